This design comes from an exercise in tuning for small area, a short achievable clock period and few clock cycles per item on the open sky130 flow, not from production work. Where RTL was checked, it was by simulation tests only, not by an equivalence proof against the original. Runs are listed by start time; runs that overlapped did not see each other's results, and the first one shown may already differ from the original design. Not every run is shown, and edits may drop behaviour that the tests do not exercise. For runs 4, 5, 14, 17 to 20, 23 to 25, 31, 32 and 37, only the layout was checked, not whether the RTL still works. Power and IR drop assume default switching activity.

`flow/design.v`:
```
module CORDIC_LUT(N, value);
	input [4:0] N;
	output signed [31:0] value;
	wire signed [31:0] atan_LUT [0:30];
	assign atan_LUT[00] = 32'b00100000000000000000000000000000;  
	assign atan_LUT[01] = 32'b00010010111001000000010100011101;  
	assign atan_LUT[02] = 32'b00001001111110110011100001011011;  
	assign atan_LUT[03] = 32'b00000101000100010001000111010100;  
	assign atan_LUT[04] = 32'b00000010100010110000110101000011;
	assign atan_LUT[05] = 32'b00000001010001011101011111100001;
	assign atan_LUT[06] = 32'b00000000101000101111011000011110;
	assign atan_LUT[07] = 32'b00000000010100010111110001010101;
	assign atan_LUT[08] = 32'b00000000001010001011111001010011;
	assign atan_LUT[09] = 32'b00000000000101000101111100101110;
	assign atan_LUT[10] = 32'b00000000000010100010111110011000;
	assign atan_LUT[11] = 32'b00000000000001010001011111001100;
	assign atan_LUT[12] = 32'b00000000000000101000101111100110;
	assign atan_LUT[13] = 32'b00000000000000010100010111110011;
	assign atan_LUT[14] = 32'b00000000000000001010001011111001;
	assign atan_LUT[15] = 32'b00000000000000000101000101111101;
	assign atan_LUT[16] = 32'b00000000000000000010100010111110;
	assign atan_LUT[17] = 32'b00000000000000000001010001011111;
	assign atan_LUT[18] = 32'b00000000000000000000101000101111;
	assign atan_LUT[19] = 32'b00000000000000000000010100011000;
	assign atan_LUT[20] = 32'b00000000000000000000001010001100;
	assign atan_LUT[21] = 32'b00000000000000000000000101000110;
	assign atan_LUT[22] = 32'b00000000000000000000000010100011;
	assign atan_LUT[23] = 32'b00000000000000000000000001010001;
	assign atan_LUT[24] = 32'b00000000000000000000000000101000;
	assign atan_LUT[25] = 32'b00000000000000000000000000010100;
	assign atan_LUT[26] = 32'b00000000000000000000000000001010;
	assign atan_LUT[27] = 32'b00000000000000000000000000000101;
	assign atan_LUT[28] = 32'b00000000000000000000000000000010;
	assign atan_LUT[29] = 32'b00000000000000000000000000000001;
	assign atan_LUT[30] = 32'b00000000000000000000000000000000;
	assign value = atan_LUT[N];
endmodule
module CORDIC_sin_cos (clock, rst, strobe_in, angle, strobe_out, cos, sin);
	parameter XY_SZ = 16;
	localparam STG = XY_SZ;
	parameter signed [XY_SZ-1:0] Xin = 32000/1.647;
	parameter signed [XY_SZ-1:0] Yin = 0;
	input clock;
	input rst;
	input strobe_in;
	input signed [31:0] angle;
	output strobe_out;
	output signed [XY_SZ:0] cos;
	output signed [XY_SZ:0] sin;
	reg signed [XY_SZ:0] X;
	reg signed [XY_SZ:0] Y;
	reg signed [31:0] Z;
	wire signed [XY_SZ:0] X_;
	wire signed [XY_SZ:0] Y_;
	wire signed [31:0] Z_;
	reg [4:0] N;
	reg state, prev_state;
	reg prev_strobe_in;
	wire signed [31:0] cordic_atan_value;
	CORDIC_LUT CORDIC_atan_LUT(N, cordic_atan_value);
	always @(posedge clock) begin
		prev_strobe_in <= strobe_in;
		prev_state <= state;
		if(rst) begin
			prev_strobe_in <= 0;
			prev_state <= 0;
			state <= 0;
		end
		else if(!prev_strobe_in & strobe_in) begin
			N<=0;
			state <=1;			
		end
		else if(state) begin
			if(N < STG)
				N<=N+1;
			else
				state <= 0;
		end
	end
	wire [1:0] quadrant = angle[31:30];
	assign X_ = (N!=0)? X : ((quadrant == 2'b01)? -Yin : ((quadrant == 2'b10)? -Yin: Xin));
	assign Y_ = (N!=0)? Y : ((quadrant == 2'b01)? Xin : ((quadrant == 2'b10)? -Xin: Yin));
	assign Z_ = (N!=0)? Z : ((quadrant == 2'b01)? {2'b00,angle[29:0]} : ((quadrant == 2'b10)? {2'b11,angle[29:0]}: angle));
	always @(posedge clock) begin
		if(!prev_strobe_in & strobe_in) begin
			X <= 0;
			Y <= 0;
			Z <= 0;
		end
		else if(state) begin
			if (Z_[31]) begin
				X <= X_ + (Y_ >>> N);
				Y <= Y_ - (X_ >>> N);
				Z <= Z_ + cordic_atan_value;
			end
			else begin
				X <= X_ - (Y_ >>> N);
				Y <= Y_ + (X_ >>> N);
				Z <= Z_ - cordic_atan_value;
			end
		end
	end
	assign cos = X;
	assign sin = Y;
	assign strobe_out = prev_state & !state;
endmodule
```
`flow/run.sh`:
```
#!/bin/bash
# synth_recipe.tcl (not shown) runs the flow's synth.tcl, then flattens the netlist and writes it again
# the make line also repeats each setting of config.mk as NAME=value (left out here)
make -C /OpenROAD-flow-scripts/flow DESIGN_CONFIG=/design/flow/config.mk WORK_HOME=/design/flow/orfs CLKGATE_MAP_FILE= SYNTH_SCRIPT=/design/flow/synth_recipe.tcl finish
```
`flow/config.mk`:
```
export PLATFORM = sky130hd
export DESIGN_NAME = CORDIC_sin_cos
export DESIGN_NICKNAME = CORDIC_sin_cos
export VERILOG_FILES = /design/flow/design.v
export SDC_FILE = /design/flow/constraint.sdc
export NUM_CORES = 4
export LEC_CHECK = 0
export CAP_MARGIN = 20
export CORE_MARGIN = 2
export CORE_UTILIZATION = 40
export SLEW_MARGIN = 20
```
`flow/constraint.sdc`:
```
create_clock -name core_clock -period 6.5 [get_ports {clock}]
set_input_delay 1.3000 -clock core_clock [delete_from_list [all_inputs] [get_ports {clock}]]
set_output_delay 1.3000 -clock core_clock [all_outputs]
set_load 0.01 [all_outputs]
```
==> flow_summary.toml, run 1 <==
[run_status]
status = "complete, no violations"

[place]
gp_congestion = 1.01
place_area_mm2 = 0.0123
dp_hpwl_um = 27500
port_buffers = 69

[sta]
min_period_ns = 6.19
whs_ns = 0.469
finalHoldViolations = 0
tightest_slew_ns = 0.848
drv_slew = 0
min_period_over_period = 0.952
maxSlewHeadroom = 0.435
setup_viol = 0
fmax_mhz = 162
clock-skew-final_ns = 0.00982

[worst_setup_path]
cp_top_family = "compound AO/OA/AOI/OAI gates"
setup.worst_path.start_class = "input pin"
cpMostUsedCell = "ha_1"
worstPathCellList = "clkdlybuf4s50_1, inv_1, ha_1, inv_2, buf_4, mux2i_2, o21ai_1, mux4_2, a211oi_2, or2_2, ha_1, nor2_1, or4_4, xor2_1, ha_1, and3_1, a21oi_2, o21ai_2, o41ai_4, o21ai_2, a31o_2, nor3_2, o211a_1, nor3_2"
crit_path_max_fanout = 6
end_kind = "register"
crit_start = "angle[31]"
reg2reg_slack_ns = 0.41
critPathMaxStageDelay_ns = 0.55
ff2ff_path_depth = 23
worstSetupPathType = "input pin to register"
crit_buf_inv = 4
slowest_stage = "mux4_2"
path_depth = 24
critical_path_arrival_ns = 6.44
r2r-start = "N[0]"
crit_required_ns = 6.75
regToRegEndpoint = "Y[16]"

[die]
rows = 58
ioPinCount = 70
die_w_um = 164
coreArea_mm2 = 0.0252
die_h_um = 164
start_util = 0.407
dieArea_mm2 = 0.0269

[finish]
syn_to_final_growth_pct = 24.0
finalNetCount = 1711
drive_gt1_frac = 0.166
antenna_cells = 0
fin_area_mm2 = 0.0127

[synth]
async_flop_share = 0
yosysTopAreaCellShare = 0.135
yosysSeqAreaShare = 0.150
synth_fp_nets = 1554
synth_flop_cell = "dfxtp_1"
ys_ff_latch = 74
ys_top_cells_by_area = "dfxtp_1 (13%), ha_1 (9.3%), nand2_1 (8.4%), mux2i_1 (7.4%), nor2_1 (5.9%)"
yosysUniqueCellTypes = 82
yosysWarnings = 3
synth_area_mm2 = 0.0102
syn_inst = 1440
yosys.area.top_type = "dfxtp_1"
syn_area_per_cell_um2 = 7.11
synth_edf_count = 5

[grt]
grt_pass1_vias = 10818
grt_usage = 0.266
grt_overflow = 0
grt_pass1_wl_um = 56900
antenna_found_initial = 0
grt_max_degree = 52

[clock_tree]
cts_max_level = 3
cts_buffers = 9
clk_pin_slew_ns = 0.07
cts.sinks = 74
clockBufferDepth = 2
clk_latency_ns = 0.36
cts_tree = "done"
clockRootBuffer = "clkbuf_16"

[drt]
via_count = 11196
drt_wl_total_um = 35900
route.detailed.drc = 0
drtPass1Iterations = 8
first_iter_violations = 951
postRouteAntennaNets = 0
wl_per_cell_um = 18.6
via_per_inst = 5.80

[power_and_ir_drop]
p_per_area_mw_per_mm2 = 402
irDropWorstVdd_mv = 0.219
p_leak_nw = 5.63
finalPower_mw = 5.10

[run]
max_cap_viol_count = 0

[hold_path]
hold_end = "Z[28]"
min_path_cells = 2
min-delay-start = "Z[28]"
hold_class = "register to register"
## layout by cell type, fill, tap and decap left out, types with 26 or more instances in the layout
cell / netlist / layout
a21oi_1: 97 / 95
buf_4: 1 / 169
a211oi_1: 28 / 26
dfxtp_1: 69 / 68
xnor2_1: 57 / 57
ha_1: 76 / 74
clkdlybuf4s50_1: 0 / 69
nor3_1: 35 / 34
nor2_1: 162 / 162
o21ai_0: 84 / 78
nand2_1: 229 / 229
xor2_1: 40 / 40
mux2i_1: 76 / 70
inv_1: 41 / 40
## what timing repair did
| item | CTS | global route |
|---|---|---|
| hold buffers | 0 | 0 |
| setup buffers | 0 | 2 |
| resized for setup | 0 | 31 |
| endpoints found under the setup margin | 0 | 10 |
| endpoints found under the hold margin | 0 | 0 |
## cells by family after synthesis
kind of cell,share of synthesized area
simple gates,0.236
buf+inv,0.0507
flops,0.150
xor+xnor,0.0830
fa+ha+maj,0.0987
compound gates,0.257
mux,0.125
## sequential cells by signal, summed over array words and instances (netlist names)
| register | flops |
|---|---|
| Z | 32 |
| X | 17 |
| N | 5 |
| state | 1 |
| Y | 17 |
| prev_strobe_in | 1 |
| prev_state | 1 |
## worst max-delay path by stage
stage                        to  slack [ns]
final                     Y[16]        0.31
after global routing      Y[16]       -0.02
after CTS                 Y[16]        0.09
after detailed placement  Y[16]       -0.26
after global placement    X[16]       -0.23
after floorplan           Y[16]        0.02
## routing by layer
layer	track usage	up-vias	routed length (um)
met3	0.0328	76	2060
met1	0.334	5223	15400
met5	0	-	0
li1	-	5504	-
met2	0.469	393	17400
met4	0.0933	0	1100
## tightest hold or removal path: stages (launching register included)
cell	delay, ns
dfxtp_1	0.31
nand2_1	0.06
a21oi_1	0.05
## through the flow
step	setup slack, ns	std cells	setup TNS [ns]	utilization
after floorplan	0.0223	1440	0	-
after detailed placement	-0.259	1914	-0.731	0.488
after global routing	-0.0188	1932	-0.0188	0.504
final	0.309	1932	0	0.504
after CTS	0.0940	1930	0	0.500
after global placement	-0.229	1914	-0.658	0.488
## cells in the mapped netlist, types with 5 or more instances
cell,count
nand2_1,229
nor2_1,162
a21oi_1,97
o21ai_0,84
ha_1,76
mux2i_1,76
clkbuf_1,73
dfxtp_1,69
xnor2_1,57
inv_1,41
xor2_1,40
nor3_1,35
a211oi_1,28
a31oi_1,26
a21o_1,25
nand3_1,24
nand2b_1,17
mux2_2,16
o21a_1,16
and2_1,15
buf_1,15
mux4_2,15
nor2b_1,15
o31ai_1,14
or2_2,12
o211ai_1,9
o21bai_1,9
a21boi_0,8
a22oi_1,7
o221ai_1,7
o22ai_1,7
a221oi_1,6
nor4_1,6
and4_1,5
edfxtp_1,5
## power by group
part / internal (mW) / switching (mW)
Sequential: 0.615 / 0.194
Clock: 0.300 / 0.243
Combinational: 1.85 / 1.90
## final cells by class
type	instances	area, um2
Clock buffer	10	229
Sequential cell	74	1540
Tap cell	330	413
Multi-Input combinational cell	1230	8310
Clock inverter	6	63.8
Fill cell	2562	12500
Timing Repair Buffer	239	1980
Inverter	43	161
Testbench counts, summed over its fixed seeds: cycles 36,872, items 2,048.
==> run 2: changes to the inputs <==
==> flow/design.v (replaced) <==
module CORDIC_LUT(N, value);
	input [3:0] N;
	output [29:0] value;
	wire [29:0] atan_LUT [0:15];
	assign atan_LUT[00] = 30'h12E4051D;  
	assign atan_LUT[01] = 30'h09FB385B;  
	assign atan_LUT[02] = 30'h051111D4;  
	assign atan_LUT[03] = 30'h028B0D43;  
	assign atan_LUT[04] = 30'h0145D7E1;  
	assign atan_LUT[05] = 30'h00A2F61E;  
	assign atan_LUT[06] = 30'h00517C55;  
	assign atan_LUT[07] = 30'h0028BE53;  
	assign atan_LUT[08] = 30'h00145F2E;  
	assign atan_LUT[09] = 30'h000A2F98;  
	assign atan_LUT[10] = 30'h000517CC;  
	assign atan_LUT[11] = 30'h00028BE6;  
	assign atan_LUT[12] = 30'h000145F3;  
	assign atan_LUT[13] = 30'h0000A2F9;  
	assign atan_LUT[14] = 30'h0000517D;  
	assign atan_LUT[15] = 30'h000028BE;  
	assign value = atan_LUT[N];
endmodule
module CORDIC_sin_cos (clock, rst, strobe_in, angle, strobe_out, cos, sin);
	input clock;
	input rst;
	input strobe_in;
	input [31:0] angle;
	output strobe_out;
	output [16:0] cos;
	output [16:0] sin;
	reg signed [15:0] X, Y;
	reg signed [29:0] Z;
	reg [3:0] C;             
	reg busy, done, prev_strobe_in;
	wire start = strobe_in & ~prev_strobe_in;
	wire [29:0] atan;
	CORDIC_LUT lut(C, atan);
	wire signed [15:0] X1 = (angle[31] ^ angle[30]) ? -16'sd19429 : 16'sd19429;
	wire signed [15:0] Y1 = angle[31] ? -16'sd19429 : 16'sd19429;
	wire signed [29:0] Z1 = {~angle[29], angle[28:0]};
	wire signed [15:0] Xs = (X >>> 1) >>> C;
	wire signed [15:0] Ys = (Y >>> 1) >>> C;
	wire pos = ~Z[29];
	wire neg = Z[29];
	always @(posedge clock) begin
		prev_strobe_in <= strobe_in;
		if (rst) begin
			prev_strobe_in <= 1'b0;
			busy <= 1'b0;
			done <= 1'b0;
		end else begin
			done <= busy & (C == 4'd15);
			if (start)
				busy <= 1'b1;
			else if (C == 4'd15)
				busy <= 1'b0;
		end
	end
	always @(posedge clock) begin
		if (start) begin
			C <= 4'd0;
			X <= X1;
			Y <= Y1;
			Z <= Z1;
		end else begin
			C <= C + 4'd1;
			X <= X + (Ys ^ {16{pos}}) + pos;
			Y <= Y + (Xs ^ {16{neg}}) + neg;
			Z <= Z + (atan ^ {30{pos}}) + pos;
		end
	end
	assign cos = {X[15], X};
	assign sin = {Y[15], Y};
	assign strobe_out = done;
endmodule
--- a/flow/config.mk
+++ b/flow/config.mk
@@ -5,7 +5,9 @@
 export SDC_FILE = /design/flow/constraint.sdc
 export NUM_CORES = 4
 export LEC_CHECK = 0
+export ABC_CLOCK_PERIOD_IN_PS = 2500
 export CAP_MARGIN = 20
 export CORE_MARGIN = 2
 export CORE_UTILIZATION = 40
+export SETUP_SLACK_MARGIN = 3.5
 export SLEW_MARGIN = 20
==> run 2 against run 1 <==
Still clean. Flip-flop and latch count is 5 lower. Routed wire length is 35% lower. Worst hold slack better by 0.0081 ns. Register-to-register slack better by 2.3 ns. Clock-buffer cell count stayed put. Core utilization is 7.5 points higher. Via count is 33% lower. First-iteration DRC count is 23% lower. Maximum frequency is 63% higher. Largest cell class unchanged. Highest routed layer unchanged.
==> flow_summary.toml, run 2 <==
[drt]
postRouteAntennaNets = 0
via_count = 7452
wl_per_cell_um = 18.0
via_per_inst = 5.71
drt_wl_total_um = 23500
route.detailed.drc = 0
drtPass1Iterations = 5
first_iter_violations = 733

[worst_setup_path]
critical_path_arrival_ns = 4.04
ff2ff_path_depth = 19
crit_start = "C[0]"
crit_path_max_fanout = 8
end_kind = "register"
setup.worst_path.start_class = "register"
r2r-start = "C[0]"
crit_required_ns = 6.74
reg2reg_slack_ns = 2.70
regToRegEndpoint = "Z[26]"
worstSetupPathType = "register to register"

[synth]
yosysSeqAreaShare = 0.190
yosysMostFrequentCell = "a21oi_1"
synth_top_family_by_area = "compound AO/OA/AOI/OAI gates"
yosysTopAreaCellShare = 0.190
synth_area_mm2 = 0.00725
synthXorXnorAreaFrac = 0.132
synth_flop_cell = "dfxtp_1"
synth_fa_ha_area_frac = 0.114
synthSimpleGateAreaFrac = 0.157
ys_top_cells_by_area = "dfxtp_1 (19%), ha_1 (11%), xnor2_1 (9.5%), a21oi_1 (6.7%), o21ai_0 (5.5%)"
synth_edf_count = 0
synth_fp_nets = 1029
synth_mux_area_frac = 0.112
ys_ff_latch = 69
synth_compound_gate_area_share = 0.248
synthTopCellsByCount = "a21oi_1 (97), nand2_1 (88), o21ai_0 (80)"
async_flop_share = 0
syn_area_per_cell_um2 = 7.80
yosysWarnings = 2
syn_inst = 930
yosysUniqueCellTypes = 69
yosys.area.top_type = "dfxtp_1"

[die]
die_h_um = 139
die_w_um = 139
ioPinCount = 70
start_util = 0.405
coreArea_mm2 = 0.0179
dieArea_mm2 = 0.0192
rows = 49

[grt]
antenna_found_initial = 0
grt_pass1_wl_um = 36400
grt_pass1_vias = 7257
grt_usage = 0.229
grt_max_degree = 47
grt_overflow = 0

[sta]
setup_viol = 0
fin_ws_ns = 2.70
maxSlewHeadroom = 0.688
tightest_slew_ns = 0.467
min_period_ns = 3.80
rsz0062_at_grt = "true"
fmax_mhz = 263
finalHoldViolations = 0
clock-skew-final_ns = 0.0106
whs_ns = 0.477
tns_ns = 0
drv_slew = 0
min_period_over_period = 0.585

[place]
port_buffers = 69
pre_cts_ws_ns = 2.03
gp_congestion = 0.903
dp_hpwl_um = 14900

[hold_path]
hold_class = "register to register"
min_path_cells = 1
hold_end = "done"
min-delay-start = "busy"

[clock_tree]
cts_max_level = 3
clk_latency_ns = 0.35
clk_pin_slew_ns = 0.06
cts_tree = "done"
clockRootBuffer = "clkbuf_16"
cts.sinks = 69
cts-hold-fix-buffers = 0
clockBufferDepth = 2
cts_buffers = 9

[finish]
syn_to_final_growth_pct = 43.0
multi_input_area_mm2 = 0.00646
largest_reg_flops = 30
seqCellArea_mm2 = 0.00140
antenna_cells = 0
finalNetCount = 1170
registers.top_by_ff_count = "Z"
final_cell_mix = "nand2_1 (84), buf_4 (83), clkdlybuf4s50_1 (69)"
nFillCells = 1559
top_regs = "Z x30, X x16, Y x16"
drive_gt1_frac = 0.307
final_common_cell = "nand2_1"

[run]
max_cap_viol_count = 0

[run_status]
status = "complete, no violations"
==> run 2: cell count changes after synthesis, sizes merged, moves of 15 or more <==
cell and change:
nor2 -91, mux2i -43, a211oi -17, ha -15, nand2 -141, nor3 -26
xnor2 +22, clkbuf -33
==> run 2: worst max-delay path, cell delays in order (launching register included) <==
cell and delay, ns:
dfxtp_4 0.39, buf_12 0.16, ha_4 0.20, buf_12 0.14, nor2_2 0.14, nor2_1 0.09, o21ai_0 0.20, nand2_1 0.13
xnor2_1 0.16, ha_1 0.25, a21o_1 0.20, a21o_1 0.16, a21oi_2 0.17, nor3b_4 0.29, a21oi_4 0.12, o211ai_1 0.21
nand3b_1 0.16, a21oi_2 0.17, o221ai_1 0.13, a41o_1 0.22
==> run 2: logic make-up after synthesis <==
family / after synthesis
adders and majority gates: 64
and+or+nand+nor: 247
muxes: 59
AOI/OAI and AO/OA: 297
DFF: 69
xor gates and xnor gates: 109
buffers and inverters: 85
==> run 2: cell type report <==
type	instances	share of cell area
Timing Repair inverter	1	0.000845
Clock buffer	10	0.0230
Inverter	29	0.0127
Clock inverter	6	0.00603
Sequential cell	69	0.135
Tap cell	229	0.0276
Timing Repair Buffer	185	0.172
Multi-Input combinational cell	776	0.623
==> run 2: worst max path at each step <==
stage	end	slack, ns	cells past startpoint
after global routing	Z[24]	2.44	20
after floorplan	Z[16]	2.74	20
after CTS	Z[26]	2.77	19
final	Z[26]	2.70	19
after global placement	Z[16]	2.10	17
after detailed placement	Z[16]	2.03	17
==> run 2: layer usage <==
layer / track usage / routed length (um) / vias to the layer above
li1: - / - / 3615
met1: 0.281 / 10000 / 3524
met2: 0.407 / 11600 / 257
met3: 0.0442 / 1170 / 56
met4: 0.0728 / 658 / 0
met5: 0 / 0 / -
==> run 2: timing repair <==
| action | CTS | global route |
|---|---|---|
| setup buffers | 68 | 36 |
| pin swaps | 80 | 41 |
| setup endpoints to repair | 57 | 53 |
| cloned | 2 | 2 |
| resized for setup | 119 | 86 |
==> run 2: stage by stage <==
| step | utilization | instance area (um2) | cells |
|---|---|---|---|
| finish | 0.579 | 10400 | 1305 |
| floorplan | - | 7610 | 930 |
| global route | 0.579 | 10400 | 1305 |
| global placement | 0.465 | 8320 | 1181 |
| CTS | 0.540 | 9660 | 1267 |
| detailed placement | 0.465 | 8320 | 1181 |
Testbench counts for the RTL of run 2, summed over its fixed seeds: cycles 34,824, items 2,048.
Power of run 2 is not shown: default switching activity piles up to over one toggle a cycle in this logic, so the estimate is an artifact.
==> run 3: changes to the inputs <==
--- a/flow/config.mk
+++ b/flow/config.mk
@@ -5,9 +5,7 @@
 export SDC_FILE = /design/flow/constraint.sdc
 export NUM_CORES = 4
 export LEC_CHECK = 0
-export ABC_CLOCK_PERIOD_IN_PS = 2500
 export CAP_MARGIN = 20
 export CORE_MARGIN = 2
 export CORE_UTILIZATION = 40
-export SETUP_SLACK_MARGIN = 3.5
 export SLEW_MARGIN = 20
==> run 3 against run 2 <==
Die area did not move. Register-to-register slack lost 1.0 ns. Synthesized cell count is the same. Worst hold slack better by 0.0044 ns. Synthesized area unchanged. Clock skew shrank 0.0026 ns. Critical path type unchanged.
==> flow_summary.toml, run 3 <==
[synth]
synth_flop_cell = "dfxtp_1"
async_flop_share = 0
yosysSeqAreaShare = 0.190
yosysUniqueCellTypes = 69
synth_area_mm2 = 0.00725
yosysTopAreaCellShare = 0.190
synth_fp_nets = 1029
synthSimpleGateAreaFrac = 0.157
ys_ff_latch = 69
syn_inst = 930
synthXorXnorAreaFrac = 0.132
syn_area_per_cell_um2 = 7.80
ys_top_cells_by_area = "dfxtp_1 (19%), ha_1 (11%), xnor2_1 (9.5%), a21oi_1 (6.7%), o21ai_0 (5.5%)"
yosys.area.top_type = "dfxtp_1"
synthTopCellsByCount = "a21oi_1 (97), nand2_1 (88), o21ai_0 (80)"
yosysMostFrequentCell = "a21oi_1"
synth_mux_area_frac = 0.112
synth_compound_gate_area_share = 0.248
synth_top_family_by_area = "compound AO/OA/AOI/OAI gates"
synth_fa_ha_area_frac = 0.114
yosysWarnings = 2
synth_edf_count = 0

[worst_setup_path]
critPathMaxStageDelay_ns = 0.67
crit_path_max_fanout = 21
worstSetupPathType = "register to register"
end_kind = "register"
worstPathCellList = "ha_1, nand2_1, o32a_1, o311a_1, nor2_1, a21oi_1, fa_1, nor2b_1, o21ai_1, a21boi_0, o21bai_1, a211oi_1, o21ai_0, nand2b_1, a21oi_1, or4b_2, nand3_1"
setup.worst_path.start_class = "register"
slowest_stage = "dfxtp_2"
ff2ff_path_depth = 17
crit_required_ns = 6.79
cpMostUsedCell = "a21oi_1"
crit_buf_inv = 0
critical_path_arrival_ns = 5.12
cp_top_family = "compound AO/OA/AOI/OAI gates"
path_depth = 17

[finish]
finalNetCount = 1064
final_util = 0.469
final_common_cell = "a21oi_1"
syn_to_final_growth_pct = 15.6
drive_gt1_frac = 0.0691
final_cell_mix = "a21oi_1 (97), nand2_1 (88), o21ai_0 (80)"
largest_reg_flops = 30
top_regs = "Z x30, X x16, Y x16"
seqCellArea_mm2 = 0.00138
nFillCells = 1848
antenna_cells = 0
multi_input_area_mm2 = 0.00554
registers.top_by_ff_count = "Z"

[run]
max_cap_viol_count = 0

[sta]
fmax_mhz = 207
fin_ws_ns = 1.67
clock-skew-final_ns = 0.00806
min_period_ns = 4.83
min_period_over_period = 0.742
finalHoldViolations = 0
setup_viol = 0
tightest_slew_ns = 1.06
tns_ns = 0
rsz0062_at_grt = "false"
drv_slew = 0
maxSlewHeadroom = 0.292

[place]
gp_congestion = 0.934
port_buffers = 69
pre_cts_ws_ns = 1.77
dp_hpwl_um = 14700

[run_status]
status = "complete, no violations"

[clock_tree]
cts_buffers = 9
cts-hold-fix-buffers = 0
cts_tree = "done"
clockBufferDepth = 2
cts.sinks = 69
clockRootBuffer = "clkbuf_16"
postCtsSetupRepairBufs = 0
clk_latency_ns = 0.35
cts-resized-gates = 0
cts_max_level = 3
clk_pin_slew_ns = 0.06

[die]
start_util = 0.405
coreArea_mm2 = 0.0179
die_h_um = 139
die_w_um = 139
rows = 49
dieArea_mm2 = 0.0192
ioPinCount = 70

[drt]
first_iter_violations = 477
drt_wl_total_um = 19900
route.detailed.drc = 0
postRouteAntennaNets = 0
via_per_inst = 5.64
wl_per_cell_um = 16.6
drtPass1Iterations = 5
via_count = 6763

[grt]
grt_overflow = 0
grt_pass1_wl_um = 32900
grt_max_degree = 47
grt_pass1_vias = 6664
grt_usage = 0.207
antenna_found_initial = 0

[hold_path]
hold_class = "register to register"
min_path_cells = 2
run 3: cell counts after synthesis:
Identical to the previous run, type by type.
run 3: metrics by stage:
step,std cells,area (um2),hold slack (ns)
finish,1199,8390,0.481
CTS,1199,8390,0.487
global route,1199,8390,0.518
detailed placement,1183,8090,0.472
floorplan,930,7250,0.448
global placement,1183,8090,0.465
run 3: final cells by class:
class	instances	share of cell area
multi-input combinational	776	0.661
sequential	69	0.165
clock buffer	12	0.0294
clock inverter	4	0.00567
inverter	29	0.0130
tap	229	0.0342
timing repair buffer	80	0.0922
run 3: path summary, 6_finish.rpt:
kind	endpoint	slack, ns	start
max	Z[16]	1.67	C[0]
min	busy	0.48	busy
max reg2reg	Z[16]	1.67	C[0]
min reg2reg	busy	0.48	busy
run 3: worst reg2reg max path, stage by stage (launching register included):
cell,delay [ns]
dfxtp_2,0.67
ha_1,0.64
nand2_1,0.16
o32a_1,0.20
o311a_1,0.35
nor2_1,0.11
a21oi_1,0.07
fa_1,0.41
nor2b_1,0.13
o21ai_1,0.09
a21boi_0,0.39
o21bai_1,0.19
a211oi_1,0.32
o21ai_0,0.12
nand2b_1,0.12
a21oi_1,0.09
or4b_2,0.61
nand3_1,0.09
run 3: layer usage:
| metal | GRT usage | vias up | wire length [um] |
|---|---|---|---|
| met4 | 0.0569 | 0 | 307 |
| li1 | - | 3417 | - |
| met5 | 0 | - | 0 |
| met1 | 0.259 | 3177 | 8920 |
| met2 | 0.368 | 150 | 9950 |
| met3 | 0.0342 | 19 | 763 |
run 3: cell families after synthesis:
group / after synthesis
DFF: 69
adders and majority gates: 64
muxes: 59
xor gates and xnor gates: 109
buffers and inverters: 85
and+or+nand+nor: 247
AOI/OAI and AO/OA: 297
Power of run 3 is left out for the same reason.
==> run 4: changes to the inputs <==
--- a/flow/design.v
+++ b/flow/design.v
@@ -29,19 +29,37 @@
 	output [16:0] cos;
 	output [16:0] sin;
 	reg signed [15:0] X, Y;
-	reg signed [29:0] Z;
-	reg [3:0] C;             
+	reg [29:0] Z;            
+	reg [7:1] PC;            
+	reg [3:0] C;                 
 	reg busy, done, prev_strobe_in;
 	wire start = strobe_in & ~prev_strobe_in;
 	wire [29:0] atan;
 	CORDIC_LUT lut(C, atan);
 	wire signed [15:0] X1 = (angle[31] ^ angle[30]) ? -16'sd19429 : 16'sd19429;
 	wire signed [15:0] Y1 = angle[31] ? -16'sd19429 : 16'sd19429;
-	wire signed [29:0] Z1 = {~angle[29], angle[28:0]};
+	wire [29:0] Z1 = {{1{~angle[29]}}, angle[28:0]};
+	wire [29:0] pend;
+	assign pend = {1'b0, PC[7], 1'b0, 1'b0, 1'b0, PC[6], 1'b0, 1'b0, 1'b0, PC[5], 1'b0, 1'b0, 1'b0, PC[4], 1'b0, 1'b0, 1'b0, PC[3], 1'b0, 1'b0, 1'b0, PC[2], 1'b0, 1'b0, 1'b0, PC[1], 1'b0, 1'b0, 1'b0, 1'b0};
+	wire [29:0] zfull = Z + pend;
+	wire neg = zfull[29];
+	wire pos = ~neg;
+	wire [29:0] K = atan ^ {30{pos}};
+	wire [29:0] Zn;
+	wire [8:0] co;
+	assign co[0] = pos;
+	RCA4 za0(Z[3:0], K[3:0], pos, Zn[3:0], co[1]);
+	RCA4 za1(Z[7:4], K[7:4], PC[1], Zn[7:4], co[2]);
+	RCA4 za2(Z[11:8], K[11:8], PC[2], Zn[11:8], co[3]);
+	RCA4 za3(Z[15:12], K[15:12], PC[3], Zn[15:12], co[4]);
+	RCA4 za4(Z[19:16], K[19:16], PC[4], Zn[19:16], co[5]);
+	RCA4 za5(Z[23:20], K[23:20], PC[5], Zn[23:20], co[6]);
+	RCA4 za6(Z[27:24], K[27:24], PC[6], Zn[27:24], co[7]);
+	RCA2 za7(Z[29:28], K[29:28], PC[7], Zn[29:28], co[8]);
 	wire signed [15:0] Xs = (X >>> 1) >>> C;
 	wire signed [15:0] Ys = (Y >>> 1) >>> C;
-	wire pos = ~Z[29];
-	wire neg = Z[29];
+	wire signed [15:0] Xn = X + (Ys ^ {16{pos}}) + pos;
+	wire signed [15:0] Yn = Y + (Xs ^ {16{neg}}) + neg;
 	always @(posedge clock) begin
 		prev_strobe_in <= strobe_in;
 		if (rst) begin
@@ -62,14 +80,44 @@
 			X <= X1;
 			Y <= Y1;
 			Z <= Z1;
+			PC <= 7'd0;
 		end else begin
 			C <= C + 4'd1;
-			X <= X + (Ys ^ {16{pos}}) + pos;
-			Y <= Y + (Xs ^ {16{neg}}) + neg;
-			Z <= Z + (atan ^ {30{pos}}) + pos;
+			X <= Xn;
+			Y <= Yn;
+			Z <= Zn;
+			PC <= co[7:1];
 		end
 	end
 	assign cos = {X[15], X};
 	assign sin = {Y[15], Y};
 	assign strobe_out = done;
 endmodule
+module RCA2(a, b, ci, s, co);
+	input [1:0] a, b;
+	input ci;
+	output [1:0] s;
+	output co;
+	wire [2:0] c;
+	assign c[0] = ci;
+	genvar i;
+	generate for (i = 0; i < 2; i = i + 1) begin : bit_
+		assign s[i] = a[i] ^ b[i] ^ c[i];
+		assign c[i+1] = (a[i] & b[i]) | (a[i] & c[i]) | (b[i] & c[i]);
+	end endgenerate
+	assign co = c[2];
+endmodule
+module RCA4(a, b, ci, s, co);
+	input [3:0] a, b;
+	input ci;
+	output [3:0] s;
+	output co;
+	wire [4:0] c;
+	assign c[0] = ci;
+	genvar i;
+	generate for (i = 0; i < 4; i = i + 1) begin : bit_
+		assign s[i] = a[i] ^ b[i] ^ c[i];
+		assign c[i+1] = (a[i] & b[i]) | (a[i] & c[i]) | (b[i] & c[i]);
+	end endgenerate
+	assign co = c[4];
+endmodule
--- a/flow/config.mk
+++ b/flow/config.mk
@@ -8,4 +8,5 @@
 export CAP_MARGIN = 20
 export CORE_MARGIN = 2
 export CORE_UTILIZATION = 40
+export SETUP_SLACK_MARGIN = 3.5
 export SLEW_MARGIN = 20
==> run 4 against run 3 <==
Synthesized cell count down 11%. Clock skew down 0.0042 ns. Clock-buffer cell count unchanged. Design area up 14%. Worst setup slack better by 0.97 ns. Register-to-register slack better by 0.97 ns. Core utilization up 8.7 points. Largest cell class unchanged. Highest routed layer unchanged.
==> flow_summary.toml, run 4 <==
[drt]
first_iter_violations = 589
wl_per_cell_um = 17.3
via_count = 6431
drt_wl_total_um = 20000
via_per_inst = 5.55
drtPass1Iterations = 6
route.detailed.drc = 0
postRouteAntennaNets = 0

[worst_setup_path]
worstSetupPathType = "register to register"
critical_path_arrival_ns = 4.15
end_kind = "register"
cpMostUsedCell = "fa_2"
setup.worst_path.start_class = "register"
crit_required_ns = 6.80
slowest_stage = "fa_2"
crit_buf_inv = 4
critPathMaxStageDelay_ns = 0.51
r2r-start = "Z[12]"
crit_start = "Z[12]"
worstPathCellList = "ha_2, a41oi_2, nor3_4, o31a_4, or2_4, buf_4, buf_12, xnor2_2, fa_2, fa_2, inv_2, fa_2, inv_1, fa_2, nand2_1, nand2_1"
crit_path_max_fanout = 7
cp_top_family = "adder cells"

[synth]
synthTopCellsByCount = "nand2_1 (112), dfxtp_1 (76), xnor2_1 (70)"
yosys.area.top_type = "dfxtp_1"
synth_fp_nets = 935
yosysUniqueCellTypes = 78
synth_area_mm2 = 0.00705
yosysWarnings = 2
yosysSeqAreaShare = 0.216
synth_flop_cell = "dfxtp_1"
synth_edf_count = 0
ys_ff_latch = 76
yosysMostFrequentCell = "nand2_1"
yosysTopAreaCellShare = 0.216
syn_inst = 832
syn_area_per_cell_um2 = 8.47
ys_top_cells_by_area = "dfxtp_1 (22%), xnor2_1 (8.7%), fa_1 (8.5%), mux4_2 (7.0%), ha_1 (6.7%)"
async_flop_share = 0

[grt]
grt_usage = 0.217
grt_max_degree = 64
grt_overflow = 0
antenna_found_initial = 0
grt_pass1_wl_um = 31800
grt_pass1_vias = 6202

[clock_tree]
clockBufferDepth = 2
cts_buffers = 9
clockRootBuffer = "clkbuf_16"
cts_tree = "done"
clk_pin_slew_ns = 0.06
clk_latency_ns = 0.35
cts_max_level = 3
cts.sinks = 76

[sta]
tns_ns = 0
finalHoldViolations = 0
rsz0062_at_grt = "true"
clock-skew-final_ns = 0.00388
min_period_over_period = 0.593
tightest_slew_ns = 0.892
maxSlewHeadroom = 0.403
min_period_ns = 3.85
fmax_mhz = 259
drv_slew = 0
setup_viol = 0

[die]
die_h_um = 137
rows = 48
start_util = 0.409
ioPinCount = 70
dieArea_mm2 = 0.0187
die_w_um = 137
coreArea_mm2 = 0.0172

[place]
gp_congestion = 0.854
dp_hpwl_um = 13200
port_buffers = 69
dp_cells = 1074

[finish]
stdcell_count = 1159
syn_to_final_growth_pct = 36.0
finalNetCount = 1032
final_common_cell = "nand2_1"
largest_reg_flops = 30
drive_gt1_frac = 0.304
antenna_cells = 0
registers.top_by_ff_count = "Z"
nFillCells = 1535
seqCellArea_mm2 = 0.00154
multi_input_area_mm2 = 0.00591
final_cell_mix = "nand2_1 (109), clkdlybuf4s50_1 (69), dfxtp_1 (68)"
top_regs = "Z x30, X x16, Y x16"

[hold_path]
min-delay-start = "busy"
hold_class = "register to register"

[run_status]
status = "complete, no violations"

[run]
max_cap_viol_count = 0
-- run 4: cell count changes in the layout (fill, tap and decap cells not counted), sizes merged, moves of 20 or more --
cell / delta
buf: +66
xor2: -20
a21oi: -41
nand2: +24
ha: -23
mux2i: -20
fa: +27
o21ai: -37
-- run 4: final cells by class --
cell class / count / area share
sequential: 76 / 0.161
timing repair buffer: 146 / 0.148
multi-input combinational: 658 / 0.617
tap: 225 / 0.0294
clock inverter: 4 / 0.00522
clock buffer: 12 / 0.0247
inverter: 38 / 0.0153
-- run 4: worst paths after layout --
kind          end  slack, ns  cells past startpoint
min          done       0.48                      1
max reg2reg  Z[7]       2.65                     16
max          Z[7]       2.65                     16
min reg2reg  done       0.48                      1
-- run 4: logic make-up after synthesis --
family          share of synthesized area
simple gates                        0.176
compound gates                      0.196
buf+inv                            0.0586
xor+xnor                            0.103
flops                               0.216
fa+ha+maj                           0.153
mux                                0.0984
-- run 4: repair_timing --
action	in CTS	in global routing
cloned	1	0
setup endpoints to repair	66	57
pin swaps	75	52
setup buffers	55	13
hold buffers	0	0
gates resized for setup	110	45
hold endpoints to repair	0	0
-- run 4: per-stage QoR --
| step | hold slack [ns] | area, um2 | utilization | setup slack [ns] |
|---|---|---|---|---|
| detailed placement | 0.469 | 7970 | 0.462 | 1.82 |
| finish | 0.477 | 9580 | 0.556 | 2.65 |
| floorplan | 0.448 | 7260 | - | 2.70 |
| CTS | 0.477 | 9240 | 0.536 | 2.65 |
| global route | 0.500 | 9580 | 0.556 | 2.42 |
| global placement | 0.461 | 7970 | 0.462 | 1.88 |
-- run 4: routing by layer --
metal	routed length [um]	GRT usage	vias to the layer above
met5	0	0	-
met4	381	0.0712	0
met3	995	0.0374	34
met2	10200	0.380	189
met1	8450	0.271	3097
li1	-	-	3111
Power of run 4 is left out for the same reason.
==> run 5: changes to the inputs <==
==> flow/design.v (replaced) <==
module CORDIC_LUT(N, value);
	input [3:0] N;
	output [29:0] value;
	wire [29:0] atan_LUT [0:15];
	assign atan_LUT[00] = 30'h12E4051D;  
	assign atan_LUT[01] = 30'h09FB385B;  
	assign atan_LUT[02] = 30'h051111D4;  
	assign atan_LUT[03] = 30'h028B0D43;  
	assign atan_LUT[04] = 30'h0145D7E1;  
	assign atan_LUT[05] = 30'h00A2F61E;  
	assign atan_LUT[06] = 30'h00517C55;  
	assign atan_LUT[07] = 30'h0028BE53;  
	assign atan_LUT[08] = 30'h00145F2E;  
	assign atan_LUT[09] = 30'h000A2F98;  
	assign atan_LUT[10] = 30'h000517CC;  
	assign atan_LUT[11] = 30'h00028BE6;  
	assign atan_LUT[12] = 30'h000145F3;  
	assign atan_LUT[13] = 30'h0000A2F9;  
	assign atan_LUT[14] = 30'h0000517D;  
	assign atan_LUT[15] = 30'h000028BE;  
	assign value = atan_LUT[N];
endmodule
module CORDIC_sin_cos (clock, rst, strobe_in, angle, strobe_out, cos, sin);
	input clock;
	input rst;
	input strobe_in;
	input [31:0] angle;
	output strobe_out;
	output [16:0] cos;
	output [16:0] sin;
	reg signed [15:0] X, Y;
	reg [29:0] Z;            
	reg [15:1] PC;            
	reg [3:0] C;                 
	reg busy, done, prev_strobe_in;
	wire start = strobe_in & ~prev_strobe_in;
	wire [29:0] atan;
	CORDIC_LUT lut(C, atan);
	wire signed [15:0] X1 = (angle[31] ^ angle[30]) ? -16'sd19429 : 16'sd19429;
	wire signed [15:0] Y1 = angle[31] ? -16'sd19429 : 16'sd19429;
	wire [29:0] Z1 = {{1{~angle[29]}}, angle[28:0]};
	wire g1 = PC[1] & (&Z[3:2]);
	wire r1 = (&Z[3:3]) & (PC[1] | Z[2]);
	wire g2 = PC[2] & (&Z[5:4]);
	wire r2 = (&Z[5:5]) & (PC[2] | Z[4]);
	wire g3 = PC[3] & (&Z[7:6]);
	wire r3 = (&Z[7:7]) & (PC[3] | Z[6]);
	wire g4 = PC[4] & (&Z[9:8]);
	wire r4 = (&Z[9:9]) & (PC[4] | Z[8]);
	wire g5 = PC[5] & (&Z[11:10]);
	wire r5 = (&Z[11:11]) & (PC[5] | Z[10]);
	wire g6 = PC[6] & (&Z[13:12]);
	wire r6 = (&Z[13:13]) & (PC[6] | Z[12]);
	wire g7 = PC[7] & (&Z[15:14]);
	wire r7 = (&Z[15:15]) & (PC[7] | Z[14]);
	wire g8 = PC[8] & (&Z[17:16]);
	wire r8 = (&Z[17:17]) & (PC[8] | Z[16]);
	wire g9 = PC[9] & (&Z[19:18]);
	wire r9 = (&Z[19:19]) & (PC[9] | Z[18]);
	wire g10 = PC[10] & (&Z[21:20]);
	wire r10 = (&Z[21:21]) & (PC[10] | Z[20]);
	wire g11 = PC[11] & (&Z[23:22]);
	wire r11 = (&Z[23:23]) & (PC[11] | Z[22]);
	wire g12 = PC[12] & (&Z[25:24]);
	wire r12 = (&Z[25:25]) & (PC[12] | Z[24]);
	wire g13 = PC[13] & (&Z[27:26]);
	wire r13 = (&Z[27:27]) & (PC[13] | Z[26]);
	wire g14 = PC[14] & (&Z[28:28]);
	wire r14 = 1'b1 & (PC[14] | Z[28]);
	wire la_g0 = g3 | (r3 & g2);
	wire la_r0 = r3 & r2;
	wire la_g1 = la_g0 | (la_r0 & g1);
	wire la_r1 = la_r0 & r1;
	wire la_g2 = g5 | (r5 & g4);
	wire la_r2 = r5 & r4;
	wire la_g3 = g7 | (r7 & g6);
	wire la_r3 = r7 & r6;
	wire la_g4 = la_g3 | (la_r3 & la_g2);
	wire la_r4 = la_r3 & la_r2;
	wire la_g5 = la_g4 | (la_r4 & la_g1);
	wire la_r5 = la_r4 & la_r1;
	wire la_g6 = g10 | (r10 & g9);
	wire la_r6 = r10 & r9;
	wire la_g7 = la_g6 | (la_r6 & g8);
	wire la_r7 = la_r6 & r8;
	wire la_g8 = g12 | (r12 & g11);
	wire la_r8 = r12 & r11;
	wire la_g9 = g14 | (r14 & g13);
	wire la_r9 = r14 & r13;
	wire la_g10 = la_g9 | (la_r9 & la_g8);
	wire la_r10 = la_r9 & la_r8;
	wire la_g11 = la_g10 | (la_r10 & la_g7);
	wire la_r11 = la_r10 & la_r7;
	wire la_g12 = la_g11 | (la_r11 & la_g5);
	wire la_r12 = la_r11 & la_r5;
	wire neg = Z[29] ^ PC[15] ^ la_g12;
	wire pos = ~neg;
	wire [29:0] K = atan ^ {30{pos}};
	wire [29:0] Zn;
	wire [16:0] co;
	RCA2 za0(Z[1:0], K[1:0], pos, Zn[1:0], co[1]);
	RCA2 za1(Z[3:2], K[3:2], PC[1], Zn[3:2], co[2]);
	RCA2 za2(Z[5:4], K[5:4], PC[2], Zn[5:4], co[3]);
	RCA2 za3(Z[7:6], K[7:6], PC[3], Zn[7:6], co[4]);
	RCA2 za4(Z[9:8], K[9:8], PC[4], Zn[9:8], co[5]);
	RCA2 za5(Z[11:10], K[11:10], PC[5], Zn[11:10], co[6]);
	RCA2 za6(Z[13:12], K[13:12], PC[6], Zn[13:12], co[7]);
	RCA2 za7(Z[15:14], K[15:14], PC[7], Zn[15:14], co[8]);
	RCA2 za8(Z[17:16], K[17:16], PC[8], Zn[17:16], co[9]);
	RCA2 za9(Z[19:18], K[19:18], PC[9], Zn[19:18], co[10]);
	RCA2 za10(Z[21:20], K[21:20], PC[10], Zn[21:20], co[11]);
	RCA2 za11(Z[23:22], K[23:22], PC[11], Zn[23:22], co[12]);
	RCA2 za12(Z[25:24], K[25:24], PC[12], Zn[25:24], co[13]);
	RCA2 za13(Z[27:26], K[27:26], PC[13], Zn[27:26], co[14]);
	RCA1 za14(Z[28:28], K[28:28], PC[14], Zn[28:28], co[15]);
	RCA1 za15(Z[29:29], K[29:29], PC[15], Zn[29:29], co[16]);
	wire signed [15:0] Xs = (X >>> 1) >>> C;
	wire signed [15:0] Ys = (Y >>> 1) >>> C;
	wire [15:0] Xn, Yn;
	ADD16 ax(X, Ys ^ {16{pos}}, pos, Xn);
	ADD16 ay(Y, Xs ^ {16{neg}}, neg, Yn);
	always @(posedge clock) begin
		prev_strobe_in <= strobe_in;
		if (rst) begin
			prev_strobe_in <= 1'b0;
			busy <= 1'b0;
			done <= 1'b0;
		end else begin
			done <= busy & (C == 4'd15);
			if (start)
				busy <= 1'b1;
			else if (C == 4'd15)
				busy <= 1'b0;
		end
	end
	always @(posedge clock) begin
		if (start) begin
			C <= 4'd0;
			X <= X1;
			Y <= Y1;
			Z <= Z1;
			PC <= 15'd0;
		end else begin
			C <= C + 4'd1;
			X <= Xn;
			Y <= Yn;
			Z <= Zn;
			PC <= co[15:1];
		end
	end
	assign cos = {X[15], X};
	assign sin = {Y[15], Y};
	assign strobe_out = done;
endmodule
module RCA1(a, b, ci, s, co);
	input [0:0] a, b;
	input ci;
	output [0:0] s;
	output co;
	wire [1:0] c;
	assign c[0] = ci;
	genvar i;
	generate for (i = 0; i < 1; i = i + 1) begin : bit_
		assign s[i] = a[i] ^ b[i] ^ c[i];
		assign c[i+1] = (a[i] & b[i]) | (a[i] & c[i]) | (b[i] & c[i]);
	end endgenerate
	assign co = c[1];
endmodule
module RCA2(a, b, ci, s, co);
	input [1:0] a, b;
	input ci;
	output [1:0] s;
	output co;
	wire [2:0] c;
	assign c[0] = ci;
	genvar i;
	generate for (i = 0; i < 2; i = i + 1) begin : bit_
		assign s[i] = a[i] ^ b[i] ^ c[i];
		assign c[i+1] = (a[i] & b[i]) | (a[i] & c[i]) | (b[i] & c[i]);
	end endgenerate
	assign co = c[2];
endmodule
module ADD16(input [15:0] a, b, input ci, output [15:0] s);
wire [16:0] g0 = {a & b, ci};
wire [16:0] p0 = {a ^ b, 1'b0};
wire gg0 = g0[1] | (p0[1] & g0[0]);
wire pp0 = p0[1] & p0[0];
wire gg1 = g0[3] | (p0[3] & g0[2]);
wire pp1 = p0[3] & p0[2];
wire gg2 = g0[5] | (p0[5] & g0[4]);
wire pp2 = p0[5] & p0[4];
wire gg3 = g0[7] | (p0[7] & g0[6]);
wire pp3 = p0[7] & p0[6];
wire gg4 = g0[9] | (p0[9] & g0[8]);
wire pp4 = p0[9] & p0[8];
wire gg5 = g0[11] | (p0[11] & g0[10]);
wire pp5 = p0[11] & p0[10];
wire gg6 = g0[13] | (p0[13] & g0[12]);
wire pp6 = p0[13] & p0[12];
wire gg7 = g0[15] | (p0[15] & g0[14]);
wire pp7 = p0[15] & p0[14];
wire gg8 = gg1 | (pp1 & gg0);
wire pp8 = pp1 & pp0;
wire gg9 = gg3 | (pp3 & gg2);
wire pp9 = pp3 & pp2;
wire gg10 = gg5 | (pp5 & gg4);
wire pp10 = pp5 & pp4;
wire gg11 = gg7 | (pp7 & gg6);
wire pp11 = pp7 & pp6;
wire gg12 = gg9 | (pp9 & gg8);
wire pp12 = pp9 & pp8;
wire gg13 = gg11 | (pp11 & gg10);
wire pp13 = pp11 & pp10;
wire gg14 = gg13 | (pp13 & gg12);
wire pp14 = pp13 & pp12;
wire gg15 = gg10 | (pp10 & gg12);
wire pp15 = pp10 & pp12;
wire gg16 = gg2 | (pp2 & gg8);
wire pp16 = pp2 & pp8;
wire gg17 = gg4 | (pp4 & gg12);
wire pp17 = pp4 & pp12;
wire gg18 = gg6 | (pp6 & gg15);
wire pp18 = pp6 & pp15;
wire gg19 = g0[2] | (p0[2] & gg0);
wire pp19 = p0[2] & pp0;
wire gg20 = g0[4] | (p0[4] & gg8);
wire pp20 = p0[4] & pp8;
wire gg21 = g0[6] | (p0[6] & gg16);
wire pp21 = p0[6] & pp16;
wire gg22 = g0[8] | (p0[8] & gg12);
wire pp22 = p0[8] & pp12;
wire gg23 = g0[10] | (p0[10] & gg17);
wire pp23 = p0[10] & pp17;
wire gg24 = g0[12] | (p0[12] & gg15);
wire pp24 = p0[12] & pp15;
wire gg25 = g0[14] | (p0[14] & gg18);
wire pp25 = p0[14] & pp18;
wire gg26 = g0[16] | (p0[16] & gg14);
wire pp26 = p0[16] & pp14;
wire [15:0] cc = {gg14, gg25, gg18, gg24, gg15, gg23, gg17, gg22, gg12, gg21, gg16, gg20, gg8, gg19, gg0, g0[0]};
assign s = a ^ b ^ cc;
endmodule
--- a/flow/config.mk
+++ b/flow/config.mk
@@ -8,5 +8,4 @@
 export CAP_MARGIN = 20
 export CORE_MARGIN = 2
 export CORE_UTILIZATION = 40
-export SETUP_SLACK_MARGIN = 3.5
 export SLEW_MARGIN = 20
==> run 5 against run 4 <==
Still clean. Design area down 15%. Clock skew up 0.0041 ns. Maximum frequency fell by 19%. Core utilization is 8.3 points lower. Routed wire length decreased by 13%. Synthesized area fell by 0.16%. Final cell count fell by 7.2%. First-iteration DRC count down 26%. Highest routed layer unchanged.
==> flow_summary.toml, run 5 <==
[grt]
grt_usage = 0.199
grt_overflow = 0
grt_pass1_vias = 5411
grt_max_degree = 53
grt_pass1_wl_um = 29000
antenna_found_initial = 0

[clock_tree]
clockBufferDepth = 2
clockRootBuffer = "clkbuf_16"
postCtsSetupRepairBufs = 0
cts-resized-gates = 0
cts-hold-fix-buffers = 0
cts_max_level = 3
cts_tree = "done"
clk_latency_ns = 0.35
cts.sinks = 84
clk_pin_slew_ns = 0.07
cts_buffers = 9

[die]
die_h_um = 137
dieArea_mm2 = 0.0187
coreArea_mm2 = 0.0172
rows = 48
die_w_um = 137
ioPinCount = 70
start_util = 0.408

[synth]
yosysTopAreaCellShare = 0.239
synth_fp_nets = 919
synth_flop_cell = "dfxtp_1"
yosysUniqueCellTypes = 61
syn_inst = 810
synth_area_mm2 = 0.00703
yosys.area.top_type = "dfxtp_1"
syn_area_per_cell_um2 = 8.68
async_flop_share = 0
yosysWarnings = 2
synth_edf_count = 0
yosysSeqAreaShare = 0.239
ys_ff_latch = 84
ys_top_cells_by_area = "dfxtp_1 (24%), fa_1 (12%), nand2_1 (6.3%), ha_1 (5.7%), xnor2_1 (5.2%)"
yosysMostFrequentCell = "nand2_1"
synthTopCellsByCount = "nand2_1 (118), dfxtp_1 (84), nor2_1 (64)"

[worst_setup_path]
worstPathCellList = "o211ai_1, o21ai_0, a32oi_1, nand3_1, a21oi_2, xnor2_4, xnor2_1, ha_1, and4_1, nand3_1, nor2_2, a2111oi_4, o21ba_2, a311oi_2, o21a_1, nor2_1, o21ba_2, fa_1, xor2_1, o21ai_0"
setup.worst_path.start_class = "register"
worstSetupPathType = "register to register"
end_kind = "register"
critical_path_arrival_ns = 5.05
crit_required_ns = 6.77
ff2ff_path_depth = 20
reg2reg_slack_ns = 1.72
critPathMaxStageDelay_ns = 0.40
crit_path_max_fanout = 12
slowest_stage = "ha_1"

[hold_path]
hold_class = "register to register"
min_path_cells = 2

[sta]
tns_ns = 0
maxSlewHeadroom = 0.316
min_period_over_period = 0.735
clock-skew-final_ns = 0.00801
fmax_mhz = 209
tightest_slew_ns = 1.03
drv_slew = 0
rsz0062_at_grt = "false"
finalHoldViolations = 0
min_period_ns = 4.78
setup_viol = 0

[drt]
wl_per_cell_um = 16.2
via_count = 5642
postRouteAntennaNets = 0
first_iter_violations = 433
via_per_inst = 5.24
route.detailed.drc = 0
drt_wl_total_um = 17400
drtPass1Iterations = 5

[run]
max_cap_viol_count = 0

[finish]
multi_input_area_mm2 = 0.00500
top_regs = "Z x30, X x16, Y x16"
largest_reg_flops = 30
drive_gt1_frac = 0.0906
final_common_cell = "nand2_1"
syn_to_final_growth_pct = 15.9
nFillCells = 1692
finalNetCount = 954
seqCellArea_mm2 = 0.00168
registers.top_by_ff_count = "Z"
final_cell_mix = "nand2_1 (118), dfxtp_1 (82), clkdlybuf4s50_1 (69)"

[place]
port_buffers = 69
gp_congestion = 0.875
dp_hpwl_um = 13100

[run_status]
status = "complete, no violations"
run 5: cell count changes after synthesis, moves of 8 or more:
cell | before | now
and2_1 | 13 | 21
dfxtp_1 | 76 | 84
fa_1 | 30 | 42
mux2_2 | 5 | 16
mux2i_1 | 13 | 24
mux4_2 | 22 | 14
nor3_1 | 15 | 6
o21ai_0 | 48 | 38
xnor2_1 | 70 | 42
xor2_1 | 10 | 38
run 5: cell type report:
type                       instances  area share
timing repair buffer              78      0.0954
sequential                        84       0.207
tap                              225      0.0345
inverter                          32      0.0147
antenna                            1    0.000307
clock buffer                      10      0.0293
multi-input combinational        640       0.613
clock inverter                     6     0.00583
run 5: metrics by stage:
step | hold WS, ns | area, um2 | instances | worst slack [ns] | utilization
after floorplan | 0.422 | 7030 | 810 | 1.93 | -
after global placement | 0.466 | 7840 | 1058 | 1.41 | 0.455
after detailed placement | 0.457 | 7870 | 1059 | 1.78 | 0.456
after CTS | 0.471 | 8150 | 1075 | 1.74 | 0.473
after global routing | 0.497 | 8150 | 1075 | 1.20 | 0.473
final | 0.471 | 8150 | 1076 | 1.72 | 0.473
run 5: worst paths after layout:
| kind | startpoint | endpoint |
|---|---|---|
| hold reg to reg | busy | done |
| setup / recovery | Z[10] | Y[14] |
| hold / removal | busy | done |
| setup reg to reg | Z[10] | Y[14] |
run 5: cell families after synthesis:
logic type | share of synthesized area
XOR/XNOR | 0.102
buffers and inverters | 0.0530
AND/OR/NAND/NOR | 0.170
flip-flops | 0.239
AO/OA/AOI/OAI | 0.146
multiplexers | 0.114
adder cells (fa/ha/maj) | 0.176
run 5: layer usage:
metal	wire length, um	part of all wire	track usage
met5	0	0	0
met4	294	0.017	0.0602
met3	799	0.046	0.0393
met2	7340	0.42	0.286
met1	8950	0.51	0.298
run 5: worst max-delay path, delay by kind of cell, from the launching register on:
| family | cells | cell delay [ns] |
|---|---|---|
| AO/OA/AOI/OAI | 10 | 2.16 |
| XOR/XNOR | 3 | 0.65 |
| adder cells (fa/ha/maj) | 2 | 0.79 |
| flip-flops | 1 | 0.34 |
| AND/OR/NAND/NOR | 5 | 0.79 |
Power of run 5 is left out for the same reason.
==> run 6: changes to the inputs <==
--- a/flow/design.v
+++ b/flow/design.v
@@ -30,7 +30,7 @@
 	output [16:0] sin;
 	reg signed [15:0] X, Y;
 	reg [29:0] Z;            
-	reg [15:1] PC;            
+	reg [10:1] PC;            
 	reg [3:0] C;                 
 	reg busy, done, prev_strobe_in;
 	wire start = strobe_in & ~prev_strobe_in;
@@ -39,81 +39,56 @@
 	wire signed [15:0] X1 = (angle[31] ^ angle[30]) ? -16'sd19429 : 16'sd19429;
 	wire signed [15:0] Y1 = angle[31] ? -16'sd19429 : 16'sd19429;
 	wire [29:0] Z1 = {{1{~angle[29]}}, angle[28:0]};
-	wire g1 = PC[1] & (&Z[3:2]);
-	wire r1 = (&Z[3:3]) & (PC[1] | Z[2]);
-	wire g2 = PC[2] & (&Z[5:4]);
-	wire r2 = (&Z[5:5]) & (PC[2] | Z[4]);
-	wire g3 = PC[3] & (&Z[7:6]);
-	wire r3 = (&Z[7:7]) & (PC[3] | Z[6]);
-	wire g4 = PC[4] & (&Z[9:8]);
-	wire r4 = (&Z[9:9]) & (PC[4] | Z[8]);
-	wire g5 = PC[5] & (&Z[11:10]);
-	wire r5 = (&Z[11:11]) & (PC[5] | Z[10]);
-	wire g6 = PC[6] & (&Z[13:12]);
-	wire r6 = (&Z[13:13]) & (PC[6] | Z[12]);
-	wire g7 = PC[7] & (&Z[15:14]);
-	wire r7 = (&Z[15:15]) & (PC[7] | Z[14]);
-	wire g8 = PC[8] & (&Z[17:16]);
-	wire r8 = (&Z[17:17]) & (PC[8] | Z[16]);
-	wire g9 = PC[9] & (&Z[19:18]);
-	wire r9 = (&Z[19:19]) & (PC[9] | Z[18]);
-	wire g10 = PC[10] & (&Z[21:20]);
-	wire r10 = (&Z[21:21]) & (PC[10] | Z[20]);
-	wire g11 = PC[11] & (&Z[23:22]);
-	wire r11 = (&Z[23:23]) & (PC[11] | Z[22]);
-	wire g12 = PC[12] & (&Z[25:24]);
-	wire r12 = (&Z[25:25]) & (PC[12] | Z[24]);
-	wire g13 = PC[13] & (&Z[27:26]);
-	wire r13 = (&Z[27:27]) & (PC[13] | Z[26]);
-	wire g14 = PC[14] & (&Z[28:28]);
-	wire r14 = 1'b1 & (PC[14] | Z[28]);
-	wire la_g0 = g3 | (r3 & g2);
-	wire la_r0 = r3 & r2;
-	wire la_g1 = la_g0 | (la_r0 & g1);
-	wire la_r1 = la_r0 & r1;
-	wire la_g2 = g5 | (r5 & g4);
-	wire la_r2 = r5 & r4;
-	wire la_g3 = g7 | (r7 & g6);
-	wire la_r3 = r7 & r6;
-	wire la_g4 = la_g3 | (la_r3 & la_g2);
-	wire la_r4 = la_r3 & la_r2;
-	wire la_g5 = la_g4 | (la_r4 & la_g1);
-	wire la_r5 = la_r4 & la_r1;
-	wire la_g6 = g10 | (r10 & g9);
-	wire la_r6 = r10 & r9;
-	wire la_g7 = la_g6 | (la_r6 & g8);
-	wire la_r7 = la_r6 & r8;
-	wire la_g8 = g12 | (r12 & g11);
-	wire la_r8 = r12 & r11;
-	wire la_g9 = g14 | (r14 & g13);
-	wire la_r9 = r14 & r13;
-	wire la_g10 = la_g9 | (la_r9 & la_g8);
-	wire la_r10 = la_r9 & la_r8;
-	wire la_g11 = la_g10 | (la_r10 & la_g7);
-	wire la_r11 = la_r10 & la_r7;
-	wire la_g12 = la_g11 | (la_r11 & la_g5);
-	wire la_r12 = la_r11 & la_r5;
-	wire neg = Z[29] ^ PC[15] ^ la_g12;
+	wire g1 = PC[1] & (&Z[5:3]);
+	wire r1 = (&Z[5:4]) & (PC[1] | Z[3]);
+	wire g2 = PC[2] & (&Z[8:6]);
+	wire r2 = (&Z[8:7]) & (PC[2] | Z[6]);
+	wire g3 = PC[3] & (&Z[11:9]);
+	wire r3 = (&Z[11:10]) & (PC[3] | Z[9]);
+	wire g4 = PC[4] & (&Z[14:12]);
+	wire r4 = (&Z[14:13]) & (PC[4] | Z[12]);
+	wire g5 = PC[5] & (&Z[17:15]);
+	wire r5 = (&Z[17:16]) & (PC[5] | Z[15]);
+	wire g6 = PC[6] & (&Z[20:18]);
+	wire r6 = (&Z[20:19]) & (PC[6] | Z[18]);
+	wire g7 = PC[7] & (&Z[23:21]);
+	wire r7 = (&Z[23:22]) & (PC[7] | Z[21]);
+	wire g8 = PC[8] & (&Z[26:24]);
+	wire r8 = (&Z[26:25]) & (PC[8] | Z[24]);
+	wire g9 = PC[9] & (&Z[28:27]);
+	wire r9 = (&Z[28:28]) & (PC[9] | Z[27]);
+	wire la_g0 = g2 | (r2 & g1);
+	wire la_r0 = r2 & r1;
+	wire la_g1 = g4 | (r4 & g3);
+	wire la_r1 = r4 & r3;
+	wire la_g2 = la_g1 | (la_r1 & la_g0);
+	wire la_r2 = la_r1 & la_r0;
+	wire la_g3 = g6 | (r6 & g5);
+	wire la_r3 = r6 & r5;
+	wire la_g4 = g9 | (r9 & g8);
+	wire la_r4 = r9 & r8;
+	wire la_g5 = la_g4 | (la_r4 & g7);
+	wire la_r5 = la_r4 & r7;
+	wire la_g6 = la_g5 | (la_r5 & la_g3);
+	wire la_r6 = la_r5 & la_r3;
+	wire la_g7 = la_g6 | (la_r6 & la_g2);
+	wire la_r7 = la_r6 & la_r2;
+	wire neg = Z[29] ^ PC[10] ^ la_g7;
 	wire pos = ~neg;
 	wire [29:0] K = atan ^ {30{pos}};
 	wire [29:0] Zn;
-	wire [16:0] co;
-	RCA2 za0(Z[1:0], K[1:0], pos, Zn[1:0], co[1]);
-	RCA2 za1(Z[3:2], K[3:2], PC[1], Zn[3:2], co[2]);
-	RCA2 za2(Z[5:4], K[5:4], PC[2], Zn[5:4], co[3]);
-	RCA2 za3(Z[7:6], K[7:6], PC[3], Zn[7:6], co[4]);
-	RCA2 za4(Z[9:8], K[9:8], PC[4], Zn[9:8], co[5]);
-	RCA2 za5(Z[11:10], K[11:10], PC[5], Zn[11:10], co[6]);
-	RCA2 za6(Z[13:12], K[13:12], PC[6], Zn[13:12], co[7]);
-	RCA2 za7(Z[15:14], K[15:14], PC[7], Zn[15:14], co[8]);
-	RCA2 za8(Z[17:16], K[17:16], PC[8], Zn[17:16], co[9]);
-	RCA2 za9(Z[19:18], K[19:18], PC[9], Zn[19:18], co[10]);
-	RCA2 za10(Z[21:20], K[21:20], PC[10], Zn[21:20], co[11]);
-	RCA2 za11(Z[23:22], K[23:22], PC[11], Zn[23:22], co[12]);
-	RCA2 za12(Z[25:24], K[25:24], PC[12], Zn[25:24], co[13]);
-	RCA2 za13(Z[27:26], K[27:26], PC[13], Zn[27:26], co[14]);
-	RCA1 za14(Z[28:28], K[28:28], PC[14], Zn[28:28], co[15]);
-	RCA1 za15(Z[29:29], K[29:29], PC[15], Zn[29:29], co[16]);
+	wire [11:0] co;
+	RCA3 za0(Z[2:0], K[2:0], pos, Zn[2:0], co[1]);
+	RCA3 za1(Z[5:3], K[5:3], PC[1], Zn[5:3], co[2]);
+	RCA3 za2(Z[8:6], K[8:6], PC[2], Zn[8:6], co[3]);
+	RCA3 za3(Z[11:9], K[11:9], PC[3], Zn[11:9], co[4]);
+	RCA3 za4(Z[14:12], K[14:12], PC[4], Zn[14:12], co[5]);
+	RCA3 za5(Z[17:15], K[17:15], PC[5], Zn[17:15], co[6]);
+	RCA3 za6(Z[20:18], K[20:18], PC[6], Zn[20:18], co[7]);
+	RCA3 za7(Z[23:21], K[23:21], PC[7], Zn[23:21], co[8]);
+	RCA3 za8(Z[26:24], K[26:24], PC[8], Zn[26:24], co[9]);
+	RCA2 za9(Z[28:27], K[28:27], PC[9], Zn[28:27], co[10]);
+	RCA1 za10(Z[29:29], K[29:29], PC[10], Zn[29:29], co[11]);
 	wire signed [15:0] Xs = (X >>> 1) >>> C;
 	wire signed [15:0] Ys = (Y >>> 1) >>> C;
 	wire [15:0] Xn, Yn;
@@ -139,13 +114,13 @@
 			X <= X1;
 			Y <= Y1;
 			Z <= Z1;
-			PC <= 15'd0;
+			PC <= 10'd0;
 		end else begin
 			C <= C + 4'd1;
 			X <= Xn;
 			Y <= Yn;
 			Z <= Zn;
-			PC <= co[15:1];
+			PC <= co[10:1];
 		end
 	end
 	assign cos = {X[15], X};
@@ -179,6 +154,20 @@
 		assign c[i+1] = (a[i] & b[i]) | (a[i] & c[i]) | (b[i] & c[i]);
 	end endgenerate
 	assign co = c[2];
+endmodule
+module RCA3(a, b, ci, s, co);
+	input [2:0] a, b;
+	input ci;
+	output [2:0] s;
+	output co;
+	wire [3:0] c;
+	assign c[0] = ci;
+	genvar i;
+	generate for (i = 0; i < 3; i = i + 1) begin : bit_
+		assign s[i] = a[i] ^ b[i] ^ c[i];
+		assign c[i+1] = (a[i] & b[i]) | (a[i] & c[i]) | (b[i] & c[i]);
+	end endgenerate
+	assign co = c[3];
 endmodule
 module ADD16(input [15:0] a, b, input ci, output [15:0] s);
 wire [16:0] g0 = {a & b, ci};
==> run 6 against run 5 <==
Flip-flop and latch count decreased by 5. Core utilization grew 0.46 points. Die area down 2.6%. Synthesized area decreased by 2.7%. Design area is 2.5% lower. First-iteration DRC count is 34% higher. Routed wire length decreased by 0.83%. Critical endpoint is now X[7].
==> flow_summary.toml, run 6 <==
[die]
coreArea_mm2 = 0.0166
dieArea_mm2 = 0.0182
die_w_um = 135
start_util = 0.411
rows = 47
ioPinCount = 70
die_h_um = 135

[clock_tree]
cts_max_level = 3
cts-resized-gates = 0
cts_buffers = 9
postCtsSetupRepairBufs = 0
clockRootBuffer = "clkbuf_16"
cts_tree = "done"
cts.sinks = 79
clockBufferDepth = 2
clk_pin_slew_ns = 0.06
cts-hold-fix-buffers = 0
clk_latency_ns = 0.35

[synth]
yosys.area.top_type = "dfxtp_1"
synth_fp_nets = 924
ys_top_cells_by_area = "dfxtp_1 (23%), fa_1 (12%), xnor2_1 (8.7%), nand2_1 (6.0%), ha_1 (5.9%)"
synthTopCellsByCount = "nand2_1 (109), dfxtp_1 (79), nor2_1 (75)"
synth_flop_cell = "dfxtp_1"
syn_area_per_cell_um2 = 8.40
synth_area_mm2 = 0.00684
syn_inst = 815
async_flop_share = 0
ys_ff_latch = 79
yosysSeqAreaShare = 0.231
yosysTopAreaCellShare = 0.231
yosysMostFrequentCell = "nand2_1"
yosysUniqueCellTypes = 56
synth_edf_count = 0
yosysWarnings = 2

[drt]
postRouteAntennaNets = 0
via_count = 5656
wl_per_cell_um = 16.0
drtPass1Iterations = 5
drt_wl_total_um = 17200
first_iter_violations = 581
via_per_inst = 5.25
route.detailed.drc = 0

[sta]
tns_ns = 0
drv_slew = 0
fmax_mhz = 207
clock-skew-final_ns = 0.00637
tightest_slew_ns = 0.999
rsz0062_at_grt = "false"
maxSlewHeadroom = 0.332
setup_viol = 0
min_period_over_period = 0.745
finalHoldViolations = 0
min_period_ns = 4.84

[finish]
stdcell_count = 1078
nFillCells = 1631
seqCellArea_mm2 = 0.00158
syn_to_final_growth_pct = 16.2
registers.top_by_ff_count = "Z"
antenna_cells = 0
top_regs = "Z x30, X x16, Y x16"
multi_input_area_mm2 = 0.00483
final_common_cell = "nand2_1"
finalNetCount = 962
drive_gt1_frac = 0.0758
largest_reg_flops = 30
final_util = 0.478
final_cell_mix = "nand2_1 (109), dfxtp_1 (78), nor2_1 (75)"

[grt]
grt_overflow = 0
grt_usage = 0.201
grt_pass1_wl_um = 28800
grt_max_degree = 77
antenna_found_initial = 0
grt_pass1_vias = 5395

[place]
gp_congestion = 0.868
dp_cells = 1062
port_buffers = 69
dp_hpwl_um = 12700

[worst_setup_path]
crit_path_max_fanout = 16
critical_path_arrival_ns = 5.12
crit_required_ns = 6.78
setup.worst_path.start_class = "register"
worstSetupPathType = "register to register"
end_kind = "register"

[hold_path]
hold_class = "register to register"

[run]
max_cap_viol_count = 0

[run_status]
status = "complete, no violations"
run 6: cell types whose count changed in the layout (fill, tap and decap cells not counted), sizes merged, moves of 5 or more:
cell / delta
a21oi: +16
and2: -5
dfxtp: -5
inv: +20
mux2i: -6
nand2: -9
nor2: +10
nor2b: -8
xnor2: +26
xor2: -27
run 6: worst max-delay path, cell delays in order (launching register included):
cell	delay, ns
dfxtp_1	0.33
o211ai_1	0.18
a221oi_1	0.07
a211oi_1	0.46
o221ai_1	0.31
or3_1	0.77
buf_4	0.37
xnor2_1	0.21
ha_1	0.30
a21o_1	0.18
a21o_1	0.16
a21oi_1	0.14
o21a_1	0.16
o21ai_0	0.15
a21o_1	0.21
a21oi_1	0.19
fa_1	0.44
a21oi_1	0.12
run 6: worst paths after layout:
kind                            start    to  slack, ns  depth (start not counted)
worst max-delay path            PC[2]  X[7]       1.66                         17
worst min-delay path             busy  done       0.45                          2
worst max register to register  PC[2]  X[7]       1.66                         17
worst min register to register   busy  done       0.45                          2
run 6: kinds of logic after synthesis:
logic type | after synthesis | synth area share
multiplexers | 49 | 0.101
flip-flops | 79 | 0.231
XOR/XNOR | 80 | 0.103
AND/OR/NAND/NOR | 243 | 0.154
AO/OA/AOI/OAI | 183 | 0.165
adder cells (fa/ha/maj) | 74 | 0.181
buffers and inverters | 107 | 0.0631
run 6: layer usage:
layer,share of wire,vias up,global-route usage
li1,-,2838,-
met1,0.51,2643,0.310
met2,0.42,149,0.286
met3,0.052,26,0.0274
met4,0.018,0,0.0678
met5,0,-,0
run 6: layout make-up:
| cell class | instances | share of cell area |
|---|---|---|
| tap | 220 | 0.0346 |
| clock inverter | 5 | 0.00740 |
| sequential | 79 | 0.199 |
| timing repair buffer | 77 | 0.0944 |
| clock buffer | 11 | 0.0293 |
| multi-input combinational | 629 | 0.608 |
| inverter | 57 | 0.0269 |
run 6: through the flow:
step	setup WS [ns]	hold slack, ns	instance area, um2
4_1_cts	1.66	0.451	7950
2_1_floorplan	2.09	0.422	6840
3_5_place_dp	1.68	0.442	7660
3_3_place_gp	1.67	0.443	7660
5_1_grt	1.28	0.478	7950
6_report	1.66	0.446	7950
Testbench counts for the RTL of run 6, summed over its fixed seeds: cycles 34,824, items 2,048.
Power of run 6 is not shown: the default activity estimate is doubtful for this run.
==> run 7: changes to the inputs <==
--- a/flow/config.mk
+++ b/flow/config.mk
@@ -5,7 +5,9 @@
 export SDC_FILE = /design/flow/constraint.sdc
 export NUM_CORES = 4
 export LEC_CHECK = 0
+export ABC_AREA = 1
 export CAP_MARGIN = 20
 export CORE_MARGIN = 2
 export CORE_UTILIZATION = 40
+export SETUP_SLACK_MARGIN = 3.0
 export SLEW_MARGIN = 20
==> run 7 against run 6 <==
Clock skew increased by 0.0012 ns. Non-clock buffer count is 39 higher. Critical path depth is 4 higher. Clock-buffer cell count fell by 1. Largest cell class unchanged.
==> flow_summary.toml, run 7 <==
[clock_tree]
clk_latency_ns = 0.35
cts_tree = "done"
clockBufferDepth = 2
clk_pin_slew_ns = 0.06
cts_max_level = 3
cts_buffers = 9
clockRootBuffer = "clkbuf_16"
cts.sinks = 79

[synth]
ys_ff_latch = 79
yosys.area.top_type = "dfxtp_1"
async_flop_share = 0
yosysUniqueCellTypes = 46
syn_inst = 943
ys_top_cells_by_area = "dfxtp_1 (24%), nand2_1 (14%), fa_1 (13%), inv_1 (6.2%), ha_1 (6.0%)"
synth_edf_count = 0
synth_fp_nets = 1052
yosysWarnings = 2
yosysSeqAreaShare = 0.237
syn_area_per_cell_um2 = 7.08
yosysTopAreaCellShare = 0.237
synth_area_mm2 = 0.00668
synth_flop_cell = "dfxtp_1"
yosysMostFrequentCell = "nand2_1"
synthTopCellsByCount = "nand2_1 (249), inv_1 (111), dfxtp_1 (79)"

[sta]
clock-skew-final_ns = 0.00759
tightest_slew_ns = 0.720
fin_ws_ns = 3.03
tns_ns = 0
fmax_mhz = 288
rsz0062_at_grt = "true"
drv_slew = 0
min_period_ns = 3.47
setup_viol = 0
maxSlewHeadroom = 0.520
min_period_over_period = 0.535
finalHoldViolations = 0
whs_ns = 0.481

[hold_path]
min-delay-start = "busy"
hold_class = "register to register"
min_path_cells = 2

[drt]
postRouteAntennaNets = 0
via_count = 6318
route.detailed.drc = 0
wl_per_cell_um = 15.1
drt_wl_total_um = 19000
drtPass1Iterations = 5
via_per_inst = 5.02
first_iter_violations = 373

[place]
gp_congestion = 0.924
dp_hpwl_um = 12900
pre_cts_ws_ns = 2.16
port_buffers = 69

[worst_setup_path]
crit_path_max_fanout = 15
worstSetupPathType = "register to register"
critical_path_arrival_ns = 3.69
crit_required_ns = 6.72
ff2ff_path_depth = 21
crit_start = "C[0]"
setup.worst_path.start_class = "register"
end_kind = "register"
r2r-start = "C[0]"

[run_status]
status = "complete, no violations"

[die]
coreArea_mm2 = 0.0165
ioPinCount = 70
dieArea_mm2 = 0.0177
die_h_um = 133
rows = 47
die_w_um = 133
start_util = 0.406

[finish]
final_cell_mix = "nand2_1 (231), inv_1 (109), clkdlybuf4s50_1 (69)"
syn_to_final_growth_pct = 31.7
antenna_cells = 0
drive_gt1_frac = 0.192
top_regs = "Z x30, X x16, Y x16"
registers.top_by_ff_count = "Z"
finalNetCount = 1144
final_common_cell = "nand2_1"
largest_reg_flops = 30

[grt]
grt_overflow = 0
grt_max_degree = 71
grt_pass1_wl_um = 30200
grt_pass1_vias = 5865
grt_usage = 0.214
antenna_found_initial = 0

[run]
max_cap_viol_count = 0
-- run 7: what timing repair did --
| item | 4_1_cts | 5_1_grt |
|---|---|---|
| cloned | 4 | 0 |
| setup endpoints to repair | 56 | 31 |
| pin swaps | 2 | 47 |
| setup buffers | 3 | 38 |
| gates resized for setup | 39 | 157 |
| hold buffers | 0 | 0 |
-- run 7: logic make-up (layout without fill, tap and decap cells) --
kind of cell / after synthesis / count (layout) / synth area share
AO/OA/AOI/OAI: 164 / 164 / 0.133
XOR/XNOR: 62 / 62 / 0.0869
adder cells (fa/ha/maj): 74 / 74 / 0.186
buffers and inverters: 163 / 257 / 0.102
flip-flops: 79 / 79 / 0.237
multiplexers: 7 / 7 / 0.0105
AND/OR/NAND/NOR: 394 / 396 / 0.245
-- run 7: per-layer routing --
metal / vias up / wire length (um) / share of wire / track usage
li1: 3183 / - / - / -
met1: 2883 / 9330 / 0.49 / 0.321
met2: 208 / 8170 / 0.43 / 0.313
met3: 44 / 1020 / 0.054 / 0.0285
met4: 0 / 514 / 0.027 / 0.0780
met5: - / 0 / 0 / 0
-- run 7: critical path: stages (launching register included) --
cell and delay [ns]:
dfxtp_4 0.40, buf_12 0.18, inv_16 0.07, nand2_4 0.06, o21ai_4 0.07, mux2i_2 0.21
o21ai_2 0.12, a221oi_2 0.29, xor2_1 0.17, inv_1 0.09, ha_4 0.28, nand2_1 0.05
inv_1 0.07, nand3_2 0.09, nand2_2 0.08, nand2_1 0.06, nand2_2 0.12, a21oi_4 0.07
o21a_1 0.22, fa_2 0.38, xor2_1 0.16, a21oi_1 0.08
-- run 7: through the flow --
step / util / std cells / cell area [um2]
after floorplan: - / 943 / 6680
after global placement: 0.454 / 1199 / 7480
after detailed placement: 0.454 / 1199 / 7480
after CTS: 0.488 / 1221 / 8040
after global routing: 0.534 / 1259 / 8800
final: 0.534 / 1259 / 8800
-- run 7: layout make-up --
| cell class | count | area, um2 |
|---|---|---|
| flip-flops and latches | 79 | 1630 |
| multi-input cells | 703 | 4900 |
| clock inverters | 5 | 106 |
| inverters | 126 | 513 |
| well taps | 220 | 275 |
| clock buffers | 10 | 229 |
| repair buffers | 116 | 1140 |
| fillers | 1580 | 7670 |
-- run 7: final timing paths --
kind | slack, ns | end
setup / recovery | 3.03 | X[14]
hold / removal | 0.48 | done
setup reg to reg | 3.03 | X[14]
hold reg to reg | 0.48 | done
Power of run 7 is not shown: the default activity estimate is doubtful for this run.
==> run 8: changes to the inputs <==
--- a/flow/design.v
+++ b/flow/design.v
@@ -33,47 +33,14 @@
 	reg [10:1] PC;            
 	reg [3:0] C;                 
 	reg busy, done, prev_strobe_in;
+	reg NEG;                     
 	wire start = strobe_in & ~prev_strobe_in;
 	wire [29:0] atan;
 	CORDIC_LUT lut(C, atan);
 	wire signed [15:0] X1 = (angle[31] ^ angle[30]) ? -16'sd19429 : 16'sd19429;
 	wire signed [15:0] Y1 = angle[31] ? -16'sd19429 : 16'sd19429;
 	wire [29:0] Z1 = {{1{~angle[29]}}, angle[28:0]};
-	wire g1 = PC[1] & (&Z[5:3]);
-	wire r1 = (&Z[5:4]) & (PC[1] | Z[3]);
-	wire g2 = PC[2] & (&Z[8:6]);
-	wire r2 = (&Z[8:7]) & (PC[2] | Z[6]);
-	wire g3 = PC[3] & (&Z[11:9]);
-	wire r3 = (&Z[11:10]) & (PC[3] | Z[9]);
-	wire g4 = PC[4] & (&Z[14:12]);
-	wire r4 = (&Z[14:13]) & (PC[4] | Z[12]);
-	wire g5 = PC[5] & (&Z[17:15]);
-	wire r5 = (&Z[17:16]) & (PC[5] | Z[15]);
-	wire g6 = PC[6] & (&Z[20:18]);
-	wire r6 = (&Z[20:19]) & (PC[6] | Z[18]);
-	wire g7 = PC[7] & (&Z[23:21]);
-	wire r7 = (&Z[23:22]) & (PC[7] | Z[21]);
-	wire g8 = PC[8] & (&Z[26:24]);
-	wire r8 = (&Z[26:25]) & (PC[8] | Z[24]);
-	wire g9 = PC[9] & (&Z[28:27]);
-	wire r9 = (&Z[28:28]) & (PC[9] | Z[27]);
-	wire la_g0 = g2 | (r2 & g1);
-	wire la_r0 = r2 & r1;
-	wire la_g1 = g4 | (r4 & g3);
-	wire la_r1 = r4 & r3;
-	wire la_g2 = la_g1 | (la_r1 & la_g0);
-	wire la_r2 = la_r1 & la_r0;
-	wire la_g3 = g6 | (r6 & g5);
-	wire la_r3 = r6 & r5;
-	wire la_g4 = g9 | (r9 & g8);
-	wire la_r4 = r9 & r8;
-	wire la_g5 = la_g4 | (la_r4 & g7);
-	wire la_r5 = la_r4 & r7;
-	wire la_g6 = la_g5 | (la_r5 & la_g3);
-	wire la_r6 = la_r5 & la_r3;
-	wire la_g7 = la_g6 | (la_r6 & la_g2);
-	wire la_r7 = la_r6 & la_r2;
-	wire neg = Z[29] ^ PC[10] ^ la_g7;
+	wire neg = NEG;
 	wire pos = ~neg;
 	wire [29:0] K = atan ^ {30{pos}};
 	wire [29:0] Zn;
@@ -89,6 +56,41 @@
 	RCA3 za8(Z[26:24], K[26:24], PC[8], Zn[26:24], co[9]);
 	RCA2 za9(Z[28:27], K[28:27], PC[9], Zn[28:27], co[10]);
 	RCA1 za10(Z[29:29], K[29:29], PC[10], Zn[29:29], co[11]);
+	wire n_g1 = co[1] & (&Zn[5:3]);
+	wire n_r1 = (&Zn[5:4]) & (co[1] | Zn[3]);
+	wire n_g2 = co[2] & (&Zn[8:6]);
+	wire n_r2 = (&Zn[8:7]) & (co[2] | Zn[6]);
+	wire n_g3 = co[3] & (&Zn[11:9]);
+	wire n_r3 = (&Zn[11:10]) & (co[3] | Zn[9]);
+	wire n_g4 = co[4] & (&Zn[14:12]);
+	wire n_r4 = (&Zn[14:13]) & (co[4] | Zn[12]);
+	wire n_g5 = co[5] & (&Zn[17:15]);
+	wire n_r5 = (&Zn[17:16]) & (co[5] | Zn[15]);
+	wire n_g6 = co[6] & (&Zn[20:18]);
+	wire n_r6 = (&Zn[20:19]) & (co[6] | Zn[18]);
+	wire n_g7 = co[7] & (&Zn[23:21]);
+	wire n_r7 = (&Zn[23:22]) & (co[7] | Zn[21]);
+	wire n_g8 = co[8] & (&Zn[26:24]);
+	wire n_r8 = (&Zn[26:25]) & (co[8] | Zn[24]);
+	wire n_g9 = co[9] & (&Zn[28:27]);
+	wire n_r9 = (&Zn[28:28]) & (co[9] | Zn[27]);
+	wire n_la_g0 = n_g2 | (n_r2 & n_g1);
+	wire n_la_r0 = n_r2 & n_r1;
+	wire n_la_g1 = n_g4 | (n_r4 & n_g3);
+	wire n_la_r1 = n_r4 & n_r3;
+	wire n_la_g2 = n_la_g1 | (n_la_r1 & n_la_g0);
+	wire n_la_r2 = n_la_r1 & n_la_r0;
+	wire n_la_g3 = n_g6 | (n_r6 & n_g5);
+	wire n_la_r3 = n_r6 & n_r5;
+	wire n_la_g4 = n_g9 | (n_r9 & n_g8);
+	wire n_la_r4 = n_r9 & n_r8;
+	wire n_la_g5 = n_la_g4 | (n_la_r4 & n_g7);
+	wire n_la_r5 = n_la_r4 & n_r7;
+	wire n_la_g6 = n_la_g5 | (n_la_r5 & n_la_g3);
+	wire n_la_r6 = n_la_r5 & n_la_r3;
+	wire n_la_g7 = n_la_g6 | (n_la_r6 & n_la_g2);
+	wire n_la_r7 = n_la_r6 & n_la_r2;
+	wire neg_n = Zn[29] ^ co[10] ^ n_la_g7;
 	wire signed [15:0] Xs = (X >>> 1) >>> C;
 	wire signed [15:0] Ys = (Y >>> 1) >>> C;
 	wire [15:0] Xn, Yn;
@@ -115,12 +117,14 @@
 			Y <= Y1;
 			Z <= Z1;
 			PC <= 10'd0;
+			NEG <= ~angle[29];
 		end else begin
 			C <= C + 4'd1;
 			X <= Xn;
 			Y <= Yn;
 			Z <= Zn;
 			PC <= co[10:1];
+			NEG <= neg_n;
 		end
 	end
 	assign cos = {X[15], X};
==> flow/flow/run.sh (new file) <==
#!/bin/bash
# Layout flow: the standard flow (standard.sh) with two changes.
#  - ADDER_MAP_FILE is empty, so synthesis maps no full/half-adder cells and ABC
#    maps the adders to plain gates, which are faster than the library's fa/ha cells.
#  - buffer_ports puts a buf_1 on each port instead of the delay buffer it picks
#    by default.
# The synthesis is otherwise the standard one, so the registers are the same.
set -euo pipefail
export ADDER_MAP_FILE=
export BUFFER_PORTS_ARGS="-buffer_cell sky130_fd_sc_hd__buf_1"
bash standard.sh > standard.log 2>&1
==> flow/standard.sh (new file) <==
#!/bin/bash
# synth_recipe.tcl (not shown) runs the flow's synth.tcl, then flattens the netlist and writes it again
# the make line also repeats each setting of config.mk as NAME=value (left out here)
make -C /OpenROAD-flow-scripts/flow DESIGN_CONFIG=/design/flow/config.mk WORK_HOME=/design/flow/orfs CLKGATE_MAP_FILE= SYNTH_SCRIPT=/design/flow/synth_recipe.tcl "${@:-finish}"
--- a/flow/config.mk
+++ b/flow/config.mk
@@ -9,5 +9,5 @@
 export CAP_MARGIN = 20
 export CORE_MARGIN = 2
 export CORE_UTILIZATION = 40
-export SETUP_SLACK_MARGIN = 3.0
+export SETUP_SLACK_MARGIN = 3.5
 export SLEW_MARGIN = 20
removed: flow/run.sh
==> run 8 against run 7 <==
Worst setup slack improved by 0.73 ns. Synthesized cell count increased by 38%. First-iteration DRC count increased by 34%.
==> flow_summary.toml, run 8 <==
[drt]
postRouteAntennaNets = 0
via_count = 7942
drt_wl_total_um = 21300
first_iter_violations = 498
via_per_inst = 5.02
route.detailed.drc = 0
wl_per_cell_um = 13.5
drtPass1Iterations = 5

[synth]
yosys.area.top_type = "nand2_1"
async_flop_share = 0
synth_fp_nets = 1337
yosysUniqueCellTypes = 43
synthTopCellsByCount = "nand2_1 (514), nand3_1 (209), inv_1 (103)"
synth_edf_count = 0
syn_inst = 1302
yosysWarnings = 2
yosysTopAreaCellShare = 0.257
yosysSeqAreaShare = 0.214
synth_flop_cell = "dfxtp_1"
synth_area_mm2 = 0.00749
yosysMostFrequentCell = "nand2_1"
ys_top_cells_by_area = "nand2_1 (26%), dfxtp_1 (21%), nand3_1 (14%), xor2_1 (6.1%), inv_1 (5.2%)"
ys_ff_latch = 80
syn_area_per_cell_um2 = 5.76

[die]
die_w_um = 141
die_h_um = 141
ioPinCount = 70
dieArea_mm2 = 0.0198
rows = 50
start_util = 0.405
coreArea_mm2 = 0.0185

[clock_tree]
cts_max_level = 3
cts-hold-fix-buffers = 0
cts.sinks = 80
clockBufferDepth = 2
cts_buffers = 9
clk_pin_slew_ns = 0.07
clk_latency_ns = 0.36
clockRootBuffer = "clkbuf_16"
cts_tree = "done"

[sta]
fmax_mhz = 365
min_period_over_period = 0.422
drv_slew = 0
tightest_slew_ns = 0.744
tns_ns = 0
rsz0062_at_grt = "true"
finalHoldViolations = 0
maxSlewHeadroom = 0.504
clock-skew-final_ns = 0.0117
min_period_ns = 2.74
setup_viol = 0

[grt]
grt_max_degree = 74
grt_usage = 0.214
antenna_found_initial = 0
grt_pass1_wl_um = 34600
grt_overflow = 0
grt_pass1_vias = 7094

[finish]
largest_reg_flops = 30
syn_to_final_growth_pct = 9.75
finalNetCount = 1378
final_common_cell = "nand2_1"
antenna_cells = 0
nFillCells = 2025
final_cell_mix = "nand2_1 (514), nand3_1 (209), inv_1 (103)"
top_regs = "Z x30, X x16, Y x16"
registers.top_by_ff_count = "Z"
drive_gt1_frac = 0.0875

[place]
gp_congestion = 0.890
dp_hpwl_um = 15700
port_buffers = 69

[worst_setup_path]
critical_path_arrival_ns = 3.00
end_kind = "register"
worstSetupPathType = "register to register"
cpMostUsedCell = "nand2_1"
r2r-start = "C[1]"
crit_required_ns = 6.75
critPathMaxStageDelay_ns = 0.40
crit_path_max_fanout = 33
crit_buf_inv = 4
slowest_stage = "dfxtp_2"
crit_start = "C[1]"
worstPathCellList = "buf_12, inv_8, nand2_2, nand2_1, inv_1, nand2_1, nand3_1, xor2_1, inv_1, nand2_1, nand2_1, nand2_1, nand2_1, nor2_1, nor2_1, nor2_2, nand2_1, nand2_1, nand2_1, nand3_1, nand2_1, nand2_1, nand2_1"
setup.worst_path.start_class = "register"
cp_top_family = "simple AND/OR/NAND/NOR gates"

[run]
max_cap_viol_count = 0

[run_status]
status = "complete, no violations"

[hold_path]
min-delay-start = "busy"
hold_class = "register to register"
==> run 8: path summary, 6_finish.rpt <==
path	endpoint	slack, ns	cells after the start
setup / recovery	NEG	3.76	23
hold / removal	done	0.49	2
setup reg to reg	NEG	3.76	23
hold reg to reg	done	0.49	2
==> run 8: metal layers <==
layer	vias to the layer above	track usage	share of wire
met5	-	0	0
li1	4235	-	-
met1	3492	0.307	0.50
met4	0	0.0811	0.020
met2	190	0.327	0.43
met3	25	0.0289	0.048
==> run 8: kinds of logic after synthesis <==
group / count (synthesis) / synth area share
simple gates: 886 / 0.521
xor+xnor: 63 / 0.0773
compound gates: 104 / 0.0801
buf+inv: 169 / 0.108
flops: 80 / 0.214
==> run 8: timing repair <==
item | in CTS | in global routing
setup buffers | 0 | 5
pin swaps | 0 | 2
endpoints found under the setup margin | 20 | 15
resized for setup | 9 | 20
gates cloned | 0 | 2
==> run 8: worst register-to-register path: stages, from the launching register on <==
cell     delay, ns
dfxtp_2       0.40
buf_12        0.19
inv_8         0.11
nand2_2       0.13
nand2_1       0.09
inv_1         0.11
nand2_1       0.10
nand3_1       0.12
xor2_1        0.25
inv_1         0.07
nand2_1       0.09
nand2_1       0.06
nand2_1       0.06
nand2_1       0.06
nor2_1        0.13
nor2_1        0.07
nor2_2        0.16
nand2_1       0.08
nand2_1       0.07
nand2_1       0.06
nand3_1       0.08
nand2_1       0.05
nand2_1       0.05
nand2_1       0.05
==> run 8: layout make-up <==
| type | count | area [um2] | area share |
|---|---|---|---|
| repair buffers | 82 | 437 | 0.0531 |
| clock buffers | 10 | 239 | 0.0291 |
| multi-input cells | 1054 | 5110 | 0.621 |
| well taps | 234 | 293 | 0.0356 |
| clock inverters | 6 | 73.8 | 0.00898 |
| flip-flops and latches | 80 | 1610 | 0.196 |
| inverters | 116 | 464 | 0.0564 |
==> run 8: stage by stage <==
step / cell area [um2] / setup WS [ns] / std cells / hold WS [ns] / utilization
2_1_floorplan: 7490 / 4.05 / 1302 / 0.430 / -
3_3_place_gp: 7750 / 3.21 / 1559 / 0.486 / 0.418
3_5_place_dp: 7750 / 3.17 / 1559 / 0.486 / 0.418
4_1_cts: 8090 / 3.55 / 1575 / 0.496 / 0.437
5_1_grt: 8220 / 3.48 / 1582 / 0.510 / 0.444
6_report: 8220 / 3.76 / 1582 / 0.494 / 0.444
Testbench counts for the RTL of run 8, summed over its fixed seeds: cycles 34,824, items 2,048.
Power of run 8 is not shown: the default activity estimate is doubtful for this run.
==> run 9: changes to the inputs <==
--- a/flow/design.v
+++ b/flow/design.v
@@ -30,7 +30,7 @@
 	output [16:0] sin;
 	reg signed [15:0] X, Y;
 	reg [29:0] Z;            
-	reg [10:1] PC;            
+	reg [8:1] PC;            
 	reg [3:0] C;                 
 	reg busy, done, prev_strobe_in;
 	reg NEG;                     
@@ -44,53 +44,43 @@
 	wire pos = ~neg;
 	wire [29:0] K = atan ^ {30{pos}};
 	wire [29:0] Zn;
-	wire [11:0] co;
-	RCA3 za0(Z[2:0], K[2:0], pos, Zn[2:0], co[1]);
-	RCA3 za1(Z[5:3], K[5:3], PC[1], Zn[5:3], co[2]);
-	RCA3 za2(Z[8:6], K[8:6], PC[2], Zn[8:6], co[3]);
-	RCA3 za3(Z[11:9], K[11:9], PC[3], Zn[11:9], co[4]);
-	RCA3 za4(Z[14:12], K[14:12], PC[4], Zn[14:12], co[5]);
-	RCA3 za5(Z[17:15], K[17:15], PC[5], Zn[17:15], co[6]);
-	RCA3 za6(Z[20:18], K[20:18], PC[6], Zn[20:18], co[7]);
-	RCA3 za7(Z[23:21], K[23:21], PC[7], Zn[23:21], co[8]);
-	RCA3 za8(Z[26:24], K[26:24], PC[8], Zn[26:24], co[9]);
-	RCA2 za9(Z[28:27], K[28:27], PC[9], Zn[28:27], co[10]);
-	RCA1 za10(Z[29:29], K[29:29], PC[10], Zn[29:29], co[11]);
-	wire n_g1 = co[1] & (&Zn[5:3]);
-	wire n_r1 = (&Zn[5:4]) & (co[1] | Zn[3]);
-	wire n_g2 = co[2] & (&Zn[8:6]);
-	wire n_r2 = (&Zn[8:7]) & (co[2] | Zn[6]);
-	wire n_g3 = co[3] & (&Zn[11:9]);
-	wire n_r3 = (&Zn[11:10]) & (co[3] | Zn[9]);
-	wire n_g4 = co[4] & (&Zn[14:12]);
-	wire n_r4 = (&Zn[14:13]) & (co[4] | Zn[12]);
-	wire n_g5 = co[5] & (&Zn[17:15]);
-	wire n_r5 = (&Zn[17:16]) & (co[5] | Zn[15]);
-	wire n_g6 = co[6] & (&Zn[20:18]);
-	wire n_r6 = (&Zn[20:19]) & (co[6] | Zn[18]);
-	wire n_g7 = co[7] & (&Zn[23:21]);
-	wire n_r7 = (&Zn[23:22]) & (co[7] | Zn[21]);
-	wire n_g8 = co[8] & (&Zn[26:24]);
-	wire n_r8 = (&Zn[26:25]) & (co[8] | Zn[24]);
-	wire n_g9 = co[9] & (&Zn[28:27]);
-	wire n_r9 = (&Zn[28:28]) & (co[9] | Zn[27]);
-	wire n_la_g0 = n_g2 | (n_r2 & n_g1);
-	wire n_la_r0 = n_r2 & n_r1;
-	wire n_la_g1 = n_g4 | (n_r4 & n_g3);
-	wire n_la_r1 = n_r4 & n_r3;
-	wire n_la_g2 = n_la_g1 | (n_la_r1 & n_la_g0);
-	wire n_la_r2 = n_la_r1 & n_la_r0;
-	wire n_la_g3 = n_g6 | (n_r6 & n_g5);
-	wire n_la_r3 = n_r6 & n_r5;
-	wire n_la_g4 = n_g9 | (n_r9 & n_g8);
-	wire n_la_r4 = n_r9 & n_r8;
-	wire n_la_g5 = n_la_g4 | (n_la_r4 & n_g7);
-	wire n_la_r5 = n_la_r4 & n_r7;
-	wire n_la_g6 = n_la_g5 | (n_la_r5 & n_la_g3);
-	wire n_la_r6 = n_la_r5 & n_la_r3;
-	wire n_la_g7 = n_la_g6 | (n_la_r6 & n_la_g2);
-	wire n_la_r7 = n_la_r6 & n_la_r2;
-	wire neg_n = Zn[29] ^ co[10] ^ n_la_g7;
+	wire [9:0] co;
+	RCA4 za0(Z[3:0], K[3:0], pos, Zn[3:0], co[1]);
+	RCA4 za1(Z[7:4], K[7:4], PC[1], Zn[7:4], co[2]);
+	RCA4 za2(Z[11:8], K[11:8], PC[2], Zn[11:8], co[3]);
+	RCA4 za3(Z[15:12], K[15:12], PC[3], Zn[15:12], co[4]);
+	RCA4 za4(Z[19:16], K[19:16], PC[4], Zn[19:16], co[5]);
+	RCA4 za5(Z[23:20], K[23:20], PC[5], Zn[23:20], co[6]);
+	RCA4 za6(Z[27:24], K[27:24], PC[6], Zn[27:24], co[7]);
+	RCA1 za7(Z[28:28], K[28:28], PC[7], Zn[28:28], co[8]);
+	RCA1 za8(Z[29:29], K[29:29], PC[8], Zn[29:29], co[9]);
+	wire n_g1 = co[1] & (&Zn[7:4]);
+	wire n_r1 = (&Zn[7:5]) & (co[1] | Zn[4]);
+	wire n_g2 = co[2] & (&Zn[11:8]);
+	wire n_r2 = (&Zn[11:9]) & (co[2] | Zn[8]);
+	wire n_g3 = co[3] & (&Zn[15:12]);
+	wire n_r3 = (&Zn[15:13]) & (co[3] | Zn[12]);
+	wire n_g4 = co[4] & (&Zn[19:16]);
+	wire n_r4 = (&Zn[19:17]) & (co[4] | Zn[16]);
+	wire n_g5 = co[5] & (&Zn[23:20]);
+	wire n_r5 = (&Zn[23:21]) & (co[5] | Zn[20]);
+	wire n_g6 = co[6] & (&Zn[27:24]);
+	wire n_r6 = (&Zn[27:25]) & (co[6] | Zn[24]);
+	wire n_g7 = co[7] & (&Zn[28:28]);
+	wire n_r7 = 1'b1 & (co[7] | Zn[28]);
+	wire n_la_g0 = n_g3 | (n_r3 & n_g2);
+	wire n_la_r0 = n_r3 & n_r2;
+	wire n_la_g1 = n_la_g0 | (n_la_r0 & n_g1);
+	wire n_la_r1 = n_la_r0 & n_r1;
+	wire n_la_g2 = n_g5 | (n_r5 & n_g4);
+	wire n_la_r2 = n_r5 & n_r4;
+	wire n_la_g3 = n_g7 | (n_r7 & n_g6);
+	wire n_la_r3 = n_r7 & n_r6;
+	wire n_la_g4 = n_la_g3 | (n_la_r3 & n_la_g2);
+	wire n_la_r4 = n_la_r3 & n_la_r2;
+	wire n_la_g5 = n_la_g4 | (n_la_r4 & n_la_g1);
+	wire n_la_r5 = n_la_r4 & n_la_r1;
+	wire neg_n = Zn[29] ^ co[8] ^ n_la_g5;
 	wire signed [15:0] Xs = (X >>> 1) >>> C;
 	wire signed [15:0] Ys = (Y >>> 1) >>> C;
 	wire [15:0] Xn, Yn;
@@ -116,14 +106,14 @@
 			X <= X1;
 			Y <= Y1;
 			Z <= Z1;
-			PC <= 10'd0;
+			PC <= 8'd0;
 			NEG <= ~angle[29];
 		end else begin
 			C <= C + 4'd1;
 			X <= Xn;
 			Y <= Yn;
 			Z <= Zn;
-			PC <= co[10:1];
+			PC <= co[8:1];
 			NEG <= neg_n;
 		end
 	end
@@ -145,33 +135,19 @@
 	end endgenerate
 	assign co = c[1];
 endmodule
-module RCA2(a, b, ci, s, co);
-	input [1:0] a, b;
+module RCA4(a, b, ci, s, co);
+	input [3:0] a, b;
 	input ci;
-	output [1:0] s;
+	output [3:0] s;
 	output co;
-	wire [2:0] c;
+	wire [4:0] c;
 	assign c[0] = ci;
 	genvar i;
-	generate for (i = 0; i < 2; i = i + 1) begin : bit_
+	generate for (i = 0; i < 4; i = i + 1) begin : bit_
 		assign s[i] = a[i] ^ b[i] ^ c[i];
 		assign c[i+1] = (a[i] & b[i]) | (a[i] & c[i]) | (b[i] & c[i]);
 	end endgenerate
-	assign co = c[2];
-endmodule
-module RCA3(a, b, ci, s, co);
-	input [2:0] a, b;
-	input ci;
-	output [2:0] s;
-	output co;
-	wire [3:0] c;
-	assign c[0] = ci;
-	genvar i;
-	generate for (i = 0; i < 3; i = i + 1) begin : bit_
-		assign s[i] = a[i] ^ b[i] ^ c[i];
-		assign c[i+1] = (a[i] & b[i]) | (a[i] & c[i]) | (b[i] & c[i]);
-	end endgenerate
-	assign co = c[3];
+	assign co = c[4];
 endmodule
 module ADD16(input [15:0] a, b, input ci, output [15:0] s);
 wire [16:0] g0 = {a & b, ci};
--- a/flow/config.mk
+++ b/flow/config.mk
@@ -9,5 +9,5 @@
 export CAP_MARGIN = 20
 export CORE_MARGIN = 2
 export CORE_UTILIZATION = 40
-export SETUP_SLACK_MARGIN = 3.5
+export SETUP_SLACK_MARGIN = 4.0
 export SLEW_MARGIN = 20
==> run 9 against run 8 <==
Still clean on timing, DRC and antenna. Maximum frequency increased by 6.2%. Die area decreased by 2.8%. Via count increased by 3.9%. Register-to-register slack improved by 0.16 ns. Synthesized cell count decreased by 2.2%. Clock skew decreased by 0.0041 ns. Synthesized area decreased by 2.9%. Final cell count increased by 0.82%. Critical path type unchanged. Highest routed layer unchanged.
==> flow_summary.toml, run 9 <==
[run_status]
status = "complete, no violations"

[finish]
finalNetCount = 1396
registers.top_by_ff_count = "Z"
antenna_cells = 0
largest_reg_flops = 30
final_common_cell = "nand2_1"
fin_area_mm2 = 0.00921
final_cell_mix = "nand2_1 (435), nand3_1 (150), inv_1 (101)"
syn_to_final_growth_pct = 26.5
top_regs = "Z x30, X x16, Y x16"
nFillCells = 1825
drive_gt1_frac = 0.225

[clock_tree]
cts_buffers = 9
cts_max_level = 3
clk_pin_slew_ns = 0.06
cts-hold-fix-buffers = 0
cts.sinks = 78
cts_tree = "done"
clockRootBuffer = "clkbuf_16"
clk_latency_ns = 0.35
clockBufferDepth = 2

[place]
port_buffers = 69
gp_congestion = 0.882
dp_hpwl_um = 14500
place_area_mm2 = 0.00756

[drt]
route.detailed.drc = 0
drtPass1Iterations = 5
wl_per_cell_um = 14.4
via_per_inst = 5.17
via_count = 8253
drt_wl_total_um = 22900
first_iter_violations = 522
postRouteAntennaNets = 0

[sta]
clock-skew-final_ns = 0.00757
min_period_ns = 2.58
min_period_over_period = 0.397
fmax_mhz = 387
whs_ns = 0.470
drv_slew = 0
tightest_slew_ns = 0.797
finalHoldViolations = 0
rsz0062_at_grt = "true"
tns_ns = 0
maxSlewHeadroom = 0.455
setup_viol = 0

[worst_setup_path]
worstSetupPathType = "register to register"
setup.worst_path.start_class = "register"
cpMostUsedCell = "nand2_1"
critPathMaxStageDelay_ns = 0.36
worstPathCellList = "buf_8, buf_4, nand2_1, inv_1, nor2_1, a31oi_4, inv_1, nand2_1, nand3b_1, nand2_1, nand2_1, a21oi_1, nor2_1, nand2_1, nand2_1, nand2_1, nand2_2, nand3_2, nand2_1, nand2_1, nand3_1, nand2_1"
reg2reg_slack_ns = 3.92
end_kind = "register"
r2r-start = "C[1]"
crit_required_ns = 6.74
ff2ff_path_depth = 22
crit_path_max_fanout = 5
crit_start = "C[1]"
regToRegEndpoint = "NEG"
slowest_stage = "dfxtp_4"
critical_path_arrival_ns = 2.82

[die]
dieArea_mm2 = 0.0193
die_w_um = 139
ioPinCount = 70
die_h_um = 139
coreArea_mm2 = 0.0179
start_util = 0.407
rows = 49

[hold_path]
min-delay-start = "Z[0]"
hold_class = "register to register"
hold_end = "Z[0]"
min_path_cells = 2

[synth]
synth_area_mm2 = 0.00728
async_flop_share = 0
yosys.area.top_type = "nand2_1"
yosysSeqAreaShare = 0.215
ys_ff_latch = 78
synth_flop_cell = "dfxtp_1"
syn_area_per_cell_um2 = 5.72
yosysTopAreaCellShare = 0.259
yosysMostFrequentCell = "nand2_1"
ys_top_cells_by_area = "nand2_1 (26%), dfxtp_1 (21%), nand3_1 (13%), xor2_1 (6.9%), inv_1 (5.5%)"
yosysWarnings = 2
syn_inst = 1273
synth_fp_nets = 1308
synth_edf_count = 0
yosysUniqueCellTypes = 45
synthTopCellsByCount = "nand2_1 (503), nand3_1 (193), inv_1 (106)"

[grt]
grt_overflow = 0
grt_max_degree = 74
grt_pass1_vias = 7111
grt_pass1_wl_um = 34500
grt_usage = 0.217
antenna_found_initial = 0

[run]
max_cap_viol_count = 0
run 9: cell count changes in the layout (fill, tap and decap cells not counted), moves of 7 or more:
cell | previous run | this run
nand2_2 | 29 | 83
nand2_1 | 514 | 435
nor2_2 | 7 | 14
o21ai_1 | 8 | 16
nand3_2 | 7 | 53
nor3_1 | 8 | 1
buf_4 | 7 | 34
nand3_1 | 209 | 150
run 9: kinds of logic (layout without fill, tap and decap cells):
group                  Yosys count  count (layout)  synth area share
flip-flops                      78              78             0.215
AND/OR/NAND/NOR                851             852             0.508
AO/OA/AOI/OAI                  100             100            0.0746
buffers and inverters          171             263             0.110
XOR/XNOR                        73              73            0.0937
run 9: repair_timing:
action,in CTS,in global routing
setup buffers,18,21
endpoints found under the hold margin,0,0
gates resized for setup,80,155
pin swaps,17,40
setup endpoints to repair,65,28
gates cloned,8,3
run 9: through the flow:
step | utilization | std cells | worst slack [ns]
global placement | 0.422 | 1529 | 3.05
finish | 0.514 | 1595 | 3.92
floorplan | - | 1273 | 4.20
detailed placement | 0.422 | 1529 | 2.96
CTS | 0.471 | 1571 | 4.00
global route | 0.514 | 1595 | 3.69
run 9: critical path, delay by kind of cell (launching register included):
kind	cells	cell delay, ns
simple gates	16	1.42
compound gates	2	0.24
flops	1	0.36
buf+inv	4	0.47
run 9: final cells by class:
cell class | count | area (um2) | area share
multi-input combinational | 1025 | 5590 | 0.607
tap | 229 | 287 | 0.0311
sequential | 78 | 1580 | 0.171
timing repair inverter | 3 | 45.0 | 0.00489
clock buffer | 11 | 243 | 0.0264
timing repair buffer | 122 | 907 | 0.0985
inverter | 122 | 528 | 0.0573
clock inverter | 5 | 35.0 | 0.00380
run 9: worst max path at each step:
stage | endpoint | slack [ns] | depth (start not counted)
3_3_place_gp | Y[15] | 3.05 | 18
5_1_grt | NEG | 3.69 | 22
4_1_cts | NEG | 4.00 | 21
3_5_place_dp | Y[15] | 2.96 | 21
6_report | NEG | 3.92 | 22
2_1_floorplan | Y[4] | 4.20 | 6
run 9: layer usage:
layer	part of all wire	track usage
met5	0	0
met4	0.035	0.0941
met3	0.064	0.0401
met2	0.43	0.327
met1	0.47	0.304
Testbench counts for the RTL of run 9, summed over its fixed seeds: cycles 34,824, items 2,048.
Power of run 9 is not shown: the default activity estimate is doubtful for this run.
==> run 10: changes to the inputs <==
==> flow/design.v (replaced) <==
module CORDIC_LUT(N, value);
	input [3:0] N;
	output [29:0] value;
	wire [29:0] atan_LUT [0:15];
	assign atan_LUT[00] = 30'h09FB385B;  
	assign atan_LUT[01] = 30'h051111D4;  
	assign atan_LUT[02] = 30'h028B0D43;  
	assign atan_LUT[03] = 30'h0145D7E1;  
	assign atan_LUT[04] = 30'h00A2F61E;  
	assign atan_LUT[05] = 30'h00517C55;  
	assign atan_LUT[06] = 30'h0028BE53;  
	assign atan_LUT[07] = 30'h00145F2E;  
	assign atan_LUT[08] = 30'h000A2F98;  
	assign atan_LUT[09] = 30'h000517CC;  
	assign atan_LUT[10] = 30'h00028BE6;  
	assign atan_LUT[11] = 30'h000145F3;  
	assign atan_LUT[12] = 30'h0000A2F9;  
	assign atan_LUT[13] = 30'h0000517D;  
	assign atan_LUT[14] = 30'h000028BE;  
	assign atan_LUT[15] = 30'h00000000;  
	assign value = atan_LUT[N];
endmodule
module CORDIC_sin_cos (clock, rst, strobe_in, angle, strobe_out, cos, sin);
	input clock;
	input rst;
	input strobe_in;
	input [31:0] angle;
	output strobe_out;
	output [16:0] cos;
	output [16:0] sin;
	reg signed [15:0] X, Y;
	reg [29:0] Z;            
	reg [10:1] PC;            
	reg [3:0] C;                 
	reg NEG;                     
	reg busy, done, prev_strobe_in;
	wire start = strobe_in & ~prev_strobe_in;
	wire signed [15:0] X1 = (angle[31] ^ angle[30]) ? -16'sd19429 : 16'sd19429;
	wire signed [15:0] Y1 = angle[31] ? -16'sd19429 : 16'sd19429;
	wire [29:0] K2 = angle[29] ? 30'h2D1BFAE3 : 30'h32E4051D;
	wire [29:0] A2 = {1'b0, angle[28:0]};
	wire [29:0] Z2;
	wire [11:0] c2;
	assign c2[0] = 1'b0;
	ZADD3 z2a0(A2[2:0], K2[2:0], 1'b0, Z2[2:0], c2[1]);
	ZADD3 z2a1(A2[5:3], K2[5:3], 1'b0, Z2[5:3], c2[2]);
	ZADD3 z2a2(A2[8:6], K2[8:6], 1'b0, Z2[8:6], c2[3]);
	ZADD3 z2a3(A2[11:9], K2[11:9], 1'b0, Z2[11:9], c2[4]);
	ZADD3 z2a4(A2[14:12], K2[14:12], 1'b0, Z2[14:12], c2[5]);
	ZADD3 z2a5(A2[17:15], K2[17:15], 1'b0, Z2[17:15], c2[6]);
	ZADD3 z2a6(A2[20:18], K2[20:18], 1'b0, Z2[20:18], c2[7]);
	ZADD3 z2a7(A2[23:21], K2[23:21], 1'b0, Z2[23:21], c2[8]);
	ZADD3 z2a8(A2[26:24], K2[26:24], 1'b0, Z2[26:24], c2[9]);
	ZADD2 z2a9(A2[28:27], K2[28:27], 1'b0, Z2[28:27], c2[10]);
	ZADD1 z2a10(A2[29:29], K2[29:29], 1'b0, Z2[29:29], c2[11]);
	wire g1 = PC[1] & (&Z[5:3]);
	wire r1 = (&Z[5:4]) & (PC[1] | Z[3]);
	wire g2 = PC[2] & (&Z[8:6]);
	wire r2 = (&Z[8:7]) & (PC[2] | Z[6]);
	wire g3 = PC[3] & (&Z[11:9]);
	wire r3 = (&Z[11:10]) & (PC[3] | Z[9]);
	wire g4 = PC[4] & (&Z[14:12]);
	wire r4 = (&Z[14:13]) & (PC[4] | Z[12]);
	wire g5 = PC[5] & (&Z[17:15]);
	wire r5 = (&Z[17:16]) & (PC[5] | Z[15]);
	wire g6 = PC[6] & (&Z[20:18]);
	wire r6 = (&Z[20:19]) & (PC[6] | Z[18]);
	wire g7 = PC[7] & (&Z[23:21]);
	wire r7 = (&Z[23:22]) & (PC[7] | Z[21]);
	wire g8 = PC[8] & (&Z[26:24]);
	wire r8 = (&Z[26:25]) & (PC[8] | Z[24]);
	wire g9 = PC[9] & (&Z[28:27]);
	wire r9 = (&Z[28:28]) & (PC[9] | Z[27]);
	wire la_g0 = g2 | (r2 & g1);
	wire la_r0 = r2 & r1;
	wire la_g1 = g4 | (r4 & g3);
	wire la_r1 = r4 & r3;
	wire la_g2 = la_g1 | (la_r1 & la_g0);
	wire la_r2 = la_r1 & la_r0;
	wire la_g3 = g6 | (r6 & g5);
	wire la_r3 = r6 & r5;
	wire la_g4 = g9 | (r9 & g8);
	wire la_r4 = r9 & r8;
	wire la_g5 = la_g4 | (la_r4 & g7);
	wire la_r5 = la_r4 & r7;
	wire la_g6 = la_g5 | (la_r5 & la_g3);
	wire la_r6 = la_r5 & la_r3;
	wire la_g7 = la_g6 | (la_r6 & la_g2);
	wire la_r7 = la_r6 & la_r2;
	wire negz = Z[29] ^ PC[10] ^ la_g7;
	wire posz = ~negz;
	wire [29:0] atan;
	CORDIC_LUT lut(C, atan);
	wire [29:0] K = atan ^ {30{posz}};
	wire [29:0] Zn;
	wire [11:0] co;
	assign co[0] = posz;
	ZADD3 za0(Z[2:0], K[2:0], posz, Zn[2:0], co[1]);
	ZADD3 za1(Z[5:3], K[5:3], PC[1], Zn[5:3], co[2]);
	ZADD3 za2(Z[8:6], K[8:6], PC[2], Zn[8:6], co[3]);
	ZADD3 za3(Z[11:9], K[11:9], PC[3], Zn[11:9], co[4]);
	ZADD3 za4(Z[14:12], K[14:12], PC[4], Zn[14:12], co[5]);
	ZADD3 za5(Z[17:15], K[17:15], PC[5], Zn[17:15], co[6]);
	ZADD3 za6(Z[20:18], K[20:18], PC[6], Zn[20:18], co[7]);
	ZADD3 za7(Z[23:21], K[23:21], PC[7], Zn[23:21], co[8]);
	ZADD3 za8(Z[26:24], K[26:24], PC[8], Zn[26:24], co[9]);
	ZADD2 za9(Z[28:27], K[28:27], PC[9], Zn[28:27], co[10]);
	ZADD1 za10(Z[29:29], K[29:29], PC[10], Zn[29:29], co[11]);
	wire pos = ~NEG;
	wire signed [15:0] Xs = (X >>> 1) >>> C;
	wire signed [15:0] Ys = (Y >>> 1) >>> C;
	wire [15:0] Xn, Yn;
	ADD16 ax(X, Ys ^ {16{pos}}, pos, Xn);
	ADD16 ay(Y, Xs ^ {16{NEG}}, NEG, Yn);
	always @(posedge clock) begin
		prev_strobe_in <= strobe_in;
		if (rst) begin
			prev_strobe_in <= 1'b0;
			busy <= 1'b0;
			done <= 1'b0;
		end else begin
			done <= busy & (C == 4'd15);
			if (start)
				busy <= 1'b1;
			else if (C == 4'd15)
				busy <= 1'b0;
		end
	end
	always @(posedge clock) begin
		if (start) begin
			C <= 4'd0;
			X <= X1;
			Y <= Y1;
			NEG <= ~angle[29];
			Z <= Z2;
			PC <= c2[10:1];
		end else begin
			C <= C + 4'd1;
			X <= Xn;
			Y <= Yn;
			NEG <= negz;
			Z <= Zn;
			PC <= co[10:1];
		end
	end
	assign cos = {X[15], X};
	assign sin = {Y[15], Y};
	assign strobe_out = done;
endmodule
module ZADD1(a, b, ci, s, co);
	input [0:0] a, b;
	input ci;
	output [0:0] s;
	output co;
	assign {co, s} = a + b + ci;
endmodule
module ZADD2(a, b, ci, s, co);
	input [1:0] a, b;
	input ci;
	output [1:0] s;
	output co;
	assign {co, s} = a + b + ci;
endmodule
module ZADD3(a, b, ci, s, co);
	input [2:0] a, b;
	input ci;
	output [2:0] s;
	output co;
	assign {co, s} = a + b + ci;
endmodule
module ADD16(input [15:0] a, b, input ci, output [15:0] s);
wire [16:0] g0 = {a & b, ci};
wire [16:0] p0 = {a ^ b, 1'b0};
wire gg0 = g0[1] | (p0[1] & g0[0]);
wire pp0 = p0[1] & p0[0];
wire gg1 = g0[3] | (p0[3] & g0[2]);
wire pp1 = p0[3] & p0[2];
wire gg2 = g0[5] | (p0[5] & g0[4]);
wire pp2 = p0[5] & p0[4];
wire gg3 = g0[7] | (p0[7] & g0[6]);
wire pp3 = p0[7] & p0[6];
wire gg4 = g0[9] | (p0[9] & g0[8]);
wire pp4 = p0[9] & p0[8];
wire gg5 = g0[11] | (p0[11] & g0[10]);
wire pp5 = p0[11] & p0[10];
wire gg6 = g0[13] | (p0[13] & g0[12]);
wire pp6 = p0[13] & p0[12];
wire gg7 = g0[15] | (p0[15] & g0[14]);
wire pp7 = p0[15] & p0[14];
wire gg8 = gg1 | (pp1 & gg0);
wire pp8 = pp1 & pp0;
wire gg9 = gg3 | (pp3 & gg2);
wire pp9 = pp3 & pp2;
wire gg10 = gg5 | (pp5 & gg4);
wire pp10 = pp5 & pp4;
wire gg11 = gg7 | (pp7 & gg6);
wire pp11 = pp7 & pp6;
wire gg12 = gg9 | (pp9 & gg8);
wire pp12 = pp9 & pp8;
wire gg13 = gg11 | (pp11 & gg10);
wire pp13 = pp11 & pp10;
wire gg14 = gg13 | (pp13 & gg12);
wire pp14 = pp13 & pp12;
wire gg15 = gg10 | (pp10 & gg12);
wire pp15 = pp10 & pp12;
wire gg16 = gg2 | (pp2 & gg8);
wire pp16 = pp2 & pp8;
wire gg17 = gg4 | (pp4 & gg12);
wire pp17 = pp4 & pp12;
wire gg18 = gg6 | (pp6 & gg15);
wire pp18 = pp6 & pp15;
wire gg19 = g0[2] | (p0[2] & gg0);
wire pp19 = p0[2] & pp0;
wire gg20 = g0[4] | (p0[4] & gg8);
wire pp20 = p0[4] & pp8;
wire gg21 = g0[6] | (p0[6] & gg16);
wire pp21 = p0[6] & pp16;
wire gg22 = g0[8] | (p0[8] & gg12);
wire pp22 = p0[8] & pp12;
wire gg23 = g0[10] | (p0[10] & gg17);
wire pp23 = p0[10] & pp17;
wire gg24 = g0[12] | (p0[12] & gg15);
wire pp24 = p0[12] & pp15;
wire gg25 = g0[14] | (p0[14] & gg18);
wire pp25 = p0[14] & pp18;
wire gg26 = g0[16] | (p0[16] & gg14);
wire pp26 = p0[16] & pp14;
wire [15:0] cc = {gg14, gg25, gg18, gg24, gg15, gg23, gg17, gg22, gg12, gg21, gg16, gg20, gg8, gg19, gg0, g0[0]};
assign s = a ^ b ^ cc;
endmodule
==> run 10 against run 9 <==
Core utilization rose by 3.0 points. Via count grew 19%. Clock-buffer cell count is 2 lower. Maximum frequency decreased by 0.93%. Critical path type unchanged. Die area grew 8.5%. Critical endpoint is now Z[14]. Sequential share of layout area down 1.7 points. Worst hold slack lost 0.0091 ns.
==> flow_summary.toml, run 10 <==
[worst_setup_path]
regToRegEndpoint = "Z[14]"
critPathMaxStageDelay_ns = 0.37
setup.worst_path.start_class = "register"
reg2reg_slack_ns = 3.89
cp_top_family = "simple AND/OR/NAND/NOR gates"
path_depth = 20
crit_buf_inv = 5
crit_path_max_fanout = 7
crit_required_ns = 6.76
ff2ff_path_depth = 20
end_kind = "register"
critical_path_arrival_ns = 2.87
slowest_stage = "dfxtp_2"
r2r-start = "Z[12]"
worstPathCellList = "inv_1, a21oi_1, inv_1, o221ai_1, nand2_2, buf_12, nand3_4, nand2_8, buf_6, buf_6, nand2_4, nand2_4, nand2_4, nand3_4, nand2_2, nand2_2, nand2_1, nand2_1, nand3_1, nand2_1"
crit_start = "Z[12]"
worstSetupPathType = "register to register"

[synth]
synth_flop_cell = "dfxtp_1"
yosysUniqueCellTypes = 51
synth_edf_count = 0
synthTopCellsByCount = "nand2_1 (521), nand3_1 (222), inv_1 (170)"
yosysSeqAreaShare = 0.202
synth_area_mm2 = 0.00792
yosysTopAreaCellShare = 0.247
syn_area_per_cell_um2 = 5.51
ys_top_cells_by_area = "nand2_1 (25%), dfxtp_1 (20%), nand3_1 (14%), inv_1 (8.1%), nor2_1 (4.8%)"
async_flop_share = 0
ys_ff_latch = 80
yosysMostFrequentCell = "nand2_1"
syn_inst = 1438
yosys.area.top_type = "nand2_1"
synth_fp_nets = 1473
yosysWarnings = 2

[sta]
min_period_ns = 2.61
clock-skew-final_ns = 0.00932
rsz0062_at_grt = "true"
maxSlewHeadroom = 0.628
finalHoldViolations = 0
fmax_mhz = 384
setup_viol = 0
drv_slew = 0
tightest_slew_ns = 0.552
min_period_over_period = 0.401
tns_ns = 0

[run]
max_cap_viol_count = 0

[die]
start_util = 0.407
dieArea_mm2 = 0.0209
coreArea_mm2 = 0.0195
rows = 51
ioPinCount = 70
die_w_um = 145
die_h_um = 145

[finish]
stdcell_count = 1820
registers.top_by_ff_count = "Z"
top_regs = "Z x30, X x16, Y x16"
syn_to_final_growth_pct = 33.7
final_cell_mix = "nand2_1 (427), nand3_1 (160), inv_1 (158)"
nFillCells = 1847
drive_gt1_frac = 0.250
final_util = 0.544
seqCellArea_mm2 = 0.00164
largest_reg_flops = 30
multi_input_area_mm2 = 0.00637
final_common_cell = "nand2_1"
finalNetCount = 1585
antenna_cells = 0

[hold_path]
min_path_cells = 2
hold_end = "done"
min-delay-start = "busy"
hold_class = "register to register"

[grt]
grt_overflow = 0
antenna_found_initial = 0
grt_usage = 0.235
grt_max_degree = 55
grt_pass1_wl_um = 39200
grt_pass1_vias = 8168

[drt]
drtPass1Iterations = 5
route.detailed.drc = 0
via_per_inst = 5.39
drt_wl_total_um = 28300
first_iter_violations = 905
via_count = 9804
postRouteAntennaNets = 0
wl_per_cell_um = 15.6

[clock_tree]
cts-hold-fix-buffers = 0
clockRootBuffer = "clkbuf_16"
clk_latency_ns = 0.37
cts_max_level = 3
cts_tree = "done"
clockBufferDepth = 2
cts.sinks = 80
cts_buffers = 9
clk_pin_slew_ns = 0.07

[place]
dp_cells = 1723
gp_congestion = 0.914
dp_hpwl_um = 17500
port_buffers = 69

[run_status]
status = "complete, no violations"
## run 10: cell types whose count changed after synthesis, sizes merged, moves of 4 or more
cell / previous run / this run
or2: 25 / 20
nand3: 203 / 232
o211ai: 1 / 5
xor2: 58 / 43
a21oi: 22 / 56
inv: 120 / 177
nor2: 79 / 106
nor3: 2 / 13
nand2: 528 / 536
buf: 36 / 40
xnor2: 13 / 8
clkbuf: 13 / 17
## run 10: final cells by class
type / count / area share
Clock inverter: 7 / 0.00745
Clock buffer: 9 / 0.0213
Timing Repair Buffer: 148 / 0.109
Tap cell: 265 / 0.0313
Sequential cell: 80 / 0.155
Inverter: 178 / 0.0694
Multi-Input combinational cell: 1129 / 0.602
Timing Repair inverter: 4 / 0.00473
## run 10: stage by stage
stage / cell area (um2) / setup slack (ns) / hold WS [ns]
2_1_floorplan: 7920 / 4.11 / 0.430
3_3_place_gp: 8220 / 3.05 / 0.452
3_5_place_dp: 8220 / 3.05 / 0.454
4_1_cts: 8900 / 4.00 / 0.463
5_1_grt: 10600 / 3.74 / 0.481
6_report: 10600 / 3.89 / 0.461
## run 10: cells by family (layout without fill, tap and decap cells)
family	count (synthesis)	after routing	synth area share
compound gates	153	153	0.112
xor+xnor	51	51	0.0564
buf+inv	235	346	0.130
flops	80	80	0.202
simple gates	919	925	0.500
## run 10: worst min-delay path: stages (launching register included)
cell and delay, ns:
dfxtp_1 0.30, nand2_1 0.07, nor3_1 0.05
## run 10: worst max-delay path by stage
stage               endpoint
global route           X[14]
global placement        X[1]
finish                 Z[14]
CTS                    Y[15]
detailed placement      X[1]
floorplan               Z[2]
## run 10: per-layer routing
layer,track usage,routed length (um),up-vias
met5,0,0,-
met4,0.0894,1250,0
met3,0.0339,1830,99
met2,0.408,13700,465
met1,0.295,11600,4427
li1,-,-,4813
## run 10: timing repair
item,CTS,global route
endpoints found under the setup margin,74,59
gates cloned,4,12
buffers inserted,11,54
pin swaps,5,85
resized for setup,50,290
Testbench counts for the RTL of run 10, summed over its fixed seeds: cycles 34,824, items 2,048.
Power of run 10 is not shown: the default activity estimate is doubtful for this run.
==> run 11: changes to the inputs <==
==> flow/design.v: back to that of run 8 <==
--- a/flow/config.mk
+++ b/flow/config.mk
@@ -9,5 +9,5 @@
 export CAP_MARGIN = 20
 export CORE_MARGIN = 2
 export CORE_UTILIZATION = 40
-export SETUP_SLACK_MARGIN = 4.0
+export SETUP_SLACK_MARGIN = 3.0
 export SLEW_MARGIN = 20
==> run 11 against run 10 <==
Still clean. Worst setup slack worse by 0.67 ns. Die area decreased by 5.2%. Critical path depth is 1 lower. Global-route usage shrank 2.1 points. Synthesized area down 5.3%. Via count is 19% lower. Non-clock buffer count shrank 72. Clock-buffer cell count is 1 higher. First-iteration DRC count down 46%.
==> flow_summary.toml, run 11 <==
[clock_tree]
cts_tree = "done"
clockBufferDepth = 2
cts.sinks = 80
clockRootBuffer = "clkbuf_16"
clk_pin_slew_ns = 0.07
postCtsSetupRepairBufs = 0
cts_max_level = 3
cts_buffers = 9
cts-resized-gates = 0
clk_latency_ns = 0.36
cts-hold-fix-buffers = 0

[run_status]
status = "complete, no violations"

[finish]
finalNetCount = 1371
final_cell_mix = "nand2_1 (514), nand3_1 (209), inv_1 (103)"
top_regs = "Z x30, X x16, Y x16"
syn_to_final_growth_pct = 7.60
registers.top_by_ff_count = "Z"
final_common_cell = "nand2_1"
nFillCells = 2040
antenna_cells = 0
final_util = 0.435
largest_reg_flops = 30
drive_gt1_frac = 0.0813

[place]
port_buffers = 69
dp_hpwl_um = 15700
gp_congestion = 0.890

[drt]
drt_wl_total_um = 20800
via_per_inst = 5.01
via_count = 7895
wl_per_cell_um = 13.2
route.detailed.drc = 0
drtPass1Iterations = 5
first_iter_violations = 491
postRouteAntennaNets = 0

[die]
rows = 50
die_h_um = 141
die_w_um = 141
ioPinCount = 70
dieArea_mm2 = 0.0198
coreArea_mm2 = 0.0185
start_util = 0.405

[worst_setup_path]
setup.worst_path.start_class = "register"
crit_required_ns = 6.75
end_kind = "register"
r2r-start = "NEG"
reg2reg_slack_ns = 3.23
ff2ff_path_depth = 19
regToRegEndpoint = "NEG"
crit_path_max_fanout = 49
worstSetupEndpoint = "NEG"
worstSetupPathType = "register to register"
critical_path_arrival_ns = 3.53
crit_start = "NEG"

[synth]
yosys.area.top_type = "nand2_1"
ys_ff_latch = 80
yosysWarnings = 2
async_flop_share = 0
yosysTopAreaCellShare = 0.257
synth_fp_nets = 1337
syn_inst = 1302
synthTopCellsByCount = "nand2_1 (514), nand3_1 (209), inv_1 (103)"
synth_flop_cell = "dfxtp_1"
yosysMostFrequentCell = "nand2_1"
synth_area_mm2 = 0.00749
syn_area_per_cell_um2 = 5.76
yosysSeqAreaShare = 0.214
synth_edf_count = 0
ys_top_cells_by_area = "nand2_1 (26%), dfxtp_1 (21%), nand3_1 (14%), xor2_1 (6.1%), inv_1 (5.2%)"
yosysUniqueCellTypes = 43

[hold_path]
hold_class = "register to register"

[sta]
rsz0062_at_grt = "true"
clock-skew-final_ns = 0.0119
min_period_over_period = 0.503
finalHoldViolations = 0
drv_slew = 0
min_period_ns = 3.27
setup_viol = 0
whs_ns = 0.494
tns_ns = 0
fmax_mhz = 306
tightest_slew_ns = 0.748
maxSlewHeadroom = 0.502

[grt]
grt_max_degree = 74
antenna_found_initial = 0
grt_pass1_vias = 7079
grt_pass1_wl_um = 34600
grt_overflow = 0
grt_usage = 0.214

[run]
max_cap_viol_count = 0
## run 11: routing by layer
| metal | share of wire | wire [um] | vias to the layer above | track usage |
|---|---|---|---|---|
| met3 | 0.044 | 917 | 29 | 0.0272 |
| met1 | 0.51 | 10600 | 3476 | 0.307 |
| met2 | 0.42 | 8800 | 167 | 0.328 |
| li1 | - | - | 4223 | - |
| met5 | 0 | 0 | - | 0 |
| met4 | 0.024 | 504 | 0 | 0.0784 |
## run 11: logic make-up (layout without fill, tap and decap cells)
logic type / count (synthesis) / count (layout) / synth area share
AOI/OAI and AO/OA: 104 / 104 / 0.0801
xor gates and xnor gates: 63 / 63 / 0.0773
buffers and inverters: 169 / 208 / 0.108
DFF: 80 / 80 / 0.214
and+or+nand+nor: 886 / 886 / 0.521
## run 11: final cells by class
class,count,area [um2],share of cell area
multi-input combinational,1053,5090,0.632
inverter,116,448,0.0556
clock buffer,10,239,0.0296
clock inverter,6,73.8,0.00916
tap,234,293,0.0363
timing repair buffer,76,312,0.0386
sequential,80,1610,0.199
## run 11: through the flow
stage	cells	setup slack (ns)	cell area, um2
2_1_floorplan	1302	4.05	7490
3_3_place_gp	1559	3.21	7750
3_5_place_dp	1559	3.17	7750
4_1_cts	1575	3.16	8060
5_1_grt	1575	2.86	8060
6_report	1575	3.23	8060
## run 11: worst min-delay path by stage
stage	start	end	slack, ns	cells after the start
global route	busy	done	0.51	2
global placement	busy	busy	0.49	2
detailed placement	busy	done	0.49	2
CTS	busy	done	0.50	2
finish	busy	done	0.49	2
floorplan	busy	done	0.43	2
## run 11: critical path: stages, from the launching register on
cell and delay [ns]:
dfxtp_2 0.32, buf_4 0.49, inv_2 0.31, buf_4 0.37, xor2_1 0.24, or2_1 0.26
nand2_2 0.08, nand2_1 0.06, nand2_1 0.07, nand2_1 0.07, nand2_1 0.08, nor2_1 0.05
nor2_1 0.17, nand3_1 0.13, nor2_1 0.12, nand2_1 0.07, nand3_1 0.07, nand2_1 0.05
nand2_1 0.05, nand2_1 0.05
Testbench counts for the RTL of run 11, summed over its fixed seeds: cycles 34,824, items 2,048.
Power of run 11 is not shown: the default activity estimate is doubtful for this run.
==> run 12: changes to the inputs <==
--- a/flow/config.mk
+++ b/flow/config.mk
@@ -9,5 +9,5 @@
 export CAP_MARGIN = 20
 export CORE_MARGIN = 2
 export CORE_UTILIZATION = 40
-export SETUP_SLACK_MARGIN = 3.0
+export SETUP_SLACK_MARGIN = 3.75
 export SLEW_MARGIN = 20
==> run 12 against run 11 <==
Flip-flop and latch count unchanged. Synthesized cell count is the same. Maximum frequency rose by 24%. Final cell count rose by 3.1%. Via count is 6.4% higher. Core utilization rose by 5.9 points. Worst hold slack got worse by 0.00090 ns. Critical path depth shrank 13. Non-clock buffer count grew 46. Worst setup slack improved by 0.64 ns. Critical endpoint is now Y[4]. Largest cell class unchanged.
==> flow_summary.toml, run 12 <==
[die]
die_h_um = 141
die_w_um = 141
coreArea_mm2 = 0.0185
ioPinCount = 70
rows = 50
start_util = 0.405
dieArea_mm2 = 0.0198

[finish]
final_cell_mix = "nand2_1 (469), nand3_1 (181), inv_1 (97)"
largest_reg_flops = 30
syn_to_final_growth_pct = 22.3
final_common_cell = "nand2_1"
drive_gt1_frac = 0.186
top_regs = "Z x30, X x16, Y x16"
antenna_cells = 0
registers.top_by_ff_count = "Z"
finalNetCount = 1420

[synth]
synth_flop_cell = "dfxtp_1"
yosysWarnings = 2
synth_area_mm2 = 0.00749
ys_top_cells_by_area = "nand2_1 (26%), dfxtp_1 (21%), nand3_1 (14%), xor2_1 (6.1%), inv_1 (5.2%)"
yosys.area.top_type = "nand2_1"
yosysSeqAreaShare = 0.214
synthTopCellsByCount = "nand2_1 (514), nand3_1 (209), inv_1 (103)"
yosysTopAreaCellShare = 0.257
yosysUniqueCellTypes = 43
async_flop_share = 0
synth_fa_ha_area_frac = 0
synth_fp_nets = 1337
synth_compound_gate_area_share = 0.0801
synth_top_family_by_area = "simple AND/OR/NAND/NOR gates"
yosysMostFrequentCell = "nand2_1"
synth_edf_count = 0
syn_area_per_cell_um2 = 5.76
ys_ff_latch = 80
synthSimpleGateAreaFrac = 0.521
synthXorXnorAreaFrac = 0.0773
synth_mux_area_frac = 0
syn_inst = 1302

[worst_setup_path]
path_depth = 6
r2r-start = "C[1]"
crit_buf_inv = 3
critical_path_arrival_ns = 2.89
end_kind = "register"
slowest_stage = "buf_4"
worstSetupPathType = "input pin to register"
critPathMaxStageDelay_ns = 0.62
regToRegEndpoint = "NEG"
crit_path_max_fanout = 73
reg2reg_slack_ns = 3.87
worstPathCellList = "buf_1, inv_1, nor2_4, buf_4, nand2_1, o31ai_1"
crit_required_ns = 6.75
ff2ff_path_depth = 20
cp_top_family = "buffers and inverters"
crit_start = "strobe_in"
worstSetupEndpoint = "Y[4]"
setup.worst_path.start_class = "input pin"

[clock_tree]
cts_max_level = 3
clk_latency_ns = 0.36
cts.sinks = 80
clockBufferDepth = 2
clk_pin_slew_ns = 0.07
clockRootBuffer = "clkbuf_16"
cts_tree = "done"
cts_buffers = 9

[drt]
drt_wl_total_um = 24000
first_iter_violations = 616
wl_per_cell_um = 14.8
drtPass1Iterations = 6
postRouteAntennaNets = 0
via_count = 8403
via_per_inst = 5.17
route.detailed.drc = 0

[grt]
gr-usage-met3 = 0.0309
grt_max_degree = 74
gr-max-usage-layer = "met2"
use_met2 = 0.328
antenna_found_initial = 0
gr-usage-met1 = 0.309
grt_pass1_wl_um = 34800
grt_pass1_vias = 7148
grt_overflow = 0
grt_usage = 0.216

[sta]
tns_ns = 0
fmax_mhz = 379
min_period_over_period = 0.405
tightest_slew_ns = 0.766
clock-skew-final_ns = 0.0119
min_period_ns = 2.64
rsz0062_at_grt = "true"
finalHoldViolations = 0
maxSlewHeadroom = 0.490
drv_slew = 0
setup_viol = 0

[place]
port_buffers = 69
dp_hpwl_um = 15700
gp_congestion = 0.890

[run_status]
status = "complete, no violations"

[hold_path]
hold_class = "register to register"

[run]
max_cap_viol_count = 0
[run 12: worst min path at each step]
stage	start	to	slack, ns	cells past startpoint
4_1_cts	busy	done	0.50	2
6_report	busy	done	0.49	2
3_5_place_dp	busy	done	0.49	2
5_1_grt	busy	done	0.51	2
3_3_place_gp	busy	busy	0.49	2
2_1_floorplan	busy	done	0.43	2
[run 12: layout make-up]
class,count,area [um2]
repair inverters,2,22.5
flip-flops and latches,80,1620
repair buffers,122,931
clock buffers,10,239
well taps,234,293
clock inverters,6,73.8
inverters,116,512
fillers,1933,9360
multi-input cells,1054,5470
[run 12: logic make-up (layout without fill, tap and decap cells)]
kind of cell	after synthesis	count (layout)
AO/OA/AOI/OAI	104	104
XOR/XNOR	63	63
buffers and inverters	169	256
flip-flops	80	80
AND/OR/NAND/NOR	886	887
[run 12: per-layer routing]
metal	up-vias	share of wire
met1	3756	0.48
li1	4311	-
met2	266	0.44
met5	-	0
met3	70	0.054
met4	0	0.033
[run 12: stage by stage]
| step | cell area, um2 | setup WS, ns | util | std cells | hold slack (ns) |
|---|---|---|---|---|---|
| after CTS | 8170 | 3.75 | 0.441 | 1579 | 0.496 |
| after detailed placement | 7750 | 3.17 | 0.418 | 1559 | 0.486 |
| after global placement | 7750 | 3.21 | 0.418 | 1559 | 0.486 |
| after global routing | 9160 | 3.68 | 0.495 | 1624 | 0.510 |
| final | 9160 | 3.86 | 0.495 | 1624 | 0.493 |
| after floorplan | 7490 | 4.05 | - | 1302 | 0.430 |
[run 12: worst register-to-register path: stages, from the launching register on]
cell and delay (ns):
dfxtp_4 0.40, buf_12 0.18, clkinv_16 0.10, nand2_2 0.11, nand3_1 0.18, o21ai_2 0.28, xor2_1 0.18, nand2_1 0.10
nand2_1 0.09, inv_1 0.04, nand2_1 0.06, nand2_1 0.07, nor2_2 0.12, o21a_1 0.16, nand3_1 0.07, nor2_1 0.09
nand2_1 0.07, nand3_1 0.08, nand2_1 0.05, nand2_1 0.05, nand2_1 0.05
[run 12: timing repair]
action	in CTS	in global routing
gates resized for setup	22	125
hold endpoints to repair	0	0
hold buffers	0	0
buffers inserted	3	33
gates cloned	1	12
pin swaps	2	23
endpoints found under the setup margin	31	19
Power of run 12 is not shown: the default activity estimate is doubtful for this run.
==> run 13: changes to the inputs <==
==> flow/design.v: back to that of run 9 <==
--- a/flow/config.mk
+++ b/flow/config.mk
@@ -9,5 +9,5 @@
 export CAP_MARGIN = 20
 export CORE_MARGIN = 2
 export CORE_UTILIZATION = 40
-export SETUP_SLACK_MARGIN = 3.75
+export SETUP_SLACK_MARGIN = 3.5
 export SLEW_MARGIN = 20
==> run 13 against run 12 <==
Still clean. Design area fell by 12%. Final cell count fell by 4.2%. Worst hold slack got worse by 0.023 ns. Clock-buffer cell count rose by 1. Synthesized cell count fell by 2.2%. Critical path type is now register to register. Highest routed layer unchanged.
==> flow_summary.toml, run 13 <==
[clock_tree]
cts-hold-fix-buffers = 0
clk_pin_slew_ns = 0.06
cts_tree = "done"
cts.sinks = 78
clk_latency_ns = 0.35
clockBufferDepth = 2
clockRootBuffer = "clkbuf_16"
cts_max_level = 3
cts_buffers = 9

[worst_setup_path]
crit_required_ns = 6.74
slowest_stage = "dfxtp_4"
cp_top_family = "simple AND/OR/NAND/NOR gates"
cpMostUsedCell = "nand2_1"
crit_path_max_fanout = 34
critPathMaxStageDelay_ns = 0.38
worstPathCellList = "buf_12, inv_8, nand2_2, nand2_1, nand2_1, xor2_1, or2_2, nand2_1, xnor2_1, nand3_1, nor2_1, nand3_1, nor2_1, nand3_1, nand2_1, nand2_1, nand3_1, nand2_1"
crit_start = "C[1]"
crit_buf_inv = 2
reg2reg_slack_ns = 3.76
r2r-start = "C[1]"
ff2ff_path_depth = 18
worstSetupEndpoint = "NEG"
regToRegEndpoint = "NEG"
setup.worst_path.start_class = "register"
end_kind = "register"
path_depth = 18
critical_path_arrival_ns = 2.98
worstSetupPathType = "register to register"

[finish]
top_regs = "Z x30, X x16, Y x16"
largest_reg_flops = 30
drive_gt1_frac = 0.0904
syn_to_final_growth_pct = 10.4
fin_area_mm2 = 0.00804
nFillCells = 1981
final_common_cell = "nand2_1"
registers.top_by_ff_count = "Z"
finalNetCount = 1357
final_cell_mix = "nand2_1 (502), nand3_1 (192), inv_1 (106)"
final_util = 0.449
antenna_cells = 0

[synth]
ys_top_cells_by_area = "nand2_1 (26%), dfxtp_1 (21%), nand3_1 (13%), xor2_1 (6.9%), inv_1 (5.5%)"
synthTopCellsByCount = "nand2_1 (503), nand3_1 (193), inv_1 (106)"
synth_flop_cell = "dfxtp_1"
yosys.area.top_type = "nand2_1"
syn_inst = 1273
synth_fp_nets = 1308
synth_area_mm2 = 0.00728
yosysTopAreaCellShare = 0.259
ys_ff_latch = 78
yosysWarnings = 2
synth_top_family_by_area = "simple AND/OR/NAND/NOR gates"
synth_compound_gate_area_share = 0.0746
yosysMostFrequentCell = "nand2_1"
yosysSeqAreaShare = 0.215
syn_area_per_cell_um2 = 5.72
async_flop_share = 0
synth_mux_area_frac = 0
synthSimpleGateAreaFrac = 0.508
synth_edf_count = 0
synth_fa_ha_area_frac = 0
yosysUniqueCellTypes = 45
synthXorXnorAreaFrac = 0.0937

[sta]
clock-skew-final_ns = 0.00655
min_period_over_period = 0.421
setup_viol = 0
fmax_mhz = 365
drv_slew = 0
finalHoldViolations = 0
whs_ns = 0.471
min_period_ns = 2.74
maxSlewHeadroom = 0.500
tightest_slew_ns = 0.750
rsz0062_at_grt = "false"
tns_ns = 0

[die]
coreArea_mm2 = 0.0179
rows = 49
die_h_um = 139
dieArea_mm2 = 0.0193
start_util = 0.407
die_w_um = 139
ioPinCount = 70

[drt]
first_iter_violations = 510
postRouteAntennaNets = 0
drt_wl_total_um = 19700
via_count = 7594
route.detailed.drc = 0
via_per_inst = 4.88
wl_per_cell_um = 12.7
drtPass1Iterations = 5

[grt]
grt_pass1_wl_um = 32500
grt_overflow = 0
grt_usage = 0.202
grt_pass1_vias = 6721
antenna_found_initial = 0
grt_max_degree = 74

[hold_path]
min_path_cells = 2
hold_class = "register to register"

[place]
dp_hpwl_um = 14500
place_area_mm2 = 0.00756
gp_congestion = 0.882
port_buffers = 69

[run_status]
status = "complete, no violations"

[run]
max_cap_viol_count = 0
run 13: cell types whose count changed after synthesis, sizes merged, moves of 4 or more:
cell    previous run  this run
o21ai             56        61
nand2            544       528
inv              116       120
nand3            216       203
buf               42        36
xnor2              9        13
nand3b             9         5
a21o               7         2
nor2              74        79
xor2              52        58
a21boi             7         1
nor3               8         2
run 13: worst reg2reg max path, delay by kind of cell, from the launching register on:
kind	cells	cell delay, ns
simple gates	14	1.60
flops	1	0.38
xor+xnor	2	0.31
buf+inv	2	0.34
run 13: what timing repair did:
| action | CTS | global route |
|---|---|---|
| cloned | 1 | 2 |
| setup buffers | 4 | 4 |
| setup endpoints to repair | 26 | 22 |
| pin swaps | 2 | 3 |
| resized for setup | 7 | 22 |
run 13: per-layer routing:
metal	global-route usage	share of wire	vias up	wire, um
li1	-	-	4132	-
met1	0.302	0.53	3277	10500
met2	0.303	0.41	167	8140
met3	0.0259	0.041	18	807
met4	0.0617	0.014	0	284
met5	0	0	-	0
run 13: kinds of logic after synthesis:
kind of cell	Yosys count
and+or+nand+nor	851
AOI/OAI and AO/OA	100
DFF	78
xor gates and xnor gates	73
buffers and inverters	171
run 13: stage by stage:
step | cells | setup slack (ns)
2_1_floorplan | 1273 | 4.20
3_3_place_gp | 1529 | 3.05
3_5_place_dp | 1529 | 2.96
4_1_cts | 1550 | 3.52
5_1_grt | 1556 | 3.50
6_report | 1556 | 3.76
run 13: layout make-up:
cell class / count / area (um2) / share of cell area
Clock inverter: 5 / 35.0 / 0.00436
Sequential cell: 78 / 1570 / 0.196
Inverter: 122 / 483 / 0.0601
Clock buffer: 11 / 243 / 0.0302
Multi-Input combinational cell: 1025 / 4960 / 0.617
Timing Repair Buffer: 86 / 454 / 0.0565
Tap cell: 229 / 287 / 0.0356
run 13: worst min path at each step:
stage                     startpoint   end  slack (ns)
after global placement          Z[0]  Z[0]        0.46
after global routing            Z[0]  Z[0]        0.51
after detailed placement        Z[0]  Z[0]        0.46
final                           Z[0]  Z[0]        0.47
after CTS                       Z[0]  Z[0]        0.47
after floorplan                 busy  done        0.43
Testbench counts for the RTL of run 13, summed over its fixed seeds: cycles 34,824, items 2,048.
Power of run 13 is not shown: the default activity estimate is doubtful for this run.
==> run 14: changes to the inputs <==
--- a/flow/design.v
+++ b/flow/design.v
@@ -30,7 +30,7 @@
 	output [16:0] sin;
 	reg signed [15:0] X, Y;
 	reg [29:0] Z;            
-	reg [8:1] PC;            
+	reg [5:1] PC;            
 	reg [3:0] C;                 
 	reg busy, done, prev_strobe_in;
 	reg NEG;                     
@@ -44,43 +44,28 @@
 	wire pos = ~neg;
 	wire [29:0] K = atan ^ {30{pos}};
 	wire [29:0] Zn;
-	wire [9:0] co;
-	RCA4 za0(Z[3:0], K[3:0], pos, Zn[3:0], co[1]);
-	RCA4 za1(Z[7:4], K[7:4], PC[1], Zn[7:4], co[2]);
-	RCA4 za2(Z[11:8], K[11:8], PC[2], Zn[11:8], co[3]);
-	RCA4 za3(Z[15:12], K[15:12], PC[3], Zn[15:12], co[4]);
-	RCA4 za4(Z[19:16], K[19:16], PC[4], Zn[19:16], co[5]);
-	RCA4 za5(Z[23:20], K[23:20], PC[5], Zn[23:20], co[6]);
-	RCA4 za6(Z[27:24], K[27:24], PC[6], Zn[27:24], co[7]);
-	RCA1 za7(Z[28:28], K[28:28], PC[7], Zn[28:28], co[8]);
-	RCA1 za8(Z[29:29], K[29:29], PC[8], Zn[29:29], co[9]);
-	wire n_g1 = co[1] & (&Zn[7:4]);
-	wire n_r1 = (&Zn[7:5]) & (co[1] | Zn[4]);
-	wire n_g2 = co[2] & (&Zn[11:8]);
-	wire n_r2 = (&Zn[11:9]) & (co[2] | Zn[8]);
-	wire n_g3 = co[3] & (&Zn[15:12]);
-	wire n_r3 = (&Zn[15:13]) & (co[3] | Zn[12]);
-	wire n_g4 = co[4] & (&Zn[19:16]);
-	wire n_r4 = (&Zn[19:17]) & (co[4] | Zn[16]);
-	wire n_g5 = co[5] & (&Zn[23:20]);
-	wire n_r5 = (&Zn[23:21]) & (co[5] | Zn[20]);
-	wire n_g6 = co[6] & (&Zn[27:24]);
-	wire n_r6 = (&Zn[27:25]) & (co[6] | Zn[24]);
-	wire n_g7 = co[7] & (&Zn[28:28]);
-	wire n_r7 = 1'b1 & (co[7] | Zn[28]);
-	wire n_la_g0 = n_g3 | (n_r3 & n_g2);
-	wire n_la_r0 = n_r3 & n_r2;
-	wire n_la_g1 = n_la_g0 | (n_la_r0 & n_g1);
-	wire n_la_r1 = n_la_r0 & n_r1;
-	wire n_la_g2 = n_g5 | (n_r5 & n_g4);
-	wire n_la_r2 = n_r5 & n_r4;
-	wire n_la_g3 = n_g7 | (n_r7 & n_g6);
-	wire n_la_r3 = n_r7 & n_r6;
-	wire n_la_g4 = n_la_g3 | (n_la_r3 & n_la_g2);
-	wire n_la_r4 = n_la_r3 & n_la_r2;
-	wire n_la_g5 = n_la_g4 | (n_la_r4 & n_la_g1);
-	wire n_la_r5 = n_la_r4 & n_la_r1;
-	wire neg_n = Zn[29] ^ co[8] ^ n_la_g5;
+	wire [6:0] co;
+	RCA6 za0(Z[5:0], K[5:0], pos, Zn[5:0], co[1]);
+	RCA6 za1(Z[11:6], K[11:6], PC[1], Zn[11:6], co[2]);
+	RCA6 za2(Z[17:12], K[17:12], PC[2], Zn[17:12], co[3]);
+	RCA6 za3(Z[23:18], K[23:18], PC[3], Zn[23:18], co[4]);
+	RCA5 za4(Z[28:24], K[28:24], PC[4], Zn[28:24], co[5]);
+	RCA1 za5(Z[29:29], K[29:29], PC[5], Zn[29:29], co[6]);
+	wire n_g1 = co[1] & (&Zn[11:6]);
+	wire n_r1 = (&Zn[11:7]) & (co[1] | Zn[6]);
+	wire n_g2 = co[2] & (&Zn[17:12]);
+	wire n_r2 = (&Zn[17:13]) & (co[2] | Zn[12]);
+	wire n_g3 = co[3] & (&Zn[23:18]);
+	wire n_r3 = (&Zn[23:19]) & (co[3] | Zn[18]);
+	wire n_g4 = co[4] & (&Zn[28:24]);
+	wire n_r4 = (&Zn[28:25]) & (co[4] | Zn[24]);
+	wire n_la_g0 = n_g2 | (n_r2 & n_g1);
+	wire n_la_r0 = n_r2 & n_r1;
+	wire n_la_g1 = n_g4 | (n_r4 & n_g3);
+	wire n_la_r1 = n_r4 & n_r3;
+	wire n_la_g2 = n_la_g1 | (n_la_r1 & n_la_g0);
+	wire n_la_r2 = n_la_r1 & n_la_r0;
+	wire neg_n = Zn[29] ^ co[5] ^ n_la_g2;
 	wire signed [15:0] Xs = (X >>> 1) >>> C;
 	wire signed [15:0] Ys = (Y >>> 1) >>> C;
 	wire [15:0] Xn, Yn;
@@ -106,14 +91,14 @@
 			X <= X1;
 			Y <= Y1;
 			Z <= Z1;
-			PC <= 8'd0;
+			PC <= 5'd0;
 			NEG <= ~angle[29];
 		end else begin
 			C <= C + 4'd1;
 			X <= Xn;
 			Y <= Yn;
 			Z <= Zn;
-			PC <= co[8:1];
+			PC <= co[5:1];
 			NEG <= neg_n;
 		end
 	end
@@ -135,19 +120,33 @@
 	end endgenerate
 	assign co = c[1];
 endmodule
-module RCA4(a, b, ci, s, co);
-	input [3:0] a, b;
+module RCA5(a, b, ci, s, co);
+	input [4:0] a, b;
 	input ci;
-	output [3:0] s;
+	output [4:0] s;
 	output co;
-	wire [4:0] c;
+	wire [5:0] c;
 	assign c[0] = ci;
 	genvar i;
-	generate for (i = 0; i < 4; i = i + 1) begin : bit_
+	generate for (i = 0; i < 5; i = i + 1) begin : bit_
 		assign s[i] = a[i] ^ b[i] ^ c[i];
 		assign c[i+1] = (a[i] & b[i]) | (a[i] & c[i]) | (b[i] & c[i]);
 	end endgenerate
-	assign co = c[4];
+	assign co = c[5];
+endmodule
+module RCA6(a, b, ci, s, co);
+	input [5:0] a, b;
+	input ci;
+	output [5:0] s;
+	output co;
+	wire [6:0] c;
+	assign c[0] = ci;
+	genvar i;
+	generate for (i = 0; i < 6; i = i + 1) begin : bit_
+		assign s[i] = a[i] ^ b[i] ^ c[i];
+		assign c[i+1] = (a[i] & b[i]) | (a[i] & c[i]) | (b[i] & c[i]);
+	end endgenerate
+	assign co = c[6];
 endmodule
 module ADD16(input [15:0] a, b, input ci, output [15:0] s);
 wire [16:0] g0 = {a & b, ci};
==> run 14 against run 13 <==
Die area is 4.1% lower. Routed wire length is 4.5% higher. Core utilization is 3.0 points higher. Synthesized cell count is 3.5% lower. Worst hold slack better by 0.011 ns. Register-to-register slack worse by 0.04 ns. Via count is 1.3% higher. Synthesized area is 4.2% lower. Design area is 2.3% higher. Sequential share of layout area is 1.1 points lower. Non-clock buffer count is 15 higher. First-iteration DRC count is 14% higher. Critical path type unchanged.
==> flow_summary.toml, run 14 <==
[run_status]
status = "complete, no violations"

[synth]
ys_top_cells_by_area = "nand2_1 (26%), dfxtp_1 (22%), nand3_1 (8.9%), xor2_1 (7.4%), inv_1 (6.8%)"
synth_edf_count = 0
synth_compound_gate_area_share = 0.121
yosysWarnings = 2
synth_fa_ha_area_frac = 0
synth_fp_nets = 1264
syn_area_per_cell_um2 = 5.67
synth_top_family_by_area = "simple AND/OR/NAND/NOR gates"
yosysMostFrequentCell = "nand2_1"
yosysUniqueCellTypes = 47
syn_inst = 1229
synthTopCellsByCount = "nand2_1 (479), inv_1 (127), nand3_1 (124)"
async_flop_share = 0
synth_area_mm2 = 0.00697
yosys.area.top_type = "nand2_1"
yosysSeqAreaShare = 0.215
synthSimpleGateAreaFrac = 0.449
ys_ff_latch = 75
synthXorXnorAreaFrac = 0.100
synth_mux_area_frac = 0.00144
yosysTopAreaCellShare = 0.258
synth_flop_cell = "dfxtp_1"

[finish]
finalNetCount = 1333
syn_to_final_growth_pct = 18.0
stdcell_count = 1528
drive_gt1_frac = 0.117
top_regs = "Z x30, X x16, Y x16"
largest_reg_flops = 30
final_cell_mix = "nand2_1 (472), inv_1 (125), nand3_1 (116)"
antenna_cells = 0
registers.top_by_ff_count = "Z"
final_common_cell = "nand2_1"

[clock_tree]
clk_pin_slew_ns = 0.07
cts.sinks = 75
cts_buffers = 9
clockRootBuffer = "clkbuf_16"
clockBufferDepth = 2
cts_max_level = 3
cts_tree = "done"
clk_latency_ns = 0.36

[worst_setup_path]
worstPathCellList = "nor2_4, inv_1, nor2_1, nand2_1, o21ai_0, xor2_1, nor2_1, inv_1, nand2_1, nand3_1, nand2_1, nor2_1, nand3_1, nor2_1, nand2_1, nand2_1, nand2_1, nand3_1, nand2_1"
cp_top_family = "simple AND/OR/NAND/NOR gates"
setup.worst_path.start_class = "register"
crit_path_max_fanout = 11
critical_path_arrival_ns = 3.02
crit_buf_inv = 2
end_kind = "register"
slowest_stage = "dfxtp_4"
critPathMaxStageDelay_ns = 0.39
crit_required_ns = 6.75
worstSetupPathType = "register to register"
cpMostUsedCell = "nand2_1"

[die]
ioPinCount = 70
die_h_um = 136
rows = 48
start_util = 0.406
dieArea_mm2 = 0.0185
coreArea_mm2 = 0.0172
die_w_um = 136

[grt]
grt_usage = 0.212
use_met2 = 0.374
grt_pass1_wl_um = 31500
antenna_found_initial = 0
gr-max-usage-layer = "met2"
gr-usage-met1 = 0.258
gr-usage-met3 = 0.0257
grt_pass1_vias = 6765
grt_max_degree = 65
grt_overflow = 0

[drt]
drt_wl_total_um = 20600
drtPass1Iterations = 5
via_count = 7691
first_iter_violations = 579
route.detailed.drc = 0
postRouteAntennaNets = 0
wl_per_cell_um = 13.5
via_per_inst = 5.03

[run]
max_cap_viol_count = 0

[place]
dp_hpwl_um = 14400
port_buffers = 69
dp_cells = 1482
gp_congestion = 0.908

[sta]
tns_ns = 0
finalHoldViolations = 0
maxSlewHeadroom = 0.573
clock-skew-final_ns = 0.0108
whs_ns = 0.481
fmax_mhz = 360
tightest_slew_ns = 0.641
rsz0062_at_grt = "true"
setup_viol = 0
min_period_over_period = 0.427
min_period_ns = 2.78
drv_slew = 0

[hold_path]
hold_class = "register to register"
==> run 14: final cells by class <==
| cell class | count | area (um2) |
|---|---|---|
| clock buffers | 12 | 256 |
| multi-input cells | 972 | 4900 |
| repair inverters | 2 | 10.0 |
| clock inverters | 4 | 72.6 |
| flip-flops and latches | 75 | 1520 |
| well taps | 225 | 282 |
| fillers | 1876 | 8950 |
| repair buffers | 101 | 634 |
| inverters | 137 | 552 |
==> run 14: worst register-to-register path, stage by stage, from the launching register on <==
cell and delay [ns]:
dfxtp_4 0.39, nor2_4 0.31, inv_1 0.21, nor2_1 0.17, nand2_1 0.14, o21ai_0 0.19, xor2_1 0.28, nor2_1 0.10
inv_1 0.08, nand2_1 0.07, nand3_1 0.11, nand2_1 0.07, nor2_1 0.10, nand3_1 0.07, nor2_1 0.09, nand2_1 0.07
nand2_1 0.06, nand2_1 0.04, nand3_1 0.06, nand2_1 0.05
==> run 14: routing by layer <==
metal | vias to the layer above | share of wire
li1 | 4021 | -
met1 | 3415 | 0.45
met2 | 211 | 0.48
met3 | 44 | 0.046
met4 | 0 | 0.032
met5 | - | 0
==> run 14: repair_timing <==
item	in CTS	in global routing
hold buffers	0	0
endpoints found under the hold margin	0	0
pin swaps	1	5
resized for setup	14	77
buffers inserted	5	16
setup endpoints to repair	32	12
cloned	1	8
==> run 14: metrics by stage <==
step                worst slack (ns)  area [um2]   util
finish                          3.72        8230  0.479
global route                    3.47        8230  0.479
CTS                             3.51        7700  0.448
detailed placement              2.89        7290  0.424
global placement                2.98        7290  0.424
floorplan                       4.19        6970      -
==> run 14: logic make-up after synthesis <==
logic type | after synthesis
AND/OR/NAND/NOR | 744
buffers and inverters | 183
multiplexers | 1
flip-flops | 75
XOR/XNOR | 76
AO/OA/AOI/OAI | 150
==> run 14: final timing paths <==
check | from | endpoint | slack, ns | cells after the start
worst max-delay path | C[3] | NEG | 3.72 | 19
worst min-delay path | busy | busy | 0.48 | 2
worst max register to register | C[3] | NEG | 3.72 | 19
worst min register to register | busy | busy | 0.48 | 2
Power of run 14 is not shown: the default activity estimate is doubtful for this run.
==> run 15: changes to the inputs <==
==> flow/design.v: back to that of run 9 <==
--- a/flow/config.mk
+++ b/flow/config.mk
@@ -9,5 +9,5 @@
 export CAP_MARGIN = 20
 export CORE_MARGIN = 2
 export CORE_UTILIZATION = 40
-export SETUP_SLACK_MARGIN = 3.5
+export SETUP_SLACK_MARGIN = 3.6
 export SLEW_MARGIN = 20
==> run 15 against run 14 <==
Still clean on timing, DRC and antenna. Via count is 0.35% lower. Worst setup slack better by 0.086 ns. Synthesized cell count is 3.6% higher. Maximum frequency is 3.2% higher. Routed wire length is 3.0% lower. Register-to-register slack better by 0.09 ns. Clock-buffer cell count is 1 lower. Sequential share of layout area is 0.80 points higher. Critical path type unchanged. Largest cell class unchanged.
==> flow_summary.toml, run 15 <==
[die]
start_util = 0.407
ioPinCount = 70
coreArea_mm2 = 0.0179
dieArea_mm2 = 0.0193
die_h_um = 139
die_w_um = 139
rows = 49

[grt]
grt_pass1_vias = 6723
grt_max_degree = 74
grt_usage = 0.203
gr-max-usage-layer = "met1"
grt_overflow = 0
use_met2 = 0.302
gr-usage-met3 = 0.0259
grt_pass1_wl_um = 32500
antenna_found_initial = 0
gr-usage-met1 = 0.302

[sta]
whs_ns = 0.456
min_period_ns = 2.69
drv_slew = 0
tns_ns = 0
rsz0062_at_grt = "true"
clock-skew-final_ns = 0.00610
finalHoldViolations = 0
setup_viol = 0
maxSlewHeadroom = 0.492
min_period_over_period = 0.414
tightest_slew_ns = 0.761
fmax_mhz = 372

[finish]
antenna_cells = 0
final_cell_mix = "nand2_1 (498), nand3_1 (188), inv_1 (105)"
final_common_cell = "nand2_1"
registers.top_by_ff_count = "Z"
drive_gt1_frac = 0.104
top_regs = "Z x30, X x16, Y x16"
stdcell_count = 1562
syn_to_final_growth_pct = 12.3
finalNetCount = 1363
fin_area_mm2 = 0.00818
largest_reg_flops = 30

[synth]
ys_top_cells_by_area = "nand2_1 (26%), dfxtp_1 (21%), nand3_1 (13%), xor2_1 (6.9%), inv_1 (5.5%)"
synth_fp_nets = 1308
yosysMostFrequentCell = "nand2_1"
async_flop_share = 0
yosysWarnings = 2
synth_flop_cell = "dfxtp_1"
yosysUniqueCellTypes = 45
yosysSeqAreaShare = 0.215
yosysTopAreaCellShare = 0.259
synth_edf_count = 0
ys_ff_latch = 78
yosys.area.top_type = "nand2_1"
synth_area_mm2 = 0.00728
syn_area_per_cell_um2 = 5.72
synthTopCellsByCount = "nand2_1 (503), nand3_1 (193), inv_1 (106)"
syn_inst = 1273

[run]
max_cap_viol_count = 0

[place]
gp_congestion = 0.882
port_buffers = 69
place_area_mm2 = 0.00756
dp_cells = 1529
dp_hpwl_um = 14500

[clock_tree]
clk_latency_ns = 0.35
cts.sinks = 78
cts-hold-fix-buffers = 0
cts_tree = "done"
clockRootBuffer = "clkbuf_16"
clk_pin_slew_ns = 0.06
clockBufferDepth = 2
cts_max_level = 3
cts_buffers = 9

[worst_setup_path]
cp_top_family = "simple AND/OR/NAND/NOR gates"
critPathMaxStageDelay_ns = 0.34
crit_buf_inv = 3
end_kind = "register"
crit_path_max_fanout = 23
worstPathCellList = "buf_12, nor2_4, buf_4, inv_1, a31oi_1, nand2_1, nand3b_1, nand2_1, nand2_1, a21oi_1, nor2_1, nand2_1, nand2_1, nand2_1, nand2_1, nand3_1, nand2_1, nand2_1, nand3_1, nand2_1"
cpMostUsedCell = "nand2_1"
slowest_stage = "dfxtp_1"
critical_path_arrival_ns = 2.93
setup.worst_path.start_class = "register"
crit_required_ns = 6.74
worstSetupPathType = "register to register"

[drt]
drt_wl_total_um = 20000
wl_per_cell_um = 12.8
first_iter_violations = 424
route.detailed.drc = 0
drtPass1Iterations = 5
postRouteAntennaNets = 0
via_per_inst = 4.91
via_count = 7664

[hold_path]
hold_class = "register to register"

[run_status]
status = "complete, no violations"
-- run 15: cells by family (layout without fill, tap and decap cells) --
group	after synthesis	in the layout	synth area share
AO/OA/AOI/OAI	100	100	0.0746
XOR/XNOR	73	73	0.0937
buffers and inverters	171	230	0.110
flip-flops	78	78	0.215
AND/OR/NAND/NOR	851	852	0.508
-- run 15: what timing repair did --
item | CTS | global route
cloned | 1 | 2
resized for setup | 12 | 40
setup endpoints to repair | 30 | 23
setup buffers | 4 | 10
pin swaps | 2 | 6
-- run 15: worst paths after layout --
kind / from / endpoint / slack [ns] / depth (start not counted)
setup reg to reg: C[3] / NEG / 3.81 / 20
hold / removal: C[0] / C[0] / 0.46 / 1
hold reg to reg: C[0] / C[0] / 0.46 / 1
setup / recovery: C[3] / NEG / 3.81 / 20
-- run 15: worst reg2reg max path, delay by kind of cell (launching register included) --
kind	cells	cell delay, ns
AO/OA/AOI/OAI	2	0.39
buffers and inverters	3	0.41
flip-flops	1	0.34
AND/OR/NAND/NOR	15	1.45
-- run 15: routing by layer --
layer / wire (um) / up-vias
met4: 324 / 0
met5: 0 / -
li1: - / 4143
met1: 10500 / 3330
met3: 833 / 22
met2: 8370 / 169
-- run 15: per-stage QoR --
stage	util	setup slack [ns]
floorplan	-	4.20
global placement	0.422	3.05
detailed placement	0.422	2.96
CTS	0.442	3.60
global route	0.457	3.56
finish	0.457	3.81
-- run 15: cell type report --
| cell class | count | area (um2) |
|---|---|---|
| Sequential cell | 78 | 1570 |
| Inverter | 122 | 504 |
| Clock buffer | 11 | 243 |
| Timing Repair Buffer | 92 | 517 |
| Clock inverter | 5 | 35.0 |
| Fill cell | 1970 | 9730 |
| Multi-Input combinational cell | 1025 | 5020 |
| Tap cell | 229 | 287 |
Testbench counts for the RTL of run 15, summed over its fixed seeds: cycles 34,824, items 2,048.
Power of run 15 is not shown: the default activity estimate is doubtful for this run.
==> run 16: changes to the inputs <==
--- a/flow/config.mk
+++ b/flow/config.mk
@@ -8,6 +8,6 @@
 export ABC_AREA = 1
 export CAP_MARGIN = 20
 export CORE_MARGIN = 2
-export CORE_UTILIZATION = 40
-export SETUP_SLACK_MARGIN = 3.6
+export CORE_UTILIZATION = 60
+export SETUP_SLACK_MARGIN = 3.5
 export SLEW_MARGIN = 20
==> run 16 against run 15 <==
Still clean on timing, DRC and antenna. Sequential share of layout area rose by 0.77 points. Clock skew fell by 0.00055 ns. Maximum frequency fell by 5.1%. Flip-flop and latch count did not move. First-iteration DRC count rose by 65%. Register-to-register slack got worse by 0.09 ns. Largest cell class unchanged.
==> flow_summary.toml, run 16 <==
[drt]
postRouteAntennaNets = 0
drt_wl_total_um = 19200
via_count = 7816
drtPass1Iterations = 6
via_per_inst = 5.32
first_iter_violations = 701
wl_per_cell_um = 13.1
route.detailed.drc = 0

[run_status]
status = "complete, no violations"

[place]
port_buffers = 69
dp_cells = 1446
dp_hpwl_um = 13900
gp_congestion = 0.922

[sta]
min_period_ns = 2.84
finalHoldViolations = 0
maxSlewHeadroom = 0.632
tns_ns = 0
tightest_slew_ns = 0.551
whs_ns = 0.483
min_period_over_period = 0.436
rsz0062_at_grt = "true"
drv_slew = 0
setup_viol = 0
clock-skew-final_ns = 0.00555
fmax_mhz = 353

[finish]
top_regs = "Z x30, X x16, Y x16"
final_common_cell = "nand2_1"
registers.top_by_ff_count = "Z"
stdcell_count = 1468
final_util = 0.660
largest_reg_flops = 30
drive_gt1_frac = 0.0833
finalNetCount = 1351
syn_to_final_growth_pct = 7.98
antenna_cells = 0
final_cell_mix = "nand2_1 (503), nand3_1 (193), inv_1 (106)"

[worst_setup_path]
worstPathCellList = "buf_1, inv_1, nor2_4, buf_8, clkinv_1, buf_4, or2_2, o21ai_0"
reg2reg_slack_ns = 3.72
slowest_stage = "or2_2"
worstSetupPathType = "input pin to register"
crit_required_ns = 6.77
crit_path_max_fanout = 74
setup.worst_path.start_class = "input pin"
crit_buf_inv = 5
end_kind = "register"
critical_path_arrival_ns = 3.10
critPathMaxStageDelay_ns = 0.40
cp_top_family = "buffers and inverters"

[die]
ioPinCount = 70
die_w_um = 114
dieArea_mm2 = 0.0130
rows = 40
start_util = 0.611
die_h_um = 114
coreArea_mm2 = 0.0119

[clock_tree]
cts.sinks = 78
cts_max_level = 3
clockRootBuffer = "clkbuf_16"
clockBufferDepth = 2
clk_latency_ns = 0.35
cts_tree = "done"
clk_pin_slew_ns = 0.06
cts_buffers = 9

[synth]
async_flop_share = 0
synth_area_mm2 = 0.00728
yosysSeqAreaShare = 0.215
synth_edf_count = 0
ys_top_cells_by_area = "nand2_1 (26%), dfxtp_1 (21%), nand3_1 (13%), xor2_1 (6.9%), inv_1 (5.5%)"
synth_flop_cell = "dfxtp_1"
ys_ff_latch = 78
yosysTopAreaCellShare = 0.259
syn_inst = 1273
yosysMostFrequentCell = "nand2_1"
syn_area_per_cell_um2 = 5.72
yosysWarnings = 2
yosys.area.top_type = "nand2_1"
synth_fp_nets = 1308
synthTopCellsByCount = "nand2_1 (503), nand3_1 (193), inv_1 (106)"
yosysUniqueCellTypes = 45

[hold_path]
hold_class = "register to register"

[grt]
grt_pass1_vias = 6612
grt_overflow = 0
grt_usage = 0.294
grt_max_degree = 75
grt_pass1_wl_um = 31000
antenna_found_initial = 0

[run]
max_cap_viol_count = 0
-- run 16: worst min-delay path: stages, from the launching register on --
cell and delay, ns:
dfxtp_1 0.31, nand2_1 0.06, a31oi_1 0.07
-- run 16: what timing repair did --
| action | CTS | global route |
|---|---|---|
| pin swaps | 2 | 1 |
| setup buffers | 3 | 2 |
| hold buffers | 0 | 0 |
| hold endpoints to repair | 0 | 0 |
| gates resized for setup | 8 | 17 |
| cloned | 0 | 1 |
| endpoints found under the setup margin | 27 | 21 |
-- run 16: cell families (layout without fill, tap and decap cells) --
| kind of cell | Yosys count | count (layout) | synth area share |
|---|---|---|---|
| simple gates | 851 | 852 | 0.508 |
| buf+inv | 171 | 218 | 0.110 |
| compound gates | 100 | 100 | 0.0746 |
| flops | 78 | 78 | 0.215 |
| xor+xnor | 73 | 73 | 0.0937 |
-- run 16: final timing paths --
path | cells past startpoint | startpoint | endpoint
max | 8 | strobe_in | Y[5]
min | 2 | Z[0] | Z[0]
max reg2reg | 20 | C[1] | NEG
min reg2reg | 2 | Z[0] | Z[0]
-- run 16: cell type report --
type | count | area [um2]
Clock buffer | 11 | 243
Clock inverter | 5 | 58.8
Fill cell | 1186 | 4050
Inverter | 122 | 487
Multi-Input combinational cell | 1025 | 4940
Sequential cell | 78 | 1570
Tap cell | 147 | 184
Timing Repair Buffer | 80 | 378
-- run 16: through the flow --
step / cell area [um2] / setup slack, ns
3_5_place_dp: 7450 / 2.99
5_1_grt: 7860 / 3.46
2_1_floorplan: 7280 / 4.20
6_report: 7860 / 3.66
4_1_cts: 7790 / 3.51
3_3_place_gp: 7450 / 3.05
-- run 16: per-layer routing --
layer / track usage / vias up / part of all wire
li1: - / 4114 / -
met1: 0.435 / 3402 / 0.49
met2: 0.444 / 269 / 0.42
met3: 0.0439 / 31 / 0.074
met4: 0.0821 / 0 / 0.018
met5: 0 / - / 0
Power of run 16 is not shown: the default activity estimate is doubtful for this run.
==> run 17: changes to the inputs <==
==> flow/design.v (replaced) <==
module CORDIC_LUT(N, D1, P, value);
	input [3:0] N;
	input D1, P;
	output [29:0] value;
	wire [29:0] atan_LUT [0:15];
	assign atan_LUT[00] = 30'h09FB385B;  
	assign atan_LUT[01] = 30'h051111D4;  
	assign atan_LUT[02] = 30'h028B0D43;  
	assign atan_LUT[03] = 30'h0145D7E1;  
	assign atan_LUT[04] = 30'h00A2F61E;  
	assign atan_LUT[05] = 30'h00517C55;  
	assign atan_LUT[06] = 30'h0028BE53;  
	assign atan_LUT[07] = 30'h00145F2E;  
	assign atan_LUT[08] = 30'h000A2F98;  
	assign atan_LUT[09] = 30'h000517CC;  
	assign atan_LUT[10] = 30'h00028BE6;  
	assign atan_LUT[11] = 30'h000145F3;  
	assign atan_LUT[12] = 30'h0000A2F9;  
	assign atan_LUT[13] = 30'h0000517D;  
	assign atan_LUT[14] = 30'h000028BE;  
	assign atan_LUT[15] = 30'h00000000;  
	wire [29:0] first = D1 ? (P ? 30'h2320C287 : 30'h3717333E) : (P ? 30'h08E8CCC1 : 30'h1CDF3D78);
	assign value = (N == 4'd0) ? first : (atan_LUT[N] ^ {30{P}});
endmodule
module CORDIC_sin_cos (clock, rst, strobe_in, angle, strobe_out, cos, sin);
	input clock;
	input rst;
	input strobe_in;
	input [31:0] angle;
	output strobe_out;
	output [16:0] cos;
	output [16:0] sin;
	reg signed [15:0] X, Y;
	reg [29:0] Z;            
	reg [5:1] PC;            
	reg [3:0] C;                 
	reg NEG;                     
	reg busy, done, prev_strobe_in;
	wire start = strobe_in & ~prev_strobe_in;
	reg signed [15:0] X2, Y2;
	always @* begin
		case (angle[31:29])
			3'd0: begin X2 = 16'sd29143; Y2 = 16'sd9715; end
			3'd1: begin X2 = 16'sd9715; Y2 = 16'sd29143; end
			3'd2: begin X2 = -16'sd9715; Y2 = 16'sd29144; end
			3'd3: begin X2 = -16'sd29143; Y2 = 16'sd9714; end
			3'd4: begin X2 = -16'sd29144; Y2 = -16'sd9714; end
			3'd5: begin X2 = -16'sd9714; Y2 = -16'sd29144; end
			3'd6: begin X2 = 16'sd9714; Y2 = -16'sd29143; end
			3'd7: begin X2 = 16'sd29144; Y2 = -16'sd9715; end
			default: begin X2 = 16'sd0; Y2 = 16'sd0; end
		endcase
	end
	wire [29:0] Z1 = {~angle[29], angle[28:0]};
	wire [29:0] Z2 = Z1 + (angle[29] ? 30'h2D1BFAE3 : 30'h12E4051D);
	wire pos = ~NEG;
	wire [29:0] K;
	CORDIC_LUT lut(C, ~Z[29], pos, K);
	wire [29:0] Zn;
	wire [6:0] co;
	assign co[0] = pos;
	ZADD6 za0(Z[5:0], K[5:0], pos, Zn[5:0], co[1]);
	ZADD6 za1(Z[11:6], K[11:6], PC[1], Zn[11:6], co[2]);
	ZADD6 za2(Z[17:12], K[17:12], PC[2], Zn[17:12], co[3]);
	ZADD6 za3(Z[23:18], K[23:18], PC[3], Zn[23:18], co[4]);
	ZADD5 za4(Z[28:24], K[28:24], PC[4], Zn[28:24], co[5]);
	ZADD1 za5(Z[29:29], K[29:29], PC[5], Zn[29:29], co[6]);
	wire g1 = co[1] & (&Zn[11:6]);
	wire r1 = (&Zn[11:7]) & (co[1] | Zn[6]);
	wire g2 = co[2] & (&Zn[17:12]);
	wire r2 = (&Zn[17:13]) & (co[2] | Zn[12]);
	wire g3 = co[3] & (&Zn[23:18]);
	wire r3 = (&Zn[23:19]) & (co[3] | Zn[18]);
	wire g4 = co[4] & (&Zn[28:24]);
	wire r4 = (&Zn[28:25]) & (co[4] | Zn[24]);
	wire la_g0 = g2 | (r2 & g1);
	wire la_r0 = r2 & r1;
	wire la_g1 = g4 | (r4 & g3);
	wire la_r1 = r4 & r3;
	wire la_g2 = la_g1 | (la_r1 & la_g0);
	wire la_r2 = la_r1 & la_r0;
	wire neg_n = Zn[29] ^ co[5] ^ la_g2;
	wire signed [15:0] Xs = (X >>> 2) >>> C;
	wire signed [15:0] Ys = (Y >>> 2) >>> C;
	wire [15:0] Xn, Yn;
	ADD16 ax(X, Ys ^ {16{pos}}, pos, Xn);
	ADD16 ay(Y, Xs ^ {16{NEG}}, NEG, Yn);
	always @(posedge clock) begin
		prev_strobe_in <= strobe_in;
		if (rst) begin
			prev_strobe_in <= 1'b0;
			busy <= 1'b0;
			done <= 1'b0;
		end else begin
			done <= busy & (C == 4'd14);
			if (start)
				busy <= 1'b1;
			else if (C == 4'd14)
				busy <= 1'b0;
		end
	end
	always @(posedge clock) begin
		if (start) begin
			C <= 4'd0;
			X <= X2;
			Y <= Y2;
			Z <= Z1;
			PC <= 5'd0;
			NEG <= Z2[29];
		end else begin
			C <= C + 4'd1;
			X <= Xn;
			Y <= Yn;
			Z <= Zn;
			PC <= co[5:1];
			NEG <= neg_n;
		end
	end
	assign cos = {X[15], X};
	assign sin = {Y[15], Y};
	assign strobe_out = done;
endmodule
module ZADD1(a, b, ci, s, co);
	input [0:0] a, b;
	input ci;
	output [0:0] s;
	output co;
	wire [1:0] c;
	assign c[0] = ci;
	genvar i;
	generate for (i = 0; i < 1; i = i + 1) begin : bit_
		assign s[i] = a[i] ^ b[i] ^ c[i];
		assign c[i+1] = (a[i] & b[i]) | (a[i] & c[i]) | (b[i] & c[i]);
	end endgenerate
	assign co = c[1];
endmodule
module ZADD5(a, b, ci, s, co);
	input [4:0] a, b;
	input ci;
	output [4:0] s;
	output co;
	wire [5:0] c;
	assign c[0] = ci;
	genvar i;
	generate for (i = 0; i < 5; i = i + 1) begin : bit_
		assign s[i] = a[i] ^ b[i] ^ c[i];
		assign c[i+1] = (a[i] & b[i]) | (a[i] & c[i]) | (b[i] & c[i]);
	end endgenerate
	assign co = c[5];
endmodule
module ZADD6(a, b, ci, s, co);
	input [5:0] a, b;
	input ci;
	output [5:0] s;
	output co;
	wire [6:0] c;
	assign c[0] = ci;
	genvar i;
	generate for (i = 0; i < 6; i = i + 1) begin : bit_
		assign s[i] = a[i] ^ b[i] ^ c[i];
		assign c[i+1] = (a[i] & b[i]) | (a[i] & c[i]) | (b[i] & c[i]);
	end endgenerate
	assign co = c[6];
endmodule
module ADD16(input [15:0] a, b, input ci, output [15:0] s);
wire [16:0] g0 = {a & b, ci};
wire [16:0] p0 = {a ^ b, 1'b0};
wire gg0 = g0[1] | (p0[1] & g0[0]);
wire pp0 = p0[1] & p0[0];
wire gg1 = g0[3] | (p0[3] & g0[2]);
wire pp1 = p0[3] & p0[2];
wire gg2 = g0[5] | (p0[5] & g0[4]);
wire pp2 = p0[5] & p0[4];
wire gg3 = g0[7] | (p0[7] & g0[6]);
wire pp3 = p0[7] & p0[6];
wire gg4 = g0[9] | (p0[9] & g0[8]);
wire pp4 = p0[9] & p0[8];
wire gg5 = g0[11] | (p0[11] & g0[10]);
wire pp5 = p0[11] & p0[10];
wire gg6 = g0[13] | (p0[13] & g0[12]);
wire pp6 = p0[13] & p0[12];
wire gg7 = g0[15] | (p0[15] & g0[14]);
wire pp7 = p0[15] & p0[14];
wire gg8 = gg1 | (pp1 & gg0);
wire pp8 = pp1 & pp0;
wire gg9 = gg3 | (pp3 & gg2);
wire pp9 = pp3 & pp2;
wire gg10 = gg5 | (pp5 & gg4);
wire pp10 = pp5 & pp4;
wire gg11 = gg7 | (pp7 & gg6);
wire pp11 = pp7 & pp6;
wire gg12 = gg9 | (pp9 & gg8);
wire pp12 = pp9 & pp8;
wire gg13 = gg11 | (pp11 & gg10);
wire pp13 = pp11 & pp10;
wire gg14 = gg13 | (pp13 & gg12);
wire pp14 = pp13 & pp12;
wire gg15 = gg10 | (pp10 & gg12);
wire pp15 = pp10 & pp12;
wire gg16 = gg2 | (pp2 & gg8);
wire pp16 = pp2 & pp8;
wire gg17 = gg4 | (pp4 & gg12);
wire pp17 = pp4 & pp12;
wire gg18 = gg6 | (pp6 & gg15);
wire pp18 = pp6 & pp15;
wire gg19 = g0[2] | (p0[2] & gg0);
wire pp19 = p0[2] & pp0;
wire gg20 = g0[4] | (p0[4] & gg8);
wire pp20 = p0[4] & pp8;
wire gg21 = g0[6] | (p0[6] & gg16);
wire pp21 = p0[6] & pp16;
wire gg22 = g0[8] | (p0[8] & gg12);
wire pp22 = p0[8] & pp12;
wire gg23 = g0[10] | (p0[10] & gg17);
wire pp23 = p0[10] & pp17;
wire gg24 = g0[12] | (p0[12] & gg15);
wire pp24 = p0[12] & pp15;
wire gg25 = g0[14] | (p0[14] & gg18);
wire pp25 = p0[14] & pp18;
wire gg26 = g0[16] | (p0[16] & gg14);
wire pp26 = p0[16] & pp14;
wire [15:0] cc = {gg14, gg25, gg18, gg24, gg15, gg23, gg17, gg22, gg12, gg21, gg16, gg20, gg8, gg19, gg0, g0[0]};
assign s = a ^ b ^ cc;
endmodule
--- a/flow/config.mk
+++ b/flow/config.mk
@@ -8,6 +8,6 @@
 export ABC_AREA = 1
 export CAP_MARGIN = 20
 export CORE_MARGIN = 2
-export CORE_UTILIZATION = 60
+export CORE_UTILIZATION = 40
 export SETUP_SLACK_MARGIN = 3.5
 export SLEW_MARGIN = 20
==> run 17 against run 16 <==
Still clean. Clock skew increased by 0.0040 ns. Worst hold slack lost 0.051 ns. Via count increased by 7.5%. Final cell count rose by 12%. Design area is 9.2% higher. Synthesized area up 4.2%. Critical endpoint is now Y[1]. Largest cell class unchanged.
==> flow_summary.toml, run 17 <==
[synth]
yosysTopAreaCellShare = 0.241
yosysMostFrequentCell = "nand2_1"
synthTopCellsByCount = "nand2_1 (487), inv_1 (132), nand3_1 (108)"
yosysWarnings = 2
yosysSeqAreaShare = 0.198
yosys.area.top_type = "nand2_1"
synth_area_mm2 = 0.00758
synth_flop_cell = "dfxtp_1"
syn_inst = 1335
yosysUniqueCellTypes = 55
syn_area_per_cell_um2 = 5.68
synth_edf_count = 0
ys_top_cells_by_area = "nand2_1 (24%), dfxtp_1 (20%), nand3_1 (7.1%), inv_1 (6.5%), xor2_1 (5.0%)"
synth_fp_nets = 1370
async_flop_share = 0
ys_ff_latch = 75

[die]
ioPinCount = 70
dieArea_mm2 = 0.0201
die_w_um = 142
die_h_um = 142
rows = 50
coreArea_mm2 = 0.0186
start_util = 0.407

[clock_tree]
cts_tree = "done"
clockBufferDepth = 2
cts-hold-fix-buffers = 0
clockRootBuffer = "clkbuf_16"
clk_pin_slew_ns = 0.07
cts.sinks = 75
cts_buffers = 9
clk_latency_ns = 0.36
cts_max_level = 3

[drt]
drt_wl_total_um = 22800
drtPass1Iterations = 6
via_per_inst = 5.12
route.detailed.drc = 0
first_iter_violations = 521
via_count = 8400
postRouteAntennaNets = 0
wl_per_cell_um = 13.9

[grt]
grt_overflow = 0
grt_max_degree = 62
grt_usage = 0.221
antenna_found_initial = 0
grt_pass1_vias = 7339
grt_pass1_wl_um = 35800

[sta]
min_period_over_period = 0.427
rsz0062_at_grt = "true"
maxSlewHeadroom = 0.415
finalHoldViolations = 0
tightest_slew_ns = 0.869
min_period_ns = 2.78
drv_slew = 0
setup_viol = 0
fmax_mhz = 360
clock-skew-final_ns = 0.00950
tns_ns = 0

[finish]
syn_to_final_growth_pct = 13.2
drive_gt1_frac = 0.130
final_common_cell = "nand2_1"
top_regs = "Z x30, X x16, Y x16"
final_cell_mix = "nand2_1 (486), inv_1 (129), nand3_1 (108)"
final_util = 0.461
finalNetCount = 1436
antenna_cells = 0
largest_reg_flops = 30
registers.top_by_ff_count = "Z"
nFillCells = 2058

[worst_setup_path]
critical_path_arrival_ns = 3.02
crit_required_ns = 6.74
end_kind = "register"
setup.worst_path.start_class = "input pin"
worstSetupPathType = "input pin to register"
crit_path_max_fanout = 42

[run]
max_cap_viol_count = 0

[hold_path]
hold_class = "register to register"

[place]
gp_congestion = 0.912
port_buffers = 69
dp_hpwl_um = 16900

[run_status]
status = "complete, no violations"
==> run 17: cell types whose count changed in the layout (fill, tap and decap cells not counted), sizes merged, moves of 4 or more <==
cell	before	now
xnor2	13	3
nand4	7	20
inv	121	149
nand3	203	118
o211ai	1	7
nor2	80	103
o21ai	61	119
a22oi	0	4
a21oi	22	45
buf	80	97
or2	25	29
xor2	58	44
==> run 17: final timing paths <==
path | end | slack (ns) | start | depth (start not counted)
worst min-delay path | done | 0.43 | busy | 2
worst max-delay path | Y[1] | 3.72 | strobe_in | 10
worst max register to register | NEG | 3.74 | C[0] | 24
worst min register to register | done | 0.43 | busy | 2
==> run 17: repair_timing <==
| item | 4_1_cts | 5_1_grt |
|---|---|---|
| setup buffers | 11 | 12 |
| endpoints found under the hold margin | 0 | 0 |
| cloned | 0 | 3 |
| gates resized for setup | 20 | 31 |
| pin swaps | 2 | 2 |
| endpoints found under the setup margin | 49 | 22 |
==> run 17: kinds of logic after synthesis <==
group	Yosys count	share of synthesized area
xor+xnor	47	0.0563
flops	75	0.198
compound gates	200	0.152
simple gates	816	0.478
buf+inv	197	0.116
==> run 17: metal layers <==
layer	vias to the layer above	wire length (um)	global-route usage	share of wire
li1	4401	-	-	-
met1	3732	11100	0.316	0.49
met2	233	9590	0.342	0.42
met3	34	1610	0.0385	0.071
met4	0	449	0.0632	0.020
met5	-	0	0	0
==> run 17: cell type report <==
class,instances,area [um2],area share
multi-input combinational,1063,5290,0.616
sequential,75,1520,0.177
timing repair buffer,101,638,0.0743
inverter,151,587,0.0683
tap,234,293,0.0341
clock buffer,11,233,0.0271
clock inverter,5,30.0,0.00350
==> run 17: critical path, cell delays in order <==
cell and delay, ns:
buf_1 0.07, inv_1 0.10, nor2_4 0.08, inv_1 0.16, buf_4 0.48, nor2_2 0.16
inv_1 0.30, nand2_1 0.15, o21ai_0 0.12, nand2_1 0.08
==> run 17: stage by stage <==
stage	hold WS, ns	cells	setup slack [ns]	cell area (um2)
2_1_floorplan	0.412	1335	3.87	7580
3_3_place_gp	0.421	1598	2.52	7880
3_5_place_dp	0.423	1598	2.48	7880
4_1_cts	0.433	1625	3.52	8310
5_1_grt	0.456	1640	3.48	8590
6_report	0.432	1640	3.72	8590
Power of run 17 is not shown: the default activity estimate is doubtful for this run.
==> run 18: changes to the inputs <==
--- a/flow/design.v
+++ b/flow/design.v
@@ -32,7 +32,7 @@
 	output [16:0] sin;
 	reg signed [15:0] X, Y;
 	reg [29:0] Z;            
-	reg [5:1] PC;            
+	reg [8:1] PC;            
 	reg [3:0] C;                 
 	reg NEG;                     
 	reg busy, done, prev_strobe_in;
@@ -57,29 +57,44 @@
 	wire [29:0] K;
 	CORDIC_LUT lut(C, ~Z[29], pos, K);
 	wire [29:0] Zn;
-	wire [6:0] co;
+	wire [9:0] co;
 	assign co[0] = pos;
-	ZADD6 za0(Z[5:0], K[5:0], pos, Zn[5:0], co[1]);
-	ZADD6 za1(Z[11:6], K[11:6], PC[1], Zn[11:6], co[2]);
-	ZADD6 za2(Z[17:12], K[17:12], PC[2], Zn[17:12], co[3]);
-	ZADD6 za3(Z[23:18], K[23:18], PC[3], Zn[23:18], co[4]);
-	ZADD5 za4(Z[28:24], K[28:24], PC[4], Zn[28:24], co[5]);
-	ZADD1 za5(Z[29:29], K[29:29], PC[5], Zn[29:29], co[6]);
-	wire g1 = co[1] & (&Zn[11:6]);
-	wire r1 = (&Zn[11:7]) & (co[1] | Zn[6]);
-	wire g2 = co[2] & (&Zn[17:12]);
-	wire r2 = (&Zn[17:13]) & (co[2] | Zn[12]);
-	wire g3 = co[3] & (&Zn[23:18]);
-	wire r3 = (&Zn[23:19]) & (co[3] | Zn[18]);
-	wire g4 = co[4] & (&Zn[28:24]);
-	wire r4 = (&Zn[28:25]) & (co[4] | Zn[24]);
-	wire la_g0 = g2 | (r2 & g1);
-	wire la_r0 = r2 & r1;
-	wire la_g1 = g4 | (r4 & g3);
-	wire la_r1 = r4 & r3;
-	wire la_g2 = la_g1 | (la_r1 & la_g0);
-	wire la_r2 = la_r1 & la_r0;
-	wire neg_n = Zn[29] ^ co[5] ^ la_g2;
+	ZADD4 za0(Z[3:0], K[3:0], pos, Zn[3:0], co[1]);
+	ZADD4 za1(Z[7:4], K[7:4], PC[1], Zn[7:4], co[2]);
+	ZADD4 za2(Z[11:8], K[11:8], PC[2], Zn[11:8], co[3]);
+	ZADD4 za3(Z[15:12], K[15:12], PC[3], Zn[15:12], co[4]);
+	ZADD4 za4(Z[19:16], K[19:16], PC[4], Zn[19:16], co[5]);
+	ZADD4 za5(Z[23:20], K[23:20], PC[5], Zn[23:20], co[6]);
+	ZADD4 za6(Z[27:24], K[27:24], PC[6], Zn[27:24], co[7]);
+	ZADD1 za7(Z[28:28], K[28:28], PC[7], Zn[28:28], co[8]);
+	ZADD1 za8(Z[29:29], K[29:29], PC[8], Zn[29:29], co[9]);
+	wire g1 = co[1] & (&Zn[7:4]);
+	wire r1 = (&Zn[7:5]) & (co[1] | Zn[4]);
+	wire g2 = co[2] & (&Zn[11:8]);
+	wire r2 = (&Zn[11:9]) & (co[2] | Zn[8]);
+	wire g3 = co[3] & (&Zn[15:12]);
+	wire r3 = (&Zn[15:13]) & (co[3] | Zn[12]);
+	wire g4 = co[4] & (&Zn[19:16]);
+	wire r4 = (&Zn[19:17]) & (co[4] | Zn[16]);
+	wire g5 = co[5] & (&Zn[23:20]);
+	wire r5 = (&Zn[23:21]) & (co[5] | Zn[20]);
+	wire g6 = co[6] & (&Zn[27:24]);
+	wire r6 = (&Zn[27:25]) & (co[6] | Zn[24]);
+	wire g7 = co[7] & (&Zn[28:28]);
+	wire r7 = 1'b1 & (co[7] | Zn[28]);
+	wire la_g0 = g3 | (r3 & g2);
+	wire la_r0 = r3 & r2;
+	wire la_g1 = la_g0 | (la_r0 & g1);
+	wire la_r1 = la_r0 & r1;
+	wire la_g2 = g5 | (r5 & g4);
+	wire la_r2 = r5 & r4;
+	wire la_g3 = g7 | (r7 & g6);
+	wire la_r3 = r7 & r6;
+	wire la_g4 = la_g3 | (la_r3 & la_g2);
+	wire la_r4 = la_r3 & la_r2;
+	wire la_g5 = la_g4 | (la_r4 & la_g1);
+	wire la_r5 = la_r4 & la_r1;
+	wire neg_n = Zn[29] ^ co[8] ^ la_g5;
 	wire signed [15:0] Xs = (X >>> 2) >>> C;
 	wire signed [15:0] Ys = (Y >>> 2) >>> C;
 	wire [15:0] Xn, Yn;
@@ -105,14 +120,14 @@
 			X <= X2;
 			Y <= Y2;
 			Z <= Z1;
-			PC <= 5'd0;
+			PC <= 8'd0;
 			NEG <= Z2[29];
 		end else begin
 			C <= C + 4'd1;
 			X <= Xn;
 			Y <= Yn;
 			Z <= Zn;
-			PC <= co[5:1];
+			PC <= co[8:1];
 			NEG <= neg_n;
 		end
 	end
@@ -134,33 +149,19 @@
 	end endgenerate
 	assign co = c[1];
 endmodule
-module ZADD5(a, b, ci, s, co);
-	input [4:0] a, b;
+module ZADD4(a, b, ci, s, co);
+	input [3:0] a, b;
 	input ci;
-	output [4:0] s;
+	output [3:0] s;
 	output co;
-	wire [5:0] c;
+	wire [4:0] c;
 	assign c[0] = ci;
 	genvar i;
-	generate for (i = 0; i < 5; i = i + 1) begin : bit_
+	generate for (i = 0; i < 4; i = i + 1) begin : bit_
 		assign s[i] = a[i] ^ b[i] ^ c[i];
 		assign c[i+1] = (a[i] & b[i]) | (a[i] & c[i]) | (b[i] & c[i]);
 	end endgenerate
-	assign co = c[5];
-endmodule
-module ZADD6(a, b, ci, s, co);
-	input [5:0] a, b;
-	input ci;
-	output [5:0] s;
-	output co;
-	wire [6:0] c;
-	assign c[0] = ci;
-	genvar i;
-	generate for (i = 0; i < 6; i = i + 1) begin : bit_
-		assign s[i] = a[i] ^ b[i] ^ c[i];
-		assign c[i+1] = (a[i] & b[i]) | (a[i] & c[i]) | (b[i] & c[i]);
-	end endgenerate
-	assign co = c[6];
+	assign co = c[4];
 endmodule
 module ADD16(input [15:0] a, b, input ci, output [15:0] s);
 wire [16:0] g0 = {a & b, ci};
==> run 18 against run 17 <==
Routed wire length grew 7.7%. Worst hold slack gained 0.067 ns. Synthesized area shrank 0.30%. Critical path depth grew 1. Non-clock buffer count shrank 2. Core utilization shrank 0.054 points. Via count grew 5.0%. First-iteration DRC count grew 13%. Largest cell class unchanged.
==> flow_summary.toml, run 18 <==
[run_status]
status = "complete, no violations"

[synth]
ys_top_cells_by_area = "nand2_1 (27%), dfxtp_1 (21%), nand3_1 (11%), inv_1 (5.8%), nor2_1 (5.0%)"
synthTopCellsByCount = "nand2_1 (539), nand3_1 (165), inv_1 (117)"
synth_edf_count = 0
syn_inst = 1371
async_flop_share = 0
synth_flop_cell = "dfxtp_1"
synth_area_mm2 = 0.00756
yosysTopAreaCellShare = 0.268
yosysUniqueCellTypes = 49
yosysMostFrequentCell = "nand2_1"
yosys.area.top_type = "nand2_1"
yosysWarnings = 2
ys_ff_latch = 78
syn_area_per_cell_um2 = 5.51
synth_fp_nets = 1406
yosysSeqAreaShare = 0.207

[grt]
grt_pass1_wl_um = 38400
antenna_found_initial = 0
grt_max_degree = 63
grt_overflow = 0
grt_usage = 0.240
grt_pass1_vias = 7495

[clock_tree]
cts_tree = "done"
clk_pin_slew_ns = 0.06
cts.sinks = 78
clockBufferDepth = 2
cts_buffers = 9
clk_latency_ns = 0.36
cts-hold-fix-buffers = 0
cts_max_level = 3
clockRootBuffer = "clkbuf_16"

[finish]
top_regs = "Z x30, X x16, Y x16"
registers.top_by_ff_count = "Z"
largest_reg_flops = 30
drive_gt1_frac = 0.0800
syn_to_final_growth_pct = 13.4
finalNetCount = 1468
final_common_cell = "nand2_1"
final_cell_mix = "nand2_1 (535), nand3_1 (165), inv_1 (116)"
antenna_cells = 0

[sta]
clock-skew-final_ns = 0.0129
maxSlewHeadroom = 0.450
rsz0062_at_grt = "true"
finalHoldViolations = 0
tightest_slew_ns = 0.819
tns_ns = 0
setup_viol = 0
fmax_mhz = 355
min_period_ns = 2.82
min_period_over_period = 0.433
drv_slew = 0

[die]
die_h_um = 141
die_w_um = 141
rows = 50
dieArea_mm2 = 0.0200
ioPinCount = 70
start_util = 0.406
coreArea_mm2 = 0.0186

[worst_setup_path]
crit_start = "angle[12]"
worstSetupPathType = "input pin to register"
regToRegEndpoint = "NEG"
crit_path_max_fanout = 3
critical_path_arrival_ns = 3.06
worstSetupEndpoint = "NEG"
ff2ff_path_depth = 22
path_depth = 11
crit_buf_inv = 2
critPathMaxStageDelay_ns = 0.25
setup.worst_path.start_class = "input pin"
slowest_stage = "o31ai_2"
reg2reg_slack_ns = 3.72
end_kind = "register"
cp_top_family = "compound AO/OA/AOI/OAI gates"
crit_required_ns = 6.75
worstPathCellList = "buf_1, nand2_1, inv_1, nand4_1, o21a_1, o221ai_2, a21oi_1, o31ai_2, a21oi_1, o21ai_0, nand2_1"
r2r-start = "C[1]"

[drt]
route.detailed.drc = 0
postRouteAntennaNets = 0
wl_per_cell_um = 14.7
drtPass1Iterations = 5
via_count = 8822
via_per_inst = 5.28
first_iter_violations = 591
drt_wl_total_um = 24500

[hold_path]
hold_class = "register to register"

[place]
gp_congestion = 0.894
port_buffers = 69
dp_hpwl_um = 17900

[run]
max_cap_viol_count = 0
run 18: cell types whose count changed after synthesis, sizes merged, moves of 7 or more:
cell   change
o21ai     -32
nand2     +21
nand3     +55
or2        -7
xor2       -9
inv       -20
run 18: layout make-up:
type / instances / area [um2]
timing repair buffer: 99 / 564
inverter: 135 / 562
multi-input combinational: 1110 / 5280
sequential: 78 / 1580
clock buffer: 13 / 260
clock inverter: 3 / 42.5
fill: 2058 / 10100
tap: 234 / 293
run 18: worst register-to-register path, delay by kind of cell, from the launching register on:
family | cells | cell delay, ns
AND/OR/NAND/NOR | 16 | 1.56
buffers and inverters | 4 | 0.44
flip-flops | 1 | 0.36
AO/OA/AOI/OAI | 2 | 0.32
run 18: through the flow:
step | utilization | area [um2] | hold slack [ns] | cells | worst slack [ns]
2_1_floorplan | - | 7560 | 0.432 | 1371 | 3.74
3_3_place_gp | 0.422 | 7870 | 0.477 | 1631 | 2.87
3_5_place_dp | 0.422 | 7870 | 0.461 | 1631 | 2.85
4_1_cts | 0.443 | 8260 | 0.476 | 1654 | 3.49
5_1_grt | 0.460 | 8580 | 0.517 | 1672 | 3.48
6_report | 0.460 | 8580 | 0.499 | 1672 | 3.68
run 18: worst min-delay path by stage:
stage / from / to / slack (ns) / depth (start not counted)
after floorplan: busy / done / 0.43 / 2
after global placement: busy / busy / 0.48 / 2
after detailed placement: busy / done / 0.46 / 2
after CTS: busy / done / 0.48 / 2
after global routing: C[0] / C[0] / 0.52 / 1
final: busy / done / 0.50 / 2
run 18: logic make-up after synthesis:
logic type / count (synthesis) / share of synthesized area
AND/OR/NAND/NOR: 895 / 0.509
buffers and inverters: 185 / 0.107
flip-flops: 78 / 0.207
AO/OA/AOI/OAI: 169 / 0.125
XOR/XNOR: 44 / 0.0528
run 18: per-layer routing:
layer,vias up,GRT usage,part of all wire
met5,-,0,0
met4,0,0.0674,0.017
met3,27,0.0385,0.082
met2,306,0.354,0.41
met1,3941,0.360,0.49
li1,4548,-,-
run 18: what timing repair did:
item / 4_1_cts / 5_1_grt
resized for setup: 14 / 43
pin swaps: 2 / 2
setup buffers: 5 / 16
endpoints found under the setup margin: 26 / 24
endpoints found under the hold margin: 0 / 0
gates cloned: 2 / 2
Power of run 18 is not shown: the default activity estimate is doubtful for this run.
==> run 19: changes to the inputs <==
--- a/flow/design.v
+++ b/flow/design.v
@@ -1,26 +1,24 @@
-module CORDIC_LUT(N, D1, P, value);
+module CORDIC_LUT(N, value);
 	input [3:0] N;
-	input D1, P;
 	output [29:0] value;
 	wire [29:0] atan_LUT [0:15];
-	assign atan_LUT[00] = 30'h09FB385B;  
-	assign atan_LUT[01] = 30'h051111D4;  
-	assign atan_LUT[02] = 30'h028B0D43;  
-	assign atan_LUT[03] = 30'h0145D7E1;  
-	assign atan_LUT[04] = 30'h00A2F61E;  
-	assign atan_LUT[05] = 30'h00517C55;  
-	assign atan_LUT[06] = 30'h0028BE53;  
-	assign atan_LUT[07] = 30'h00145F2E;  
-	assign atan_LUT[08] = 30'h000A2F98;  
-	assign atan_LUT[09] = 30'h000517CC;  
-	assign atan_LUT[10] = 30'h00028BE6;  
-	assign atan_LUT[11] = 30'h000145F3;  
-	assign atan_LUT[12] = 30'h0000A2F9;  
-	assign atan_LUT[13] = 30'h0000517D;  
-	assign atan_LUT[14] = 30'h000028BE;  
-	assign atan_LUT[15] = 30'h00000000;  
-	wire [29:0] first = D1 ? (P ? 30'h2320C287 : 30'h3717333E) : (P ? 30'h08E8CCC1 : 30'h1CDF3D78);
-	assign value = (N == 4'd0) ? first : (atan_LUT[N] ^ {30{P}});
+	assign atan_LUT[00] = 30'h000028BE;  
+	assign atan_LUT[01] = 30'h12E4051D;  
+	assign atan_LUT[02] = 30'h09FB385B;  
+	assign atan_LUT[03] = 30'h051111D4;  
+	assign atan_LUT[04] = 30'h028B0D43;  
+	assign atan_LUT[05] = 30'h0145D7E1;  
+	assign atan_LUT[06] = 30'h00A2F61E;  
+	assign atan_LUT[07] = 30'h00517C55;  
+	assign atan_LUT[08] = 30'h0028BE53;  
+	assign atan_LUT[09] = 30'h00145F2E;  
+	assign atan_LUT[10] = 30'h000A2F98;  
+	assign atan_LUT[11] = 30'h000517CC;  
+	assign atan_LUT[12] = 30'h00028BE6;  
+	assign atan_LUT[13] = 30'h000145F3;  
+	assign atan_LUT[14] = 30'h0000A2F9;  
+	assign atan_LUT[15] = 30'h0000517D;  
+	assign value = atan_LUT[N];
 endmodule
 module CORDIC_sin_cos (clock, rst, strobe_in, angle, strobe_out, cos, sin);
 	input clock;
@@ -35,27 +33,16 @@
 	reg [8:1] PC;            
 	reg [3:0] C;                 
 	reg NEG;                     
+	reg [3:0] CZ;                
 	reg busy, done, prev_strobe_in;
 	wire start = strobe_in & ~prev_strobe_in;
-	reg signed [15:0] X2, Y2;
-	always @* begin
-		case (angle[31:29])
-			3'd0: begin X2 = 16'sd29143; Y2 = 16'sd9715; end
-			3'd1: begin X2 = 16'sd9715; Y2 = 16'sd29143; end
-			3'd2: begin X2 = -16'sd9715; Y2 = 16'sd29144; end
-			3'd3: begin X2 = -16'sd29143; Y2 = 16'sd9714; end
-			3'd4: begin X2 = -16'sd29144; Y2 = -16'sd9714; end
-			3'd5: begin X2 = -16'sd9714; Y2 = -16'sd29144; end
-			3'd6: begin X2 = 16'sd9714; Y2 = -16'sd29143; end
-			3'd7: begin X2 = 16'sd29144; Y2 = -16'sd9715; end
-			default: begin X2 = 16'sd0; Y2 = 16'sd0; end
-		endcase
-	end
+	wire signed [15:0] X1 = (angle[31] ^ angle[30]) ? -16'sd19429 : 16'sd19429;
+	wire signed [15:0] Y1 = angle[31] ? -16'sd19429 : 16'sd19429;
 	wire [29:0] Z1 = {~angle[29], angle[28:0]};
-	wire [29:0] Z2 = Z1 + (angle[29] ? 30'h2D1BFAE3 : 30'h12E4051D);
 	wire pos = ~NEG;
-	wire [29:0] K;
-	CORDIC_LUT lut(C, ~Z[29], pos, K);
+	wire [29:0] atan;
+	CORDIC_LUT lut(CZ, atan);
+	wire [29:0] K = atan ^ {30{pos}};
 	wire [29:0] Zn;
 	wire [9:0] co;
 	assign co[0] = pos;
@@ -95,8 +82,8 @@
 	wire la_g5 = la_g4 | (la_r4 & la_g1);
 	wire la_r5 = la_r4 & la_r1;
 	wire neg_n = Zn[29] ^ co[8] ^ la_g5;
-	wire signed [15:0] Xs = (X >>> 2) >>> C;
-	wire signed [15:0] Ys = (Y >>> 2) >>> C;
+	wire signed [15:0] Xs = (X >>> 1) >>> C;
+	wire signed [15:0] Ys = (Y >>> 1) >>> C;
 	wire [15:0] Xn, Yn;
 	ADD16 ax(X, Ys ^ {16{pos}}, pos, Xn);
 	ADD16 ay(Y, Xs ^ {16{NEG}}, NEG, Yn);
@@ -107,23 +94,25 @@
 			busy <= 1'b0;
 			done <= 1'b0;
 		end else begin
-			done <= busy & (C == 4'd14);
+			done <= busy & (C == 4'd15);
 			if (start)
 				busy <= 1'b1;
-			else if (C == 4'd14)
+			else if (C == 4'd15)
 				busy <= 1'b0;
 		end
 	end
 	always @(posedge clock) begin
 		if (start) begin
 			C <= 4'd0;
-			X <= X2;
-			Y <= Y2;
+			CZ <= 4'd1;
+			X <= X1;
+			Y <= Y1;
 			Z <= Z1;
 			PC <= 8'd0;
-			NEG <= Z2[29];
+			NEG <= ~angle[29];
 		end else begin
 			C <= C + 4'd1;
+			CZ <= CZ + 4'd1;
 			X <= Xn;
 			Y <= Yn;
 			Z <= Zn;
==> run 19 against run 18 <==
Core utilization is 1.4 points lower. Maximum frequency up 5.1%. Clock-buffer cell count down 4. Critical path depth increased by 9. Largest cell class unchanged. Critical endpoint unchanged. Routed wire length is 14% lower. Final cell count down 4.2%. Flip-flop and latch count up 4. Via count decreased by 7.6%. Synthesized area is 1.7% higher.
==> flow_summary.toml, run 19 <==
[worst_setup_path]
worstSetupPathType = "register to register"
critical_path_arrival_ns = 2.94
crit_path_max_fanout = 10
setup.worst_path.start_class = "register"
reg2reg_slack_ns = 3.82
end_kind = "register"
crit_required_ns = 6.76

[synth]
syn_area_per_cell_um2 = 5.80
yosysSeqAreaShare = 0.213
yosysUniqueCellTypes = 44
synth_flop_cell = "dfxtp_1"
syn_inst = 1326
synth_area_mm2 = 0.00769
yosysTopAreaCellShare = 0.246
yosys.area.top_type = "nand2_1"
synthTopCellsByCount = "nand2_1 (505), nand3_1 (215), inv_1 (99)"
yosysMostFrequentCell = "nand2_1"
ys_ff_latch = 82
ys_top_cells_by_area = "nand2_1 (25%), dfxtp_1 (21%), nand3_1 (14%), xor2_1 (5.5%), inv_1 (4.8%)"
synth_fp_nets = 1361
synth_edf_count = 0
yosysWarnings = 2
async_flop_share = 0

[sta]
fin_ws_ns = 3.82
drv_slew = 0
clock-skew-final_ns = 0.00843
setup_viol = 0
tns_ns = 0
tightest_slew_ns = 0.575
finalHoldViolations = 0
min_period_ns = 2.68
maxSlewHeadroom = 0.617
rsz0062_at_grt = "false"
fmax_mhz = 373
min_period_over_period = 0.412

[finish]
largest_reg_flops = 30
top_regs = "Z x30, X x16, Y x16"
drive_gt1_frac = 0.106
finalNetCount = 1397
final_common_cell = "nand2_1"
registers.top_by_ff_count = "Z"
antenna_cells = 0
final_cell_mix = "nand2_1 (505), nand3_1 (215), inv_1 (98)"
stdcell_count = 1601
syn_to_final_growth_pct = 8.82

[place]
dp_hpwl_um = 15600
gp_congestion = 0.870
port_buffers = 69
pre_cts_ws_ns = 3.01
dp_cells = 1578

[die]
die_h_um = 143
ioPinCount = 70
dieArea_mm2 = 0.0204
rows = 50
die_w_um = 143
start_util = 0.410
coreArea_mm2 = 0.0188

[clock_tree]
clk_latency_ns = 0.37
clockBufferDepth = 2
cts.sinks = 82
clk_pin_slew_ns = 0.07
cts_buffers = 9
cts_tree = "done"
cts_max_level = 3
clockRootBuffer = "clkbuf_16"

[grt]
grt_pass1_wl_um = 34500
use_met2 = 0.365
gr-usage-met3 = 0.0211
antenna_found_initial = 0
grt_overflow = 0
gr-usage-met1 = 0.266
gr-max-usage-layer = "met2"
grt_max_degree = 60
grt_usage = 0.210
grt_pass1_vias = 7182

[drt]
postRouteAntennaNets = 0
drtPass1Iterations = 7
drt_wl_total_um = 21100
route.detailed.drc = 0
first_iter_violations = 568
wl_per_cell_um = 13.2
via_per_inst = 5.09
via_count = 8154

[run_status]
status = "complete, no violations"

[run]
max_cap_viol_count = 0

[hold_path]
hold_class = "register to register"
-- run 19: cell type report --
type                            instances  area, um2
Clock buffer                            9        225
Clock inverter                          7       88.8
Fill cell                            2050      10400
Inverter                              113        443
Multi-Input combinational cell       1077       5300
Sequential cell                        82       1660
Tap cell                              234        293
Timing Repair Buffer                   78        349
Timing Repair inverter                  1       7.51
-- run 19: routing by layer --
metal / vias up / part of all wire
li1: 4321 / -
met1: 3594 / 0.45
met2: 201 / 0.47
met3: 38 / 0.044
met4: 0 / 0.034
met5: - / 0
-- run 19: worst paths after layout --
path	end	cells after the start	startpoint
setup reg to reg	NEG	20	CZ[1]
hold / removal	Z[0]	2	Z[0]
setup / recovery	NEG	20	CZ[1]
hold reg to reg	Z[0]	2	Z[0]
-- run 19: stage by stage --
stage                     hold slack, ns  instance area [um2]  utilization
after floorplan                    0.435                 7690            -
after global placement             0.462                 7950        0.423
after detailed placement           0.476                 7950        0.423
after CTS                          0.485                 8290        0.442
after global routing               0.515                 8370        0.446
final                              0.480                 8370        0.446
-- run 19: cells by family after synthesis --
group,after synthesis,synth area share
and+or+nand+nor,898,0.527
buffers and inverters,167,0.0984
DFF,82,0.213
xor gates and xnor gates,65,0.0769
AOI/OAI and AO/OA,114,0.0847
-- run 19: timing repair --
| action | in CTS | in global routing |
|---|---|---|
| setup buffers | 0 | 6 |
| setup endpoints to repair | 25 | 22 |
| gates resized for setup | 10 | 14 |
| hold buffers | 0 | 0 |
| endpoints found under the hold margin | 0 | 0 |
| cloned | 1 | 0 |
-- run 19: worst max-delay path: stages (launching register included) --
cell	delay [ns]
dfxtp_2	0.51
inv_2	0.14
nor2_4	0.17
nor2_1	0.09
nor2_2	0.21
nand3_1	0.15
nand3_1	0.11
nand3_1	0.13
nand2_1	0.08
nand2_1	0.07
nand2_1	0.08
nand2_1	0.07
nand2_1	0.06
nand2_1	0.06
nor2_1	0.15
a21boi_2	0.18
nand2_1	0.08
nand3b_1	0.09
nand2_1	0.05
nand2_1	0.05
nand2_1	0.05
Power of run 19 is not shown: the default activity estimate is doubtful for this run.
==> run 20: changes to the inputs <==
--- a/flow/design.v
+++ b/flow/design.v
@@ -30,7 +30,7 @@
 	output [16:0] sin;
 	reg signed [15:0] X, Y;
 	reg [29:0] Z;            
-	reg [8:1] PC;            
+	reg [5:1] PC;            
 	reg [3:0] C;                 
 	reg NEG;                     
 	reg [3:0] CZ;                
@@ -44,44 +44,29 @@
 	CORDIC_LUT lut(CZ, atan);
 	wire [29:0] K = atan ^ {30{pos}};
 	wire [29:0] Zn;
-	wire [9:0] co;
+	wire [6:0] co;
 	assign co[0] = pos;
-	ZADD4 za0(Z[3:0], K[3:0], pos, Zn[3:0], co[1]);
-	ZADD4 za1(Z[7:4], K[7:4], PC[1], Zn[7:4], co[2]);
-	ZADD4 za2(Z[11:8], K[11:8], PC[2], Zn[11:8], co[3]);
-	ZADD4 za3(Z[15:12], K[15:12], PC[3], Zn[15:12], co[4]);
-	ZADD4 za4(Z[19:16], K[19:16], PC[4], Zn[19:16], co[5]);
-	ZADD4 za5(Z[23:20], K[23:20], PC[5], Zn[23:20], co[6]);
-	ZADD4 za6(Z[27:24], K[27:24], PC[6], Zn[27:24], co[7]);
-	ZADD1 za7(Z[28:28], K[28:28], PC[7], Zn[28:28], co[8]);
-	ZADD1 za8(Z[29:29], K[29:29], PC[8], Zn[29:29], co[9]);
-	wire g1 = co[1] & (&Zn[7:4]);
-	wire r1 = (&Zn[7:5]) & (co[1] | Zn[4]);
-	wire g2 = co[2] & (&Zn[11:8]);
-	wire r2 = (&Zn[11:9]) & (co[2] | Zn[8]);
-	wire g3 = co[3] & (&Zn[15:12]);
-	wire r3 = (&Zn[15:13]) & (co[3] | Zn[12]);
-	wire g4 = co[4] & (&Zn[19:16]);
-	wire r4 = (&Zn[19:17]) & (co[4] | Zn[16]);
-	wire g5 = co[5] & (&Zn[23:20]);
-	wire r5 = (&Zn[23:21]) & (co[5] | Zn[20]);
-	wire g6 = co[6] & (&Zn[27:24]);
-	wire r6 = (&Zn[27:25]) & (co[6] | Zn[24]);
-	wire g7 = co[7] & (&Zn[28:28]);
-	wire r7 = 1'b1 & (co[7] | Zn[28]);
-	wire la_g0 = g3 | (r3 & g2);
-	wire la_r0 = r3 & r2;
-	wire la_g1 = la_g0 | (la_r0 & g1);
-	wire la_r1 = la_r0 & r1;
-	wire la_g2 = g5 | (r5 & g4);
-	wire la_r2 = r5 & r4;
-	wire la_g3 = g7 | (r7 & g6);
-	wire la_r3 = r7 & r6;
-	wire la_g4 = la_g3 | (la_r3 & la_g2);
-	wire la_r4 = la_r3 & la_r2;
-	wire la_g5 = la_g4 | (la_r4 & la_g1);
-	wire la_r5 = la_r4 & la_r1;
-	wire neg_n = Zn[29] ^ co[8] ^ la_g5;
+	ZADD6 za0(Z[5:0], K[5:0], pos, Zn[5:0], co[1]);
+	ZADD6 za1(Z[11:6], K[11:6], PC[1], Zn[11:6], co[2]);
+	ZADD6 za2(Z[17:12], K[17:12], PC[2], Zn[17:12], co[3]);
+	ZADD6 za3(Z[23:18], K[23:18], PC[3], Zn[23:18], co[4]);
+	ZADD5 za4(Z[28:24], K[28:24], PC[4], Zn[28:24], co[5]);
+	ZADD1 za5(Z[29:29], K[29:29], PC[5], Zn[29:29], co[6]);
+	wire g1 = co[1] & (&Zn[11:6]);
+	wire r1 = (&Zn[11:7]) & (co[1] | Zn[6]);
+	wire g2 = co[2] & (&Zn[17:12]);
+	wire r2 = (&Zn[17:13]) & (co[2] | Zn[12]);
+	wire g3 = co[3] & (&Zn[23:18]);
+	wire r3 = (&Zn[23:19]) & (co[3] | Zn[18]);
+	wire g4 = co[4] & (&Zn[28:24]);
+	wire r4 = (&Zn[28:25]) & (co[4] | Zn[24]);
+	wire la_g0 = g2 | (r2 & g1);
+	wire la_r0 = r2 & r1;
+	wire la_g1 = g4 | (r4 & g3);
+	wire la_r1 = r4 & r3;
+	wire la_g2 = la_g1 | (la_r1 & la_g0);
+	wire la_r2 = la_r1 & la_r0;
+	wire neg_n = Zn[29] ^ co[5] ^ la_g2;
 	wire signed [15:0] Xs = (X >>> 1) >>> C;
 	wire signed [15:0] Ys = (Y >>> 1) >>> C;
 	wire [15:0] Xn, Yn;
@@ -108,7 +93,7 @@
 			X <= X1;
 			Y <= Y1;
 			Z <= Z1;
-			PC <= 8'd0;
+			PC <= 5'd0;
 			NEG <= ~angle[29];
 		end else begin
 			C <= C + 4'd1;
@@ -116,7 +101,7 @@
 			X <= Xn;
 			Y <= Yn;
 			Z <= Zn;
-			PC <= co[8:1];
+			PC <= co[5:1];
 			NEG <= neg_n;
 		end
 	end
@@ -138,19 +123,33 @@
 	end endgenerate
 	assign co = c[1];
 endmodule
-module ZADD4(a, b, ci, s, co);
-	input [3:0] a, b;
+module ZADD5(a, b, ci, s, co);
+	input [4:0] a, b;
 	input ci;
-	output [3:0] s;
+	output [4:0] s;
 	output co;
-	wire [4:0] c;
+	wire [5:0] c;
 	assign c[0] = ci;
 	genvar i;
-	generate for (i = 0; i < 4; i = i + 1) begin : bit_
+	generate for (i = 0; i < 5; i = i + 1) begin : bit_
 		assign s[i] = a[i] ^ b[i] ^ c[i];
 		assign c[i+1] = (a[i] & b[i]) | (a[i] & c[i]) | (b[i] & c[i]);
 	end endgenerate
-	assign co = c[4];
+	assign co = c[5];
+endmodule
+module ZADD6(a, b, ci, s, co);
+	input [5:0] a, b;
+	input ci;
+	output [5:0] s;
+	output co;
+	wire [6:0] c;
+	assign c[0] = ci;
+	genvar i;
+	generate for (i = 0; i < 6; i = i + 1) begin : bit_
+		assign s[i] = a[i] ^ b[i] ^ c[i];
+		assign c[i+1] = (a[i] & b[i]) | (a[i] & c[i]) | (b[i] & c[i]);
+	end endgenerate
+	assign co = c[6];
 endmodule
 module ADD16(input [15:0] a, b, input ci, output [15:0] s);
 wire [16:0] g0 = {a & b, ci};
==> run 20 against run 19 <==
Still clean on timing, DRC and antenna. Global-route usage down 0.16 points. Critical endpoint is now Y[15]. Critical path depth up 6. Synthesized area down 6.9%. Die area down 6.7%. Design area down 0.43%. Highest routed layer unchanged. Synthesized cell count down 6.0%. Flip-flop and latch count down 3. Register-to-register slack worse by 0.098 ns.
==> flow_summary.toml, run 20 <==
[synth]
yosysUniqueCellTypes = 46
yosys.area.top_type = "nand2_1"
synth_area_mm2 = 0.00716
synth_fp_nets = 1282
synthTopCellsByCount = "nand2_1 (466), nand3_1 (118), inv_1 (115)"
async_flop_share = 0
yosysWarnings = 2
ys_ff_latch = 79
yosysMostFrequentCell = "nand2_1"
syn_area_per_cell_um2 = 5.75
synth_edf_count = 0
ys_top_cells_by_area = "nand2_1 (24%), dfxtp_1 (22%), nand3_1 (8.2%), xor2_1 (7.7%), inv_1 (6.0%)"
syn_inst = 1247
yosysSeqAreaShare = 0.221
yosysTopAreaCellShare = 0.244
synth_flop_cell = "dfxtp_1"

[die]
rows = 48
ioPinCount = 70
coreArea_mm2 = 0.0174
die_h_um = 138
start_util = 0.411
die_w_um = 138
dieArea_mm2 = 0.0190

[sta]
tightest_slew_ns = 0.551
clock-skew-final_ns = 0.00841
maxSlewHeadroom = 0.633
rsz0062_at_grt = "false"
setup_viol = 0
finalHoldViolations = 0
whs_ns = 0.459
min_period_over_period = 0.428
min_period_ns = 2.78
fmax_mhz = 360
drv_slew = 0
tns_ns = 0

[clock_tree]
cts.sinks = 79
clockRootBuffer = "clkbuf_16"
clockBufferDepth = 2
clk_latency_ns = 0.35
cts_tree = "done"
cts_buffers = 9
cts-hold-fix-buffers = 0
cts_max_level = 3
clk_pin_slew_ns = 0.07

[worst_setup_path]
r2r-start = "C[0]"
reg2reg_slack_ns = 3.72
ff2ff_path_depth = 26
end_kind = "register"
worstSetupPathType = "register to register"
crit_path_max_fanout = 5
setup.worst_path.start_class = "register"
crit_required_ns = 6.73
critical_path_arrival_ns = 3.01
regToRegEndpoint = "Y[15]"

[hold_path]
hold_end = "done"
min_path_cells = 2
hold_class = "register to register"
min-delay-start = "busy"

[drt]
postRouteAntennaNets = 0
via_per_inst = 5.03
drt_wl_total_um = 20600
drtPass1Iterations = 5
wl_per_cell_um = 13.3
via_count = 7745
first_iter_violations = 482
route.detailed.drc = 0

[place]
gp_congestion = 0.873
port_buffers = 69
dp_hpwl_um = 14600

[finish]
final_cell_mix = "nand2_1 (451), inv_1 (113), nand3_1 (111)"
finalNetCount = 1346
registers.top_by_ff_count = "Z"
largest_reg_flops = 30
syn_to_final_growth_pct = 16.3
drive_gt1_frac = 0.141
final_common_cell = "nand2_1"
antenna_cells = 0
top_regs = "Z x30, X x16, Y x16"

[grt]
grt_overflow = 0
grt_pass1_vias = 6751
grt_usage = 0.209
antenna_found_initial = 0
grt_max_degree = 67
grt_pass1_wl_um = 31600

[run_status]
status = "complete, no violations"

[run]
max_cap_viol_count = 0
[run 20: critical path, cell delays in order, from the launching register on]
cell and delay, ns:
dfxtp_4 0.39, buf_4 0.16, buf_4 0.14, nand2_1 0.05, o21ai_1 0.11, mux2i_1 0.25
nand2_1 0.10, nand3_2 0.10, nand2_1 0.06, nand2_1 0.09, nand2_1 0.06, nand2_1 0.09
nand2_1 0.09, nor2_1 0.11, nand2_1 0.08, nand2_2 0.08, nand2_2 0.06, nand2_2 0.09
nand2_2 0.06, nand2_2 0.07, nand2_2 0.06, nand2_2 0.07, nand2_1 0.07, nand2_1 0.06
nand2_1 0.04, nand3_1 0.07, nand2_1 0.05
[run 20: cells by family (layout without fill, tap and decap cells)]
group,count (synthesis),after routing,share of synthesized area
AO/OA/AOI/OAI,176,176,0.138
XOR/XNOR,72,72,0.0899
buffers and inverters,179,248,0.108
flip-flops,79,79,0.221
multiplexers,3,3,0.00471
AND/OR/NAND/NOR,738,738,0.439
[run 20: stage by stage]
stage               cell area (um2)  cells  setup WS (ns)  utilization
finish                         8330   1541           3.72        0.479
global route                   8330   1541           3.46        0.479
CTS                            7780   1516           3.48        0.447
detailed placement             7480   1499           2.99        0.430
global placement               7480   1499           3.04        0.430
floorplan                      7160   1247           4.15            -
[run 20: final cells by class]
type                            instances  area (um2)
Tap cell                              225         282
Clock inverter                          7        48.8
Inverter                              133         523
Fill cell                            1939        9080
Sequential cell                        79        1610
Timing Repair Buffer                   99         641
Multi-Input combinational cell        989        5000
Clock buffer                            9         225
[run 20: how the worst max path moves through the flow]
stage,startpoint,end,slack [ns],cells after the start
floorplan,Y[15],X[15],4.15,25
global placement,NEG,NEG,3.04,21
detailed placement,NEG,NEG,2.99,24
CTS,CZ[0],NEG,3.48,25
global route,C[0],Y[15],3.46,25
finish,C[0],Y[15],3.72,26
[run 20: repair_timing]
| item | 4_1_cts | 5_1_grt |
|---|---|---|
| hold endpoints to repair | 0 | 0 |
| endpoints found under the setup margin | 28 | 22 |
| pin swaps | 0 | 16 |
| buffers inserted | 1 | 21 |
| resized for setup | 10 | 92 |
| cloned | 0 | 4 |
[run 20: routing by layer]
metal / part of all wire / global-route usage
met3: 0.038 / 0.0379
met2: 0.51 / 0.382
met5: 0 / 0
met1: 0.44 / 0.250
met4: 0.014 / 0.0533
Power of run 20 is not shown: the default activity estimate is doubtful for this run.
==> run 21: changes to the inputs <==
==> flow/design.v (replaced) <==
module CORDIC_LUT(N, value);
	input [3:0] N;
	output [29:0] value;
	wire [29:0] atan_LUT [0:15];
	assign atan_LUT[00] = 30'h12E4051D;  
	assign atan_LUT[01] = 30'h13F670B6;  
	assign atan_LUT[02] = 30'h14444750;  
	assign atan_LUT[03] = 30'h14586A18;  
	assign atan_LUT[04] = 30'h145D7E10;  
	assign atan_LUT[05] = 30'h145EC3C0;  
	assign atan_LUT[06] = 30'h145F1540;  
	assign atan_LUT[07] = 30'h145F2980;  
	assign atan_LUT[08] = 30'h145F2E00;  
	assign atan_LUT[09] = 30'h145F3000;  
	assign atan_LUT[10] = 30'h145F3000;  
	assign atan_LUT[11] = 30'h145F3000;  
	assign atan_LUT[12] = 30'h145F3000;  
	assign atan_LUT[13] = 30'h145F2000;  
	assign atan_LUT[14] = 30'h145F4000;  
	assign atan_LUT[15] = 30'h145F0000;  
	assign value = atan_LUT[N];
endmodule
module CORDIC_sin_cos (clock, rst, strobe_in, angle, strobe_out, cos, sin);
	input clock;
	input rst;
	input strobe_in;
	input [31:0] angle;
	output strobe_out;
	output [16:0] cos;
	output [16:0] sin;
	reg signed [15:0] X, Y;
	reg [29:0] W;                
	reg NEG;                     
	reg [3:0] C;                 
	reg busy, done, prev_strobe_in;
	wire start = strobe_in & ~prev_strobe_in;
	wire signed [15:0] X1 = (angle[31] ^ angle[30]) ? -16'sd19429 : 16'sd19429;
	wire signed [15:0] Y1 = angle[31] ? -16'sd19429 : 16'sd19429;
	wire [29:0] Z1 = {~angle[29], angle[28:0]};
	wire pos = ~NEG;
	wire [29:0] Bn;
	CORDIC_LUT lut(C, Bn);
	wire [29:0] T;
	ZADD30 za(W, Bn ^ {30{pos}}, pos, T);
	wire signed [15:0] Xs = (X >>> 1) >>> C;
	wire signed [15:0] Ys = (Y >>> 1) >>> C;
	wire [15:0] Xn, Yn;
	ADD16 ax(X, Ys ^ {16{pos}}, pos, Xn);
	ADD16 ay(Y, Xs ^ {16{NEG}}, NEG, Yn);
	always @(posedge clock) begin
		prev_strobe_in <= strobe_in;
		if (rst) begin
			prev_strobe_in <= 1'b0;
			busy <= 1'b0;
			done <= 1'b0;
		end else begin
			done <= busy & (C == 4'd15);
			if (start)
				busy <= 1'b1;
			else if (C == 4'd15)
				busy <= 1'b0;
		end
	end
	always @(posedge clock) begin
		if (start) begin
			C <= 4'd0;
			X <= X1;
			Y <= Y1;
			W <= Z1;
			NEG <= ~angle[29];
		end else begin
			C <= C + 4'd1;
			X <= Xn;
			Y <= Yn;
			W <= {T[28:0], 1'b0};
			NEG <= T[29];
		end
	end
	assign cos = {X[15], X};
	assign sin = {Y[15], Y};
	assign strobe_out = done;
endmodule
module ZADD30(input [29:0] a, b, input ci, output [29:0] s);
wire [30:0] g0 = {a & b, ci};
wire [30:0] p0 = {a ^ b, 1'b0};
wire gg0 = g0[1] | (p0[1] & g0[0]);
wire pp0 = p0[1] & p0[0];
wire gg1 = g0[3] | (p0[3] & g0[2]);
wire pp1 = p0[3] & p0[2];
wire gg2 = g0[5] | (p0[5] & g0[4]);
wire pp2 = p0[5] & p0[4];
wire gg3 = g0[7] | (p0[7] & g0[6]);
wire pp3 = p0[7] & p0[6];
wire gg4 = g0[9] | (p0[9] & g0[8]);
wire pp4 = p0[9] & p0[8];
wire gg5 = g0[11] | (p0[11] & g0[10]);
wire pp5 = p0[11] & p0[10];
wire gg6 = g0[13] | (p0[13] & g0[12]);
wire pp6 = p0[13] & p0[12];
wire gg7 = g0[15] | (p0[15] & g0[14]);
wire pp7 = p0[15] & p0[14];
wire gg8 = g0[17] | (p0[17] & g0[16]);
wire pp8 = p0[17] & p0[16];
wire gg9 = g0[19] | (p0[19] & g0[18]);
wire pp9 = p0[19] & p0[18];
wire gg10 = g0[21] | (p0[21] & g0[20]);
wire pp10 = p0[21] & p0[20];
wire gg11 = g0[23] | (p0[23] & g0[22]);
wire pp11 = p0[23] & p0[22];
wire gg12 = g0[25] | (p0[25] & g0[24]);
wire pp12 = p0[25] & p0[24];
wire gg13 = g0[27] | (p0[27] & g0[26]);
wire pp13 = p0[27] & p0[26];
wire gg14 = g0[29] | (p0[29] & g0[28]);
wire pp14 = p0[29] & p0[28];
wire gg15 = gg1 | (pp1 & gg0);
wire pp15 = pp1 & pp0;
wire gg16 = gg3 | (pp3 & gg2);
wire pp16 = pp3 & pp2;
wire gg17 = gg5 | (pp5 & gg4);
wire pp17 = pp5 & pp4;
wire gg18 = gg7 | (pp7 & gg6);
wire pp18 = pp7 & pp6;
wire gg19 = gg9 | (pp9 & gg8);
wire pp19 = pp9 & pp8;
wire gg20 = gg11 | (pp11 & gg10);
wire pp20 = pp11 & pp10;
wire gg21 = gg13 | (pp13 & gg12);
wire pp21 = pp13 & pp12;
wire gg22 = gg16 | (pp16 & gg15);
wire pp22 = pp16 & pp15;
wire gg23 = gg18 | (pp18 & gg17);
wire pp23 = pp18 & pp17;
wire gg24 = gg20 | (pp20 & gg19);
wire pp24 = pp20 & pp19;
wire gg25 = gg23 | (pp23 & gg22);
wire pp25 = pp23 & pp22;
wire gg26 = gg24 | (pp24 & gg25);
wire pp26 = pp24 & pp25;
wire gg27 = gg17 | (pp17 & gg22);
wire pp27 = pp17 & pp22;
wire gg28 = gg19 | (pp19 & gg25);
wire pp28 = pp19 & pp25;
wire gg29 = gg21 | (pp21 & gg26);
wire pp29 = pp21 & pp26;
wire gg30 = gg2 | (pp2 & gg15);
wire pp30 = pp2 & pp15;
wire gg31 = gg4 | (pp4 & gg22);
wire pp31 = pp4 & pp22;
wire gg32 = gg6 | (pp6 & gg27);
wire pp32 = pp6 & pp27;
wire gg33 = gg8 | (pp8 & gg25);
wire pp33 = pp8 & pp25;
wire gg34 = gg10 | (pp10 & gg28);
wire pp34 = pp10 & pp28;
wire gg35 = gg12 | (pp12 & gg26);
wire pp35 = pp12 & pp26;
wire gg36 = gg14 | (pp14 & gg29);
wire pp36 = pp14 & pp29;
wire gg37 = g0[2] | (p0[2] & gg0);
wire pp37 = p0[2] & pp0;
wire gg38 = g0[4] | (p0[4] & gg15);
wire pp38 = p0[4] & pp15;
wire gg39 = g0[6] | (p0[6] & gg30);
wire pp39 = p0[6] & pp30;
wire gg40 = g0[8] | (p0[8] & gg22);
wire pp40 = p0[8] & pp22;
wire gg41 = g0[10] | (p0[10] & gg31);
wire pp41 = p0[10] & pp31;
wire gg42 = g0[12] | (p0[12] & gg27);
wire pp42 = p0[12] & pp27;
wire gg43 = g0[14] | (p0[14] & gg32);
wire pp43 = p0[14] & pp32;
wire gg44 = g0[16] | (p0[16] & gg25);
wire pp44 = p0[16] & pp25;
wire gg45 = g0[18] | (p0[18] & gg33);
wire pp45 = p0[18] & pp33;
wire gg46 = g0[20] | (p0[20] & gg28);
wire pp46 = p0[20] & pp28;
wire gg47 = g0[22] | (p0[22] & gg34);
wire pp47 = p0[22] & pp34;
wire gg48 = g0[24] | (p0[24] & gg26);
wire pp48 = p0[24] & pp26;
wire gg49 = g0[26] | (p0[26] & gg35);
wire pp49 = p0[26] & pp35;
wire gg50 = g0[28] | (p0[28] & gg29);
wire pp50 = p0[28] & pp29;
wire gg51 = g0[30] | (p0[30] & gg36);
wire pp51 = p0[30] & pp36;
wire [29:0] cc = {gg36, gg50, gg29, gg49, gg35, gg48, gg26, gg47, gg34, gg46, gg28, gg45, gg33, gg44, gg25, gg43, gg32, gg42, gg27, gg41, gg31, gg40, gg22, gg39, gg30, gg38, gg15, gg37, gg0, g0[0]};
assign s = a ^ b ^ cc;
endmodule
module ADD16(input [15:0] a, b, input ci, output [15:0] s);
wire [16:0] g0 = {a & b, ci};
wire [16:0] p0 = {a ^ b, 1'b0};
wire gg0 = g0[1] | (p0[1] & g0[0]);
wire pp0 = p0[1] & p0[0];
wire gg1 = g0[3] | (p0[3] & g0[2]);
wire pp1 = p0[3] & p0[2];
wire gg2 = g0[5] | (p0[5] & g0[4]);
wire pp2 = p0[5] & p0[4];
wire gg3 = g0[7] | (p0[7] & g0[6]);
wire pp3 = p0[7] & p0[6];
wire gg4 = g0[9] | (p0[9] & g0[8]);
wire pp4 = p0[9] & p0[8];
wire gg5 = g0[11] | (p0[11] & g0[10]);
wire pp5 = p0[11] & p0[10];
wire gg6 = g0[13] | (p0[13] & g0[12]);
wire pp6 = p0[13] & p0[12];
wire gg7 = g0[15] | (p0[15] & g0[14]);
wire pp7 = p0[15] & p0[14];
wire gg8 = gg1 | (pp1 & gg0);
wire pp8 = pp1 & pp0;
wire gg9 = gg3 | (pp3 & gg2);
wire pp9 = pp3 & pp2;
wire gg10 = gg5 | (pp5 & gg4);
wire pp10 = pp5 & pp4;
wire gg11 = gg7 | (pp7 & gg6);
wire pp11 = pp7 & pp6;
wire gg12 = gg9 | (pp9 & gg8);
wire pp12 = pp9 & pp8;
wire gg13 = gg11 | (pp11 & gg10);
wire pp13 = pp11 & pp10;
wire gg14 = gg13 | (pp13 & gg12);
wire pp14 = pp13 & pp12;
wire gg15 = gg10 | (pp10 & gg12);
wire pp15 = pp10 & pp12;
wire gg16 = gg2 | (pp2 & gg8);
wire pp16 = pp2 & pp8;
wire gg17 = gg4 | (pp4 & gg12);
wire pp17 = pp4 & pp12;
wire gg18 = gg6 | (pp6 & gg15);
wire pp18 = pp6 & pp15;
wire gg19 = g0[2] | (p0[2] & gg0);
wire pp19 = p0[2] & pp0;
wire gg20 = g0[4] | (p0[4] & gg8);
wire pp20 = p0[4] & pp8;
wire gg21 = g0[6] | (p0[6] & gg16);
wire pp21 = p0[6] & pp16;
wire gg22 = g0[8] | (p0[8] & gg12);
wire pp22 = p0[8] & pp12;
wire gg23 = g0[10] | (p0[10] & gg17);
wire pp23 = p0[10] & pp17;
wire gg24 = g0[12] | (p0[12] & gg15);
wire pp24 = p0[12] & pp15;
wire gg25 = g0[14] | (p0[14] & gg18);
wire pp25 = p0[14] & pp18;
wire gg26 = g0[16] | (p0[16] & gg14);
wire pp26 = p0[16] & pp14;
wire [15:0] cc = {gg14, gg25, gg18, gg24, gg15, gg23, gg17, gg22, gg12, gg21, gg16, gg20, gg8, gg19, gg0, g0[0]};
assign s = a ^ b ^ cc;
endmodule
--- a/flow/config.mk
+++ b/flow/config.mk
@@ -9,5 +9,5 @@
 export CAP_MARGIN = 20
 export CORE_MARGIN = 2
 export CORE_UTILIZATION = 40
-export SETUP_SLACK_MARGIN = 3.5
+export SETUP_SLACK_MARGIN = 3.75
 export SLEW_MARGIN = 20
==> run 21 against run 20 <==
Still clean. Clock skew is essentially flat. Worst hold slack lost 0.0068 ns. Maximum frequency grew 4.8%. Worst setup slack gained 0.13 ns. Design area grew 3.5%. Final cell count is essentially flat. Synthesized area shrank 7.3%. Sequential share of layout area shrank 2.9 points. Critical endpoint is now Y[14]. Largest cell class unchanged.
==> flow_summary.toml, run 21 <==
[sta]
drv_slew = 0
tightest_slew_ns = 0.402
tns_ns = 0
finalHoldViolations = 0
setup_viol = 0
min_period_over_period = 0.408
fmax_mhz = 377
clock-skew-final_ns = 0.00857
maxSlewHeadroom = 0.732
min_period_ns = 2.65
rsz0062_at_grt = "true"
fin_ws_ns = 3.85

[die]
die_w_um = 133
coreArea_mm2 = 0.0164
start_util = 0.405
die_h_um = 133
dieArea_mm2 = 0.0177
rows = 47
ioPinCount = 70

[finish]
top_regs = "W x30, X x16, Y x16"
nFillCells = 1702
antenna_cells = 0
finalNetCount = 1352
largest_reg_flops = 30
final_common_cell = "nand2_1"
multi_input_area_mm2 = 0.00521
registers.top_by_ff_count = "W"
drive_gt1_frac = 0.218
syn_to_final_growth_pct = 29.8
final_cell_mix = "nand2_1 (428), nand3_1 (137), inv_1 (103)"
seqCellArea_mm2 = 0.00142
final_util = 0.526

[worst_setup_path]
worstSetupPathType = "register to register"
r2r-start = "C[3]"
ff2ff_path_depth = 19
worstSetupEndpoint = "Y[14]"
end_kind = "register"
setup.worst_path.start_class = "register"
regToRegEndpoint = "Y[14]"
crit_start = "C[3]"
crit_path_max_fanout = 7
reg2reg_slack_ns = 3.85
critical_path_arrival_ns = 2.89
crit_required_ns = 6.74

[synth]
yosysSeqAreaShare = 0.211
yosysUniqueCellTypes = 43
synth_edf_count = 0
yosysMostFrequentCell = "nand2_1"
synth_flop_cell = "dfxtp_1"
ys_top_cells_by_area = "nand2_1 (29%), dfxtp_1 (21%), nand3_1 (14%), inv_1 (6.1%), nor2_1 (5.4%)"
syn_inst = 1227
synth_area_mm2 = 0.00664
syn_area_per_cell_um2 = 5.41
yosys.area.top_type = "nand2_1"
synth_fp_nets = 1262
yosysWarnings = 2
synthTopCellsByCount = "nand2_1 (507), nand3_1 (181), inv_1 (108)"
async_flop_share = 0
ys_ff_latch = 70
yosysTopAreaCellShare = 0.286

[place]
dp_hpwl_um = 14500
port_buffers = 69
pre_cts_ws_ns = 2.91
gp_congestion = 0.883

[drt]
drtPass1Iterations = 8
drt_wl_total_um = 22000
route.detailed.drc = 0
first_iter_violations = 620
via_per_inst = 5.13
via_count = 7918
postRouteAntennaNets = 0
wl_per_cell_um = 14.3

[run]
max_cap_viol_count = 0

[grt]
grt_pass1_vias = 7015
grt_max_degree = 50
grt_pass1_wl_um = 33100
grt_overflow = 0
antenna_found_initial = 0
grt_usage = 0.231

[clock_tree]
cts_buffers = 9
clockRootBuffer = "clkbuf_16"
clk_pin_slew_ns = 0.07
clockBufferDepth = 2
cts.sinks = 70
cts_max_level = 3
clk_latency_ns = 0.36
cts_tree = "done"

[hold_path]
hold_class = "register to register"

[run_status]
status = "complete, no violations"
-- run 21: changes by cell type after synthesis, sizes merged, moves of 4 or more --
cell    before  now
nor2        78  100
or2         34   19
o21ai      121   66
nand2      491  518
dfxtp       79   70
xor2        63   28
inv        132  118
nand3b       1    5
nand3      120  182
o211ai      13    2
-- run 21: through the flow --
step                      area [um2]  instances  hold slack [ns]
final                           8630       1542            0.452
after global routing            8630       1542            0.475
after CTS                       7540       1504            0.453
after detailed placement        6990       1479            0.440
after global placement          6990       1479            0.444
after floorplan                 6640       1227            0.430
-- run 21: worst min path at each step --
stage               cells past startpoint  start   end  slack, ns
floorplan                               2   busy  done       0.43
global placement                        2   busy  done       0.44
detailed placement                      2   busy  done       0.44
CTS                                     2   busy  done       0.45
global route                            2   busy  done       0.47
finish                                  2   busy  done       0.45
-- run 21: layout make-up --
type / count / share of cell area
Clock buffer: 9 / 0.0261
Tap cell: 220 / 0.0319
Sequential cell: 70 / 0.165
Inverter: 120 / 0.0619
Clock inverter: 7 / 0.00711
Timing Repair Buffer: 120 / 0.102
Multi-Input combinational cell: 994 / 0.604
Timing Repair inverter: 2 / 0.00232
-- run 21: worst max-delay path, cell delays in order, from the launching register on --
cell     delay (ns)
dfxtp_4        0.38
buf_12         0.14
nor2_4         0.24
buf_6          0.18
buf_6          0.12
nand3_1        0.10
nand3_1        0.13
xnor3_2        0.30
inv_1          0.06
o21ai_0        0.07
nor2_1         0.13
nand2_2        0.10
nand2_2        0.09
nand2_2        0.06
nand2_2        0.08
nand2_2        0.07
nand2_2        0.07
nand3_1        0.06
nand3_1        0.08
nand2_1        0.06
-- run 21: what timing repair did --
| action | CTS | global route |
|---|---|---|
| endpoints found under the hold margin | 0 | 0 |
| gates resized for setup | 40 | 211 |
| endpoints found under the setup margin | 57 | 41 |
| hold buffers | 0 | 0 |
| pin swaps | 1 | 51 |
| cloned | 2 | 6 |
| buffers inserted | 7 | 32 |
-- run 21: cell families (layout without fill, tap and decap cells) --
logic type,after synthesis,in the layout,share of synthesized area
simple gates,841,841,0.532
buf+inv,163,258,0.105
compound gates,112,112,0.0927
flops,70,70,0.211
xor+xnor,41,41,0.0593
-- run 21: per-layer routing --
metal,up-vias,routed length (um),GRT usage,share of wire
met1,3533,10200,0.321,0.46
met3,46,1320,0.0330,0.060
met4,0,499,0.0806,0.023
met5,-,0,0,0
met2,258,10000,0.366,0.46
li1,4081,-,-,-
Testbench counts for the RTL of run 21, summed over its fixed seeds: cycles 34,824, items 2,048.
Power of run 21 is not shown: the default activity estimate is doubtful for this run.
==> run 22: changes to the inputs <==
--- a/flow/config.mk
+++ b/flow/config.mk
@@ -9,5 +9,5 @@
 export CAP_MARGIN = 20
 export CORE_MARGIN = 2
 export CORE_UTILIZATION = 40
-export SETUP_SLACK_MARGIN = 3.75
+export SETUP_SLACK_MARGIN = 3.5
 export SLEW_MARGIN = 20
==> run 22 against run 21 <==
Largest cell class unchanged. Clock-buffer cell count unchanged. Sequential share of layout area up 1.9 points. Global-route usage down 0.58 points. Synthesized cell count unchanged. Flip-flop and latch count unchanged. Die area unchanged.
==> flow_summary.toml, run 22 <==
[synth]
synth_fp_nets = 1262
ys_ff_latch = 70
async_flop_share = 0
syn_area_per_cell_um2 = 5.41
yosys.area.top_type = "nand2_1"
ys_top_cells_by_area = "nand2_1 (29%), dfxtp_1 (21%), nand3_1 (14%), inv_1 (6.1%), nor2_1 (5.4%)"
synth_area_mm2 = 0.00664
synth_edf_count = 0
yosysTopAreaCellShare = 0.286
yosysMostFrequentCell = "nand2_1"
yosysSeqAreaShare = 0.211
yosysUniqueCellTypes = 43
synthTopCellsByCount = "nand2_1 (507), nand3_1 (181), inv_1 (108)"
yosysWarnings = 2
synth_flop_cell = "dfxtp_1"
syn_inst = 1227

[sta]
min_period_ns = 2.79
tightest_slew_ns = 0.518
setup_viol = 0
drv_slew = 0
whs_ns = 0.452
maxSlewHeadroom = 0.655
min_period_over_period = 0.429
fmax_mhz = 359
rsz0062_at_grt = "false"
tns_ns = 0
clock-skew-final_ns = 0.00798
finalHoldViolations = 0
fin_ws_ns = 3.71

[run]
max_cap_viol_count = 0

[finish]
final_common_cell = "nand2_1"
final_cell_mix = "nand2_1 (493), nand3_1 (175), inv_1 (108)"
stdcell_count = 1510
largest_reg_flops = 30
syn_to_final_growth_pct = 16.0
registers.top_by_ff_count = "W"
top_regs = "W x30, X x16, Y x16"
antenna_cells = 0
drive_gt1_frac = 0.0938
finalNetCount = 1320

[drt]
wl_per_cell_um = 13.3
drtPass1Iterations = 5
first_iter_violations = 510
drt_wl_total_um = 20000
via_per_inst = 5.00
postRouteAntennaNets = 0
via_count = 7556
route.detailed.drc = 0

[worst_setup_path]
reg2reg_slack_ns = 3.73
end_kind = "register"
crit_start = "strobe_in"
ff2ff_path_depth = 24
crit_required_ns = 6.72
critPathMaxStageDelay_ns = 0.37
worstPathCellList = "buf_1, inv_1, nor2_4, buf_4, inv_4, buf_4, nor2_1, inv_1, o21ai_0"
setup.worst_path.start_class = "input pin"
crit_path_max_fanout = 49
slowest_stage = "buf_4"
worstSetupPathType = "input pin to register"
critical_path_arrival_ns = 3.01
r2r-start = "C[0]"

[hold_path]
hold_class = "register to register"
min-delay-start = "busy"
min_path_cells = 2

[grt]
grt_usage = 0.225
grt_overflow = 0
grt_max_degree = 55
antenna_found_initial = 0
grt_pass1_vias = 6863
grt_pass1_wl_um = 32300

[clock_tree]
cts_buffers = 9
cts-hold-fix-buffers = 0
cts_tree = "done"
cts_max_level = 3
clk_latency_ns = 0.35
cts.sinks = 70
clockBufferDepth = 2
clockRootBuffer = "clkbuf_16"
clk_pin_slew_ns = 0.07

[die]
die_w_um = 133
rows = 47
coreArea_mm2 = 0.0164
die_h_um = 133
ioPinCount = 70
start_util = 0.405
dieArea_mm2 = 0.0177

[place]
port_buffers = 69
dp_cells = 1479
dp_hpwl_um = 14500
pre_cts_ws_ns = 2.91
gp_congestion = 0.883

[run_status]
status = "complete, no violations"
[run 22: cell types whose count changed in the layout (fill, tap and decap cells not counted), sizes merged]
cell    before  now
clkbuf      14   13
clkinv       4    1
bufbuf       2    0
inv        123  124
buf        113   86
[run 22: final timing paths]
check,endpoint
max,X[10]
min,done
max reg2reg,Y[14]
min reg2reg,done
[run 22: critical path, delay by kind of cell]
kind,cells,cell delay [ns]
buffers and inverters,6,1.43
AND/OR/NAND/NOR,2,0.14
AO/OA/AOI/OAI,1,0.13
[run 22: layout make-up]
type                            instances  area, um2
Fill cell                            1823       8700
Multi-Input combinational cell        994       4700
Sequential cell                        70       1420
Timing Repair Buffer                   90        537
Inverter                              120        492
Tap cell                              220        275
Clock buffer                            9        225
Clock inverter                          7       61.3
[run 22: what timing repair did]
action,4_1_cts,5_1_grt
pin swaps,0,8
resized for setup,12,66
setup endpoints to repair,49,34
setup buffers,1,10
cloned,0,4
[run 22: metal layers]
| layer | track usage | part of all wire | vias to the layer above |
|---|---|---|---|
| met5 | 0 | 0 | - |
| met4 | 0.0795 | 0.022 | 0 |
| met3 | 0.0326 | 0.062 | 31 |
| met2 | 0.352 | 0.43 | 205 |
| met1 | 0.316 | 0.49 | 3302 |
| li1 | - | - | 4018 |
[run 22: metrics by stage]
stage               area (um2)  utilization
floorplan                 6640            -
global placement          6990        0.426
detailed placement        6990        0.426
CTS                       7320        0.446
global route              7710        0.470
finish                    7710        0.470
[run 22: logic make-up after synthesis]
logic type / synth area share
buf+inv: 0.105
compound gates: 0.0927
flops: 0.211
simple gates: 0.532
xor+xnor: 0.0593
Power of run 22 is not shown: the default activity estimate is doubtful for this run.
==> run 23: changes to the inputs <==
--- a/flow/design.v
+++ b/flow/design.v
@@ -32,6 +32,7 @@
 	reg [29:0] W;                
 	reg NEG;                     
 	reg [3:0] C;                 
+	reg [3:0] CX;                
 	reg busy, done, prev_strobe_in;
 	wire start = strobe_in & ~prev_strobe_in;
 	wire signed [15:0] X1 = (angle[31] ^ angle[30]) ? -16'sd19429 : 16'sd19429;
@@ -42,7 +43,7 @@
 	CORDIC_LUT lut(C, Bn);
 	wire [29:0] T;
 	ZADD30 za(W, Bn ^ {30{pos}}, pos, T);
-	wire signed [15:0] Xs = (X >>> 1) >>> C;
+	wire signed [15:0] Xs = (X >>> 1) >>> (~CX);
 	wire signed [15:0] Ys = (Y >>> 1) >>> C;
 	wire [15:0] Xn, Yn;
 	ADD16 ax(X, Ys ^ {16{pos}}, pos, Xn);
@@ -64,12 +65,14 @@
 	always @(posedge clock) begin
 		if (start) begin
 			C <= 4'd0;
+			CX <= 4'd15;
 			X <= X1;
 			Y <= Y1;
 			W <= Z1;
 			NEG <= ~angle[29];
 		end else begin
 			C <= C + 4'd1;
+			CX <= CX - 4'd1;
 			X <= Xn;
 			Y <= Yn;
 			W <= {T[28:0], 1'b0};
==> run 23 against run 22 <==
Worst setup slack improved by 0.018 ns. Maximum frequency up 0.64%. Clock-buffer cell count grew 3. Non-clock buffer count up 13. Global-route usage increased by 0.28 points. Die area is 5.3% higher. Worst hold slack better by 0.0095 ns. Routed wire length increased by 7.0%. Still clean. Critical path depth rose by 13. Synthesized cell count grew 3.9%. Core utilization down 0.49 points.
==> flow_summary.toml, run 23 <==
[hold_path]
hold_end = "done"
min-delay-start = "busy"
min_path_cells = 2
hold_class = "register to register"

[finish]
seqCellArea_mm2 = 0.00152
multi_input_area_mm2 = 0.00483
final_common_cell = "nand2_1"
registers.top_by_ff_count = "W"
final_cell_mix = "nand2_1 (494), nand3_1 (199), inv_1 (119)"
largest_reg_flops = 30
antenna_cells = 0
syn_to_final_growth_pct = 14.4
nFillCells = 1962
finalNetCount = 1374
top_regs = "W x30, X x16, Y x16"
drive_gt1_frac = 0.101

[worst_setup_path]
critPathMaxStageDelay_ns = 0.40
cp_top_family = "simple AND/OR/NAND/NOR gates"
ff2ff_path_depth = 22
reg2reg_slack_ns = 3.73
setup.worst_path.start_class = "register"
crit_path_max_fanout = 8
r2r-start = "CX[1]"
worstSetupPathType = "register to register"
crit_buf_inv = 4
worstPathCellList = "clkinvlp_4, buf_2, buf_4, nand2_1, nand3_1, nand3_1, nand2_1, or2_1, nand2_1, inv_1, nand2_1, nand2_2, nand2_1, nand2_1, nand2_1, nand2_1, nand2_1, nand2_1, nand2_1, nand3_1, nand3_1, nand2_1"
path_depth = 22
critical_path_arrival_ns = 3.00
slowest_stage = "dfxtp_4"
crit_required_ns = 6.73
end_kind = "register"
cpMostUsedCell = "nand2_1"
regToRegEndpoint = "Y[15]"

[synth]
synth_fa_ha_area_frac = 0
yosysSeqAreaShare = 0.212
async_flop_share = 0
synthSimpleGateAreaFrac = 0.521
synthXorXnorAreaFrac = 0.0627
synth_fp_nets = 1310
ys_top_cells_by_area = "nand2_1 (27%), dfxtp_1 (21%), nand3_1 (15%), inv_1 (6.5%), nor2_1 (4.8%)"
ys_ff_latch = 74
synth_compound_gate_area_share = 0.0936
synth_area_mm2 = 0.00700
synth_flop_cell = "dfxtp_1"
yosysMostFrequentCell = "nand2_1"
syn_inst = 1275
synth_top_family_by_area = "simple AND/OR/NAND/NOR gates"
synth_edf_count = 0
synth_mux_area_frac = 0
yosys.area.top_type = "nand2_1"
yosysWarnings = 2
synthTopCellsByCount = "nand2_1 (498), nand3_1 (206), inv_1 (122)"
yosysTopAreaCellShare = 0.267
syn_area_per_cell_um2 = 5.49
yosysUniqueCellTypes = 45

[clock_tree]
cts_tree = "done"
clockRootBuffer = "clkbuf_16"
clk_latency_ns = 0.35
cts_buffers = 9
clockBufferDepth = 2
cts.sinks = 74
clk_pin_slew_ns = 0.07
cts_max_level = 3

[die]
die_h_um = 136
start_util = 0.406
ioPinCount = 70
dieArea_mm2 = 0.0186
die_w_um = 136
rows = 48
coreArea_mm2 = 0.0172

[drt]
via_per_inst = 5.10
postRouteAntennaNets = 0
drt_wl_total_um = 21400
drtPass1Iterations = 5
route.detailed.drc = 0
via_count = 8004
wl_per_cell_um = 13.7
first_iter_violations = 537

[sta]
min_period_ns = 2.77
setup_viol = 0
clock-skew-final_ns = 0.0106
maxSlewHeadroom = 0.649
drv_slew = 0
tightest_slew_ns = 0.527
min_period_over_period = 0.426
tns_ns = 0
finalHoldViolations = 0
fmax_mhz = 361
rsz0062_at_grt = "true"

[grt]
grt_usage = 0.228
grt_overflow = 0
grt_max_degree = 61
antenna_found_initial = 0
grt_pass1_wl_um = 33600
grt_pass1_vias = 6822

[run]
max_cap_viol_count = 0

[run_status]
status = "complete, no violations"

[place]
gp_congestion = 0.911
port_buffers = 69
dp_hpwl_um = 15500
==> run 23: final cells by class <==
| cell class | instances | area share |
|---|---|---|
| clock buffers | 12 | 0.0308 |
| clock inverters | 4 | 0.00640 |
| inverters | 131 | 0.0649 |
| multi-input cells | 1020 | 0.602 |
| flip-flops and latches | 74 | 0.189 |
| well taps | 225 | 0.0351 |
| repair buffers | 103 | 0.0715 |
==> run 23: worst max-delay path by stage <==
stage | startpoint | to | slack (ns)
2_1_floorplan | strobe_in | NEG | 4.02
3_3_place_gp | C[0] | X[14] | 3.29
3_5_place_dp | C[0] | W[25] | 3.22
4_1_cts | C[0] | W[25] | 3.57
5_1_grt | CX[0] | Y[15] | 3.40
6_report | CX[1] | Y[15] | 3.73
==> run 23: per-layer routing <==
metal | GRT usage | up-vias | share of wire
li1 | - | 4182 | -
met1 | 0.308 | 3600 | 0.47
met2 | 0.374 | 188 | 0.46
met3 | 0.0291 | 34 | 0.042
met4 | 0.0793 | 0 | 0.024
met5 | 0 | - | 0
==> run 23: kinds of logic after synthesis <==
logic type | count (synthesis)
flops | 74
simple gates | 855
xor+xnor | 46
buf+inv | 181
compound gates | 119
==> run 23: timing repair <==
action                                  CTS  global route
setup buffers                             0            30
endpoints found under the setup margin   30            35
hold buffers                              0             0
cloned                                    0             0
pin swaps                                 0             1
gates resized for setup                   9            44
==> run 23: metrics by stage <==
step                      hold slack (ns)  worst slack [ns]  utilization  area, um2  instances
final                               0.461              3.73        0.465       8020       1569
after global placement              0.452              3.29        0.423       7300       1523
after floorplan                     0.430              4.02            -       7000       1275
after detailed placement            0.452              3.22        0.423       7300       1523
after global routing                0.493              3.40        0.465       8020       1569
after CTS                           0.465              3.57        0.442       7610       1539
==> run 23: worst register-to-register path: stages, from the launching register on <==
cell,delay [ns]
dfxtp_4,0.40
clkinvlp_4,0.17
buf_2,0.21
buf_4,0.15
nand2_1,0.05
nand3_1,0.07
nand3_1,0.08
nand2_1,0.08
or2_1,0.23
nand2_1,0.12
inv_1,0.06
nand2_1,0.07
nand2_2,0.08
nand2_1,0.09
nand2_1,0.09
nand2_1,0.10
nand2_1,0.07
nand2_1,0.07
nand2_1,0.08
nand2_1,0.14
nand3_1,0.10
nand3_1,0.10
nand2_1,0.06
Power of run 23 is not shown: the default activity estimate is doubtful for this run.
==> run 24: changes to the inputs <==
--- a/flow/design.v
+++ b/flow/design.v
@@ -32,7 +32,6 @@
 	reg [29:0] W;                
 	reg NEG;                     
 	reg [3:0] C;                 
-	reg [3:0] CX;                
 	reg busy, done, prev_strobe_in;
 	wire start = strobe_in & ~prev_strobe_in;
 	wire signed [15:0] X1 = (angle[31] ^ angle[30]) ? -16'sd19429 : 16'sd19429;
@@ -43,7 +42,7 @@
 	CORDIC_LUT lut(C, Bn);
 	wire [29:0] T;
 	ZADD30 za(W, Bn ^ {30{pos}}, pos, T);
-	wire signed [15:0] Xs = (X >>> 1) >>> (~CX);
+	wire signed [15:0] Xs = (X >>> 1) >>> C;
 	wire signed [15:0] Ys = (Y >>> 1) >>> C;
 	wire [15:0] Xn, Yn;
 	ADD16 ax(X, Ys ^ {16{pos}}, pos, Xn);
@@ -63,16 +62,14 @@
 		end
 	end
 	always @(posedge clock) begin
-		if (start) begin
+		if (!busy) begin
 			C <= 4'd0;
-			CX <= 4'd15;
 			X <= X1;
 			Y <= Y1;
 			W <= Z1;
 			NEG <= ~angle[29];
 		end else begin
 			C <= C + 4'd1;
-			CX <= CX - 4'd1;
 			X <= Xn;
 			Y <= Yn;
 			W <= {T[28:0], 1'b0};
==> run 24 against run 23 <==
Still clean on timing, DRC and antenna. Worst hold slack better by 0.0084 ns. Clock skew is 0.0018 ns higher. Flip-flop and latch count is 4 lower. Register-to-register slack worse by 0.12 ns. Via count is 2.9% lower. Worst setup slack worse by 0.12 ns. Global-route usage is 0.13 points higher.
==> flow_summary.toml, run 24 <==
[drt]
via_per_inst = 5.08
via_count = 7768
wl_per_cell_um = 14.2
route.detailed.drc = 0
postRouteAntennaNets = 0
first_iter_violations = 644
drtPass1Iterations = 6
drt_wl_total_um = 21600

[finish]
nFillCells = 1763
final_util = 0.503
antenna_cells = 0
largest_reg_flops = 30
finalNetCount = 1338
syn_to_final_growth_pct = 24.2
registers.top_by_ff_count = "W"
final_common_cell = "nand2_1"
final_cell_mix = "nand2_1 (444), nand3_1 (153), inv_1 (114)"
top_regs = "W x30, X x16, Y x16"
fin_area_mm2 = 0.00825
drive_gt1_frac = 0.177

[clock_tree]
cts_max_level = 3
clockRootBuffer = "clkbuf_16"
clk_pin_slew_ns = 0.07
cts_buffers = 9
cts.sinks = 70
cts_tree = "done"
clockBufferDepth = 2
clk_latency_ns = 0.36

[synth]
yosys.area.top_type = "nand2_1"
synthTopCellsByCount = "nand2_1 (502), nand3_1 (189), inv_1 (117)"
ys_top_cells_by_area = "nand2_1 (28%), dfxtp_1 (21%), nand3_1 (14%), inv_1 (6.6%), xor2_1 (5.4%)"
synth_edf_count = 0
yosysMostFrequentCell = "nand2_1"
yosysTopAreaCellShare = 0.284
synth_area_mm2 = 0.00664
syn_inst = 1222
ys_ff_latch = 70
yosysWarnings = 2
async_flop_share = 0
synth_fp_nets = 1257
yosysSeqAreaShare = 0.211
synth_flop_cell = "dfxtp_1"
syn_area_per_cell_um2 = 5.44
yosysUniqueCellTypes = 36

[worst_setup_path]
slowest_stage = "dfxtp_4"
setup.worst_path.start_class = "register"
cpMostUsedCell = "nand2_1"
end_kind = "register"
crit_required_ns = 6.78
critical_path_arrival_ns = 3.17
worstSetupPathType = "register to register"
crit_path_max_fanout = 7
critPathMaxStageDelay_ns = 0.36
worstPathCellList = "buf_12, clkinvlp_4, clkbuf_16, nand2_2, nand3_2, nand3_1, nand3_1, xor2_1, xor2_2, nand3_1, nor2_1, nand2_2, nand2_1, nand2_1, nand2_2, nand2_2, nand2_1, nand2_1, nand2_1, nand2_1, nand2_1"

[sta]
fmax_mhz = 346
drv_slew = 0
whs_ns = 0.470
clock-skew-final_ns = 0.0124
tns_ns = 0
finalHoldViolations = 0
min_period_ns = 2.89
min_period_over_period = 0.444
setup_viol = 0
maxSlewHeadroom = 0.608
tightest_slew_ns = 0.588
rsz0062_at_grt = "true"

[place]
port_buffers = 69
place_area_mm2 = 0.00699
gp_congestion = 0.918
dp_hpwl_um = 14600

[power_and_ir_drop]
p_leak_nw = 4.42
p_per_area_mw_per_mm2 = 505
irDropWorstVdd_mv = 0.208

[grt]
gr-max-usage-layer = "met2"
grt_overflow = 0
antenna_found_initial = 0
gr-usage-met3 = 0.0372
use_met2 = 0.344
grt_max_degree = 58
grt_usage = 0.229
grt_pass1_vias = 6644
grt_pass1_wl_um = 32800
gr-usage-met1 = 0.328

[hold_path]
hold_class = "register to register"

[die]
start_util = 0.405
ioPinCount = 70
rows = 47
coreArea_mm2 = 0.0164
die_w_um = 133
dieArea_mm2 = 0.0177
die_h_um = 133

[run]
max_cap_viol_count = 0

[run_status]
status = "complete, no violations"
## run 24: cell types whose count changed after synthesis, moves of 5 or more
cell     previous run  this run
a21oi_1            32        17
nor2_2              7         1
or2_2              15        20
xnor2_1             9        15
nand2_2            12         4
nand3_1           206       189
o21ai_1             8        19
o21ai_0            54        42
inv_1             122       117
xor2_1             33        41
## run 24: report_power, final
part | switching (mW) | total [mW] | internal [mW]
Sequential | 0.190 | 0.776 | 0.585
Combinational | 1.77 | 2.87 | 1.09
Clock | 0.225 | 0.528 | 0.303
Total | 2.19 | 4.17 | 1.98
## run 24: cells by family after synthesis
| family | synth area share |
|---|---|
| simple gates | 0.516 |
| buf+inv | 0.107 |
| compound gates | 0.0821 |
| flops | 0.211 |
| xor+xnor | 0.0840 |
## run 24: layout make-up
class                   count  area, um2  area share
clock buffers               9        225      0.0273
multi-input cells         980       5040       0.610
inverters                 128        508      0.0616
repair inverters            3       21.3     0.00258
clock inverters             7       78.8     0.00955
repair buffers            111        686      0.0831
well taps                 220        275      0.0334
flip-flops and latches     70       1420       0.172
## run 24: worst paths after layout
kind,start,end,slack (ns),depth (start not counted)
worst max-delay path,C[0],X[14],3.61,21
worst min-delay path,prev_strobe_in,busy,0.47,3
worst max register to register,C[0],X[14],3.61,21
worst min register to register,prev_strobe_in,busy,0.47,3
## run 24: per-layer routing
| layer | share of wire | up-vias |
|---|---|---|
| met5 | 0 | - |
| met2 | 0.44 | 269 |
| met1 | 0.47 | 3427 |
| met4 | 0.027 | 0 |
| met3 | 0.060 | 53 |
| li1 | - | 4019 |
## run 24: per-stage QoR
| stage | total power, mW | instances | setup WS (ns) |
|---|---|---|---|
| finish | 4.17 | 1528 | 3.61 |
| global route | 4.60 | 1528 | 3.42 |
| CTS | 3.79 | 1496 | 3.48 |
| detailed placement | 3.22 | 1471 | 2.68 |
| global placement | 3.20 | 1471 | 2.68 |
| floorplan | 2.72 | 1222 | 4.11 |
## run 24: timing repair
item                       CTS  global route
gates cloned                 2             6
pin swaps                    1            33
buffers inserted             7            26
hold buffers                 0             0
setup endpoints to repair   53            37
gates resized for setup     22           143
## run 24: worst max-delay path, delay by kind of cell (launching register included)
kind,cells,cell delay [ns]
AND/OR/NAND/NOR,16,1.25
XOR/XNOR,2,0.62
buffers and inverters,3,0.55
flip-flops,1,0.36
==> run 25: changes to the inputs <==
--- a/flow/config.mk
+++ b/flow/config.mk
@@ -9,5 +9,5 @@
 export CAP_MARGIN = 20
 export CORE_MARGIN = 2
 export CORE_UTILIZATION = 40
-export SETUP_SLACK_MARGIN = 3.5
+export SETUP_SLACK_MARGIN = 3.75
 export SLEW_MARGIN = 20
==> run 25 against run 24 <==
Die area unchanged. Maximum frequency up 1.4%. Global-route usage up 0.98 points. Worst setup slack better by 0.040 ns. Non-clock buffer count up 26. Critical path type unchanged. Critical endpoint is now Y[15]. Largest cell class unchanged.
==> flow_summary.toml, run 25 <==
[synth]
yosysMostFrequentCell = "nand2_1"
syn_area_per_cell_um2 = 5.44
ys_ff_latch = 70
syn_inst = 1222
synthTopCellsByCount = "nand2_1 (502), nand3_1 (189), inv_1 (117)"
synth_flop_cell = "dfxtp_1"
yosysTopAreaCellShare = 0.284
synth_area_mm2 = 0.00664
yosysWarnings = 2
ys_top_cells_by_area = "nand2_1 (28%), dfxtp_1 (21%), nand3_1 (14%), inv_1 (6.6%), xor2_1 (5.4%)"
yosysUniqueCellTypes = 36
synth_fp_nets = 1257
async_flop_share = 0
yosysSeqAreaShare = 0.211
yosys.area.top_type = "nand2_1"
synth_edf_count = 0

[finish]
fin_area_mm2 = 0.00907
seqCellArea_mm2 = 0.00142
final_common_cell = "nand2_1"
drive_gt1_frac = 0.273
stdcell_count = 1554
multi_input_area_mm2 = 0.00563
syn_to_final_growth_pct = 36.5
antenna_cells = 0
top_regs = "W x30, X x16, Y x16"
largest_reg_flops = 30
finalNetCount = 1364
registers.top_by_ff_count = "W"
final_cell_mix = "nand2_1 (379), nand3_1 (134), inv_1 (111)"
nFillCells = 1658

[run]
max_cap_viol_count = 0

[place]
dp_hpwl_um = 14600
port_buffers = 69
gp_congestion = 0.918
place_area_mm2 = 0.00699
dp_cells = 1471

[sta]
clock-skew-final_ns = 0.0117
fmax_mhz = 351
maxSlewHeadroom = 0.602
drv_slew = 0
tns_ns = 0
tightest_slew_ns = 0.596
setup_viol = 0
whs_ns = 0.474
min_period_ns = 2.85
min_period_over_period = 0.438
rsz0062_at_grt = "true"
finalHoldViolations = 0

[drt]
first_iter_violations = 730
wl_per_cell_um = 14.6
drt_wl_total_um = 22600
via_per_inst = 5.20
route.detailed.drc = 0
postRouteAntennaNets = 0
via_count = 8076
drtPass1Iterations = 7

[worst_setup_path]
critical_path_arrival_ns = 3.08
critPathMaxStageDelay_ns = 0.36
end_kind = "register"
worstPathCellList = "buf_12, clkinvlp_4, buf_6, nand2_4, nand3_4, nand3_1, nand3_1, nand2_1, nand2_1, xnor2_2, nand3_1, nor3_1, nand2_4, nand2_4, nand2_4, nand2_4, nand2_2, nand2_1, nand2_1, nand3_1, nand2_1"
crit_path_max_fanout = 7
crit_required_ns = 6.73
worstSetupPathType = "register to register"
setup.worst_path.start_class = "register"
slowest_stage = "dfxtp_4"

[clock_tree]
clk_latency_ns = 0.36
cts_buffers = 9
cts_tree = "done"
cts.sinks = 70
clk_pin_slew_ns = 0.07
clockBufferDepth = 2
clockRootBuffer = "clkbuf_16"
cts_max_level = 3

[die]
ioPinCount = 70
die_w_um = 133
start_util = 0.405
rows = 47
dieArea_mm2 = 0.0177
coreArea_mm2 = 0.0164
die_h_um = 133

[power_and_ir_drop]
finalPower_mw = 4.64
p_leak_nw = 4.75
irDropWorstVdd_mv = 0.214
p_per_area_mw_per_mm2 = 512

[grt]
grt_pass1_wl_um = 34100
grt_pass1_vias = 6828
grt_usage = 0.239
antenna_found_initial = 0
grt_max_degree = 58
grt_overflow = 0

[run_status]
status = "complete, no violations"

[hold_path]
hold_class = "register to register"
==> run 25: cell counts after synthesis <==
Identical to the previous run, type by type.
==> run 25: path summary, 6_finish.rpt <==
check / start / endpoint / slack (ns) / cells past startpoint
worst max-delay path: C[0] / Y[15] / 3.65 / 21
worst min-delay path: prev_strobe_in / busy / 0.47 / 3
worst max register to register: C[0] / Y[15] / 3.65 / 21
worst min register to register: prev_strobe_in / busy / 0.47 / 3
==> run 25: area by class of cell <==
cell class,instances,area share
multi-input cells,980,0.621
flip-flops and latches,70,0.157
repair buffers,137,0.0996
inverters,128,0.0563
well taps,220,0.0304
clock buffers,9,0.0248
clock inverters,7,0.00869
repair inverters,3,0.00235
==> run 25: worst max-delay path: cells and delay by family (launching register included) <==
kind,cells,cell delay (ns)
DFF,1,0.36
xor gates and xnor gates,1,0.23
buffers and inverters,3,0.56
and+or+nand+nor,17,1.55
==> run 25: cell families after synthesis <==
group	synth area share
simple gates	0.516
flops	0.211
compound gates	0.0821
xor+xnor	0.0840
buf+inv	0.107
==> run 25: per-layer routing <==
| metal | wire (um) | up-vias | GRT usage |
|---|---|---|---|
| met1 | 10200 | 3621 | 0.341 |
| met4 | 850 | 0 | 0.102 |
| li1 | - | 4070 | - |
| met5 | 0 | - | 0 |
| met3 | 1510 | 78 | 0.0337 |
| met2 | 10100 | 307 | 0.359 |
==> run 25: report_power, final <==
part | total, mW | internal, mW | leakage (nW) | switching (mW)
Clock | 0.531 | 0.303 | 0.151 | 0.228
Combinational | 3.32 | 1.31 | 4.01 | 2.01
Sequential | 0.794 | 0.585 | 0.592 | 0.208
Total | 4.64 | 2.20 | 4.75 | 2.44
==> run 25: repair_timing <==
| item | 4_1_cts | 5_1_grt |
|---|---|---|
| resized for setup | 53 | 272 |
| endpoints found under the setup margin | 58 | 42 |
| cloned | 5 | 3 |
| pin swaps | 15 | 94 |
| setup buffers | 20 | 39 |
| hold buffers | 0 | 0 |
==> run 25: stage by stage <==
stage          utilization  setup WS (ns)
6_report             0.553           3.65
5_1_grt              0.553           3.48
4_1_cts              0.470           3.70
3_5_place_dp         0.426           2.68
3_3_place_gp         0.426           2.68
2_1_floorplan            -           4.11
==> run 26: changes to the inputs <==
--- a/flow/design.v
+++ b/flow/design.v
@@ -62,7 +62,7 @@
 		end
 	end
 	always @(posedge clock) begin
-		if (!busy) begin
+		if (start) begin
 			C <= 4'd0;
 			X <= X1;
 			Y <= Y1;
--- a/flow/config.mk
+++ b/flow/config.mk
@@ -9,5 +9,5 @@
 export CAP_MARGIN = 20
 export CORE_MARGIN = 2
 export CORE_UTILIZATION = 40
-export SETUP_SLACK_MARGIN = 3.75
+export SETUP_SLACK_MARGIN = 3.6
 export SLEW_MARGIN = 20
==> run 26 against run 25 <==
Synthesized cell count is 0.41% higher. Critical path type is now input pin to register. Via count is 5.1% lower. Highest routed layer unchanged. Design area is 11% lower. Final cell count is 2.0% lower. Flip-flop and latch count stayed put. Critical path depth is 12 lower. Worst hold slack worse by 0.022 ns. Worst setup slack better by 0.12 ns. Clock-buffer cell count stayed put.
==> flow_summary.toml, run 26 <==
[sta]
tightest_slew_ns = 0.536
rsz0062_at_grt = "true"
fmax_mhz = 366
clock-skew-final_ns = 0.00828
tns_ns = 0
finalHoldViolations = 0
min_period_ns = 2.73
maxSlewHeadroom = 0.642
min_period_over_period = 0.420
drv_slew = 0
setup_viol = 0

[finish]
registers.top_by_ff_count = "W"
multi_input_area_mm2 = 0.00486
syn_to_final_growth_pct = 21.0
top_regs = "W x30, X x16, Y x16"
final_common_cell = "nand2_1"
drive_gt1_frac = 0.134
largest_reg_flops = 30
finalNetCount = 1333
final_cell_mix = "nand2_1 (475), nand3_1 (166), inv_1 (106)"
nFillCells = 1775
seqCellArea_mm2 = 0.00142
antenna_cells = 0

[synth]
ys_ff_latch = 70
yosysTopAreaCellShare = 0.286
yosys.area.top_type = "nand2_1"
syn_inst = 1227
yosysSeqAreaShare = 0.211
synth_flop_cell = "dfxtp_1"
syn_area_per_cell_um2 = 5.41
yosysUniqueCellTypes = 43
yosysMostFrequentCell = "nand2_1"
ys_top_cells_by_area = "nand2_1 (29%), dfxtp_1 (21%), nand3_1 (14%), inv_1 (6.1%), nor2_1 (5.4%)"
synth_area_mm2 = 0.00664
async_flop_share = 0
synthTopCellsByCount = "nand2_1 (507), nand3_1 (181), inv_1 (108)"
synth_fp_nets = 1262
synth_edf_count = 0
yosysWarnings = 2

[hold_path]
hold_class = "register to register"

[drt]
drt_wl_total_um = 20700
via_count = 7664
drtPass1Iterations = 6
route.detailed.drc = 0
wl_per_cell_um = 13.6
first_iter_violations = 508
via_per_inst = 5.03
postRouteAntennaNets = 0

[run_status]
status = "complete, no violations"

[worst_setup_path]
slowest_stage = "buf_4"
setup.worst_path.start_class = "input pin"
critical_path_arrival_ns = 2.95
worstPathCellList = "buf_1, inv_1, nor2_4, buf_4, inv_6, buf_4, nor2_1, inv_1, o21ai_0"
crit_path_max_fanout = 49
worstSetupPathType = "input pin to register"
crit_required_ns = 6.72
critPathMaxStageDelay_ns = 0.36
end_kind = "register"
reg2reg_slack_ns = 3.80

[clock_tree]
cts-hold-fix-buffers = 0
cts_tree = "done"
cts.sinks = 70
clk_latency_ns = 0.35
clk_pin_slew_ns = 0.07
cts_max_level = 3
clockBufferDepth = 2
cts_buffers = 9
clockRootBuffer = "clkbuf_16"

[die]
ioPinCount = 70
dieArea_mm2 = 0.0177
die_w_um = 133
die_h_um = 133
rows = 47
coreArea_mm2 = 0.0164
start_util = 0.405

[place]
dp_hpwl_um = 14500
gp_congestion = 0.883
port_buffers = 69

[grt]
grt_max_degree = 55
grt_overflow = 0
grt_pass1_vias = 6888
grt_pass1_wl_um = 32400
grt_usage = 0.226
antenna_found_initial = 0

[run]
max_cap_viol_count = 0
run 26: final cells by class:
cell class,instances,area share
clock inverters,7,0.00763
repair buffers,103,0.0861
clock buffers,9,0.0280
multi-input cells,994,0.605
well taps,220,0.0343
inverters,120,0.0624
flip-flops and latches,70,0.176
run 26: stage by stage:
step / hold WS, ns / util / setup WS, ns / std cells / area, um2
after detailed placement: 0.440 / 0.426 / 2.91 / 1479 / 6990
after global routing: 0.475 / 0.490 / 3.54 / 1523 / 8040
final: 0.452 / 0.490 / 3.77 / 1523 / 8040
after global placement: 0.444 / 0.426 / 2.95 / 1479 / 6990
after floorplan: 0.430 / - / 4.19 / 1227 / 6640
after CTS: 0.453 / 0.450 / 3.60 / 1501 / 7390
run 26: cells by family after synthesis:
group,Yosys count,synth area share
AO/OA/AOI/OAI,112,0.0927
XOR/XNOR,41,0.0593
buffers and inverters,163,0.105
flip-flops,70,0.211
AND/OR/NAND/NOR,841,0.532
run 26: worst paths after layout:
path | cells past startpoint | endpoint | startpoint
setup / recovery | 9 | X[10] | strobe_in
hold / removal | 2 | done | busy
setup reg to reg | 21 | Y[15] | C[2]
hold reg to reg | 2 | done | busy
run 26: routing by layer:
layer	routed length (um)	track usage	vias up	part of all wire
li1	-	-	4042	-
met1	9810	0.316	3376	0.47
met2	9120	0.357	215	0.44
met3	1310	0.0337	31	0.063
met4	447	0.0765	0	0.022
met5	0	0	-	0
run 26: worst max-delay path: cells and delay by family:
family / cells / cell delay, ns
compound gates: 1 / 0.13
simple gates: 2 / 0.14
buf+inv: 6 / 1.37
run 26: timing repair:
item / 4_1_cts / 5_1_grt
resized for setup: 19 / 118
pin swaps: 1 / 18
setup endpoints to repair: 55 / 38
buffers inserted: 6 / 17
gates cloned: 0 / 5
Testbench counts for the RTL of run 26, summed over its fixed seeds: cycles 34,824, items 2,048.
Power of run 26 is not shown: the default activity estimate is doubtful for this run.
==> run 27: changes to the inputs <==
--- a/flow/config.mk
+++ b/flow/config.mk
@@ -9,5 +9,5 @@
 export CAP_MARGIN = 20
 export CORE_MARGIN = 2
 export CORE_UTILIZATION = 40
-export SETUP_SLACK_MARGIN = 3.6
+export SETUP_SLACK_MARGIN = 3.4
 export SLEW_MARGIN = 20
==> run 27 against run 26 <==
Synthesized cell count is the same. Via count shrank 1.6%. Maximum frequency shrank 3.3%. Still clean on timing, DRC and antenna. Final cell count shrank 1.2%. Worst setup slack lost 0.093 ns. Routed wire length shrank 5.4%. First-iteration DRC count shrank 0.98%. Critical path depth grew 16.
==> flow_summary.toml, run 27 <==
[finish]
final_common_cell = "nand2_1"
fin_area_mm2 = 0.00751
drive_gt1_frac = 0.0755
antenna_cells = 0
registers.top_by_ff_count = "W"
top_regs = "W x30, X x16, Y x16"
largest_reg_flops = 30
syn_to_final_growth_pct = 13.0
finalNetCount = 1314
final_cell_mix = "nand2_1 (505), nand3_1 (176), inv_1 (108)"

[synth]
yosysSeqAreaShare = 0.211
ys_ff_latch = 70
syn_inst = 1227
async_flop_share = 0
syn_area_per_cell_um2 = 5.41
yosysTopAreaCellShare = 0.286
synthTopCellsByCount = "nand2_1 (507), nand3_1 (181), inv_1 (108)"
synth_area_mm2 = 0.00664
synth_flop_cell = "dfxtp_1"
synth_edf_count = 0
yosysUniqueCellTypes = 43
yosys.area.top_type = "nand2_1"
synth_fp_nets = 1262
yosysMostFrequentCell = "nand2_1"
ys_top_cells_by_area = "nand2_1 (29%), dfxtp_1 (21%), nand3_1 (14%), inv_1 (6.1%), nor2_1 (5.4%)"
yosysWarnings = 2

[die]
start_util = 0.405
coreArea_mm2 = 0.0164
ioPinCount = 70
dieArea_mm2 = 0.0177
die_w_um = 133
rows = 47
die_h_um = 133

[sta]
drv_slew = 0
tns_ns = 0
finalHoldViolations = 0
clock-skew-final_ns = 0.00764
maxSlewHeadroom = 0.652
tightest_slew_ns = 0.523
whs_ns = 0.451
setup_viol = 0
fin_ws_ns = 3.68
min_period_ns = 2.82
min_period_over_period = 0.434
rsz0062_at_grt = "true"
fmax_mhz = 354

[grt]
antenna_found_initial = 0
grt_pass1_vias = 6846
gr-max-usage-layer = "met2"
gr-usage-met3 = 0.0326
grt_usage = 0.224
use_met2 = 0.350
grt_max_degree = 55
grt_overflow = 0
grt_pass1_wl_um = 32200
gr-usage-met1 = 0.315

[worst_setup_path]
critical_path_arrival_ns = 3.07
end_kind = "register"
crit_required_ns = 6.75
worstSetupPathType = "register to register"
crit_path_max_fanout = 27
setup.worst_path.start_class = "register"

[run_status]
status = "complete, no violations"

[clock_tree]
cts_max_level = 3
clockBufferDepth = 2
clockRootBuffer = "clkbuf_16"
clk_pin_slew_ns = 0.07
cts_buffers = 9
clk_latency_ns = 0.35
cts-hold-fix-buffers = 0
cts_tree = "done"
cts.sinks = 70

[drt]
wl_per_cell_um = 13.0
route.detailed.drc = 0
via_count = 7542
via_per_inst = 5.01
first_iter_violations = 503
drt_wl_total_um = 19600
postRouteAntennaNets = 0
drtPass1Iterations = 6

[place]
dp_hpwl_um = 14500
place_area_mm2 = 0.00699
pre_cts_ws_ns = 2.91
gp_congestion = 0.883
port_buffers = 69

[hold_path]
hold_class = "register to register"

[run]
max_cap_viol_count = 0
## run 27: final cells by class
cell class | instances | area, um2
multi-input combinational | 994 | 4610
tap | 220 | 275
fill | 1840 | 8900
sequential | 70 | 1420
inverter | 120 | 478
clock inverter | 7 | 61.3
timing repair buffer | 84 | 439
clock buffer | 9 | 225
## run 27: per-stage QoR
| step | instances | utilization |
|---|---|---|
| 6_report | 1504 | 0.458 |
| 5_1_grt | 1504 | 0.458 |
| 4_1_cts | 1495 | 0.445 |
| 3_5_place_dp | 1479 | 0.426 |
| 3_3_place_gp | 1479 | 0.426 |
| 2_1_floorplan | 1227 | - |
## run 27: worst paths after layout
check | to | from | slack [ns] | cells after the start
max reg2reg | NEG | C[0] | 3.68 | 25
max | NEG | C[0] | 3.68 | 25
min | done | busy | 0.45 | 2
min reg2reg | done | busy | 0.45 | 2
## run 27: worst max-delay path: stages, from the launching register on
cell and delay (ns):
dfxtp_4 0.38, buf_12 0.16, inv_12 0.11, nand2_1 0.08
nand2_1 0.17, nand2_1 0.13, nand2_1 0.11, nand2_1 0.08
nand2_1 0.10, inv_1 0.04, nor2_1 0.15, nand2_1 0.08
nor2_1 0.08, nand2_1 0.07, nand2_2 0.09, nand3_1 0.11
nand3_2 0.13, nand2_1 0.09, nand2_2 0.08, nand2_1 0.07
nand2_1 0.10, nand2_1 0.07, nand2_1 0.06, nand2_1 0.05
nand3_1 0.05, nand2_1 0.05
## run 27: timing repair
action | 4_1_cts | 5_1_grt
gates cloned | 0 | 1
pin swaps | 0 | 2
resized for setup | 10 | 38
setup endpoints to repair | 44 | 28
buffers inserted | 0 | 8
## run 27: logic make-up (layout without fill, tap and decap cells)
logic type / Yosys count / in the layout / share of synthesized area
compound gates: 112 / 112 / 0.0927
simple gates: 841 / 841 / 0.532
buf+inv: 163 / 220 / 0.105
flops: 70 / 70 / 0.211
xor+xnor: 41 / 41 / 0.0593
## run 27: routing by layer
| layer | part of all wire | vias to the layer above |
|---|---|---|
| met1 | 0.50 | 3300 |
| met3 | 0.052 | 29 |
| met4 | 0.021 | 0 |
| li1 | - | 4009 |
| met2 | 0.43 | 204 |
| met5 | 0 | - |
Power of run 27 is not shown: the default activity estimate is doubtful for this run.
==> run 28: changes to the inputs <==
--- a/flow/config.mk
+++ b/flow/config.mk
@@ -9,5 +9,5 @@
 export CAP_MARGIN = 20
 export CORE_MARGIN = 2
 export CORE_UTILIZATION = 40
-export SETUP_SLACK_MARGIN = 3.4
+export SETUP_SLACK_MARGIN = 3.2
 export SLEW_MARGIN = 20
==> run 28 against run 27 <==
Global-route usage unchanged. Worst setup slack got worse by 0.18 ns. Non-clock buffer count shrank 6. Sequential share of layout area increased by 0.36 points. Core utilization down 0.97 points. Critical path type is now input pin to register. Routed wire length fell by 0.99%. Largest cell class unchanged. Via count is 1.2% lower. Maximum frequency is 6.0% lower. Still clean on timing, DRC and antenna. First-iteration DRC count rose by 2.6%. Synthesized cell count did not move. Register-to-register slack worse by 0.099 ns. Critical endpoint is now X[10]. Flip-flop and latch count unchanged.
==> flow_summary.toml, run 28 <==
[run_status]
status = "complete, no violations"

[synth]
synthSimpleGateAreaFrac = 0.532
ys_top_cells_by_area = "nand2_1 (29%), dfxtp_1 (21%), nand3_1 (14%), inv_1 (6.1%), nor2_1 (5.4%)"
synth_edf_count = 0
synth_fa_ha_area_frac = 0
syn_area_per_cell_um2 = 5.41
synth_flop_cell = "dfxtp_1"
async_flop_share = 0
synth_fp_nets = 1262
synth_top_family_by_area = "simple AND/OR/NAND/NOR gates"
yosys.area.top_type = "nand2_1"
yosysMostFrequentCell = "nand2_1"
synth_area_mm2 = 0.00664
yosysUniqueCellTypes = 43
ys_ff_latch = 70
yosysSeqAreaShare = 0.211
synth_mux_area_frac = 0
yosysWarnings = 2
yosysTopAreaCellShare = 0.286
syn_inst = 1227
synthXorXnorAreaFrac = 0.0593
synthTopCellsByCount = "nand2_1 (507), nand3_1 (181), inv_1 (108)"
synth_compound_gate_area_share = 0.0927

[drt]
routed-wl-met2_um = 8270
route.detailed.drc = 0
first_iter_violations = 516
postRouteAntennaNets = 0
drt_wl_total_um = 19400
via_count = 7452
via_per_inst = 4.97
highest_layer = "met4"
drtPass1Iterations = 7
wl_met3_um = 937
wl_per_cell_um = 12.9
wirelength_met1_um = 9770

[sta]
maxSlewHeadroom = 0.586
min_period_over_period = 0.462
rsz0062_at_grt = "true"
tightest_slew_ns = 0.620
tns_ns = 0
clock-skew-final_ns = 0.00918
finalHoldViolations = 0
fmax_mhz = 333
min_period_ns = 3.00
drv_slew = 0
setup_viol = 0

[grt]
grt_overflow = 0
grt_max_degree = 55
antenna_found_initial = 0
grt_pass1_wl_um = 32200
grt_pass1_vias = 6840
grt_usage = 0.224

[die]
start_util = 0.405
die_w_um = 133
rows = 47
dieArea_mm2 = 0.0177
die_h_um = 133
coreArea_mm2 = 0.0164
ioPinCount = 70

[clock_tree]
cts_tree = "done"
clk_pin_slew_ns = 0.07
cts_max_level = 3
clk_latency_ns = 0.35
clockBufferDepth = 2
cts.sinks = 70
cts_buffers = 9
cts-hold-fix-buffers = 0
clockRootBuffer = "clkbuf_16"

[worst_setup_path]
ff2ff_path_depth = 23
slowest_stage = "inv_2"
reg2reg_slack_ns = 3.58
worstPathCellList = "buf_1, inv_1, nor2_4, buf_4, inv_2, buf_4, nor2_1, inv_1, o21ai_0"
critPathMaxStageDelay_ns = 0.53
critical_path_arrival_ns = 3.22
crit_required_ns = 6.72
setup.worst_path.start_class = "input pin"
r2r-start = "C[3]"
worstSetupPathType = "input pin to register"
end_kind = "register"
regToRegEndpoint = "X[15]"
crit_path_max_fanout = 49

[hold_path]
min-delay-start = "busy"
hold_end = "done"
hold_class = "register to register"
min_path_cells = 2

[place]
dp_hpwl_um = 14500
gp_congestion = 0.883
port_buffers = 69

[finish]
syn_to_final_growth_pct = 10.6
finalNetCount = 1308
top_regs = "W x30, X x16, Y x16"
registers.top_by_ff_count = "W"
drive_gt1_frac = 0.0618
antenna_cells = 0
largest_reg_flops = 30
final_cell_mix = "nand2_1 (507), nand3_1 (181), inv_1 (108)"
final_common_cell = "nand2_1"

[run]
max_cap_viol_count = 0
==> run 28: changes by cell type in the layout (fill, tap and decap cells not counted), moves of 2 or more <==
cell / before / now
a21oi_2: 2 / 0
nand3_2: 6 / 1
nor2_4: 4 / 2
nand2_1: 505 / 507
a21oi_1: 22 / 24
nand2_2: 12 / 10
nand3_1: 176 / 181
buf_4: 10 / 6
buf_12: 4 / 1
==> run 28: area by class of cell <==
type | instances | area (um2)
Clock inverter | 7 | 61.3
Timing Repair Buffer | 78 | 350
Multi-Input combinational cell | 994 | 4560
Tap cell | 220 | 275
Inverter | 120 | 465
Clock buffer | 9 | 225
Sequential cell | 70 | 1410
Fill cell | 1866 | 9060
==> run 28: worst max-delay path: cells and delay by family <==
family / cells / cell delay (ns)
AOI/OAI and AO/OA: 1 / 0.13
and+or+nand+nor: 2 / 0.14
buffers and inverters: 6 / 1.63
==> run 28: logic make-up (layout without fill, tap and decap cells) <==
family,count (synthesis),count (layout)
simple gates,841,841
buf+inv,163,214
flops,70,70
compound gates,112,112
xor+xnor,41,41
==> run 28: worst max path at each step <==
stage / startpoint / endpoint
floorplan: NEG / Y[14]
finish: strobe_in / X[10]
global route: C[1] / X[15]
detailed placement: NEG / W[29]
global placement: C[1] / X[14]
CTS: C[2] / X[15]
==> run 28: what timing repair did <==
item | in CTS | in global routing
setup buffers | 0 | 3
pin swaps | 0 | 1
endpoints found under the setup margin | 27 | 36
gates resized for setup | 3 | 18
==> run 28: per-stage QoR <==
stage,util,instance area (um2),setup slack (ns),hold slack [ns],instances
3_5_place_dp,0.426,6990,2.91,0.440,1479
4_1_cts,0.444,7280,3.21,0.453,1495
2_1_floorplan,-,6640,4.19,0.430,1227
3_3_place_gp,0.426,6990,2.95,0.444,1479
5_1_grt,0.448,7350,3.17,0.475,1498
6_report,0.448,7350,3.50,0.451,1498
==> run 28: routing by layer <==
| layer | vias up | track usage |
|---|---|---|
| li1 | 3990 | - |
| met1 | 3253 | 0.315 |
| met2 | 178 | 0.351 |
| met3 | 31 | 0.0322 |
| met4 | 0 | 0.0765 |
| met5 | - | 0 |
Power of run 28 is not shown: the default activity estimate is doubtful for this run.
==> run 29: changes to the inputs <==
--- a/flow/config.mk
+++ b/flow/config.mk
@@ -9,5 +9,6 @@
 export CAP_MARGIN = 20
 export CORE_MARGIN = 2
 export CORE_UTILIZATION = 40
-export SETUP_SLACK_MARGIN = 3.2
+export CTS_BUF_LIST = sky130_fd_sc_hd__clkbuf_8
+export SETUP_SLACK_MARGIN = 3.4
 export SLEW_MARGIN = 20
==> run 29 against run 28 <==
Still clean. Flip-flop and latch count is the same. Critical path depth grew 16. Routed wire length rose by 1.2%. Highest routed layer unchanged.
==> flow_summary.toml, run 29 <==
[worst_setup_path]
ff2ff_path_depth = 25
critPathMaxStageDelay_ns = 0.39
critical_path_arrival_ns = 3.09
regToRegEndpoint = "NEG"
crit_path_max_fanout = 27
reg2reg_slack_ns = 3.69
setup.worst_path.start_class = "register"
crit_start = "C[0]"
r2r-start = "C[0]"
cpMostUsedCell = "nand2_1"
slowest_stage = "dfxtp_4"
end_kind = "register"
cp_top_family = "simple AND/OR/NAND/NOR gates"
crit_required_ns = 6.78
worstSetupPathType = "register to register"
path_depth = 25
crit_buf_inv = 3
worstSetupEndpoint = "NEG"

[synth]
syn_area_per_cell_um2 = 5.41
synth_fp_nets = 1262
yosysSeqAreaShare = 0.211
synth_edf_count = 0
synth_area_mm2 = 0.00664
ys_top_cells_by_area = "nand2_1 (29%), dfxtp_1 (21%), nand3_1 (14%), inv_1 (6.1%), nor2_1 (5.4%)"
synthTopCellsByCount = "nand2_1 (507), nand3_1 (181), inv_1 (108)"
yosysWarnings = 2
syn_inst = 1227
yosysMostFrequentCell = "nand2_1"
yosysUniqueCellTypes = 43
yosys.area.top_type = "nand2_1"
async_flop_share = 0
ys_ff_latch = 70
synth_flop_cell = "dfxtp_1"
yosysTopAreaCellShare = 0.286

[run]
max_cap_viol_count = 0

[die]
die_w_um = 133
rows = 47
coreArea_mm2 = 0.0164
start_util = 0.405
ioPinCount = 70
die_h_um = 133
dieArea_mm2 = 0.0177

[drt]
first_iter_violations = 480
route.detailed.drc = 0
drt_wl_total_um = 19600
wl_per_cell_um = 13.0
postRouteAntennaNets = 0
via_count = 7498
drtPass1Iterations = 5
via_per_inst = 4.98

[sta]
clock-skew-final_ns = 0.0114
maxSlewHeadroom = 0.648
min_period_over_period = 0.432
tightest_slew_ns = 0.527
min_period_ns = 2.81
tns_ns = 0
setup_viol = 0
rsz0062_at_grt = "false"
drv_slew = 0
fmax_mhz = 356
finalHoldViolations = 0

[grt]
gr-usage-met1 = 0.315
grt_overflow = 0
gr-max-usage-layer = "met2"
grt_pass1_vias = 6808
grt_pass1_wl_um = 32000
use_met2 = 0.348
antenna_found_initial = 0
grt_usage = 0.223
gr-usage-met3 = 0.0310
grt_max_degree = 55

[finish]
final_cell_mix = "nand2_1 (503), nand3_1 (176), inv_1 (108)"
antenna_cells = 0
final_common_cell = "nand2_1"
syn_to_final_growth_pct = 12.1
largest_reg_flops = 30
drive_gt1_frac = 0.0778
finalNetCount = 1315
registers.top_by_ff_count = "W"
top_regs = "W x30, X x16, Y x16"
nFillCells = 1855

[clock_tree]
cts_buffers = 9
clk_latency_ns = 0.38
clockBufferDepth = 2
cts_tree = "done"
cts.sinks = 70
clk_pin_slew_ns = 0.10
clockRootBuffer = "clkbuf_8"
cts_max_level = 3

[run_status]
status = "complete, no violations"

[place]
port_buffers = 69
gp_congestion = 0.883
dp_hpwl_um = 14500

[hold_path]
hold_class = "register to register"
## run 29: cell counts after synthesis
No cell type changed its count.
## run 29: final cells by class
class	count	area (um2)	share of cell area
multi-input combinational	994	4630	0.621
inverter	120	488	0.0655
clock buffer	9	124	0.0166
sequential	70	1420	0.190
timing repair buffer	85	459	0.0616
clock inverter	7	61.3	0.00823
tap	220	275	0.0370
## run 29: cells by family (layout without fill, tap and decap cells)
group,count (synthesis),after routing,share of synthesized area
DFF,70,70,0.211
and+or+nand+nor,841,841,0.532
xor gates and xnor gates,41,41,0.0593
AOI/OAI and AO/OA,112,112,0.0927
buffers and inverters,163,221,0.105
## run 29: worst min path at each step
| stage | startpoint | end | slack (ns) | depth (start not counted) |
|---|---|---|---|---|
| after floorplan | busy | done | 0.43 | 2 |
| after global placement | busy | done | 0.44 | 2 |
| after detailed placement | busy | done | 0.44 | 2 |
| after CTS | busy | done | 0.45 | 2 |
| after global routing | busy | done | 0.48 | 2 |
| final | busy | done | 0.45 | 2 |
## run 29: timing repair
item,CTS,global route
resized for setup,10,44
pin swaps,0,2
endpoints found under the hold margin,0,0
cloned,0,2
setup buffers,0,8
hold buffers,0,0
endpoints found under the setup margin,44,26
## run 29: metal layers
| metal | up-vias | part of all wire |
|---|---|---|
| met4 | 0 | 0.020 |
| met3 | 28 | 0.048 |
| li1 | 4007 | - |
| met2 | 187 | 0.43 |
| met1 | 3276 | 0.51 |
| met5 | - | 0 |
## run 29: worst reg2reg max path, delay by kind of cell (launching register included)
kind,cells,cell delay [ns]
simple gates,22,1.98
flops,1,0.39
buf+inv,3,0.33
## run 29: per-stage QoR
| step | hold WS, ns | setup WS (ns) | area, um2 | cells | util |
|---|---|---|---|---|---|
| after floorplan | 0.430 | 4.19 | 6640 | 1227 | - |
| after global placement | 0.444 | 2.95 | 6990 | 1479 | 0.426 |
| after detailed placement | 0.440 | 2.91 | 6990 | 1479 | 0.426 |
| after CTS | 0.454 | 3.47 | 7200 | 1495 | 0.439 |
| after global routing | 0.476 | 3.38 | 7450 | 1505 | 0.454 |
| final | 0.454 | 3.69 | 7450 | 1505 | 0.454 |
Power of run 29 is not shown: the default activity estimate is doubtful for this run.
==> run 30: changes to the inputs <==
--- a/flow/config.mk
+++ b/flow/config.mk
@@ -8,7 +8,7 @@
 export ABC_AREA = 1
 export CAP_MARGIN = 20
 export CORE_MARGIN = 2
-export CORE_UTILIZATION = 40
+export CORE_UTILIZATION = 55
 export CTS_BUF_LIST = sky130_fd_sc_hd__clkbuf_8
 export SETUP_SLACK_MARGIN = 3.4
 export SLEW_MARGIN = 20
==> run 30 against run 29 <==
Non-clock buffer count up 7. Core utilization up 17 points. Clock-buffer cell count up 1. Register-to-register slack about the same. Via count up 0.63%. Design area down 0.72%. Sequential share of layout area up 0.14 points. Global-route usage up 6.4 points. Still clean. Final cell count down 4.3%. Flip-flop and latch count unchanged. Worst hold slack better by 0.020 ns.
==> flow_summary.toml, run 30 <==
[synth]
syn_area_per_cell_um2 = 5.41
synth_edf_count = 0
synth_fp_nets = 1262
yosysWarnings = 2
yosysTopAreaCellShare = 0.286
syn_inst = 1227
yosys.area.top_type = "nand2_1"
synth_flop_cell = "dfxtp_1"
async_flop_share = 0
synthTopCellsByCount = "nand2_1 (507), nand3_1 (181), inv_1 (108)"
ys_top_cells_by_area = "nand2_1 (29%), dfxtp_1 (21%), nand3_1 (14%), inv_1 (6.1%), nor2_1 (5.4%)"
yosysSeqAreaShare = 0.211
synth_area_mm2 = 0.00664
yosysUniqueCellTypes = 43
ys_ff_latch = 70
yosysMostFrequentCell = "nand2_1"

[finish]
drive_gt1_frac = 0.0742
syn_to_final_growth_pct = 11.3
largest_reg_flops = 30
nFillCells = 1267
top_regs = "W x30, X x16, Y x16"
final_common_cell = "nand2_1"
stdcell_count = 1440
final_cell_mix = "nand2_1 (506), nand3_1 (181), inv_1 (109)"
antenna_cells = 0
finalNetCount = 1323
registers.top_by_ff_count = "W"

[drt]
first_iter_violations = 562
drtPass1Iterations = 5
route.detailed.drc = 0
via_count = 7545
drt_wl_total_um = 18600
wl_per_cell_um = 12.9
via_per_inst = 5.24
postRouteAntennaNets = 0

[worst_setup_path]
crit_buf_inv = 3
worstSetupPathType = "register to register"
cpMostUsedCell = "nand2_1"
reg2reg_slack_ns = 3.69
critical_path_arrival_ns = 3.08
worstPathCellList = "buf_4, nand2_4, inv_2, a21oi_1, nand2_1, nand2_1, nand2_1, nand2_1, inv_1, nor2_1, nand2_1, nor2_1, nand3_1, nand3_2, nand2_1, nand2_2, nand2_1, nand2_1, o21ai_0, a21oi_1, nor2_1"
r2r-start = "C[2]"
setup.worst_path.start_class = "register"
crit_path_max_fanout = 13
critPathMaxStageDelay_ns = 0.40
end_kind = "register"
path_depth = 21
cp_top_family = "simple AND/OR/NAND/NOR gates"
regToRegEndpoint = "W[25]"
slowest_stage = "dfxtp_4"
ff2ff_path_depth = 21
crit_required_ns = 6.77

[grt]
grt_usage = 0.286
grt_overflow = 0
grt_max_degree = 54
antenna_found_initial = 0
grt_pass1_vias = 6341
grt_pass1_wl_um = 30000

[place]
gp_congestion = 0.902
dp_hpwl_um = 13600
port_buffers = 69
pre_cts_ws_ns = 3.11
dp_cells = 1406

[sta]
finalHoldViolations = 0
drv_slew = 0
rsz0062_at_grt = "false"
maxSlewHeadroom = 0.608
fin_ws_ns = 3.69
tns_ns = 0
min_period_over_period = 0.433
tightest_slew_ns = 0.587
clock-skew-final_ns = 0.0113
fmax_mhz = 355
whs_ns = 0.474
setup_viol = 0
min_period_ns = 2.81

[clock_tree]
cts_buffers = 9
cts_max_level = 3
clockBufferDepth = 2
cts_tree = "done"
clk_latency_ns = 0.37
cts-hold-fix-buffers = 0
clockRootBuffer = "clkbuf_8"
cts.sinks = 70
clk_pin_slew_ns = 0.08

[hold_path]
min_path_cells = 2
hold_end = "done"
min-delay-start = "busy"
hold_class = "register to register"

[die]
start_util = 0.558
dieArea_mm2 = 0.0130
rows = 40
die_h_um = 114
die_w_um = 114
ioPinCount = 70
coreArea_mm2 = 0.0119

[run]
max_cap_viol_count = 0

[run_status]
status = "complete, no violations"
[run 30: worst max-delay path by stage]
stage / from / to / slack (ns)
floorplan: NEG / Y[14] / 4.19
global placement: C[1] / W[29] / 3.18
detailed placement: C[1] / W[29] / 3.11
CTS: C[0] / W[29] / 3.46
global route: C[0] / NEG / 3.41
finish: C[2] / W[25] / 3.69
[run 30: repair_timing]
item / in CTS / in global routing
endpoints found under the setup margin: 32 / 34
pin swaps: 0 / 1
resized for setup: 3 / 36
gates cloned: 0 / 2
buffers inserted: 0 / 16
[run 30: stage by stage]
stage                     cell area [um2]  utilization
after floorplan                      6640            -
after global placement               6900        0.579
after detailed placement             6900        0.579
after CTS                            7130        0.598
after global routing                 7390        0.621
final                                7390        0.621
[run 30: layer usage]
layer	vias to the layer above	part of all wire	track usage
met4	0	0.018	0.0789
met3	23	0.059	0.0308
li1	4020	-	-
met2	224	0.42	0.440
met1	3278	0.51	0.425
met5	-	0	0
[run 30: layout make-up]
class / count / area [um2] / area share
Clock inverter: 6 / 86.3 / 0.0117
Inverter: 120 / 482 / 0.0651
Clock buffer: 10 / 138 / 0.0186
Timing Repair Buffer: 92 / 502 / 0.0679
Sequential cell: 70 / 1420 / 0.191
Multi-Input combinational cell: 995 / 4590 / 0.620
Tap cell: 147 / 184 / 0.0249
[run 30: cells by family (layout without fill, tap and decap cells)]
kind of cell | count (synthesis) | after routing | synth area share
xor gates and xnor gates | 41 | 41 | 0.0593
AOI/OAI and AO/OA | 112 | 112 | 0.0927
and+or+nand+nor | 841 | 842 | 0.532
DFF | 70 | 70 | 0.211
buffers and inverters | 163 | 228 | 0.105
[run 30: worst register-to-register path: cells and delay by family (launching register included)]
| family | cells | cell delay, ns |
|---|---|---|
| AOI/OAI and AO/OA | 3 | 0.51 |
| and+or+nand+nor | 15 | 1.44 |
| DFF | 1 | 0.40 |
| buffers and inverters | 3 | 0.33 |
Power of run 30 is not shown: the default activity estimate is doubtful for this run.
==> run 31: changes to the inputs <==
--- a/flow/design.v
+++ b/flow/design.v
@@ -2,22 +2,22 @@
 	input [3:0] N;
 	output [29:0] value;
 	wire [29:0] atan_LUT [0:15];
-	assign atan_LUT[00] = 30'h12E4051D;  
-	assign atan_LUT[01] = 30'h13F670B6;  
-	assign atan_LUT[02] = 30'h14444750;  
-	assign atan_LUT[03] = 30'h14586A18;  
-	assign atan_LUT[04] = 30'h145D7E10;  
-	assign atan_LUT[05] = 30'h145EC3C0;  
-	assign atan_LUT[06] = 30'h145F1540;  
-	assign atan_LUT[07] = 30'h145F2980;  
-	assign atan_LUT[08] = 30'h145F2E00;  
-	assign atan_LUT[09] = 30'h145F3000;  
+	assign atan_LUT[00] = 30'h145F0000;  
+	assign atan_LUT[01] = 30'h12E4051D;  
+	assign atan_LUT[02] = 30'h13F670B6;  
+	assign atan_LUT[03] = 30'h14444750;  
+	assign atan_LUT[04] = 30'h14586A18;  
+	assign atan_LUT[05] = 30'h145D7E10;  
+	assign atan_LUT[06] = 30'h145EC3C0;  
+	assign atan_LUT[07] = 30'h145F1540;  
+	assign atan_LUT[08] = 30'h145F2980;  
+	assign atan_LUT[09] = 30'h145F2E00;  
 	assign atan_LUT[10] = 30'h145F3000;  
 	assign atan_LUT[11] = 30'h145F3000;  
 	assign atan_LUT[12] = 30'h145F3000;  
-	assign atan_LUT[13] = 30'h145F2000;  
-	assign atan_LUT[14] = 30'h145F4000;  
-	assign atan_LUT[15] = 30'h145F0000;  
+	assign atan_LUT[13] = 30'h145F3000;  
+	assign atan_LUT[14] = 30'h145F2000;  
+	assign atan_LUT[15] = 30'h145F4000;  
 	assign value = atan_LUT[N];
 endmodule
 module CORDIC_sin_cos (clock, rst, strobe_in, angle, strobe_out, cos, sin);
@@ -32,6 +32,7 @@
 	reg [29:0] W;                
 	reg NEG;                     
 	reg [3:0] C;                 
+	reg [3:0] CZ;                
 	reg busy, done, prev_strobe_in;
 	wire start = strobe_in & ~prev_strobe_in;
 	wire signed [15:0] X1 = (angle[31] ^ angle[30]) ? -16'sd19429 : 16'sd19429;
@@ -39,7 +40,7 @@
 	wire [29:0] Z1 = {~angle[29], angle[28:0]};
 	wire pos = ~NEG;
 	wire [29:0] Bn;
-	CORDIC_LUT lut(C, Bn);
+	CORDIC_LUT lut(CZ, Bn);
 	wire [29:0] T;
 	ZADD30 za(W, Bn ^ {30{pos}}, pos, T);
 	wire signed [15:0] Xs = (X >>> 1) >>> C;
@@ -64,12 +65,14 @@
 	always @(posedge clock) begin
 		if (start) begin
 			C <= 4'd0;
+			CZ <= 4'd1;
 			X <= X1;
 			Y <= Y1;
 			W <= Z1;
 			NEG <= ~angle[29];
 		end else begin
 			C <= C + 4'd1;
+			CZ <= CZ + 4'd1;
 			X <= Xn;
 			Y <= Yn;
 			W <= {T[28:0], 1'b0};
--- a/flow/config.mk
+++ b/flow/config.mk
@@ -8,7 +8,7 @@
 export ABC_AREA = 1
 export CAP_MARGIN = 20
 export CORE_MARGIN = 2
-export CORE_UTILIZATION = 55
+export CORE_UTILIZATION = 40
 export CTS_BUF_LIST = sky130_fd_sc_hd__clkbuf_8
 export SETUP_SLACK_MARGIN = 3.4
 export SLEW_MARGIN = 20
==> run 31 against run 30 <==
Critical path depth down 14. Die area up 44%. Routed wire length up 3.6%. Via count up 1.1%. Clock skew up 0.00083 ns. Design area up 3.2%. Maximum frequency up 1.5%. Final cell count up 6.8%. Worst hold slack worse by 0.010 ns. Flip-flop and latch count up 4. Worst setup slack better by 0.041 ns. Synthesized area up 6.3%.
==> flow_summary.toml, run 31 <==
[run_status]
status = "complete, no violations"

[worst_setup_path]
crit_required_ns = 6.81
crit_path_max_fanout = 55
setup.worst_path.start_class = "input pin"
critPathMaxStageDelay_ns = 0.51
slowest_stage = "buf_4"
crit_buf_inv = 4
cp_top_family = "buffers and inverters"
worstSetupPathType = "input pin to register"
critical_path_arrival_ns = 3.08
worstPathCellList = "buf_1, inv_1, nor2_4, buf_4, inv_4, or2_2, o21ai_0"
end_kind = "register"

[clock_tree]
clockRootBuffer = "clkbuf_8"
clockBufferDepth = 2
cts_buffers = 9
cts_max_level = 3
clk_latency_ns = 0.38
cts.sinks = 74
clk_pin_slew_ns = 0.08
cts_tree = "done"

[drt]
wirelength_met1_um = 9100
via_per_inst = 4.96
drtPass1Iterations = 5
highest_layer = "met4"
postRouteAntennaNets = 0
wl_met3_um = 761
routed-wl-met2_um = 9110
route.detailed.drc = 0
drt_wl_total_um = 19300
first_iter_violations = 531
via_count = 7631
wl_per_cell_um = 12.6

[die]
dieArea_mm2 = 0.0187
rows = 48
ioPinCount = 70
die_w_um = 137
die_h_um = 137
coreArea_mm2 = 0.0173
start_util = 0.408

[sta]
min_period_over_period = 0.426
drv_slew = 0
clock-skew-final_ns = 0.0122
maxSlewHeadroom = 0.587
fmax_mhz = 361
rsz0062_at_grt = "true"
tns_ns = 0
finalHoldViolations = 0
setup_viol = 0
tightest_slew_ns = 0.620
whs_ns = 0.464
min_period_ns = 2.77

[synth]
yosysTopAreaCellShare = 0.276
synth_flop_cell = "dfxtp_1"
yosysSeqAreaShare = 0.210
async_flop_share = 0
synthTopCellsByCount = "nand2_1 (520), nand3_1 (208), inv_1 (110)"
syn_inst = 1272
ys_ff_latch = 74
ys_top_cells_by_area = "nand2_1 (28%), dfxtp_1 (21%), nand3_1 (15%), inv_1 (5.8%), xor2_1 (4.8%)"
synth_fp_nets = 1307
synth_area_mm2 = 0.00706
yosysMostFrequentCell = "nand2_1"
syn_area_per_cell_um2 = 5.55
yosysUniqueCellTypes = 51
yosysWarnings = 2
yosys.area.top_type = "nand2_1"
synth_edf_count = 0

[run]
max_cap_viol_count = 0

[finish]
final_cell_mix = "nand2_1 (520), nand3_1 (208), inv_1 (108)"
syn_to_final_growth_pct = 8.06
drive_gt1_frac = 0.0754
finalNetCount = 1344
nFillCells = 1892
multi_input_area_mm2 = 0.00485
antenna_cells = 0
final_common_cell = "nand2_1"
largest_reg_flops = 30
final_util = 0.441
seqCellArea_mm2 = 0.00149
registers.top_by_ff_count = "W"
fin_area_mm2 = 0.00763
top_regs = "W x30, X x16, Y x16"

[place]
place_area_mm2 = 0.00736
dp_hpwl_um = 13900
port_buffers = 69
gp_congestion = 0.881

[grt]
grt_overflow = 0
antenna_found_initial = 0
grt_max_degree = 60
grt_pass1_vias = 6503
grt_pass1_wl_um = 30900
grt_usage = 0.208

[hold_path]
hold_class = "register to register"
[run 31: final cells by class]
type                            instances  area share
Sequential cell                        74       0.196
Clock inverter                          3     0.00312
Timing Repair Buffer                   74      0.0410
Tap cell                              225      0.0369
Multi-Input combinational cell       1027       0.636
Timing Repair inverter                  2     0.00197
Clock buffer                           12      0.0216
Inverter                              121      0.0641
[run 31: cells by family after synthesis]
logic type / synth area share
DFF: 0.210
buffers and inverters: 0.105
xor gates and xnor gates: 0.0606
and+or+nand+nor: 0.546
AOI/OAI and AO/OA: 0.0794
[run 31: per-layer routing]
| metal | up-vias | track usage |
|---|---|---|
| met1 | 3329 | 0.268 |
| met2 | 168 | 0.358 |
| met4 | 0 | 0.0596 |
| met5 | - | 0 |
| li1 | 4115 | - |
| met3 | 19 | 0.0307 |
[run 31: path summary, 6_finish.rpt]
path | cells past startpoint | endpoint | startpoint | slack, ns
max | 7 | X[12] | strobe_in | 3.73
min | 2 | done | busy | 0.46
max reg2reg | 21 | NEG | NEG | 3.74
min reg2reg | 2 | done | busy | 0.46
[run 31: worst reg2reg max path, cell delays in order (launching register included)]
cell,delay [ns]
dfxtp_2,0.33
buf_12,0.20
inv_12,0.27
nand4_1,0.15
nand2_2,0.14
clkinv_1,0.21
nor2_1,0.28
a21oi_4,0.07
nand2_1,0.08
nand2_2,0.10
nand2_2,0.10
nand3_4,0.11
nand2_2,0.09
nand2_2,0.07
nand2_2,0.08
nand2_2,0.05
nand2_1,0.09
nand2_1,0.05
nand2_1,0.06
nand2_1,0.04
nand2_1,0.05
nand2_1,0.05
[run 31: what timing repair did]
action / in CTS / in global routing
setup buffers: 0 / 2
gates resized for setup: 8 / 17
gates cloned: 1 / 1
hold buffers: 0 / 0
setup endpoints to repair: 45 / 39
[run 31: through the flow]
stage | setup slack (ns) | cells
after floorplan | 4.24 | 1272
after global placement | 2.91 | 1519
after detailed placement | 2.89 | 1519
after CTS | 3.41 | 1535
after global routing | 3.39 | 1538
final | 3.73 | 1538
Power of run 31 is not shown: the default activity estimate is doubtful for this run.
==> run 32: changes to the inputs <==
--- a/flow/design.v
+++ b/flow/design.v
@@ -33,6 +33,7 @@
 	reg NEG;                     
 	reg [3:0] C;                 
 	reg [3:0] CZ;                
+	reg [3:0] CX;                
 	reg busy, done, prev_strobe_in;
 	wire start = strobe_in & ~prev_strobe_in;
 	wire signed [15:0] X1 = (angle[31] ^ angle[30]) ? -16'sd19429 : 16'sd19429;
@@ -43,7 +44,7 @@
 	CORDIC_LUT lut(CZ, Bn);
 	wire [29:0] T;
 	ZADD30 za(W, Bn ^ {30{pos}}, pos, T);
-	wire signed [15:0] Xs = (X >>> 1) >>> C;
+	wire signed [15:0] Xs = (X >>> 1) >>> (~CX);
 	wire signed [15:0] Ys = (Y >>> 1) >>> C;
 	wire [15:0] Xn, Yn;
 	ADD16 ax(X, Ys ^ {16{pos}}, pos, Xn);
@@ -65,6 +66,7 @@
 	always @(posedge clock) begin
 		if (start) begin
 			C <= 4'd0;
+			CX <= 4'd15;
 			CZ <= 4'd1;
 			X <= X1;
 			Y <= Y1;
@@ -72,6 +74,7 @@
 			NEG <= ~angle[29];
 		end else begin
 			C <= C + 4'd1;
+			CX <= CX - 4'd1;
 			CZ <= CZ + 4'd1;
 			X <= Xn;
 			Y <= Yn;
==> run 32 against run 31 <==
Still clean on timing, DRC and antenna. Critical path depth increased by 12. Synthesized cell count increased by 1.8%. Final cell count increased by 1.9%. Design area increased by 1.7%. Register-to-register slack got worse by 0.03 ns. Via count increased by 3.4%. Worst hold slack got worse by 0.015 ns. Routed wire length increased by 4.9%. Clock skew decreased by 0.0014 ns. Maximum frequency decreased by 0.72%. Critical path type is now register to register. Largest cell class unchanged.
==> flow_summary.toml, run 32 <==
[run_status]
status = "complete, no violations"

[sta]
drv_slew = 0
maxSlewHeadroom = 0.523
tightest_slew_ns = 0.716
setup_viol = 0
fmax_mhz = 358
finalHoldViolations = 0
rsz0062_at_grt = "true"
min_period_over_period = 0.429
min_period_ns = 2.79
clock-skew-final_ns = 0.0108
tns_ns = 0

[finish]
syn_to_final_growth_pct = 9.38
final_util = 0.449
finalNetCount = 1372
antenna_cells = 0
largest_reg_flops = 30
final_cell_mix = "nand2_1 (523), nand3_1 (215), inv_1 (113)"
registers.top_by_ff_count = "W"
nFillCells = 1942
final_common_cell = "nand2_1"
top_regs = "W x30, X x16, Y x16"
drive_gt1_frac = 0.0700

[synth]
ys_top_cells_by_area = "nand2_1 (28%), dfxtp_1 (22%), nand3_1 (15%), inv_1 (6.3%), nor2_1 (4.9%)"
yosysUniqueCellTypes = 47
yosys.area.top_type = "nand2_1"
synth_flop_cell = "dfxtp_1"
async_flop_share = 0
synth_edf_count = 0
ys_ff_latch = 78
synthTopCellsByCount = "nand2_1 (523), nand3_1 (215), inv_1 (119)"
yosysMostFrequentCell = "nand2_1"
synth_area_mm2 = 0.00710
syn_inst = 1295
yosysSeqAreaShare = 0.220
yosysTopAreaCellShare = 0.277
syn_area_per_cell_um2 = 5.48
yosysWarnings = 2
synth_fp_nets = 1330

[worst_setup_path]
setup.worst_path.start_class = "register"
reg2reg_slack_ns = 3.71
critical_path_arrival_ns = 3.13
crit_required_ns = 6.84
crit_path_max_fanout = 53
worstSetupPathType = "register to register"
end_kind = "register"

[grt]
grt_overflow = 0
antenna_found_initial = 0
grt_usage = 0.221
grt_max_degree = 61
grt_pass1_vias = 7032
grt_pass1_wl_um = 33100

[clock_tree]
cts.sinks = 78
cts_max_level = 3
clockBufferDepth = 2
clk_latency_ns = 0.39
clockRootBuffer = "clkbuf_8"
cts_tree = "done"
cts_buffers = 9
cts-hold-fix-buffers = 0
clk_pin_slew_ns = 0.08

[die]
start_util = 0.410
ioPinCount = 70
rows = 48
die_h_um = 137
dieArea_mm2 = 0.0188
coreArea_mm2 = 0.0173
die_w_um = 137

[run]
max_cap_viol_count = 0

[drt]
drtPass1Iterations = 6
via_per_inst = 5.04
wl_per_cell_um = 12.9
route.detailed.drc = 0
first_iter_violations = 488
drt_wl_total_um = 20200
via_count = 7892
postRouteAntennaNets = 0

[place]
dp_hpwl_um = 14800
gp_congestion = 0.906
port_buffers = 69

[hold_path]
hold_class = "register to register"
-- run 32: cell types whose count changed after synthesis, sizes merged, moves of 2 or more --
cell / change
a31oi: +2
dfxtp: +4
o21bai: +4
nand3: +4
a21oi: +2
inv: +9
o31ai: +3
xor2: -4
buf: +3
nor2: +15
clkbuf: -2
nand3b: -4
nand2: -9
o211ai: -2
-- run 32: cells by family (layout without fill, tap and decap cells) --
logic type	Yosys count	after routing	synth area share
AOI/OAI and AO/OA	106	106	0.0851
xor gates and xnor gates	44	44	0.0543
buffers and inverters	180	227	0.109
DFF	78	78	0.220
and+or+nand+nor	887	887	0.532
-- run 32: metal layers --
layer / GRT usage / vias to the layer above / wire, um
met1: 0.275 / 3490 / 9230
met2: 0.381 / 171 / 9560
li1: - / 4190 / -
met5: 0 / - / 0
met4: 0.0888 / 0 / 594
met3: 0.0364 / 41 / 856
-- run 32: what timing repair did --
| action | in CTS | in global routing |
|---|---|---|
| gates resized for setup | 2 | 21 |
| setup endpoints to repair | 6 | 24 |
| setup buffers | 0 | 9 |
-- run 32: worst max-delay path, stage by stage (launching register included) --
cell and delay (ns):
dfxtp_2 0.34, clkbuf_8 0.38, xor2_1 0.34, nand2_1 0.08, o21ai_0 0.13, or2_1 0.19, nand2_1 0.06, inv_1 0.10
nand2_1 0.05, o21ai_0 0.27, a21oi_1 0.17, nand2_2 0.12, nand2_2 0.06, nand2_2 0.08, nand2_2 0.06, nand2_1 0.07
nand2_1 0.05, nand2_1 0.06, nand2_1 0.05, nand2_1 0.08
-- run 32: through the flow --
stage               cells  area (um2)  setup WS [ns]  hold WS [ns]
finish               1567        7760           3.71         0.449
global placement     1542        7390           3.36         0.431
CTS                  1558        7650           3.42         0.452
floorplan            1295        7100           4.22         0.417
detailed placement   1542        7390           3.33         0.437
global route         1567        7760           3.36         0.470
-- run 32: final timing paths --
| kind | cells past startpoint | from | endpoint |
|---|---|---|---|
| min | 2 | busy | done |
| max reg2reg | 19 | NEG | W[29] |
| max | 19 | NEG | W[29] |
| min reg2reg | 2 | busy | done |
-- run 32: area by class of cell --
type                    count  area [um2]  area share
clock buffers              10         138      0.0177
repair buffers             82         367      0.0472
clock inverters             6         115      0.0148
flip-flops and latches     78        1590       0.205
multi-input cells        1037        4770       0.615
inverters                 129         502      0.0646
well taps                 225         282      0.0363
Power of run 32 is not shown: the default activity estimate is doubtful for this run.
==> run 33: changes to the inputs <==
--- a/flow/design.v
+++ b/flow/design.v
@@ -2,22 +2,22 @@
 	input [3:0] N;
 	output [29:0] value;
 	wire [29:0] atan_LUT [0:15];
-	assign atan_LUT[00] = 30'h145F0000;  
-	assign atan_LUT[01] = 30'h12E4051D;  
-	assign atan_LUT[02] = 30'h13F670B6;  
-	assign atan_LUT[03] = 30'h14444750;  
-	assign atan_LUT[04] = 30'h14586A18;  
-	assign atan_LUT[05] = 30'h145D7E10;  
-	assign atan_LUT[06] = 30'h145EC3C0;  
-	assign atan_LUT[07] = 30'h145F1540;  
-	assign atan_LUT[08] = 30'h145F2980;  
-	assign atan_LUT[09] = 30'h145F2E00;  
+	assign atan_LUT[00] = 30'h12E4051D;  
+	assign atan_LUT[01] = 30'h13F670B6;  
+	assign atan_LUT[02] = 30'h14444750;  
+	assign atan_LUT[03] = 30'h14586A18;  
+	assign atan_LUT[04] = 30'h145D7E10;  
+	assign atan_LUT[05] = 30'h145EC3C0;  
+	assign atan_LUT[06] = 30'h145F1540;  
+	assign atan_LUT[07] = 30'h145F2980;  
+	assign atan_LUT[08] = 30'h145F2E00;  
+	assign atan_LUT[09] = 30'h145F3000;  
 	assign atan_LUT[10] = 30'h145F3000;  
 	assign atan_LUT[11] = 30'h145F3000;  
 	assign atan_LUT[12] = 30'h145F3000;  
-	assign atan_LUT[13] = 30'h145F3000;  
-	assign atan_LUT[14] = 30'h145F2000;  
-	assign atan_LUT[15] = 30'h145F4000;  
+	assign atan_LUT[13] = 30'h145F2000;  
+	assign atan_LUT[14] = 30'h145F4000;  
+	assign atan_LUT[15] = 30'h145F0000;  
 	assign value = atan_LUT[N];
 endmodule
 module CORDIC_sin_cos (clock, rst, strobe_in, angle, strobe_out, cos, sin);
@@ -32,8 +32,6 @@
 	reg [29:0] W;                
 	reg NEG;                     
 	reg [3:0] C;                 
-	reg [3:0] CZ;                
-	reg [3:0] CX;                
 	reg busy, done, prev_strobe_in;
 	wire start = strobe_in & ~prev_strobe_in;
 	wire signed [15:0] X1 = (angle[31] ^ angle[30]) ? -16'sd19429 : 16'sd19429;
@@ -41,10 +39,10 @@
 	wire [29:0] Z1 = {~angle[29], angle[28:0]};
 	wire pos = ~NEG;
 	wire [29:0] Bn;
-	CORDIC_LUT lut(CZ, Bn);
+	CORDIC_LUT lut(C, Bn);
 	wire [29:0] T;
 	ZADD30 za(W, Bn ^ {30{pos}}, pos, T);
-	wire signed [15:0] Xs = (X >>> 1) >>> (~CX);
+	wire signed [15:0] Xs = (X >>> 1) >>> C;
 	wire signed [15:0] Ys = (Y >>> 1) >>> C;
 	wire [15:0] Xn, Yn;
 	ADD16 ax(X, Ys ^ {16{pos}}, pos, Xn);
@@ -66,16 +64,12 @@
 	always @(posedge clock) begin
 		if (start) begin
 			C <= 4'd0;
-			CX <= 4'd15;
-			CZ <= 4'd1;
 			X <= X1;
 			Y <= Y1;
 			W <= Z1;
 			NEG <= ~angle[29];
 		end else begin
 			C <= C + 4'd1;
-			CX <= CX - 4'd1;
-			CZ <= CZ + 4'd1;
 			X <= Xn;
 			Y <= Yn;
 			W <= {T[28:0], 1'b0};
--- a/flow/config.mk
+++ b/flow/config.mk
@@ -12,3 +12,4 @@
 export CTS_BUF_LIST = sky130_fd_sc_hd__clkbuf_8
 export SETUP_SLACK_MARGIN = 3.4
 export SLEW_MARGIN = 20
+export TNS_END_PERCENT = 20
==> run 33 against run 32 <==
Still clean on timing, DRC and antenna. First-iteration DRC count down 1.6%. Clock skew up 0.0030 ns. Synthesized cell count down 5.3%. Core utilization up 0.47 points. Highest routed layer unchanged.
==> flow_summary.toml, run 33 <==
[run_status]
status = "complete, no violations"

[drt]
first_iter_violations = 480
via_per_inst = 4.99
drtPass1Iterations = 5
wl_per_cell_um = 13.0
drt_wl_total_um = 19600
route.detailed.drc = 0
via_count = 7509
postRouteAntennaNets = 0

[sta]
finalHoldViolations = 0
maxSlewHeadroom = 0.581
fmax_mhz = 336
fin_ws_ns = 3.52
min_period_over_period = 0.458
tightest_slew_ns = 0.628
tns_ns = 0
clock-skew-final_ns = 0.0138
min_period_ns = 2.98
drv_slew = 0
rsz0062_at_grt = "true"
setup_viol = 0
whs_ns = 0.454

[clock_tree]
clockRootBuffer = "clkbuf_8"
clk_pin_slew_ns = 0.09
cts_tree = "done"
cts.sinks = 70
clk_latency_ns = 0.38
cts_max_level = 3
cts_buffers = 9
clockBufferDepth = 2

[finish]
registers.top_by_ff_count = "W"
final_util = 0.454
antenna_cells = 0
top_regs = "W x30, X x16, Y x16"
drive_gt1_frac = 0.0770
syn_to_final_growth_pct = 12.0
largest_reg_flops = 30
final_cell_mix = "nand2_1 (503), nand3_1 (177), inv_1 (108)"
multi_input_area_mm2 = 0.00462
seqCellArea_mm2 = 0.00142
finalNetCount = 1315
nFillCells = 1857
final_common_cell = "nand2_1"

[hold_path]
hold_class = "register to register"
min-delay-start = "busy"
min_path_cells = 2

[synth]
synth_edf_count = 0
synth_fp_nets = 1262
yosysSeqAreaShare = 0.211
ys_top_cells_by_area = "nand2_1 (29%), dfxtp_1 (21%), nand3_1 (14%), inv_1 (6.1%), nor2_1 (5.4%)"
ys_ff_latch = 70
async_flop_share = 0
yosysTopAreaCellShare = 0.286
synth_area_mm2 = 0.00664
yosysUniqueCellTypes = 43
synth_flop_cell = "dfxtp_1"
yosysMostFrequentCell = "nand2_1"
synthTopCellsByCount = "nand2_1 (507), nand3_1 (181), inv_1 (108)"
syn_area_per_cell_um2 = 5.41
yosysWarnings = 2
syn_inst = 1227
yosys.area.top_type = "nand2_1"

[grt]
grt_pass1_wl_um = 32000
grt_max_degree = 55
grt_overflow = 0
antenna_found_initial = 0
grt_pass1_vias = 6808
grt_usage = 0.223

[place]
gp_congestion = 0.883
dp_hpwl_um = 14500
port_buffers = 69
pre_cts_ws_ns = 2.91

[worst_setup_path]
crit_required_ns = 6.75
setup.worst_path.start_class = "input pin"
r2r-start = "C[0]"
critical_path_arrival_ns = 3.23
crit_path_max_fanout = 49
end_kind = "register"
worstSetupPathType = "input pin to register"
crit_start = "strobe_in"
ff2ff_path_depth = 25

[die]
die_h_um = 133
coreArea_mm2 = 0.0164
rows = 47
die_w_um = 133
start_util = 0.405
dieArea_mm2 = 0.0177
ioPinCount = 70

[run]
max_cap_viol_count = 0
[run 33: cell types whose count changed after synthesis, moves of 5 or more]
cell and change:
buf_4 -7, dfxtp_1 -8, inv_1 -11, nand2_1 -16, nand3_1 -34, o21ai_0 +14, o21bai_1 -5, or2_1 -5
xor2_1 -9
[run 33: final cells by class]
cell class,instances,area share
clock buffers,9,0.0166
clock inverters,7,0.00824
inverters,120,0.0652
multi-input cells,994,0.621
flip-flops and latches,70,0.190
well taps,220,0.0370
repair buffers,85,0.0617
[run 33: worst paths after layout]
path            to  slack, ns
max          X[12]       3.52
min           done       0.45
max reg2reg    NEG       3.68
min reg2reg   done       0.45
[run 33: per-layer routing]
metal  track usage  routed length [um]  vias up  share of wire
li1              -                   -     4001              -
met1         0.315                9830     3296           0.50
met2         0.348                8390      184           0.43
met3        0.0310                 987       28          0.050
met4        0.0729                 383        0          0.020
met5             0                   0        -              0
[run 33: worst max-delay path, stage by stage]
cell	delay (ns)
buf_1	0.07
inv_1	0.10
nor2_4	0.03
buf_4	0.29
inv_2	0.54
buf_4	0.41
nor2_1	0.11
inv_1	0.24
o21ai_0	0.13
[run 33: repair_timing]
action | in CTS | in global routing
hold endpoints to repair | 0 | 0
setup endpoints to repair | 44 | 26
cloned | 0 | 2
hold buffers | 0 | 0
pin swaps | 0 | 2
buffers inserted | 0 | 8
resized for setup | 10 | 41
[run 33: cell families after synthesis]
| family | after synthesis | synth area share |
|---|---|---|
| AO/OA/AOI/OAI | 112 | 0.0927 |
| XOR/XNOR | 41 | 0.0593 |
| buffers and inverters | 163 | 0.105 |
| flip-flops | 70 | 0.211 |
| AND/OR/NAND/NOR | 841 | 0.532 |
[run 33: through the flow]
stage / std cells / instance area [um2]
3_5_place_dp: 1479 / 6990
3_3_place_gp: 1479 / 6990
2_1_floorplan: 1227 / 6640
6_report: 1505 / 7440
5_1_grt: 1505 / 7440
4_1_cts: 1495 / 7200
Testbench counts for the RTL of run 33, summed over its fixed seeds: cycles 34,824, items 2,048.
Power of run 33 is not shown: the default activity estimate is doubtful for this run.
==> run 34: changes to the inputs <==
--- a/flow/config.mk
+++ b/flow/config.mk
@@ -10,6 +10,6 @@
 export CORE_MARGIN = 2
 export CORE_UTILIZATION = 40
 export CTS_BUF_LIST = sky130_fd_sc_hd__clkbuf_8
+export GPL_TIMING_DRIVEN = 0
 export SETUP_SLACK_MARGIN = 3.4
 export SLEW_MARGIN = 20
-export TNS_END_PERCENT = 20
==> run 34 against run 33 <==
Worst hold slack gained 0.026 ns. Via count grew 1.4%. Clock-buffer cell count grew 1. Synthesized cell count is the same. Maximum frequency grew 7.6%. Still clean. Flip-flop and latch count is the same. Die area is the same. Core utilization is the same. Register-to-register slack gained 0.05 ns. Critical path depth grew 16. Critical path type is now register to register. Routed wire length grew 12%.
==> flow_summary.toml, run 34 <==
[worst_setup_path]
slowest_stage = "dfxtp_1"
cpMostUsedCell = "nand2_1"
crit_required_ns = 6.77
worstSetupPathType = "register to register"
critical_path_arrival_ns = 3.04
r2r-start = "C[1]"
crit_path_max_fanout = 8
critPathMaxStageDelay_ns = 0.32
setup.worst_path.start_class = "register"
crit_start = "C[1]"
end_kind = "register"

[synth]
async_flop_share = 0
synth_fp_nets = 1262
synth_flop_cell = "dfxtp_1"
syn_area_per_cell_um2 = 5.41
ys_ff_latch = 70
yosysUniqueCellTypes = 43
yosys.area.top_type = "nand2_1"
synthTopCellsByCount = "nand2_1 (507), nand3_1 (181), inv_1 (108)"
ys_top_cells_by_area = "nand2_1 (29%), dfxtp_1 (21%), nand3_1 (14%), inv_1 (6.1%), nor2_1 (5.4%)"
syn_inst = 1227
yosysMostFrequentCell = "nand2_1"
yosysSeqAreaShare = 0.211
yosysWarnings = 2
synth_area_mm2 = 0.00664
synth_edf_count = 0
yosysTopAreaCellShare = 0.286

[clock_tree]
cts-hold-fix-buffers = 0
cts.sinks = 70
cts-resized-gates = 0
postCtsSetupRepairBufs = 0
cts_buffers = 9
cts_max_level = 3
clk_latency_ns = 0.38
clk_pin_slew_ns = 0.09
clockBufferDepth = 2
clockRootBuffer = "clkbuf_8"
cts_tree = "done"

[place]
gp_congestion = 0.930
dp_hpwl_um = 17000
port_buffers = 69

[drt]
drtPass1Iterations = 8
first_iter_violations = 541
route.detailed.drc = 0
postRouteAntennaNets = 0
via_per_inst = 4.97
wl_per_cell_um = 14.4
via_count = 7612
drt_wl_total_um = 22000

[grt]
grt_usage = 0.251
grt_pass1_vias = 6833
grt_overflow = 0
antenna_found_initial = 0
grt_max_degree = 14
grt_pass1_wl_um = 34900

[finish]
top_regs = "W x30, X x16, Y x16"
nFillCells = 1847
registers.top_by_ff_count = "W"
antenna_cells = 0
final_common_cell = "nand2_1"
syn_to_final_growth_pct = 12.0
drive_gt1_frac = 0.0823
finalNetCount = 1342
largest_reg_flops = 30
final_cell_mix = "nand2_1 (503), nand3_1 (177), inv_1 (108)"

[sta]
setup_viol = 0
min_period_ns = 2.77
min_period_over_period = 0.426
finalHoldViolations = 0
rsz0062_at_grt = "false"
fmax_mhz = 361
maxSlewHeadroom = 0.392
drv_slew = 0
tns_ns = 0
tightest_slew_ns = 0.913
clock-skew-final_ns = 0.00863

[die]
dieArea_mm2 = 0.0177
die_w_um = 133
ioPinCount = 70
coreArea_mm2 = 0.0164
start_util = 0.405
die_h_um = 133
rows = 47

[hold_path]
hold_class = "register to register"
min-delay-start = "busy"

[run_status]
status = "complete, no violations"

[run]
max_cap_viol_count = 0
[run 34: cell count changes in the layout (fill, tap and decap cells not counted), sizes merged]
cell	delta
buf	+14
inv	-6
clkinv	+5
clkbuf	+14
[run 34: metal layers]
metal | global-route usage | part of all wire
met5 | 0 | 0
met2 | 0.388 | 0.42
met4 | 0.0944 | 0.026
met3 | 0.0398 | 0.072
met1 | 0.352 | 0.48
[run 34: layout make-up]
cell class,count,area (um2),area share
timing repair buffer,69,259,0.0348
clock buffer,10,138,0.0185
inverter,120,460,0.0619
clock inverter,6,46.3,0.00622
multi-input combinational,994,4610,0.619
buffer,43,253,0.0340
sequential,70,1400,0.189
tap,220,275,0.0370
[run 34: critical path, delay by kind of cell (launching register included)]
family / cells / cell delay, ns
and+or+nand+nor: 21 / 1.93
DFF: 1 / 0.32
buffers and inverters: 4 / 0.42
[run 34: final timing paths]
kind / to / slack (ns) / cells after the start
setup / recovery: NEG / 3.73 / 25
hold / removal: done / 0.48 / 2
setup reg to reg: NEG / 3.73 / 25
hold reg to reg: done / 0.48 / 2
[run 34: kinds of logic after synthesis]
group	count (synthesis)	synth area share
and+or+nand+nor	841	0.532
AOI/OAI and AO/OA	112	0.0927
xor gates and xnor gates	41	0.0593
buffers and inverters	163	0.105
DFF	70	0.211
[run 34: through the flow]
| step | hold WS (ns) | worst slack [ns] | util | area (um2) | cells |
|---|---|---|---|---|---|
| after floorplan | 0.430 | 4.19 | - | 6640 | 1227 |
| after global placement | 0.467 | 3.44 | 0.438 | 7180 | 1516 |
| after detailed placement | 0.476 | 3.45 | 0.438 | 7180 | 1516 |
| after CTS | 0.485 | 3.57 | 0.449 | 7360 | 1532 |
| after global routing | 0.498 | 3.40 | 0.454 | 7440 | 1532 |
| final | 0.480 | 3.73 | 0.454 | 7440 | 1532 |
Power of run 34 is not shown: the default activity estimate is doubtful for this run.
==> run 35: changes to the inputs <==
--- a/flow/config.mk
+++ b/flow/config.mk
@@ -11,5 +11,5 @@
 export CORE_UTILIZATION = 40
 export CTS_BUF_LIST = sky130_fd_sc_hd__clkbuf_8
 export GPL_TIMING_DRIVEN = 0
-export SETUP_SLACK_MARGIN = 3.4
+export SETUP_SLACK_MARGIN = 3.5
 export SLEW_MARGIN = 20
==> run 35 against run 34 <==
First-iteration DRC count down 2.4%. Critical endpoint is now Y[14]. Die area unchanged. Sequential share of layout area down 0.34 points. Still clean. Maximum frequency up 0.50%. Synthesized cell count unchanged. Synthesized area unchanged. Worst setup slack better by 0.014 ns. Clock skew up 0.0035 ns. Critical path depth down 7.
==> flow_summary.toml, run 35 <==
[run_status]
status = "complete, no violations"

[finish]
seqCellArea_mm2 = 0.00141
final_cell_mix = "nand2_1 (489), nand3_1 (171), inv_1 (108)"
multi_input_area_mm2 = 0.00471
syn_to_final_growth_pct = 14.2
largest_reg_flops = 30
registers.top_by_ff_count = "W"
antenna_cells = 0
final_common_cell = "nand2_1"
top_regs = "W x30, X x16, Y x16"
drive_gt1_frac = 0.105
finalNetCount = 1345
fin_area_mm2 = 0.00758
nFillCells = 1836

[sta]
finalHoldViolations = 0
fmax_mhz = 363
tns_ns = 0
maxSlewHeadroom = 0.400
setup_viol = 0
min_period_ns = 2.75
drv_slew = 0
clock-skew-final_ns = 0.0121
tightest_slew_ns = 0.899
rsz0062_at_grt = "false"
min_period_over_period = 0.424
whs_ns = 0.475

[die]
die_h_um = 133
start_util = 0.405
dieArea_mm2 = 0.0177
rows = 47
die_w_um = 133
ioPinCount = 70
coreArea_mm2 = 0.0164

[clock_tree]
clockBufferDepth = 2
clockRootBuffer = "clkbuf_8"
cts-hold-fix-buffers = 0
cts.sinks = 70
clk_pin_slew_ns = 0.09
cts_tree = "done"
cts_buffers = 9
cts_max_level = 3
clk_latency_ns = 0.39

[worst_setup_path]
regToRegEndpoint = "Y[14]"
r2r-start = "NEG"
crit_path_max_fanout = 10
worstSetupPathType = "register to register"
crit_required_ns = 6.75
worstSetupEndpoint = "Y[14]"
critical_path_arrival_ns = 3.00
reg2reg_slack_ns = 3.75
end_kind = "register"
ff2ff_path_depth = 18
setup.worst_path.start_class = "register"
crit_start = "NEG"

[drt]
drt_wl_total_um = 22300
via_per_inst = 4.98
drtPass1Iterations = 5
wl_per_cell_um = 14.5
route.detailed.drc = 0
postRouteAntennaNets = 0
via_count = 7642
first_iter_violations = 528

[hold_path]
hold_class = "register to register"

[grt]
grt_overflow = 0
grt_pass1_wl_um = 34900
antenna_found_initial = 0
grt_max_degree = 14
grt_usage = 0.251
grt_pass1_vias = 6833

[synth]
synth_fp_nets = 1262
yosysSeqAreaShare = 0.211
yosys.area.top_type = "nand2_1"
yosysMostFrequentCell = "nand2_1"
yosysTopAreaCellShare = 0.286
async_flop_share = 0
syn_area_per_cell_um2 = 5.41
synth_area_mm2 = 0.00664
synth_flop_cell = "dfxtp_1"
ys_ff_latch = 70
ys_top_cells_by_area = "nand2_1 (29%), dfxtp_1 (21%), nand3_1 (14%), inv_1 (6.1%), nor2_1 (5.4%)"
syn_inst = 1227
synthTopCellsByCount = "nand2_1 (507), nand3_1 (181), inv_1 (108)"
yosysWarnings = 2
synth_edf_count = 0
yosysUniqueCellTypes = 43

[place]
port_buffers = 69
place_area_mm2 = 0.00718
gp_congestion = 0.930
dp_hpwl_um = 17000

[run]
max_cap_viol_count = 0
## run 35: per-layer routing
| layer | GRT usage | share of wire | routed length, um |
|---|---|---|---|
| met1 | 0.352 | 0.48 | 10800 |
| met2 | 0.388 | 0.42 | 9440 |
| met3 | 0.0398 | 0.064 | 1430 |
| met4 | 0.0944 | 0.030 | 679 |
| met5 | 0 | 0 | 0 |
## run 35: repair_timing
item                                    in CTS  in global routing
gates resized for setup                      0                 76
buffers inserted                             0                  2
hold endpoints to repair                     0                  0
endpoints found under the setup margin       0                 24
## run 35: worst min path at each step
stage	startpoint	end	slack, ns	cells after the start
floorplan	busy	done	0.43	2
finish	busy	done	0.48	2
detailed placement	busy	busy	0.48	2
global placement	busy	busy	0.47	2
CTS	busy	done	0.48	2
global route	busy	done	0.50	2
## run 35: kinds of logic after synthesis
kind of cell | after synthesis | share of synthesized area
simple gates | 841 | 0.532
flops | 70 | 0.211
xor+xnor | 41 | 0.0593
buf+inv | 163 | 0.105
compound gates | 112 | 0.0927
## run 35: per-stage QoR
stage	setup WS (ns)	std cells	util
after floorplan	4.19	1227	-
after global placement	3.44	1516	0.438
after detailed placement	3.45	1516	0.438
after CTS	3.57	1532	0.449
after global routing	3.48	1535	0.462
final	3.75	1535	0.462
## run 35: layout make-up
cell class,count,share of cell area
clock inverter,6,0.00610
clock buffer,10,0.0181
sequential,70,0.185
buffer,43,0.0356
timing repair buffer,72,0.0371
multi-input combinational,994,0.620
inverter,120,0.0610
tap,220,0.0363
## run 35: worst max-delay path, stage by stage, from the launching register on
cell	delay [ns]
dfxtp_1	0.32
buf_4	0.15
clkinv_1	0.19
buf_2	0.26
buf_4	0.21
buf_6	0.18
nand2_1	0.08
nand2_1	0.05
or2_2	0.28
nand2_1	0.09
o21ai_0	0.08
nor2_1	0.16
nand2_1	0.09
nand2_1	0.09
nand2_1	0.07
nand2_1	0.09
nand3_1	0.07
nand3_1	0.09
nand2_1	0.05
Power of run 35 is not shown: the default activity estimate is doubtful for this run.
==> run 36: changes to the inputs <==
--- a/flow/config.mk
+++ b/flow/config.mk
@@ -11,5 +11,5 @@
 export CORE_UTILIZATION = 40
 export CTS_BUF_LIST = sky130_fd_sc_hd__clkbuf_8
 export GPL_TIMING_DRIVEN = 0
-export SETUP_SLACK_MARGIN = 3.5
+export SETUP_SLACK_MARGIN = 3.3
 export SLEW_MARGIN = 20
==> run 36 against run 35 <==
Still clean on timing, DRC and antenna. Die area is the same. Register-to-register slack worse by 0.09 ns. Synthesized cell count is the same. Flip-flop and latch count is the same. Via count increased by 0.39%. Critical path depth increased by 8. Clock skew fell by 0.0015 ns. Routed wire length shrank 1.9%. Global-route usage unchanged. Core utilization fell by 1.3 points. Synthesized area is the same. Worst hold slack improved by 0.0059 ns. Critical path type unchanged.
==> flow_summary.toml, run 36 <==
[place]
place_area_mm2 = 0.00718
dp_hpwl_um = 17000
pre_cts_ws_ns = 3.45
port_buffers = 69
gp_congestion = 0.930

[sta]
whs_ns = 0.481
tns_ns = 0
setup_viol = 0
tightest_slew_ns = 0.908
drv_slew = 0
fmax_mhz = 352
maxSlewHeadroom = 0.395
min_period_ns = 2.84
fin_ws_ns = 3.66
min_period_over_period = 0.437
clock-skew-final_ns = 0.0106
rsz0062_at_grt = "true"
finalHoldViolations = 0

[synth]
yosysTopAreaCellShare = 0.286
synth_area_mm2 = 0.00664
ys_top_cells_by_area = "nand2_1 (29%), dfxtp_1 (21%), nand3_1 (14%), inv_1 (6.1%), nor2_1 (5.4%)"
ys_ff_latch = 70
yosysMostFrequentCell = "nand2_1"
syn_area_per_cell_um2 = 5.41
yosys.area.top_type = "nand2_1"
yosysWarnings = 2
syn_inst = 1227
async_flop_share = 0
yosysSeqAreaShare = 0.211
synthTopCellsByCount = "nand2_1 (507), nand3_1 (181), inv_1 (108)"
synth_edf_count = 0
yosysUniqueCellTypes = 43
synth_fp_nets = 1262
synth_flop_cell = "dfxtp_1"

[worst_setup_path]
critical_path_arrival_ns = 3.10
end_kind = "register"
crit_path_max_fanout = 10
worstSetupPathType = "register to register"
crit_required_ns = 6.76
ff2ff_path_depth = 26
setup.worst_path.start_class = "register"

[finish]
final_common_cell = "nand2_1"
fin_area_mm2 = 0.00737
antenna_cells = 0
top_regs = "W x30, X x16, Y x16"
final_cell_mix = "nand2_1 (507), nand3_1 (181), inv_1 (108)"
finalNetCount = 1342
largest_reg_flops = 30
registers.top_by_ff_count = "W"
drive_gt1_frac = 0.0709
syn_to_final_growth_pct = 11.0
nFillCells = 1854

[clock_tree]
clockRootBuffer = "clkbuf_8"
clk_pin_slew_ns = 0.09
cts.sinks = 70
cts_tree = "done"
clockBufferDepth = 2
cts_buffers = 9
postCtsSetupRepairBufs = 0
clk_latency_ns = 0.38
cts_max_level = 3

[die]
coreArea_mm2 = 0.0164
rows = 47
start_util = 0.405
ioPinCount = 70
die_h_um = 133
die_w_um = 133
dieArea_mm2 = 0.0177

[grt]
grt_overflow = 0
grt_usage = 0.251
antenna_found_initial = 0
grt_pass1_vias = 6833
grt_pass1_wl_um = 34900
grt_max_degree = 14

[drt]
route.detailed.drc = 0
highest_layer = "met4"
postRouteAntennaNets = 0
wirelength_met1_um = 10500
via_per_inst = 5.01
wl_met3_um = 1620
routed-wl-met2_um = 9140
first_iter_violations = 648
drtPass1Iterations = 9
via_count = 7672
drt_wl_total_um = 21900
wl_per_cell_um = 14.3

[hold_path]
min_path_cells = 2
hold_class = "register to register"

[run]
max_cap_viol_count = 0

[run_status]
status = "complete, no violations"
==> run 36: worst max-delay path: stages (launching register included) <==
cell     delay (ns)
dfxtp_1        0.32
buf_6          0.14
inv_4          0.12
buf_6          0.17
nand2_1        0.08
nand3_1        0.08
nand2_1        0.08
nand2_1        0.09
nand3_1        0.16
nand2_1        0.13
nand2_1        0.05
nand3_1        0.09
nand2_1        0.10
nor2_1         0.11
nand2_1        0.05
nand2_1        0.11
nand2_1        0.08
nand2_2        0.11
nand2_1        0.09
nand2_1        0.09
nand2_1        0.08
nand2_1        0.08
nand2_1        0.08
nand2_1        0.06
nand2_1        0.04
nand3_1        0.07
nand2_1        0.06
==> run 36: worst paths after layout <==
check	from	to	slack [ns]
worst max-delay path	C[0]	Y[15]	3.66
worst min-delay path	busy	done	0.48
worst max register to register	C[0]	Y[15]	3.66
worst min register to register	busy	done	0.48
==> run 36: timing repair <==
| item | 4_1_cts | 5_1_grt |
|---|---|---|
| setup endpoints to repair | 0 | 6 |
| endpoints found under the hold margin | 0 | 0 |
| gates resized for setup | 0 | 6 |
| hold buffers | 0 | 0 |
==> run 36: cell families (layout without fill, tap and decap cells) <==
family | count (synthesis) | after routing | synth area share
xor gates and xnor gates | 41 | 41 | 0.0593
DFF | 70 | 70 | 0.211
AOI/OAI and AO/OA | 112 | 112 | 0.0927
and+or+nand+nor | 841 | 841 | 0.532
buffers and inverters | 163 | 248 | 0.105
==> run 36: area by class of cell <==
type / instances / area [um2] / share of cell area
Sequential cell: 70 / 1400 / 0.190
Timing Repair Buffer: 69 / 259 / 0.0351
Clock buffer: 10 / 138 / 0.0187
Multi-Input combinational cell: 994 / 4550 / 0.617
Buffer: 43 / 250 / 0.0339
Clock inverter: 6 / 46.3 / 0.00628
Inverter: 120 / 458 / 0.0621
Tap cell: 220 / 275 / 0.0373
==> run 36: routing by layer <==
layer	vias to the layer above	GRT usage
li1	4054	-
met1	3331	0.352
met2	246	0.388
met3	41	0.0398
met4	0	0.0944
met5	-	0
==> run 36: metrics by stage <==
step	utilization	instances
after floorplan	-	1227
after global placement	0.438	1516
after detailed placement	0.438	1516
after CTS	0.449	1532
after global routing	0.449	1532
final	0.449	1532
Power of run 36 is not shown: the default activity estimate is doubtful for this run.
==> run 37: changes to the inputs <==
--- a/flow/design.v
+++ b/flow/design.v
@@ -62,7 +62,7 @@
 		end
 	end
 	always @(posedge clock) begin
-		if (start) begin
+		if (!busy) begin
 			C <= 4'd0;
 			X <= X1;
 			Y <= Y1;
--- a/flow/config.mk
+++ b/flow/config.mk
@@ -11,5 +11,5 @@
 export CORE_UTILIZATION = 40
 export CTS_BUF_LIST = sky130_fd_sc_hd__clkbuf_8
 export GPL_TIMING_DRIVEN = 0
-export SETUP_SLACK_MARGIN = 3.3
+export SETUP_SLACK_MARGIN = 3.4
 export SLEW_MARGIN = 20
==> run 37 against run 36 <==
Maximum frequency fell by 1.8%. Die area barely moved. Synthesized cell count is 0.41% lower. Via count grew 0.29%. Worst hold slack got worse by 0.019 ns. Clock-buffer cell count shrank 1. Highest routed layer unchanged. Design area is 2.3% higher. Global-route usage about the same. Non-clock buffer count increased by 4. Clock skew up 0.0057 ns. Worst setup slack got worse by 0.053 ns. Sequential share of layout area is 0.38 points lower.
==> flow_summary.toml, run 37 <==
[worst_setup_path]
crit_buf_inv = 5
worstSetupPathType = "register to register"
crit_path_max_fanout = 10
critical_path_arrival_ns = 3.18
slowest_stage = "dfxtp_1"
cpMostUsedCell = "nand2_1"
critPathMaxStageDelay_ns = 0.43
worstPathCellList = "clkbuf_4, buf_2, buf_2, buf_2, xor2_1, nor2_1, inv_1, nand2_1, nor2_1, nand2_1, nand2_1, nand2_1, nand3_1, nand2_1, nand2_1, nand2_1"
end_kind = "register"
r2r-start = "NEG"
cp_top_family = "buffers and inverters"
regToRegEndpoint = "X[14]"
crit_start = "NEG"
reg2reg_slack_ns = 3.61
crit_required_ns = 6.79
ff2ff_path_depth = 16
setup.worst_path.start_class = "register"

[finish]
largest_reg_flops = 30
final_common_cell = "nand2_1"
drive_gt1_frac = 0.0848
nFillCells = 1866
registers.top_by_ff_count = "W"
syn_to_final_growth_pct = 13.6
finalNetCount = 1339
antenna_cells = 0
top_regs = "W x30, X x16, Y x16"
final_cell_mix = "nand2_1 (494), nand3_1 (185), inv_1 (117)"

[synth]
synthTopCellsByCount = "nand2_1 (502), nand3_1 (189), inv_1 (117)"
yosys.area.top_type = "nand2_1"
yosysUniqueCellTypes = 36
ys_top_cells_by_area = "nand2_1 (28%), dfxtp_1 (21%), nand3_1 (14%), inv_1 (6.6%), xor2_1 (5.4%)"
synth_area_mm2 = 0.00664
synth_flop_cell = "dfxtp_1"
syn_inst = 1222
yosysWarnings = 2
yosysTopAreaCellShare = 0.284
async_flop_share = 0
yosysSeqAreaShare = 0.211
synth_fp_nets = 1257
ys_ff_latch = 70
synth_edf_count = 0
syn_area_per_cell_um2 = 5.44
yosysMostFrequentCell = "nand2_1"

[grt]
grt_overflow = 0
grt_pass1_vias = 6816
grt_pass1_wl_um = 34800
antenna_found_initial = 0
grt_usage = 0.251
grt_max_degree = 15

[hold_path]
min_path_cells = 3
hold_end = "busy"
min-delay-start = "prev_strobe_in"
hold_class = "register to register"

[clock_tree]
cts.sinks = 70
clockRootBuffer = "clkbuf_8"
clockBufferDepth = 2
clk_pin_slew_ns = 0.10
cts_tree = "done"
cts_max_level = 3
cts_buffers = 9
clk_latency_ns = 0.40

[drt]
postRouteAntennaNets = 0
first_iter_violations = 590
route.detailed.drc = 0
highest_layer = "met4"
via_count = 7694
via_per_inst = 5.03
drtPass1Iterations = 5
wirelength_met1_um = 10700
routed-wl-met2_um = 9370
wl_met3_um = 1330
drt_wl_total_um = 21900
wl_per_cell_um = 14.4

[place]
dp_hpwl_um = 17000
port_buffers = 69
pre_cts_ws_ns = 3.53
gp_congestion = 0.979

[power_and_ir_drop]
p_leak_nw = 4.18
p_per_area_mw_per_mm2 = 497
finalPower_mw = 3.75
irDropWorstVdd_mv = 0.218

[sta]
setup_viol = 0
rsz0062_at_grt = "true"
min_period_ns = 2.89
maxSlewHeadroom = 0.426
fmax_mhz = 346
finalHoldViolations = 0
whs_ns = 0.462
tns_ns = 0
fin_ws_ns = 3.61
min_period_over_period = 0.445
tightest_slew_ns = 0.862
drv_slew = 0
clock-skew-final_ns = 0.0163

[die]
ioPinCount = 70
rows = 47
die_w_um = 133
coreArea_mm2 = 0.0164
die_h_um = 133
dieArea_mm2 = 0.0177
start_util = 0.405

[run_status]
status = "complete, no violations"

[run]
max_cap_viol_count = 0
## run 37: timing repair
action                                  4_1_cts  5_1_grt
gates resized for setup                       0       52
buffers inserted                              0        2
endpoints found under the setup margin        0       23
hold buffers                                  0        0
## run 37: worst register-to-register path, cell delays in order (launching register included)
cell and delay, ns:
dfxtp_1 0.43, clkbuf_4 0.29, buf_2 0.28, buf_2 0.35
buf_2 0.34, xor2_1 0.27, nor2_1 0.09, inv_1 0.07
nand2_1 0.08, nor2_1 0.10, nand2_1 0.05, nand2_1 0.09
nand2_1 0.10, nand3_1 0.08, nand2_1 0.05, nand2_1 0.05
nand2_1 0.06
## run 37: worst max path at each step
stage / endpoint / slack, ns / cells past startpoint
floorplan: W[29] / 4.11 / 19
global placement: X[14] / 3.54 / 24
detailed placement: W[29] / 3.53 / 20
CTS: W[29] / 3.50 / 20
global route: X[14] / 3.38 / 16
finish: X[14] / 3.61 / 16
## run 37: routing by layer
metal  up-vias  track usage
li1       4018            -
met4         0       0.0998
met2       234        0.388
met3        37       0.0352
met5         -            0
met1      3405        0.351
## run 37: cells by family after synthesis
logic type,Yosys count,synth area share
buffers and inverters,173,0.107
xor gates and xnor gates,59,0.0840
AOI/OAI and AO/OA,99,0.0821
DFF,70,0.211
and+or+nand+nor,821,0.516
## run 37: through the flow
| stage | cells | utilization | instance area (um2) |
|---|---|---|---|
| floorplan | 1222 | - | 6640 |
| global placement | 1511 | 0.437 | 7180 |
| detailed placement | 1511 | 0.437 | 7180 |
| CTS | 1527 | 0.450 | 7380 |
| global route | 1529 | 0.460 | 7550 |
| finish | 1529 | 0.460 | 7550 |
## run 37: final cells by class
class | instances | area, um2 | area share
Buffer | 45 | 280 | 0.0371
Inverter | 128 | 483 | 0.0640
Timing Repair Buffer | 71 | 274 | 0.0363
Tap cell | 220 | 275 | 0.0365
Sequential cell | 70 | 1410 | 0.186
Clock inverter | 7 | 78.8 | 0.0104
Clock buffer | 9 | 124 | 0.0164
Multi-Input combinational cell | 979 | 4630 | 0.613
## run 37: power by group
group	leakage [nW]	internal, mW	total, mW	switching [mW]
Sequential	0.590	0.584	0.753	0.169
Clock	0.105	0.183	0.400	0.217
Combinational	3.49	0.961	2.59	1.63
==> run 38: changes to the inputs <==
--- a/flow/design.v
+++ b/flow/design.v
@@ -62,7 +62,7 @@
 		end
 	end
 	always @(posedge clock) begin
-		if (!busy) begin
+		if (start) begin
 			C <= 4'd0;
 			X <= X1;
 			Y <= Y1;
--- a/flow/config.mk
+++ b/flow/config.mk
@@ -11,5 +11,6 @@
 export CORE_UTILIZATION = 40
 export CTS_BUF_LIST = sky130_fd_sc_hd__clkbuf_8
 export GPL_TIMING_DRIVEN = 0
+export PLACE_DENSITY = 0.75
 export SETUP_SLACK_MARGIN = 3.4
 export SLEW_MARGIN = 20
==> run 38 against run 37 <==
Maximum frequency grew 2.1%. Worst setup slack gained 0.059 ns. Clock-buffer cell count stayed put. Non-clock buffer count decreased by 4. Via count increased by 0.83%. Routed wire length down 2.2%. Final cell count up 0.20%. Sequential share of layout area up 0.37 points. Worst hold slack gained 0.028 ns.
==> flow_summary.toml, run 38 <==
[run_status]
status = "complete, no violations"

[die]
dieArea_mm2 = 0.0177
ioPinCount = 70
start_util = 0.405
coreArea_mm2 = 0.0164
die_h_um = 133
die_w_um = 133
rows = 47

[grt]
grt_pass1_vias = 6934
grt_overflow = 0
grt_pass1_wl_um = 34300
grt_usage = 0.245
antenna_found_initial = 0
grt_max_degree = 16

[synth]
synthTopCellsByCount = "nand2_1 (507), nand3_1 (181), inv_1 (108)"
yosysUniqueCellTypes = 43
yosysTopAreaCellShare = 0.286
synth_flop_cell = "dfxtp_1"
ys_ff_latch = 70
ys_top_cells_by_area = "nand2_1 (29%), dfxtp_1 (21%), nand3_1 (14%), inv_1 (6.1%), nor2_1 (5.4%)"
synthSimpleGateAreaFrac = 0.532
synthXorXnorAreaFrac = 0.0593
syn_area_per_cell_um2 = 5.41
synth_area_mm2 = 0.00664
yosys.area.top_type = "nand2_1"
yosysMostFrequentCell = "nand2_1"
yosysWarnings = 2
synth_compound_gate_area_share = 0.0927
yosysSeqAreaShare = 0.211
syn_inst = 1227
async_flop_share = 0
synth_top_family_by_area = "simple AND/OR/NAND/NOR gates"
synth_edf_count = 0
synth_mux_area_frac = 0
synth_fp_nets = 1262
synth_fa_ha_area_frac = 0

[sta]
fmax_mhz = 353
min_period_ns = 2.84
clock-skew-final_ns = 0.0128
finalHoldViolations = 0
setup_viol = 0
tightest_slew_ns = 0.882
maxSlewHeadroom = 0.412
tns_ns = 0
rsz0062_at_grt = "false"
drv_slew = 0
min_period_over_period = 0.436

[place]
gp_congestion = 0.960
dp_hpwl_um = 16600
dp_cells = 1516
port_buffers = 69

[clock_tree]
clk_latency_ns = 0.40
cts_buffers = 9
cts-hold-fix-buffers = 0
cts.sinks = 70
cts_tree = "done"
clockRootBuffer = "clkbuf_8"
cts_max_level = 3
clk_pin_slew_ns = 0.10
clockBufferDepth = 2

[worst_setup_path]
setup.worst_path.start_class = "register"
worstSetupPathType = "register to register"
crit_path_max_fanout = 10
critical_path_arrival_ns = 3.14
crit_required_ns = 6.81
end_kind = "register"

[finish]
multi_input_area_mm2 = 0.00456
final_cell_mix = "nand2_1 (507), nand3_1 (179), inv_1 (108)"
final_common_cell = "nand2_1"
syn_to_final_growth_pct = 11.3
registers.top_by_ff_count = "W"
drive_gt1_frac = 0.0739
largest_reg_flops = 30
seqCellArea_mm2 = 0.00140
finalNetCount = 1342
nFillCells = 1801
stdcell_count = 1532
top_regs = "W x30, X x16, Y x16"
antenna_cells = 0

[drt]
drtPass1Iterations = 7
route.detailed.drc = 0
wl_per_cell_um = 14.0
via_per_inst = 5.06
postRouteAntennaNets = 0
drt_wl_total_um = 21500
first_iter_violations = 607
via_count = 7758

[hold_path]
hold_class = "register to register"

[run]
max_cap_viol_count = 0
run 38: layer usage:
| layer | vias to the layer above | wire length (um) | part of all wire | global-route usage |
|---|---|---|---|---|
| met1 | 3397 | 9760 | 0.45 | 0.331 |
| met3 | 44 | 1600 | 0.074 | 0.0333 |
| met5 | - | 0 | 0 | 0 |
| met4 | 0 | 697 | 0.032 | 0.117 |
| li1 | 4053 | - | - | - |
| met2 | 264 | 9410 | 0.44 | 0.387 |
run 38: what timing repair did:
action                     4_1_cts  5_1_grt
setup endpoints to repair        0       13
resized for setup                0       12
setup buffers                    0        0
run 38: through the flow:
step           cell area, um2  utilization  hold slack, ns  setup slack [ns]
3_3_place_gp             7180        0.438           0.467              3.50
3_5_place_dp             7180        0.438           0.476              3.52
5_1_grt                  7390        0.451           0.529              3.41
4_1_cts                  7360        0.449           0.489              3.60
2_1_floorplan            6640            -           0.430              4.19
6_report                 7390        0.451           0.491              3.66
run 38: area by class of cell:
class / count / share of cell area
plain buffers: 43 / 0.0342
clock buffers: 9 / 0.0168
clock inverters: 7 / 0.00829
inverters: 120 / 0.0623
multi-input cells: 994 / 0.616
flip-flops and latches: 70 / 0.190
well taps: 220 / 0.0372
repair buffers: 69 / 0.0350
run 38: final timing paths:
check | from | endpoint | slack, ns | cells after the start
max | C[0] | W[29] | 3.66 | 21
max reg2reg | C[0] | W[29] | 3.66 | 21
min | busy | busy | 0.49 | 2
min reg2reg | busy | busy | 0.49 | 2
run 38: logic make-up (layout without fill, tap and decap cells):
logic type             after synthesis  in the layout
AO/OA/AOI/OAI                      112            112
XOR/XNOR                            41             41
buffers and inverters              163            248
flip-flops                          70             70
AND/OR/NAND/NOR                    841            841
run 38: worst max-delay path, cell delays in order (launching register included):
cell and delay (ns):
dfxtp_1 0.33, buf_6 0.14, nor2_2 0.25, nand2_1 0.20
o21ai_0 0.35, inv_1 0.13, nand4_1 0.11, nand2_1 0.11
nand2_1 0.10, nand2_2 0.08, nand3_1 0.11, nand3_2 0.14
nand2_1 0.13, nand2_2 0.07, nand2_1 0.09, nand2_1 0.08
nand2_2 0.09, nand2_1 0.05, nand2_1 0.05, nand2_1 0.05
nand2_1 0.05, nand2_1 0.04
Testbench counts for the RTL of run 38, summed over its fixed seeds: cycles 34,824, items 2,048.
Power of run 38 is not shown: the default activity estimate is doubtful for this run.
==> run 39: changes to the inputs <==
--- a/flow/config.mk
+++ b/flow/config.mk
@@ -11,6 +11,6 @@
 export CORE_UTILIZATION = 40
 export CTS_BUF_LIST = sky130_fd_sc_hd__clkbuf_8
 export GPL_TIMING_DRIVEN = 0
-export PLACE_DENSITY = 0.75
+export PLACE_DENSITY = 0.45
 export SETUP_SLACK_MARGIN = 3.4
 export SLEW_MARGIN = 20
==> run 39 against run 38 <==
Still clean. Final cell count is 0.33% higher. Critical path depth decreased by 1. Synthesized area did not move. Highest routed layer unchanged.
==> flow_summary.toml, run 39 <==
[die]
die_w_um = 133
rows = 47
start_util = 0.405
die_h_um = 133
dieArea_mm2 = 0.0177
coreArea_mm2 = 0.0164
ioPinCount = 70

[synth]
synthTopCellsByCount = "nand2_1 (507), nand3_1 (181), inv_1 (108)"
yosysWarnings = 2
synthSimpleGateAreaFrac = 0.532
synth_compound_gate_area_share = 0.0927
yosysMostFrequentCell = "nand2_1"
syn_inst = 1227
yosysUniqueCellTypes = 43
synth_fp_nets = 1262
ys_ff_latch = 70
yosys.area.top_type = "nand2_1"
synthXorXnorAreaFrac = 0.0593
synth_area_mm2 = 0.00664
yosysSeqAreaShare = 0.211
async_flop_share = 0
synth_flop_cell = "dfxtp_1"
synth_edf_count = 0
synth_top_family_by_area = "simple AND/OR/NAND/NOR gates"
synth_mux_area_frac = 0
ys_top_cells_by_area = "nand2_1 (29%), dfxtp_1 (21%), nand3_1 (14%), inv_1 (6.1%), nor2_1 (5.4%)"
synth_fa_ha_area_frac = 0
yosysTopAreaCellShare = 0.286
syn_area_per_cell_um2 = 5.41

[grt]
grt_max_degree = 14
grt_pass1_vias = 6754
antenna_found_initial = 0
grt_usage = 0.260
grt_overflow = 0
grt_pass1_wl_um = 35700

[worst_setup_path]
critPathMaxStageDelay_ns = 0.34
worstSetupPathType = "register to register"
r2r-start = "C[1]"
crit_start = "C[1]"
critical_path_arrival_ns = 3.08
cpMostUsedCell = "nand2_1"
setup.worst_path.start_class = "register"
regToRegEndpoint = "W[29]"
end_kind = "register"
crit_required_ns = 6.79
reg2reg_slack_ns = 3.71
crit_path_max_fanout = 8
ff2ff_path_depth = 20
slowest_stage = "a21boi_0"
worstPathCellList = "buf_6, inv_4, nand2_2, a21oi_1, xor2_1, nand2b_1, a21boi_0, o21ai_1, inv_1, nor2_1, nor2_1, nand2_2, nand2_1, nand2_1, nand2_2, nand2_1, nand2_1, nand2_1, nand2_1, nand2_1"

[sta]
setup_viol = 0
min_period_over_period = 0.429
tns_ns = 0
whs_ns = 0.468
rsz0062_at_grt = "true"
maxSlewHeadroom = 0.371
drv_slew = 0
tightest_slew_ns = 0.944
fmax_mhz = 358
finalHoldViolations = 0
clock-skew-final_ns = 0.0134
min_period_ns = 2.79

[hold_path]
hold_class = "register to register"
hold_end = "done"
min-delay-start = "busy"
min_path_cells = 2

[clock_tree]
clockBufferDepth = 2
cts_max_level = 3
cts-hold-fix-buffers = 0
clk_latency_ns = 0.39
cts_buffers = 9
clk_pin_slew_ns = 0.09
clockRootBuffer = "clkbuf_8"
cts_tree = "done"
cts.sinks = 70

[finish]
drive_gt1_frac = 0.0850
final_common_cell = "nand2_1"
final_cell_mix = "nand2_1 (502), nand3_1 (178), inv_1 (108)"
final_util = 0.455
registers.top_by_ff_count = "W"
antenna_cells = 0
fin_area_mm2 = 0.00747
finalNetCount = 1347
top_regs = "W x30, X x16, Y x16"
largest_reg_flops = 30
syn_to_final_growth_pct = 12.4

[drt]
via_per_inst = 4.94
drtPass1Iterations = 5
first_iter_violations = 570
wl_per_cell_um = 15.0
drt_wl_total_um = 23000
via_count = 7595
route.detailed.drc = 0
postRouteAntennaNets = 0

[place]
port_buffers = 69
gp_congestion = 0.908
dp_hpwl_um = 17900
place_area_mm2 = 0.00718

[run_status]
status = "complete, no violations"

[run]
max_cap_viol_count = 0
## run 39: cell counts after synthesis
Identical to the previous run, type by type.
## run 39: per-layer routing
metal / vias to the layer above / global-route usage / routed length [um]
met5: - / 0 / 0
met4: 0 / 0.0651 / 346
met3: 26 / 0.0349 / 1230
met2: 202 / 0.389 / 9600
met1: 3307 / 0.389 / 11800
li1: 4060 / - / -
## run 39: worst max-delay path by stage
stage,to,slack [ns]
finish,W[29],3.71
global placement,X[15],3.41
detailed placement,X[15],3.41
CTS,NEG,3.60
global route,X[14],3.39
floorplan,Y[14],4.19
## run 39: cell families (layout without fill, tap and decap cells)
kind of cell / Yosys count / after routing
compound gates: 112 / 112
simple gates: 841 / 841
flops: 70 / 70
buf+inv: 163 / 253
xor+xnor: 41 / 41
## run 39: stage by stage
step / setup slack (ns) / instances
global placement: 3.41 / 1516
CTS: 3.60 / 1532
floorplan: 4.19 / 1227
global route: 3.39 / 1537
detailed placement: 3.41 / 1516
finish: 3.71 / 1537
## run 39: area by class of cell
type	count	area, um2
Buffer	43	259
Fill cell	1859	8940
Clock inverter	6	45.0
Sequential cell	70	1410
Inverter	120	458
Timing Repair Buffer	74	294
Tap cell	220	275
Clock buffer	10	138
Multi-Input combinational cell	994	4600
## run 39: critical path, delay by kind of cell, from the launching register on
family	cells	cell delay, ns
AO/OA/AOI/OAI	3	0.68
XOR/XNOR	1	0.26
AND/OR/NAND/NOR	13	1.05
flip-flops	1	0.31
buffers and inverters	3	0.38
## run 39: timing repair
item,4_1_cts,5_1_grt
pin swaps,0,3
buffers inserted,0,4
endpoints found under the hold margin,0,0
gates cloned,0,1
gates resized for setup,1,27
endpoints found under the setup margin,2,14
Power of run 39 is not shown: the default activity estimate is doubtful for this run.

## port drivers added, routing unchanged
In the flow no input, the clock included, has a driving cell. The finished layouts below were timed again as built, in two steps.
Step 1, drivers: a clkbuf_16 drives clock and a buf_2 each remaining input, both assumed.
Step 2 adds t to the input delays and takes it off the output delays; t is the mean of the earliest and latest rising clock arrival at the registers after step 1. Input paths then give back, and output paths get back, about the clock's delay inside the block.
Three values: no drivers, after step 1, after step 2; two values: the first two.
| run | t, ns | setup slack, ns | worst hold slack (ns) | slew at the worst register clock pin (ns) | worst slew at a driven data input, ns |
|---|---|---|---|---|---|
| run 1 | 0.403 | 0.309 / 0.337 / -0.066 | 0.469 / 0.469 / 0.469 | 0.07 / 0.07 | 0.03 |
| run 2 | 0.391 | 2.699 / 2.699 / 2.699 | 0.477 / 0.477 / 0.477 | 0.06 / 0.06 | 0.04 |
| run 3 | 0.398 | 1.674 / 1.674 / 1.674 | 0.481 / 0.481 / 0.481 | 0.06 / 0.06 | 0.03 |
| run 4 | 0.395 | 2.645 / 2.645 / 2.645 | 0.477 / 0.477 / 0.477 | 0.06 / 0.06 | 0.03 |
| run 5 | 0.395 | 1.720 / 1.720 / 1.720 | 0.471 / 0.471 / 0.471 | 0.07 / 0.07 | 0.04 |
| run 6 | 0.385 | 1.660 / 1.660 / 1.660 | 0.446 / 0.446 / 0.446 | 0.06 / 0.06 | 0.04 |
| run 7 | 0.390 | 3.026 / 3.026 / 3.026 | 0.481 / 0.481 / 0.481 | 0.06 / 0.06 | 0.03 |
| run 8 | 0.397 | 3.759 / 3.759 / 3.496 | 0.494 / 0.494 / 0.494 | 0.07 / 0.07 | 0.03 |
| run 9 | 0.397 | 3.919 / 3.919 / 3.742 | 0.470 / 0.470 / 0.470 | 0.07 / 0.07 | 0.03 |
| run 10 | 0.411 | 3.895 / 3.895 / 3.730 | 0.461 / 0.461 / 0.461 | 0.07 / 0.07 | 0.03 |
| run 11 | 0.397 | 3.228 / 3.228 / 3.228 | 0.494 / 0.494 / 0.494 | 0.07 / 0.07 | 0.03 |
| run 12 | 0.400 | 3.865 / 3.872 / 3.490 | 0.493 / 0.493 / 0.493 | 0.07 / 0.07 | 0.03 |
| run 13 | 0.396 | 3.763 / 3.763 / 3.652 | 0.471 / 0.471 / 0.471 | 0.07 / 0.07 | 0.03 |
| run 14 | 0.393 | 3.723 / 3.723 / 3.684 | 0.481 / 0.481 / 0.481 | 0.07 / 0.07 | 0.04 |
| run 15 | 0.395 | 3.809 / 3.809 / 3.640 | 0.456 / 0.456 / 0.456 | 0.07 / 0.07 | 0.03 |
| run 16 | 0.386 | 3.665 / 3.682 / 3.296 | 0.483 / 0.483 / 0.483 | 0.06 / 0.06 | 0.03 |
| run 17 | 0.397 | 3.725 / 3.739 / 3.353 | 0.432 / 0.432 / 0.432 | 0.07 / 0.07 | 0.04 |
| run 18 | 0.399 | 3.683 / 3.706 / 3.307 | 0.499 / 0.499 / 0.499 | 0.07 / 0.07 | 0.03 |
| run 19 | 0.403 | 3.819 / 3.819 / 3.532 | 0.480 / 0.480 / 0.480 | 0.08 / 0.08 | 0.04 |
| run 20 | 0.389 | 3.721 / 3.721 / 3.483 | 0.459 / 0.459 / 0.459 | 0.07 / 0.07 | 0.03 |
| run 21 | 0.393 | 3.849 / 3.849 / 3.567 | 0.452 / 0.452 / 0.452 | 0.07 / 0.07 | 0.04 |
| run 22 | 0.393 | 3.715 / 3.727 / 3.346 | 0.452 / 0.452 / 0.452 | 0.07 / 0.07 | 0.04 |
| run 23 | 0.386 | 3.732 / 3.732 / 3.621 | 0.461 / 0.461 / 0.461 | 0.07 / 0.07 | 0.04 |
| run 24 | 0.398 | 3.611 / 3.611 / 3.611 | 0.470 / 0.470 / 0.470 | 0.07 / 0.07 | 0.04 |
| run 25 | 0.396 | 3.651 / 3.651 / 3.651 | 0.474 / 0.474 / 0.474 | 0.07 / 0.07 | 0.04 |
| run 26 | 0.393 | 3.771 / 3.794 / 3.401 | 0.452 / 0.452 / 0.452 | 0.07 / 0.07 | 0.04 |
| run 27 | 0.392 | 3.679 / 3.679 / 3.331 | 0.451 / 0.451 / 0.451 | 0.07 / 0.07 | 0.04 |
| run 28 | 0.393 | 3.500 / 3.523 / 3.130 | 0.451 / 0.451 / 0.451 | 0.07 / 0.07 | 0.04 |
| run 29 | 0.412 | 3.695 / 3.695 / 3.341 | 0.454 / 0.454 / 0.454 | 0.10 / 0.10 | 0.04 |
| run 30 | 0.402 | 3.687 / 3.687 / 3.687 | 0.474 / 0.474 / 0.474 | 0.09 / 0.09 | 0.03 |
| run 31 | 0.414 | 3.728 / 3.736 / 3.328 | 0.464 / 0.464 / 0.464 | 0.09 / 0.09 | 0.03 |
| run 32 | 0.427 | 3.708 / 3.708 / 3.663 | 0.449 / 0.449 / 0.449 | 0.09 / 0.09 | 0.04 |
| run 33 | 0.414 | 3.522 / 3.540 / 3.126 | 0.454 / 0.454 / 0.454 | 0.10 / 0.10 | 0.04 |
| run 34 | 0.416 | 3.732 / 3.732 / 3.479 | 0.480 / 0.480 / 0.480 | 0.09 / 0.09 | 0.03 |
| run 35 | 0.423 | 3.746 / 3.746 / 3.469 | 0.475 / 0.475 / 0.475 | 0.10 / 0.10 | 0.03 |
| run 36 | 0.419 | 3.659 / 3.659 / 3.450 | 0.481 / 0.481 / 0.481 | 0.09 / 0.09 | 0.03 |
| run 37 | 0.431 | 3.606 / 3.606 / 3.606 | 0.462 / 0.462 / 0.462 | 0.10 / 0.10 | 0.03 |
| run 38 | 0.433 | 3.665 / 3.665 / 3.464 | 0.491 / 0.491 / 0.491 | 0.10 / 0.10 | 0.04 |
| run 39 | 0.425 | 3.709 / 3.709 / 3.541 | 0.468 / 0.468 / 0.468 | 0.09 / 0.09 | 0.03 |
Met with ideal ports but missed after step 2: setup timing in run 1. The setup slack of run 31, which loses most, moves by +0.008 ns with the drivers and by -0.400 ns with both steps.
